From an optimization exercise on the open Yosys and OpenROAD flow, aimed at small area and a short achievable clock period; shortcuts taken in it are not production practice. Where RTL was checked, it was by simulation tests only, not by an equivalence proof against the original. Order is by start time. A run may have started before the one above it ended, and the first run may already hold edits. Not every run is shown, and edits may drop behaviour that the tests do not exercise. Function not checked in runs 25 to 27: the RTL went through the layout flow alone. Power figures rest on the tool's default switching activity, not on a simulated workload.

File: flow/run.sh
#!/bin/bash
# synth_recipe.tcl (not shown) runs the flow's synth.tcl, then flattens the netlist and writes it again
# the make line also repeats each setting of config.mk as NAME=value (left out here)
make -C /OpenROAD-flow-scripts/flow DESIGN_CONFIG=/design/flow/config.mk WORK_HOME=/design/flow/orfs CLKGATE_MAP_FILE= SYNTH_SCRIPT=/design/flow/synth_recipe.tcl finish
File: flow/constraint.sdc
create_clock -name core_clock -period 55.0 [get_ports {clk}]
set_input_delay 11.0000 -clock core_clock [delete_from_list [all_inputs] [get_ports {clk}]]
set_output_delay 11.0000 -clock core_clock [all_outputs]
set_load 0.01 [all_outputs]
File: flow/design.v
module correlation_32(num_1, num_2, num_3, num_4, num_5, num_6, num_7, num_8, num_9, num_10, num_11, num_12, num_13, num_14, num_15, num_16, Target_Num, clk, Reset, Out_4);
input clk, Reset;
input [31:0] Target_Num,
num_1, num_2, num_3, num_4, num_5, num_6, num_7, num_8, num_9, num_10, num_11, num_12, num_13, num_14, num_15, num_16;
output [3:0] Out_4;
reg [4:0] i;
reg [5:0] corr [1:16];
reg [5:0] max_corr;
reg [4:0] max_num;
always@(posedge clk)
begin
	if(Reset)
	begin
		for(i = 1; i < 16; i = i + 1)
			corr[i] = 0;
	end
	else
	begin
		corr[1] = cal_correlation(num_1, Target_Num);
		corr[2] = cal_correlation(num_2, Target_Num);
		corr[3] = cal_correlation(num_3, Target_Num);
		corr[4] = cal_correlation(num_4, Target_Num);
		corr[5] = cal_correlation(num_5, Target_Num);
		corr[6] = cal_correlation(num_6, Target_Num);
		corr[7] = cal_correlation(num_7, Target_Num);
		corr[8] = cal_correlation(num_8, Target_Num);
		corr[9] = cal_correlation(num_9, Target_Num);
		corr[10] = cal_correlation(num_10, Target_Num);
		corr[11] = cal_correlation(num_11, Target_Num);
		corr[12] = cal_correlation(num_12, Target_Num);
		corr[13] = cal_correlation(num_13, Target_Num);
		corr[14] = cal_correlation(num_14, Target_Num);
		corr[15] = cal_correlation(num_15, Target_Num);
		corr[16] = cal_correlation(num_16, Target_Num);
		max_corr = 0;
		max_num = 1;
		for (i = 1; i <= 16; i = i + 1)
		begin
			if(max_corr < corr[i])
			begin
				max_corr = corr[i];
				max_num = i;
			end
		end
	end
end
assign Out_4 = max_num - 1;
function [5:0] cal_correlation;
input [31:0] num, target_num;
integer i;
begin
	cal_correlation = 0;
	for(i = 0; i < 32; i = i + 1)
	begin
		if(num[i] == target_num[i])
			cal_correlation = cal_correlation + 1;
	end
end
endfunction 
endmodule 
module RFCorrelator(bit_stream, clk, reset, Target_Num,
num_1, num_2, num_3, num_4, num_5, num_6, num_7, num_8, num_9, num_10, num_11, num_12, num_13, num_14, num_15, num_16, Out_str);
output [31:0] Target_Num;
input clk, reset, bit_stream;
output [3:0] Out_str;
input [31:0] num_1, num_2, num_3, num_4, num_5, num_6, num_7, num_8, num_9, num_10, num_11, num_12, num_13, num_14, num_15, num_16;
reg [31:0] shift_reg;
reg [5:0] current_bit;
reg [31:0] Target_Num;
wire [3:0] Out_4;
correlation_32 u(num_1, num_2, num_3, num_4, num_5, num_6, num_7, num_8, num_9, num_10, num_11, num_12, num_13, num_14, num_15, num_16, Target_Num, clk, reset, Out_4);
assign Out_str = Out_4;
always@(posedge clk)
begin
	if(reset)
	begin
		shift_reg <= 0;
		current_bit <= 0;
	end
	else if(current_bit < 32)
	begin
		shift_reg <= shift_reg >> 1;
		shift_reg[31] <= bit_stream;
		current_bit <= current_bit + 1;
	end
	else
	begin
		Target_Num <= shift_reg;
		shift_reg <= 0;
		current_bit <= 0;	
	end
end
endmodule 
File: flow/config.mk
export PLATFORM = sky130hd
export DESIGN_NAME = RFCorrelator
export DESIGN_NICKNAME = RFCorrelator
export VERILOG_FILES = /design/flow/design.v
export SDC_FILE = /design/flow/constraint.sdc
export NUM_CORES = 4
export LEC_CHECK = 0
export CAP_MARGIN = 20
export CORE_MARGIN = 2
export CORE_UTILIZATION = 40
export PLACE_DENSITY = 0.6
export SLEW_MARGIN = 20
==> run_results.csv, run 1 <==
group,metric,value,unit
drt,drc,0,
global_routing,first_global_vias,68900,
place,detailed_place_hpwl,203000,um
clock_network,ctsRootBufferMaster,"clkbuf_16",
logic_synthesis,avgSynthCellArea,7.44,um2
clock_network,h-tree-depth,3,
worst_hold_path,worstHoldPathType,"reg2reg",
global_routing,grt_util_all_layers,24.8,%
drt,num_vias,70300,
logic_synthesis,ys.warnings.count,3,
layout,area_growth,13.1,%
floorplan,die_w,427,um
logic_synthesis,synth_area_leaders,"xnor2_1 21%, xor2_1 10%, ha_1 10%",
drt,ant_nets,0,
drt,drtIter0Drc,3455,
place,io_buffers,550,
worst_setup_path,worst_r2r_endpoint,"u.max_num[1]",
clock_network,cts_buffers,9,
drt,drt-total-wl,236000,um
timing,fin_crit_sh,94.9,%
timing,fmax,0.0192,GHz
logic_synthesis,synthTopCellsByCount,"1,734 x xnor2_1, 1,212 x nand2_1, 823 x xor2_1, 813 x nor2_1, 573 x ha_1",
logic_synthesis,synth_edf_count,36,
layout,nNetsFinal,11200,
floorplan,coreArea,0.178,mm2
drt,drtPass1Iterations,8,
drt,vias_per_cell,5.60,
worst_hold_path,hold_path_end,"Target_Num[0]",
drt,wl_per_cell,18.8,um
layout,drive_above_1_share,4.06,%
logic_synthesis,synth_top_area_share,21.2,%
worst_setup_path,r2r_cells,217,
global_routing,antenna_found_initial,69,
clock_network,cts_sinks,74,
worst_setup_path,cpPeakStageDelay,0.47,ns
logic_synthesis,syn_nets,10700,
timing,worst_pin_slew,1.06,ns
floorplan,die_h,427,um
floorplan,pin_count,551,
global_routing,overflow,0,
floorplan,dieArea,0.182,mm2
timing,tns,0,ns
worst_setup_path,critical_path_class,"in2reg",
worst_hold_path,min_path_cells,0,
timing,slew_headroom,28.5,%
worst_setup_path,start_kind,"primary input",
logic_synthesis,syn_inst,9625,
logic_synthesis,synth_area_leader_cell,"xnor2_1",
run,max_cap_viol_count,0,
clock_network,cts_tree,"yes",
logic_synthesis,async_flop_share,0,%
place,place_congestion,0.966,
outcome,status,"timing/DRC/antenna clean",
logic_synthesis,synth_most_common_cell,"xnor2_1",
clock_network,cts.path.max_buffers,2,
global_routing,grt_max_degree,33,
worst_setup_path,critPathCaptureType,"register",
worst_setup_path,cp_slowest_cell,"clkdlybuf4s50_1",
worst_setup_path,crit_fanout,15,
floorplan,start_util,40.2,%
timing,final_max_slew_viol_count,0,
worst_setup_path,cp.required,55.09,ns
timing,finalHoldViolations,0,
timing,finalSetupViolCount,0,
clock_network,clock_latency,0.37,ns
logic_synthesis,synth_ff_type,"dfxtp_1",
global_routing,grt_pass1_wl,363000,um
logic_synthesis,synth_cell_type_count,100,
worst_setup_path,r2r_start,"Target_Num[1]",
worst_setup_path,cpMostUsedCell,"ha_1",
worst_setup_path,cp.arrival,52.30,ns
logic_synthesis,yosysSeqAreaShare,2.57,%
layout,layout.core_utilization,45.4,%
floorplan,rows,155,
worst_setup_path,r2r_slack,13.36,ns
clock_network,clk_pin_slew,0.06,ns
logic_synthesis,synthesis.area,0.0716,mm2
worst_hold_path,worstHoldStart,"shift_reg[0]",
timing,finalClockSkew,0.00856,ns
timing,period_minus_slack,52.20,ns
clock_network,hold_buffers,0,
logic_synthesis,yosys_register_bits,74,
-- how the worst max path moves through the flow --
stage,cells past startpoint,to,startpoint
after floorplan,223,u.max_num[1],num_2[2]
after global placement,227,u.max_num[0],num_2[0]
final,230,u.max_num[1],num_2[0]
after global routing,230,u.max_num[1],num_2[0]
after CTS,225,u.max_num[1],num_2[2]
after detailed placement,225,u.max_num[1],num_2[2]
-- placed cells by master, fill, tap and decap left out, drive strengths merged, types with 79 or more instances in the layout --
| cell | netlist | final |
|---|---|---|
| a21oi | 429 | 429 |
| a31oi | 135 | 135 |
| and2 | 125 | 125 |
| buf | 67 | 99 |
| clkdlybuf4s50 | 0 | 550 |
| ha | 573 | 573 |
| inv | 412 | 414 |
| mux2 | 84 | 84 |
| mux2i | 194 | 194 |
| nand2 | 1212 | 1212 |
| nand2b | 79 | 79 |
| nand3 | 284 | 284 |
| nand4 | 132 | 132 |
| nor2 | 813 | 813 |
| nor2b | 87 | 87 |
| nor3 | 218 | 218 |
| o21ai | 379 | 379 |
| o31ai | 84 | 84 |
| xnor2 | 1756 | 1756 |
| xnor3 | 229 | 229 |
| xor2 | 837 | 837 |
-- metrics by stage --
stage | setup WS (ns) | std cells | area, um2 | hold slack (ns)
after floorplan | 5.51 | 9625 | 71600 | 0.386
after global placement | 0.293 | 12500 | 80100 | 0.387
after detailed placement | -1.00 | 12500 | 80100 | 0.401
after CTS | 0.0354 | 12500 | 80500 | 0.414
after global routing | -0.0575 | 12500 | 81000 | 0.421
final | 2.80 | 12500 | 81000 | 0.413
-- metal layers --
| metal | part of all wire, % | global-route usage (%) | wire, um | vias up |
|---|---|---|---|---|
| li1 | - | - | - | 35200 |
| met1 | 40 | 27.3 | 93700 | 33200 |
| met2 | 51 | 47.0 | 121000 | 1346 |
| met3 | 3.1 | 1.57 | 7400 | 436 |
| met4 | 5.9 | 13.8 | 13800 | 40 |
| met5 | 0.10 | 0 | 237 | - |
-- critical path, delay by kind of cell --
kind | cells | cell delay, ns
compound gates | 81 | 13.75
fa+ha+maj | 44 | 13.24
simple gates | 64 | 7.62
buf+inv | 27 | 3.50
mux | 9 | 1.87
xor+xnor | 5 | 1.19
-- layout make-up --
cell class / instances / area, um2
multi-input combinational: 9005 / 68000
clock buffer: 9 / 225
clock inverter: 7 / 76.3
sequential: 74 / 1840
tap: 2355 / 2950
fill: 18000 / 97200
inverter: 413 / 1550
timing repair buffer: 649 / 6250
antenna: 37 / 92.6
-- cell families after synthesis --
family          Yosys count  share of synthesized area [%]
compound gates         1877                           17.4
flops                    74                           2.57
simple gates           3412                           22.5
mux                     278                           4.03
xor+xnor               2852                           40.3
buf+inv                 547                           2.99
fa+ha+maj               585                           10.2
-- timing repair --
action | 4_1_cts | 5_1_grt
resized for setup | 3 | 70
cloned | 0 | 1
buffers inserted | 0 | 16
endpoints found under the setup margin | 4 | 4
hold endpoints to repair | 0 | 0
pin swaps | 0 | 13
Power of run 1 is left out: the tool's default activity adds up to more than one toggle a clock period on the data nets, which glitch-free logic cannot reach.
==> inputs of run 2 (changes only) <==
==> flow/design.v (replaced) <==
module correlation_32(num_1, num_2, num_3, num_4, num_5, num_6, num_7, num_8, num_9, num_10, num_11, num_12, num_13, num_14, num_15, num_16, Target_Num, Out_4);
  input [31:0] Target_Num, num_1, num_2, num_3, num_4, num_5, num_6, num_7, num_8, num_9, num_10, num_11, num_12, num_13, num_14, num_15, num_16;
  output [3:0] Out_4;
  wire [31:0] x0 = num_1 ^ Target_Num;
  wire p0_s0, p0_c0;
  fa_cell p0_f1 (x0[0], x0[10], x0[11], p0_s0, p0_c0);
  wire p0_s1, p0_c1;
  fa_cell p0_f2 (x0[12], x0[13], x0[14], p0_s1, p0_c1);
  wire p0_s2, p0_c2;
  fa_cell p0_f3 (x0[15], x0[16], x0[17], p0_s2, p0_c2);
  wire p0_s3, p0_c3;
  fa_cell p0_f4 (x0[18], x0[19], x0[1], p0_s3, p0_c3);
  wire p0_s4, p0_c4;
  fa_cell p0_f5 (x0[20], x0[21], x0[22], p0_s4, p0_c4);
  wire p0_s5, p0_c5;
  fa_cell p0_f6 (x0[23], x0[24], x0[25], p0_s5, p0_c5);
  wire p0_s6, p0_c6;
  fa_cell p0_f7 (x0[26], x0[27], x0[28], p0_s6, p0_c6);
  wire p0_s7, p0_c7;
  fa_cell p0_f8 (x0[29], x0[2], x0[30], p0_s7, p0_c7);
  wire p0_s8, p0_c8;
  fa_cell p0_f9 (x0[31], x0[3], x0[4], p0_s8, p0_c8);
  wire p0_s9, p0_c9;
  fa_cell p0_f10 (x0[5], x0[6], x0[7], p0_s9, p0_c9);
  wire p0_s10, p0_c10;
  fa_cell p0_f11 (x0[8], x0[9], p0_s0, p0_s10, p0_c10);
  wire p0_s11, p0_c11;
  fa_cell p0_f12 (p0_s1, p0_s2, p0_s3, p0_s11, p0_c11);
  wire p0_s12, p0_c12;
  fa_cell p0_f13 (p0_s4, p0_s5, p0_s6, p0_s12, p0_c12);
  wire p0_s13, p0_c13;
  fa_cell p0_f14 (p0_s7, p0_s8, p0_s9, p0_s13, p0_c13);
  wire p0_s14, p0_c14;
  fa_cell p0_f15 (p0_s10, p0_s11, p0_s12, p0_s14, p0_c14);
  wire p0_s15, p0_c15;
  ha_cell p0_h16 (p0_s13, p0_s14, p0_s15, p0_c15);
  wire p0_s16, p0_c16;
  fa_cell p0_f17 (p0_c0, p0_c1, p0_c2, p0_s16, p0_c16);
  wire p0_s17, p0_c17;
  fa_cell p0_f18 (p0_c3, p0_c4, p0_c5, p0_s17, p0_c17);
  wire p0_s18, p0_c18;
  fa_cell p0_f19 (p0_c6, p0_c7, p0_c8, p0_s18, p0_c18);
  wire p0_s19, p0_c19;
  fa_cell p0_f20 (p0_c9, p0_c10, p0_c11, p0_s19, p0_c19);
  wire p0_s20, p0_c20;
  fa_cell p0_f21 (p0_c12, p0_c13, p0_s16, p0_s20, p0_c20);
  wire p0_s21, p0_c21;
  fa_cell p0_f22 (p0_s17, p0_s18, p0_c14, p0_s21, p0_c21);
  wire p0_s22, p0_c22;
  fa_cell p0_f23 (p0_s19, p0_s20, p0_c15, p0_s22, p0_c22);
  wire p0_s23, p0_c23;
  ha_cell p0_h24 (p0_s21, p0_s22, p0_s23, p0_c23);
  wire p0_s24, p0_c24;
  fa_cell p0_f25 (p0_c16, p0_c17, p0_c18, p0_s24, p0_c24);
  wire p0_s25, p0_c25;
  fa_cell p0_f26 (p0_c19, p0_c20, p0_s24, p0_s25, p0_c25);
  wire p0_s26, p0_c26;
  fa_cell p0_f27 (p0_c21, p0_s25, p0_c22, p0_s26, p0_c26);
  wire p0_s27, p0_c27;
  ha_cell p0_h28 (p0_c23, p0_s26, p0_s27, p0_c27);
  wire p0_s28, p0_c28;
  fa_cell p0_f29 (p0_c24, p0_c25, p0_c26, p0_s28, p0_c28);
  wire p0_s29, p0_c29;
  ha_cell p0_h30 (p0_c27, p0_s28, p0_s29, p0_c29);
  wire p0_s30, p0_c30;
  ha_cell p0_h31 (p0_c28, p0_c29, p0_s30, p0_c30);
  wire [5:0] d0 = {p0_c30, p0_s30, p0_s29, p0_s27, p0_s23, p0_s15};
  wire [31:0] x1 = num_2 ^ Target_Num;
  wire p1_s0, p1_c0;
  fa_cell p1_f1 (x1[0], x1[10], x1[11], p1_s0, p1_c0);
  wire p1_s1, p1_c1;
  fa_cell p1_f2 (x1[12], x1[13], x1[14], p1_s1, p1_c1);
  wire p1_s2, p1_c2;
  fa_cell p1_f3 (x1[15], x1[16], x1[17], p1_s2, p1_c2);
  wire p1_s3, p1_c3;
  fa_cell p1_f4 (x1[18], x1[19], x1[1], p1_s3, p1_c3);
  wire p1_s4, p1_c4;
  fa_cell p1_f5 (x1[20], x1[21], x1[22], p1_s4, p1_c4);
  wire p1_s5, p1_c5;
  fa_cell p1_f6 (x1[23], x1[24], x1[25], p1_s5, p1_c5);
  wire p1_s6, p1_c6;
  fa_cell p1_f7 (x1[26], x1[27], x1[28], p1_s6, p1_c6);
  wire p1_s7, p1_c7;
  fa_cell p1_f8 (x1[29], x1[2], x1[30], p1_s7, p1_c7);
  wire p1_s8, p1_c8;
  fa_cell p1_f9 (x1[31], x1[3], x1[4], p1_s8, p1_c8);
  wire p1_s9, p1_c9;
  fa_cell p1_f10 (x1[5], x1[6], x1[7], p1_s9, p1_c9);
  wire p1_s10, p1_c10;
  fa_cell p1_f11 (x1[8], x1[9], p1_s0, p1_s10, p1_c10);
  wire p1_s11, p1_c11;
  fa_cell p1_f12 (p1_s1, p1_s2, p1_s3, p1_s11, p1_c11);
  wire p1_s12, p1_c12;
  fa_cell p1_f13 (p1_s4, p1_s5, p1_s6, p1_s12, p1_c12);
  wire p1_s13, p1_c13;
  fa_cell p1_f14 (p1_s7, p1_s8, p1_s9, p1_s13, p1_c13);
  wire p1_s14, p1_c14;
  fa_cell p1_f15 (p1_s10, p1_s11, p1_s12, p1_s14, p1_c14);
  wire p1_s15, p1_c15;
  ha_cell p1_h16 (p1_s13, p1_s14, p1_s15, p1_c15);
  wire p1_s16, p1_c16;
  fa_cell p1_f17 (p1_c0, p1_c1, p1_c2, p1_s16, p1_c16);
  wire p1_s17, p1_c17;
  fa_cell p1_f18 (p1_c3, p1_c4, p1_c5, p1_s17, p1_c17);
  wire p1_s18, p1_c18;
  fa_cell p1_f19 (p1_c6, p1_c7, p1_c8, p1_s18, p1_c18);
  wire p1_s19, p1_c19;
  fa_cell p1_f20 (p1_c9, p1_c10, p1_c11, p1_s19, p1_c19);
  wire p1_s20, p1_c20;
  fa_cell p1_f21 (p1_c12, p1_c13, p1_s16, p1_s20, p1_c20);
  wire p1_s21, p1_c21;
  fa_cell p1_f22 (p1_s17, p1_s18, p1_c14, p1_s21, p1_c21);
  wire p1_s22, p1_c22;
  fa_cell p1_f23 (p1_s19, p1_s20, p1_c15, p1_s22, p1_c22);
  wire p1_s23, p1_c23;
  ha_cell p1_h24 (p1_s21, p1_s22, p1_s23, p1_c23);
  wire p1_s24, p1_c24;
  fa_cell p1_f25 (p1_c16, p1_c17, p1_c18, p1_s24, p1_c24);
  wire p1_s25, p1_c25;
  fa_cell p1_f26 (p1_c19, p1_c20, p1_s24, p1_s25, p1_c25);
  wire p1_s26, p1_c26;
  fa_cell p1_f27 (p1_c21, p1_s25, p1_c22, p1_s26, p1_c26);
  wire p1_s27, p1_c27;
  ha_cell p1_h28 (p1_c23, p1_s26, p1_s27, p1_c27);
  wire p1_s28, p1_c28;
  fa_cell p1_f29 (p1_c24, p1_c25, p1_c26, p1_s28, p1_c28);
  wire p1_s29, p1_c29;
  ha_cell p1_h30 (p1_c27, p1_s28, p1_s29, p1_c29);
  wire p1_s30, p1_c30;
  ha_cell p1_h31 (p1_c28, p1_c29, p1_s30, p1_c30);
  wire [5:0] d1 = {p1_c30, p1_s30, p1_s29, p1_s27, p1_s23, p1_s15};
  wire [31:0] x2 = num_3 ^ Target_Num;
  wire p2_s0, p2_c0;
  fa_cell p2_f1 (x2[0], x2[10], x2[11], p2_s0, p2_c0);
  wire p2_s1, p2_c1;
  fa_cell p2_f2 (x2[12], x2[13], x2[14], p2_s1, p2_c1);
  wire p2_s2, p2_c2;
  fa_cell p2_f3 (x2[15], x2[16], x2[17], p2_s2, p2_c2);
  wire p2_s3, p2_c3;
  fa_cell p2_f4 (x2[18], x2[19], x2[1], p2_s3, p2_c3);
  wire p2_s4, p2_c4;
  fa_cell p2_f5 (x2[20], x2[21], x2[22], p2_s4, p2_c4);
  wire p2_s5, p2_c5;
  fa_cell p2_f6 (x2[23], x2[24], x2[25], p2_s5, p2_c5);
  wire p2_s6, p2_c6;
  fa_cell p2_f7 (x2[26], x2[27], x2[28], p2_s6, p2_c6);
  wire p2_s7, p2_c7;
  fa_cell p2_f8 (x2[29], x2[2], x2[30], p2_s7, p2_c7);
  wire p2_s8, p2_c8;
  fa_cell p2_f9 (x2[31], x2[3], x2[4], p2_s8, p2_c8);
  wire p2_s9, p2_c9;
  fa_cell p2_f10 (x2[5], x2[6], x2[7], p2_s9, p2_c9);
  wire p2_s10, p2_c10;
  fa_cell p2_f11 (x2[8], x2[9], p2_s0, p2_s10, p2_c10);
  wire p2_s11, p2_c11;
  fa_cell p2_f12 (p2_s1, p2_s2, p2_s3, p2_s11, p2_c11);
  wire p2_s12, p2_c12;
  fa_cell p2_f13 (p2_s4, p2_s5, p2_s6, p2_s12, p2_c12);
  wire p2_s13, p2_c13;
  fa_cell p2_f14 (p2_s7, p2_s8, p2_s9, p2_s13, p2_c13);
  wire p2_s14, p2_c14;
  fa_cell p2_f15 (p2_s10, p2_s11, p2_s12, p2_s14, p2_c14);
  wire p2_s15, p2_c15;
  ha_cell p2_h16 (p2_s13, p2_s14, p2_s15, p2_c15);
  wire p2_s16, p2_c16;
  fa_cell p2_f17 (p2_c0, p2_c1, p2_c2, p2_s16, p2_c16);
  wire p2_s17, p2_c17;
  fa_cell p2_f18 (p2_c3, p2_c4, p2_c5, p2_s17, p2_c17);
  wire p2_s18, p2_c18;
  fa_cell p2_f19 (p2_c6, p2_c7, p2_c8, p2_s18, p2_c18);
  wire p2_s19, p2_c19;
  fa_cell p2_f20 (p2_c9, p2_c10, p2_c11, p2_s19, p2_c19);
  wire p2_s20, p2_c20;
  fa_cell p2_f21 (p2_c12, p2_c13, p2_s16, p2_s20, p2_c20);
  wire p2_s21, p2_c21;
  fa_cell p2_f22 (p2_s17, p2_s18, p2_c14, p2_s21, p2_c21);
  wire p2_s22, p2_c22;
  fa_cell p2_f23 (p2_s19, p2_s20, p2_c15, p2_s22, p2_c22);
  wire p2_s23, p2_c23;
  ha_cell p2_h24 (p2_s21, p2_s22, p2_s23, p2_c23);
  wire p2_s24, p2_c24;
  fa_cell p2_f25 (p2_c16, p2_c17, p2_c18, p2_s24, p2_c24);
  wire p2_s25, p2_c25;
  fa_cell p2_f26 (p2_c19, p2_c20, p2_s24, p2_s25, p2_c25);
  wire p2_s26, p2_c26;
  fa_cell p2_f27 (p2_c21, p2_s25, p2_c22, p2_s26, p2_c26);
  wire p2_s27, p2_c27;
  ha_cell p2_h28 (p2_c23, p2_s26, p2_s27, p2_c27);
  wire p2_s28, p2_c28;
  fa_cell p2_f29 (p2_c24, p2_c25, p2_c26, p2_s28, p2_c28);
  wire p2_s29, p2_c29;
  ha_cell p2_h30 (p2_c27, p2_s28, p2_s29, p2_c29);
  wire p2_s30, p2_c30;
  ha_cell p2_h31 (p2_c28, p2_c29, p2_s30, p2_c30);
  wire [5:0] d2 = {p2_c30, p2_s30, p2_s29, p2_s27, p2_s23, p2_s15};
  wire [31:0] x3 = num_4 ^ Target_Num;
  wire p3_s0, p3_c0;
  fa_cell p3_f1 (x3[0], x3[10], x3[11], p3_s0, p3_c0);
  wire p3_s1, p3_c1;
  fa_cell p3_f2 (x3[12], x3[13], x3[14], p3_s1, p3_c1);
  wire p3_s2, p3_c2;
  fa_cell p3_f3 (x3[15], x3[16], x3[17], p3_s2, p3_c2);
  wire p3_s3, p3_c3;
  fa_cell p3_f4 (x3[18], x3[19], x3[1], p3_s3, p3_c3);
  wire p3_s4, p3_c4;
  fa_cell p3_f5 (x3[20], x3[21], x3[22], p3_s4, p3_c4);
  wire p3_s5, p3_c5;
  fa_cell p3_f6 (x3[23], x3[24], x3[25], p3_s5, p3_c5);
  wire p3_s6, p3_c6;
  fa_cell p3_f7 (x3[26], x3[27], x3[28], p3_s6, p3_c6);
  wire p3_s7, p3_c7;
  fa_cell p3_f8 (x3[29], x3[2], x3[30], p3_s7, p3_c7);
  wire p3_s8, p3_c8;
  fa_cell p3_f9 (x3[31], x3[3], x3[4], p3_s8, p3_c8);
  wire p3_s9, p3_c9;
  fa_cell p3_f10 (x3[5], x3[6], x3[7], p3_s9, p3_c9);
  wire p3_s10, p3_c10;
  fa_cell p3_f11 (x3[8], x3[9], p3_s0, p3_s10, p3_c10);
  wire p3_s11, p3_c11;
  fa_cell p3_f12 (p3_s1, p3_s2, p3_s3, p3_s11, p3_c11);
  wire p3_s12, p3_c12;
  fa_cell p3_f13 (p3_s4, p3_s5, p3_s6, p3_s12, p3_c12);
  wire p3_s13, p3_c13;
  fa_cell p3_f14 (p3_s7, p3_s8, p3_s9, p3_s13, p3_c13);
  wire p3_s14, p3_c14;
  fa_cell p3_f15 (p3_s10, p3_s11, p3_s12, p3_s14, p3_c14);
  wire p3_s15, p3_c15;
  ha_cell p3_h16 (p3_s13, p3_s14, p3_s15, p3_c15);
  wire p3_s16, p3_c16;
  fa_cell p3_f17 (p3_c0, p3_c1, p3_c2, p3_s16, p3_c16);
  wire p3_s17, p3_c17;
  fa_cell p3_f18 (p3_c3, p3_c4, p3_c5, p3_s17, p3_c17);
  wire p3_s18, p3_c18;
  fa_cell p3_f19 (p3_c6, p3_c7, p3_c8, p3_s18, p3_c18);
  wire p3_s19, p3_c19;
  fa_cell p3_f20 (p3_c9, p3_c10, p3_c11, p3_s19, p3_c19);
  wire p3_s20, p3_c20;
  fa_cell p3_f21 (p3_c12, p3_c13, p3_s16, p3_s20, p3_c20);
  wire p3_s21, p3_c21;
  fa_cell p3_f22 (p3_s17, p3_s18, p3_c14, p3_s21, p3_c21);
  wire p3_s22, p3_c22;
  fa_cell p3_f23 (p3_s19, p3_s20, p3_c15, p3_s22, p3_c22);
  wire p3_s23, p3_c23;
  ha_cell p3_h24 (p3_s21, p3_s22, p3_s23, p3_c23);
  wire p3_s24, p3_c24;
  fa_cell p3_f25 (p3_c16, p3_c17, p3_c18, p3_s24, p3_c24);
  wire p3_s25, p3_c25;
  fa_cell p3_f26 (p3_c19, p3_c20, p3_s24, p3_s25, p3_c25);
  wire p3_s26, p3_c26;
  fa_cell p3_f27 (p3_c21, p3_s25, p3_c22, p3_s26, p3_c26);
  wire p3_s27, p3_c27;
  ha_cell p3_h28 (p3_c23, p3_s26, p3_s27, p3_c27);
  wire p3_s28, p3_c28;
  fa_cell p3_f29 (p3_c24, p3_c25, p3_c26, p3_s28, p3_c28);
  wire p3_s29, p3_c29;
  ha_cell p3_h30 (p3_c27, p3_s28, p3_s29, p3_c29);
  wire p3_s30, p3_c30;
  ha_cell p3_h31 (p3_c28, p3_c29, p3_s30, p3_c30);
  wire [5:0] d3 = {p3_c30, p3_s30, p3_s29, p3_s27, p3_s23, p3_s15};
  wire [31:0] x4 = num_5 ^ Target_Num;
  wire p4_s0, p4_c0;
  fa_cell p4_f1 (x4[0], x4[10], x4[11], p4_s0, p4_c0);
  wire p4_s1, p4_c1;
  fa_cell p4_f2 (x4[12], x4[13], x4[14], p4_s1, p4_c1);
  wire p4_s2, p4_c2;
  fa_cell p4_f3 (x4[15], x4[16], x4[17], p4_s2, p4_c2);
  wire p4_s3, p4_c3;
  fa_cell p4_f4 (x4[18], x4[19], x4[1], p4_s3, p4_c3);
  wire p4_s4, p4_c4;
  fa_cell p4_f5 (x4[20], x4[21], x4[22], p4_s4, p4_c4);
  wire p4_s5, p4_c5;
  fa_cell p4_f6 (x4[23], x4[24], x4[25], p4_s5, p4_c5);
  wire p4_s6, p4_c6;
  fa_cell p4_f7 (x4[26], x4[27], x4[28], p4_s6, p4_c6);
  wire p4_s7, p4_c7;
  fa_cell p4_f8 (x4[29], x4[2], x4[30], p4_s7, p4_c7);
  wire p4_s8, p4_c8;
  fa_cell p4_f9 (x4[31], x4[3], x4[4], p4_s8, p4_c8);
  wire p4_s9, p4_c9;
  fa_cell p4_f10 (x4[5], x4[6], x4[7], p4_s9, p4_c9);
  wire p4_s10, p4_c10;
  fa_cell p4_f11 (x4[8], x4[9], p4_s0, p4_s10, p4_c10);
  wire p4_s11, p4_c11;
  fa_cell p4_f12 (p4_s1, p4_s2, p4_s3, p4_s11, p4_c11);
  wire p4_s12, p4_c12;
  fa_cell p4_f13 (p4_s4, p4_s5, p4_s6, p4_s12, p4_c12);
  wire p4_s13, p4_c13;
  fa_cell p4_f14 (p4_s7, p4_s8, p4_s9, p4_s13, p4_c13);
  wire p4_s14, p4_c14;
  fa_cell p4_f15 (p4_s10, p4_s11, p4_s12, p4_s14, p4_c14);
  wire p4_s15, p4_c15;
  ha_cell p4_h16 (p4_s13, p4_s14, p4_s15, p4_c15);
  wire p4_s16, p4_c16;
  fa_cell p4_f17 (p4_c0, p4_c1, p4_c2, p4_s16, p4_c16);
  wire p4_s17, p4_c17;
  fa_cell p4_f18 (p4_c3, p4_c4, p4_c5, p4_s17, p4_c17);
  wire p4_s18, p4_c18;
  fa_cell p4_f19 (p4_c6, p4_c7, p4_c8, p4_s18, p4_c18);
  wire p4_s19, p4_c19;
  fa_cell p4_f20 (p4_c9, p4_c10, p4_c11, p4_s19, p4_c19);
  wire p4_s20, p4_c20;
  fa_cell p4_f21 (p4_c12, p4_c13, p4_s16, p4_s20, p4_c20);
  wire p4_s21, p4_c21;
  fa_cell p4_f22 (p4_s17, p4_s18, p4_c14, p4_s21, p4_c21);
  wire p4_s22, p4_c22;
  fa_cell p4_f23 (p4_s19, p4_s20, p4_c15, p4_s22, p4_c22);
  wire p4_s23, p4_c23;
  ha_cell p4_h24 (p4_s21, p4_s22, p4_s23, p4_c23);
  wire p4_s24, p4_c24;
  fa_cell p4_f25 (p4_c16, p4_c17, p4_c18, p4_s24, p4_c24);
  wire p4_s25, p4_c25;
  fa_cell p4_f26 (p4_c19, p4_c20, p4_s24, p4_s25, p4_c25);
  wire p4_s26, p4_c26;
  fa_cell p4_f27 (p4_c21, p4_s25, p4_c22, p4_s26, p4_c26);
  wire p4_s27, p4_c27;
  ha_cell p4_h28 (p4_c23, p4_s26, p4_s27, p4_c27);
  wire p4_s28, p4_c28;
  fa_cell p4_f29 (p4_c24, p4_c25, p4_c26, p4_s28, p4_c28);
  wire p4_s29, p4_c29;
  ha_cell p4_h30 (p4_c27, p4_s28, p4_s29, p4_c29);
  wire p4_s30, p4_c30;
  ha_cell p4_h31 (p4_c28, p4_c29, p4_s30, p4_c30);
  wire [5:0] d4 = {p4_c30, p4_s30, p4_s29, p4_s27, p4_s23, p4_s15};
  wire [31:0] x5 = num_6 ^ Target_Num;
  wire p5_s0, p5_c0;
  fa_cell p5_f1 (x5[0], x5[10], x5[11], p5_s0, p5_c0);
  wire p5_s1, p5_c1;
  fa_cell p5_f2 (x5[12], x5[13], x5[14], p5_s1, p5_c1);
  wire p5_s2, p5_c2;
  fa_cell p5_f3 (x5[15], x5[16], x5[17], p5_s2, p5_c2);
  wire p5_s3, p5_c3;
  fa_cell p5_f4 (x5[18], x5[19], x5[1], p5_s3, p5_c3);
  wire p5_s4, p5_c4;
  fa_cell p5_f5 (x5[20], x5[21], x5[22], p5_s4, p5_c4);
  wire p5_s5, p5_c5;
  fa_cell p5_f6 (x5[23], x5[24], x5[25], p5_s5, p5_c5);
  wire p5_s6, p5_c6;
  fa_cell p5_f7 (x5[26], x5[27], x5[28], p5_s6, p5_c6);
  wire p5_s7, p5_c7;
  fa_cell p5_f8 (x5[29], x5[2], x5[30], p5_s7, p5_c7);
  wire p5_s8, p5_c8;
  fa_cell p5_f9 (x5[31], x5[3], x5[4], p5_s8, p5_c8);
  wire p5_s9, p5_c9;
  fa_cell p5_f10 (x5[5], x5[6], x5[7], p5_s9, p5_c9);
  wire p5_s10, p5_c10;
  fa_cell p5_f11 (x5[8], x5[9], p5_s0, p5_s10, p5_c10);
  wire p5_s11, p5_c11;
  fa_cell p5_f12 (p5_s1, p5_s2, p5_s3, p5_s11, p5_c11);
  wire p5_s12, p5_c12;
  fa_cell p5_f13 (p5_s4, p5_s5, p5_s6, p5_s12, p5_c12);
  wire p5_s13, p5_c13;
  fa_cell p5_f14 (p5_s7, p5_s8, p5_s9, p5_s13, p5_c13);
  wire p5_s14, p5_c14;
  fa_cell p5_f15 (p5_s10, p5_s11, p5_s12, p5_s14, p5_c14);
  wire p5_s15, p5_c15;
  ha_cell p5_h16 (p5_s13, p5_s14, p5_s15, p5_c15);
  wire p5_s16, p5_c16;
  fa_cell p5_f17 (p5_c0, p5_c1, p5_c2, p5_s16, p5_c16);
  wire p5_s17, p5_c17;
  fa_cell p5_f18 (p5_c3, p5_c4, p5_c5, p5_s17, p5_c17);
  wire p5_s18, p5_c18;
  fa_cell p5_f19 (p5_c6, p5_c7, p5_c8, p5_s18, p5_c18);
  wire p5_s19, p5_c19;
  fa_cell p5_f20 (p5_c9, p5_c10, p5_c11, p5_s19, p5_c19);
  wire p5_s20, p5_c20;
  fa_cell p5_f21 (p5_c12, p5_c13, p5_s16, p5_s20, p5_c20);
  wire p5_s21, p5_c21;
  fa_cell p5_f22 (p5_s17, p5_s18, p5_c14, p5_s21, p5_c21);
  wire p5_s22, p5_c22;
  fa_cell p5_f23 (p5_s19, p5_s20, p5_c15, p5_s22, p5_c22);
  wire p5_s23, p5_c23;
  ha_cell p5_h24 (p5_s21, p5_s22, p5_s23, p5_c23);
  wire p5_s24, p5_c24;
  fa_cell p5_f25 (p5_c16, p5_c17, p5_c18, p5_s24, p5_c24);
  wire p5_s25, p5_c25;
  fa_cell p5_f26 (p5_c19, p5_c20, p5_s24, p5_s25, p5_c25);
  wire p5_s26, p5_c26;
  fa_cell p5_f27 (p5_c21, p5_s25, p5_c22, p5_s26, p5_c26);
  wire p5_s27, p5_c27;
  ha_cell p5_h28 (p5_c23, p5_s26, p5_s27, p5_c27);
  wire p5_s28, p5_c28;
  fa_cell p5_f29 (p5_c24, p5_c25, p5_c26, p5_s28, p5_c28);
  wire p5_s29, p5_c29;
  ha_cell p5_h30 (p5_c27, p5_s28, p5_s29, p5_c29);
  wire p5_s30, p5_c30;
  ha_cell p5_h31 (p5_c28, p5_c29, p5_s30, p5_c30);
  wire [5:0] d5 = {p5_c30, p5_s30, p5_s29, p5_s27, p5_s23, p5_s15};
  wire [31:0] x6 = num_7 ^ Target_Num;
  wire p6_s0, p6_c0;
  fa_cell p6_f1 (x6[0], x6[10], x6[11], p6_s0, p6_c0);
  wire p6_s1, p6_c1;
  fa_cell p6_f2 (x6[12], x6[13], x6[14], p6_s1, p6_c1);
  wire p6_s2, p6_c2;
  fa_cell p6_f3 (x6[15], x6[16], x6[17], p6_s2, p6_c2);
  wire p6_s3, p6_c3;
  fa_cell p6_f4 (x6[18], x6[19], x6[1], p6_s3, p6_c3);
  wire p6_s4, p6_c4;
  fa_cell p6_f5 (x6[20], x6[21], x6[22], p6_s4, p6_c4);
  wire p6_s5, p6_c5;
  fa_cell p6_f6 (x6[23], x6[24], x6[25], p6_s5, p6_c5);
  wire p6_s6, p6_c6;
  fa_cell p6_f7 (x6[26], x6[27], x6[28], p6_s6, p6_c6);
  wire p6_s7, p6_c7;
  fa_cell p6_f8 (x6[29], x6[2], x6[30], p6_s7, p6_c7);
  wire p6_s8, p6_c8;
  fa_cell p6_f9 (x6[31], x6[3], x6[4], p6_s8, p6_c8);
  wire p6_s9, p6_c9;
  fa_cell p6_f10 (x6[5], x6[6], x6[7], p6_s9, p6_c9);
  wire p6_s10, p6_c10;
  fa_cell p6_f11 (x6[8], x6[9], p6_s0, p6_s10, p6_c10);
  wire p6_s11, p6_c11;
  fa_cell p6_f12 (p6_s1, p6_s2, p6_s3, p6_s11, p6_c11);
  wire p6_s12, p6_c12;
  fa_cell p6_f13 (p6_s4, p6_s5, p6_s6, p6_s12, p6_c12);
  wire p6_s13, p6_c13;
  fa_cell p6_f14 (p6_s7, p6_s8, p6_s9, p6_s13, p6_c13);
  wire p6_s14, p6_c14;
  fa_cell p6_f15 (p6_s10, p6_s11, p6_s12, p6_s14, p6_c14);
  wire p6_s15, p6_c15;
  ha_cell p6_h16 (p6_s13, p6_s14, p6_s15, p6_c15);
  wire p6_s16, p6_c16;
  fa_cell p6_f17 (p6_c0, p6_c1, p6_c2, p6_s16, p6_c16);
  wire p6_s17, p6_c17;
  fa_cell p6_f18 (p6_c3, p6_c4, p6_c5, p6_s17, p6_c17);
  wire p6_s18, p6_c18;
  fa_cell p6_f19 (p6_c6, p6_c7, p6_c8, p6_s18, p6_c18);
  wire p6_s19, p6_c19;
  fa_cell p6_f20 (p6_c9, p6_c10, p6_c11, p6_s19, p6_c19);
  wire p6_s20, p6_c20;
  fa_cell p6_f21 (p6_c12, p6_c13, p6_s16, p6_s20, p6_c20);
  wire p6_s21, p6_c21;
  fa_cell p6_f22 (p6_s17, p6_s18, p6_c14, p6_s21, p6_c21);
  wire p6_s22, p6_c22;
  fa_cell p6_f23 (p6_s19, p6_s20, p6_c15, p6_s22, p6_c22);
  wire p6_s23, p6_c23;
  ha_cell p6_h24 (p6_s21, p6_s22, p6_s23, p6_c23);
  wire p6_s24, p6_c24;
  fa_cell p6_f25 (p6_c16, p6_c17, p6_c18, p6_s24, p6_c24);
  wire p6_s25, p6_c25;
  fa_cell p6_f26 (p6_c19, p6_c20, p6_s24, p6_s25, p6_c25);
  wire p6_s26, p6_c26;
  fa_cell p6_f27 (p6_c21, p6_s25, p6_c22, p6_s26, p6_c26);
  wire p6_s27, p6_c27;
  ha_cell p6_h28 (p6_c23, p6_s26, p6_s27, p6_c27);
  wire p6_s28, p6_c28;
  fa_cell p6_f29 (p6_c24, p6_c25, p6_c26, p6_s28, p6_c28);
  wire p6_s29, p6_c29;
  ha_cell p6_h30 (p6_c27, p6_s28, p6_s29, p6_c29);
  wire p6_s30, p6_c30;
  ha_cell p6_h31 (p6_c28, p6_c29, p6_s30, p6_c30);
  wire [5:0] d6 = {p6_c30, p6_s30, p6_s29, p6_s27, p6_s23, p6_s15};
  wire [31:0] x7 = num_8 ^ Target_Num;
  wire p7_s0, p7_c0;
  fa_cell p7_f1 (x7[0], x7[10], x7[11], p7_s0, p7_c0);
  wire p7_s1, p7_c1;
  fa_cell p7_f2 (x7[12], x7[13], x7[14], p7_s1, p7_c1);
  wire p7_s2, p7_c2;
  fa_cell p7_f3 (x7[15], x7[16], x7[17], p7_s2, p7_c2);
  wire p7_s3, p7_c3;
  fa_cell p7_f4 (x7[18], x7[19], x7[1], p7_s3, p7_c3);
  wire p7_s4, p7_c4;
  fa_cell p7_f5 (x7[20], x7[21], x7[22], p7_s4, p7_c4);
  wire p7_s5, p7_c5;
  fa_cell p7_f6 (x7[23], x7[24], x7[25], p7_s5, p7_c5);
  wire p7_s6, p7_c6;
  fa_cell p7_f7 (x7[26], x7[27], x7[28], p7_s6, p7_c6);
  wire p7_s7, p7_c7;
  fa_cell p7_f8 (x7[29], x7[2], x7[30], p7_s7, p7_c7);
  wire p7_s8, p7_c8;
  fa_cell p7_f9 (x7[31], x7[3], x7[4], p7_s8, p7_c8);
  wire p7_s9, p7_c9;
  fa_cell p7_f10 (x7[5], x7[6], x7[7], p7_s9, p7_c9);
  wire p7_s10, p7_c10;
  fa_cell p7_f11 (x7[8], x7[9], p7_s0, p7_s10, p7_c10);
  wire p7_s11, p7_c11;
  fa_cell p7_f12 (p7_s1, p7_s2, p7_s3, p7_s11, p7_c11);
  wire p7_s12, p7_c12;
  fa_cell p7_f13 (p7_s4, p7_s5, p7_s6, p7_s12, p7_c12);
  wire p7_s13, p7_c13;
  fa_cell p7_f14 (p7_s7, p7_s8, p7_s9, p7_s13, p7_c13);
  wire p7_s14, p7_c14;
  fa_cell p7_f15 (p7_s10, p7_s11, p7_s12, p7_s14, p7_c14);
  wire p7_s15, p7_c15;
  ha_cell p7_h16 (p7_s13, p7_s14, p7_s15, p7_c15);
  wire p7_s16, p7_c16;
  fa_cell p7_f17 (p7_c0, p7_c1, p7_c2, p7_s16, p7_c16);
  wire p7_s17, p7_c17;
  fa_cell p7_f18 (p7_c3, p7_c4, p7_c5, p7_s17, p7_c17);
  wire p7_s18, p7_c18;
  fa_cell p7_f19 (p7_c6, p7_c7, p7_c8, p7_s18, p7_c18);
  wire p7_s19, p7_c19;
  fa_cell p7_f20 (p7_c9, p7_c10, p7_c11, p7_s19, p7_c19);
  wire p7_s20, p7_c20;
  fa_cell p7_f21 (p7_c12, p7_c13, p7_s16, p7_s20, p7_c20);
  wire p7_s21, p7_c21;
  fa_cell p7_f22 (p7_s17, p7_s18, p7_c14, p7_s21, p7_c21);
  wire p7_s22, p7_c22;
  fa_cell p7_f23 (p7_s19, p7_s20, p7_c15, p7_s22, p7_c22);
  wire p7_s23, p7_c23;
  ha_cell p7_h24 (p7_s21, p7_s22, p7_s23, p7_c23);
  wire p7_s24, p7_c24;
  fa_cell p7_f25 (p7_c16, p7_c17, p7_c18, p7_s24, p7_c24);
  wire p7_s25, p7_c25;
  fa_cell p7_f26 (p7_c19, p7_c20, p7_s24, p7_s25, p7_c25);
  wire p7_s26, p7_c26;
  fa_cell p7_f27 (p7_c21, p7_s25, p7_c22, p7_s26, p7_c26);
  wire p7_s27, p7_c27;
  ha_cell p7_h28 (p7_c23, p7_s26, p7_s27, p7_c27);
  wire p7_s28, p7_c28;
  fa_cell p7_f29 (p7_c24, p7_c25, p7_c26, p7_s28, p7_c28);
  wire p7_s29, p7_c29;
  ha_cell p7_h30 (p7_c27, p7_s28, p7_s29, p7_c29);
  wire p7_s30, p7_c30;
  ha_cell p7_h31 (p7_c28, p7_c29, p7_s30, p7_c30);
  wire [5:0] d7 = {p7_c30, p7_s30, p7_s29, p7_s27, p7_s23, p7_s15};
  wire [31:0] x8 = num_9 ^ Target_Num;
  wire p8_s0, p8_c0;
  fa_cell p8_f1 (x8[0], x8[10], x8[11], p8_s0, p8_c0);
  wire p8_s1, p8_c1;
  fa_cell p8_f2 (x8[12], x8[13], x8[14], p8_s1, p8_c1);
  wire p8_s2, p8_c2;
  fa_cell p8_f3 (x8[15], x8[16], x8[17], p8_s2, p8_c2);
  wire p8_s3, p8_c3;
  fa_cell p8_f4 (x8[18], x8[19], x8[1], p8_s3, p8_c3);
  wire p8_s4, p8_c4;
  fa_cell p8_f5 (x8[20], x8[21], x8[22], p8_s4, p8_c4);
  wire p8_s5, p8_c5;
  fa_cell p8_f6 (x8[23], x8[24], x8[25], p8_s5, p8_c5);
  wire p8_s6, p8_c6;
  fa_cell p8_f7 (x8[26], x8[27], x8[28], p8_s6, p8_c6);
  wire p8_s7, p8_c7;
  fa_cell p8_f8 (x8[29], x8[2], x8[30], p8_s7, p8_c7);
  wire p8_s8, p8_c8;
  fa_cell p8_f9 (x8[31], x8[3], x8[4], p8_s8, p8_c8);
  wire p8_s9, p8_c9;
  fa_cell p8_f10 (x8[5], x8[6], x8[7], p8_s9, p8_c9);
  wire p8_s10, p8_c10;
  fa_cell p8_f11 (x8[8], x8[9], p8_s0, p8_s10, p8_c10);
  wire p8_s11, p8_c11;
  fa_cell p8_f12 (p8_s1, p8_s2, p8_s3, p8_s11, p8_c11);
  wire p8_s12, p8_c12;
  fa_cell p8_f13 (p8_s4, p8_s5, p8_s6, p8_s12, p8_c12);
  wire p8_s13, p8_c13;
  fa_cell p8_f14 (p8_s7, p8_s8, p8_s9, p8_s13, p8_c13);
  wire p8_s14, p8_c14;
  fa_cell p8_f15 (p8_s10, p8_s11, p8_s12, p8_s14, p8_c14);
  wire p8_s15, p8_c15;
  ha_cell p8_h16 (p8_s13, p8_s14, p8_s15, p8_c15);
  wire p8_s16, p8_c16;
  fa_cell p8_f17 (p8_c0, p8_c1, p8_c2, p8_s16, p8_c16);
  wire p8_s17, p8_c17;
  fa_cell p8_f18 (p8_c3, p8_c4, p8_c5, p8_s17, p8_c17);
  wire p8_s18, p8_c18;
  fa_cell p8_f19 (p8_c6, p8_c7, p8_c8, p8_s18, p8_c18);
  wire p8_s19, p8_c19;
  fa_cell p8_f20 (p8_c9, p8_c10, p8_c11, p8_s19, p8_c19);
  wire p8_s20, p8_c20;
  fa_cell p8_f21 (p8_c12, p8_c13, p8_s16, p8_s20, p8_c20);
  wire p8_s21, p8_c21;
  fa_cell p8_f22 (p8_s17, p8_s18, p8_c14, p8_s21, p8_c21);
  wire p8_s22, p8_c22;
  fa_cell p8_f23 (p8_s19, p8_s20, p8_c15, p8_s22, p8_c22);
  wire p8_s23, p8_c23;
  ha_cell p8_h24 (p8_s21, p8_s22, p8_s23, p8_c23);
  wire p8_s24, p8_c24;
  fa_cell p8_f25 (p8_c16, p8_c17, p8_c18, p8_s24, p8_c24);
  wire p8_s25, p8_c25;
  fa_cell p8_f26 (p8_c19, p8_c20, p8_s24, p8_s25, p8_c25);
  wire p8_s26, p8_c26;
  fa_cell p8_f27 (p8_c21, p8_s25, p8_c22, p8_s26, p8_c26);
  wire p8_s27, p8_c27;
  ha_cell p8_h28 (p8_c23, p8_s26, p8_s27, p8_c27);
  wire p8_s28, p8_c28;
  fa_cell p8_f29 (p8_c24, p8_c25, p8_c26, p8_s28, p8_c28);
  wire p8_s29, p8_c29;
  ha_cell p8_h30 (p8_c27, p8_s28, p8_s29, p8_c29);
  wire p8_s30, p8_c30;
  ha_cell p8_h31 (p8_c28, p8_c29, p8_s30, p8_c30);
  wire [5:0] d8 = {p8_c30, p8_s30, p8_s29, p8_s27, p8_s23, p8_s15};
  wire [31:0] x9 = num_10 ^ Target_Num;
  wire p9_s0, p9_c0;
  fa_cell p9_f1 (x9[0], x9[10], x9[11], p9_s0, p9_c0);
  wire p9_s1, p9_c1;
  fa_cell p9_f2 (x9[12], x9[13], x9[14], p9_s1, p9_c1);
  wire p9_s2, p9_c2;
  fa_cell p9_f3 (x9[15], x9[16], x9[17], p9_s2, p9_c2);
  wire p9_s3, p9_c3;
  fa_cell p9_f4 (x9[18], x9[19], x9[1], p9_s3, p9_c3);
  wire p9_s4, p9_c4;
  fa_cell p9_f5 (x9[20], x9[21], x9[22], p9_s4, p9_c4);
  wire p9_s5, p9_c5;
  fa_cell p9_f6 (x9[23], x9[24], x9[25], p9_s5, p9_c5);
  wire p9_s6, p9_c6;
  fa_cell p9_f7 (x9[26], x9[27], x9[28], p9_s6, p9_c6);
  wire p9_s7, p9_c7;
  fa_cell p9_f8 (x9[29], x9[2], x9[30], p9_s7, p9_c7);
  wire p9_s8, p9_c8;
  fa_cell p9_f9 (x9[31], x9[3], x9[4], p9_s8, p9_c8);
  wire p9_s9, p9_c9;
  fa_cell p9_f10 (x9[5], x9[6], x9[7], p9_s9, p9_c9);
  wire p9_s10, p9_c10;
  fa_cell p9_f11 (x9[8], x9[9], p9_s0, p9_s10, p9_c10);
  wire p9_s11, p9_c11;
  fa_cell p9_f12 (p9_s1, p9_s2, p9_s3, p9_s11, p9_c11);
  wire p9_s12, p9_c12;
  fa_cell p9_f13 (p9_s4, p9_s5, p9_s6, p9_s12, p9_c12);
  wire p9_s13, p9_c13;
  fa_cell p9_f14 (p9_s7, p9_s8, p9_s9, p9_s13, p9_c13);
  wire p9_s14, p9_c14;
  fa_cell p9_f15 (p9_s10, p9_s11, p9_s12, p9_s14, p9_c14);
  wire p9_s15, p9_c15;
  ha_cell p9_h16 (p9_s13, p9_s14, p9_s15, p9_c15);
  wire p9_s16, p9_c16;
  fa_cell p9_f17 (p9_c0, p9_c1, p9_c2, p9_s16, p9_c16);
  wire p9_s17, p9_c17;
  fa_cell p9_f18 (p9_c3, p9_c4, p9_c5, p9_s17, p9_c17);
  wire p9_s18, p9_c18;
  fa_cell p9_f19 (p9_c6, p9_c7, p9_c8, p9_s18, p9_c18);
  wire p9_s19, p9_c19;
  fa_cell p9_f20 (p9_c9, p9_c10, p9_c11, p9_s19, p9_c19);
  wire p9_s20, p9_c20;
  fa_cell p9_f21 (p9_c12, p9_c13, p9_s16, p9_s20, p9_c20);
  wire p9_s21, p9_c21;
  fa_cell p9_f22 (p9_s17, p9_s18, p9_c14, p9_s21, p9_c21);
  wire p9_s22, p9_c22;
  fa_cell p9_f23 (p9_s19, p9_s20, p9_c15, p9_s22, p9_c22);
  wire p9_s23, p9_c23;
  ha_cell p9_h24 (p9_s21, p9_s22, p9_s23, p9_c23);
  wire p9_s24, p9_c24;
  fa_cell p9_f25 (p9_c16, p9_c17, p9_c18, p9_s24, p9_c24);
  wire p9_s25, p9_c25;
  fa_cell p9_f26 (p9_c19, p9_c20, p9_s24, p9_s25, p9_c25);
  wire p9_s26, p9_c26;
  fa_cell p9_f27 (p9_c21, p9_s25, p9_c22, p9_s26, p9_c26);
  wire p9_s27, p9_c27;
  ha_cell p9_h28 (p9_c23, p9_s26, p9_s27, p9_c27);
  wire p9_s28, p9_c28;
  fa_cell p9_f29 (p9_c24, p9_c25, p9_c26, p9_s28, p9_c28);
  wire p9_s29, p9_c29;
  ha_cell p9_h30 (p9_c27, p9_s28, p9_s29, p9_c29);
  wire p9_s30, p9_c30;
  ha_cell p9_h31 (p9_c28, p9_c29, p9_s30, p9_c30);
  wire [5:0] d9 = {p9_c30, p9_s30, p9_s29, p9_s27, p9_s23, p9_s15};
  wire [31:0] x10 = num_11 ^ Target_Num;
  wire p10_s0, p10_c0;
  fa_cell p10_f1 (x10[0], x10[10], x10[11], p10_s0, p10_c0);
  wire p10_s1, p10_c1;
  fa_cell p10_f2 (x10[12], x10[13], x10[14], p10_s1, p10_c1);
  wire p10_s2, p10_c2;
  fa_cell p10_f3 (x10[15], x10[16], x10[17], p10_s2, p10_c2);
  wire p10_s3, p10_c3;
  fa_cell p10_f4 (x10[18], x10[19], x10[1], p10_s3, p10_c3);
  wire p10_s4, p10_c4;
  fa_cell p10_f5 (x10[20], x10[21], x10[22], p10_s4, p10_c4);
  wire p10_s5, p10_c5;
  fa_cell p10_f6 (x10[23], x10[24], x10[25], p10_s5, p10_c5);
  wire p10_s6, p10_c6;
  fa_cell p10_f7 (x10[26], x10[27], x10[28], p10_s6, p10_c6);
  wire p10_s7, p10_c7;
  fa_cell p10_f8 (x10[29], x10[2], x10[30], p10_s7, p10_c7);
  wire p10_s8, p10_c8;
  fa_cell p10_f9 (x10[31], x10[3], x10[4], p10_s8, p10_c8);
  wire p10_s9, p10_c9;
  fa_cell p10_f10 (x10[5], x10[6], x10[7], p10_s9, p10_c9);
  wire p10_s10, p10_c10;
  fa_cell p10_f11 (x10[8], x10[9], p10_s0, p10_s10, p10_c10);
  wire p10_s11, p10_c11;
  fa_cell p10_f12 (p10_s1, p10_s2, p10_s3, p10_s11, p10_c11);
  wire p10_s12, p10_c12;
  fa_cell p10_f13 (p10_s4, p10_s5, p10_s6, p10_s12, p10_c12);
  wire p10_s13, p10_c13;
  fa_cell p10_f14 (p10_s7, p10_s8, p10_s9, p10_s13, p10_c13);
  wire p10_s14, p10_c14;
  fa_cell p10_f15 (p10_s10, p10_s11, p10_s12, p10_s14, p10_c14);
  wire p10_s15, p10_c15;
  ha_cell p10_h16 (p10_s13, p10_s14, p10_s15, p10_c15);
  wire p10_s16, p10_c16;
  fa_cell p10_f17 (p10_c0, p10_c1, p10_c2, p10_s16, p10_c16);
  wire p10_s17, p10_c17;
  fa_cell p10_f18 (p10_c3, p10_c4, p10_c5, p10_s17, p10_c17);
  wire p10_s18, p10_c18;
  fa_cell p10_f19 (p10_c6, p10_c7, p10_c8, p10_s18, p10_c18);
  wire p10_s19, p10_c19;
  fa_cell p10_f20 (p10_c9, p10_c10, p10_c11, p10_s19, p10_c19);
  wire p10_s20, p10_c20;
  fa_cell p10_f21 (p10_c12, p10_c13, p10_s16, p10_s20, p10_c20);
  wire p10_s21, p10_c21;
  fa_cell p10_f22 (p10_s17, p10_s18, p10_c14, p10_s21, p10_c21);
  wire p10_s22, p10_c22;
  fa_cell p10_f23 (p10_s19, p10_s20, p10_c15, p10_s22, p10_c22);
  wire p10_s23, p10_c23;
  ha_cell p10_h24 (p10_s21, p10_s22, p10_s23, p10_c23);
  wire p10_s24, p10_c24;
  fa_cell p10_f25 (p10_c16, p10_c17, p10_c18, p10_s24, p10_c24);
  wire p10_s25, p10_c25;
  fa_cell p10_f26 (p10_c19, p10_c20, p10_s24, p10_s25, p10_c25);
  wire p10_s26, p10_c26;
  fa_cell p10_f27 (p10_c21, p10_s25, p10_c22, p10_s26, p10_c26);
  wire p10_s27, p10_c27;
  ha_cell p10_h28 (p10_c23, p10_s26, p10_s27, p10_c27);
  wire p10_s28, p10_c28;
  fa_cell p10_f29 (p10_c24, p10_c25, p10_c26, p10_s28, p10_c28);
  wire p10_s29, p10_c29;
  ha_cell p10_h30 (p10_c27, p10_s28, p10_s29, p10_c29);
  wire p10_s30, p10_c30;
  ha_cell p10_h31 (p10_c28, p10_c29, p10_s30, p10_c30);
  wire [5:0] d10 = {p10_c30, p10_s30, p10_s29, p10_s27, p10_s23, p10_s15};
  wire [31:0] x11 = num_12 ^ Target_Num;
  wire p11_s0, p11_c0;
  fa_cell p11_f1 (x11[0], x11[10], x11[11], p11_s0, p11_c0);
  wire p11_s1, p11_c1;
  fa_cell p11_f2 (x11[12], x11[13], x11[14], p11_s1, p11_c1);
  wire p11_s2, p11_c2;
  fa_cell p11_f3 (x11[15], x11[16], x11[17], p11_s2, p11_c2);
  wire p11_s3, p11_c3;
  fa_cell p11_f4 (x11[18], x11[19], x11[1], p11_s3, p11_c3);
  wire p11_s4, p11_c4;
  fa_cell p11_f5 (x11[20], x11[21], x11[22], p11_s4, p11_c4);
  wire p11_s5, p11_c5;
  fa_cell p11_f6 (x11[23], x11[24], x11[25], p11_s5, p11_c5);
  wire p11_s6, p11_c6;
  fa_cell p11_f7 (x11[26], x11[27], x11[28], p11_s6, p11_c6);
  wire p11_s7, p11_c7;
  fa_cell p11_f8 (x11[29], x11[2], x11[30], p11_s7, p11_c7);
  wire p11_s8, p11_c8;
  fa_cell p11_f9 (x11[31], x11[3], x11[4], p11_s8, p11_c8);
  wire p11_s9, p11_c9;
  fa_cell p11_f10 (x11[5], x11[6], x11[7], p11_s9, p11_c9);
  wire p11_s10, p11_c10;
  fa_cell p11_f11 (x11[8], x11[9], p11_s0, p11_s10, p11_c10);
  wire p11_s11, p11_c11;
  fa_cell p11_f12 (p11_s1, p11_s2, p11_s3, p11_s11, p11_c11);
  wire p11_s12, p11_c12;
  fa_cell p11_f13 (p11_s4, p11_s5, p11_s6, p11_s12, p11_c12);
  wire p11_s13, p11_c13;
  fa_cell p11_f14 (p11_s7, p11_s8, p11_s9, p11_s13, p11_c13);
  wire p11_s14, p11_c14;
  fa_cell p11_f15 (p11_s10, p11_s11, p11_s12, p11_s14, p11_c14);
  wire p11_s15, p11_c15;
  ha_cell p11_h16 (p11_s13, p11_s14, p11_s15, p11_c15);
  wire p11_s16, p11_c16;
  fa_cell p11_f17 (p11_c0, p11_c1, p11_c2, p11_s16, p11_c16);
  wire p11_s17, p11_c17;
  fa_cell p11_f18 (p11_c3, p11_c4, p11_c5, p11_s17, p11_c17);
  wire p11_s18, p11_c18;
  fa_cell p11_f19 (p11_c6, p11_c7, p11_c8, p11_s18, p11_c18);
  wire p11_s19, p11_c19;
  fa_cell p11_f20 (p11_c9, p11_c10, p11_c11, p11_s19, p11_c19);
  wire p11_s20, p11_c20;
  fa_cell p11_f21 (p11_c12, p11_c13, p11_s16, p11_s20, p11_c20);
  wire p11_s21, p11_c21;
  fa_cell p11_f22 (p11_s17, p11_s18, p11_c14, p11_s21, p11_c21);
  wire p11_s22, p11_c22;
  fa_cell p11_f23 (p11_s19, p11_s20, p11_c15, p11_s22, p11_c22);
  wire p11_s23, p11_c23;
  ha_cell p11_h24 (p11_s21, p11_s22, p11_s23, p11_c23);
  wire p11_s24, p11_c24;
  fa_cell p11_f25 (p11_c16, p11_c17, p11_c18, p11_s24, p11_c24);
  wire p11_s25, p11_c25;
  fa_cell p11_f26 (p11_c19, p11_c20, p11_s24, p11_s25, p11_c25);
  wire p11_s26, p11_c26;
  fa_cell p11_f27 (p11_c21, p11_s25, p11_c22, p11_s26, p11_c26);
  wire p11_s27, p11_c27;
  ha_cell p11_h28 (p11_c23, p11_s26, p11_s27, p11_c27);
  wire p11_s28, p11_c28;
  fa_cell p11_f29 (p11_c24, p11_c25, p11_c26, p11_s28, p11_c28);
  wire p11_s29, p11_c29;
  ha_cell p11_h30 (p11_c27, p11_s28, p11_s29, p11_c29);
  wire p11_s30, p11_c30;
  ha_cell p11_h31 (p11_c28, p11_c29, p11_s30, p11_c30);
  wire [5:0] d11 = {p11_c30, p11_s30, p11_s29, p11_s27, p11_s23, p11_s15};
  wire [31:0] x12 = num_13 ^ Target_Num;
  wire p12_s0, p12_c0;
  fa_cell p12_f1 (x12[0], x12[10], x12[11], p12_s0, p12_c0);
  wire p12_s1, p12_c1;
  fa_cell p12_f2 (x12[12], x12[13], x12[14], p12_s1, p12_c1);
  wire p12_s2, p12_c2;
  fa_cell p12_f3 (x12[15], x12[16], x12[17], p12_s2, p12_c2);
  wire p12_s3, p12_c3;
  fa_cell p12_f4 (x12[18], x12[19], x12[1], p12_s3, p12_c3);
  wire p12_s4, p12_c4;
  fa_cell p12_f5 (x12[20], x12[21], x12[22], p12_s4, p12_c4);
  wire p12_s5, p12_c5;
  fa_cell p12_f6 (x12[23], x12[24], x12[25], p12_s5, p12_c5);
  wire p12_s6, p12_c6;
  fa_cell p12_f7 (x12[26], x12[27], x12[28], p12_s6, p12_c6);
  wire p12_s7, p12_c7;
  fa_cell p12_f8 (x12[29], x12[2], x12[30], p12_s7, p12_c7);
  wire p12_s8, p12_c8;
  fa_cell p12_f9 (x12[31], x12[3], x12[4], p12_s8, p12_c8);
  wire p12_s9, p12_c9;
  fa_cell p12_f10 (x12[5], x12[6], x12[7], p12_s9, p12_c9);
  wire p12_s10, p12_c10;
  fa_cell p12_f11 (x12[8], x12[9], p12_s0, p12_s10, p12_c10);
  wire p12_s11, p12_c11;
  fa_cell p12_f12 (p12_s1, p12_s2, p12_s3, p12_s11, p12_c11);
  wire p12_s12, p12_c12;
  fa_cell p12_f13 (p12_s4, p12_s5, p12_s6, p12_s12, p12_c12);
  wire p12_s13, p12_c13;
  fa_cell p12_f14 (p12_s7, p12_s8, p12_s9, p12_s13, p12_c13);
  wire p12_s14, p12_c14;
  fa_cell p12_f15 (p12_s10, p12_s11, p12_s12, p12_s14, p12_c14);
  wire p12_s15, p12_c15;
  ha_cell p12_h16 (p12_s13, p12_s14, p12_s15, p12_c15);
  wire p12_s16, p12_c16;
  fa_cell p12_f17 (p12_c0, p12_c1, p12_c2, p12_s16, p12_c16);
  wire p12_s17, p12_c17;
  fa_cell p12_f18 (p12_c3, p12_c4, p12_c5, p12_s17, p12_c17);
  wire p12_s18, p12_c18;
  fa_cell p12_f19 (p12_c6, p12_c7, p12_c8, p12_s18, p12_c18);
  wire p12_s19, p12_c19;
  fa_cell p12_f20 (p12_c9, p12_c10, p12_c11, p12_s19, p12_c19);
  wire p12_s20, p12_c20;
  fa_cell p12_f21 (p12_c12, p12_c13, p12_s16, p12_s20, p12_c20);
  wire p12_s21, p12_c21;
  fa_cell p12_f22 (p12_s17, p12_s18, p12_c14, p12_s21, p12_c21);
  wire p12_s22, p12_c22;
  fa_cell p12_f23 (p12_s19, p12_s20, p12_c15, p12_s22, p12_c22);
  wire p12_s23, p12_c23;
  ha_cell p12_h24 (p12_s21, p12_s22, p12_s23, p12_c23);
  wire p12_s24, p12_c24;
  fa_cell p12_f25 (p12_c16, p12_c17, p12_c18, p12_s24, p12_c24);
  wire p12_s25, p12_c25;
  fa_cell p12_f26 (p12_c19, p12_c20, p12_s24, p12_s25, p12_c25);
  wire p12_s26, p12_c26;
  fa_cell p12_f27 (p12_c21, p12_s25, p12_c22, p12_s26, p12_c26);
  wire p12_s27, p12_c27;
  ha_cell p12_h28 (p12_c23, p12_s26, p12_s27, p12_c27);
  wire p12_s28, p12_c28;
  fa_cell p12_f29 (p12_c24, p12_c25, p12_c26, p12_s28, p12_c28);
  wire p12_s29, p12_c29;
  ha_cell p12_h30 (p12_c27, p12_s28, p12_s29, p12_c29);
  wire p12_s30, p12_c30;
  ha_cell p12_h31 (p12_c28, p12_c29, p12_s30, p12_c30);
  wire [5:0] d12 = {p12_c30, p12_s30, p12_s29, p12_s27, p12_s23, p12_s15};
  wire [31:0] x13 = num_14 ^ Target_Num;
  wire p13_s0, p13_c0;
  fa_cell p13_f1 (x13[0], x13[10], x13[11], p13_s0, p13_c0);
  wire p13_s1, p13_c1;
  fa_cell p13_f2 (x13[12], x13[13], x13[14], p13_s1, p13_c1);
  wire p13_s2, p13_c2;
  fa_cell p13_f3 (x13[15], x13[16], x13[17], p13_s2, p13_c2);
  wire p13_s3, p13_c3;
  fa_cell p13_f4 (x13[18], x13[19], x13[1], p13_s3, p13_c3);
  wire p13_s4, p13_c4;
  fa_cell p13_f5 (x13[20], x13[21], x13[22], p13_s4, p13_c4);
  wire p13_s5, p13_c5;
  fa_cell p13_f6 (x13[23], x13[24], x13[25], p13_s5, p13_c5);
  wire p13_s6, p13_c6;
  fa_cell p13_f7 (x13[26], x13[27], x13[28], p13_s6, p13_c6);
  wire p13_s7, p13_c7;
  fa_cell p13_f8 (x13[29], x13[2], x13[30], p13_s7, p13_c7);
  wire p13_s8, p13_c8;
  fa_cell p13_f9 (x13[31], x13[3], x13[4], p13_s8, p13_c8);
  wire p13_s9, p13_c9;
  fa_cell p13_f10 (x13[5], x13[6], x13[7], p13_s9, p13_c9);
  wire p13_s10, p13_c10;
  fa_cell p13_f11 (x13[8], x13[9], p13_s0, p13_s10, p13_c10);
  wire p13_s11, p13_c11;
  fa_cell p13_f12 (p13_s1, p13_s2, p13_s3, p13_s11, p13_c11);
  wire p13_s12, p13_c12;
  fa_cell p13_f13 (p13_s4, p13_s5, p13_s6, p13_s12, p13_c12);
  wire p13_s13, p13_c13;
  fa_cell p13_f14 (p13_s7, p13_s8, p13_s9, p13_s13, p13_c13);
  wire p13_s14, p13_c14;
  fa_cell p13_f15 (p13_s10, p13_s11, p13_s12, p13_s14, p13_c14);
  wire p13_s15, p13_c15;
  ha_cell p13_h16 (p13_s13, p13_s14, p13_s15, p13_c15);
  wire p13_s16, p13_c16;
  fa_cell p13_f17 (p13_c0, p13_c1, p13_c2, p13_s16, p13_c16);
  wire p13_s17, p13_c17;
  fa_cell p13_f18 (p13_c3, p13_c4, p13_c5, p13_s17, p13_c17);
  wire p13_s18, p13_c18;
  fa_cell p13_f19 (p13_c6, p13_c7, p13_c8, p13_s18, p13_c18);
  wire p13_s19, p13_c19;
  fa_cell p13_f20 (p13_c9, p13_c10, p13_c11, p13_s19, p13_c19);
  wire p13_s20, p13_c20;
  fa_cell p13_f21 (p13_c12, p13_c13, p13_s16, p13_s20, p13_c20);
  wire p13_s21, p13_c21;
  fa_cell p13_f22 (p13_s17, p13_s18, p13_c14, p13_s21, p13_c21);
  wire p13_s22, p13_c22;
  fa_cell p13_f23 (p13_s19, p13_s20, p13_c15, p13_s22, p13_c22);
  wire p13_s23, p13_c23;
  ha_cell p13_h24 (p13_s21, p13_s22, p13_s23, p13_c23);
  wire p13_s24, p13_c24;
  fa_cell p13_f25 (p13_c16, p13_c17, p13_c18, p13_s24, p13_c24);
  wire p13_s25, p13_c25;
  fa_cell p13_f26 (p13_c19, p13_c20, p13_s24, p13_s25, p13_c25);
  wire p13_s26, p13_c26;
  fa_cell p13_f27 (p13_c21, p13_s25, p13_c22, p13_s26, p13_c26);
  wire p13_s27, p13_c27;
  ha_cell p13_h28 (p13_c23, p13_s26, p13_s27, p13_c27);
  wire p13_s28, p13_c28;
  fa_cell p13_f29 (p13_c24, p13_c25, p13_c26, p13_s28, p13_c28);
  wire p13_s29, p13_c29;
  ha_cell p13_h30 (p13_c27, p13_s28, p13_s29, p13_c29);
  wire p13_s30, p13_c30;
  ha_cell p13_h31 (p13_c28, p13_c29, p13_s30, p13_c30);
  wire [5:0] d13 = {p13_c30, p13_s30, p13_s29, p13_s27, p13_s23, p13_s15};
  wire [31:0] x14 = num_15 ^ Target_Num;
  wire p14_s0, p14_c0;
  fa_cell p14_f1 (x14[0], x14[10], x14[11], p14_s0, p14_c0);
  wire p14_s1, p14_c1;
  fa_cell p14_f2 (x14[12], x14[13], x14[14], p14_s1, p14_c1);
  wire p14_s2, p14_c2;
  fa_cell p14_f3 (x14[15], x14[16], x14[17], p14_s2, p14_c2);
  wire p14_s3, p14_c3;
  fa_cell p14_f4 (x14[18], x14[19], x14[1], p14_s3, p14_c3);
  wire p14_s4, p14_c4;
  fa_cell p14_f5 (x14[20], x14[21], x14[22], p14_s4, p14_c4);
  wire p14_s5, p14_c5;
  fa_cell p14_f6 (x14[23], x14[24], x14[25], p14_s5, p14_c5);
  wire p14_s6, p14_c6;
  fa_cell p14_f7 (x14[26], x14[27], x14[28], p14_s6, p14_c6);
  wire p14_s7, p14_c7;
  fa_cell p14_f8 (x14[29], x14[2], x14[30], p14_s7, p14_c7);
  wire p14_s8, p14_c8;
  fa_cell p14_f9 (x14[31], x14[3], x14[4], p14_s8, p14_c8);
  wire p14_s9, p14_c9;
  fa_cell p14_f10 (x14[5], x14[6], x14[7], p14_s9, p14_c9);
  wire p14_s10, p14_c10;
  fa_cell p14_f11 (x14[8], x14[9], p14_s0, p14_s10, p14_c10);
  wire p14_s11, p14_c11;
  fa_cell p14_f12 (p14_s1, p14_s2, p14_s3, p14_s11, p14_c11);
  wire p14_s12, p14_c12;
  fa_cell p14_f13 (p14_s4, p14_s5, p14_s6, p14_s12, p14_c12);
  wire p14_s13, p14_c13;
  fa_cell p14_f14 (p14_s7, p14_s8, p14_s9, p14_s13, p14_c13);
  wire p14_s14, p14_c14;
  fa_cell p14_f15 (p14_s10, p14_s11, p14_s12, p14_s14, p14_c14);
  wire p14_s15, p14_c15;
  ha_cell p14_h16 (p14_s13, p14_s14, p14_s15, p14_c15);
  wire p14_s16, p14_c16;
  fa_cell p14_f17 (p14_c0, p14_c1, p14_c2, p14_s16, p14_c16);
  wire p14_s17, p14_c17;
  fa_cell p14_f18 (p14_c3, p14_c4, p14_c5, p14_s17, p14_c17);
  wire p14_s18, p14_c18;
  fa_cell p14_f19 (p14_c6, p14_c7, p14_c8, p14_s18, p14_c18);
  wire p14_s19, p14_c19;
  fa_cell p14_f20 (p14_c9, p14_c10, p14_c11, p14_s19, p14_c19);
  wire p14_s20, p14_c20;
  fa_cell p14_f21 (p14_c12, p14_c13, p14_s16, p14_s20, p14_c20);
  wire p14_s21, p14_c21;
  fa_cell p14_f22 (p14_s17, p14_s18, p14_c14, p14_s21, p14_c21);
  wire p14_s22, p14_c22;
  fa_cell p14_f23 (p14_s19, p14_s20, p14_c15, p14_s22, p14_c22);
  wire p14_s23, p14_c23;
  ha_cell p14_h24 (p14_s21, p14_s22, p14_s23, p14_c23);
  wire p14_s24, p14_c24;
  fa_cell p14_f25 (p14_c16, p14_c17, p14_c18, p14_s24, p14_c24);
  wire p14_s25, p14_c25;
  fa_cell p14_f26 (p14_c19, p14_c20, p14_s24, p14_s25, p14_c25);
  wire p14_s26, p14_c26;
  fa_cell p14_f27 (p14_c21, p14_s25, p14_c22, p14_s26, p14_c26);
  wire p14_s27, p14_c27;
  ha_cell p14_h28 (p14_c23, p14_s26, p14_s27, p14_c27);
  wire p14_s28, p14_c28;
  fa_cell p14_f29 (p14_c24, p14_c25, p14_c26, p14_s28, p14_c28);
  wire p14_s29, p14_c29;
  ha_cell p14_h30 (p14_c27, p14_s28, p14_s29, p14_c29);
  wire p14_s30, p14_c30;
  ha_cell p14_h31 (p14_c28, p14_c29, p14_s30, p14_c30);
  wire [5:0] d14 = {p14_c30, p14_s30, p14_s29, p14_s27, p14_s23, p14_s15};
  wire [31:0] x15 = num_16 ^ Target_Num;
  wire p15_s0, p15_c0;
  fa_cell p15_f1 (x15[0], x15[10], x15[11], p15_s0, p15_c0);
  wire p15_s1, p15_c1;
  fa_cell p15_f2 (x15[12], x15[13], x15[14], p15_s1, p15_c1);
  wire p15_s2, p15_c2;
  fa_cell p15_f3 (x15[15], x15[16], x15[17], p15_s2, p15_c2);
  wire p15_s3, p15_c3;
  fa_cell p15_f4 (x15[18], x15[19], x15[1], p15_s3, p15_c3);
  wire p15_s4, p15_c4;
  fa_cell p15_f5 (x15[20], x15[21], x15[22], p15_s4, p15_c4);
  wire p15_s5, p15_c5;
  fa_cell p15_f6 (x15[23], x15[24], x15[25], p15_s5, p15_c5);
  wire p15_s6, p15_c6;
  fa_cell p15_f7 (x15[26], x15[27], x15[28], p15_s6, p15_c6);
  wire p15_s7, p15_c7;
  fa_cell p15_f8 (x15[29], x15[2], x15[30], p15_s7, p15_c7);
  wire p15_s8, p15_c8;
  fa_cell p15_f9 (x15[31], x15[3], x15[4], p15_s8, p15_c8);
  wire p15_s9, p15_c9;
  fa_cell p15_f10 (x15[5], x15[6], x15[7], p15_s9, p15_c9);
  wire p15_s10, p15_c10;
  fa_cell p15_f11 (x15[8], x15[9], p15_s0, p15_s10, p15_c10);
  wire p15_s11, p15_c11;
  fa_cell p15_f12 (p15_s1, p15_s2, p15_s3, p15_s11, p15_c11);
  wire p15_s12, p15_c12;
  fa_cell p15_f13 (p15_s4, p15_s5, p15_s6, p15_s12, p15_c12);
  wire p15_s13, p15_c13;
  fa_cell p15_f14 (p15_s7, p15_s8, p15_s9, p15_s13, p15_c13);
  wire p15_s14, p15_c14;
  fa_cell p15_f15 (p15_s10, p15_s11, p15_s12, p15_s14, p15_c14);
  wire p15_s15, p15_c15;
  ha_cell p15_h16 (p15_s13, p15_s14, p15_s15, p15_c15);
  wire p15_s16, p15_c16;
  fa_cell p15_f17 (p15_c0, p15_c1, p15_c2, p15_s16, p15_c16);
  wire p15_s17, p15_c17;
  fa_cell p15_f18 (p15_c3, p15_c4, p15_c5, p15_s17, p15_c17);
  wire p15_s18, p15_c18;
  fa_cell p15_f19 (p15_c6, p15_c7, p15_c8, p15_s18, p15_c18);
  wire p15_s19, p15_c19;
  fa_cell p15_f20 (p15_c9, p15_c10, p15_c11, p15_s19, p15_c19);
  wire p15_s20, p15_c20;
  fa_cell p15_f21 (p15_c12, p15_c13, p15_s16, p15_s20, p15_c20);
  wire p15_s21, p15_c21;
  fa_cell p15_f22 (p15_s17, p15_s18, p15_c14, p15_s21, p15_c21);
  wire p15_s22, p15_c22;
  fa_cell p15_f23 (p15_s19, p15_s20, p15_c15, p15_s22, p15_c22);
  wire p15_s23, p15_c23;
  ha_cell p15_h24 (p15_s21, p15_s22, p15_s23, p15_c23);
  wire p15_s24, p15_c24;
  fa_cell p15_f25 (p15_c16, p15_c17, p15_c18, p15_s24, p15_c24);
  wire p15_s25, p15_c25;
  fa_cell p15_f26 (p15_c19, p15_c20, p15_s24, p15_s25, p15_c25);
  wire p15_s26, p15_c26;
  fa_cell p15_f27 (p15_c21, p15_s25, p15_c22, p15_s26, p15_c26);
  wire p15_s27, p15_c27;
  ha_cell p15_h28 (p15_c23, p15_s26, p15_s27, p15_c27);
  wire p15_s28, p15_c28;
  fa_cell p15_f29 (p15_c24, p15_c25, p15_c26, p15_s28, p15_c28);
  wire p15_s29, p15_c29;
  ha_cell p15_h30 (p15_c27, p15_s28, p15_s29, p15_c29);
  wire p15_s30, p15_c30;
  ha_cell p15_h31 (p15_c28, p15_c29, p15_s30, p15_c30);
  wire [5:0] d15 = {p15_c30, p15_s30, p15_s29, p15_s27, p15_s23, p15_s15};
  wire [6:0] l0g0_L01_c;
  assign l0g0_L01_c[0] = 1'b0;
  assign l0g0_L01_c[1] = (~d1[0] & d0[0]) | (l0g0_L01_c[0] & (~d1[0] | d0[0]));
  assign l0g0_L01_c[2] = (~d1[1] & d0[1]) | (l0g0_L01_c[1] & (~d1[1] | d0[1]));
  assign l0g0_L01_c[3] = (~d1[2] & d0[2]) | (l0g0_L01_c[2] & (~d1[2] | d0[2]));
  assign l0g0_L01_c[4] = (~d1[3] & d0[3]) | (l0g0_L01_c[3] & (~d1[3] | d0[3]));
  assign l0g0_L01_c[5] = (~d1[4] & d0[4]) | (l0g0_L01_c[4] & (~d1[4] | d0[4]));
  assign l0g0_L01_c[6] = (~d1[5] & d0[5]) | (l0g0_L01_c[5] & (~d1[5] | d0[5]));
  wire l0g0_L01 = l0g0_L01_c[6];
  wire l0g0_w0 = ~l0g0_L01;
  wire l0g0_w1 = l0g0_L01;
  wire [5:0] l0g0_v = ({6{l0g0_w0}} & d0) | ({6{l0g0_w1}} & d1);
  wire [0:0] l0g0_i = {(l0g0_w1)};
  wire [6:0] l0g1_L01_c;
  assign l0g1_L01_c[0] = 1'b0;
  assign l0g1_L01_c[1] = (~d3[0] & d2[0]) | (l0g1_L01_c[0] & (~d3[0] | d2[0]));
  assign l0g1_L01_c[2] = (~d3[1] & d2[1]) | (l0g1_L01_c[1] & (~d3[1] | d2[1]));
  assign l0g1_L01_c[3] = (~d3[2] & d2[2]) | (l0g1_L01_c[2] & (~d3[2] | d2[2]));
  assign l0g1_L01_c[4] = (~d3[3] & d2[3]) | (l0g1_L01_c[3] & (~d3[3] | d2[3]));
  assign l0g1_L01_c[5] = (~d3[4] & d2[4]) | (l0g1_L01_c[4] & (~d3[4] | d2[4]));
  assign l0g1_L01_c[6] = (~d3[5] & d2[5]) | (l0g1_L01_c[5] & (~d3[5] | d2[5]));
  wire l0g1_L01 = l0g1_L01_c[6];
  wire l0g1_w0 = ~l0g1_L01;
  wire l0g1_w1 = l0g1_L01;
  wire [5:0] l0g1_v = ({6{l0g1_w0}} & d2) | ({6{l0g1_w1}} & d3);
  wire [0:0] l0g1_i = {(l0g1_w1)};
  wire [6:0] l0g2_L01_c;
  assign l0g2_L01_c[0] = 1'b0;
  assign l0g2_L01_c[1] = (~d5[0] & d4[0]) | (l0g2_L01_c[0] & (~d5[0] | d4[0]));
  assign l0g2_L01_c[2] = (~d5[1] & d4[1]) | (l0g2_L01_c[1] & (~d5[1] | d4[1]));
  assign l0g2_L01_c[3] = (~d5[2] & d4[2]) | (l0g2_L01_c[2] & (~d5[2] | d4[2]));
  assign l0g2_L01_c[4] = (~d5[3] & d4[3]) | (l0g2_L01_c[3] & (~d5[3] | d4[3]));
  assign l0g2_L01_c[5] = (~d5[4] & d4[4]) | (l0g2_L01_c[4] & (~d5[4] | d4[4]));
  assign l0g2_L01_c[6] = (~d5[5] & d4[5]) | (l0g2_L01_c[5] & (~d5[5] | d4[5]));
  wire l0g2_L01 = l0g2_L01_c[6];
  wire l0g2_w0 = ~l0g2_L01;
  wire l0g2_w1 = l0g2_L01;
  wire [5:0] l0g2_v = ({6{l0g2_w0}} & d4) | ({6{l0g2_w1}} & d5);
  wire [0:0] l0g2_i = {(l0g2_w1)};
  wire [6:0] l0g3_L01_c;
  assign l0g3_L01_c[0] = 1'b0;
  assign l0g3_L01_c[1] = (~d7[0] & d6[0]) | (l0g3_L01_c[0] & (~d7[0] | d6[0]));
  assign l0g3_L01_c[2] = (~d7[1] & d6[1]) | (l0g3_L01_c[1] & (~d7[1] | d6[1]));
  assign l0g3_L01_c[3] = (~d7[2] & d6[2]) | (l0g3_L01_c[2] & (~d7[2] | d6[2]));
  assign l0g3_L01_c[4] = (~d7[3] & d6[3]) | (l0g3_L01_c[3] & (~d7[3] | d6[3]));
  assign l0g3_L01_c[5] = (~d7[4] & d6[4]) | (l0g3_L01_c[4] & (~d7[4] | d6[4]));
  assign l0g3_L01_c[6] = (~d7[5] & d6[5]) | (l0g3_L01_c[5] & (~d7[5] | d6[5]));
  wire l0g3_L01 = l0g3_L01_c[6];
  wire l0g3_w0 = ~l0g3_L01;
  wire l0g3_w1 = l0g3_L01;
  wire [5:0] l0g3_v = ({6{l0g3_w0}} & d6) | ({6{l0g3_w1}} & d7);
  wire [0:0] l0g3_i = {(l0g3_w1)};
  wire [6:0] l0g4_L01_c;
  assign l0g4_L01_c[0] = 1'b0;
  assign l0g4_L01_c[1] = (~d9[0] & d8[0]) | (l0g4_L01_c[0] & (~d9[0] | d8[0]));
  assign l0g4_L01_c[2] = (~d9[1] & d8[1]) | (l0g4_L01_c[1] & (~d9[1] | d8[1]));
  assign l0g4_L01_c[3] = (~d9[2] & d8[2]) | (l0g4_L01_c[2] & (~d9[2] | d8[2]));
  assign l0g4_L01_c[4] = (~d9[3] & d8[3]) | (l0g4_L01_c[3] & (~d9[3] | d8[3]));
  assign l0g4_L01_c[5] = (~d9[4] & d8[4]) | (l0g4_L01_c[4] & (~d9[4] | d8[4]));
  assign l0g4_L01_c[6] = (~d9[5] & d8[5]) | (l0g4_L01_c[5] & (~d9[5] | d8[5]));
  wire l0g4_L01 = l0g4_L01_c[6];
  wire l0g4_w0 = ~l0g4_L01;
  wire l0g4_w1 = l0g4_L01;
  wire [5:0] l0g4_v = ({6{l0g4_w0}} & d8) | ({6{l0g4_w1}} & d9);
  wire [0:0] l0g4_i = {(l0g4_w1)};
  wire [6:0] l0g5_L01_c;
  assign l0g5_L01_c[0] = 1'b0;
  assign l0g5_L01_c[1] = (~d11[0] & d10[0]) | (l0g5_L01_c[0] & (~d11[0] | d10[0]));
  assign l0g5_L01_c[2] = (~d11[1] & d10[1]) | (l0g5_L01_c[1] & (~d11[1] | d10[1]));
  assign l0g5_L01_c[3] = (~d11[2] & d10[2]) | (l0g5_L01_c[2] & (~d11[2] | d10[2]));
  assign l0g5_L01_c[4] = (~d11[3] & d10[3]) | (l0g5_L01_c[3] & (~d11[3] | d10[3]));
  assign l0g5_L01_c[5] = (~d11[4] & d10[4]) | (l0g5_L01_c[4] & (~d11[4] | d10[4]));
  assign l0g5_L01_c[6] = (~d11[5] & d10[5]) | (l0g5_L01_c[5] & (~d11[5] | d10[5]));
  wire l0g5_L01 = l0g5_L01_c[6];
  wire l0g5_w0 = ~l0g5_L01;
  wire l0g5_w1 = l0g5_L01;
  wire [5:0] l0g5_v = ({6{l0g5_w0}} & d10) | ({6{l0g5_w1}} & d11);
  wire [0:0] l0g5_i = {(l0g5_w1)};
  wire [6:0] l0g6_L01_c;
  assign l0g6_L01_c[0] = 1'b0;
  assign l0g6_L01_c[1] = (~d13[0] & d12[0]) | (l0g6_L01_c[0] & (~d13[0] | d12[0]));
  assign l0g6_L01_c[2] = (~d13[1] & d12[1]) | (l0g6_L01_c[1] & (~d13[1] | d12[1]));
  assign l0g6_L01_c[3] = (~d13[2] & d12[2]) | (l0g6_L01_c[2] & (~d13[2] | d12[2]));
  assign l0g6_L01_c[4] = (~d13[3] & d12[3]) | (l0g6_L01_c[3] & (~d13[3] | d12[3]));
  assign l0g6_L01_c[5] = (~d13[4] & d12[4]) | (l0g6_L01_c[4] & (~d13[4] | d12[4]));
  assign l0g6_L01_c[6] = (~d13[5] & d12[5]) | (l0g6_L01_c[5] & (~d13[5] | d12[5]));
  wire l0g6_L01 = l0g6_L01_c[6];
  wire l0g6_w0 = ~l0g6_L01;
  wire l0g6_w1 = l0g6_L01;
  wire [5:0] l0g6_v = ({6{l0g6_w0}} & d12) | ({6{l0g6_w1}} & d13);
  wire [0:0] l0g6_i = {(l0g6_w1)};
  wire [6:0] l0g7_L01_c;
  assign l0g7_L01_c[0] = 1'b0;
  assign l0g7_L01_c[1] = (~d15[0] & d14[0]) | (l0g7_L01_c[0] & (~d15[0] | d14[0]));
  assign l0g7_L01_c[2] = (~d15[1] & d14[1]) | (l0g7_L01_c[1] & (~d15[1] | d14[1]));
  assign l0g7_L01_c[3] = (~d15[2] & d14[2]) | (l0g7_L01_c[2] & (~d15[2] | d14[2]));
  assign l0g7_L01_c[4] = (~d15[3] & d14[3]) | (l0g7_L01_c[3] & (~d15[3] | d14[3]));
  assign l0g7_L01_c[5] = (~d15[4] & d14[4]) | (l0g7_L01_c[4] & (~d15[4] | d14[4]));
  assign l0g7_L01_c[6] = (~d15[5] & d14[5]) | (l0g7_L01_c[5] & (~d15[5] | d14[5]));
  wire l0g7_L01 = l0g7_L01_c[6];
  wire l0g7_w0 = ~l0g7_L01;
  wire l0g7_w1 = l0g7_L01;
  wire [5:0] l0g7_v = ({6{l0g7_w0}} & d14) | ({6{l0g7_w1}} & d15);
  wire [0:0] l0g7_i = {(l0g7_w1)};
  wire [6:0] l1g0_L01_c;
  assign l1g0_L01_c[0] = 1'b0;
  assign l1g0_L01_c[1] = (~l0g1_v[0] & l0g0_v[0]) | (l1g0_L01_c[0] & (~l0g1_v[0] | l0g0_v[0]));
  assign l1g0_L01_c[2] = (~l0g1_v[1] & l0g0_v[1]) | (l1g0_L01_c[1] & (~l0g1_v[1] | l0g0_v[1]));
  assign l1g0_L01_c[3] = (~l0g1_v[2] & l0g0_v[2]) | (l1g0_L01_c[2] & (~l0g1_v[2] | l0g0_v[2]));
  assign l1g0_L01_c[4] = (~l0g1_v[3] & l0g0_v[3]) | (l1g0_L01_c[3] & (~l0g1_v[3] | l0g0_v[3]));
  assign l1g0_L01_c[5] = (~l0g1_v[4] & l0g0_v[4]) | (l1g0_L01_c[4] & (~l0g1_v[4] | l0g0_v[4]));
  assign l1g0_L01_c[6] = (~l0g1_v[5] & l0g0_v[5]) | (l1g0_L01_c[5] & (~l0g1_v[5] | l0g0_v[5]));
  wire l1g0_L01 = l1g0_L01_c[6];
  wire l1g0_w0 = ~l1g0_L01;
  wire l1g0_w1 = l1g0_L01;
  wire [5:0] l1g0_v = ({6{l1g0_w0}} & l0g0_v) | ({6{l1g0_w1}} & l0g1_v);
  wire [1:0] l1g0_i = {(l1g0_w1), (({1{l1g0_w0}} & l0g0_i) | ({1{l1g0_w1}} & l0g1_i))};
  wire [6:0] l1g1_L01_c;
  assign l1g1_L01_c[0] = 1'b0;
  assign l1g1_L01_c[1] = (~l0g3_v[0] & l0g2_v[0]) | (l1g1_L01_c[0] & (~l0g3_v[0] | l0g2_v[0]));
  assign l1g1_L01_c[2] = (~l0g3_v[1] & l0g2_v[1]) | (l1g1_L01_c[1] & (~l0g3_v[1] | l0g2_v[1]));
  assign l1g1_L01_c[3] = (~l0g3_v[2] & l0g2_v[2]) | (l1g1_L01_c[2] & (~l0g3_v[2] | l0g2_v[2]));
  assign l1g1_L01_c[4] = (~l0g3_v[3] & l0g2_v[3]) | (l1g1_L01_c[3] & (~l0g3_v[3] | l0g2_v[3]));
  assign l1g1_L01_c[5] = (~l0g3_v[4] & l0g2_v[4]) | (l1g1_L01_c[4] & (~l0g3_v[4] | l0g2_v[4]));
  assign l1g1_L01_c[6] = (~l0g3_v[5] & l0g2_v[5]) | (l1g1_L01_c[5] & (~l0g3_v[5] | l0g2_v[5]));
  wire l1g1_L01 = l1g1_L01_c[6];
  wire l1g1_w0 = ~l1g1_L01;
  wire l1g1_w1 = l1g1_L01;
  wire [5:0] l1g1_v = ({6{l1g1_w0}} & l0g2_v) | ({6{l1g1_w1}} & l0g3_v);
  wire [1:0] l1g1_i = {(l1g1_w1), (({1{l1g1_w0}} & l0g2_i) | ({1{l1g1_w1}} & l0g3_i))};
  wire [6:0] l1g2_L01_c;
  assign l1g2_L01_c[0] = 1'b0;
  assign l1g2_L01_c[1] = (~l0g5_v[0] & l0g4_v[0]) | (l1g2_L01_c[0] & (~l0g5_v[0] | l0g4_v[0]));
  assign l1g2_L01_c[2] = (~l0g5_v[1] & l0g4_v[1]) | (l1g2_L01_c[1] & (~l0g5_v[1] | l0g4_v[1]));
  assign l1g2_L01_c[3] = (~l0g5_v[2] & l0g4_v[2]) | (l1g2_L01_c[2] & (~l0g5_v[2] | l0g4_v[2]));
  assign l1g2_L01_c[4] = (~l0g5_v[3] & l0g4_v[3]) | (l1g2_L01_c[3] & (~l0g5_v[3] | l0g4_v[3]));
  assign l1g2_L01_c[5] = (~l0g5_v[4] & l0g4_v[4]) | (l1g2_L01_c[4] & (~l0g5_v[4] | l0g4_v[4]));
  assign l1g2_L01_c[6] = (~l0g5_v[5] & l0g4_v[5]) | (l1g2_L01_c[5] & (~l0g5_v[5] | l0g4_v[5]));
  wire l1g2_L01 = l1g2_L01_c[6];
  wire l1g2_w0 = ~l1g2_L01;
  wire l1g2_w1 = l1g2_L01;
  wire [5:0] l1g2_v = ({6{l1g2_w0}} & l0g4_v) | ({6{l1g2_w1}} & l0g5_v);
  wire [1:0] l1g2_i = {(l1g2_w1), (({1{l1g2_w0}} & l0g4_i) | ({1{l1g2_w1}} & l0g5_i))};
  wire [6:0] l1g3_L01_c;
  assign l1g3_L01_c[0] = 1'b0;
  assign l1g3_L01_c[1] = (~l0g7_v[0] & l0g6_v[0]) | (l1g3_L01_c[0] & (~l0g7_v[0] | l0g6_v[0]));
  assign l1g3_L01_c[2] = (~l0g7_v[1] & l0g6_v[1]) | (l1g3_L01_c[1] & (~l0g7_v[1] | l0g6_v[1]));
  assign l1g3_L01_c[3] = (~l0g7_v[2] & l0g6_v[2]) | (l1g3_L01_c[2] & (~l0g7_v[2] | l0g6_v[2]));
  assign l1g3_L01_c[4] = (~l0g7_v[3] & l0g6_v[3]) | (l1g3_L01_c[3] & (~l0g7_v[3] | l0g6_v[3]));
  assign l1g3_L01_c[5] = (~l0g7_v[4] & l0g6_v[4]) | (l1g3_L01_c[4] & (~l0g7_v[4] | l0g6_v[4]));
  assign l1g3_L01_c[6] = (~l0g7_v[5] & l0g6_v[5]) | (l1g3_L01_c[5] & (~l0g7_v[5] | l0g6_v[5]));
  wire l1g3_L01 = l1g3_L01_c[6];
  wire l1g3_w0 = ~l1g3_L01;
  wire l1g3_w1 = l1g3_L01;
  wire [5:0] l1g3_v = ({6{l1g3_w0}} & l0g6_v) | ({6{l1g3_w1}} & l0g7_v);
  wire [1:0] l1g3_i = {(l1g3_w1), (({1{l1g3_w0}} & l0g6_i) | ({1{l1g3_w1}} & l0g7_i))};
  wire [6:0] l2g0_L01_c;
  assign l2g0_L01_c[0] = 1'b0;
  assign l2g0_L01_c[1] = (~l1g1_v[0] & l1g0_v[0]) | (l2g0_L01_c[0] & (~l1g1_v[0] | l1g0_v[0]));
  assign l2g0_L01_c[2] = (~l1g1_v[1] & l1g0_v[1]) | (l2g0_L01_c[1] & (~l1g1_v[1] | l1g0_v[1]));
  assign l2g0_L01_c[3] = (~l1g1_v[2] & l1g0_v[2]) | (l2g0_L01_c[2] & (~l1g1_v[2] | l1g0_v[2]));
  assign l2g0_L01_c[4] = (~l1g1_v[3] & l1g0_v[3]) | (l2g0_L01_c[3] & (~l1g1_v[3] | l1g0_v[3]));
  assign l2g0_L01_c[5] = (~l1g1_v[4] & l1g0_v[4]) | (l2g0_L01_c[4] & (~l1g1_v[4] | l1g0_v[4]));
  assign l2g0_L01_c[6] = (~l1g1_v[5] & l1g0_v[5]) | (l2g0_L01_c[5] & (~l1g1_v[5] | l1g0_v[5]));
  wire l2g0_L01 = l2g0_L01_c[6];
  wire [6:0] l2g0_L02_c;
  assign l2g0_L02_c[0] = 1'b0;
  assign l2g0_L02_c[1] = (~l1g2_v[0] & l1g0_v[0]) | (l2g0_L02_c[0] & (~l1g2_v[0] | l1g0_v[0]));
  assign l2g0_L02_c[2] = (~l1g2_v[1] & l1g0_v[1]) | (l2g0_L02_c[1] & (~l1g2_v[1] | l1g0_v[1]));
  assign l2g0_L02_c[3] = (~l1g2_v[2] & l1g0_v[2]) | (l2g0_L02_c[2] & (~l1g2_v[2] | l1g0_v[2]));
  assign l2g0_L02_c[4] = (~l1g2_v[3] & l1g0_v[3]) | (l2g0_L02_c[3] & (~l1g2_v[3] | l1g0_v[3]));
  assign l2g0_L02_c[5] = (~l1g2_v[4] & l1g0_v[4]) | (l2g0_L02_c[4] & (~l1g2_v[4] | l1g0_v[4]));
  assign l2g0_L02_c[6] = (~l1g2_v[5] & l1g0_v[5]) | (l2g0_L02_c[5] & (~l1g2_v[5] | l1g0_v[5]));
  wire l2g0_L02 = l2g0_L02_c[6];
  wire [6:0] l2g0_L03_c;
  assign l2g0_L03_c[0] = 1'b0;
  assign l2g0_L03_c[1] = (~l1g3_v[0] & l1g0_v[0]) | (l2g0_L03_c[0] & (~l1g3_v[0] | l1g0_v[0]));
  assign l2g0_L03_c[2] = (~l1g3_v[1] & l1g0_v[1]) | (l2g0_L03_c[1] & (~l1g3_v[1] | l1g0_v[1]));
  assign l2g0_L03_c[3] = (~l1g3_v[2] & l1g0_v[2]) | (l2g0_L03_c[2] & (~l1g3_v[2] | l1g0_v[2]));
  assign l2g0_L03_c[4] = (~l1g3_v[3] & l1g0_v[3]) | (l2g0_L03_c[3] & (~l1g3_v[3] | l1g0_v[3]));
  assign l2g0_L03_c[5] = (~l1g3_v[4] & l1g0_v[4]) | (l2g0_L03_c[4] & (~l1g3_v[4] | l1g0_v[4]));
  assign l2g0_L03_c[6] = (~l1g3_v[5] & l1g0_v[5]) | (l2g0_L03_c[5] & (~l1g3_v[5] | l1g0_v[5]));
  wire l2g0_L03 = l2g0_L03_c[6];
  wire [6:0] l2g0_L12_c;
  assign l2g0_L12_c[0] = 1'b0;
  assign l2g0_L12_c[1] = (~l1g2_v[0] & l1g1_v[0]) | (l2g0_L12_c[0] & (~l1g2_v[0] | l1g1_v[0]));
  assign l2g0_L12_c[2] = (~l1g2_v[1] & l1g1_v[1]) | (l2g0_L12_c[1] & (~l1g2_v[1] | l1g1_v[1]));
  assign l2g0_L12_c[3] = (~l1g2_v[2] & l1g1_v[2]) | (l2g0_L12_c[2] & (~l1g2_v[2] | l1g1_v[2]));
  assign l2g0_L12_c[4] = (~l1g2_v[3] & l1g1_v[3]) | (l2g0_L12_c[3] & (~l1g2_v[3] | l1g1_v[3]));
  assign l2g0_L12_c[5] = (~l1g2_v[4] & l1g1_v[4]) | (l2g0_L12_c[4] & (~l1g2_v[4] | l1g1_v[4]));
  assign l2g0_L12_c[6] = (~l1g2_v[5] & l1g1_v[5]) | (l2g0_L12_c[5] & (~l1g2_v[5] | l1g1_v[5]));
  wire l2g0_L12 = l2g0_L12_c[6];
  wire [6:0] l2g0_L13_c;
  assign l2g0_L13_c[0] = 1'b0;
  assign l2g0_L13_c[1] = (~l1g3_v[0] & l1g1_v[0]) | (l2g0_L13_c[0] & (~l1g3_v[0] | l1g1_v[0]));
  assign l2g0_L13_c[2] = (~l1g3_v[1] & l1g1_v[1]) | (l2g0_L13_c[1] & (~l1g3_v[1] | l1g1_v[1]));
  assign l2g0_L13_c[3] = (~l1g3_v[2] & l1g1_v[2]) | (l2g0_L13_c[2] & (~l1g3_v[2] | l1g1_v[2]));
  assign l2g0_L13_c[4] = (~l1g3_v[3] & l1g1_v[3]) | (l2g0_L13_c[3] & (~l1g3_v[3] | l1g1_v[3]));
  assign l2g0_L13_c[5] = (~l1g3_v[4] & l1g1_v[4]) | (l2g0_L13_c[4] & (~l1g3_v[4] | l1g1_v[4]));
  assign l2g0_L13_c[6] = (~l1g3_v[5] & l1g1_v[5]) | (l2g0_L13_c[5] & (~l1g3_v[5] | l1g1_v[5]));
  wire l2g0_L13 = l2g0_L13_c[6];
  wire [6:0] l2g0_L23_c;
  assign l2g0_L23_c[0] = 1'b0;
  assign l2g0_L23_c[1] = (~l1g3_v[0] & l1g2_v[0]) | (l2g0_L23_c[0] & (~l1g3_v[0] | l1g2_v[0]));
  assign l2g0_L23_c[2] = (~l1g3_v[1] & l1g2_v[1]) | (l2g0_L23_c[1] & (~l1g3_v[1] | l1g2_v[1]));
  assign l2g0_L23_c[3] = (~l1g3_v[2] & l1g2_v[2]) | (l2g0_L23_c[2] & (~l1g3_v[2] | l1g2_v[2]));
  assign l2g0_L23_c[4] = (~l1g3_v[3] & l1g2_v[3]) | (l2g0_L23_c[3] & (~l1g3_v[3] | l1g2_v[3]));
  assign l2g0_L23_c[5] = (~l1g3_v[4] & l1g2_v[4]) | (l2g0_L23_c[4] & (~l1g3_v[4] | l1g2_v[4]));
  assign l2g0_L23_c[6] = (~l1g3_v[5] & l1g2_v[5]) | (l2g0_L23_c[5] & (~l1g3_v[5] | l1g2_v[5]));
  wire l2g0_L23 = l2g0_L23_c[6];
  wire l2g0_w0 = ~l2g0_L01 & ~l2g0_L02 & ~l2g0_L03;
  wire l2g0_w1 = l2g0_L01 & ~l2g0_L12 & ~l2g0_L13;
  wire l2g0_w2 = l2g0_L02 & l2g0_L12 & ~l2g0_L23;
  wire l2g0_w3 = l2g0_L03 & l2g0_L13 & l2g0_L23;
  wire [3:0] l2g0_i = {(l2g0_w2 | l2g0_w3), (l2g0_w1 | l2g0_w3), (({2{l2g0_w0}} & l1g0_i) | ({2{l2g0_w1}} & l1g1_i) | ({2{l2g0_w2}} & l1g2_i) | ({2{l2g0_w3}} & l1g3_i))};
  assign Out_4 = l2g0_i;
endmodule
module fa_cell(a, b, c, s, co);
  input a, b, c;
  output s, co;
  assign s = a ^ b ^ c;
  assign co = (a & b) | (c & (a ^ b));
endmodule
module ha_cell(a, b, s, co);
  input a, b;
  output s, co;
  assign s = a ^ b;
  assign co = a & b;
endmodule
module RFCorrelator(bit_stream, clk, reset, Target_Num,
num_1, num_2, num_3, num_4, num_5, num_6, num_7, num_8, num_9, num_10, num_11, num_12, num_13, num_14, num_15, num_16, Out_str);
output [31:0] Target_Num;
input clk, reset, bit_stream;
output [3:0] Out_str;
input [31:0] num_1, num_2, num_3, num_4, num_5, num_6, num_7, num_8, num_9, num_10, num_11, num_12, num_13, num_14, num_15, num_16;
reg [31:0] shift_reg;
reg [5:0] current_bit;
reg [31:0] Target_Num;
reg [3:0] Out_str;
wire [3:0] best;
correlation_32 u(num_1, num_2, num_3, num_4, num_5, num_6, num_7, num_8, num_9, num_10, num_11, num_12, num_13, num_14, num_15, num_16, Target_Num, best);
wire load = current_bit[5];
always @(posedge clk)
begin
	shift_reg <= {bit_stream, shift_reg[31:1]};
	Out_str <= best;
	if (reset)
		current_bit <= 0;
	else if (load)
		current_bit <= 0;
	else
		current_bit <= current_bit + 1;
	if (!reset && load)
		Target_Num <= shift_reg;
end
endmodule
--- a/flow/config.mk
+++ b/flow/config.mk
@@ -10,3 +10,4 @@
 export CORE_UTILIZATION = 40
 export PLACE_DENSITY = 0.6
 export SLEW_MARGIN = 20
+export SYNTH_HIERARCHICAL = 1
==> run_results.csv, run 2 <==
group,metric,value,unit
outcome,status,"timing/DRC/antenna clean",
timing,finalClockSkew,0.00467,ns
drt,wl_per_cell,27.9,um
timing,final_max_slew_viol_count,0,
logic_synthesis,synth_cell_type_count,82,
clock_network,cts_buffers,9,
drt,vias_per_cell,5.39,
layout,nNetsFinal,3197,
logic_synthesis,synth_ff_type,"dfxtp_1",
layout,final_cell_mix,"550 x clkdlybuf4s50_1, 512 x xor2_1, 416 x fa_1",
drt,drtPass1Iterations,5,
drt,ant_nets,0,
worst_setup_path,crit_fanout,12,
logic_synthesis,syn_inst,1662,
layout,drive_above_1_share,4.47,%
logic_synthesis,async_flop_share,0,%
clock_network,h-tree-depth,3,
clock_network,hold_buffers,0,
clock_network,cts_sinks,74,
layout,fill_cells,4189,
timing,finalSetupViolCount,0,
timing,fin_crit_sh,35.0,%
layout,fin_area,0.0259,mm2
logic_synthesis,synthesis.area,0.0193,mm2
drt,drc,0,
logic_synthesis,ys.warnings.count,7,
logic_synthesis,syn_nets,2674,
layout,final_common_cell,"clkdlybuf4s50_1",
layout,multiInputGateArea,0.0170,mm2
drt,num_vias,15100,
global_routing,overflow,0,
layout,regArea,0.00180,mm2
place,place_congestion,0.950,
global_routing,antenna_found_initial,1,
worst_setup_path,start_kind,"primary input",
clock_network,clk_pin_slew,0.06,ns
global_routing,grt_max_degree,23,
floorplan,pin_count,551,
logic_synthesis,synthTopCellsByCount,"512 x xor2_1, 416 x fa_1, 81 x ha_1, 55 x nand2_1, 52 x clkbuf_1",
clock_network,cts_resized,0,
logic_synthesis,synth_most_common_cell,"xor2_1",
worst_setup_path,cp.arrival,19.53,ns
floorplan,start_util,40.4,%
floorplan,coreArea,0.0476,mm2
place,io_buffers,550,
logic_synthesis,synth_area_leaders,"fa_1 43%, xor2_1 23%, ha_1 5.3%",
clock_network,cts.path.max_buffers,2,
timing,rsz0062_at_grt,"no",
drt,drtIter0Drc,1134,
clock_network,cts_setup_buffers,0,
global_routing,grt_util_all_layers,31.5,%
worst_setup_path,critical_path_class,"in2reg",
floorplan,dieArea,0.0499,mm2
logic_synthesis,synth_area_leader_cell,"fa_1",
floorplan,die_w,223,um
worst_setup_path,critPathCaptureType,"register",
timing,tns,0,ns
clock_network,cts_tree,"yes",
global_routing,busiest_layer,"met2",
global_routing,grt_pass1_wl,113000,um
place,detailed_place_hpwl,62100,um
logic_synthesis,avgSynthCellArea,11.6,um2
timing,finalHoldViolations,0,
logic_synthesis,synth_top_area_share,43.2,%
worst_setup_path,cp.required,55.26,ns
floorplan,rows,80,
logic_synthesis,synth_edf_count,32,
global_routing,use_met2,53.3,%
clock_network,clock_latency,0.34,ns
run,max_cap_viol_count,0,
global_routing,first_global_vias,16900,
global_routing,use_met1,41.5,%
place,place_area,0.0255,mm2
layout,diodes,0,
timing,period_minus_slack,19.27,ns
floorplan,die_h,223,um
drt,drt-total-wl,78400,um
logic_synthesis,yosys_register_bits,74,
layout,area_growth,34.3,%
timing,fmax,0.0519,GHz
worst_hold_path,worstHoldPathType,"reg2reg",
global_routing,met3_usage,5.70,%
logic_synthesis,yosysSeqAreaShare,9.35,%
clock_network,ctsRootBufferMaster,"clkbuf_16",
timing,slew_headroom,26.4,%
timing,worst_pin_slew,1.10,ns
==> run 2: cell types whose count changed after synthesis, moves of 159 or more <==
cell and delta:
ha_1 -492, nor3_1 -206, nand3_1 -273, xnor2_1 -1733, xnor3_1 -225, nor2_1 -769, o21ai_0 -338, fa_1 +416
inv_1 -365, a21oi_1 -397, nand2_1 -1157, mux2i_1 -159, xor2_1 -311
==> run 2: critical path: stages <==
cell	delay, ns
clkdlybuf4s50_1	0.47
xor2_1	0.22
fa_1	0.59
fa_1	0.63
fa_1	0.47
fa_1	0.49
fa_1	0.43
fa_1	0.49
ha_1	0.21
ha_1	0.31
nand2b_1	0.15
a221oi_1	0.27
nor2_1	0.07
nand2_1	0.25
mux2_2	0.37
o21ai_0	0.15
a22oi_1	0.09
o211ai_1	0.89
mux2_2	0.46
a221oi_1	0.28
nor3b_1	0.09
or3_1	0.40
or3b_1	0.40
mux2_2	0.28
o221ai_2	0.06
==> run 2: logic make-up after synthesis <==
family	count (synthesis)	synth area share, %
and+or+nand+nor	209	5.75
buffers and inverters	117	2.39
AOI/OAI and AO/OA	180	6.73
xor gates and xnor gates	513	23.3
DFF	74	9.35
muxes	55	3.07
adders and majority gates	514	49.4
==> run 2: cell type report <==
class | instances | share of cell area (%)
well taps | 615 | 2.97
repair buffers | 584 | 22.3
multi-input cells | 1471 | 65.7
inverters | 45 | 0.653
flip-flops and latches | 74 | 6.96
clock buffers | 10 | 0.885
clock inverters | 6 | 0.532
==> run 2: metrics by stage <==
step / hold slack, ns / setup WS, ns / std cells / util, %
after floorplan: 0.327 / 36.99 / 1662 / -
after global placement: 0.331 / 35.46 / 2789 / 53.5
after detailed placement: 0.337 / 35.37 / 2789 / 53.5
after CTS: 0.350 / 35.72 / 2805 / 54.3
after global routing: 0.358 / 35.33 / 2805 / 54.3
final: 0.349 / 35.73 / 2805 / 54.3
==> run 2: path summary, 6_finish.rpt <==
path / start / to / slack [ns] / cells after the start
worst max-delay path: num_8[29] / Out_str[0] / 35.73 / 25
worst max register to register: Target_Num[2] / Out_str[0] / 45.86 / 25
worst min register to register: shift_reg[11] / shift_reg[10] / 0.35 / 0
worst min-delay path: shift_reg[11] / shift_reg[10] / 0.35 / 0
==> run 2: Yosys stat by module, one instance, submodules excluded <==
module	times used	cells
correlation_32	1	1074
RFCorrelator	1	92
fa_cell	416	1
ha_cell	80	1
==> run 2: per-layer routing <==
layer | up-vias | routed length, um
met5 | - | 15
met4 | 2 | 2410
met3 | 85 | 5520
met2 | 696 | 38000
met1 | 7822 | 32500
li1 | 6514 | -
Power of run 2 is left out for the same reason.
==> inputs of run 3 (changes only) <==
==> flow/flow/run.sh (new file) <==
#!/bin/bash
# The standard layout, except that the port buffers are the smallest buffer
# (buf_1) instead of the resizer's default choice.
set -euo pipefail
export BUFFER_PORTS_ARGS="-buffer_cell sky130_fd_sc_hd__buf_1"
bash standard.sh > standard_flow.log 2>&1
==> flow/standard.sh (new file) <==
#!/bin/bash
# synth_recipe.tcl (not shown) runs the flow's synth.tcl, then flattens the netlist and writes it again
# the make line also repeats each setting of config.mk as NAME=value (left out here)
make -C /OpenROAD-flow-scripts/flow DESIGN_CONFIG=/design/flow/config.mk WORK_HOME=/design/flow/orfs CLKGATE_MAP_FILE= SYNTH_SCRIPT=/design/flow/synth_recipe.tcl "${@:-finish}"
--- a/flow/config.mk
+++ b/flow/config.mk
@@ -5,6 +5,7 @@
 export SDC_FILE = /design/flow/constraint.sdc
 export NUM_CORES = 4
 export LEC_CHECK = 0
+export ABC_AREA = 1
 export CAP_MARGIN = 20
 export CORE_MARGIN = 2
 export CORE_UTILIZATION = 40
removed: flow/run.sh
==> run_results.csv, run 3 <==
group,metric,value,unit
floorplan,pin_count,551,
logic_synthesis,avgSynthCellArea,10.3,um2
clock_network,ctsRootBufferMaster,"clkbuf_16",
layout,fill_cells,4563,
logic_synthesis,yosysSeqAreaShare,9.44,%
worst_setup_path,start_kind,"primary input",
drt,wl_per_cell,23.8,um
logic_synthesis,synth_mux_area_share,0,%
clock_network,cts_tree,"yes",
place,place_congestion,0.958,
clock_network,cts.path.max_buffers,2,
outcome,status,"timing/DRC/antenna clean",
drt,num_vias,15200,
run,max_cap_viol_count,0,
logic_synthesis,ys.warnings.count,7,
logic_synthesis,synth_compound_area_share,2.47,%
layout,drive_above_1_share,5.23,%
drt,vias_per_cell,5.05,
worst_setup_path,critical_path_class,"in2reg",
worst_setup_path,r2r_cells,35,
logic_synthesis,synth_area_leaders,"fa_1 44%, xor2_1 24%, nand2_1 6.2%",
logic_synthesis,synth-adder-area-share,49.0,%
global_routing,overflow,0,
logic_synthesis,synth_edf_count,32,
clock_network,cts_sinks,74,
worst_setup_path,cp-endpoint,"Out_str[0]",
layout,final_common_cell,"buf_1",
logic_synthesis,syn_inst,1858,
place,io_buffers,550,
timing,period_minus_slack,17.32,ns
worst_setup_path,r2r_slack,47.56,ns
logic_synthesis,synth-simple-area-share,10.9,%
floorplan,dieArea,0.0495,mm2
drt,ant_nets,0,
worst_setup_path,cp.required,55.25,ns
floorplan,die_h,222,um
worst_hold_path,min_path_cells,0,
clock_network,hold_buffers,0,
worst_setup_path,cp.arrival,17.57,ns
clock_network,cts_resized,0,
floorplan,die_w,222,um
global_routing,grt_util_all_layers,29.5,%
logic_synthesis,synthesis.area,0.0191,mm2
global_routing,antenna_found_initial,0,
worst_setup_path,critPathCaptureType,"register",
logic_synthesis,synth_cell_type_count,35,
drt,drtPass1Iterations,7,
logic_synthesis,syn_nets,2870,
place,detailed_place_hpwl,59800,um
timing,slew_headroom,60.9,%
drt,drt-total-wl,71500,um
logic_synthesis,synth_ff_type,"dfxtp_1",
floorplan,rows,80,
timing,fmax,0.0577,GHz
timing,rsz0062_at_grt,"no",
clock_network,cts_setup_buffers,0,
clock_network,clk_pin_slew,0.08,ns
timing,finalSetupViolCount,0,
worst_setup_path,worst_r2r_endpoint,"Out_str[0]",
logic_synthesis,synth_area_leader_cell,"fa_1",
worst_setup_path,r2r_start,"Target_Num[13]",
logic_synthesis,yosys_register_bits,74,
timing,fin_crit_sh,31.5,%
worst_setup_path,cpPeakStageDelay,0.64,ns
timing,final_max_slew_viol_count,0,
drt,drc,0,
floorplan,coreArea,0.0474,mm2
floorplan,start_util,40.2,%
worst_setup_path,cp_slowest_cell,"fa_1",
worst_setup_path,crit_fanout,14,
layout,area_growth,16.3,%
drt,drtIter0Drc,870,
layout,final_cell_mix,"550 x buf_1, 512 x xor2_1, 416 x fa_1",
timing,worst_pin_slew,0.587,ns
timing,tns,0,ns
global_routing,grt_pass1_wl,106000,um
logic_synthesis,synth_top_area_share,43.7,%
clock_network,cts_buffers,9,
layout,nNetsFinal,3396,
logic_synthesis,synth_top_family_by_area,"adder cells",
layout,diodes,0,
worst_hold_path,worstHoldPathType,"reg2reg",
worst_setup_path,cpMostUsedCell,"fa_1",
logic_synthesis,async_flop_share,0,%
clock_network,clock_latency,0.37,ns
logic_synthesis,synth_most_common_cell,"xor2_1",
worst_setup_path,critPathLaunch,"num_1[13]",
logic_synthesis,synthTopCellsByCount,"512 x xor2_1, 416 x fa_1, 314 x nand2_1, 139 x inv_1, 81 x ha_1",
logic_synthesis,synthXorXnorAreaFrac,23.6,%
global_routing,grt_max_degree,33,
global_routing,first_global_vias,17100,
timing,finalHoldViolations,0,
timing,finalClockSkew,0.0175,ns
clock_network,h-tree-depth,3,
## run 3: changes by cell type after synthesis, moves of 19 or more
cell | before | now
nand3_1 | 11 | 69
inv_1 | 45 | 139
inv_2 | 0 | 19
mux2i_1 | 35 | 0
nor2b_1 | 22 | 0
o21ai_1 | 5 | 24
a21oi_1 | 32 | 4
nand2_1 | 55 | 314
## run 3: critical path, delay by kind of cell
| kind | cells | cell delay (ns) |
|---|---|---|
| adder cells (fa/ha/maj) | 9 | 3.50 |
| AND/OR/NAND/NOR | 15 | 1.32 |
| XOR/XNOR | 1 | 0.37 |
| AO/OA/AOI/OAI | 4 | 0.89 |
| buffers and inverters | 6 | 0.46 |
## run 3: final cells by class
cell class,instances,area (um2),share of cell area (%)
Clock buffer,9,225,1.02
Multi-Input combinational cell,1556,16400,73.9
Inverter,160,601,2.71
Timing Repair Buffer,583,2310,10.4
Tap cell,615,769,3.47
Clock inverter,7,82.6,0.372
Sequential cell,74,1800,8.12
## run 3: how the worst min path moves through the flow
stage	from	endpoint
CTS	shift_reg[26]	shift_reg[25]
detailed placement	shift_reg[15]	shift_reg[14]
finish	shift_reg[26]	shift_reg[25]
global route	shift_reg[26]	shift_reg[25]
floorplan	shift_reg[1]	shift_reg[0]
global placement	shift_reg[30]	shift_reg[29]
## run 3: stage by stage
stage               util, %  worst slack (ns)  area (um2)  hold slack (ns)  std cells
global route           46.8             37.28       22200            0.338       3004
floorplan                 -             38.42       19100            0.327       1858
global placement       46.1             37.33       21900            0.330       2988
CTS                    46.8             37.64       22200            0.337       3004
finish                 46.8             37.68       22200            0.348       3004
detailed placement     46.1             37.24       21900            0.335       2988
## run 3: logic make-up after synthesis
family / count (synthesis)
XOR/XNOR: 513
adder cells (fa/ha/maj): 497
AND/OR/NAND/NOR: 470
buffers and inverters: 228
AO/OA/AOI/OAI: 76
flip-flops: 74
## run 3: per-module statistics from Yosys, one instance, submodules excluded
module          flops+latches  copies in the design  cells inside  area (um2)
correlation_32              0                     1          1264        7840
RFCorrelator               74                     1            98        1910
fa_cell                     0                   416             1        20.0
ha_cell                     0                    80             1        12.5
## run 3: layer usage
metal	up-vias	part of all wire (%)	track usage [%]
met5	-	0	0
met4	0	4.7	12.2
met3	137	7.2	4.24
met2	812	49	51.1
met1	7499	39	37.1
li1	6722	-	-
Power of run 3 is left out for the same reason.
==> inputs of run 4 (changes only) <==
--- a/flow/config.mk
+++ b/flow/config.mk
@@ -8,7 +8,7 @@
 export ABC_AREA = 1
 export CAP_MARGIN = 20
 export CORE_MARGIN = 2
-export CORE_UTILIZATION = 40
-export PLACE_DENSITY = 0.6
+export CORE_UTILIZATION = 55
+export PLACE_DENSITY = 0.75
 export SLEW_MARGIN = 20
 export SYNTH_HIERARCHICAL = 1
==> run_results.csv, run 4 <==
group,metric,value,unit
timing,fin_crit_sh,31.2,%
worst_setup_path,cpPeakStageDelay,0.59,ns
clock_network,clk_pin_slew,0.07,ns
floorplan,pin_count,551,
timing,final_max_slew_viol_count,0,
clock_network,cts_resized,0,
timing,rsz0062_at_grt,"no",
logic_synthesis,syn_nets,2870,
worst_setup_path,cp.arrival,17.45,ns
clock_network,cts_sinks,74,
layout,area_growth,15.2,%
global_routing,antenna_found_initial,0,
place,io_buffers,550,
logic_synthesis,synth-adder-area-share,49.0,%
timing,worst_pin_slew,0.550,ns
logic_synthesis,synth_top_area_share,43.7,%
logic_synthesis,yosysSeqAreaShare,9.44,%
worst_setup_path,critPathCaptureType,"register",
timing,tns,0,ns
clock_network,cts_tree,"yes",
logic_synthesis,synth_top_family_by_area,"adder cells",
logic_synthesis,synth_area_leader_cell,"fa_1",
logic_synthesis,avgSynthCellArea,10.3,um2
layout,final_cell_mix,"550 x buf_1, 512 x xor2_1, 416 x fa_1",
drt,vias_per_cell,5.51,
drt,num_vias,15700,
logic_synthesis,async_flop_share,0,%
timing,finalClockSkew,0.00777,ns
timing,slew_headroom,63.4,%
logic_synthesis,synth_edf_count,32,
floorplan,die_h,190,um
timing,finalSetupViolCount,0,
drt,drt-total-wl,68200,um
floorplan,rows,68,
global_routing,overflow,0,
logic_synthesis,synthesis.area,0.0191,mm2
worst_hold_path,worstHoldPathType,"reg2reg",
clock_network,hold_buffers,0,
place,detailed_place_hpwl,54400,um
outcome,status,"timing/DRC/antenna clean",
timing,period_minus_slack,17.16,ns
worst_setup_path,crit_fanout,13,
global_routing,grt_max_degree,33,
drt,ant_nets,0,
clock_network,h-tree-depth,3,
global_routing,grt_pass1_wl,100000,um
logic_synthesis,synth_most_common_cell,"xor2_1",
timing,fmax,0.0583,GHz
layout,diodes,0,
worst_setup_path,critical_path_class,"in2reg",
logic_synthesis,synth_area_leaders,"fa_1 44%, xor2_1 24%, nand2_1 6.2%",
clock_network,ctsRootBufferMaster,"clkbuf_16",
clock_network,cts_setup_buffers,0,
logic_synthesis,synth_mux_area_share,0,%
global_routing,grt_util_all_layers,38.6,%
logic_synthesis,synth-simple-area-share,10.9,%
global_routing,first_global_vias,17300,
clock_network,cts.path.max_buffers,2,
drt,drtPass1Iterations,5,
layout,nNetsFinal,3396,
logic_synthesis,synth_cell_type_count,35,
place,place_congestion,0.966,
floorplan,die_w,190,um
drt,wl_per_cell,24.0,um
timing,finalHoldViolations,0,
clock_network,clock_latency,0.35,ns
layout,final_common_cell,"buf_1",
floorplan,dieArea,0.0362,mm2
layout,drive_above_1_share,5.23,%
worst_setup_path,start_kind,"primary input",
worst_setup_path,cp.required,55.29,ns
worst_setup_path,cpMostUsedCell,"nand2_1",
worst_setup_path,cp_slowest_cell,"fa_1",
logic_synthesis,synthXorXnorAreaFrac,23.6,%
logic_synthesis,synthTopCellsByCount,"512 x xor2_1, 416 x fa_1, 314 x nand2_1, 139 x inv_1, 81 x ha_1",
run,max_cap_viol_count,0,
floorplan,start_util,55.5,%
floorplan,coreArea,0.0344,mm2
clock_network,cts_buffers,9,
drt,drc,0,
drt,drtIter0Drc,1195,
logic_synthesis,synth_compound_area_share,2.47,%
logic_synthesis,synth_ff_type,"dfxtp_1",
logic_synthesis,syn_inst,1858,
logic_synthesis,ys.warnings.count,7,
logic_synthesis,yosys_register_bits,74,
[run 4: cell counts in the layout (fill, tap and decap cells not counted)]
No cell type changed its count.
[run 4: path summary, 6_finish.rpt]
path,from,end,slack (ns),depth (start not counted)
setup / recovery,num_14[12],Out_str[0],37.84,36
hold / removal,shift_reg[12],shift_reg[11],0.35,0
setup reg to reg,Target_Num[12],Out_str[1],47.66,37
hold reg to reg,shift_reg[12],shift_reg[11],0.35,0
[run 4: kinds of logic (layout without fill, tap and decap cells)]
family,count (synthesis),in the layout
buffers and inverters,228,759
AOI/OAI and AO/OA,76,76
xor gates and xnor gates,513,513
and+or+nand+nor,470,470
DFF,74,74
adders and majority gates,497,497
[run 4: area by class of cell]
cell class,instances,area [um2]
clock buffers,9,225
clock inverters,7,82.6
fillers,2835,12400
inverters,160,601
multi-input cells,1556,16400
flip-flops and latches,74,1800
well taps,455,569
repair buffers,583,2310
[run 4: per-stage QoR]
| stage | setup slack, ns | instances | hold WS, ns | instance area, um2 | utilization, % |
|---|---|---|---|---|---|
| floorplan | 38.42 | 1858 | 0.327 | 19100 | - |
| global placement | 37.61 | 2828 | 0.332 | 21700 | 63.1 |
| detailed placement | 37.55 | 2828 | 0.336 | 21700 | 63.1 |
| CTS | 37.91 | 2844 | 0.351 | 22000 | 64.0 |
| global route | 37.35 | 2844 | 0.355 | 22000 | 64.0 |
| finish | 37.84 | 2844 | 0.350 | 22000 | 64.0 |
[run 4: per-layer routing]
| metal | routed length, um | part of all wire, % | track usage, % | up-vias |
|---|---|---|---|---|
| met5 | 0 | 0 | 0 | - |
| met4 | 4920 | 7.2 | 24.1 | 0 |
| met3 | 7080 | 10 | 9.48 | 242 |
| met2 | 32700 | 48 | 64.7 | 1057 |
| met1 | 23500 | 34 | 44.6 | 7643 |
| li1 | - | - | - | 6719 |
[run 4: worst max-delay path, delay by kind of cell]
family / cells / cell delay [ns]
adder cells (fa/ha/maj): 9 / 3.43
AND/OR/NAND/NOR: 20 / 1.73
AO/OA/AOI/OAI: 3 / 0.64
buffers and inverters: 3 / 0.35
XOR/XNOR: 1 / 0.25
[run 4: modules after synthesis, one instance, submodules excluded]
module          times used  cells  area, um2
RFCorrelator             1     98       1910
correlation_32           1   1264       7840
fa_cell                416      1       20.0
ha_cell                 80      1       12.5
Power of run 4 is left out for the same reason.
==> inputs of run 5 (changes only) <==
--- a/flow/config.mk
+++ b/flow/config.mk
@@ -8,7 +8,7 @@
 export ABC_AREA = 1
 export CAP_MARGIN = 20
 export CORE_MARGIN = 2
-export CORE_UTILIZATION = 55
-export PLACE_DENSITY = 0.75
+export CORE_UTILIZATION = 70
+export PLACE_DENSITY = 0.85
 export SLEW_MARGIN = 20
 export SYNTH_HIERARCHICAL = 1
==> run_results.csv, run 5 <==
group,metric,value,unit
drt,drt-total-wl,71100,um
outcome,status,"timing/DRC/antenna clean",
floorplan,die_h,169,um
logic_synthesis,synth_area_leader_cell,"fa_1",
timing,tns,0,ns
drt,vias_per_cell,6.01,
logic_synthesis,synthTopCellsByCount,"512 x xor2_1, 416 x fa_1, 314 x nand2_1, 139 x inv_1, 81 x ha_1",
run,max_cap_viol_count,0,
worst_setup_path,cpMostUsedCell,"nand2_1",
floorplan,rows,60,
timing,finalSetupViolCount,0,
timing,timing.hold.ws,0.352,ns
drt,ant_nets,0,
clock_network,h-tree-depth,3,
worst_hold_path,worstHoldPathType,"reg2reg",
logic_synthesis,synth_ff_type,"dfxtp_1",
global_routing,antenna_found_initial,7,
timing,finalClockSkew,0.0159,ns
timing,period_minus_slack,17.30,ns
worst_setup_path,cp_slowest_cell,"fa_1",
clock_network,clk_pin_slew,0.06,ns
floorplan,start_util,71.0,%
logic_synthesis,yosysSeqAreaShare,9.44,%
drt,num_vias,16500,
drt,drtIter0Drc,1888,
layout,nNetsFinal,3396,
clock_network,ctsRootBufferMaster,"clkbuf_16",
logic_synthesis,synth_edf_count,32,
logic_synthesis,syn_inst,1858,
drt,drc,0,
logic_synthesis,synth_top_area_share,43.7,%
global_routing,grt_util_all_layers,50.5,%
clock_network,hold_buffers,0,
floorplan,pin_count,551,
worst_setup_path,cp.required,55.20,ns
global_routing,grt_pass1_wl,103000,um
worst_setup_path,crit_fanout,14,
logic_synthesis,synthesis.area,0.0191,mm2
logic_synthesis,yosys_register_bits,74,
timing,fmax,0.0578,GHz
floorplan,die_w,169,um
logic_synthesis,synth_cell_type_count,35,
worst_setup_path,critical_path_class,"in2reg",
clock_network,cts_buffers,9,
layout,fill_cells,1625,
timing,worst_pin_slew,0.565,ns
layout,area_growth,14.4,%
timing,slew_headroom,62.3,%
place,place_congestion,1.01,
worst_setup_path,critPathCaptureType,"register",
place,detailed_place_hpwl,54900,um
logic_synthesis,ys.warnings.count,7,
clock_network,cts_sinks,74,
worst_setup_path,start_kind,"primary input",
worst_setup_path,cpPeakStageDelay,0.66,ns
logic_synthesis,avgSynthCellArea,10.3,um2
worst_setup_path,cp.arrival,17.50,ns
global_routing,first_global_vias,17800,
timing,fin_crit_sh,31.5,%
clock_network,clock_latency,0.35,ns
layout,drive_above_1_share,5.19,%
timing,finalHoldViolations,0,
timing,rsz0062_at_grt,"no",
logic_synthesis,synth_most_common_cell,"xor2_1",
clock_network,cts.path.max_buffers,2,
clock_network,cts_tree,"yes",
drt,drtPass1Iterations,6,
logic_synthesis,async_flop_share,0,%
logic_synthesis,synth_area_leaders,"fa_1 44%, xor2_1 24%, nand2_1 6.2%",
global_routing,overflow,0,
drt,wl_per_cell,26.0,um
floorplan,coreArea,0.0269,mm2
floorplan,dieArea,0.0286,mm2
timing,final_max_slew_viol_count,0,
layout,final_common_cell,"buf_1",
logic_synthesis,syn_nets,2870,
layout,final_cell_mix,"550 x buf_1, 512 x xor2_1, 416 x fa_1",
clock_network,cts_setup_buffers,0,
global_routing,grt_max_degree,33,
clock_network,cts_resized,0,
place,io_buffers,550,
## run 5: layout make-up
cell class	count	area, um2	share of cell area [%]
repair buffers	583	2310	10.6
flip-flops and latches	74	1800	8.26
multi-input cells	1556	16400	75.1
clock buffers	10	229	1.05
clock inverters	6	41.3	0.189
inverters	160	601	2.75
well taps	341	427	1.96
diodes	6	15.0	0.0688
## run 5: logic make-up (layout without fill, tap and decap cells)
logic type / after synthesis / after routing / synth area share, %
AND/OR/NAND/NOR: 470 / 470 / 10.9
flip-flops: 74 / 74 / 9.44
XOR/XNOR: 513 / 513 / 23.6
other: 0 / 6 / 0
buffers and inverters: 228 / 759 / 4.64
AO/OA/AOI/OAI: 76 / 76 / 2.47
adder cells (fa/ha/maj): 497 / 497 / 49.0
## run 5: metal layers
metal | up-vias | global-route usage (%) | share of wire [%] | routed length [um]
met1 | 7883 | 57.1 | 32 | 23100
met4 | 4 | 44.1 | 10 | 7170
met5 | - | 0 | 0.041 | 29
met2 | 1396 | 75.7 | 45 | 32000
li1 | 6725 | - | - | -
met3 | 449 | 18.5 | 12 | 8840
## run 5: path summary, 6_finish.rpt
| check | start | end | slack (ns) | cells past startpoint |
|---|---|---|---|---|
| min reg2reg | shift_reg[28] | shift_reg[27] | 0.35 | 0 |
| max | num_2[12] | Out_str[0] | 37.70 | 37 |
| max reg2reg | Target_Num[12] | Out_str[0] | 47.45 | 37 |
| min | shift_reg[28] | shift_reg[27] | 0.35 | 0 |
## run 5: worst max-delay path: cells and delay by family
kind	cells	cell delay, ns
buffers and inverters	5	0.37
xor gates and xnor gates	1	0.26
and+or+nand+nor	19	1.76
AOI/OAI and AO/OA	3	0.54
adders and majority gates	9	3.55
## run 5: stage by stage
step / instances / setup slack, ns / utilization [%] / area [um2]
global placement: 2714 / 37.63 / 80.1 / 21500
global route: 2733 / 37.43 / 81.2 / 21800
CTS: 2730 / 37.88 / 81.1 / 21800
detailed placement: 2714 / 37.56 / 80.1 / 21500
floorplan: 1858 / 38.42 / - / 19100
finish: 2736 / 37.70 / 81.2 / 21800
## run 5: per-module statistics from Yosys (local to each module, per instance)
module          cell area, um2  flip-flops and latches  copies in the design
correlation_32            7840                       0                     1
RFCorrelator              1910                      74                     1
fa_cell                   20.0                       0                   416
ha_cell                   12.5                       0                    80
Power of run 5 is left out for the same reason.
==> inputs of run 6 (changes only) <==
--- a/flow/design.v
+++ b/flow/design.v
@@ -1,6 +1,6 @@
-module correlation_32(num_1, num_2, num_3, num_4, num_5, num_6, num_7, num_8, num_9, num_10, num_11, num_12, num_13, num_14, num_15, num_16, Target_Num, Out_4);
+module correlation_32(num_1, num_2, num_3, num_4, num_5, num_6, num_7, num_8, num_9, num_10, num_11, num_12, num_13, num_14, num_15, num_16, Target_Num, hdist);
   input [31:0] Target_Num, num_1, num_2, num_3, num_4, num_5, num_6, num_7, num_8, num_9, num_10, num_11, num_12, num_13, num_14, num_15, num_16;
-  output [3:0] Out_4;
+  output [95:0] hdist;
   wire [31:0] x0 = num_1 ^ Target_Num;
   wire p0_s0, p0_c0;
   fa_cell p0_f1 (x0[0], x0[10], x0[11], p0_s0, p0_c0);
@@ -64,7 +64,7 @@
   ha_cell p0_h30 (p0_c27, p0_s28, p0_s29, p0_c29);
   wire p0_s30, p0_c30;
   ha_cell p0_h31 (p0_c28, p0_c29, p0_s30, p0_c30);
-  wire [5:0] d0 = {p0_c30, p0_s30, p0_s29, p0_s27, p0_s23, p0_s15};
+  assign hdist[5:0] = {p0_c30, p0_s30, p0_s29, p0_s27, p0_s23, p0_s15};
   wire [31:0] x1 = num_2 ^ Target_Num;
   wire p1_s0, p1_c0;
   fa_cell p1_f1 (x1[0], x1[10], x1[11], p1_s0, p1_c0);
@@ -128,7 +128,7 @@
   ha_cell p1_h30 (p1_c27, p1_s28, p1_s29, p1_c29);
   wire p1_s30, p1_c30;
   ha_cell p1_h31 (p1_c28, p1_c29, p1_s30, p1_c30);
-  wire [5:0] d1 = {p1_c30, p1_s30, p1_s29, p1_s27, p1_s23, p1_s15};
+  assign hdist[11:6] = {p1_c30, p1_s30, p1_s29, p1_s27, p1_s23, p1_s15};
   wire [31:0] x2 = num_3 ^ Target_Num;
   wire p2_s0, p2_c0;
   fa_cell p2_f1 (x2[0], x2[10], x2[11], p2_s0, p2_c0);
@@ -192,7 +192,7 @@
   ha_cell p2_h30 (p2_c27, p2_s28, p2_s29, p2_c29);
   wire p2_s30, p2_c30;
   ha_cell p2_h31 (p2_c28, p2_c29, p2_s30, p2_c30);
-  wire [5:0] d2 = {p2_c30, p2_s30, p2_s29, p2_s27, p2_s23, p2_s15};
+  assign hdist[17:12] = {p2_c30, p2_s30, p2_s29, p2_s27, p2_s23, p2_s15};
   wire [31:0] x3 = num_4 ^ Target_Num;
   wire p3_s0, p3_c0;
   fa_cell p3_f1 (x3[0], x3[10], x3[11], p3_s0, p3_c0);
@@ -256,7 +256,7 @@
   ha_cell p3_h30 (p3_c27, p3_s28, p3_s29, p3_c29);
   wire p3_s30, p3_c30;
   ha_cell p3_h31 (p3_c28, p3_c29, p3_s30, p3_c30);
-  wire [5:0] d3 = {p3_c30, p3_s30, p3_s29, p3_s27, p3_s23, p3_s15};
+  assign hdist[23:18] = {p3_c30, p3_s30, p3_s29, p3_s27, p3_s23, p3_s15};
   wire [31:0] x4 = num_5 ^ Target_Num;
   wire p4_s0, p4_c0;
   fa_cell p4_f1 (x4[0], x4[10], x4[11], p4_s0, p4_c0);
@@ -320,7 +320,7 @@
   ha_cell p4_h30 (p4_c27, p4_s28, p4_s29, p4_c29);
   wire p4_s30, p4_c30;
   ha_cell p4_h31 (p4_c28, p4_c29, p4_s30, p4_c30);
-  wire [5:0] d4 = {p4_c30, p4_s30, p4_s29, p4_s27, p4_s23, p4_s15};
+  assign hdist[29:24] = {p4_c30, p4_s30, p4_s29, p4_s27, p4_s23, p4_s15};
   wire [31:0] x5 = num_6 ^ Target_Num;
   wire p5_s0, p5_c0;
   fa_cell p5_f1 (x5[0], x5[10], x5[11], p5_s0, p5_c0);
@@ -384,7 +384,7 @@
   ha_cell p5_h30 (p5_c27, p5_s28, p5_s29, p5_c29);
   wire p5_s30, p5_c30;
   ha_cell p5_h31 (p5_c28, p5_c29, p5_s30, p5_c30);
-  wire [5:0] d5 = {p5_c30, p5_s30, p5_s29, p5_s27, p5_s23, p5_s15};
+  assign hdist[35:30] = {p5_c30, p5_s30, p5_s29, p5_s27, p5_s23, p5_s15};
   wire [31:0] x6 = num_7 ^ Target_Num;
   wire p6_s0, p6_c0;
   fa_cell p6_f1 (x6[0], x6[10], x6[11], p6_s0, p6_c0);
@@ -448,7 +448,7 @@
   ha_cell p6_h30 (p6_c27, p6_s28, p6_s29, p6_c29);
   wire p6_s30, p6_c30;
   ha_cell p6_h31 (p6_c28, p6_c29, p6_s30, p6_c30);
-  wire [5:0] d6 = {p6_c30, p6_s30, p6_s29, p6_s27, p6_s23, p6_s15};
+  assign hdist[41:36] = {p6_c30, p6_s30, p6_s29, p6_s27, p6_s23, p6_s15};
   wire [31:0] x7 = num_8 ^ Target_Num;
   wire p7_s0, p7_c0;
   fa_cell p7_f1 (x7[0], x7[10], x7[11], p7_s0, p7_c0);
@@ -512,7 +512,7 @@
   ha_cell p7_h30 (p7_c27, p7_s28, p7_s29, p7_c29);
   wire p7_s30, p7_c30;
   ha_cell p7_h31 (p7_c28, p7_c29, p7_s30, p7_c30);
-  wire [5:0] d7 = {p7_c30, p7_s30, p7_s29, p7_s27, p7_s23, p7_s15};
+  assign hdist[47:42] = {p7_c30, p7_s30, p7_s29, p7_s27, p7_s23, p7_s15};
   wire [31:0] x8 = num_9 ^ Target_Num;
   wire p8_s0, p8_c0;
   fa_cell p8_f1 (x8[0], x8[10], x8[11], p8_s0, p8_c0);
@@ -576,7 +576,7 @@
   ha_cell p8_h30 (p8_c27, p8_s28, p8_s29, p8_c29);
   wire p8_s30, p8_c30;
   ha_cell p8_h31 (p8_c28, p8_c29, p8_s30, p8_c30);
-  wire [5:0] d8 = {p8_c30, p8_s30, p8_s29, p8_s27, p8_s23, p8_s15};
+  assign hdist[53:48] = {p8_c30, p8_s30, p8_s29, p8_s27, p8_s23, p8_s15};
   wire [31:0] x9 = num_10 ^ Target_Num;
   wire p9_s0, p9_c0;
   fa_cell p9_f1 (x9[0], x9[10], x9[11], p9_s0, p9_c0);
@@ -640,7 +640,7 @@
   ha_cell p9_h30 (p9_c27, p9_s28, p9_s29, p9_c29);
   wire p9_s30, p9_c30;
   ha_cell p9_h31 (p9_c28, p9_c29, p9_s30, p9_c30);
-  wire [5:0] d9 = {p9_c30, p9_s30, p9_s29, p9_s27, p9_s23, p9_s15};
+  assign hdist[59:54] = {p9_c30, p9_s30, p9_s29, p9_s27, p9_s23, p9_s15};
   wire [31:0] x10 = num_11 ^ Target_Num;
   wire p10_s0, p10_c0;
   fa_cell p10_f1 (x10[0], x10[10], x10[11], p10_s0, p10_c0);
@@ -704,7 +704,7 @@
   ha_cell p10_h30 (p10_c27, p10_s28, p10_s29, p10_c29);
   wire p10_s30, p10_c30;
   ha_cell p10_h31 (p10_c28, p10_c29, p10_s30, p10_c30);
-  wire [5:0] d10 = {p10_c30, p10_s30, p10_s29, p10_s27, p10_s23, p10_s15};
+  assign hdist[65:60] = {p10_c30, p10_s30, p10_s29, p10_s27, p10_s23, p10_s15};
   wire [31:0] x11 = num_12 ^ Target_Num;
   wire p11_s0, p11_c0;
   fa_cell p11_f1 (x11[0], x11[10], x11[11], p11_s0, p11_c0);
@@ -768,7 +768,7 @@
   ha_cell p11_h30 (p11_c27, p11_s28, p11_s29, p11_c29);
   wire p11_s30, p11_c30;
   ha_cell p11_h31 (p11_c28, p11_c29, p11_s30, p11_c30);
-  wire [5:0] d11 = {p11_c30, p11_s30, p11_s29, p11_s27, p11_s23, p11_s15};
+  assign hdist[71:66] = {p11_c30, p11_s30, p11_s29, p11_s27, p11_s23, p11_s15};
   wire [31:0] x12 = num_13 ^ Target_Num;
   wire p12_s0, p12_c0;
   fa_cell p12_f1 (x12[0], x12[10], x12[11], p12_s0, p12_c0);
@@ -832,7 +832,7 @@
   ha_cell p12_h30 (p12_c27, p12_s28, p12_s29, p12_c29);
   wire p12_s30, p12_c30;
   ha_cell p12_h31 (p12_c28, p12_c29, p12_s30, p12_c30);
-  wire [5:0] d12 = {p12_c30, p12_s30, p12_s29, p12_s27, p12_s23, p12_s15};
+  assign hdist[77:72] = {p12_c30, p12_s30, p12_s29, p12_s27, p12_s23, p12_s15};
   wire [31:0] x13 = num_14 ^ Target_Num;
   wire p13_s0, p13_c0;
   fa_cell p13_f1 (x13[0], x13[10], x13[11], p13_s0, p13_c0);
@@ -896,7 +896,7 @@
   ha_cell p13_h30 (p13_c27, p13_s28, p13_s29, p13_c29);
   wire p13_s30, p13_c30;
   ha_cell p13_h31 (p13_c28, p13_c29, p13_s30, p13_c30);
-  wire [5:0] d13 = {p13_c30, p13_s30, p13_s29, p13_s27, p13_s23, p13_s15};
+  assign hdist[83:78] = {p13_c30, p13_s30, p13_s29, p13_s27, p13_s23, p13_s15};
   wire [31:0] x14 = num_15 ^ Target_Num;
   wire p14_s0, p14_c0;
   fa_cell p14_f1 (x14[0], x14[10], x14[11], p14_s0, p14_c0);
@@ -960,7 +960,7 @@
   ha_cell p14_h30 (p14_c27, p14_s28, p14_s29, p14_c29);
   wire p14_s30, p14_c30;
   ha_cell p14_h31 (p14_c28, p14_c29, p14_s30, p14_c30);
-  wire [5:0] d14 = {p14_c30, p14_s30, p14_s29, p14_s27, p14_s23, p14_s15};
+  assign hdist[89:84] = {p14_c30, p14_s30, p14_s29, p14_s27, p14_s23, p14_s15};
   wire [31:0] x15 = num_16 ^ Target_Num;
   wire p15_s0, p15_c0;
   fa_cell p15_f1 (x15[0], x15[10], x15[11], p15_s0, p15_c0);
@@ -1024,7 +1024,27 @@
   ha_cell p15_h30 (p15_c27, p15_s28, p15_s29, p15_c29);
   wire p15_s30, p15_c30;
   ha_cell p15_h31 (p15_c28, p15_c29, p15_s30, p15_c30);
-  wire [5:0] d15 = {p15_c30, p15_s30, p15_s29, p15_s27, p15_s23, p15_s15};
+  assign hdist[95:90] = {p15_c30, p15_s30, p15_s29, p15_s27, p15_s23, p15_s15};
+endmodule
+module argmin_16(hdist, best);
+  input [95:0] hdist;
+  output [3:0] best;
+  wire [5:0] d0 = hdist[5:0];
+  wire [5:0] d1 = hdist[11:6];
+  wire [5:0] d2 = hdist[17:12];
+  wire [5:0] d3 = hdist[23:18];
+  wire [5:0] d4 = hdist[29:24];
+  wire [5:0] d5 = hdist[35:30];
+  wire [5:0] d6 = hdist[41:36];
+  wire [5:0] d7 = hdist[47:42];
+  wire [5:0] d8 = hdist[53:48];
+  wire [5:0] d9 = hdist[59:54];
+  wire [5:0] d10 = hdist[65:60];
+  wire [5:0] d11 = hdist[71:66];
+  wire [5:0] d12 = hdist[77:72];
+  wire [5:0] d13 = hdist[83:78];
+  wire [5:0] d14 = hdist[89:84];
+  wire [5:0] d15 = hdist[95:90];
   wire [6:0] l0g0_L01_c;
   assign l0g0_L01_c[0] = 1'b0;
   assign l0g0_L01_c[1] = (~d1[0] & d0[0]) | (l0g0_L01_c[0] & (~d1[0] | d0[0]));
@@ -1240,7 +1260,7 @@
   wire l2g0_w2 = l2g0_L02 & l2g0_L12 & ~l2g0_L23;
   wire l2g0_w3 = l2g0_L03 & l2g0_L13 & l2g0_L23;
   wire [3:0] l2g0_i = {(l2g0_w2 | l2g0_w3), (l2g0_w1 | l2g0_w3), (({2{l2g0_w0}} & l1g0_i) | ({2{l2g0_w1}} & l1g1_i) | ({2{l2g0_w2}} & l1g2_i) | ({2{l2g0_w3}} & l1g3_i))};
-  assign Out_4 = l2g0_i;
+  assign best = l2g0_i;
 endmodule
 module fa_cell(a, b, c, s, co);
   input a, b, c;
@@ -1263,14 +1283,15 @@
 reg [31:0] shift_reg;
 reg [5:0] current_bit;
 reg [31:0] Target_Num;
-reg [3:0] Out_str;
-wire [3:0] best;
-correlation_32 u(num_1, num_2, num_3, num_4, num_5, num_6, num_7, num_8, num_9, num_10, num_11, num_12, num_13, num_14, num_15, num_16, Target_Num, best);
+reg [95:0] hdist_reg;
+wire [95:0] hdist;
+correlation_32 u(num_1, num_2, num_3, num_4, num_5, num_6, num_7, num_8, num_9, num_10, num_11, num_12, num_13, num_14, num_15, num_16, Target_Num, hdist);
+argmin_16 s(hdist_reg, Out_str);
 wire load = current_bit[5];
 always @(posedge clk)
 begin
 	shift_reg <= {bit_stream, shift_reg[31:1]};
-	Out_str <= best;
+	hdist_reg <= hdist;
 	if (reset)
 		current_bit <= 0;
 	else if (load)
--- a/flow/config.mk
+++ b/flow/config.mk
@@ -8,7 +8,7 @@
 export ABC_AREA = 1
 export CAP_MARGIN = 20
 export CORE_MARGIN = 2
-export CORE_UTILIZATION = 70
-export PLACE_DENSITY = 0.85
+export CORE_UTILIZATION = 40
+export PLACE_DENSITY = 0.6
 export SLEW_MARGIN = 20
 export SYNTH_HIERARCHICAL = 1
==> run_results.csv, run 6 <==
group,metric,value,unit
logic_synthesis,yosysSeqAreaShare,13.8,%
logic_synthesis,synth_top_family_by_area,"adder cells",
timing,finalHoldViolations,0,
timing,tns,0,ns
timing,fin_crit_sh,26.6,%
clock_network,cts_tree,"yes",
layout,regArea,0.00364,mm2
logic_synthesis,synthXorXnorAreaFrac,0.0332,%
logic_synthesis,yosys_register_bits,166,
logic_synthesis,async_flop_share,0,%
timing,finalClockSkew,0.0212,ns
worst_setup_path,cp_slowest_cell,"fa_1",
place,io_buffers,550,
floorplan,dieArea,0.0680,mm2
drt,drtPass1Iterations,6,
layout,nNetsFinal,5063,
worst_setup_path,start_kind,"primary input",
worst_setup_path,critPathCaptureType,"register",
logic_synthesis,synthTopCellsByCount,"1,731 x nand2_1, 651 x inv_1, 416 x fa_1, 139 x nand2_2, 134 x dfxtp_1",
timing,rsz0062_at_grt,"no",
logic_synthesis,synthesis.area,0.0264,mm2
power,finalPower,0.00142,W
clock_network,cts_buffers,17,
worst_setup_path,crit_path_cell_trace,"buf_1 -> inv_1 -> nand2_1 -> nand2_1 -> fa_1 -> fa_1 -> fa_1 -> ha_1 -> fa_1 -> fa_1 -> fa_1 -> ha_1 -> ha_1",
global_routing,grt_max_degree,33,
global_routing,overflow,0,
clock_network,cts_setup_buffers,0,
power,power_density,49.6,mW/mm2
logic_synthesis,syn_nets,4658,
floorplan,die_w,261,um
clock_network,clk_pin_slew,0.07,ns
timing,finalSetupViolCount,0,
floorplan,rows,94,
layout,final_common_cell,"nand2_1",
outcome,status,"timing/DRC/antenna clean",
timing,period_minus_slack,14.61,ns
global_routing,grt_pass1_wl,137000,um
logic_synthesis,synth_mux_area_share,0,%
logic_synthesis,synth_area_leader_cell,"fa_1",
clock_network,clock_latency,0.46,ns
floorplan,pin_count,551,
drt,drtIter0Drc,1703,
drt,wl_per_cell,19.6,um
place,dpl_worst_slack,39.97,ns
worst_setup_path,cpMostUsedCell,"fa_1",
floorplan,die_h,261,um
logic_synthesis,synth-adder-area-share,35.4,%
clock_network,cts_resized,0,
logic_synthesis,ys.warnings.count,7,
drt,vias_per_cell,4.68,
worst_setup_path,cpPeakStageDelay,0.66,ns
clock_network,cts_sinks,166,
power,leakagePower,15.9,nW
logic_synthesis,synth_ff_type,"dfxtp_1",
logic_synthesis,synth_most_common_cell,"nand2_1",
timing,final_max_slew_viol_count,0,
logic_synthesis,avgSynthCellArea,7.23,um2
worst_hold_path,worstHoldPathType,"reg2reg",
layout,final_cell_mix,"1,731 x nand2_1, 651 x inv_1, 550 x buf_1",
drt,num_vias,23100,
worst_setup_path,cp.required,55.33,ns
logic_synthesis,synth_cell_type_count,37,
worst_hold_path,worstHoldStart,"shift_reg[9]",
place,detailed_place_hpwl,83000,um
drt,drt-total-wl,96700,um
timing,setup_ws,40.39,ns
clock_network,hold_buffers,0,
worst_setup_path,critPathLaunch,"num_11[26]",
global_routing,first_global_vias,21500,
timing,slew_headroom,33.6,%
logic_synthesis,synth-simple-area-share,30.9,%
layout,largest_register_ffs,96,
timing,worst_pin_slew,0.995,ns
power,ir_worst_vdd,0.0562,mV
logic_synthesis,synth_top_area_share,31.6,%
logic_synthesis,synth_compound_area_share,1.77,%
worst_setup_path,r2r_start,"Target_Num[17]",
run,max_cap_viol_count,0,
logic_synthesis,synth_edf_count,32,
floorplan,start_util,40.3,%
timing,fmax,0.0684,GHz
drt,ant_nets,0,
drt,drc,0,
worst_setup_path,crit_fanout,2,
global_routing,grt_util_all_layers,28.2,%
layout,area_growth,8.11,%
clock_network,ctsRootBufferMaster,"clkbuf_16",
clock_network,h-tree-depth,4,
place,place_congestion,1.02,
layout,drive_above_1_share,7.11,%
worst_setup_path,cp.arrival,14.94,ns
logic_synthesis,syn_inst,3646,
global_routing,antenna_found_initial,15,
floorplan,coreArea,0.0655,mm2
worst_setup_path,critical_path_class,"in2reg",
clock_network,cts.path.max_buffers,2,
layout,fill_cells,6719,
logic_synthesis,synth_area_leaders,"fa_1 32%, nand2_1 25%, dfxtp_1 10%",
layout,multiInputGateArea,0.0180,mm2
-- run 6: cell types whose count changed after synthesis, moves of 2 or more --
cell	delta
inv_8	+28
buf_4	+104
nand2_1	+1417
inv_6	+4
inv_1	+512
nand2_2	+120
dfxtp_1	+92
clkbuf_1	-54
buf_1	-10
xor2_1	-512
buf_12	+8
buf_6	+78
buf_8	+2
-- run 6: layer usage --
| layer | GRT usage [%] | vias up | part of all wire (%) |
|---|---|---|---|
| met3 | 5.49 | 161 | 7.9 |
| met4 | 10.1 | 8 | 3.3 |
| met2 | 45.8 | 875 | 46 |
| met5 | 0 | - | 0.055 |
| met1 | 37.2 | 10900 | 42 |
| li1 | - | 11200 | - |
-- run 6: power breakdown --
group          total, W  internal [W]  switching (W)
Clock          0.000121     0.0000678      0.0000536
Combinational   0.00110      0.000397       0.000704
Sequential     0.000192      0.000170      0.0000222
-- run 6: logic make-up after synthesis --
| kind of cell | Yosys count |
|---|---|
| AOI/OAI and AO/OA | 76 |
| xor gates and xnor gates | 1 |
| adders and majority gates | 497 |
| buffers and inverters | 900 |
| DFF | 166 |
| and+or+nand+nor | 2006 |
-- run 6: worst paths after layout --
| check | to | cells after the start | slack, ns |
|---|---|---|---|
| max | hdist_reg[64] | 13 | 40.39 |
| min | shift_reg[8] | 0 | 0.35 |
| max reg2reg | hdist_reg[16] | 12 | 49.98 |
| min reg2reg | shift_reg[8] | 0 | 0.35 |
-- run 6: Yosys stat by module, one instance, submodules excluded --
module,area [um2],cells inside
ha_cell,12.5,1
RFCorrelator,3750,190
argmin_16,3090,688
correlation_32,10200,2272
fa_cell,20.0,1
-- run 6: through the flow --
stage / area [um2] / util, % / cells / hold WS (ns)
6_report: 28500 / 43.5 / 4940 / 0.350
5_1_grt: 28500 / 43.5 / 4935 / 0.354
4_1_cts: 28500 / 43.4 / 4927 / 0.349
3_5_place_dp: 27900 / 42.5 / 4895 / 0.334
3_3_place_gp: 27900 / 42.5 / 4895 / 0.331
2_1_floorplan: 26400 / - / 3646 / 0.327
-- run 6: cell type report --
| cell class | count | area share [%] |
|---|---|---|
| inverters | 704 | 10.1 |
| flip-flops and latches | 166 | 12.8 |
| clock inverters | 12 | 0.448 |
| diodes | 12 | 0.105 |
| clock buffers | 20 | 1.64 |
| repair buffers | 582 | 8.15 |
| multi-input cells | 2580 | 63.0 |
| well taps | 864 | 3.79 |
-- run 6: worst max-delay path, delay by kind of cell --
family	cells	cell delay (ns)
buffers and inverters	2	0.17
AND/OR/NAND/NOR	2	0.13
adder cells (fa/ha/maj)	9	3.64
--- run 7: outline of the changes from run 6 ---
flow/design.v: 1304 -> 1789 lines; modules unchanged: 4
  correlation_32: edited, 1028 -> 1508 lines, shown in part
  xor_cell: new, 5 lines
==> module correlation_32, changes in run 7, first 31 of 1221 lines <==
@@ -1,7 +1,39 @@
 module correlation_32(num_1, num_2, num_3, num_4, num_5, num_6, num_7, num_8, num_9, num_10, num_11, num_12, num_13, num_14, num_15, num_16, Target_Num, hdist);
   input [31:0] Target_Num, num_1, num_2, num_3, num_4, num_5, num_6, num_7, num_8, num_9, num_10, num_11, num_12, num_13, num_14, num_15, num_16;
   output [95:0] hdist;
-  wire [31:0] x0 = num_1 ^ Target_Num;
+  wire [31:0] x0;
+  xor_cell p0_x0 (num_1[0], Target_Num[0], x0[0]);
+  xor_cell p0_x1 (num_1[1], Target_Num[1], x0[1]);
+  xor_cell p0_x2 (num_1[2], Target_Num[2], x0[2]);
+  xor_cell p0_x3 (num_1[3], Target_Num[3], x0[3]);
+  xor_cell p0_x4 (num_1[4], Target_Num[4], x0[4]);
+  xor_cell p0_x5 (num_1[5], Target_Num[5], x0[5]);
+  xor_cell p0_x6 (num_1[6], Target_Num[6], x0[6]);
+  xor_cell p0_x7 (num_1[7], Target_Num[7], x0[7]);
+  xor_cell p0_x8 (num_1[8], Target_Num[8], x0[8]);
+  xor_cell p0_x9 (num_1[9], Target_Num[9], x0[9]);
+  xor_cell p0_x10 (num_1[10], Target_Num[10], x0[10]);
+  xor_cell p0_x11 (num_1[11], Target_Num[11], x0[11]);
+  xor_cell p0_x12 (num_1[12], Target_Num[12], x0[12]);
+  xor_cell p0_x13 (num_1[13], Target_Num[13], x0[13]);
+  xor_cell p0_x14 (num_1[14], Target_Num[14], x0[14]);
+  xor_cell p0_x15 (num_1[15], Target_Num[15], x0[15]);
+  xor_cell p0_x16 (num_1[16], Target_Num[16], x0[16]);
+  xor_cell p0_x17 (num_1[17], Target_Num[17], x0[17]);
+  xor_cell p0_x18 (num_1[18], Target_Num[18], x0[18]);
+  xor_cell p0_x19 (num_1[19], Target_Num[19], x0[19]);
+  xor_cell p0_x20 (num_1[20], Target_Num[20], x0[20]);
+  xor_cell p0_x21 (num_1[21], Target_Num[21], x0[21]);
+  xor_cell p0_x22 (num_1[22], Target_Num[22], x0[22]);
+  xor_cell p0_x23 (num_1[23], Target_Num[23], x0[23]);
+  xor_cell p0_x24 (num_1[24], Target_Num[24], x0[24]);
==> module xor_cell as of run 7 <==
module xor_cell(a, b, y);
  input a, b;
  output y;
  assign y = a ^ b;
endmodule
==> flow/flow/run.sh (replaced) <==
#!/bin/bash
# The standard layout (standard.sh) with two changes:
#  - synthesis maps the logic with ABC scripts of our own (flow/abc_*.script):
#    the argmin module with flow/abc_argmin.script, everything else with
#    flow/abc_main.script. Everything else in synthesis is the standard flow's script
#    (synth_recipe.tcl), so the registers are the standard synthesis's.
#  - the port buffers are the smallest buffer (buf_1).
# Each tool's output goes to the ORFS logs under orfs/logs; make's own
# output goes to flow_make.log.
set -euo pipefail
W=$PWD
export MY_ABC_SCRIPT=$W/flow/abc_main.script
export MY_ABC_SEL_SCRIPT=$W/flow/abc_argmin.script
export BUFFER_PORTS_ARGS="-buffer_cell sky130_fd_sc_hd__buf_1"
cat > $W/my_synth.tcl <<EOF
proc abc {args} {
  set i [lsearch -exact \$args -script]
  if { \$i >= 0 } {
    set a1 \$args
    lset a1 [expr {\$i + 1}] \$::env(MY_ABC_SCRIPT)
    set a2 \$args
    lset a2 [expr {\$i + 1}] \$::env(MY_ABC_SEL_SCRIPT)
    yosys abc {*}\$a2 argmin_16
    yosys abc {*}\$a1
    return
  }
  yosys abc {*}\$args
}
source $W/synth_recipe.tcl
EOF
grep -q 'SYNTH_SCRIPT=[^ ]*synth_recipe.tcl' standard.sh
sed "s#SYNTH_SCRIPT=[^ ]*synth_recipe.tcl#SYNTH_SCRIPT=$W/my_synth.tcl#" standard.sh > my_standard.sh
bash my_standard.sh > flow_make.log 2>&1
==> flow/flow/abc_argmin.script (new file) <==
strash; dch; map -a; topo; buffer -c; upsize -c; dnsize -c; stime -c
==> flow/flow/abc_main.script (new file) <==
strash; dch; map -a; topo; stime -c
==> run_results.csv, run 7 <==
group,metric,value,unit
outcome,status,"timing/DRC/antenna clean",
worst_setup_path,critical_path_class,"reg2out",
clock_network,cts_buffers,17,
layout,diodes,0,
clock_network,ctsRootBufferMaster,"clkbuf_16",
worst_hold_path,min_path_cells,0,
timing,finalSetupViolCount,0,
timing,fmax,0.0618,GHz
worst_hold_path,worstHoldPathType,"reg2reg",
floorplan,die_w,226,um
logic_synthesis,yosysSeqAreaShare,18.4,%
drt,drtPass1Iterations,5,
logic_synthesis,synth_area_leaders,"fa_1 42%, xor2_1 23%, dfxtp_1 14%",
drt,drt-total-wl,71600,um
global_routing,grt_pass1_wl,102000,um
worst_hold_path,hold_path_end,"shift_reg[7]",
clock_network,cts_resized,0,
global_routing,grt_util_all_layers,28.3,%
layout,drive_above_1_share,4.32,%
floorplan,dieArea,0.0512,mm2
logic_synthesis,synth_cell_type_count,46,
clock_network,cts_tree,"yes",
global_routing,grt_max_degree,33,
power,ir_worst_vdd,0.0693,mV
timing,rsz0062_at_grt,"no",
timing,fin_crit_sh,29.4,%
logic_synthesis,synth_ff_type,"dfxtp_1",
clock_network,hold_buffers,0,
logic_synthesis,synthTopCellsByCount,"512 x xor2_1, 416 x fa_1, 134 x dfxtp_1, 117 x nand2_1, 90 x inv_1",
worst_hold_path,worstHoldStart,"shift_reg[8]",
clock_network,cts_sinks,166,
worst_setup_path,r2r_cells,11,
clock_network,cts.path.max_buffers,2,
worst_setup_path,cp_slowest_cell,"o21ai_0",
global_routing,overflow,0,
drt,num_vias,14700,
power,power_density,60.9,mW/mm2
timing,finalHoldViolations,0,
place,detailed_place_hpwl,56100,um
global_routing,first_global_vias,16300,
place,place_congestion,0.923,
worst_setup_path,crit_fanout,13,
global_routing,antenna_found_initial,0,
place,io_buffers,550,
timing,finalClockSkew,0.0165,ns
timing,worst_pin_slew,0.791,ns
drt,drtIter0Drc,992,
drt,vias_per_cell,5.07,
logic_synthesis,ys.warnings.count,7,
layout,layout.core_utilization,48.1,%
floorplan,rows,81,
worst_setup_path,critPathCaptureType,"output pin",
timing,slew_headroom,46.7,%
logic_synthesis,yosys_register_bits,166,
run,max_cap_viol_count,0,
layout,area_growth,18.8,%
worst_setup_path,r2r_start,"Target_Num[1]",
worst_setup_path,start_kind,"register",
logic_synthesis,avgSynthCellArea,12.1,um2
worst_setup_path,r2r_slack,50.21,ns
clock_network,clock_latency,0.44,ns
logic_synthesis,synth_top_area_share,42.1,%
drt,ant_nets,0,
logic_synthesis,syn_inst,1637,
drt,wl_per_cell,24.6,um
worst_setup_path,cp.arrival,5.18,ns
worst_setup_path,cp.required,44.00,ns
floorplan,pin_count,551,
clock_network,h-tree-depth,4,
floorplan,coreArea,0.0488,mm2
timing,tns,0,ns
timing,final_max_slew_viol_count,0,
logic_synthesis,synth_edf_count,32,
logic_synthesis,async_flop_share,0,%
worst_setup_path,cpPeakStageDelay,0.46,ns
layout,nNetsFinal,3243,
drt,drc,0,
logic_synthesis,synth_most_common_cell,"xor2_1",
layout,largest_register_ffs,96,
layout,final_cell_mix,"550 x buf_1, 512 x xor2_1, 416 x fa_1",
logic_synthesis,syn_nets,2649,
timing,period_minus_slack,16.18,ns
floorplan,die_h,226,um
layout,final_common_cell,"buf_1",
worst_setup_path,worst_r2r_endpoint,"hdist_reg[10]",
floorplan,start_util,40.5,%
logic_synthesis,synthesis.area,0.0198,mm2
clock_network,cts_setup_buffers,0,
logic_synthesis,synth_area_leader_cell,"fa_1",
layout,fill_cells,4533,
clock_network,clk_pin_slew,0.07,ns
power,leakagePower,9.52,nW
==> run 7: cell type report <==
type | instances | area [um2] | share of cell area (%)
Sequential cell | 166 | 3640 | 15.5
Multi-Input combinational cell | 1358 | 15700 | 66.7
Inverter | 105 | 397 | 1.69
Clock inverter | 15 | 196 | 0.837
Timing Repair Buffer | 583 | 2310 | 9.85
Tap cell | 664 | 831 | 3.54
Clock buffer | 17 | 425 | 1.81
==> run 7: stage by stage <==
step	cells	power [W]	hold slack (ns)	setup WS, ns	area (um2)
after CTS	2908	0.00144	0.347	38.87	23500
after detailed placement	2876	0.00131	0.332	39.35	22900
after global routing	2908	0.00160	0.355	38.25	23500
after global placement	2876	0.00130	0.332	39.47	22900
final	2908	0.00143	0.349	38.82	23500
after floorplan	1637	0.000976	0.327	40.40	19800
==> run 7: how the worst max path moves through the flow <==
stage / cells past startpoint / endpoint / slack (ns) / start
after floorplan: 10 / hdist_reg[10] / 40.40 / num_2[12]
after global placement: 30 / Out_str[0] / 39.47 / hdist_reg[85]
after detailed placement: 28 / Out_str[1] / 39.35 / hdist_reg[67]
after CTS: 28 / Out_str[1] / 38.87 / hdist_reg[67]
after global routing: 28 / Out_str[1] / 38.25 / hdist_reg[67]
final: 27 / Out_str[1] / 38.82 / hdist_reg[67]
==> run 7: cells by family after synthesis <==
kind of cell | synth area share [%]
and+or+nand+nor | 3.51
AOI/OAI and AO/OA | 5.46
DFF | 18.4
adders and majority gates | 47.6
buffers and inverters | 2.30
xor gates and xnor gates | 22.7
==> run 7: power by group <==
group | internal (W) | leakage (nW) | switching [W] | total, W
clock network | 0.0000624 | 0.301 | 0.0000593 | 0.000122
logic | 0.000436 | 7.81 | 0.000673 | 0.00111
registers | 0.000178 | 1.41 | 0.0000224 | 0.000200
==> run 7: modules after synthesis (local to each module, per instance), excerpt <==
module	flops+latches	cells inside	area [um2]
RFCorrelator	166	186	3750
xor_cell	0	1	8.76
argmin_16	0	443	2200
fa_cell	0	1	20.0
ha_cell	0	1	12.5
==> run 7: metal layers <==
| layer | part of all wire [%] | vias to the layer above | wire length, um | GRT usage, % |
|---|---|---|---|---|
| met5 | 0 | - | 0 | 0 |
| met4 | 3.2 | 0 | 2290 | 9.00 |
| met3 | 7.3 | 132 | 5240 | 6.13 |
| met2 | 50 | 668 | 35600 | 48.2 |
| met1 | 40 | 7530 | 28500 | 36.0 |
| li1 | - | 6402 | - | - |
==> run 7: worst max-delay path, delay by kind of cell, from the launching register on <==
kind	cells	cell delay (ns)
AOI/OAI and AO/OA	15	2.85
buffers and inverters	5	0.60
and+or+nand+nor	6	0.75
adders and majority gates	1	0.24
DFF	1	0.30
==> inputs of run 8 (changes only) <==
==> flow/flow/abc_argmin.script (replaced) <==
strash; dch; map; topo; buffer -c; upsize -c; dnsize -c; stime -c
==> run_results.csv, run 8 <==
group,metric,value,unit
floorplan,die_h,233,um
layout,final_cell_mix,"550 x buf_1, 512 x xor2_1, 416 x fa_1",
clock_network,cts_tree,"yes",
clock_network,hold_buffers,0,
clock_network,cts.path.max_buffers,2,
layout,area_growth,17.9,%
logic_synthesis,synth_area_leaders,"fa_1 40%, xor2_1 21%, dfxtp_1 13%",
logic_synthesis,ys.warnings.count,7,
timing,slew_headroom,49.5,%
timing,finalClockSkew,0.0131,ns
timing,period_minus_slack,15.17,ns
logic_synthesis,yosys_register_bits,166,
logic_synthesis,synth_cell_type_count,62,
logic_synthesis,synth_area_leader_cell,"fa_1",
place,detailed_place_hpwl,62800,um
worst_setup_path,critical_path_class,"reg2out",
worst_hold_path,worstHoldStart,"shift_reg[25]",
place,io_buffers,550,
layout,nNetsFinal,3412,
logic_synthesis,syn_inst,1800,
drt,num_vias,16200,
clock_network,cts_sinks,166,
global_routing,grt_util_all_layers,28.7,%
clock_network,clock_latency,0.45,ns
logic_synthesis,synthTopCellsByCount,"512 x xor2_1, 416 x fa_1, 146 x nand2_1, 134 x dfxtp_1, 111 x inv_1",
drt,wl_per_cell,25.0,um
worst_setup_path,crit_fanout,13,
timing,finalSetupViolCount,0,
floorplan,die_w,233,um
drt,vias_per_cell,5.24,
global_routing,overflow,0,
timing,fmax,0.0659,GHz
drt,drtPass1Iterations,5,
outcome,status,"timing/DRC/antenna clean",
timing,worst_pin_slew,0.754,ns
clock_network,h-tree-depth,4,
worst_setup_path,critPathLaunch,"hdist_reg[92]",
logic_synthesis,synth_top_area_share,39.8,%
logic_synthesis,async_flop_share,0,%
drt,ant_nets,0,
drt,drt-total-wl,77200,um
floorplan,start_util,40.6,%
worst_setup_path,start_kind,"register",
drt,drtIter0Drc,1057,
place,place_congestion,0.998,
clock_network,ctsRootBufferMaster,"clkbuf_16",
layout,largest_register_ffs,96,
clock_network,cts_resized,0,
logic_synthesis,synth_ff_type,"dfxtp_1",
global_routing,grt_max_degree,33,
logic_synthesis,avgSynthCellArea,11.6,um2
clock_network,cts_buffers,17,
run,max_cap_viol_count,0,
worst_setup_path,cp.arrival,4.17,ns
timing,final_max_slew_viol_count,0,
floorplan,coreArea,0.0515,mm2
drt,drc,0,
floorplan,pin_count,551,
clock_network,clk_pin_slew,0.07,ns
global_routing,first_global_vias,18000,
worst_setup_path,critPathCaptureType,"output pin",
logic_synthesis,synth_most_common_cell,"xor2_1",
worst_setup_path,cp.required,44.00,ns
clock_network,cts_setup_buffers,0,
logic_synthesis,synthesis.area,0.0209,mm2
layout,diodes,0,
floorplan,dieArea,0.0541,mm2
timing,finalHoldViolations,0,
worst_setup_path,r2r_start,"Target_Num[30]",
layout,drive_above_1_share,5.80,%
timing,fin_crit_sh,27.6,%
timing,tns,0,ns
global_routing,antenna_found_initial,0,
logic_synthesis,yosysSeqAreaShare,17.4,%
worst_hold_path,worstHoldPathType,"reg2reg",
timing,rsz0062_at_grt,"no",
layout,final_common_cell,"buf_1",
floorplan,rows,83,
logic_synthesis,synth_edf_count,32,
logic_synthesis,syn_nets,2812,
global_routing,grt_pass1_wl,111000,um
-- run 8: final timing paths --
kind,end,slack [ns],cells past startpoint
setup / recovery,Out_str[2],39.83,18
hold / removal,shift_reg[24],0.35,0
setup reg to reg,hdist_reg[76],50.09,10
hold reg to reg,shift_reg[24],0.35,0
-- run 8: kinds of logic (layout without fill, tap and decap cells) --
family                     count (synthesis)  in the layout  share of synthesized area, %
DFF                                      166            166                          17.4
AOI/OAI and AO/OA                        202            202                          7.23
buffers and inverters                    122            735                          2.26
and+or+nand+nor                          301            301                          6.93
adders and majority gates                497            497                          44.7
xor gates and xnor gates                 512            512                          21.5
-- run 8: modules after synthesis, one instance, submodules excluded, a selection --
module | flip-flops and latches | times used | cells
RFCorrelator | 166 | 1 | 186
argmin_16 | 0 | 1 | 606
fa_cell | 0 | 416 | 1
ha_cell | 0 | 80 | 1
xor_cell | 0 | 512 | 1
-- run 8: critical path, stage by stage (launching register included) --
cell	delay [ns]
dfxtp_1	0.40
o22ai_1	0.12
o21ai_1	0.20
a21oi_2	0.10
nor2_2	0.25
nand2_1	0.11
o21ai_0	0.12
nand2_1	0.11
o21ai_0	0.10
a21oi_1	0.07
o21ai_2	0.47
nand2_1	0.14
o21ai_1	0.34
o22ai_1	0.20
o21bai_1	0.25
a22oi_2	0.23
nand2_1	0.12
o32ai_1	0.19
buf_1	0.20
-- run 8: per-layer routing --
layer	up-vias	GRT usage [%]	part of all wire, %
met5	-	0	0
li1	7085	-	-
met3	153	6.07	7.1
met1	8264	38.5	42
met4	0	10.3	3.5
met2	709	46.1	47
-- run 8: metrics by stage --
| stage | instance area, um2 | utilization, % | hold slack, ns | instances | setup WS (ns) |
|---|---|---|---|---|---|
| floorplan | 20900 | - | 0.327 | 1800 | 40.40 |
| global placement | 24000 | 46.7 | 0.332 | 3061 | 40.04 |
| detailed placement | 24000 | 46.7 | 0.334 | 3061 | 40.02 |
| CTS | 24600 | 47.9 | 0.350 | 3093 | 39.88 |
| global route | 24600 | 47.9 | 0.355 | 3093 | 39.46 |
| finish | 24600 | 47.9 | 0.350 | 3093 | 39.83 |
-- run 8: final cells by class --
cell class	count	area [um2]
Inverter	120	450
Fill cell	4872	26900
Sequential cell	166	3640
Clock inverter	15	181
Tap cell	680	851
Timing Repair Buffer	583	2310
Multi-Input combinational cell	1512	16800
Clock buffer	17	425
Power of run 8 is not shown: the default activity estimate is doubtful for this run.
==> inputs of run 9 (changes only) <==
--- a/flow/design.v
+++ b/flow/design.v
@@ -1534,101 +1534,237 @@
   assign l0g0_L01_c[5] = (~d1[4] & d0[4]) | (l0g0_L01_c[4] & (~d1[4] | d0[4]));
   assign l0g0_L01_c[6] = (~d1[5] & d0[5]) | (l0g0_L01_c[5] & (~d1[5] | d0[5]));
   wire l0g0_L01 = l0g0_L01_c[6];
-  wire l0g0_w0 = ~l0g0_L01;
-  wire l0g0_w1 = l0g0_L01;
-  wire [5:0] l0g0_v = ({6{l0g0_w0}} & d0) | ({6{l0g0_w1}} & d1);
-  wire [0:0] l0g0_i = {(l0g0_w1)};
+  wire [6:0] l0g0_L02_c;
+  assign l0g0_L02_c[0] = 1'b0;
+  assign l0g0_L02_c[1] = (~d2[0] & d0[0]) | (l0g0_L02_c[0] & (~d2[0] | d0[0]));
+  assign l0g0_L02_c[2] = (~d2[1] & d0[1]) | (l0g0_L02_c[1] & (~d2[1] | d0[1]));
+  assign l0g0_L02_c[3] = (~d2[2] & d0[2]) | (l0g0_L02_c[2] & (~d2[2] | d0[2]));
+  assign l0g0_L02_c[4] = (~d2[3] & d0[3]) | (l0g0_L02_c[3] & (~d2[3] | d0[3]));
+  assign l0g0_L02_c[5] = (~d2[4] & d0[4]) | (l0g0_L02_c[4] & (~d2[4] | d0[4]));
+  assign l0g0_L02_c[6] = (~d2[5] & d0[5]) | (l0g0_L02_c[5] & (~d2[5] | d0[5]));
+  wire l0g0_L02 = l0g0_L02_c[6];
+  wire [6:0] l0g0_L03_c;
+  assign l0g0_L03_c[0] = 1'b0;
+  assign l0g0_L03_c[1] = (~d3[0] & d0[0]) | (l0g0_L03_c[0] & (~d3[0] | d0[0]));
+  assign l0g0_L03_c[2] = (~d3[1] & d0[1]) | (l0g0_L03_c[1] & (~d3[1] | d0[1]));
+  assign l0g0_L03_c[3] = (~d3[2] & d0[2]) | (l0g0_L03_c[2] & (~d3[2] | d0[2]));
+  assign l0g0_L03_c[4] = (~d3[3] & d0[3]) | (l0g0_L03_c[3] & (~d3[3] | d0[3]));
+  assign l0g0_L03_c[5] = (~d3[4] & d0[4]) | (l0g0_L03_c[4] & (~d3[4] | d0[4]));
+  assign l0g0_L03_c[6] = (~d3[5] & d0[5]) | (l0g0_L03_c[5] & (~d3[5] | d0[5]));
+  wire l0g0_L03 = l0g0_L03_c[6];
+  wire [6:0] l0g0_L12_c;
+  assign l0g0_L12_c[0] = 1'b0;
+  assign l0g0_L12_c[1] = (~d2[0] & d1[0]) | (l0g0_L12_c[0] & (~d2[0] | d1[0]));
+  assign l0g0_L12_c[2] = (~d2[1] & d1[1]) | (l0g0_L12_c[1] & (~d2[1] | d1[1]));
+  assign l0g0_L12_c[3] = (~d2[2] & d1[2]) | (l0g0_L12_c[2] & (~d2[2] | d1[2]));
+  assign l0g0_L12_c[4] = (~d2[3] & d1[3]) | (l0g0_L12_c[3] & (~d2[3] | d1[3]));
+  assign l0g0_L12_c[5] = (~d2[4] & d1[4]) | (l0g0_L12_c[4] & (~d2[4] | d1[4]));
+  assign l0g0_L12_c[6] = (~d2[5] & d1[5]) | (l0g0_L12_c[5] & (~d2[5] | d1[5]));
+  wire l0g0_L12 = l0g0_L12_c[6];
+  wire [6:0] l0g0_L13_c;
+  assign l0g0_L13_c[0] = 1'b0;
+  assign l0g0_L13_c[1] = (~d3[0] & d1[0]) | (l0g0_L13_c[0] & (~d3[0] | d1[0]));
+  assign l0g0_L13_c[2] = (~d3[1] & d1[1]) | (l0g0_L13_c[1] & (~d3[1] | d1[1]));
+  assign l0g0_L13_c[3] = (~d3[2] & d1[2]) | (l0g0_L13_c[2] & (~d3[2] | d1[2]));
+  assign l0g0_L13_c[4] = (~d3[3] & d1[3]) | (l0g0_L13_c[3] & (~d3[3] | d1[3]));
+  assign l0g0_L13_c[5] = (~d3[4] & d1[4]) | (l0g0_L13_c[4] & (~d3[4] | d1[4]));
+  assign l0g0_L13_c[6] = (~d3[5] & d1[5]) | (l0g0_L13_c[5] & (~d3[5] | d1[5]));
+  wire l0g0_L13 = l0g0_L13_c[6];
+  wire [6:0] l0g0_L23_c;
+  assign l0g0_L23_c[0] = 1'b0;
+  assign l0g0_L23_c[1] = (~d3[0] & d2[0]) | (l0g0_L23_c[0] & (~d3[0] | d2[0]));
+  assign l0g0_L23_c[2] = (~d3[1] & d2[1]) | (l0g0_L23_c[1] & (~d3[1] | d2[1]));
+  assign l0g0_L23_c[3] = (~d3[2] & d2[2]) | (l0g0_L23_c[2] & (~d3[2] | d2[2]));
+  assign l0g0_L23_c[4] = (~d3[3] & d2[3]) | (l0g0_L23_c[3] & (~d3[3] | d2[3]));
+  assign l0g0_L23_c[5] = (~d3[4] & d2[4]) | (l0g0_L23_c[4] & (~d3[4] | d2[4]));
+  assign l0g0_L23_c[6] = (~d3[5] & d2[5]) | (l0g0_L23_c[5] & (~d3[5] | d2[5]));
+  wire l0g0_L23 = l0g0_L23_c[6];
+  wire l0g0_w0 = ~l0g0_L01 & ~l0g0_L02 & ~l0g0_L03;
+  wire l0g0_w1 = l0g0_L01 & ~l0g0_L12 & ~l0g0_L13;
+  wire l0g0_w2 = l0g0_L02 & l0g0_L12 & ~l0g0_L23;
+  wire l0g0_w3 = l0g0_L03 & l0g0_L13 & l0g0_L23;
+  wire [5:0] l0g0_v = ({6{l0g0_w0}} & d0) | ({6{l0g0_w1}} & d1) | ({6{l0g0_w2}} & d2) | ({6{l0g0_w3}} & d3);
+  wire [1:0] l0g0_i = {(l0g0_w2 | l0g0_w3), (l0g0_w1 | l0g0_w3)};
   wire [6:0] l0g1_L01_c;
   assign l0g1_L01_c[0] = 1'b0;
-  assign l0g1_L01_c[1] = (~d3[0] & d2[0]) | (l0g1_L01_c[0] & (~d3[0] | d2[0]));
-  assign l0g1_L01_c[2] = (~d3[1] & d2[1]) | (l0g1_L01_c[1] & (~d3[1] | d2[1]));
-  assign l0g1_L01_c[3] = (~d3[2] & d2[2]) | (l0g1_L01_c[2] & (~d3[2] | d2[2]));
-  assign l0g1_L01_c[4] = (~d3[3] & d2[3]) | (l0g1_L01_c[3] & (~d3[3] | d2[3]));
-  assign l0g1_L01_c[5] = (~d3[4] & d2[4]) | (l0g1_L01_c[4] & (~d3[4] | d2[4]));
-  assign l0g1_L01_c[6] = (~d3[5] & d2[5]) | (l0g1_L01_c[5] & (~d3[5] | d2[5]));
+  assign l0g1_L01_c[1] = (~d5[0] & d4[0]) | (l0g1_L01_c[0] & (~d5[0] | d4[0]));
+  assign l0g1_L01_c[2] = (~d5[1] & d4[1]) | (l0g1_L01_c[1] & (~d5[1] | d4[1]));
+  assign l0g1_L01_c[3] = (~d5[2] & d4[2]) | (l0g1_L01_c[2] & (~d5[2] | d4[2]));
+  assign l0g1_L01_c[4] = (~d5[3] & d4[3]) | (l0g1_L01_c[3] & (~d5[3] | d4[3]));
+  assign l0g1_L01_c[5] = (~d5[4] & d4[4]) | (l0g1_L01_c[4] & (~d5[4] | d4[4]));
+  assign l0g1_L01_c[6] = (~d5[5] & d4[5]) | (l0g1_L01_c[5] & (~d5[5] | d4[5]));
   wire l0g1_L01 = l0g1_L01_c[6];
-  wire l0g1_w0 = ~l0g1_L01;
-  wire l0g1_w1 = l0g1_L01;
-  wire [5:0] l0g1_v = ({6{l0g1_w0}} & d2) | ({6{l0g1_w1}} & d3);
-  wire [0:0] l0g1_i = {(l0g1_w1)};
+  wire [6:0] l0g1_L02_c;
+  assign l0g1_L02_c[0] = 1'b0;
+  assign l0g1_L02_c[1] = (~d6[0] & d4[0]) | (l0g1_L02_c[0] & (~d6[0] | d4[0]));
+  assign l0g1_L02_c[2] = (~d6[1] & d4[1]) | (l0g1_L02_c[1] & (~d6[1] | d4[1]));
+  assign l0g1_L02_c[3] = (~d6[2] & d4[2]) | (l0g1_L02_c[2] & (~d6[2] | d4[2]));
+  assign l0g1_L02_c[4] = (~d6[3] & d4[3]) | (l0g1_L02_c[3] & (~d6[3] | d4[3]));
+  assign l0g1_L02_c[5] = (~d6[4] & d4[4]) | (l0g1_L02_c[4] & (~d6[4] | d4[4]));
+  assign l0g1_L02_c[6] = (~d6[5] & d4[5]) | (l0g1_L02_c[5] & (~d6[5] | d4[5]));
+  wire l0g1_L02 = l0g1_L02_c[6];
+  wire [6:0] l0g1_L03_c;
+  assign l0g1_L03_c[0] = 1'b0;
+  assign l0g1_L03_c[1] = (~d7[0] & d4[0]) | (l0g1_L03_c[0] & (~d7[0] | d4[0]));
+  assign l0g1_L03_c[2] = (~d7[1] & d4[1]) | (l0g1_L03_c[1] & (~d7[1] | d4[1]));
+  assign l0g1_L03_c[3] = (~d7[2] & d4[2]) | (l0g1_L03_c[2] & (~d7[2] | d4[2]));
+  assign l0g1_L03_c[4] = (~d7[3] & d4[3]) | (l0g1_L03_c[3] & (~d7[3] | d4[3]));
+  assign l0g1_L03_c[5] = (~d7[4] & d4[4]) | (l0g1_L03_c[4] & (~d7[4] | d4[4]));
+  assign l0g1_L03_c[6] = (~d7[5] & d4[5]) | (l0g1_L03_c[5] & (~d7[5] | d4[5]));
+  wire l0g1_L03 = l0g1_L03_c[6];
+  wire [6:0] l0g1_L12_c;
+  assign l0g1_L12_c[0] = 1'b0;
+  assign l0g1_L12_c[1] = (~d6[0] & d5[0]) | (l0g1_L12_c[0] & (~d6[0] | d5[0]));
+  assign l0g1_L12_c[2] = (~d6[1] & d5[1]) | (l0g1_L12_c[1] & (~d6[1] | d5[1]));
+  assign l0g1_L12_c[3] = (~d6[2] & d5[2]) | (l0g1_L12_c[2] & (~d6[2] | d5[2]));
+  assign l0g1_L12_c[4] = (~d6[3] & d5[3]) | (l0g1_L12_c[3] & (~d6[3] | d5[3]));
+  assign l0g1_L12_c[5] = (~d6[4] & d5[4]) | (l0g1_L12_c[4] & (~d6[4] | d5[4]));
+  assign l0g1_L12_c[6] = (~d6[5] & d5[5]) | (l0g1_L12_c[5] & (~d6[5] | d5[5]));
+  wire l0g1_L12 = l0g1_L12_c[6];
+  wire [6:0] l0g1_L13_c;
+  assign l0g1_L13_c[0] = 1'b0;
+  assign l0g1_L13_c[1] = (~d7[0] & d5[0]) | (l0g1_L13_c[0] & (~d7[0] | d5[0]));
+  assign l0g1_L13_c[2] = (~d7[1] & d5[1]) | (l0g1_L13_c[1] & (~d7[1] | d5[1]));
+  assign l0g1_L13_c[3] = (~d7[2] & d5[2]) | (l0g1_L13_c[2] & (~d7[2] | d5[2]));
+  assign l0g1_L13_c[4] = (~d7[3] & d5[3]) | (l0g1_L13_c[3] & (~d7[3] | d5[3]));
+  assign l0g1_L13_c[5] = (~d7[4] & d5[4]) | (l0g1_L13_c[4] & (~d7[4] | d5[4]));
+  assign l0g1_L13_c[6] = (~d7[5] & d5[5]) | (l0g1_L13_c[5] & (~d7[5] | d5[5]));
+  wire l0g1_L13 = l0g1_L13_c[6];
+  wire [6:0] l0g1_L23_c;
+  assign l0g1_L23_c[0] = 1'b0;
+  assign l0g1_L23_c[1] = (~d7[0] & d6[0]) | (l0g1_L23_c[0] & (~d7[0] | d6[0]));
+  assign l0g1_L23_c[2] = (~d7[1] & d6[1]) | (l0g1_L23_c[1] & (~d7[1] | d6[1]));
+  assign l0g1_L23_c[3] = (~d7[2] & d6[2]) | (l0g1_L23_c[2] & (~d7[2] | d6[2]));
+  assign l0g1_L23_c[4] = (~d7[3] & d6[3]) | (l0g1_L23_c[3] & (~d7[3] | d6[3]));
+  assign l0g1_L23_c[5] = (~d7[4] & d6[4]) | (l0g1_L23_c[4] & (~d7[4] | d6[4]));
+  assign l0g1_L23_c[6] = (~d7[5] & d6[5]) | (l0g1_L23_c[5] & (~d7[5] | d6[5]));
+  wire l0g1_L23 = l0g1_L23_c[6];
+  wire l0g1_w0 = ~l0g1_L01 & ~l0g1_L02 & ~l0g1_L03;
+  wire l0g1_w1 = l0g1_L01 & ~l0g1_L12 & ~l0g1_L13;
+  wire l0g1_w2 = l0g1_L02 & l0g1_L12 & ~l0g1_L23;
+  wire l0g1_w3 = l0g1_L03 & l0g1_L13 & l0g1_L23;
+  wire [5:0] l0g1_v = ({6{l0g1_w0}} & d4) | ({6{l0g1_w1}} & d5) | ({6{l0g1_w2}} & d6) | ({6{l0g1_w3}} & d7);
+  wire [1:0] l0g1_i = {(l0g1_w2 | l0g1_w3), (l0g1_w1 | l0g1_w3)};
   wire [6:0] l0g2_L01_c;
   assign l0g2_L01_c[0] = 1'b0;
-  assign l0g2_L01_c[1] = (~d5[0] & d4[0]) | (l0g2_L01_c[0] & (~d5[0] | d4[0]));
-  assign l0g2_L01_c[2] = (~d5[1] & d4[1]) | (l0g2_L01_c[1] & (~d5[1] | d4[1]));
-  assign l0g2_L01_c[3] = (~d5[2] & d4[2]) | (l0g2_L01_c[2] & (~d5[2] | d4[2]));
-  assign l0g2_L01_c[4] = (~d5[3] & d4[3]) | (l0g2_L01_c[3] & (~d5[3] | d4[3]));
-  assign l0g2_L01_c[5] = (~d5[4] & d4[4]) | (l0g2_L01_c[4] & (~d5[4] | d4[4]));
-  assign l0g2_L01_c[6] = (~d5[5] & d4[5]) | (l0g2_L01_c[5] & (~d5[5] | d4[5]));
+  assign l0g2_L01_c[1] = (~d9[0] & d8[0]) | (l0g2_L01_c[0] & (~d9[0] | d8[0]));
+  assign l0g2_L01_c[2] = (~d9[1] & d8[1]) | (l0g2_L01_c[1] & (~d9[1] | d8[1]));
+  assign l0g2_L01_c[3] = (~d9[2] & d8[2]) | (l0g2_L01_c[2] & (~d9[2] | d8[2]));
+  assign l0g2_L01_c[4] = (~d9[3] & d8[3]) | (l0g2_L01_c[3] & (~d9[3] | d8[3]));
+  assign l0g2_L01_c[5] = (~d9[4] & d8[4]) | (l0g2_L01_c[4] & (~d9[4] | d8[4]));
+  assign l0g2_L01_c[6] = (~d9[5] & d8[5]) | (l0g2_L01_c[5] & (~d9[5] | d8[5]));
   wire l0g2_L01 = l0g2_L01_c[6];
-  wire l0g2_w0 = ~l0g2_L01;
-  wire l0g2_w1 = l0g2_L01;
-  wire [5:0] l0g2_v = ({6{l0g2_w0}} & d4) | ({6{l0g2_w1}} & d5);
-  wire [0:0] l0g2_i = {(l0g2_w1)};
+  wire [6:0] l0g2_L02_c;
+  assign l0g2_L02_c[0] = 1'b0;
+  assign l0g2_L02_c[1] = (~d10[0] & d8[0]) | (l0g2_L02_c[0] & (~d10[0] | d8[0]));
+  assign l0g2_L02_c[2] = (~d10[1] & d8[1]) | (l0g2_L02_c[1] & (~d10[1] | d8[1]));
+  assign l0g2_L02_c[3] = (~d10[2] & d8[2]) | (l0g2_L02_c[2] & (~d10[2] | d8[2]));
+  assign l0g2_L02_c[4] = (~d10[3] & d8[3]) | (l0g2_L02_c[3] & (~d10[3] | d8[3]));
+  assign l0g2_L02_c[5] = (~d10[4] & d8[4]) | (l0g2_L02_c[4] & (~d10[4] | d8[4]));
+  assign l0g2_L02_c[6] = (~d10[5] & d8[5]) | (l0g2_L02_c[5] & (~d10[5] | d8[5]));
+  wire l0g2_L02 = l0g2_L02_c[6];
+  wire [6:0] l0g2_L03_c;
+  assign l0g2_L03_c[0] = 1'b0;
+  assign l0g2_L03_c[1] = (~d11[0] & d8[0]) | (l0g2_L03_c[0] & (~d11[0] | d8[0]));
+  assign l0g2_L03_c[2] = (~d11[1] & d8[1]) | (l0g2_L03_c[1] & (~d11[1] | d8[1]));
+  assign l0g2_L03_c[3] = (~d11[2] & d8[2]) | (l0g2_L03_c[2] & (~d11[2] | d8[2]));
+  assign l0g2_L03_c[4] = (~d11[3] & d8[3]) | (l0g2_L03_c[3] & (~d11[3] | d8[3]));
+  assign l0g2_L03_c[5] = (~d11[4] & d8[4]) | (l0g2_L03_c[4] & (~d11[4] | d8[4]));
+  assign l0g2_L03_c[6] = (~d11[5] & d8[5]) | (l0g2_L03_c[5] & (~d11[5] | d8[5]));
+  wire l0g2_L03 = l0g2_L03_c[6];
+  wire [6:0] l0g2_L12_c;
+  assign l0g2_L12_c[0] = 1'b0;
+  assign l0g2_L12_c[1] = (~d10[0] & d9[0]) | (l0g2_L12_c[0] & (~d10[0] | d9[0]));
+  assign l0g2_L12_c[2] = (~d10[1] & d9[1]) | (l0g2_L12_c[1] & (~d10[1] | d9[1]));
+  assign l0g2_L12_c[3] = (~d10[2] & d9[2]) | (l0g2_L12_c[2] & (~d10[2] | d9[2]));
+  assign l0g2_L12_c[4] = (~d10[3] & d9[3]) | (l0g2_L12_c[3] & (~d10[3] | d9[3]));
+  assign l0g2_L12_c[5] = (~d10[4] & d9[4]) | (l0g2_L12_c[4] & (~d10[4] | d9[4]));
+  assign l0g2_L12_c[6] = (~d10[5] & d9[5]) | (l0g2_L12_c[5] & (~d10[5] | d9[5]));
+  wire l0g2_L12 = l0g2_L12_c[6];
+  wire [6:0] l0g2_L13_c;
+  assign l0g2_L13_c[0] = 1'b0;
+  assign l0g2_L13_c[1] = (~d11[0] & d9[0]) | (l0g2_L13_c[0] & (~d11[0] | d9[0]));
+  assign l0g2_L13_c[2] = (~d11[1] & d9[1]) | (l0g2_L13_c[1] & (~d11[1] | d9[1]));
+  assign l0g2_L13_c[3] = (~d11[2] & d9[2]) | (l0g2_L13_c[2] & (~d11[2] | d9[2]));
+  assign l0g2_L13_c[4] = (~d11[3] & d9[3]) | (l0g2_L13_c[3] & (~d11[3] | d9[3]));
+  assign l0g2_L13_c[5] = (~d11[4] & d9[4]) | (l0g2_L13_c[4] & (~d11[4] | d9[4]));
+  assign l0g2_L13_c[6] = (~d11[5] & d9[5]) | (l0g2_L13_c[5] & (~d11[5] | d9[5]));
+  wire l0g2_L13 = l0g2_L13_c[6];
+  wire [6:0] l0g2_L23_c;
+  assign l0g2_L23_c[0] = 1'b0;
+  assign l0g2_L23_c[1] = (~d11[0] & d10[0]) | (l0g2_L23_c[0] & (~d11[0] | d10[0]));
+  assign l0g2_L23_c[2] = (~d11[1] & d10[1]) | (l0g2_L23_c[1] & (~d11[1] | d10[1]));
+  assign l0g2_L23_c[3] = (~d11[2] & d10[2]) | (l0g2_L23_c[2] & (~d11[2] | d10[2]));
+  assign l0g2_L23_c[4] = (~d11[3] & d10[3]) | (l0g2_L23_c[3] & (~d11[3] | d10[3]));
+  assign l0g2_L23_c[5] = (~d11[4] & d10[4]) | (l0g2_L23_c[4] & (~d11[4] | d10[4]));
+  assign l0g2_L23_c[6] = (~d11[5] & d10[5]) | (l0g2_L23_c[5] & (~d11[5] | d10[5]));
+  wire l0g2_L23 = l0g2_L23_c[6];
+  wire l0g2_w0 = ~l0g2_L01 & ~l0g2_L02 & ~l0g2_L03;
+  wire l0g2_w1 = l0g2_L01 & ~l0g2_L12 & ~l0g2_L13;
+  wire l0g2_w2 = l0g2_L02 & l0g2_L12 & ~l0g2_L23;
+  wire l0g2_w3 = l0g2_L03 & l0g2_L13 & l0g2_L23;
+  wire [5:0] l0g2_v = ({6{l0g2_w0}} & d8) | ({6{l0g2_w1}} & d9) | ({6{l0g2_w2}} & d10) | ({6{l0g2_w3}} & d11);
+  wire [1:0] l0g2_i = {(l0g2_w2 | l0g2_w3), (l0g2_w1 | l0g2_w3)};
   wire [6:0] l0g3_L01_c;
   assign l0g3_L01_c[0] = 1'b0;
-  assign l0g3_L01_c[1] = (~d7[0] & d6[0]) | (l0g3_L01_c[0] & (~d7[0] | d6[0]));
-  assign l0g3_L01_c[2] = (~d7[1] & d6[1]) | (l0g3_L01_c[1] & (~d7[1] | d6[1]));
-  assign l0g3_L01_c[3] = (~d7[2] & d6[2]) | (l0g3_L01_c[2] & (~d7[2] | d6[2]));
-  assign l0g3_L01_c[4] = (~d7[3] & d6[3]) | (l0g3_L01_c[3] & (~d7[3] | d6[3]));
-  assign l0g3_L01_c[5] = (~d7[4] & d6[4]) | (l0g3_L01_c[4] & (~d7[4] | d6[4]));
-  assign l0g3_L01_c[6] = (~d7[5] & d6[5]) | (l0g3_L01_c[5] & (~d7[5] | d6[5]));
+  assign l0g3_L01_c[1] = (~d13[0] & d12[0]) | (l0g3_L01_c[0] & (~d13[0] | d12[0]));
+  assign l0g3_L01_c[2] = (~d13[1] & d12[1]) | (l0g3_L01_c[1] & (~d13[1] | d12[1]));
+  assign l0g3_L01_c[3] = (~d13[2] & d12[2]) | (l0g3_L01_c[2] & (~d13[2] | d12[2]));
+  assign l0g3_L01_c[4] = (~d13[3] & d12[3]) | (l0g3_L01_c[3] & (~d13[3] | d12[3]));
+  assign l0g3_L01_c[5] = (~d13[4] & d12[4]) | (l0g3_L01_c[4] & (~d13[4] | d12[4]));
+  assign l0g3_L01_c[6] = (~d13[5] & d12[5]) | (l0g3_L01_c[5] & (~d13[5] | d12[5]));
   wire l0g3_L01 = l0g3_L01_c[6];
-  wire l0g3_w0 = ~l0g3_L01;
-  wire l0g3_w1 = l0g3_L01;
-  wire [5:0] l0g3_v = ({6{l0g3_w0}} & d6) | ({6{l0g3_w1}} & d7);
-  wire [0:0] l0g3_i = {(l0g3_w1)};
-  wire [6:0] l0g4_L01_c;
-  assign l0g4_L01_c[0] = 1'b0;
-  assign l0g4_L01_c[1] = (~d9[0] & d8[0]) | (l0g4_L01_c[0] & (~d9[0] | d8[0]));
-  assign l0g4_L01_c[2] = (~d9[1] & d8[1]) | (l0g4_L01_c[1] & (~d9[1] | d8[1]));
-  assign l0g4_L01_c[3] = (~d9[2] & d8[2]) | (l0g4_L01_c[2] & (~d9[2] | d8[2]));
-  assign l0g4_L01_c[4] = (~d9[3] & d8[3]) | (l0g4_L01_c[3] & (~d9[3] | d8[3]));
-  assign l0g4_L01_c[5] = (~d9[4] & d8[4]) | (l0g4_L01_c[4] & (~d9[4] | d8[4]));
-  assign l0g4_L01_c[6] = (~d9[5] & d8[5]) | (l0g4_L01_c[5] & (~d9[5] | d8[5]));
-  wire l0g4_L01 = l0g4_L01_c[6];
-  wire l0g4_w0 = ~l0g4_L01;
-  wire l0g4_w1 = l0g4_L01;
-  wire [5:0] l0g4_v = ({6{l0g4_w0}} & d8) | ({6{l0g4_w1}} & d9);
-  wire [0:0] l0g4_i = {(l0g4_w1)};
-  wire [6:0] l0g5_L01_c;
-  assign l0g5_L01_c[0] = 1'b0;
-  assign l0g5_L01_c[1] = (~d11[0] & d10[0]) | (l0g5_L01_c[0] & (~d11[0] | d10[0]));
-  assign l0g5_L01_c[2] = (~d11[1] & d10[1]) | (l0g5_L01_c[1] & (~d11[1] | d10[1]));
-  assign l0g5_L01_c[3] = (~d11[2] & d10[2]) | (l0g5_L01_c[2] & (~d11[2] | d10[2]));
-  assign l0g5_L01_c[4] = (~d11[3] & d10[3]) | (l0g5_L01_c[3] & (~d11[3] | d10[3]));
-  assign l0g5_L01_c[5] = (~d11[4] & d10[4]) | (l0g5_L01_c[4] & (~d11[4] | d10[4]));
-  assign l0g5_L01_c[6] = (~d11[5] & d10[5]) | (l0g5_L01_c[5] & (~d11[5] | d10[5]));
-  wire l0g5_L01 = l0g5_L01_c[6];
-  wire l0g5_w0 = ~l0g5_L01;
-  wire l0g5_w1 = l0g5_L01;
-  wire [5:0] l0g5_v = ({6{l0g5_w0}} & d10) | ({6{l0g5_w1}} & d11);
-  wire [0:0] l0g5_i = {(l0g5_w1)};
-  wire [6:0] l0g6_L01_c;
-  assign l0g6_L01_c[0] = 1'b0;
-  assign l0g6_L01_c[1] = (~d13[0] & d12[0]) | (l0g6_L01_c[0] & (~d13[0] | d12[0]));
-  assign l0g6_L01_c[2] = (~d13[1] & d12[1]) | (l0g6_L01_c[1] & (~d13[1] | d12[1]));
-  assign l0g6_L01_c[3] = (~d13[2] & d12[2]) | (l0g6_L01_c[2] & (~d13[2] | d12[2]));
-  assign l0g6_L01_c[4] = (~d13[3] & d12[3]) | (l0g6_L01_c[3] & (~d13[3] | d12[3]));
-  assign l0g6_L01_c[5] = (~d13[4] & d12[4]) | (l0g6_L01_c[4] & (~d13[4] | d12[4]));
-  assign l0g6_L01_c[6] = (~d13[5] & d12[5]) | (l0g6_L01_c[5] & (~d13[5] | d12[5]));
-  wire l0g6_L01 = l0g6_L01_c[6];
-  wire l0g6_w0 = ~l0g6_L01;
-  wire l0g6_w1 = l0g6_L01;
-  wire [5:0] l0g6_v = ({6{l0g6_w0}} & d12) | ({6{l0g6_w1}} & d13);
-  wire [0:0] l0g6_i = {(l0g6_w1)};
-  wire [6:0] l0g7_L01_c;
-  assign l0g7_L01_c[0] = 1'b0;
-  assign l0g7_L01_c[1] = (~d15[0] & d14[0]) | (l0g7_L01_c[0] & (~d15[0] | d14[0]));
-  assign l0g7_L01_c[2] = (~d15[1] & d14[1]) | (l0g7_L01_c[1] & (~d15[1] | d14[1]));
-  assign l0g7_L01_c[3] = (~d15[2] & d14[2]) | (l0g7_L01_c[2] & (~d15[2] | d14[2]));
-  assign l0g7_L01_c[4] = (~d15[3] & d14[3]) | (l0g7_L01_c[3] & (~d15[3] | d14[3]));
-  assign l0g7_L01_c[5] = (~d15[4] & d14[4]) | (l0g7_L01_c[4] & (~d15[4] | d14[4]));
-  assign l0g7_L01_c[6] = (~d15[5] & d14[5]) | (l0g7_L01_c[5] & (~d15[5] | d14[5]));
-  wire l0g7_L01 = l0g7_L01_c[6];
-  wire l0g7_w0 = ~l0g7_L01;
-  wire l0g7_w1 = l0g7_L01;
-  wire [5:0] l0g7_v = ({6{l0g7_w0}} & d14) | ({6{l0g7_w1}} & d15);
-  wire [0:0] l0g7_i = {(l0g7_w1)};
+  wire [6:0] l0g3_L02_c;
+  assign l0g3_L02_c[0] = 1'b0;
+  assign l0g3_L02_c[1] = (~d14[0] & d12[0]) | (l0g3_L02_c[0] & (~d14[0] | d12[0]));
+  assign l0g3_L02_c[2] = (~d14[1] & d12[1]) | (l0g3_L02_c[1] & (~d14[1] | d12[1]));
+  assign l0g3_L02_c[3] = (~d14[2] & d12[2]) | (l0g3_L02_c[2] & (~d14[2] | d12[2]));
+  assign l0g3_L02_c[4] = (~d14[3] & d12[3]) | (l0g3_L02_c[3] & (~d14[3] | d12[3]));
+  assign l0g3_L02_c[5] = (~d14[4] & d12[4]) | (l0g3_L02_c[4] & (~d14[4] | d12[4]));
+  assign l0g3_L02_c[6] = (~d14[5] & d12[5]) | (l0g3_L02_c[5] & (~d14[5] | d12[5]));
+  wire l0g3_L02 = l0g3_L02_c[6];
+  wire [6:0] l0g3_L03_c;
+  assign l0g3_L03_c[0] = 1'b0;
+  assign l0g3_L03_c[1] = (~d15[0] & d12[0]) | (l0g3_L03_c[0] & (~d15[0] | d12[0]));
+  assign l0g3_L03_c[2] = (~d15[1] & d12[1]) | (l0g3_L03_c[1] & (~d15[1] | d12[1]));
+  assign l0g3_L03_c[3] = (~d15[2] & d12[2]) | (l0g3_L03_c[2] & (~d15[2] | d12[2]));
+  assign l0g3_L03_c[4] = (~d15[3] & d12[3]) | (l0g3_L03_c[3] & (~d15[3] | d12[3]));
+  assign l0g3_L03_c[5] = (~d15[4] & d12[4]) | (l0g3_L03_c[4] & (~d15[4] | d12[4]));
+  assign l0g3_L03_c[6] = (~d15[5] & d12[5]) | (l0g3_L03_c[5] & (~d15[5] | d12[5]));
+  wire l0g3_L03 = l0g3_L03_c[6];
+  wire [6:0] l0g3_L12_c;
+  assign l0g3_L12_c[0] = 1'b0;
+  assign l0g3_L12_c[1] = (~d14[0] & d13[0]) | (l0g3_L12_c[0] & (~d14[0] | d13[0]));
+  assign l0g3_L12_c[2] = (~d14[1] & d13[1]) | (l0g3_L12_c[1] & (~d14[1] | d13[1]));
+  assign l0g3_L12_c[3] = (~d14[2] & d13[2]) | (l0g3_L12_c[2] & (~d14[2] | d13[2]));
+  assign l0g3_L12_c[4] = (~d14[3] & d13[3]) | (l0g3_L12_c[3] & (~d14[3] | d13[3]));
+  assign l0g3_L12_c[5] = (~d14[4] & d13[4]) | (l0g3_L12_c[4] & (~d14[4] | d13[4]));
+  assign l0g3_L12_c[6] = (~d14[5] & d13[5]) | (l0g3_L12_c[5] & (~d14[5] | d13[5]));
+  wire l0g3_L12 = l0g3_L12_c[6];
+  wire [6:0] l0g3_L13_c;
+  assign l0g3_L13_c[0] = 1'b0;
+  assign l0g3_L13_c[1] = (~d15[0] & d13[0]) | (l0g3_L13_c[0] & (~d15[0] | d13[0]));
+  assign l0g3_L13_c[2] = (~d15[1] & d13[1]) | (l0g3_L13_c[1] & (~d15[1] | d13[1]));
+  assign l0g3_L13_c[3] = (~d15[2] & d13[2]) | (l0g3_L13_c[2] & (~d15[2] | d13[2]));
+  assign l0g3_L13_c[4] = (~d15[3] & d13[3]) | (l0g3_L13_c[3] & (~d15[3] | d13[3]));
+  assign l0g3_L13_c[5] = (~d15[4] & d13[4]) | (l0g3_L13_c[4] & (~d15[4] | d13[4]));
+  assign l0g3_L13_c[6] = (~d15[5] & d13[5]) | (l0g3_L13_c[5] & (~d15[5] | d13[5]));
+  wire l0g3_L13 = l0g3_L13_c[6];
+  wire [6:0] l0g3_L23_c;
+  assign l0g3_L23_c[0] = 1'b0;
+  assign l0g3_L23_c[1] = (~d15[0] & d14[0]) | (l0g3_L23_c[0] & (~d15[0] | d14[0]));
+  assign l0g3_L23_c[2] = (~d15[1] & d14[1]) | (l0g3_L23_c[1] & (~d15[1] | d14[1]));
+  assign l0g3_L23_c[3] = (~d15[2] & d14[2]) | (l0g3_L23_c[2] & (~d15[2] | d14[2]));
+  assign l0g3_L23_c[4] = (~d15[3] & d14[3]) | (l0g3_L23_c[3] & (~d15[3] | d14[3]));
+  assign l0g3_L23_c[5] = (~d15[4] & d14[4]) | (l0g3_L23_c[4] & (~d15[4] | d14[4]));
+  assign l0g3_L23_c[6] = (~d15[5] & d14[5]) | (l0g3_L23_c[5] & (~d15[5] | d14[5]));
+  wire l0g3_L23 = l0g3_L23_c[6];
+  wire l0g3_w0 = ~l0g3_L01 & ~l0g3_L02 & ~l0g3_L03;
+  wire l0g3_w1 = l0g3_L01 & ~l0g3_L12 & ~l0g3_L13;
+  wire l0g3_w2 = l0g3_L02 & l0g3_L12 & ~l0g3_L23;
+  wire l0g3_w3 = l0g3_L03 & l0g3_L13 & l0g3_L23;
+  wire [5:0] l0g3_v = ({6{l0g3_w0}} & d12) | ({6{l0g3_w1}} & d13) | ({6{l0g3_w2}} & d14) | ({6{l0g3_w3}} & d15);
+  wire [1:0] l0g3_i = {(l0g3_w2 | l0g3_w3), (l0g3_w1 | l0g3_w3)};
   wire [6:0] l1g0_L01_c;
   assign l1g0_L01_c[0] = 1'b0;
   assign l1g0_L01_c[1] = (~l0g1_v[0] & l0g0_v[0]) | (l1g0_L01_c[0] & (~l0g1_v[0] | l0g0_v[0]));
@@ -1638,109 +1774,57 @@
   assign l1g0_L01_c[5] = (~l0g1_v[4] & l0g0_v[4]) | (l1g0_L01_c[4] & (~l0g1_v[4] | l0g0_v[4]));
   assign l1g0_L01_c[6] = (~l0g1_v[5] & l0g0_v[5]) | (l1g0_L01_c[5] & (~l0g1_v[5] | l0g0_v[5]));
   wire l1g0_L01 = l1g0_L01_c[6];
-  wire l1g0_w0 = ~l1g0_L01;
-  wire l1g0_w1 = l1g0_L01;
-  wire [5:0] l1g0_v = ({6{l1g0_w0}} & l0g0_v) | ({6{l1g0_w1}} & l0g1_v);
-  wire [1:0] l1g0_i = {(l1g0_w1), (({1{l1g0_w0}} & l0g0_i) | ({1{l1g0_w1}} & l0g1_i))};
-  wire [6:0] l1g1_L01_c;
-  assign l1g1_L01_c[0] = 1'b0;
-  assign l1g1_L01_c[1] = (~l0g3_v[0] & l0g2_v[0]) | (l1g1_L01_c[0] & (~l0g3_v[0] | l0g2_v[0]));
-  assign l1g1_L01_c[2] = (~l0g3_v[1] & l0g2_v[1]) | (l1g1_L01_c[1] & (~l0g3_v[1] | l0g2_v[1]));
-  assign l1g1_L01_c[3] = (~l0g3_v[2] & l0g2_v[2]) | (l1g1_L01_c[2] & (~l0g3_v[2] | l0g2_v[2]));
-  assign l1g1_L01_c[4] = (~l0g3_v[3] & l0g2_v[3]) | (l1g1_L01_c[3] & (~l0g3_v[3] | l0g2_v[3]));
-  assign l1g1_L01_c[5] = (~l0g3_v[4] & l0g2_v[4]) | (l1g1_L01_c[4] & (~l0g3_v[4] | l0g2_v[4]));
-  assign l1g1_L01_c[6] = (~l0g3_v[5] & l0g2_v[5]) | (l1g1_L01_c[5] & (~l0g3_v[5] | l0g2_v[5]));
-  wire l1g1_L01 = l1g1_L01_c[6];
-  wire l1g1_w0 = ~l1g1_L01;
-  wire l1g1_w1 = l1g1_L01;
-  wire [5:0] l1g1_v = ({6{l1g1_w0}} & l0g2_v) | ({6{l1g1_w1}} & l0g3_v);
-  wire [1:0] l1g1_i = {(l1g1_w1), (({1{l1g1_w0}} & l0g2_i) | ({1{l1g1_w1}} & l0g3_i))};
-  wire [6:0] l1g2_L01_c;
-  assign l1g2_L01_c[0] = 1'b0;
-  assign l1g2_L01_c[1] = (~l0g5_v[0] & l0g4_v[0]) | (l1g2_L01_c[0] & (~l0g5_v[0] | l0g4_v[0]));
-  assign l1g2_L01_c[2] = (~l0g5_v[1] & l0g4_v[1]) | (l1g2_L01_c[1] & (~l0g5_v[1] | l0g4_v[1]));
-  assign l1g2_L01_c[3] = (~l0g5_v[2] & l0g4_v[2]) | (l1g2_L01_c[2] & (~l0g5_v[2] | l0g4_v[2]));
-  assign l1g2_L01_c[4] = (~l0g5_v[3] & l0g4_v[3]) | (l1g2_L01_c[3] & (~l0g5_v[3] | l0g4_v[3]));
-  assign l1g2_L01_c[5] = (~l0g5_v[4] & l0g4_v[4]) | (l1g2_L01_c[4] & (~l0g5_v[4] | l0g4_v[4]));
-  assign l1g2_L01_c[6] = (~l0g5_v[5] & l0g4_v[5]) | (l1g2_L01_c[5] & (~l0g5_v[5] | l0g4_v[5]));
-  wire l1g2_L01 = l1g2_L01_c[6];
-  wire l1g2_w0 = ~l1g2_L01;
-  wire l1g2_w1 = l1g2_L01;
-  wire [5:0] l1g2_v = ({6{l1g2_w0}} & l0g4_v) | ({6{l1g2_w1}} & l0g5_v);
-  wire [1:0] l1g2_i = {(l1g2_w1), (({1{l1g2_w0}} & l0g4_i) | ({1{l1g2_w1}} & l0g5_i))};
-  wire [6:0] l1g3_L01_c;
-  assign l1g3_L01_c[0] = 1'b0;
-  assign l1g3_L01_c[1] = (~l0g7_v[0] & l0g6_v[0]) | (l1g3_L01_c[0] & (~l0g7_v[0] | l0g6_v[0]));
-  assign l1g3_L01_c[2] = (~l0g7_v[1] & l0g6_v[1]) | (l1g3_L01_c[1] & (~l0g7_v[1] | l0g6_v[1]));
-  assign l1g3_L01_c[3] = (~l0g7_v[2] & l0g6_v[2]) | (l1g3_L01_c[2] & (~l0g7_v[2] | l0g6_v[2]));
-  assign l1g3_L01_c[4] = (~l0g7_v[3] & l0g6_v[3]) | (l1g3_L01_c[3] & (~l0g7_v[3] | l0g6_v[3]));
-  assign l1g3_L01_c[5] = (~l0g7_v[4] & l0g6_v[4]) | (l1g3_L01_c[4] & (~l0g7_v[4] | l0g6_v[4]));
-  assign l1g3_L01_c[6] = (~l0g7_v[5] & l0g6_v[5]) | (l1g3_L01_c[5] & (~l0g7_v[5] | l0g6_v[5]));
-  wire l1g3_L01 = l1g3_L01_c[6];
-  wire l1g3_w0 = ~l1g3_L01;
-  wire l1g3_w1 = l1g3_L01;
-  wire [5:0] l1g3_v = ({6{l1g3_w0}} & l0g6_v) | ({6{l1g3_w1}} & l0g7_v);
-  wire [1:0] l1g3_i = {(l1g3_w1), (({1{l1g3_w0}} & l0g6_i) | ({1{l1g3_w1}} & l0g7_i))};
-  wire [6:0] l2g0_L01_c;
-  assign l2g0_L01_c[0] = 1'b0;
-  assign l2g0_L01_c[1] = (~l1g1_v[0] & l1g0_v[0]) | (l2g0_L01_c[0] & (~l1g1_v[0] | l1g0_v[0]));
-  assign l2g0_L01_c[2] = (~l1g1_v[1] & l1g0_v[1]) | (l2g0_L01_c[1] & (~l1g1_v[1] | l1g0_v[1]));
-  assign l2g0_L01_c[3] = (~l1g1_v[2] & l1g0_v[2]) | (l2g0_L01_c[2] & (~l1g1_v[2] | l1g0_v[2]));
-  assign l2g0_L01_c[4] = (~l1g1_v[3] & l1g0_v[3]) | (l2g0_L01_c[3] & (~l1g1_v[3] | l1g0_v[3]));
-  assign l2g0_L01_c[5] = (~l1g1_v[4] & l1g0_v[4]) | (l2g0_L01_c[4] & (~l1g1_v[4] | l1g0_v[4]));
-  assign l2g0_L01_c[6] = (~l1g1_v[5] & l1g0_v[5]) | (l2g0_L01_c[5] & (~l1g1_v[5] | l1g0_v[5]));
-  wire l2g0_L01 = l2g0_L01_c[6];
-  wire [6:0] l2g0_L02_c;
-  assign l2g0_L02_c[0] = 1'b0;
-  assign l2g0_L02_c[1] = (~l1g2_v[0] & l1g0_v[0]) | (l2g0_L02_c[0] & (~l1g2_v[0] | l1g0_v[0]));
-  assign l2g0_L02_c[2] = (~l1g2_v[1] & l1g0_v[1]) | (l2g0_L02_c[1] & (~l1g2_v[1] | l1g0_v[1]));
-  assign l2g0_L02_c[3] = (~l1g2_v[2] & l1g0_v[2]) | (l2g0_L02_c[2] & (~l1g2_v[2] | l1g0_v[2]));
-  assign l2g0_L02_c[4] = (~l1g2_v[3] & l1g0_v[3]) | (l2g0_L02_c[3] & (~l1g2_v[3] | l1g0_v[3]));
-  assign l2g0_L02_c[5] = (~l1g2_v[4] & l1g0_v[4]) | (l2g0_L02_c[4] & (~l1g2_v[4] | l1g0_v[4]));
-  assign l2g0_L02_c[6] = (~l1g2_v[5] & l1g0_v[5]) | (l2g0_L02_c[5] & (~l1g2_v[5] | l1g0_v[5]));
-  wire l2g0_L02 = l2g0_L02_c[6];
-  wire [6:0] l2g0_L03_c;
-  assign l2g0_L03_c[0] = 1'b0;
-  assign l2g0_L03_c[1] = (~l1g3_v[0] & l1g0_v[0]) | (l2g0_L03_c[0] & (~l1g3_v[0] | l1g0_v[0]));
-  assign l2g0_L03_c[2] = (~l1g3_v[1] & l1g0_v[1]) | (l2g0_L03_c[1] & (~l1g3_v[1] | l1g0_v[1]));
-  assign l2g0_L03_c[3] = (~l1g3_v[2] & l1g0_v[2]) | (l2g0_L03_c[2] & (~l1g3_v[2] | l1g0_v[2]));
-  assign l2g0_L03_c[4] = (~l1g3_v[3] & l1g0_v[3]) | (l2g0_L03_c[3] & (~l1g3_v[3] | l1g0_v[3]));
-  assign l2g0_L03_c[5] = (~l1g3_v[4] & l1g0_v[4]) | (l2g0_L03_c[4] & (~l1g3_v[4] | l1g0_v[4]));
-  assign l2g0_L03_c[6] = (~l1g3_v[5] & l1g0_v[5]) | (l2g0_L03_c[5] & (~l1g3_v[5] | l1g0_v[5]));
-  wire l2g0_L03 = l2g0_L03_c[6];
-  wire [6:0] l2g0_L12_c;
-  assign l2g0_L12_c[0] = 1'b0;
-  assign l2g0_L12_c[1] = (~l1g2_v[0] & l1g1_v[0]) | (l2g0_L12_c[0] & (~l1g2_v[0] | l1g1_v[0]));
-  assign l2g0_L12_c[2] = (~l1g2_v[1] & l1g1_v[1]) | (l2g0_L12_c[1] & (~l1g2_v[1] | l1g1_v[1]));
-  assign l2g0_L12_c[3] = (~l1g2_v[2] & l1g1_v[2]) | (l2g0_L12_c[2] & (~l1g2_v[2] | l1g1_v[2]));
-  assign l2g0_L12_c[4] = (~l1g2_v[3] & l1g1_v[3]) | (l2g0_L12_c[3] & (~l1g2_v[3] | l1g1_v[3]));
-  assign l2g0_L12_c[5] = (~l1g2_v[4] & l1g1_v[4]) | (l2g0_L12_c[4] & (~l1g2_v[4] | l1g1_v[4]));
-  assign l2g0_L12_c[6] = (~l1g2_v[5] & l1g1_v[5]) | (l2g0_L12_c[5] & (~l1g2_v[5] | l1g1_v[5]));
-  wire l2g0_L12 = l2g0_L12_c[6];
-  wire [6:0] l2g0_L13_c;
-  assign l2g0_L13_c[0] = 1'b0;
-  assign l2g0_L13_c[1] = (~l1g3_v[0] & l1g1_v[0]) | (l2g0_L13_c[0] & (~l1g3_v[0] | l1g1_v[0]));
-  assign l2g0_L13_c[2] = (~l1g3_v[1] & l1g1_v[1]) | (l2g0_L13_c[1] & (~l1g3_v[1] | l1g1_v[1]));
-  assign l2g0_L13_c[3] = (~l1g3_v[2] & l1g1_v[2]) | (l2g0_L13_c[2] & (~l1g3_v[2] | l1g1_v[2]));
-  assign l2g0_L13_c[4] = (~l1g3_v[3] & l1g1_v[3]) | (l2g0_L13_c[3] & (~l1g3_v[3] | l1g1_v[3]));
-  assign l2g0_L13_c[5] = (~l1g3_v[4] & l1g1_v[4]) | (l2g0_L13_c[4] & (~l1g3_v[4] | l1g1_v[4]));
-  assign l2g0_L13_c[6] = (~l1g3_v[5] & l1g1_v[5]) | (l2g0_L13_c[5] & (~l1g3_v[5] | l1g1_v[5]));
-  wire l2g0_L13 = l2g0_L13_c[6];
-  wire [6:0] l2g0_L23_c;
-  assign l2g0_L23_c[0] = 1'b0;
-  assign l2g0_L23_c[1] = (~l1g3_v[0] & l1g2_v[0]) | (l2g0_L23_c[0] & (~l1g3_v[0] | l1g2_v[0]));
-  assign l2g0_L23_c[2] = (~l1g3_v[1] & l1g2_v[1]) | (l2g0_L23_c[1] & (~l1g3_v[1] | l1g2_v[1]));
-  assign l2g0_L23_c[3] = (~l1g3_v[2] & l1g2_v[2]) | (l2g0_L23_c[2] & (~l1g3_v[2] | l1g2_v[2]));
-  assign l2g0_L23_c[4] = (~l1g3_v[3] & l1g2_v[3]) | (l2g0_L23_c[3] & (~l1g3_v[3] | l1g2_v[3]));
-  assign l2g0_L23_c[5] = (~l1g3_v[4] & l1g2_v[4]) | (l2g0_L23_c[4] & (~l1g3_v[4] | l1g2_v[4]));
-  assign l2g0_L23_c[6] = (~l1g3_v[5] & l1g2_v[5]) | (l2g0_L23_c[5] & (~l1g3_v[5] | l1g2_v[5]));
-  wire l2g0_L23 = l2g0_L23_c[6];
-  wire l2g0_w0 = ~l2g0_L01 & ~l2g0_L02 & ~l2g0_L03;
-  wire l2g0_w1 = l2g0_L01 & ~l2g0_L12 & ~l2g0_L13;
-  wire l2g0_w2 = l2g0_L02 & l2g0_L12 & ~l2g0_L23;
-  wire l2g0_w3 = l2g0_L03 & l2g0_L13 & l2g0_L23;
-  wire [3:0] l2g0_i = {(l2g0_w2 | l2g0_w3), (l2g0_w1 | l2g0_w3), (({2{l2g0_w0}} & l1g0_i) | ({2{l2g0_w1}} & l1g1_i) | ({2{l2g0_w2}} & l1g2_i) | ({2{l2g0_w3}} & l1g3_i))};
-  assign best = l2g0_i;
+  wire [6:0] l1g0_L02_c;
+  assign l1g0_L02_c[0] = 1'b0;
+  assign l1g0_L02_c[1] = (~l0g2_v[0] & l0g0_v[0]) | (l1g0_L02_c[0] & (~l0g2_v[0] | l0g0_v[0]));
+  assign l1g0_L02_c[2] = (~l0g2_v[1] & l0g0_v[1]) | (l1g0_L02_c[1] & (~l0g2_v[1] | l0g0_v[1]));
+  assign l1g0_L02_c[3] = (~l0g2_v[2] & l0g0_v[2]) | (l1g0_L02_c[2] & (~l0g2_v[2] | l0g0_v[2]));
+  assign l1g0_L02_c[4] = (~l0g2_v[3] & l0g0_v[3]) | (l1g0_L02_c[3] & (~l0g2_v[3] | l0g0_v[3]));
+  assign l1g0_L02_c[5] = (~l0g2_v[4] & l0g0_v[4]) | (l1g0_L02_c[4] & (~l0g2_v[4] | l0g0_v[4]));
+  assign l1g0_L02_c[6] = (~l0g2_v[5] & l0g0_v[5]) | (l1g0_L02_c[5] & (~l0g2_v[5] | l0g0_v[5]));
+  wire l1g0_L02 = l1g0_L02_c[6];
+  wire [6:0] l1g0_L03_c;
+  assign l1g0_L03_c[0] = 1'b0;
+  assign l1g0_L03_c[1] = (~l0g3_v[0] & l0g0_v[0]) | (l1g0_L03_c[0] & (~l0g3_v[0] | l0g0_v[0]));
+  assign l1g0_L03_c[2] = (~l0g3_v[1] & l0g0_v[1]) | (l1g0_L03_c[1] & (~l0g3_v[1] | l0g0_v[1]));
+  assign l1g0_L03_c[3] = (~l0g3_v[2] & l0g0_v[2]) | (l1g0_L03_c[2] & (~l0g3_v[2] | l0g0_v[2]));
+  assign l1g0_L03_c[4] = (~l0g3_v[3] & l0g0_v[3]) | (l1g0_L03_c[3] & (~l0g3_v[3] | l0g0_v[3]));
+  assign l1g0_L03_c[5] = (~l0g3_v[4] & l0g0_v[4]) | (l1g0_L03_c[4] & (~l0g3_v[4] | l0g0_v[4]));
+  assign l1g0_L03_c[6] = (~l0g3_v[5] & l0g0_v[5]) | (l1g0_L03_c[5] & (~l0g3_v[5] | l0g0_v[5]));
+  wire l1g0_L03 = l1g0_L03_c[6];
+  wire [6:0] l1g0_L12_c;
+  assign l1g0_L12_c[0] = 1'b0;
+  assign l1g0_L12_c[1] = (~l0g2_v[0] & l0g1_v[0]) | (l1g0_L12_c[0] & (~l0g2_v[0] | l0g1_v[0]));
+  assign l1g0_L12_c[2] = (~l0g2_v[1] & l0g1_v[1]) | (l1g0_L12_c[1] & (~l0g2_v[1] | l0g1_v[1]));
+  assign l1g0_L12_c[3] = (~l0g2_v[2] & l0g1_v[2]) | (l1g0_L12_c[2] & (~l0g2_v[2] | l0g1_v[2]));
+  assign l1g0_L12_c[4] = (~l0g2_v[3] & l0g1_v[3]) | (l1g0_L12_c[3] & (~l0g2_v[3] | l0g1_v[3]));
+  assign l1g0_L12_c[5] = (~l0g2_v[4] & l0g1_v[4]) | (l1g0_L12_c[4] & (~l0g2_v[4] | l0g1_v[4]));
+  assign l1g0_L12_c[6] = (~l0g2_v[5] & l0g1_v[5]) | (l1g0_L12_c[5] & (~l0g2_v[5] | l0g1_v[5]));
+  wire l1g0_L12 = l1g0_L12_c[6];
+  wire [6:0] l1g0_L13_c;
+  assign l1g0_L13_c[0] = 1'b0;
+  assign l1g0_L13_c[1] = (~l0g3_v[0] & l0g1_v[0]) | (l1g0_L13_c[0] & (~l0g3_v[0] | l0g1_v[0]));
+  assign l1g0_L13_c[2] = (~l0g3_v[1] & l0g1_v[1]) | (l1g0_L13_c[1] & (~l0g3_v[1] | l0g1_v[1]));
+  assign l1g0_L13_c[3] = (~l0g3_v[2] & l0g1_v[2]) | (l1g0_L13_c[2] & (~l0g3_v[2] | l0g1_v[2]));
+  assign l1g0_L13_c[4] = (~l0g3_v[3] & l0g1_v[3]) | (l1g0_L13_c[3] & (~l0g3_v[3] | l0g1_v[3]));
+  assign l1g0_L13_c[5] = (~l0g3_v[4] & l0g1_v[4]) | (l1g0_L13_c[4] & (~l0g3_v[4] | l0g1_v[4]));
+  assign l1g0_L13_c[6] = (~l0g3_v[5] & l0g1_v[5]) | (l1g0_L13_c[5] & (~l0g3_v[5] | l0g1_v[5]));
+  wire l1g0_L13 = l1g0_L13_c[6];
+  wire [6:0] l1g0_L23_c;
+  assign l1g0_L23_c[0] = 1'b0;
+  assign l1g0_L23_c[1] = (~l0g3_v[0] & l0g2_v[0]) | (l1g0_L23_c[0] & (~l0g3_v[0] | l0g2_v[0]));
+  assign l1g0_L23_c[2] = (~l0g3_v[1] & l0g2_v[1]) | (l1g0_L23_c[1] & (~l0g3_v[1] | l0g2_v[1]));
+  assign l1g0_L23_c[3] = (~l0g3_v[2] & l0g2_v[2]) | (l1g0_L23_c[2] & (~l0g3_v[2] | l0g2_v[2]));
+  assign l1g0_L23_c[4] = (~l0g3_v[3] & l0g2_v[3]) | (l1g0_L23_c[3] & (~l0g3_v[3] | l0g2_v[3]));
+  assign l1g0_L23_c[5] = (~l0g3_v[4] & l0g2_v[4]) | (l1g0_L23_c[4] & (~l0g3_v[4] | l0g2_v[4]));
+  assign l1g0_L23_c[6] = (~l0g3_v[5] & l0g2_v[5]) | (l1g0_L23_c[5] & (~l0g3_v[5] | l0g2_v[5]));
+  wire l1g0_L23 = l1g0_L23_c[6];
+  wire l1g0_w0 = ~l1g0_L01 & ~l1g0_L02 & ~l1g0_L03;
+  wire l1g0_w1 = l1g0_L01 & ~l1g0_L12 & ~l1g0_L13;
+  wire l1g0_w2 = l1g0_L02 & l1g0_L12 & ~l1g0_L23;
+  wire l1g0_w3 = l1g0_L03 & l1g0_L13 & l1g0_L23;
+  wire [3:0] l1g0_i = {(l1g0_w2 | l1g0_w3), (l1g0_w1 | l1g0_w3), (({2{l1g0_w0}} & l0g0_i) | ({2{l1g0_w1}} & l0g1_i) | ({2{l1g0_w2}} & l0g2_i) | ({2{l1g0_w3}} & l0g3_i))};
+  assign best = l1g0_i;
 endmodule
 module fa_cell(a, b, c, s, co);
   input a, b, c;
==> run_results.csv, run 9 <==
group,metric,value,unit
run,max_cap_viol_count,0,
layout,nNetsFinal,3479,
place,place_congestion,0.965,
worst_setup_path,critical_path_class,"in2reg",
logic_synthesis,avgSynthCellArea,11.5,um2
timing,tns,0,ns
timing,final_max_slew_viol_count,0,
global_routing,antenna_found_initial,0,
timing,finalClockSkew,0.0144,ns
timing,timing.hold.ws,0.352,ns
clock_network,cts_buffers,17,
logic_synthesis,yosys_register_bits,166,
worst_setup_path,cp_slowest_cell,"fa_1",
place,place_area,0.0247,mm2
clock_network,clock_latency,0.47,ns
power,p_clk_share,8.1,%
timing,slew_headroom,30.3,%
global_routing,grt_pass1_wl,122000,um
worst_setup_path,cpPeakStageDelay,0.58,ns
clock_network,cts.path.max_buffers,2,
logic_synthesis,synthTopCellsByCount,"512 x xor2_1, 416 x fa_1, 134 x dfxtp_1, 102 x nand2_1, 101 x inv_1",
drt,drt-total-wl,84300,um
worst_setup_path,crit_path_cell_trace,"buf_1 -> xor2_1 -> fa_1 -> fa_1 -> fa_1 -> ha_1 -> fa_1 -> fa_1 -> fa_1 -> ha_1 -> ha_1",
floorplan,dieArea,0.0559,mm2
global_routing,grt_util_all_layers,30.3,%
timing,worst_pin_slew,1.05,ns
layout,largest_register_ffs,96,
logic_synthesis,syn_nets,2885,
power,p_int,0.000686,W
logic_synthesis,ys.warnings.count,7,
worst_setup_path,cpMostUsedCell,"fa_1",
layout,diodes,0,
power,leakagePower,10.2,nW
clock_network,cts_sinks,166,
drt,drtIter0Drc,1364,
power,power_frac_comb,74.6,%
logic_synthesis,async_flop_share,0,%
worst_setup_path,cp.arrival,14.95,ns
worst_setup_path,crit_family,"adder cells",
worst_setup_path,critPathCaptureType,"register",
floorplan,pin_count,551,
layout,fill_cells,5038,
layout,regArea,0.00364,mm2
logic_synthesis,synth_cell_type_count,64,
clock_network,cts_tree,"yes",
worst_setup_path,worst-path-buf-inv,1,
global_routing,overflow,0,
logic_synthesis,synth_most_common_cell,"xor2_1",
floorplan,coreArea,0.0536,mm2
logic_synthesis,synth_edf_count,32,
worst_setup_path,cp.required,55.34,ns
clock_network,cts_setup_buffers,0,
floorplan,die_h,236,um
drt,num_vias,17600,
global_routing,grt_max_degree,33,
logic_synthesis,syn_inst,1873,
timing,setup_ws,40.39,ns
clock_network,cts_resized,0,
floorplan,rows,85,
layout,final_common_cell,"buf_1",
clock_network,ctsRootBufferMaster,"clkbuf_16",
layout,drive_above_1_share,6.21,%
layout,area_growth,17.4,%
global_routing,busiest_layer,"met2",
drt,vias_per_cell,5.55,
clock_network,clk_pin_slew,0.07,ns
global_routing,met3_usage,6.02,%
logic_synthesis,synth_top_area_share,38.5,%
outcome,status,"timing/DRC/antenna clean",
global_routing,use_met1,40.4,%
logic_synthesis,synth_ff_type,"dfxtp_1",
place,detailed_place_hpwl,67100,um
timing,period_minus_slack,14.61,ns
power,power_density,58.4,mW/mm2
logic_synthesis,synth_area_leader_cell,"fa_1",
timing,finalSetupViolCount,0,
layout,multiInputGateArea,0.0174,mm2
power,seq_power_share,17.3,%
global_routing,first_global_vias,19100,
floorplan,start_util,40.3,%
layout,final_cell_mix,"550 x buf_1, 512 x xor2_1, 416 x fa_1",
drt,drc,0,
power,ir_worst_vdd,0.0402,mV
drt,drtPass1Iterations,5,
timing,rsz0062_at_grt,"no",
power,p_sw_share,53.7,%
logic_synthesis,synth_area_leaders,"fa_1 39%, xor2_1 21%, dfxtp_1 12%",
drt,ant_nets,0,
place,io_buffers,550,
global_routing,use_met2,47.4,%
timing,finalHoldViolations,0,
place,dpl_worst_slack,39.88,ns
timing,fmax,0.0684,GHz
layout,fin_area,0.0254,mm2
worst_setup_path,start_kind,"primary input",
logic_synthesis,yosysSeqAreaShare,16.9,%
power,p_sw,0.000794,W
clock_network,h-tree-depth,4,
drt,wl_per_cell,26.5,um
logic_synthesis,synthesis.area,0.0216,mm2
floorplan,die_w,236,um
worst_setup_path,crit_fanout,1,
worst_hold_path,worstHoldPathType,"reg2reg",
timing,fin_crit_sh,26.6,%
clock_network,hold_buffers,0,
==> run 9: layout make-up <==
cell class | count | area share [%]
clock buffers | 19 | 1.75
clock inverters | 13 | 0.558
inverters | 129 | 1.91
multi-input cells | 1569 | 68.8
flip-flops and latches | 166 | 14.4
well taps | 696 | 3.43
repair buffers | 584 | 9.23
==> run 9: metrics by stage <==
stage	std cells	util, %	total power [W]
2_1_floorplan	1873	-	0.00100
3_3_place_gp	3143	46.2	0.00133
3_5_place_dp	3143	46.2	0.00134
4_1_cts	3175	47.3	0.00148
5_1_grt	3176	47.3	0.00163
6_report	3176	47.3	0.00148
==> run 9: worst paths after layout <==
path / slack (ns) / endpoint / startpoint / cells after the start
max: 40.39 / hdist_reg[4] / num_1[15] / 11
min: 0.35 / shift_reg[5] / shift_reg[6] / 0
max reg2reg: 49.60 / hdist_reg[4] / Target_Num[21] / 11
min reg2reg: 0.35 / shift_reg[5] / shift_reg[6] / 0
==> run 9: layer usage <==
metal	share of wire [%]	wire length (um)	up-vias
met5	0	0	-
met3	7.8	6530	175
met2	46	38600	939
met1	42	35000	8963
met4	4.9	4130	0
li1	-	-	7561
==> run 9: power groups by stage <==
stage / Sequential [W] / Clock, W / Combinational [W]
global route: 0.000260 / 0.000127 / 0.00124
global placement: 0.000259 / 0 / 0.00107
detailed placement: 0.000255 / 0 / 0.00109
finish: 0.000256 / 0.000120 / 0.00110
CTS: 0.000253 / 0.000123 / 0.00110
floorplan: 0.000215 / 0 / 0.000789
==> run 9: logic make-up after synthesis <==
| group | after synthesis | share of synthesized area [%] |
|---|---|---|
| adders and majority gates | 497 | 43.2 |
| xor gates and xnor gates | 512 | 20.8 |
| buffers and inverters | 138 | 2.46 |
| and+or+nand+nor | 270 | 6.29 |
| DFF | 166 | 16.9 |
| AOI/OAI and AO/OA | 290 | 10.4 |
==> run 9: worst reg2reg max path: stages (launching register included) <==
cell and delay [ns]:
edfxtp_1 1.03, buf_4 0.46, xor2_1 0.24, fa_1 0.47
fa_1 0.68, fa_1 0.47, ha_1 0.21, fa_1 0.39
fa_1 0.39, fa_1 0.45, ha_1 0.20, ha_1 0.29
==> run 9: modules after synthesis, one instance, submodules excluded, excerpt <==
module,times used,cell area [um2]
RFCorrelator,1,3740
argmin_16,1,4050
fa_cell,416,20.0
ha_cell,80,12.5
xor_cell,512,8.76
==> inputs of run 10 (changes only) <==
--- a/flow/config.mk
+++ b/flow/config.mk
@@ -6,9 +6,10 @@
 export NUM_CORES = 4
 export LEC_CHECK = 0
 export ABC_AREA = 1
-export CAP_MARGIN = 20
+export CAP_MARGIN = 5
 export CORE_MARGIN = 2
 export CORE_UTILIZATION = 40
+export CTS_BUF_LIST = sky130_fd_sc_hd__clkbuf_8
 export PLACE_DENSITY = 0.6
-export SLEW_MARGIN = 20
+export SLEW_MARGIN = 5
 export SYNTH_HIERARCHICAL = 1
==> run_results.csv, run 10 <==
group,metric,value,unit
worst_setup_path,cp_slowest_cell,"dfxtp_1",
logic_synthesis,synth_top_area_share,38.5,%
run,max_cap_viol_count,0,
logic_synthesis,synthTopCellsByCount,"512 x xor2_1, 416 x fa_1, 134 x dfxtp_1, 102 x nand2_1, 101 x inv_1",
worst_setup_path,r2r_start,"Target_Num[21]",
clock_network,clock_latency,0.52,ns
logic_synthesis,synth_ff_type,"dfxtp_1",
layout,multiInputGateArea,0.0174,mm2
timing,period_minus_slack,14.67,ns
floorplan,die_h,236,um
logic_synthesis,syn_nets,2885,
layout,final_cell_mix,"550 x buf_1, 512 x xor2_1, 416 x fa_1",
global_routing,grt_pass1_wl,122000,um
floorplan,pin_count,551,
clock_network,hold_buffers,0,
timing,fmax,0.0682,GHz
logic_synthesis,yosys_register_bits,166,
worst_setup_path,cp.required,44.00,ns
global_routing,grt_util_all_layers,30.3,%
worst_setup_path,crit_path_cell_trace,"inv_1 -> o2bb2ai_1 -> a21oi_1 -> o21ai_2 -> a21oi_4 -> nand4_1 -> nand4_1 -> a32oi_1 -> o21ai_1 -> nand3_1 -> a31oi_1 -> nand4_1 -> nand4_1 -> buf_1",
timing,tns,0,ns
worst_setup_path,critPathLaunch,"hdist_reg[32]",
drt,wl_met2,38500,um
place,dp.cells,3143,
drt,drc,0,
power,seq_power_share,17.7,%
floorplan,coreArea,0.0536,mm2
power,finalPower,0.00145,W
timing,rsz0062_at_grt,"no",
worst_setup_path,cpMostUsedCell,"nand4_1",
clock_network,h-tree-depth,4,
worst_setup_path,r2r_slack,49.58,ns
power,p_int,0.000659,W
floorplan,die_w,236,um
logic_synthesis,avgSynthCellArea,11.5,um2
logic_synthesis,syn_inst,1873,
worst_setup_path,crit_fanout,8,
drt,wl_met3,7050,um
logic_synthesis,ys.warnings.count,7,
drt,drtPass1Iterations,5,
layout,nNetsFinal,3478,
layout,drive_above_1_share,6.17,%
layout,layout.core_utilization,46.9,%
clock_network,cts_resized,0,
outcome,status,"timing/DRC/antenna clean",
power,p_clk_share,6.2,%
clock_network,ctsRootBufferMaster,"clkbuf_8",
worst_setup_path,critPathCaptureType,"output pin",
drt,met1_length,34400,um
power,power_density,57.7,mW/mm2
floorplan,start_util,40.3,%
layout,area_growth,16.4,%
place,io_buffers,550,
worst_hold_path,worstHoldStart,"shift_reg[9]",
drt,wl_per_cell,26.5,um
logic_synthesis,synth_cell_type_count,64,
timing,finalHoldViolations,0,
drt,vias_per_cell,5.55,
worst_setup_path,worst-path-buf-inv,2,
logic_synthesis,synth_area_leader_cell,"fa_1",
clock_network,cts.path.max_buffers,2,
layout,final_common_cell,"buf_1",
drt,drt-total-wl,84200,um
global_routing,first_global_vias,19200,
floorplan,dieArea,0.0559,mm2
layout,regArea,0.00364,mm2
timing,finalSetupViolCount,0,
clock_network,cts_sinks,166,
worst_setup_path,cpPeakStageDelay,0.52,ns
worst_hold_path,min_path_cells,0,
logic_synthesis,async_flop_share,0,%
worst_setup_path,start_kind,"register",
floorplan,rows,85,
worst_hold_path,worstHoldPathType,"reg2reg",
layout,fill_cells,5052,
power,ir_worst_vdd,0.0414,mV
power,p_sw_share,54.6,%
timing,final_max_slew_viol_count,0,
worst_hold_path,hold_path_end,"shift_reg[8]",
global_routing,grt_max_degree,33,
global_routing,overflow,0,
drt,num_vias,17600,
place,place_congestion,0.965,
layout,largest_register_ffs,96,
clock_network,cts_buffers,17,
clock_network,clk_pin_slew,0.09,ns
drt,dr.max_layer_used,"met4",
worst_setup_path,crit_family,"compound AO/OA/AOI/OAI gates",
worst_setup_path,critical_path_class,"reg2out",
power,leakagePower,10.1,nW
logic_synthesis,synth_most_common_cell,"xor2_1",
power,p_sw,0.000791,W
logic_synthesis,synth_area_leaders,"fa_1 39%, xor2_1 21%, dfxtp_1 12%",
timing,worst_pin_slew,1.24,ns
place,detailed_place_hpwl,67100,um
logic_synthesis,yosysSeqAreaShare,16.9,%
timing,slew_headroom,17.2,%
logic_synthesis,synthesis.area,0.0216,mm2
drt,ant_nets,0,
worst_setup_path,cp.arrival,3.67,ns
global_routing,antenna_found_initial,1,
timing,fin_crit_sh,26.7,%
clock_network,cts_setup_buffers,0,
power,power_frac_comb,76.1,%
timing,finalClockSkew,0.0175,ns
worst_setup_path,worst_r2r_endpoint,"hdist_reg[4]",
layout,finalNonFillerCells,3176,
drt,drtIter0Drc,1362,
logic_synthesis,synth_edf_count,32,
worst_setup_path,r2r_cells,11,
clock_network,cts_tree,"yes",
[run 10: cell counts after synthesis]
No cell type changed its count.
[run 10: per-module statistics from Yosys, one instance, submodules excluded, excerpt]
module | cells inside | flip-flops and latches | area, um2
fa_cell | 1 | 0 | 20.0
argmin_16 | 679 | 0 | 4050
xor_cell | 1 | 0 | 8.76
ha_cell | 1 | 0 | 12.5
RFCorrelator | 186 | 166 | 3740
[run 10: area by class of cell]
class                      instances  share of cell area (%)
clock inverter                    14                   0.577
multi-input combinational       1569                    69.3
tap                              696                    3.46
timing repair buffer             583                    9.20
clock buffer                      18                   0.985
inverter                         129                    1.93
antenna                            1                 0.00995
sequential                       166                    14.5
[run 10: per-stage QoR]
step                      setup slack [ns]  hold slack [ns]  area (um2)
final                                40.33            0.356       25100
after global routing                 40.10            0.363       25100
after CTS                            40.38            0.353       25100
after detailed placement             39.88            0.335       24700
after global placement               39.94            0.331       24700
after floorplan                      40.40            0.327       21600
[run 10: power groups by stage]
stage | clock (W) | combinational [W] | sequential [W]
after global placement | 0 | 0.00107 | 0.000259
after CTS | 0.0000923 | 0.00110 | 0.000253
after global routing | 0.0000971 | 0.00124 | 0.000260
final | 0.0000900 | 0.00110 | 0.000256
after detailed placement | 0 | 0.00109 | 0.000255
after floorplan | 0 | 0.000789 | 0.000215
[run 10: worst max-delay path by stage]
stage | end | depth (start not counted) | slack [ns]
finish | Out_str[0] | 14 | 40.33
global route | Out_str[2] | 14 | 40.10
CTS | Out_str[0] | 14 | 40.38
detailed placement | hdist_reg[4] | 11 | 39.88
global placement | hdist_reg[4] | 11 | 39.94
floorplan | hdist_reg[10] | 10 | 40.40
[run 10: worst reg2reg max path, delay by kind of cell (launching register included)]
family / cells / cell delay, ns
buf+inv: 1 / 0.46
fa+ha+maj: 9 / 3.55
xor+xnor: 1 / 0.24
flops: 1 / 1.06
[run 10: logic make-up (layout without fill, tap and decap cells)]
logic type / Yosys count / in the layout / synth area share (%)
buffers and inverters: 138 / 744 / 2.46
xor gates and xnor gates: 512 / 512 / 20.8
AOI/OAI and AO/OA: 290 / 290 / 10.4
DFF: 166 / 166 / 16.9
and+or+nand+nor: 270 / 270 / 6.29
other: 0 / 1 / 0
adders and majority gates: 497 / 497 / 43.2
[run 10: layer usage]
layer | up-vias | global-route usage (%)
met5 | - | 0
li1 | 7546 | -
met4 | 0 | 14.5
met1 | 8933 | 40.4
met2 | 951 | 47.4
met3 | 189 | 5.91
==> inputs of run 11 (changes only) <==
==> flow/flow/abc_argmin.script (replaced) <==
strash; dch; map -D 2000; topo; buffer -c; upsize -c; dnsize -c; stime -c
==> run_results.csv, run 11 <==
group,metric,value,unit
timing,period_minus_slack,15.20,ns
global_routing,grt_util_all_layers,28.3,%
timing,finalHoldViolations,0,
clock_network,hold_buffers,0,
place,dpl_worst_slack,40.00,ns
global_routing,met3_usage,5.00,%
global_routing,first_global_vias,17700,
logic_synthesis,synth_top_area_share,40.3,%
layout,nNetsFinal,3353,
floorplan,dieArea,0.0535,mm2
drt,vias_per_cell,5.31,
run,max_cap_viol_count,0,
clock_network,clk_pin_slew,0.12,ns
timing,finalClockSkew,0.0341,ns
power,power_density,53.8,mW/mm2
layout,final_common_cell,"buf_1",
layout,largest_register_ffs,96,
worst_setup_path,critical_path_class,"reg2out",
power,leakagePower,9.70,nW
timing,rsz0062_at_grt,"no",
floorplan,coreArea,0.0512,mm2
clock_network,cts_resized,0,
layout,layout.core_utilization,47.3,%
clock_network,clock_latency,0.50,ns
timing,finalSetupViolCount,0,
timing,slew_headroom,31.7,%
global_routing,grt_max_degree,33,
logic_synthesis,synthesis.area,0.0207,mm2
floorplan,die_h,231,um
logic_synthesis,synthXorXnorAreaFrac,21.7,%
drt,num_vias,16100,
outcome,status,"timing/DRC/antenna clean",
drt,ant_nets,0,
worst_setup_path,cp.arrival,4.20,ns
floorplan,start_util,40.3,%
logic_synthesis,yosysSeqAreaShare,17.6,%
timing,final_max_slew_viol_count,0,
drt,drc,0,
logic_synthesis,synth_edf_count,32,
logic_synthesis,synth_area_leader_cell,"fa_1",
logic_synthesis,synth_ff_type,"dfxtp_1",
place,io_buffers,550,
layout,drive_above_1_share,5.31,%
timing,worst_pin_slew,0.999,ns
worst_setup_path,cp.required,44.00,ns
logic_synthesis,synthTopCellsByCount,"512 x xor2_1, 416 x fa_1, 134 x dfxtp_1, 114 x nand2_1, 100 x inv_1",
logic_synthesis,syn_nets,2753,
clock_network,cts.path.max_buffers,2,
power,ir_worst_vdd,0.0474,mV
timing,tns,0,ns
logic_synthesis,synth-adder-area-share,45.3,%
worst_setup_path,critPathCaptureType,"output pin",
logic_synthesis,synth_area_leaders,"fa_1 40%, xor2_1 22%, dfxtp_1 13%",
global_routing,antenna_found_initial,1,
global_routing,use_met2,46.9,%
logic_synthesis,syn_inst,1741,
logic_synthesis,synth_cell_type_count,58,
place,detailed_place_hpwl,59000,um
logic_synthesis,synth_top_family_by_area,"adder cells",
logic_synthesis,async_flop_share,0,%
global_routing,busiest_layer,"met2",
timing,setup_ws,39.80,ns
layout,area_growth,17.2,%
clock_network,cts_setup_buffers,0,
clock_network,h-tree-depth,4,
global_routing,use_met1,36.7,%
clock_network,cts_tree,"yes",
logic_synthesis,synth_mux_area_share,0,%
place,place_congestion,0.932,
worst_setup_path,crit_fanout,8,
worst_setup_path,start_kind,"register",
drt,drtPass1Iterations,5,
timing,fmax,0.0658,GHz
drt,wl_per_cell,24.6,um
logic_synthesis,ys.warnings.count,7,
logic_synthesis,avgSynthCellArea,11.9,um2
global_routing,grt_pass1_wl,108000,um
clock_network,cts_sinks,166,
logic_synthesis,synth-simple-area-share,4.84,%
clock_network,ctsRootBufferMaster,"clkbuf_8",
drt,drt-total-wl,74700,um
layout,final_cell_mix,"550 x buf_1, 512 x xor2_1, 416 x fa_1",
floorplan,rows,83,
clock_network,cts_buffers,17,
floorplan,pin_count,551,
worst_hold_path,worstHoldPathType,"reg2reg",
logic_synthesis,synth_most_common_cell,"xor2_1",
logic_synthesis,yosys_register_bits,166,
logic_synthesis,synth_compound_area_share,8.30,%
floorplan,die_w,231,um
global_routing,overflow,0,
timing,fin_crit_sh,27.6,%
drt,drtIter0Drc,1140,
==> run 11: cell count changes in the layout (fill, tap and decap cells not counted), sizes merged, moves of 16 or more <==
cell and change:
a22oi -34, nand3 -16, nand4 -58, nor2 +19, o221ai +20, o22ai -38
==> run 11: report_power, final <==
group / internal (W) / leakage [nW] / switching (W)
clock: 0.0000339 / 0.195 / 0.0000543
sequential: 0.000178 / 1.41 / 0.0000570
combinational: 0.000396 / 8.10 / 0.000583
total: 0.000607 / 9.70 / 0.000694
==> run 11: per-layer routing <==
metal	part of all wire [%]	vias to the layer above
met5	0	-
met4	3.9	0
met3	7.0	136
met2	49	768
met1	40	8224
li1	-	6976
==> run 11: worst paths after layout <==
check | startpoint | end | slack [ns] | cells after the start
worst max-delay path | hdist_reg[8] | Out_str[1] | 39.80 | 16
worst max register to register | Target_Num[6] | hdist_reg[52] | 50.01 | 10
worst min register to register | shift_reg[26] | shift_reg[25] | 0.32 | 0
worst min-delay path | shift_reg[26] | shift_reg[25] | 0.32 | 0
==> run 11: modules after synthesis (local to each module, per instance), excerpt <==
module / cells inside / copies in the design
RFCorrelator: 186 / 1
argmin_16: 547 / 1
fa_cell: 1 / 416
ha_cell: 1 / 80
xor_cell: 1 / 512
==> run 11: cells by family (layout without fill, tap and decap cells) <==
group	after synthesis	after routing
xor+xnor	512	512
buf+inv	119	732
compound gates	225	225
simple gates	220	220
flops	166	166
other cells	0	1
fa+ha+maj	499	499
==> run 11: layout make-up <==
type / count / area, um2
Clock buffer: 17 / 234
Multi-Input combinational cell: 1456 / 16600
Clock inverter: 15 / 161
Fill cell: 4811 / 27000
Timing Repair Buffer: 583 / 2310
Tap cell: 680 / 851
Antenna cell: 1 / 2.50
Sequential cell: 166 / 3640
Inverter: 117 / 439
==> run 11: through the flow <==
step	total power, W	area (um2)	cells	hold WS [ns]
after global placement	0.00119	23800	3002	0.330
after global routing	0.00145	24200	3035	0.324
after CTS	0.00131	24200	3034	0.317
after floorplan	0.000912	20700	1741	0.327
final	0.00130	24200	3035	0.319
after detailed placement	0.00121	23800	3002	0.334
==> run 11: worst max-delay path, stage by stage (launching register included) <==
cell	delay (ns)
dfxtp_1	0.51
o22ai_1	0.14
a31oi_1	0.20
a221oi_1	0.08
a21oi_1	0.16
nor2_1	0.06
nor2_1	0.19
nor2_2	0.15
a2111oi_0	0.88
o22ai_1	0.16
nand3_1	0.12
o221ai_1	0.12
o211ai_2	0.10
a31o_1	0.25
o2111ai_1	0.17
nand4_1	0.20
buf_1	0.20
==> inputs of run 12 (changes only) <==
--- a/flow/config.mk
+++ b/flow/config.mk
@@ -6,10 +6,9 @@
 export NUM_CORES = 4
 export LEC_CHECK = 0
 export ABC_AREA = 1
-export CAP_MARGIN = 5
+export CAP_MARGIN = 20
 export CORE_MARGIN = 2
 export CORE_UTILIZATION = 40
-export CTS_BUF_LIST = sky130_fd_sc_hd__clkbuf_8
 export PLACE_DENSITY = 0.6
-export SLEW_MARGIN = 5
+export SLEW_MARGIN = 20
 export SYNTH_HIERARCHICAL = 1
==> run_results.csv, run 12 <==
group,metric,value,unit
outcome,status,"timing/DRC/antenna clean",
logic_synthesis,synth_most_common_cell,"xor2_1",
clock_network,clk_pin_slew,0.08,ns
worst_hold_path,min_path_cells,0,
logic_synthesis,synth_top_area_share,40.3,%
floorplan,start_util,40.3,%
worst_hold_path,worstHoldPathType,"reg2reg",
logic_synthesis,yosys_register_bits,166,
logic_synthesis,synthesis.area,0.0207,mm2
clock_network,cts_resized,0,
logic_synthesis,syn_inst,1741,
worst_setup_path,start_kind,"register",
logic_synthesis,synth_area_leader_cell,"fa_1",
global_routing,grt_pass1_wl,108000,um
global_routing,grt_util_all_layers,28.2,%
power,seq_power_share,17.7,%
floorplan,die_w,231,um
logic_synthesis,async_flop_share,0,%
floorplan,dieArea,0.0535,mm2
worst_setup_path,critical_path_class,"reg2out",
logic_synthesis,synth_cell_type_count,58,
drt,num_vias,16100,
floorplan,rows,83,
drt,drtIter0Drc,1149,
global_routing,grt_max_degree,33,
place,dpl_worst_slack,40.00,ns
worst_setup_path,cp.required,44.00,ns
clock_network,cts.path.max_buffers,2,
clock_network,hold_buffers,0,
floorplan,die_h,231,um
layout,drive_above_1_share,5.31,%
timing,finalClockSkew,0.0194,ns
clock_network,cts_tree,"yes",
drt,dr.max_layer_used,"met4",
drt,wl_per_cell,24.7,um
logic_synthesis,avgSynthCellArea,11.9,um2
clock_network,h-tree-depth,4,
layout,regArea,0.00364,mm2
power,p_sw_share,52.4,%
worst_setup_path,crit_fanout,5,
place,dp.cells,3002,
power,leakagePower,9.79,nW
worst_setup_path,cp.arrival,4.07,ns
timing,fmax,0.0664,GHz
place,place_congestion,0.932,
clock_network,cts_sinks,166,
timing,rsz0062_at_grt,"no",
layout,largest_register_ffs,96,
clock_network,cts_buffers,17,
layout,finalNonFillerCells,3034,
layout,area_growth,18.1,%
clock_network,clock_latency,0.45,ns
power,power_frac_comb,73.4,%
run,max_cap_viol_count,0,
power,power_density,54.6,mW/mm2
timing,worst_pin_slew,0.936,ns
drt,vias_per_cell,5.30,
drt,drt-total-wl,74800,um
drt,wl_met2,36200,um
global_routing,overflow,0,
global_routing,antenna_found_initial,0,
power,ir_worst_vdd,0.0485,mV
drt,ant_nets,0,
logic_synthesis,syn_nets,2753,
timing,slew_headroom,36.0,%
logic_synthesis,yosysSeqAreaShare,17.6,%
logic_synthesis,synth_edf_count,32,
layout,fill_cells,4788,
drt,drc,0,
drt,wl_met3,6250,um
layout,nNetsFinal,3353,
timing,fin_crit_sh,27.4,%
worst_setup_path,critPathCaptureType,"output pin",
clock_network,cts_setup_buffers,0,
layout,final_cell_mix,"550 x buf_1, 512 x xor2_1, 416 x fa_1",
place,detailed_place_hpwl,59000,um
timing,tns,0,ns
logic_synthesis,synthTopCellsByCount,"512 x xor2_1, 416 x fa_1, 134 x dfxtp_1, 114 x nand2_1, 100 x inv_1",
timing,period_minus_slack,15.07,ns
power,p_int,0.000634,W
clock_network,ctsRootBufferMaster,"clkbuf_16",
logic_synthesis,ys.warnings.count,7,
timing,setup_ws,39.93,ns
drt,drtPass1Iterations,5,
logic_synthesis,synth_area_leaders,"fa_1 40%, xor2_1 22%, dfxtp_1 13%",
place,io_buffers,550,
power,p_sw,0.000698,W
timing,finalHoldViolations,0,
logic_synthesis,synth_ff_type,"dfxtp_1",
floorplan,pin_count,551,
floorplan,coreArea,0.0512,mm2
layout,final_common_cell,"buf_1",
worst_setup_path,r2r_cells,10,
layout,multiInputGateArea,0.0166,mm2
global_routing,first_global_vias,17700,
power,p_clk_share,8.9,%
layout,diodes,0,
timing,finalSetupViolCount,0,
timing,final_max_slew_viol_count,0,
drt,met1_length,29300,um
==> run 12: metal layers <==
layer | track usage [%] | up-vias
met4 | 11.8 | 0
met1 | 35.5 | 8195
li1 | - | 6971
met3 | 6.88 | 141
met5 | 0 | -
met2 | 46.5 | 781
==> run 12: per-stage QoR <==
stage          utilization [%]  instance area (um2)  hold WS (ns)  power, W
6_report                  47.7                24400         0.335   0.00133
5_1_grt                   47.7                24400         0.344   0.00148
4_1_cts                   47.7                24400         0.331   0.00134
3_5_place_dp              46.5                23800         0.334   0.00121
3_3_place_gp              46.5                23800         0.330   0.00119
2_1_floorplan                -                20700         0.327  0.000912
==> run 12: logic make-up (layout without fill, tap and decap cells) <==
logic type / after synthesis / in the layout / share of synthesized area, %
flops: 166 / 166 / 17.6
compound gates: 225 / 225 / 8.30
fa+ha+maj: 499 / 499 / 45.3
simple gates: 220 / 220 / 4.84
xor+xnor: 512 / 512 / 21.7
buf+inv: 119 / 732 / 2.17
==> run 12: modules after synthesis, one instance, submodules excluded, a selection <==
| module | cell area [um2] | copies in the design | flops+latches |
|---|---|---|---|
| RFCorrelator | 3740 | 1 | 166 |
| argmin_16 | 3100 | 1 | 0 |
| xor_cell | 8.76 | 512 | 0 |
| ha_cell | 12.5 | 80 | 0 |
| fa_cell | 20.0 | 416 | 0 |
==> run 12: area by class of cell <==
class	count	area share, %
clock buffers	18	1.76
clock inverters	14	0.646
inverters	117	1.80
multi-input cells	1456	67.9
flip-flops and latches	166	14.9
well taps	680	3.49
repair buffers	583	9.48
==> run 12: power groups by stage <==
stage	Combinational, W	Clock, W	Sequential (W)
floorplan	0.000701	0	0.000211
finish	0.000978	0.000119	0.000235
global placement	0.000950	0	0.000238
detailed placement	0.000975	0	0.000236
global route	0.00112	0.000126	0.000240
CTS	0.000983	0.000122	0.000234
==> run 12: path summary, 6_finish.rpt <==
kind	startpoint	end	slack (ns)
max	hdist_reg[13]	Out_str[1]	39.93
min reg2reg	shift_reg[26]	shift_reg[25]	0.33
max reg2reg	Target_Num[6]	hdist_reg[52]	49.98
min	shift_reg[26]	shift_reg[25]	0.33
==> run 12: worst max-delay path, cell delays in order, from the launching register on <==
cell and delay, ns:
dfxtp_1 0.48, inv_2 0.08, o22ai_1 0.15, o221ai_1 0.12
o21ai_1 0.09, o21ai_0 0.13, a31oi_2 0.28, nor4_1 0.14
a2111oi_0 0.84, o22ai_1 0.16, nand3_1 0.12, o221ai_1 0.13
o211ai_2 0.10, a31o_1 0.25, o2111ai_1 0.17, nand4_1 0.19
buf_1 0.19
--- run 13: outline of the changes from run 12 ---
flow/design.v: 1873 -> 1722 lines; modules unchanged: 3
  correlation_32: edited, 1508 -> 1532 lines, shown in part
  pair_min: new, 13 lines
  argmin_16: edited, 320 -> 132 lines
  RFCorrelator: edited, 28 -> 28 lines
==> module correlation_32, changes in run 13, first 40 of 687 lines <==
@@ -1,6 +1,6 @@
-module correlation_32(num_1, num_2, num_3, num_4, num_5, num_6, num_7, num_8, num_9, num_10, num_11, num_12, num_13, num_14, num_15, num_16, Target_Num, hdist);
+module correlation_32(num_1, num_2, num_3, num_4, num_5, num_6, num_7, num_8, num_9, num_10, num_11, num_12, num_13, num_14, num_15, num_16, Target_Num, hpair);
   input [31:0] Target_Num, num_1, num_2, num_3, num_4, num_5, num_6, num_7, num_8, num_9, num_10, num_11, num_12, num_13, num_14, num_15, num_16;
-  output [95:0] hdist;
+  output [55:0] hpair;
   wire [31:0] x0;
   xor_cell p0_x0 (num_1[0], Target_Num[0], x0[0]);
   xor_cell p0_x1 (num_1[1], Target_Num[1], x0[1]);
@@ -34,6 +34,7 @@
   xor_cell p0_x29 (num_1[29], Target_Num[29], x0[29]);
   xor_cell p0_x30 (num_1[30], Target_Num[30], x0[30]);
   xor_cell p0_x31 (num_1[31], Target_Num[31], x0[31]);
+  wire [5:0] d0;
   wire p0_s0, p0_c0;
   fa_cell p0_f1 (x0[0], x0[10], x0[11], p0_s0, p0_c0);
   wire p0_s1, p0_c1;
@@ -65,7 +66,7 @@
   wire p0_s14, p0_c14;
   fa_cell p0_f15 (p0_s10, p0_s11, p0_s12, p0_s14, p0_c14);
   wire p0_c15;
-  ha_cell p0_h16 (p0_s13, p0_s14, hdist[0], p0_c15);
+  ha_cell p0_h16 (p0_s13, p0_s14, d0[0], p0_c15);
   wire p0_s16, p0_c16;
   fa_cell p0_f17 (p0_c0, p0_c1, p0_c2, p0_s16, p0_c16);
   wire p0_s17, p0_c17;
@@ -81,7 +82,7 @@
   wire p0_s22, p0_c22;
   fa_cell p0_f23 (p0_s19, p0_s20, p0_c15, p0_s22, p0_c22);
   wire p0_c23;
-  ha_cell p0_h24 (p0_s21, p0_s22, hdist[1], p0_c23);
+  ha_cell p0_h24 (p0_s21, p0_s22, d0[1], p0_c23);
   wire p0_s24, p0_c24;
   fa_cell p0_f25 (p0_c16, p0_c17, p0_c18, p0_s24, p0_c24);
   wire p0_s25, p0_c25;
@@ -89,12 +90,12 @@
   wire p0_s26, p0_c26;
   fa_cell p0_f27 (p0_c21, p0_s25, p0_c22, p0_s26, p0_c26);
   wire p0_c27;
-  ha_cell p0_h28 (p0_c23, p0_s26, hdist[2], p0_c27);
==> module pair_min as of run 13 <==
module pair_min(a, b, m, sel);
  input [5:0] a, b;
  output [5:0] m;
  output sel;
  wire [6:0] c;
  assign c[0] = 1'b0;
  genvar k;
  generate for (k = 0; k < 6; k = k + 1) begin : chain
    assign c[k+1] = (~b[k] & a[k]) | (c[k] & (~b[k] | a[k]));
  end endgenerate
  assign sel = c[6];
  assign m = sel ? b : a;
endmodule
==> module argmin_16 as of run 13 <==
module argmin_16(hpair, best);
  input [55:0] hpair;
  output [3:0] best;
  wire [5:0] v0 = hpair[5:0];
  wire s0 = hpair[6];
  wire [5:0] v1 = hpair[12:7];
  wire s1 = hpair[13];
  wire [5:0] v2 = hpair[19:14];
  wire s2 = hpair[20];
  wire [5:0] v3 = hpair[26:21];
  wire s3 = hpair[27];
  wire [5:0] v4 = hpair[33:28];
  wire s4 = hpair[34];
  wire [5:0] v5 = hpair[40:35];
  wire s5 = hpair[41];
  wire [5:0] v6 = hpair[47:42];
  wire s6 = hpair[48];
  wire [5:0] v7 = hpair[54:49];
  wire s7 = hpair[55];
  wire [6:0] l0g0_L01_c;
  assign l0g0_L01_c[0] = 1'b0;
  assign l0g0_L01_c[1] = (~v1[0] & v0[0]) | (l0g0_L01_c[0] & (~v1[0] | v0[0]));
  assign l0g0_L01_c[2] = (~v1[1] & v0[1]) | (l0g0_L01_c[1] & (~v1[1] | v0[1]));
  assign l0g0_L01_c[3] = (~v1[2] & v0[2]) | (l0g0_L01_c[2] & (~v1[2] | v0[2]));
  assign l0g0_L01_c[4] = (~v1[3] & v0[3]) | (l0g0_L01_c[3] & (~v1[3] | v0[3]));
  assign l0g0_L01_c[5] = (~v1[4] & v0[4]) | (l0g0_L01_c[4] & (~v1[4] | v0[4]));
  assign l0g0_L01_c[6] = (~v1[5] & v0[5]) | (l0g0_L01_c[5] & (~v1[5] | v0[5]));
  wire l0g0_L01 = l0g0_L01_c[6];
  wire l0g0_w0 = ~l0g0_L01;
  wire l0g0_w1 = l0g0_L01;
  wire [5:0] l0g0_v = ({6{l0g0_w0}} & v0) | ({6{l0g0_w1}} & v1);
  wire [1:0] l0g0_i = {(l0g0_w1), (({1{l0g0_w0}} & s0) | ({1{l0g0_w1}} & s1))};
  wire [6:0] l0g1_L01_c;
  assign l0g1_L01_c[0] = 1'b0;
  assign l0g1_L01_c[1] = (~v3[0] & v2[0]) | (l0g1_L01_c[0] & (~v3[0] | v2[0]));
  assign l0g1_L01_c[2] = (~v3[1] & v2[1]) | (l0g1_L01_c[1] & (~v3[1] | v2[1]));
  assign l0g1_L01_c[3] = (~v3[2] & v2[2]) | (l0g1_L01_c[2] & (~v3[2] | v2[2]));
  assign l0g1_L01_c[4] = (~v3[3] & v2[3]) | (l0g1_L01_c[3] & (~v3[3] | v2[3]));
  assign l0g1_L01_c[5] = (~v3[4] & v2[4]) | (l0g1_L01_c[4] & (~v3[4] | v2[4]));
  assign l0g1_L01_c[6] = (~v3[5] & v2[5]) | (l0g1_L01_c[5] & (~v3[5] | v2[5]));
  wire l0g1_L01 = l0g1_L01_c[6];
  wire l0g1_w0 = ~l0g1_L01;
  wire l0g1_w1 = l0g1_L01;
  wire [5:0] l0g1_v = ({6{l0g1_w0}} & v2) | ({6{l0g1_w1}} & v3);
  wire [1:0] l0g1_i = {(l0g1_w1), (({1{l0g1_w0}} & s2) | ({1{l0g1_w1}} & s3))};
  wire [6:0] l0g2_L01_c;
  assign l0g2_L01_c[0] = 1'b0;
  assign l0g2_L01_c[1] = (~v5[0] & v4[0]) | (l0g2_L01_c[0] & (~v5[0] | v4[0]));
  assign l0g2_L01_c[2] = (~v5[1] & v4[1]) | (l0g2_L01_c[1] & (~v5[1] | v4[1]));
  assign l0g2_L01_c[3] = (~v5[2] & v4[2]) | (l0g2_L01_c[2] & (~v5[2] | v4[2]));
  assign l0g2_L01_c[4] = (~v5[3] & v4[3]) | (l0g2_L01_c[3] & (~v5[3] | v4[3]));
  assign l0g2_L01_c[5] = (~v5[4] & v4[4]) | (l0g2_L01_c[4] & (~v5[4] | v4[4]));
  assign l0g2_L01_c[6] = (~v5[5] & v4[5]) | (l0g2_L01_c[5] & (~v5[5] | v4[5]));
  wire l0g2_L01 = l0g2_L01_c[6];
  wire l0g2_w0 = ~l0g2_L01;
  wire l0g2_w1 = l0g2_L01;
  wire [5:0] l0g2_v = ({6{l0g2_w0}} & v4) | ({6{l0g2_w1}} & v5);
  wire [1:0] l0g2_i = {(l0g2_w1), (({1{l0g2_w0}} & s4) | ({1{l0g2_w1}} & s5))};
  wire [6:0] l0g3_L01_c;
  assign l0g3_L01_c[0] = 1'b0;
  assign l0g3_L01_c[1] = (~v7[0] & v6[0]) | (l0g3_L01_c[0] & (~v7[0] | v6[0]));
  assign l0g3_L01_c[2] = (~v7[1] & v6[1]) | (l0g3_L01_c[1] & (~v7[1] | v6[1]));
  assign l0g3_L01_c[3] = (~v7[2] & v6[2]) | (l0g3_L01_c[2] & (~v7[2] | v6[2]));
  assign l0g3_L01_c[4] = (~v7[3] & v6[3]) | (l0g3_L01_c[3] & (~v7[3] | v6[3]));
  assign l0g3_L01_c[5] = (~v7[4] & v6[4]) | (l0g3_L01_c[4] & (~v7[4] | v6[4]));
  assign l0g3_L01_c[6] = (~v7[5] & v6[5]) | (l0g3_L01_c[5] & (~v7[5] | v6[5]));
  wire l0g3_L01 = l0g3_L01_c[6];
  wire l0g3_w0 = ~l0g3_L01;
  wire l0g3_w1 = l0g3_L01;
  wire [5:0] l0g3_v = ({6{l0g3_w0}} & v6) | ({6{l0g3_w1}} & v7);
  wire [1:0] l0g3_i = {(l0g3_w1), (({1{l0g3_w0}} & s6) | ({1{l0g3_w1}} & s7))};
  wire [6:0] l1g0_L01_c;
  assign l1g0_L01_c[0] = 1'b0;
  assign l1g0_L01_c[1] = (~l0g1_v[0] & l0g0_v[0]) | (l1g0_L01_c[0] & (~l0g1_v[0] | l0g0_v[0]));
  assign l1g0_L01_c[2] = (~l0g1_v[1] & l0g0_v[1]) | (l1g0_L01_c[1] & (~l0g1_v[1] | l0g0_v[1]));
  assign l1g0_L01_c[3] = (~l0g1_v[2] & l0g0_v[2]) | (l1g0_L01_c[2] & (~l0g1_v[2] | l0g0_v[2]));
  assign l1g0_L01_c[4] = (~l0g1_v[3] & l0g0_v[3]) | (l1g0_L01_c[3] & (~l0g1_v[3] | l0g0_v[3]));
  assign l1g0_L01_c[5] = (~l0g1_v[4] & l0g0_v[4]) | (l1g0_L01_c[4] & (~l0g1_v[4] | l0g0_v[4]));
  assign l1g0_L01_c[6] = (~l0g1_v[5] & l0g0_v[5]) | (l1g0_L01_c[5] & (~l0g1_v[5] | l0g0_v[5]));
  wire l1g0_L01 = l1g0_L01_c[6];
  wire [6:0] l1g0_L02_c;
  assign l1g0_L02_c[0] = 1'b0;
  assign l1g0_L02_c[1] = (~l0g2_v[0] & l0g0_v[0]) | (l1g0_L02_c[0] & (~l0g2_v[0] | l0g0_v[0]));
  assign l1g0_L02_c[2] = (~l0g2_v[1] & l0g0_v[1]) | (l1g0_L02_c[1] & (~l0g2_v[1] | l0g0_v[1]));
  assign l1g0_L02_c[3] = (~l0g2_v[2] & l0g0_v[2]) | (l1g0_L02_c[2] & (~l0g2_v[2] | l0g0_v[2]));
  assign l1g0_L02_c[4] = (~l0g2_v[3] & l0g0_v[3]) | (l1g0_L02_c[3] & (~l0g2_v[3] | l0g0_v[3]));
  assign l1g0_L02_c[5] = (~l0g2_v[4] & l0g0_v[4]) | (l1g0_L02_c[4] & (~l0g2_v[4] | l0g0_v[4]));
  assign l1g0_L02_c[6] = (~l0g2_v[5] & l0g0_v[5]) | (l1g0_L02_c[5] & (~l0g2_v[5] | l0g0_v[5]));
  wire l1g0_L02 = l1g0_L02_c[6];
  wire [6:0] l1g0_L03_c;
  assign l1g0_L03_c[0] = 1'b0;
  assign l1g0_L03_c[1] = (~l0g3_v[0] & l0g0_v[0]) | (l1g0_L03_c[0] & (~l0g3_v[0] | l0g0_v[0]));
  assign l1g0_L03_c[2] = (~l0g3_v[1] & l0g0_v[1]) | (l1g0_L03_c[1] & (~l0g3_v[1] | l0g0_v[1]));
  assign l1g0_L03_c[3] = (~l0g3_v[2] & l0g0_v[2]) | (l1g0_L03_c[2] & (~l0g3_v[2] | l0g0_v[2]));
  assign l1g0_L03_c[4] = (~l0g3_v[3] & l0g0_v[3]) | (l1g0_L03_c[3] & (~l0g3_v[3] | l0g0_v[3]));
  assign l1g0_L03_c[5] = (~l0g3_v[4] & l0g0_v[4]) | (l1g0_L03_c[4] & (~l0g3_v[4] | l0g0_v[4]));
  assign l1g0_L03_c[6] = (~l0g3_v[5] & l0g0_v[5]) | (l1g0_L03_c[5] & (~l0g3_v[5] | l0g0_v[5]));
  wire l1g0_L03 = l1g0_L03_c[6];
  wire [6:0] l1g0_L12_c;
  assign l1g0_L12_c[0] = 1'b0;
  assign l1g0_L12_c[1] = (~l0g2_v[0] & l0g1_v[0]) | (l1g0_L12_c[0] & (~l0g2_v[0] | l0g1_v[0]));
  assign l1g0_L12_c[2] = (~l0g2_v[1] & l0g1_v[1]) | (l1g0_L12_c[1] & (~l0g2_v[1] | l0g1_v[1]));
  assign l1g0_L12_c[3] = (~l0g2_v[2] & l0g1_v[2]) | (l1g0_L12_c[2] & (~l0g2_v[2] | l0g1_v[2]));
  assign l1g0_L12_c[4] = (~l0g2_v[3] & l0g1_v[3]) | (l1g0_L12_c[3] & (~l0g2_v[3] | l0g1_v[3]));
  assign l1g0_L12_c[5] = (~l0g2_v[4] & l0g1_v[4]) | (l1g0_L12_c[4] & (~l0g2_v[4] | l0g1_v[4]));
  assign l1g0_L12_c[6] = (~l0g2_v[5] & l0g1_v[5]) | (l1g0_L12_c[5] & (~l0g2_v[5] | l0g1_v[5]));
  wire l1g0_L12 = l1g0_L12_c[6];
  wire [6:0] l1g0_L13_c;
  assign l1g0_L13_c[0] = 1'b0;
  assign l1g0_L13_c[1] = (~l0g3_v[0] & l0g1_v[0]) | (l1g0_L13_c[0] & (~l0g3_v[0] | l0g1_v[0]));
  assign l1g0_L13_c[2] = (~l0g3_v[1] & l0g1_v[1]) | (l1g0_L13_c[1] & (~l0g3_v[1] | l0g1_v[1]));
  assign l1g0_L13_c[3] = (~l0g3_v[2] & l0g1_v[2]) | (l1g0_L13_c[2] & (~l0g3_v[2] | l0g1_v[2]));
  assign l1g0_L13_c[4] = (~l0g3_v[3] & l0g1_v[3]) | (l1g0_L13_c[3] & (~l0g3_v[3] | l0g1_v[3]));
  assign l1g0_L13_c[5] = (~l0g3_v[4] & l0g1_v[4]) | (l1g0_L13_c[4] & (~l0g3_v[4] | l0g1_v[4]));
  assign l1g0_L13_c[6] = (~l0g3_v[5] & l0g1_v[5]) | (l1g0_L13_c[5] & (~l0g3_v[5] | l0g1_v[5]));
  wire l1g0_L13 = l1g0_L13_c[6];
  wire [6:0] l1g0_L23_c;
  assign l1g0_L23_c[0] = 1'b0;
  assign l1g0_L23_c[1] = (~l0g3_v[0] & l0g2_v[0]) | (l1g0_L23_c[0] & (~l0g3_v[0] | l0g2_v[0]));
  assign l1g0_L23_c[2] = (~l0g3_v[1] & l0g2_v[1]) | (l1g0_L23_c[1] & (~l0g3_v[1] | l0g2_v[1]));
  assign l1g0_L23_c[3] = (~l0g3_v[2] & l0g2_v[2]) | (l1g0_L23_c[2] & (~l0g3_v[2] | l0g2_v[2]));
  assign l1g0_L23_c[4] = (~l0g3_v[3] & l0g2_v[3]) | (l1g0_L23_c[3] & (~l0g3_v[3] | l0g2_v[3]));
  assign l1g0_L23_c[5] = (~l0g3_v[4] & l0g2_v[4]) | (l1g0_L23_c[4] & (~l0g3_v[4] | l0g2_v[4]));
  assign l1g0_L23_c[6] = (~l0g3_v[5] & l0g2_v[5]) | (l1g0_L23_c[5] & (~l0g3_v[5] | l0g2_v[5]));
  wire l1g0_L23 = l1g0_L23_c[6];
  wire l1g0_w0 = ~l1g0_L01 & ~l1g0_L02 & ~l1g0_L03;
  wire l1g0_w1 = l1g0_L01 & ~l1g0_L12 & ~l1g0_L13;
  wire l1g0_w2 = l1g0_L02 & l1g0_L12 & ~l1g0_L23;
  wire l1g0_w3 = l1g0_L03 & l1g0_L13 & l1g0_L23;
  wire [3:0] l1g0_i = {(l1g0_w2 | l1g0_w3), (l1g0_w1 | l1g0_w3), (({2{l1g0_w0}} & l0g0_i) | ({2{l1g0_w1}} & l0g1_i) | ({2{l1g0_w2}} & l0g2_i) | ({2{l1g0_w3}} & l0g3_i))};
  assign best = l1g0_i;
endmodule
==> module RFCorrelator as of run 13 <==
module RFCorrelator(bit_stream, clk, reset, Target_Num,
num_1, num_2, num_3, num_4, num_5, num_6, num_7, num_8, num_9, num_10, num_11, num_12, num_13, num_14, num_15, num_16, Out_str);
output [31:0] Target_Num;
input clk, reset, bit_stream;
output [3:0] Out_str;
input [31:0] num_1, num_2, num_3, num_4, num_5, num_6, num_7, num_8, num_9, num_10, num_11, num_12, num_13, num_14, num_15, num_16;
reg [31:0] shift_reg;
reg [5:0] current_bit;
reg [31:0] Target_Num;
reg [55:0] hpair_reg;
wire [55:0] hpair;
correlation_32 u(num_1, num_2, num_3, num_4, num_5, num_6, num_7, num_8, num_9, num_10, num_11, num_12, num_13, num_14, num_15, num_16, Target_Num, hpair);
argmin_16 s(hpair_reg, Out_str);
wire load = current_bit[5];
always @(posedge clk)
begin
	shift_reg <= {bit_stream, shift_reg[31:1]};
	hpair_reg <= hpair;
	if (reset)
		current_bit <= 0;
	else if (load)
		current_bit <= 0;
	else
		current_bit <= current_bit + 1;
	if (!reset && load)
		Target_Num <= shift_reg;
end
endmodule
--- a/flow/flow/run.sh
+++ b/flow/flow/run.sh
@@ -1,7 +1,7 @@
 #!/bin/bash
 # The standard layout (standard.sh) with two changes:
 #  - synthesis maps the logic with ABC scripts of our own (flow/abc_*.script):
-#    the argmin module with flow/abc_argmin.script, everything else with
+#    the argmin_16 and pair_min modules with flow/abc_argmin.script, the rest with
 #    flow/abc_main.script. Everything else in synthesis is the standard flow's script
 #    (synth_recipe.tcl), so the registers are the standard synthesis's.
 #  - the port buffers are the smallest buffer (buf_1).
@@ -20,7 +20,7 @@
     lset a1 [expr {\$i + 1}] \$::env(MY_ABC_SCRIPT)
     set a2 \$args
     lset a2 [expr {\$i + 1}] \$::env(MY_ABC_SEL_SCRIPT)
-    yosys abc {*}\$a2 argmin_16
+    yosys abc {*}\$a2 argmin_16 pair_min
     yosys abc {*}\$a1
     return
   }
==> run_results.csv, run 13 <==
group,metric,value,unit
layout,final_common_cell,"buf_1",
clock_network,cts_buffers,17,
worst_setup_path,critPathCaptureType,"register",
run,max_cap_viol_count,0,
logic_synthesis,syn_inst,1605,
timing,tns,0,ns
timing,rsz0062_at_grt,"no",
worst_setup_path,cpPeakStageDelay,0.71,ns
place,place_congestion,0.919,
logic_synthesis,synth_edf_count,32,
worst_setup_path,crit_family,"adder cells",
clock_network,cts_tree,"yes",
timing,fmax,0.0646,GHz
logic_synthesis,synthesis.area,0.0191,mm2
clock_network,ctsRootBufferMaster,"clkbuf_16",
clock_network,cts_setup_buffers,0,
layout,fin_area,0.0227,mm2
floorplan,start_util,40.3,%
timing,period_minus_slack,15.47,ns
global_routing,grt_util_all_layers,28.8,%
logic_synthesis,yosys_register_bits,126,
layout,diodes,0,
layout,layout.core_utilization,47.8,%
worst_setup_path,critical_path_class,"in2reg",
worst_setup_path,start_kind,"primary input",
timing,fin_crit_sh,28.1,%
timing,worst_pin_slew,0.705,ns
worst_setup_path,worst-path-buf-inv,2,
outcome,status,"timing/DRC/antenna clean",
global_routing,overflow,0,
logic_synthesis,synthTopCellsByCount,"512 x xor2_1, 416 x fa_1, 106 x inv_1, 94 x dfxtp_1, 81 x ha_1",
clock_network,clock_latency,0.41,ns
layout,largest_register_ffs,56,
drt,drtPass1Iterations,6,
layout,fill_cells,4412,
clock_network,clk_pin_slew,0.06,ns
clock_network,cts_sinks,126,
power,leakagePower,9.19,nW
floorplan,die_h,223,um
worst_setup_path,crit_path_cell_trace,"buf_1 -> xor2_1 -> fa_1 -> fa_1 -> fa_1 -> ha_1 -> fa_1 -> fa_1 -> fa_1 -> ha_1 -> inv_1 -> o22ai_1 -> a21oi_1 -> a21oi_1 -> a21oi_1 -> o22ai_1 -> o21ai_1 -> nand2_1 -> o21ai_1",
clock_network,cts_resized,0,
timing,finalSetupViolCount,0,
floorplan,rows,80,
drt,drt-total-wl,69900,um
layout,final_cell_mix,"550 x buf_1, 512 x xor2_1, 416 x fa_1",
place,io_buffers,550,
floorplan,dieArea,0.0496,mm2
worst_hold_path,worstHoldPathType,"reg2reg",
logic_synthesis,yosysSeqAreaShare,14.9,%
layout,area_growth,18.6,%
logic_synthesis,ys.warnings.count,7,
layout,drive_above_1_share,4.66,%
floorplan,coreArea,0.0474,mm2
global_routing,grt_pass1_wl,102000,um
logic_synthesis,synth_most_common_cell,"xor2_1",
drt,num_vias,14400,
place,detailed_place_hpwl,54300,um
logic_synthesis,syn_nets,2617,
logic_synthesis,synth_ff_type,"dfxtp_1",
drt,wl_per_cell,24.7,um
logic_synthesis,synth_cell_type_count,47,
floorplan,pin_count,551,
logic_synthesis,synth_area_leaders,"fa_1 44%, xor2_1 23%, dfxtp_1 9.8%",
logic_synthesis,async_flop_share,0,%
clock_network,cts.path.max_buffers,2,
drt,ant_nets,0,
logic_synthesis,synth_top_area_share,43.6,%
clock_network,h-tree-depth,4,
global_routing,antenna_found_initial,0,
logic_synthesis,avgSynthCellArea,11.9,um2
worst_setup_path,cp.arrival,15.81,ns
place,place_area,0.0221,mm2
worst_setup_path,cpMostUsedCell,"fa_1",
floorplan,die_w,223,um
logic_synthesis,synth_area_leader_cell,"fa_1",
global_routing,grt_max_degree,26,
power,power_density,63.8,mW/mm2
drt,drc,0,
timing,final_max_slew_viol_count,0,
drt,vias_per_cell,5.11,
worst_setup_path,cp_slowest_cell,"fa_1",
power,ir_worst_vdd,0.0488,mV
timing,finalClockSkew,0.00978,ns
clock_network,hold_buffers,0,
layout,nNetsFinal,3208,
drt,drtIter0Drc,1037,
timing,finalHoldViolations,0,
worst_setup_path,crit_fanout,11,
worst_setup_path,cp.required,55.34,ns
timing,slew_headroom,52.8,%
global_routing,first_global_vias,16500,
worst_setup_path,r2r_slack,49.19,ns
## run 13: cell count changes after synthesis, moves of 13 or more
cell,previous run,this run
nor2_1,50,71
o22ai_1,50,25
nand3_1,16,1
a21oi_1,18,65
nand4_1,19,6
a31oi_1,16,2
nand2_1,114,59
dfxtp_1,134,94
## run 13: worst register-to-register path, stage by stage (launching register included)
cell	delay, ns
edfxtp_1	0.44
buf_4	0.53
xor2_1	0.21
fa_1	0.71
fa_1	0.50
fa_1	0.49
ha_1	0.20
fa_1	0.38
fa_1	0.39
fa_1	0.45
ha_1	0.28
inv_1	0.09
o22ai_1	0.08
a21oi_1	0.13
a21oi_1	0.06
a21oi_1	0.13
o22ai_1	0.09
o21ai_1	0.36
nand2_1	0.12
o21ai_1	0.11
## run 13: where the power goes
part	internal (W)	leakage [nW]	total (W)	switching, W
clock network	0.0000648	0.291	0.000113	0.0000482
logic	0.000476	7.82	0.00118	0.000706
registers	0.000139	1.08	0.000153	0.0000139
## run 13: layout make-up
type	instances	area [um2]	share of cell area, %
flip-flops and latches	126	2840	12.5
well taps	615	769	3.39
inverters	117	439	1.94
multi-input cells	1351	15700	69.3
repair buffers	583	2310	10.2
clock inverters	15	174	0.767
clock buffers	17	425	1.88
## run 13: logic make-up after synthesis
family                     share of synthesized area [%]
AOI/OAI and AO/OA                                   6.69
xor gates and xnor gates                            23.5
adders and majority gates                           48.9
and+or+nand+nor                                     3.18
buffers and inverters                               2.93
DFF                                                 14.9
## run 13: worst paths after layout
| kind | end | depth (start not counted) | from |
|---|---|---|---|
| max | hpair_reg[11] | 19 | num_4[0] |
| min | shift_reg[11] | 0 | shift_reg[12] |
| max reg2reg | hpair_reg[11] | 19 | Target_Num[0] |
| min reg2reg | shift_reg[11] | 0 | shift_reg[12] |
## run 13: per-stage QoR
step           hold WS, ns  cells  power, W  worst slack, ns
5_1_grt              0.357   2824   0.00164            39.26
4_1_cts              0.349   2824   0.00145            39.57
2_1_floorplan        0.327   1605   0.00111            39.74
3_3_place_gp         0.333   2792   0.00130            39.23
6_report             0.350   2824   0.00145            39.53
3_5_place_dp         0.335   2792   0.00133            39.12
## run 13: routing by layer
layer / up-vias / GRT usage, % / wire length (um)
li1: 6321 / - / -
met1: 7370 / 36.7 / 27900
met2: 639 / 48.6 / 34500
met3: 114 / 6.27 / 5040
met4: 0 / 10.0 / 2430
met5: - / 0 / 0
## run 13: per-module statistics from Yosys, one instance, submodules excluded, excerpt
module | flops+latches | times used
pair_min | 0 | 8
argmin_16 | 0 | 1
ha_cell | 0 | 80
xor_cell | 0 | 512
fa_cell | 0 | 416
RFCorrelator | 126 | 1
==> inputs of run 14 (changes only) <==
--- a/flow/design.v
+++ b/flow/design.v
@@ -89,13 +89,8 @@
   fa_cell p0_f26 (p0_c19, p0_c20, p0_s24, p0_s25, p0_c25);
   wire p0_s26, p0_c26;
   fa_cell p0_f27 (p0_c21, p0_s25, p0_c22, p0_s26, p0_c26);
-  wire p0_c27;
-  ha_cell p0_h28 (p0_c23, p0_s26, d0[2], p0_c27);
-  wire p0_s28, p0_c28;
-  fa_cell p0_f29 (p0_c24, p0_c25, p0_c26, p0_s28, p0_c28);
-  wire p0_c29;
-  ha_cell p0_h30 (p0_c27, p0_s28, d0[3], p0_c29);
-  ha_cell p0_h31 (p0_c28, p0_c29, d0[4], d0[5]);
+  ha_cell p0_h28 (p0_c23, p0_s26, d0[2], d0[3]);
+  fa_cell p0_f29 (p0_c24, p0_c25, p0_c26, d0[4], d0[5]);
   wire [31:0] x1;
   xor_cell p1_x0 (num_2[0], Target_Num[0], x1[0]);
   xor_cell p1_x1 (num_2[1], Target_Num[1], x1[1]);
@@ -184,13 +179,8 @@
   fa_cell p1_f26 (p1_c19, p1_c20, p1_s24, p1_s25, p1_c25);
   wire p1_s26, p1_c26;
   fa_cell p1_f27 (p1_c21, p1_s25, p1_c22, p1_s26, p1_c26);
-  wire p1_c27;
-  ha_cell p1_h28 (p1_c23, p1_s26, d1[2], p1_c27);
-  wire p1_s28, p1_c28;
-  fa_cell p1_f29 (p1_c24, p1_c25, p1_c26, p1_s28, p1_c28);
-  wire p1_c29;
-  ha_cell p1_h30 (p1_c27, p1_s28, d1[3], p1_c29);
-  ha_cell p1_h31 (p1_c28, p1_c29, d1[4], d1[5]);
+  ha_cell p1_h28 (p1_c23, p1_s26, d1[2], d1[3]);
+  fa_cell p1_f29 (p1_c24, p1_c25, p1_c26, d1[4], d1[5]);
   wire [31:0] x2;
   xor_cell p2_x0 (num_3[0], Target_Num[0], x2[0]);
   xor_cell p2_x1 (num_3[1], Target_Num[1], x2[1]);
@@ -279,13 +269,8 @@
   fa_cell p2_f26 (p2_c19, p2_c20, p2_s24, p2_s25, p2_c25);
   wire p2_s26, p2_c26;
   fa_cell p2_f27 (p2_c21, p2_s25, p2_c22, p2_s26, p2_c26);
-  wire p2_c27;
-  ha_cell p2_h28 (p2_c23, p2_s26, d2[2], p2_c27);
-  wire p2_s28, p2_c28;
-  fa_cell p2_f29 (p2_c24, p2_c25, p2_c26, p2_s28, p2_c28);
-  wire p2_c29;
-  ha_cell p2_h30 (p2_c27, p2_s28, d2[3], p2_c29);
-  ha_cell p2_h31 (p2_c28, p2_c29, d2[4], d2[5]);
+  ha_cell p2_h28 (p2_c23, p2_s26, d2[2], d2[3]);
+  fa_cell p2_f29 (p2_c24, p2_c25, p2_c26, d2[4], d2[5]);
   wire [31:0] x3;
   xor_cell p3_x0 (num_4[0], Target_Num[0], x3[0]);
   xor_cell p3_x1 (num_4[1], Target_Num[1], x3[1]);
@@ -374,13 +359,8 @@
   fa_cell p3_f26 (p3_c19, p3_c20, p3_s24, p3_s25, p3_c25);
   wire p3_s26, p3_c26;
   fa_cell p3_f27 (p3_c21, p3_s25, p3_c22, p3_s26, p3_c26);
-  wire p3_c27;
-  ha_cell p3_h28 (p3_c23, p3_s26, d3[2], p3_c27);
-  wire p3_s28, p3_c28;
-  fa_cell p3_f29 (p3_c24, p3_c25, p3_c26, p3_s28, p3_c28);
-  wire p3_c29;
-  ha_cell p3_h30 (p3_c27, p3_s28, d3[3], p3_c29);
-  ha_cell p3_h31 (p3_c28, p3_c29, d3[4], d3[5]);
+  ha_cell p3_h28 (p3_c23, p3_s26, d3[2], d3[3]);
+  fa_cell p3_f29 (p3_c24, p3_c25, p3_c26, d3[4], d3[5]);
   wire [31:0] x4;
   xor_cell p4_x0 (num_5[0], Target_Num[0], x4[0]);
   xor_cell p4_x1 (num_5[1], Target_Num[1], x4[1]);
@@ -469,13 +449,8 @@
   fa_cell p4_f26 (p4_c19, p4_c20, p4_s24, p4_s25, p4_c25);
   wire p4_s26, p4_c26;
   fa_cell p4_f27 (p4_c21, p4_s25, p4_c22, p4_s26, p4_c26);
-  wire p4_c27;
-  ha_cell p4_h28 (p4_c23, p4_s26, d4[2], p4_c27);
-  wire p4_s28, p4_c28;
-  fa_cell p4_f29 (p4_c24, p4_c25, p4_c26, p4_s28, p4_c28);
-  wire p4_c29;
-  ha_cell p4_h30 (p4_c27, p4_s28, d4[3], p4_c29);
-  ha_cell p4_h31 (p4_c28, p4_c29, d4[4], d4[5]);
+  ha_cell p4_h28 (p4_c23, p4_s26, d4[2], d4[3]);
+  fa_cell p4_f29 (p4_c24, p4_c25, p4_c26, d4[4], d4[5]);
   wire [31:0] x5;
   xor_cell p5_x0 (num_6[0], Target_Num[0], x5[0]);
   xor_cell p5_x1 (num_6[1], Target_Num[1], x5[1]);
@@ -564,13 +539,8 @@
   fa_cell p5_f26 (p5_c19, p5_c20, p5_s24, p5_s25, p5_c25);
   wire p5_s26, p5_c26;
   fa_cell p5_f27 (p5_c21, p5_s25, p5_c22, p5_s26, p5_c26);
-  wire p5_c27;
-  ha_cell p5_h28 (p5_c23, p5_s26, d5[2], p5_c27);
-  wire p5_s28, p5_c28;
-  fa_cell p5_f29 (p5_c24, p5_c25, p5_c26, p5_s28, p5_c28);
-  wire p5_c29;
-  ha_cell p5_h30 (p5_c27, p5_s28, d5[3], p5_c29);
-  ha_cell p5_h31 (p5_c28, p5_c29, d5[4], d5[5]);
+  ha_cell p5_h28 (p5_c23, p5_s26, d5[2], d5[3]);
+  fa_cell p5_f29 (p5_c24, p5_c25, p5_c26, d5[4], d5[5]);
   wire [31:0] x6;
   xor_cell p6_x0 (num_7[0], Target_Num[0], x6[0]);
   xor_cell p6_x1 (num_7[1], Target_Num[1], x6[1]);
@@ -659,13 +629,8 @@
   fa_cell p6_f26 (p6_c19, p6_c20, p6_s24, p6_s25, p6_c25);
   wire p6_s26, p6_c26;
   fa_cell p6_f27 (p6_c21, p6_s25, p6_c22, p6_s26, p6_c26);
-  wire p6_c27;
-  ha_cell p6_h28 (p6_c23, p6_s26, d6[2], p6_c27);
-  wire p6_s28, p6_c28;
-  fa_cell p6_f29 (p6_c24, p6_c25, p6_c26, p6_s28, p6_c28);
-  wire p6_c29;
-  ha_cell p6_h30 (p6_c27, p6_s28, d6[3], p6_c29);
-  ha_cell p6_h31 (p6_c28, p6_c29, d6[4], d6[5]);
+  ha_cell p6_h28 (p6_c23, p6_s26, d6[2], d6[3]);
+  fa_cell p6_f29 (p6_c24, p6_c25, p6_c26, d6[4], d6[5]);
   wire [31:0] x7;
   xor_cell p7_x0 (num_8[0], Target_Num[0], x7[0]);
   xor_cell p7_x1 (num_8[1], Target_Num[1], x7[1]);
@@ -754,13 +719,8 @@
   fa_cell p7_f26 (p7_c19, p7_c20, p7_s24, p7_s25, p7_c25);
   wire p7_s26, p7_c26;
   fa_cell p7_f27 (p7_c21, p7_s25, p7_c22, p7_s26, p7_c26);
-  wire p7_c27;
-  ha_cell p7_h28 (p7_c23, p7_s26, d7[2], p7_c27);
-  wire p7_s28, p7_c28;
-  fa_cell p7_f29 (p7_c24, p7_c25, p7_c26, p7_s28, p7_c28);
-  wire p7_c29;
-  ha_cell p7_h30 (p7_c27, p7_s28, d7[3], p7_c29);
-  ha_cell p7_h31 (p7_c28, p7_c29, d7[4], d7[5]);
+  ha_cell p7_h28 (p7_c23, p7_s26, d7[2], d7[3]);
+  fa_cell p7_f29 (p7_c24, p7_c25, p7_c26, d7[4], d7[5]);
   wire [31:0] x8;
   xor_cell p8_x0 (num_9[0], Target_Num[0], x8[0]);
   xor_cell p8_x1 (num_9[1], Target_Num[1], x8[1]);
@@ -849,13 +809,8 @@
   fa_cell p8_f26 (p8_c19, p8_c20, p8_s24, p8_s25, p8_c25);
   wire p8_s26, p8_c26;
   fa_cell p8_f27 (p8_c21, p8_s25, p8_c22, p8_s26, p8_c26);
-  wire p8_c27;
-  ha_cell p8_h28 (p8_c23, p8_s26, d8[2], p8_c27);
-  wire p8_s28, p8_c28;
-  fa_cell p8_f29 (p8_c24, p8_c25, p8_c26, p8_s28, p8_c28);
-  wire p8_c29;
-  ha_cell p8_h30 (p8_c27, p8_s28, d8[3], p8_c29);
-  ha_cell p8_h31 (p8_c28, p8_c29, d8[4], d8[5]);
+  ha_cell p8_h28 (p8_c23, p8_s26, d8[2], d8[3]);
+  fa_cell p8_f29 (p8_c24, p8_c25, p8_c26, d8[4], d8[5]);
   wire [31:0] x9;
   xor_cell p9_x0 (num_10[0], Target_Num[0], x9[0]);
   xor_cell p9_x1 (num_10[1], Target_Num[1], x9[1]);
@@ -944,13 +899,8 @@
   fa_cell p9_f26 (p9_c19, p9_c20, p9_s24, p9_s25, p9_c25);
   wire p9_s26, p9_c26;
   fa_cell p9_f27 (p9_c21, p9_s25, p9_c22, p9_s26, p9_c26);
-  wire p9_c27;
-  ha_cell p9_h28 (p9_c23, p9_s26, d9[2], p9_c27);
-  wire p9_s28, p9_c28;
-  fa_cell p9_f29 (p9_c24, p9_c25, p9_c26, p9_s28, p9_c28);
-  wire p9_c29;
-  ha_cell p9_h30 (p9_c27, p9_s28, d9[3], p9_c29);
-  ha_cell p9_h31 (p9_c28, p9_c29, d9[4], d9[5]);
+  ha_cell p9_h28 (p9_c23, p9_s26, d9[2], d9[3]);
+  fa_cell p9_f29 (p9_c24, p9_c25, p9_c26, d9[4], d9[5]);
   wire [31:0] x10;
   xor_cell p10_x0 (num_11[0], Target_Num[0], x10[0]);
   xor_cell p10_x1 (num_11[1], Target_Num[1], x10[1]);
@@ -1039,13 +989,8 @@
   fa_cell p10_f26 (p10_c19, p10_c20, p10_s24, p10_s25, p10_c25);
   wire p10_s26, p10_c26;
   fa_cell p10_f27 (p10_c21, p10_s25, p10_c22, p10_s26, p10_c26);
-  wire p10_c27;
-  ha_cell p10_h28 (p10_c23, p10_s26, d10[2], p10_c27);
-  wire p10_s28, p10_c28;
-  fa_cell p10_f29 (p10_c24, p10_c25, p10_c26, p10_s28, p10_c28);
-  wire p10_c29;
-  ha_cell p10_h30 (p10_c27, p10_s28, d10[3], p10_c29);
-  ha_cell p10_h31 (p10_c28, p10_c29, d10[4], d10[5]);
+  ha_cell p10_h28 (p10_c23, p10_s26, d10[2], d10[3]);
+  fa_cell p10_f29 (p10_c24, p10_c25, p10_c26, d10[4], d10[5]);
   wire [31:0] x11;
   xor_cell p11_x0 (num_12[0], Target_Num[0], x11[0]);
   xor_cell p11_x1 (num_12[1], Target_Num[1], x11[1]);
@@ -1134,13 +1079,8 @@
   fa_cell p11_f26 (p11_c19, p11_c20, p11_s24, p11_s25, p11_c25);
   wire p11_s26, p11_c26;
   fa_cell p11_f27 (p11_c21, p11_s25, p11_c22, p11_s26, p11_c26);
-  wire p11_c27;
-  ha_cell p11_h28 (p11_c23, p11_s26, d11[2], p11_c27);
-  wire p11_s28, p11_c28;
-  fa_cell p11_f29 (p11_c24, p11_c25, p11_c26, p11_s28, p11_c28);
-  wire p11_c29;
-  ha_cell p11_h30 (p11_c27, p11_s28, d11[3], p11_c29);
-  ha_cell p11_h31 (p11_c28, p11_c29, d11[4], d11[5]);
+  ha_cell p11_h28 (p11_c23, p11_s26, d11[2], d11[3]);
+  fa_cell p11_f29 (p11_c24, p11_c25, p11_c26, d11[4], d11[5]);
   wire [31:0] x12;
   xor_cell p12_x0 (num_13[0], Target_Num[0], x12[0]);
   xor_cell p12_x1 (num_13[1], Target_Num[1], x12[1]);
@@ -1229,13 +1169,8 @@
   fa_cell p12_f26 (p12_c19, p12_c20, p12_s24, p12_s25, p12_c25);
   wire p12_s26, p12_c26;
   fa_cell p12_f27 (p12_c21, p12_s25, p12_c22, p12_s26, p12_c26);
-  wire p12_c27;
-  ha_cell p12_h28 (p12_c23, p12_s26, d12[2], p12_c27);
-  wire p12_s28, p12_c28;
-  fa_cell p12_f29 (p12_c24, p12_c25, p12_c26, p12_s28, p12_c28);
-  wire p12_c29;
-  ha_cell p12_h30 (p12_c27, p12_s28, d12[3], p12_c29);
-  ha_cell p12_h31 (p12_c28, p12_c29, d12[4], d12[5]);
+  ha_cell p12_h28 (p12_c23, p12_s26, d12[2], d12[3]);
+  fa_cell p12_f29 (p12_c24, p12_c25, p12_c26, d12[4], d12[5]);
   wire [31:0] x13;
   xor_cell p13_x0 (num_14[0], Target_Num[0], x13[0]);
   xor_cell p13_x1 (num_14[1], Target_Num[1], x13[1]);
@@ -1324,13 +1259,8 @@
   fa_cell p13_f26 (p13_c19, p13_c20, p13_s24, p13_s25, p13_c25);
   wire p13_s26, p13_c26;
   fa_cell p13_f27 (p13_c21, p13_s25, p13_c22, p13_s26, p13_c26);
-  wire p13_c27;
-  ha_cell p13_h28 (p13_c23, p13_s26, d13[2], p13_c27);
-  wire p13_s28, p13_c28;
-  fa_cell p13_f29 (p13_c24, p13_c25, p13_c26, p13_s28, p13_c28);
-  wire p13_c29;
-  ha_cell p13_h30 (p13_c27, p13_s28, d13[3], p13_c29);
-  ha_cell p13_h31 (p13_c28, p13_c29, d13[4], d13[5]);
+  ha_cell p13_h28 (p13_c23, p13_s26, d13[2], d13[3]);
+  fa_cell p13_f29 (p13_c24, p13_c25, p13_c26, d13[4], d13[5]);
   wire [31:0] x14;
   xor_cell p14_x0 (num_15[0], Target_Num[0], x14[0]);
   xor_cell p14_x1 (num_15[1], Target_Num[1], x14[1]);
@@ -1419,13 +1349,8 @@
   fa_cell p14_f26 (p14_c19, p14_c20, p14_s24, p14_s25, p14_c25);
   wire p14_s26, p14_c26;
   fa_cell p14_f27 (p14_c21, p14_s25, p14_c22, p14_s26, p14_c26);
-  wire p14_c27;
-  ha_cell p14_h28 (p14_c23, p14_s26, d14[2], p14_c27);
-  wire p14_s28, p14_c28;
-  fa_cell p14_f29 (p14_c24, p14_c25, p14_c26, p14_s28, p14_c28);
-  wire p14_c29;
-  ha_cell p14_h30 (p14_c27, p14_s28, d14[3], p14_c29);
-  ha_cell p14_h31 (p14_c28, p14_c29, d14[4], d14[5]);
+  ha_cell p14_h28 (p14_c23, p14_s26, d14[2], d14[3]);
+  fa_cell p14_f29 (p14_c24, p14_c25, p14_c26, d14[4], d14[5]);
   wire [31:0] x15;
   xor_cell p15_x0 (num_16[0], Target_Num[0], x15[0]);
   xor_cell p15_x1 (num_16[1], Target_Num[1], x15[1]);
@@ -1514,13 +1439,8 @@
   fa_cell p15_f26 (p15_c19, p15_c20, p15_s24, p15_s25, p15_c25);
   wire p15_s26, p15_c26;
   fa_cell p15_f27 (p15_c21, p15_s25, p15_c22, p15_s26, p15_c26);
-  wire p15_c27;
-  ha_cell p15_h28 (p15_c23, p15_s26, d15[2], p15_c27);
-  wire p15_s28, p15_c28;
-  fa_cell p15_f29 (p15_c24, p15_c25, p15_c26, p15_s28, p15_c28);
-  wire p15_c29;
-  ha_cell p15_h30 (p15_c27, p15_s28, d15[3], p15_c29);
-  ha_cell p15_h31 (p15_c28, p15_c29, d15[4], d15[5]);
+  ha_cell p15_h28 (p15_c23, p15_s26, d15[2], d15[3]);
+  fa_cell p15_f29 (p15_c24, p15_c25, p15_c26, d15[4], d15[5]);
   pair_min q0 (d0, d1, hpair[5:0], hpair[6]);
   pair_min q1 (d2, d3, hpair[12:7], hpair[13]);
   pair_min q2 (d4, d5, hpair[19:14], hpair[20]);
@@ -1534,34 +1454,133 @@
   input [5:0] a, b;
   output [5:0] m;
   output sel;
-  wire [6:0] c;
+  wire [4:1] ta, tb;
+  assign ta[1] = ((a[3]) | (a[4]) | (a[5]));
+  assign tb[1] = ((b[3]) | (b[4]) | (b[5]));
+  assign ta[2] = ((a[5]) | (a[3] & a[4]));
+  assign tb[2] = ((b[5]) | (b[3] & b[4]));
+  assign ta[3] = ((a[3] & a[5]) | (a[4] & a[5]));
+  assign tb[3] = ((b[3] & b[5]) | (b[4] & b[5]));
+  assign ta[4] = ((a[3] & a[4] & a[5]));
+  assign tb[4] = ((b[3] & b[4] & b[5]));
+  wire top_lt = |(ta & ~tb);
+  wire top_gt = |(tb & ~ta);
+  wire [3:0] c;
   assign c[0] = 1'b0;
   genvar k;
-  generate for (k = 0; k < 6; k = k + 1) begin : chain
+  generate for (k = 0; k < 3; k = k + 1) begin : chain
     assign c[k+1] = (~b[k] & a[k]) | (c[k] & (~b[k] | a[k]));
   end endgenerate
-  assign sel = c[6];
+  assign sel = top_lt | (~top_gt & c[3]);
   assign m = sel ? b : a;
 endmodule
 module argmin_16(hpair, best);
   input [55:0] hpair;
   output [3:0] best;
-  wire [5:0] v0 = hpair[5:0];
+  wire [5:0] r0 = hpair[5:0];
   wire s0 = hpair[6];
-  wire [5:0] v1 = hpair[12:7];
+  wire [5:0] v0;
+  assign v0[0] = r0[0];
+  assign v0[1] = r0[1];
+  assign v0[2] = r0[2];
+  wire v0_s0 = r0[3] ^ r0[4];
+  wire v0_c0 = r0[3] & r0[4];
+  assign v0[3] = v0_s0;
+  wire v0_s1 = r0[5] ^ v0_c0;
+  wire v0_c1 = r0[5] & v0_c0;
+  assign v0[4] = v0_s1;
+  assign v0[5] = v0_c1;
+  wire [5:0] r1 = hpair[12:7];
   wire s1 = hpair[13];
-  wire [5:0] v2 = hpair[19:14];
+  wire [5:0] v1;
+  assign v1[0] = r1[0];
+  assign v1[1] = r1[1];
+  assign v1[2] = r1[2];
+  wire v1_s0 = r1[3] ^ r1[4];
+  wire v1_c0 = r1[3] & r1[4];
+  assign v1[3] = v1_s0;
+  wire v1_s1 = r1[5] ^ v1_c0;
+  wire v1_c1 = r1[5] & v1_c0;
+  assign v1[4] = v1_s1;
+  assign v1[5] = v1_c1;
+  wire [5:0] r2 = hpair[19:14];
   wire s2 = hpair[20];
-  wire [5:0] v3 = hpair[26:21];
+  wire [5:0] v2;
+  assign v2[0] = r2[0];
+  assign v2[1] = r2[1];
+  assign v2[2] = r2[2];
+  wire v2_s0 = r2[3] ^ r2[4];
+  wire v2_c0 = r2[3] & r2[4];
+  assign v2[3] = v2_s0;
+  wire v2_s1 = r2[5] ^ v2_c0;
+  wire v2_c1 = r2[5] & v2_c0;
+  assign v2[4] = v2_s1;
+  assign v2[5] = v2_c1;
+  wire [5:0] r3 = hpair[26:21];
   wire s3 = hpair[27];
-  wire [5:0] v4 = hpair[33:28];
+  wire [5:0] v3;
+  assign v3[0] = r3[0];
+  assign v3[1] = r3[1];
+  assign v3[2] = r3[2];
+  wire v3_s0 = r3[3] ^ r3[4];
+  wire v3_c0 = r3[3] & r3[4];
+  assign v3[3] = v3_s0;
+  wire v3_s1 = r3[5] ^ v3_c0;
+  wire v3_c1 = r3[5] & v3_c0;
+  assign v3[4] = v3_s1;
+  assign v3[5] = v3_c1;
+  wire [5:0] r4 = hpair[33:28];
   wire s4 = hpair[34];
-  wire [5:0] v5 = hpair[40:35];
+  wire [5:0] v4;
+  assign v4[0] = r4[0];
+  assign v4[1] = r4[1];
+  assign v4[2] = r4[2];
+  wire v4_s0 = r4[3] ^ r4[4];
+  wire v4_c0 = r4[3] & r4[4];
+  assign v4[3] = v4_s0;
+  wire v4_s1 = r4[5] ^ v4_c0;
+  wire v4_c1 = r4[5] & v4_c0;
+  assign v4[4] = v4_s1;
+  assign v4[5] = v4_c1;
+  wire [5:0] r5 = hpair[40:35];
   wire s5 = hpair[41];
-  wire [5:0] v6 = hpair[47:42];
+  wire [5:0] v5;
+  assign v5[0] = r5[0];
+  assign v5[1] = r5[1];
+  assign v5[2] = r5[2];
+  wire v5_s0 = r5[3] ^ r5[4];
+  wire v5_c0 = r5[3] & r5[4];
+  assign v5[3] = v5_s0;
+  wire v5_s1 = r5[5] ^ v5_c0;
+  wire v5_c1 = r5[5] & v5_c0;
+  assign v5[4] = v5_s1;
+  assign v5[5] = v5_c1;
+  wire [5:0] r6 = hpair[47:42];
   wire s6 = hpair[48];
-  wire [5:0] v7 = hpair[54:49];
+  wire [5:0] v6;
+  assign v6[0] = r6[0];
+  assign v6[1] = r6[1];
+  assign v6[2] = r6[2];
+  wire v6_s0 = r6[3] ^ r6[4];
+  wire v6_c0 = r6[3] & r6[4];
+  assign v6[3] = v6_s0;
+  wire v6_s1 = r6[5] ^ v6_c0;
+  wire v6_c1 = r6[5] & v6_c0;
+  assign v6[4] = v6_s1;
+  assign v6[5] = v6_c1;
+  wire [5:0] r7 = hpair[54:49];
   wire s7 = hpair[55];
+  wire [5:0] v7;
+  assign v7[0] = r7[0];
+  assign v7[1] = r7[1];
+  assign v7[2] = r7[2];
+  wire v7_s0 = r7[3] ^ r7[4];
+  wire v7_c0 = r7[3] & r7[4];
+  assign v7[3] = v7_s0;
+  wire v7_s1 = r7[5] ^ v7_c0;
+  wire v7_c1 = r7[5] & v7_c0;
+  assign v7[4] = v7_s1;
+  assign v7[5] = v7_c1;
   wire [6:0] l0g0_L01_c;
   assign l0g0_L01_c[0] = 1'b0;
   assign l0g0_L01_c[1] = (~v1[0] & v0[0]) | (l0g0_L01_c[0] & (~v1[0] | v0[0]));
--- a/flow/flow/run.sh
+++ b/flow/flow/run.sh
@@ -1,8 +1,9 @@
 #!/bin/bash
 # The standard layout (standard.sh) with two changes:
 #  - synthesis maps the logic with ABC scripts of our own (flow/abc_*.script):
-#    the argmin_16 and pair_min modules with flow/abc_argmin.script, the rest with
-#    flow/abc_main.script. Everything else in synthesis is the standard flow's script
+#    the pair_min module with flow/abc_pair.script, the argmin_16 module with
+#    flow/abc_argmin.script, the rest with flow/abc_main.script. Everything
+#    else in synthesis is the standard flow's script
 #    (synth_recipe.tcl), so the registers are the standard synthesis's.
 #  - the port buffers are the smallest buffer (buf_1).
 # Each tool's output goes to the ORFS logs under orfs/logs; make's own
@@ -11,6 +12,7 @@
 W=$PWD
 export MY_ABC_SCRIPT=$W/flow/abc_main.script
 export MY_ABC_SEL_SCRIPT=$W/flow/abc_argmin.script
+export MY_ABC_PAIR_SCRIPT=$W/flow/abc_pair.script
 export BUFFER_PORTS_ARGS="-buffer_cell sky130_fd_sc_hd__buf_1"
 cat > $W/my_synth.tcl <<EOF
 proc abc {args} {
@@ -20,7 +22,10 @@
     lset a1 [expr {\$i + 1}] \$::env(MY_ABC_SCRIPT)
     set a2 \$args
     lset a2 [expr {\$i + 1}] \$::env(MY_ABC_SEL_SCRIPT)
-    yosys abc {*}\$a2 argmin_16 pair_min
+    set a3 \$args
+    lset a3 [expr {\$i + 1}] \$::env(MY_ABC_PAIR_SCRIPT)
+    yosys abc {*}\$a3 pair_min
+    yosys abc {*}\$a2 argmin_16
     yosys abc {*}\$a1
     return
   }
==> flow/flow/abc_pair.script (new file) <==
strash; dch; map -a; topo; stime -c
==> run_results.csv, run 14 <==
group,metric,value,unit
outcome,status,"timing/DRC/antenna clean",
logic_synthesis,synth_most_common_cell,"xor2_1",
worst_setup_path,cpPeakStageDelay,0.56,ns
clock_network,hold_buffers,0,
timing,slew_headroom,21.6,%
power,leakagePower,9.04,nW
timing,worst_pin_slew,1.18,ns
drt,drc,0,
logic_synthesis,synth_top_area_share,43.3,%
clock_network,cts_resized,0,
run,max_cap_viol_count,0,
drt,ant_nets,0,
logic_synthesis,syn_inst,1672,
timing,finalSetupViolCount,0,
timing,setup_ws,39.70,ns
logic_synthesis,yosys_register_bits,126,
place,dpl_worst_slack,39.32,ns
logic_synthesis,synth_area_leaders,"fa_1 43%, xor2_1 23%, dfxtp_1 9.8%",
layout,largest_register_ffs,56,
drt,vias_per_cell,5.23,
drt,wl_per_cell,24.7,um
power,ir_worst_vdd,0.0414,mV
logic_synthesis,synth_ff_type,"dfxtp_1",
worst_setup_path,crit_path_cell_trace,"buf_1 -> xor2_1 -> fa_1 -> fa_1 -> fa_1 -> ha_1 -> fa_1 -> fa_1 -> fa_1 -> clkinv_1 -> nor3_1 -> a22oi_1 -> o2111ai_1 -> nand2_1 -> nor2_1 -> a21oi_1",
worst_setup_path,start_kind,"primary input",
layout,fill_cells,4435,
worst_setup_path,cp.arrival,15.60,ns
global_routing,first_global_vias,17000,
logic_synthesis,synth_edf_count,32,
floorplan,coreArea,0.0476,mm2
global_routing,grt_pass1_wl,104000,um
place,place_congestion,0.912,
timing,rsz0062_at_grt,"no",
logic_synthesis,ys.warnings.count,7,
clock_network,ctsRootBufferMaster,"clkbuf_16",
global_routing,grt_max_degree,33,
global_routing,antenna_found_initial,0,
layout,final_common_cell,"buf_1",
layout,diodes,0,
drt,drt-total-wl,71600,um
floorplan,start_util,40.4,%
place,detailed_place_hpwl,56800,um
layout,drive_above_1_share,4.16,%
worst_hold_path,worstHoldPathType,"reg2reg",
timing,final_max_slew_viol_count,0,
logic_synthesis,synthesis.area,0.0192,mm2
timing,tns,0,ns
logic_synthesis,synth_area_leader_cell,"fa_1",
logic_synthesis,async_flop_share,0,%
worst_setup_path,cp.required,55.30,ns
layout,final_cell_mix,"550 x buf_1, 512 x xor2_1, 416 x fa_1",
layout,nNetsFinal,3267,
power,power_density,66.9,mW/mm2
timing,finalHoldViolations,0,
global_routing,grt_util_all_layers,29.2,%
worst_setup_path,critPathCaptureType,"register",
layout,area_growth,19.0,%
clock_network,clk_pin_slew,0.06,ns
drt,drtIter0Drc,1159,
clock_network,cts_buffers,17,
worst_setup_path,cp_slowest_cell,"fa_1",
clock_network,cts_sinks,126,
worst_setup_path,crit_fanout,13,
clock_network,cts_tree,"yes",
worst_setup_path,critical_path_class,"in2reg",
worst_setup_path,cpMostUsedCell,"fa_1",
floorplan,pin_count,551,
place,io_buffers,550,
timing,finalClockSkew,0.0142,ns
timing,fmax,0.0653,GHz
layout,regArea,0.00284,mm2
timing,fin_crit_sh,27.8,%
logic_synthesis,synth_cell_type_count,45,
floorplan,die_w,223,um
drt,drtPass1Iterations,5,
timing,period_minus_slack,15.30,ns
clock_network,cts.path.max_buffers,2,
logic_synthesis,yosysSeqAreaShare,14.8,%
floorplan,rows,80,
drt,num_vias,15200,
logic_synthesis,syn_nets,2668,
logic_synthesis,avgSynthCellArea,11.5,um2
clock_network,cts_setup_buffers,0,
global_routing,overflow,0,
clock_network,clock_latency,0.44,ns
timing,timing.hold.ws,0.343,ns
floorplan,die_h,223,um
floorplan,dieArea,0.0499,mm2
layout,multiInputGateArea,0.0159,mm2
clock_network,h-tree-depth,4,
logic_synthesis,synthTopCellsByCount,"512 x xor2_1, 416 x fa_1, 94 x dfxtp_1, 93 x nand2_1, 68 x clkinv_1",
==> run 14: cell types whose count changed after synthesis, moves of 18 or more <==
| cell | delta |
|---|---|
| o21ai_1 | -18 |
| inv_1 | -55 |
| clkinv_1 | +64 |
| o21ai_0 | +36 |
| nand2_1 | +34 |
| nor3_1 | +24 |
==> run 14: cell type report <==
| class | instances | share of cell area [%] |
|---|---|---|
| well taps | 615 | 3.36 |
| inverters | 125 | 2.05 |
| flip-flops and latches | 126 | 12.4 |
| repair buffers | 584 | 10.2 |
| multi-input cells | 1417 | 69.4 |
| clock buffers | 18 | 1.92 |
| clock inverters | 14 | 0.634 |
==> run 14: kinds of logic after synthesis <==
logic type,share of synthesized area [%]
XOR/XNOR,23.3
flip-flops,14.8
adder cells (fa/ha/maj),47.5
multiplexers,0.0520
buffers and inverters,2.61
AO/OA/AOI/OAI,7.44
AND/OR/NAND/NOR,4.31
==> run 14: report_power, final <==
part	internal, W	total, W	switching [W]
Combinational	0.000488	0.00127	0.000781
Clock	0.0000649	0.000113	0.0000480
Sequential	0.000139	0.000150	0.0000114
Total	0.000691	0.00153	0.000841
==> run 14: path summary, 6_finish.rpt <==
| check | slack (ns) | to | cells after the start | start |
|---|---|---|---|---|
| min reg2reg | 0.34 | shift_reg[25] | 0 | shift_reg[26] |
| max | 39.70 | hpair_reg[4] | 16 | num_2[10] |
| min | 0.34 | shift_reg[25] | 0 | shift_reg[26] |
| max reg2reg | 49.09 | hpair_reg[4] | 14 | Target_Num[2] |
==> run 14: metal layers <==
| layer | up-vias | GRT usage, % | share of wire (%) |
|---|---|---|---|
| li1 | 6613 | - | - |
| met1 | 7737 | 36.6 | 40 |
| met2 | 682 | 49.0 | 49 |
| met3 | 130 | 6.08 | 7.1 |
| met4 | 0 | 12.3 | 4.1 |
| met5 | - | 0 | 0 |
==> run 14: critical path, delay by kind of cell <==
family                   cells  cell delay (ns)
AND/OR/NAND/NOR              3             0.70
XOR/XNOR                     1             0.32
adder cells (fa/ha/maj)      7             3.06
AO/OA/AOI/OAI                3             0.28
buffers and inverters        2             0.23
==> run 14: per-module statistics from Yosys (local to each module, per instance), a selection <==
module / area, um2 / cells
RFCorrelator: 2950 / 146
xor_cell: 8.76 / 1
fa_cell: 20.0 / 1
pair_min: 184 / 38
argmin_16: 1410 / 246
ha_cell: 12.5 / 1
==> run 14: per-stage QoR <==
stage | cell area, um2 | utilization, % | std cells | power [W]
6_report | 22900 | 48.1 | 2899 | 0.00153
4_1_cts | 22900 | 48.0 | 2898 | 0.00153
5_1_grt | 22900 | 48.1 | 2899 | 0.00172
2_1_floorplan | 19200 | - | 1672 | 0.00110
3_5_place_dp | 22300 | 46.8 | 2866 | 0.00141
3_3_place_gp | 22300 | 46.8 | 2866 | 0.00138
==> inputs of run 15 (changes only) <==
--- a/flow/config.mk
+++ b/flow/config.mk
@@ -9,6 +9,7 @@
 export CAP_MARGIN = 20
 export CORE_MARGIN = 2
 export CORE_UTILIZATION = 40
+export CTS_BUF_LIST = sky130_fd_sc_hd__clkbuf_8
 export PLACE_DENSITY = 0.6
 export SLEW_MARGIN = 20
 export SYNTH_HIERARCHICAL = 1
==> run_results.csv, run 15 <==
group,metric,value,unit
outcome,status,"timing/DRC/antenna clean",
logic_synthesis,synth_cell_type_count,45,
place,io_buffers,550,
global_routing,antenna_found_initial,0,
power,p_clk_share,5.5,%
worst_hold_path,worstHoldStart,"shift_reg[8]",
power,ir_worst_vdd,0.0412,mV
logic_synthesis,synthesis.area,0.0192,mm2
clock_network,cts.path.max_buffers,2,
place,place_congestion,0.912,
logic_synthesis,ys.warnings.count,7,
layout,area_growth,18.0,%
floorplan,die_h,223,um
drt,dr.max_layer_used,"met4",
clock_network,cts_tree,"yes",
timing,rsz0062_at_grt,"no",
power,power_density,66.0,mW/mm2
power,seq_power_share,10.0,%
power,p_int,0.000665,W
clock_network,clock_latency,0.47,ns
floorplan,rows,80,
power,p_sw_share,55.7,%
logic_synthesis,synth_top_area_share,43.3,%
floorplan,pin_count,551,
place,dpl_worst_slack,39.32,ns
global_routing,grt_max_degree,33,
clock_network,clk_pin_slew,0.09,ns
worst_setup_path,start_kind,"primary input",
worst_setup_path,cpMostUsedCell,"fa_1",
power,leakagePower,8.95,nW
logic_synthesis,synth_ff_type,"dfxtp_1",
logic_synthesis,yosys_register_bits,126,
worst_setup_path,cp.required,55.33,ns
worst_setup_path,crit_fanout,13,
layout,drive_above_1_share,4.16,%
floorplan,dieArea,0.0499,mm2
power,power_frac_comb,84.5,%
global_routing,grt_pass1_wl,103000,um
place,detailed_place_hpwl,56800,um
logic_synthesis,synth_area_leader_cell,"fa_1",
timing,period_minus_slack,15.24,ns
drt,drtPass1Iterations,5,
timing,final_max_slew_viol_count,0,
drt,ant_nets,0,
layout,nNetsFinal,3267,
timing,fin_crit_sh,27.7,%
layout,final_common_cell,"buf_1",
floorplan,die_w,223,um
clock_network,cts_setup_buffers,0,
clock_network,cts_buffers,17,
worst_hold_path,min_path_cells,0,
global_routing,overflow,0,
run,max_cap_viol_count,0,
floorplan,start_util,40.4,%
drt,drtIter0Drc,1141,
drt,drt-total-wl,71500,um
drt,wl_met3,5510,um
clock_network,ctsRootBufferMaster,"clkbuf_8",
layout,final_cell_mix,"550 x buf_1, 512 x xor2_1, 416 x fa_1",
logic_synthesis,avgSynthCellArea,11.5,um2
worst_setup_path,cpPeakStageDelay,0.56,ns
drt,drc,0,
clock_network,hold_buffers,0,
worst_setup_path,worst_r2r_endpoint,"hpair_reg[12]",
global_routing,first_global_vias,17000,
worst_setup_path,r2r_slack,49.09,ns
worst_setup_path,crit_path_cell_trace,"buf_1 -> xor2_1 -> fa_1 -> fa_1 -> fa_1 -> ha_1 -> fa_1 -> fa_1 -> fa_1 -> clkinv_1 -> nor3_1 -> a22oi_1 -> o2111ai_1 -> nand2_1 -> nor2_1 -> a21oi_1",
worst_setup_path,cp_slowest_cell,"fa_1",
logic_synthesis,synth_most_common_cell,"xor2_1",
timing,finalSetupViolCount,0,
clock_network,cts_resized,0,
logic_synthesis,syn_nets,2668,
global_routing,grt_util_all_layers,29.1,%
clock_network,cts_sinks,126,
logic_synthesis,yosysSeqAreaShare,14.8,%
drt,met1_length,28100,um
timing,slew_headroom,22.9,%
timing,finalClockSkew,0.0184,ns
drt,wl_per_cell,24.7,um
timing,worst_pin_slew,1.16,ns
timing,tns,0,ns
worst_setup_path,r2r_cells,14,
timing,fmax,0.0656,GHz
timing,finalHoldViolations,0,
worst_hold_path,worstHoldPathType,"reg2reg",
worst_setup_path,critical_path_class,"in2reg",
logic_synthesis,async_flop_share,0,%
worst_setup_path,cp.arrival,15.57,ns
power,p_sw,0.000835,W
logic_synthesis,syn_inst,1672,
worst_setup_path,critPathCaptureType,"register",
clock_network,h-tree-depth,4,
logic_synthesis,synth_area_leaders,"fa_1 43%, xor2_1 23%, dfxtp_1 9.8%",
worst_hold_path,hold_path_end,"shift_reg[7]",
worst_setup_path,r2r_start,"Target_Num[2]",
logic_synthesis,synthTopCellsByCount,"512 x xor2_1, 416 x fa_1, 94 x dfxtp_1, 93 x nand2_1, 68 x clkinv_1",
drt,wl_met2,34700,um
timing,setup_ws,39.76,ns
drt,num_vias,15200,
layout,largest_register_ffs,56,
floorplan,coreArea,0.0476,mm2
logic_synthesis,synth_edf_count,32,
layout,diodes,0,
drt,vias_per_cell,5.23,
run 15: cell count changes in the layout (fill, tap and decap cells not counted):
cell	previous run	this run
clkbuf_8	1	18
clkbuf_16	17	0
run 15: layout make-up:
class                      instances  area (um2)
timing repair buffer             584        2340
multi-input combinational       1417       15900
tap                              615         769
clock inverter                    14         145
clock buffer                      18         248
sequential                       126        2840
inverter                         125         470
fill                            4456       24900
run 15: cells by family after synthesis:
| group | synth area share, % |
|---|---|
| flip-flops | 14.8 |
| AND/OR/NAND/NOR | 4.31 |
| XOR/XNOR | 23.3 |
| adder cells (fa/ha/maj) | 47.5 |
| buffers and inverters | 2.61 |
| AO/OA/AOI/OAI | 7.44 |
| multiplexers | 0.0520 |
run 15: stage by stage:
| step | hold WS [ns] | cell area [um2] | std cells | power (W) | util [%] |
|---|---|---|---|---|---|
| floorplan | 0.327 | 19200 | 1672 | 0.00110 | - |
| global placement | 0.332 | 22300 | 2866 | 0.00138 | 46.8 |
| detailed placement | 0.336 | 22300 | 2866 | 0.00141 | 46.8 |
| CTS | 0.347 | 22700 | 2898 | 0.00150 | 47.6 |
| global route | 0.357 | 22700 | 2899 | 0.00169 | 47.7 |
| finish | 0.346 | 22700 | 2899 | 0.00150 | 47.7 |
run 15: layer usage:
layer	GRT usage, %	vias up
met2	48.7	745
li1	-	6615
met4	12.3	0
met5	0	-
met3	6.23	154
met1	36.5	7644
run 15: critical path: cells and delay by family:
kind	cells	cell delay [ns]
adder cells (fa/ha/maj)	7	3.07
AND/OR/NAND/NOR	3	0.69
buffers and inverters	2	0.23
AO/OA/AOI/OAI	3	0.26
XOR/XNOR	1	0.33
run 15: Yosys stat by module, one instance, submodules excluded, excerpt:
module        times used  cells  area, um2
pair_min               8     38        184
xor_cell             512      1       8.76
ha_cell               48      1       12.5
RFCorrelator           1    146       2950
fa_cell              416      1       20.0
argmin_16              1    246       1410
run 15: how the worst max path moves through the flow:
stage                         start            end  slack (ns)  cells after the start
after floorplan           num_4[12]  hpair_reg[10]       39.90                     15
after CTS                 num_2[10]   hpair_reg[4]       39.82                     16
final                     num_2[10]   hpair_reg[4]       39.76                     16
after detailed placement  num_2[10]   hpair_reg[4]       39.32                     16
after global placement    num_2[15]   hpair_reg[4]       39.40                     16
after global routing      num_8[12]  hpair_reg[25]       39.53                     16
run 15: power by group through the flow:
| stage | registers (W) | clock network (W) | logic [W] |
|---|---|---|---|
| global route | 0.000153 | 0.0000887 | 0.00145 |
| finish | 0.000150 | 0.0000823 | 0.00127 |
| global placement | 0.000153 | 0 | 0.00123 |
| CTS | 0.000150 | 0.0000855 | 0.00127 |
| floorplan | 0.000147 | 0 | 0.000949 |
| detailed placement | 0.000152 | 0 | 0.00126 |
==> inputs of run 16 (changes only) <==
==> flow/flow/abc_pair.script (replaced) <==
strash; dch; map -a; topo; buffer -c; upsize -c; dnsize -c; stime -c
==> run_results.csv, run 16 <==
group,metric,value,unit
worst_setup_path,start_kind,"primary input",
timing,tns,0,ns
worst_setup_path,cp.required,55.39,ns
logic_synthesis,synth_ff_type,"dfxtp_1",
drt,drtIter0Drc,1086,
place,place_congestion,0.917,
layout,final_cell_mix,"550 x buf_1, 512 x xor2_1, 416 x fa_1",
global_routing,overflow,0,
logic_synthesis,synth_edf_count,32,
clock_network,h-tree-depth,4,
logic_synthesis,yosysSeqAreaShare,14.6,%
logic_synthesis,synth_cell_type_count,47,
clock_network,cts_resized,0,
worst_setup_path,critical_path_class,"in2reg",
timing,period_minus_slack,15.13,ns
drt,drt-total-wl,71000,um
worst_setup_path,critPathCaptureType,"register",
timing,worst_pin_slew,0.660,ns
floorplan,dieArea,0.0504,mm2
timing,rsz0062_at_grt,"no",
clock_network,cts_setup_buffers,0,
worst_setup_path,r2r_cells,15,
outcome,status,"timing/DRC/antenna clean",
timing,finalHoldViolations,0,
logic_synthesis,yosys_register_bits,126,
timing,finalClockSkew,0.0204,ns
global_routing,first_global_vias,16700,
run,max_cap_viol_count,0,
floorplan,start_util,40.7,%
global_routing,grt_pass1_wl,102000,um
worst_setup_path,crit_fanout,13,
worst_setup_path,cp.arrival,15.52,ns
drt,drtPass1Iterations,5,
logic_synthesis,syn_inst,1680,
logic_synthesis,async_flop_share,0,%
logic_synthesis,synth_area_leader_cell,"fa_1",
layout,diodes,0,
logic_synthesis,synth_top_area_share,42.8,%
logic_synthesis,synthesis.area,0.0195,mm2
clock_network,hold_buffers,0,
layout,largest_register_ffs,56,
place,io_buffers,550,
worst_setup_path,r2r_start,"Target_Num[20]",
logic_synthesis,ys.warnings.count,7,
worst_setup_path,r2r_slack,49.53,ns
drt,num_vias,15100,
global_routing,grt_util_all_layers,28.4,%
layout,nNetsFinal,3266,
drt,ant_nets,0,
logic_synthesis,synth_area_leaders,"fa_1 43%, xor2_1 23%, dfxtp_1 9.7%",
timing,slew_headroom,55.6,%
worst_hold_path,worstHoldPathType,"reg2reg",
floorplan,pin_count,551,
logic_synthesis,avgSynthCellArea,11.6,um2
clock_network,clk_pin_slew,0.10,ns
timing,final_max_slew_viol_count,0,
drt,drc,0,
layout,area_growth,17.2,%
floorplan,coreArea,0.0478,mm2
global_routing,grt_max_degree,30,
layout,final_common_cell,"buf_1",
clock_network,clock_latency,0.47,ns
worst_setup_path,critPathLaunch,"num_1[12]",
timing,finalSetupViolCount,0,
floorplan,rows,80,
global_routing,antenna_found_initial,1,
clock_network,ctsRootBufferMaster,"clkbuf_8",
logic_synthesis,synth_most_common_cell,"xor2_1",
floorplan,die_h,225,um
drt,vias_per_cell,5.20,
drt,wl_per_cell,24.5,um
worst_setup_path,cp-endpoint,"hpair_reg[5]",
timing,fmax,0.0661,GHz
clock_network,cts_buffers,17,
floorplan,die_w,225,um
worst_setup_path,worst_r2r_endpoint,"hpair_reg[31]",
logic_synthesis,synthTopCellsByCount,"512 x xor2_1, 416 x fa_1, 115 x inv_1, 94 x dfxtp_1, 85 x nand2_1",
place,detailed_place_hpwl,56900,um
clock_network,cts_sinks,126,
logic_synthesis,syn_nets,2676,
timing,fin_crit_sh,27.5,%
clock_network,cts_tree,"yes",
layout,drive_above_1_share,5.52,%
clock_network,cts.path.max_buffers,2,
==> run 16: cell types whose count changed after synthesis, moves of 16 or more <==
| cell | change |
|---|---|
| o21ai_0 | -24 |
| inv_1 | +64 |
| o21ai_1 | +16 |
| clkinv_1 | -64 |
==> run 16: logic make-up (layout without fill, tap and decap cells) <==
| group | after synthesis | count (layout) | share of synthesized area [%] |
|---|---|---|---|
| fa+ha+maj | 481 | 481 | 47.0 |
| flops | 126 | 126 | 14.6 |
| mux | 1 | 1 | 0.0515 |
| simple gates | 200 | 200 | 4.57 |
| compound gates | 223 | 223 | 7.67 |
| xor+xnor | 512 | 512 | 23.1 |
| buf+inv | 137 | 740 | 3.05 |
==> run 16: how the worst min path moves through the flow <==
stage	to	cells past startpoint	startpoint	slack, ns
after floorplan	shift_reg[0]	0	shift_reg[1]	0.33
after global placement	shift_reg[11]	0	shift_reg[12]	0.33
after detailed placement	shift_reg[9]	0	shift_reg[10]	0.34
after CTS	shift_reg[5]	0	shift_reg[6]	0.35
after global routing	shift_reg[2]	0	shift_reg[3]	0.35
final	shift_reg[15]	0	shift_reg[16]	0.35
==> run 16: Yosys stat by module, one instance, submodules excluded, excerpt <==
module        flip-flops and latches  cells inside
RFCorrelator                     126           146
argmin_16                          0           246
fa_cell                            0             1
ha_cell                            0             1
pair_min                           0            39
xor_cell                           0             1
==> run 16: worst max-delay path: stages <==
cell	delay [ns]
buf_1	0.09
xor2_1	0.34
fa_1	0.49
fa_1	0.66
fa_1	0.45
ha_1	0.21
fa_1	0.38
fa_1	0.38
fa_1	0.59
o21ai_0	0.15
a22oi_1	0.22
o2111ai_1	0.15
nand2_2	0.22
nor2_1	0.06
a21oi_1	0.12
==> run 16: metrics by stage <==
step | hold WS [ns] | cells | instance area, um2 | util, % | worst slack [ns]
finish | 0.351 | 2898 | 22800 | 47.7 | 39.87
floorplan | 0.327 | 1680 | 19500 | - | 39.99
detailed placement | 0.336 | 2866 | 22400 | 46.8 | 39.44
global route | 0.353 | 2898 | 22800 | 47.7 | 39.55
global placement | 0.333 | 2866 | 22400 | 46.8 | 39.46
CTS | 0.354 | 2898 | 22800 | 47.7 | 39.92
==> run 16: layout make-up <==
type	instances	area (um2)
fillers	4462	25000
multi-input cells	1417	16000
flip-flops and latches	126	2840
repair buffers	583	2310
well taps	615	769
inverters	125	470
clock buffers	17	234
clock inverters	15	159
==> run 16: layer usage <==
layer | GRT usage (%) | part of all wire, %
met1 | 35.7 | 40
met2 | 46.4 | 47
met3 | 7.52 | 8.4
met4 | 12.4 | 4.8
met5 | 0 | 0.013
Power of run 16 is not shown: the default activity estimate is doubtful for this run.
==> inputs of run 17 (changes only) <==
==> flow/flow/abc_pair.script (replaced) <==
strash; dch; map -a; topo; stime -c
--- a/flow/config.mk
+++ b/flow/config.mk
@@ -6,10 +6,10 @@
 export NUM_CORES = 4
 export LEC_CHECK = 0
 export ABC_AREA = 1
-export CAP_MARGIN = 20
+export CAP_MARGIN = 5
 export CORE_MARGIN = 2
 export CORE_UTILIZATION = 40
 export CTS_BUF_LIST = sky130_fd_sc_hd__clkbuf_8
 export PLACE_DENSITY = 0.6
-export SLEW_MARGIN = 20
+export SLEW_MARGIN = 5
 export SYNTH_HIERARCHICAL = 1
==> run_results.csv, run 17 <==
group,metric,value,unit
floorplan,die_w,223,um
global_routing,overflow,0,
floorplan,pin_count,551,
logic_synthesis,yosys_register_bits,126,
drt,met1_length,28200,um
place,dpl_worst_slack,39.32,ns
logic_synthesis,synth_most_common_cell,"xor2_1",
clock_network,cts_buffers,17,
worst_setup_path,r2r_start,"Target_Num[31]",
timing,fin_crit_sh,27.7,%
layout,fin_area,0.0227,mm2
drt,ant_nets,0,
timing,finalHoldViolations,0,
global_routing,first_global_vias,17000,
drt,vias_per_cell,5.24,
drt,wl_met2,34700,um
clock_network,clk_pin_slew,0.09,ns
power,power_density,66.0,mW/mm2
worst_setup_path,cpMostUsedCell,"fa_1",
worst_setup_path,critical_path_class,"in2reg",
layout,drive_above_1_share,4.12,%
run,max_cap_viol_count,0,
clock_network,cts_setup_buffers,0,
clock_network,cts_tree,"yes",
clock_network,cts_sinks,126,
clock_network,cts_resized,0,
timing,rsz0062_at_grt,"no",
logic_synthesis,ys.warnings.count,7,
layout,area_growth,17.9,%
power,ir_worst_vdd,0.0414,mV
timing,finalClockSkew,0.0173,ns
worst_setup_path,cp.required,55.33,ns
clock_network,h-tree-depth,4,
floorplan,dieArea,0.0499,mm2
place,detailed_place_hpwl,56800,um
logic_synthesis,synthTopCellsByCount,"512 x xor2_1, 416 x fa_1, 94 x dfxtp_1, 93 x nand2_1, 68 x clkinv_1",
worst_setup_path,cp.depth,16,
logic_synthesis,synth_top_area_share,43.3,%
drt,dr.max_layer_used,"met4",
timing,worst_pin_slew,1.19,ns
layout,diodes,0,
worst_setup_path,crit_family,"adder cells",
worst_setup_path,cpPeakStageDelay,0.56,ns
outcome,status,"timing/DRC/antenna clean",
floorplan,die_h,223,um
worst_setup_path,worst_r2r_endpoint,"hpair_reg[4]",
worst_setup_path,cp_slowest_cell,"fa_1",
drt,wl_met3,5380,um
logic_synthesis,yosysSeqAreaShare,14.8,%
worst_setup_path,critPathCaptureType,"register",
global_routing,grt_util_all_layers,29.1,%
logic_synthesis,synth_cell_type_count,45,
timing,fmax,0.0656,GHz
clock_network,ctsRootBufferMaster,"clkbuf_8",
place,place_congestion,0.912,
logic_synthesis,synthesis.area,0.0192,mm2
worst_setup_path,r2r_slack,49.09,ns
place,io_buffers,550,
timing,tns,0,ns
layout,nNetsFinal,3266,
drt,drtPass1Iterations,5,
timing,final_max_slew_viol_count,0,
clock_network,hold_buffers,0,
logic_synthesis,synth_area_leader_cell,"fa_1",
worst_hold_path,min_path_cells,0,
clock_network,clock_latency,0.47,ns
timing,period_minus_slack,15.25,ns
floorplan,start_util,40.4,%
power,leakagePower,8.94,nW
worst_hold_path,worstHoldPathType,"reg2reg",
layout,final_common_cell,"buf_1",
logic_synthesis,synth_area_leaders,"fa_1 43%, xor2_1 23%, dfxtp_1 9.8%",
clock_network,cts.path.max_buffers,2,
drt,drc,0,
timing,finalSetupViolCount,0,
layout,final_cell_mix,"550 x buf_1, 512 x xor2_1, 416 x fa_1",
floorplan,rows,80,
drt,num_vias,15200,
global_routing,antenna_found_initial,0,
place,place_area,0.0223,mm2
worst_setup_path,cp-endpoint,"hpair_reg[4]",
worst_setup_path,crit_fanout,13,
logic_synthesis,synth_ff_type,"dfxtp_1",
layout,largest_register_ffs,56,
drt,drt-total-wl,71400,um
logic_synthesis,async_flop_share,0,%
logic_synthesis,syn_inst,1672,
logic_synthesis,syn_nets,2668,
global_routing,grt_pass1_wl,103000,um
timing,slew_headroom,20.6,%
worst_setup_path,r2r_cells,14,
worst_setup_path,crit_path_cell_trace,"buf_1 -> xor2_1 -> fa_1 -> fa_1 -> fa_1 -> ha_1 -> fa_1 -> fa_1 -> fa_1 -> clkinv_1 -> nor3_1 -> a22oi_1 -> o2111ai_1 -> nand2_1 -> nor2_1 -> a21oi_1",
worst_setup_path,critPathLaunch,"num_2[10]",
global_routing,grt_max_degree,33,
worst_setup_path,cp.arrival,15.58,ns
logic_synthesis,synth_edf_count,32,
drt,wl_per_cell,24.6,um
worst_setup_path,worst-path-buf-inv,2,
timing,setup_ws,39.75,ns
drt,drtIter0Drc,1134,
floorplan,coreArea,0.0476,mm2
worst_setup_path,start_kind,"primary input",
logic_synthesis,avgSynthCellArea,11.5,um2
-- run 17: metrics by stage --
stage                     total power (W)  cells  util, %  hold WS [ns]
after floorplan                   0.00110   1672        -         0.327
after global placement            0.00138   2866     46.8         0.332
after detailed placement          0.00141   2866     46.8         0.336
after CTS                         0.00150   2898     47.6         0.347
after global routing              0.00169   2898     47.6         0.357
final                             0.00150   2898     47.6         0.348
-- run 17: logic make-up (layout without fill, tap and decap cells) --
group | count (synthesis) | after routing | share of synthesized area (%)
adder cells (fa/ha/maj) | 481 | 481 | 47.5
flip-flops | 126 | 126 | 14.8
multiplexers | 1 | 1 | 0.0520
AO/OA/AOI/OAI | 223 | 223 | 7.44
AND/OR/NAND/NOR | 200 | 200 | 4.31
XOR/XNOR | 512 | 512 | 23.3
buffers and inverters | 129 | 740 | 2.61
-- run 17: cell type report --
| type | instances | area, um2 |
|---|---|---|
| Sequential cell | 126 | 2840 |
| Multi-Input combinational cell | 1417 | 15900 |
| Inverter | 125 | 470 |
| Clock buffer | 18 | 248 |
| Fill cell | 4457 | 25000 |
| Tap cell | 615 | 769 |
| Clock inverter | 14 | 145 |
| Timing Repair Buffer | 583 | 2310 |
-- run 17: per-module statistics from Yosys (local to each module, per instance), excerpt --
module / copies in the design / flip-flops and latches
ha_cell: 48 / 0
xor_cell: 512 / 0
argmin_16: 1 / 0
fa_cell: 416 / 0
pair_min: 8 / 0
RFCorrelator: 1 / 126
-- run 17: worst min-delay path by stage --
stage / to / start / slack, ns
floorplan: shift_reg[0] / shift_reg[1] / 0.33
finish: shift_reg[7] / shift_reg[8] / 0.35
global route: shift_reg[7] / shift_reg[8] / 0.36
global placement: shift_reg[24] / shift_reg[25] / 0.33
detailed placement: shift_reg[9] / shift_reg[10] / 0.34
CTS: shift_reg[7] / shift_reg[8] / 0.35
-- run 17: power breakdown --
group / internal (W) / switching (W) / leakage, nW
sequential: 0.000139 / 0.0000114 / 1.08
combinational: 0.000487 / 0.000778 / 7.67
clock: 0.0000384 / 0.0000438 / 0.192
-- run 17: per-layer routing --
layer	vias up	global-route usage [%]
met2	714	48.7
li1	6615	-
met4	0	12.3
met5	-	0
met1	7716	36.5
met3	150	6.23
==> inputs of run 18 (changes only) <==
--- a/flow/config.mk
+++ b/flow/config.mk
@@ -6,10 +6,10 @@
 export NUM_CORES = 4
 export LEC_CHECK = 0
 export ABC_AREA = 1
-export CAP_MARGIN = 5
+export CAP_MARGIN = 20
 export CORE_MARGIN = 2
-export CORE_UTILIZATION = 40
+export CORE_UTILIZATION = 60
 export CTS_BUF_LIST = sky130_fd_sc_hd__clkbuf_8
-export PLACE_DENSITY = 0.6
-export SLEW_MARGIN = 5
+export PLACE_DENSITY = 0.75
+export SLEW_MARGIN = 20
 export SYNTH_HIERARCHICAL = 1
==> run_results.csv, run 18 <==
group,metric,value,unit
worst_hold_path,min_path_cells,0,
floorplan,die_w,183,um
logic_synthesis,yosysSeqAreaShare,14.8,%
logic_synthesis,synth_compound_area_share,7.44,%
layout,finalNonFillerCells,2687,
logic_synthesis,synth_mux_area_share,0.0520,%
place,place_congestion,0.957,
logic_synthesis,synth_area_leaders,"fa_1 43%, xor2_1 23%, dfxtp_1 9.8%",
clock_network,cts_resized,0,
timing,finalClockSkew,0.0228,ns
logic_synthesis,synth-adder-area-share,47.5,%
global_routing,overflow,0,
clock_network,hold_buffers,0,
timing,slew_headroom,60.4,%
place,detailed_place_hpwl,53000,um
worst_hold_path,worstHoldPathType,"reg2reg",
timing,period_minus_slack,15.44,ns
timing,fmax,0.0648,GHz
global_routing,grt_max_degree,33,
logic_synthesis,yosys_register_bits,126,
logic_synthesis,synth_area_leader_cell,"fa_1",
run,max_cap_viol_count,0,
floorplan,die_h,183,um
worst_hold_path,hold_path_end,"shift_reg[20]",
timing,fin_crit_sh,28.1,%
logic_synthesis,avgSynthCellArea,11.5,um2
clock_network,ctsRootBufferMaster,"clkbuf_8",
worst_setup_path,cp.required,55.32,ns
layout,nNetsFinal,3266,
drt,ant_nets,0,
logic_synthesis,synth_most_common_cell,"xor2_1",
worst_setup_path,cp.arrival,15.76,ns
power,p_clk_share,5.9,%
power,leakagePower,8.97,nW
floorplan,rows,65,
worst_setup_path,crit_fanout,13,
logic_synthesis,synth_cell_type_count,45,
timing,worst_pin_slew,0.588,ns
clock_network,cts_tree,"yes",
logic_synthesis,synthesis.area,0.0192,mm2
power,ir_worst_vdd,0.0490,mV
logic_synthesis,synth-simple-area-share,4.31,%
place,dp.cells,2653,
power,finalPower,0.00151,W
floorplan,dieArea,0.0335,mm2
floorplan,start_util,61.0,%
timing,tns,0,ns
worst_setup_path,r2r_start,"Target_Num[23]",
clock_network,clk_pin_slew,0.08,ns
worst_setup_path,critical_path_class,"in2reg",
logic_synthesis,synth_top_area_share,43.3,%
clock_network,clock_latency,0.45,ns
layout,largest_register_ffs,56,
clock_network,cts_buffers,17,
timing,timing.hold.ws,0.348,ns
clock_network,cts_sinks,126,
logic_synthesis,synthXorXnorAreaFrac,23.3,%
layout,area_growth,16.8,%
layout,drive_above_1_share,4.03,%
worst_setup_path,r2r_slack,49.32,ns
logic_synthesis,syn_nets,2668,
power,power_frac_comb,84.1,%
layout,layout.core_utilization,71.2,%
layout,final_common_cell,"buf_1",
worst_setup_path,r2r_cells,16,
worst_hold_path,worstHoldStart,"shift_reg[21]",
global_routing,grt_pass1_wl,96000,um
timing,rsz0062_at_grt,"no",
logic_synthesis,synth_edf_count,32,
logic_synthesis,synth_top_family_by_area,"adder cells",
global_routing,antenna_found_initial,2,
drt,drtPass1Iterations,5,
drt,vias_per_cell,5.84,
logic_synthesis,synthTopCellsByCount,"512 x xor2_1, 416 x fa_1, 94 x dfxtp_1, 93 x nand2_1, 68 x clkinv_1",
layout,final_cell_mix,"550 x buf_1, 512 x xor2_1, 416 x fa_1",
layout,fill_cells,2355,
logic_synthesis,synth_ff_type,"dfxtp_1",
floorplan,pin_count,551,
drt,drt-total-wl,66900,um
timing,final_max_slew_viol_count,0,
logic_synthesis,async_flop_share,0,%
drt,drc,0,
power,power_density,67.1,mW/mm2
power,p_sw,0.000828,W
worst_setup_path,critPathCaptureType,"register",
drt,num_vias,15700,
timing,finalHoldViolations,0,
worst_setup_path,worst_r2r_endpoint,"hpair_reg[25]",
power,p_sw_share,54.9,%
drt,wl_per_cell,24.9,um
drt,drtIter0Drc,1411,
timing,finalSetupViolCount,0,
place,io_buffers,550,
worst_setup_path,start_kind,"primary input",
floorplan,coreArea,0.0316,mm2
clock_network,cts.path.max_buffers,2,
clock_network,h-tree-depth,4,
power,p_int,0.000679,W
global_routing,grt_util_all_layers,40.2,%
logic_synthesis,ys.warnings.count,7,
logic_synthesis,syn_inst,1672,
power,seq_power_share,10.0,%
outcome,status,"timing/DRC/antenna clean",
clock_network,cts_setup_buffers,0,
global_routing,first_global_vias,16600,
[run 18: changes by cell type in the layout (fill, tap and decap cells not counted), moves of 2 or more]
cell / previous run / this run
bufinv_16: 1 / 4
clkinv_4: 2 / 4
diode_2: 0 / 2
inv_6: 6 / 1
inv_8: 2 / 0
[run 18: modules after synthesis, one instance, submodules excluded, a selection]
module / area [um2] / cells / flops+latches / times used
RFCorrelator: 2950 / 146 / 126 / 1
argmin_16: 1410 / 246 / 0 / 1
fa_cell: 20.0 / 1 / 0 / 416
ha_cell: 12.5 / 1 / 0 / 48
pair_min: 184 / 38 / 0 / 8
xor_cell: 8.76 / 1 / 0 / 512
[run 18: final cells by class]
cell class | instances | area, um2 | share of cell area [%]
Inverter | 125 | 470 | 2.09
Tap cell | 402 | 503 | 2.24
Sequential cell | 126 | 2840 | 12.7
Multi-Input combinational cell | 1417 | 15900 | 70.8
Timing Repair Buffer | 583 | 2310 | 10.3
Clock buffer | 18 | 248 | 1.10
Antenna cell | 2 | 5.00 | 0.0223
Clock inverter | 14 | 191 | 0.852
[run 18: worst max-delay path: stages]
cell	delay, ns
buf_1	0.08
xor2_1	0.42
fa_1	0.51
fa_1	0.62
fa_1	0.48
ha_1	0.22
fa_1	0.38
fa_1	0.39
fa_1	0.54
clkinv_1	0.11
nor3_1	0.28
a22oi_1	0.12
o2111ai_1	0.11
nand2_1	0.27
nor2_1	0.17
a21oi_1	0.05
[run 18: per-layer routing]
metal / part of all wire [%] / global-route usage, % / wire (um)
met5: 0 / 0 / 0
met2: 47 / 64.2 / 31300
met4: 5.2 / 18.8 / 3500
met1: 37 / 50.9 / 24600
met3: 11 / 11.8 / 7520
[run 18: cell families (layout without fill, tap and decap cells)]
family                   count (synthesis)  after routing
AO/OA/AOI/OAI                          223            223
XOR/XNOR                               512            512
adder cells (fa/ha/maj)                481            481
buffers and inverters                  129            740
flip-flops                             126            126
multiplexers                             1              1
other                                    0              2
AND/OR/NAND/NOR                        200            200
[run 18: through the flow]
step / setup slack [ns] / instance area [um2]
CTS: 39.68 / 22500
detailed placement: 39.19 / 22000
floorplan: 39.90 / 19200
finish: 39.56 / 22500
global route: 39.37 / 22500
global placement: 39.41 / 22000
[run 18: power by group through the flow]
stage               logic [W]  registers [W]  clock network (W)
floorplan            0.000949       0.000147                  0
CTS                   0.00125       0.000151          0.0000905
detailed placement    0.00124       0.000152                  0
finish                0.00127       0.000151          0.0000891
global route          0.00142       0.000153          0.0000940
global placement      0.00120       0.000152                  0
[run 18: how the worst max path moves through the flow]
stage / from / endpoint / slack [ns]
detailed placement: num_8[23] / hpair_reg[24] / 39.19
global route: num_8[23] / hpair_reg[25] / 39.37
finish: num_8[23] / hpair_reg[25] / 39.56
CTS: num_8[23] / hpair_reg[24] / 39.68
global placement: num_8[20] / hpair_reg[25] / 39.41
floorplan: num_4[12] / hpair_reg[10] / 39.90
==> inputs of run 19 (changes only) <==
==> flow/flow/abc_argmin.script (replaced) <==
strash; dch; map -a; topo; buffer -c; upsize -c; dnsize -c; stime -c
==> flow/flow/abc_pair.script (replaced) <==
strash; dch; map -a; topo; buffer -c; upsize -c; dnsize -c; stime -c
--- a/flow/config.mk
+++ b/flow/config.mk
@@ -8,8 +8,8 @@
 export ABC_AREA = 1
 export CAP_MARGIN = 20
 export CORE_MARGIN = 2
-export CORE_UTILIZATION = 60
+export CORE_UTILIZATION = 40
 export CTS_BUF_LIST = sky130_fd_sc_hd__clkbuf_8
-export PLACE_DENSITY = 0.75
+export PLACE_DENSITY = 0.6
 export SLEW_MARGIN = 20
 export SYNTH_HIERARCHICAL = 1
==> run_results.csv, run 19 <==
group,metric,value,unit
outcome,status,"timing/DRC/antenna clean",
logic_synthesis,syn_nets,2657,
logic_synthesis,synth_top_area_share,43.0,%
timing,finalHoldViolations,0,
worst_setup_path,cp_slowest_cell,"o21ai_0",
floorplan,rows,80,
timing,tns,0,ns
layout,diodes,0,
global_routing,grt_max_degree,33,
clock_network,cts.path.max_buffers,2,
layout,largest_register_ffs,56,
floorplan,die_h,224,um
drt,ant_nets,0,
clock_network,cts_sinks,126,
timing,final_max_slew_viol_count,0,
clock_network,clock_latency,0.46,ns
worst_setup_path,crit_path_cell_trace,"ha_1 -> ha_1 -> a221oi_1 -> o22ai_2 -> o21ai_0 -> nand3_1 -> o21ai_0 -> o21ai_0 -> o221ai_1 -> o221ai_1 -> a31oi_1 -> inv_1 -> nor3_2 -> inv_2 -> o221ai_1 -> buf_1",
place,io_buffers,550,
worst_setup_path,critPathCaptureType,"output pin",
worst_hold_path,worstHoldPathType,"reg2reg",
clock_network,ctsRootBufferMaster,"clkbuf_8",
logic_synthesis,async_flop_share,0,%
drt,drtPass1Iterations,6,
global_routing,overflow,0,
timing,finalClockSkew,0.0252,ns
clock_network,hold_buffers,0,
logic_synthesis,yosys_register_bits,126,
logic_synthesis,synth_most_common_cell,"xor2_1",
worst_setup_path,cp.required,44.00,ns
place,dp.cells,2851,
global_routing,antenna_found_initial,0,
drt,drt-total-wl,70200,um
clock_network,cts_resized,0,
drt,drtIter0Drc,1015,
floorplan,coreArea,0.0477,mm2
global_routing,grt_util_all_layers,28.4,%
global_routing,first_global_vias,16800,
worst_setup_path,cpPeakStageDelay,0.58,ns
layout,finalNonFillerCells,2883,
floorplan,pin_count,551,
timing,fmax,0.0659,GHz
logic_synthesis,avgSynthCellArea,11.6,um2
clock_network,h-tree-depth,4,
floorplan,start_util,40.5,%
worst_setup_path,start_kind,"register",
timing,rsz0062_at_grt,"no",
logic_synthesis,synth_edf_count,32,
clock_network,clk_pin_slew,0.08,ns
logic_synthesis,synth_area_leaders,"fa_1 43%, xor2_1 23%, dfxtp_1 9.7%",
logic_synthesis,synth_area_leader_cell,"fa_1",
layout,final_common_cell,"buf_1",
logic_synthesis,synth_ff_type,"dfxtp_1",
worst_setup_path,crit_fanout,5,
drt,wl_per_cell,24.4,um
drt,num_vias,15100,
floorplan,dieArea,0.0501,mm2
worst_setup_path,cp.arrival,4.18,ns
logic_synthesis,yosysSeqAreaShare,14.7,%
clock_network,cts_buffers,17,
layout,final_cell_mix,"550 x buf_1, 512 x xor2_1, 416 x fa_1",
floorplan,die_w,224,um
logic_synthesis,synth_cell_type_count,39,
timing,finalSetupViolCount,0,
clock_network,cts_tree,"yes",
place,detailed_place_hpwl,56800,um
logic_synthesis,syn_inst,1661,
layout,fin_area,0.0227,mm2
drt,vias_per_cell,5.24,
layout,drive_above_1_share,5.73,%
timing,worst_pin_slew,1.25,ns
logic_synthesis,synthesis.area,0.0193,mm2
logic_synthesis,ys.warnings.count,7,
layout,layout.core_utilization,47.5,%
timing,slew_headroom,16.6,%
layout,nNetsFinal,3251,
worst_setup_path,critical_path_class,"reg2out",
run,max_cap_viol_count,0,
timing,fin_crit_sh,27.6,%
logic_synthesis,synthTopCellsByCount,"512 x xor2_1, 416 x fa_1, 104 x inv_1, 94 x dfxtp_1, 69 x nand2_1",
drt,drc,0,
place,place_area,0.0223,mm2
global_routing,grt_pass1_wl,102000,um
place,place_congestion,0.958,
timing,period_minus_slack,15.18,ns
clock_network,cts_setup_buffers,0,
layout,area_growth,17.3,%
-- run 19: logic make-up (layout without fill, tap and decap cells) --
| kind of cell | after synthesis | in the layout | synth area share [%] |
|---|---|---|---|
| adder cells (fa/ha/maj) | 485 | 485 | 47.5 |
| AO/OA/AOI/OAI | 223 | 223 | 7.42 |
| buffers and inverters | 132 | 739 | 2.91 |
| flip-flops | 126 | 126 | 14.7 |
| XOR/XNOR | 512 | 512 | 23.2 |
| AND/OR/NAND/NOR | 183 | 183 | 4.33 |
-- run 19: final cells by class --
type	count	area, um2
fill	4450	25100
clock inverter	14	109
multi-input combinational	1403	15900
inverter	123	462
clock buffer	18	248
sequential	126	2840
timing repair buffer	584	2320
tap	615	769
-- run 19: per-stage QoR --
stage | worst slack [ns] | hold WS, ns
after floorplan | 39.99 | 0.327
after global placement | 39.51 | 0.332
after detailed placement | 39.46 | 0.337
after CTS | 39.83 | 0.353
after global routing | 39.49 | 0.357
final | 39.82 | 0.352
-- run 19: metal layers --
metal / global-route usage [%] / wire length [um] / vias to the layer above
li1: - / - / 6567
met1: 36.2 / 27900 / 7677
met2: 46.7 / 33500 / 728
met3: 7.59 / 6140 / 141
met4: 10.3 / 2690 / 0
met5: 0 / 0 / -
-- run 19: per-module statistics from Yosys (local to each module, per instance), a selection --
module	flops+latches	cell area [um2]
xor_cell	0	8.76
argmin_16	0	1310
RFCorrelator	126	2950
pair_min	0	210
ha_cell	0	12.5
fa_cell	0	20.0
-- run 19: path summary, 6_finish.rpt --
kind                                startpoint            end  slack, ns  cells past startpoint
worst min-delay path              shift_reg[6]   shift_reg[5]       0.35                      0
worst max register to register  Target_Num[26]  hpair_reg[52]      49.21                     15
worst min register to register    shift_reg[6]   shift_reg[5]       0.35                      0
worst max-delay path              hpair_reg[3]     Out_str[1]      39.82                     16
-- run 19: worst max-delay path: cells and delay by family (launching register included) --
family                     cells  cell delay, ns
DFF                            1            0.31
and+or+nand+nor                2            0.35
AOI/OAI and AO/OA              9            2.21
buffers and inverters          3            0.37
adders and majority gates      2            0.50
Power of run 19 is not shown: the default activity estimate is doubtful for this run.
==> inputs of run 20 (changes only) <==
==> flow/flow/abc_pair.script (replaced) <==
strash; dch; map -a; topo; stime -c
--- a/flow/config.mk
+++ b/flow/config.mk
@@ -10,6 +10,8 @@
 export CORE_MARGIN = 2
 export CORE_UTILIZATION = 40
 export CTS_BUF_LIST = sky130_fd_sc_hd__clkbuf_8
+export CTS_CLUSTER_DIAMETER = 80
+export CTS_CLUSTER_SIZE = 30
 export PLACE_DENSITY = 0.6
 export SLEW_MARGIN = 20
 export SYNTH_HIERARCHICAL = 1
==> run_results.csv, run 20 <==
group,metric,value,unit
logic_synthesis,yosysSeqAreaShare,14.9,%
logic_synthesis,synth_most_common_cell,"xor2_1",
power,seq_power_share,10.4,%
worst_hold_path,worstHoldStart,"shift_reg[16]",
clock_network,clk_pin_slew,0.09,ns
timing,worst_pin_slew,1.14,ns
worst_setup_path,r2r_cells,14,
clock_network,hold_buffers,0,
global_routing,grt_pass1_wl,99800,um
power,ir_worst_vdd,0.0426,mV
timing,tns,0,ns
global_routing,grt_util_all_layers,28.1,%
logic_synthesis,synth_area_leaders,"fa_1 44%, xor2_1 23%, dfxtp_1 9.8%",
worst_setup_path,cpMostUsedCell,"fa_1",
global_routing,grt_max_degree,21,
timing,slew_headroom,24.2,%
power,p_sw,0.000815,W
layout,drive_above_1_share,4.19,%
logic_synthesis,syn_nets,2649,
worst_setup_path,crit_family,"adder cells",
layout,area_growth,18.1,%
worst_setup_path,r2r_slack,49.15,ns
worst_setup_path,cp_slowest_cell,"fa_1",
floorplan,start_util,40.3,%
clock_network,clock_latency,0.47,ns
worst_setup_path,cp.arrival,15.55,ns
layout,multiInputGateArea,0.0158,mm2
power,p_int,0.000659,W
timing,finalHoldViolations,0,
floorplan,dieArea,0.0496,mm2
worst_setup_path,r2r_start,"Target_Num[29]",
drt,ant_nets,0,
place,place_congestion,0.924,
clock_network,cts.path.max_buffers,2,
global_routing,antenna_found_initial,2,
worst_setup_path,crit_path_cell_trace,"buf_1 -> xor2_1 -> fa_1 -> fa_1 -> fa_1 -> ha_1 -> fa_1 -> fa_1 -> fa_1 -> clkinv_1 -> nor3_1 -> a22oi_1 -> o2111ai_1 -> nand2_1 -> o21ai_0",
layout,final_common_cell,"buf_1",
power,power_frac_comb,84.2,%
outcome,status,"timing/DRC/antenna clean",
layout,final_cell_mix,"550 x buf_1, 512 x xor2_1, 416 x fa_1",
layout,regArea,0.00284,mm2
timing,fin_crit_sh,27.6,%
clock_network,ctsRootBufferMaster,"clkbuf_8",
logic_synthesis,ys.warnings.count,7,
drt,drt-total-wl,68600,um
place,detailed_place_hpwl,53300,um
timing,fmax,0.0658,GHz
global_routing,first_global_vias,16500,
logic_synthesis,async_flop_share,0,%
layout,finalNonFillerCells,2883,
clock_network,cts_setup_buffers,0,
logic_synthesis,syn_inst,1653,
worst_hold_path,min_path_cells,0,
worst_hold_path,worstHoldPathType,"reg2reg",
logic_synthesis,synth_top_area_share,43.5,%
worst_setup_path,cpPeakStageDelay,0.58,ns
drt,wl_per_cell,23.8,um
floorplan,coreArea,0.0474,mm2
drt,drtIter0Drc,925,
timing,timing.hold.ws,0.345,ns
logic_synthesis,synth_edf_count,32,
worst_setup_path,start_kind,"primary input",
clock_network,h-tree-depth,4,
global_routing,overflow,0,
power,power_density,65.3,mW/mm2
timing,period_minus_slack,15.20,ns
worst_setup_path,cp.required,55.35,ns
worst_hold_path,hold_path_end,"shift_reg[15]",
power,p_clk_share,5.4,%
logic_synthesis,synthesis.area,0.0191,mm2
logic_synthesis,synth_area_leader_cell,"fa_1",
timing,rsz0062_at_grt,"no",
place,dp.cells,2850,
logic_synthesis,yosys_register_bits,126,
drt,drtPass1Iterations,6,
layout,fill_cells,4424,
power,p_sw_share,55.3,%
power,leakagePower,8.85,nW
clock_network,cts_sinks,126,
layout,largest_register_ffs,56,
layout,nNetsFinal,3250,
worst_setup_path,worst_r2r_endpoint,"hpair_reg[26]",
worst_setup_path,critPathCaptureType,"register",
clock_network,cts_tree,"yes",
drt,drc,0,
logic_synthesis,synthTopCellsByCount,"512 x xor2_1, 416 x fa_1, 94 x dfxtp_1, 77 x nand2_1, 69 x clkinv_1",
logic_synthesis,synth_cell_type_count,38,
worst_setup_path,critical_path_class,"in2reg",
logic_synthesis,synth_ff_type,"dfxtp_1",
floorplan,die_w,223,um
clock_network,cts_resized,0,
drt,num_vias,14900,
run,max_cap_viol_count,0,
worst_setup_path,crit_fanout,13,
timing,final_max_slew_viol_count,0,
timing,finalClockSkew,0.0201,ns
timing,finalSetupViolCount,0,
floorplan,pin_count,551,
floorplan,rows,80,
worst_setup_path,worst-path-buf-inv,2,
drt,vias_per_cell,5.18,
place,io_buffers,550,
clock_network,cts_buffers,17,
logic_synthesis,avgSynthCellArea,11.6,um2
floorplan,die_h,223,um
[run 20: cell count changes after synthesis, moves of 16 or more]
cell,before,now
o21ai_1,30,14
inv_1,104,40
o21ai_0,28,52
clkinv_1,5,69
[run 20: worst max-delay path by stage]
stage                  start             to  depth (start not counted)
2_1_floorplan      num_4[12]  hpair_reg[10]                         15
3_3_place_gp       num_2[21]   hpair_reg[0]                         15
3_5_place_dp       num_3[16]  hpair_reg[12]                         15
4_1_cts            num_2[13]   hpair_reg[0]                         15
5_1_grt        hpair_reg[45]     Out_str[0]                         21
6_report           num_2[13]   hpair_reg[0]                         15
[run 20: layout make-up]
| cell class | instances | area share (%) |
|---|---|---|
| antenna | 1 | 0.0111 |
| clock buffer | 17 | 1.04 |
| clock inverter | 15 | 0.659 |
| inverter | 123 | 2.04 |
| multi-input combinational | 1403 | 70.0 |
| sequential | 126 | 12.6 |
| tap | 615 | 3.41 |
| timing repair buffer | 583 | 10.2 |
[run 20: routing by layer]
layer  routed length [um]  global-route usage (%)  up-vias
li1                     -                       -     6560
met5                    0                       0        -
met3                 5300                    6.25      144
met1                27700                    35.9     7469
met4                 2710                    10.8        0
met2                32900                    46.4      748
[run 20: per-stage QoR]
step	total power (W)	util, %	setup slack [ns]	area (um2)
2_1_floorplan	0.00107	-	39.90	19100
3_5_place_dp	0.00139	46.8	39.36	22200
6_report	0.00147	47.6	39.80	22600
3_3_place_gp	0.00136	46.8	39.48	22200
4_1_cts	0.00148	47.6	39.83	22600
5_1_grt	0.00166	47.6	39.55	22600
[run 20: kinds of logic after synthesis]
family | Yosys count | share of synthesized area (%)
XOR/XNOR | 512 | 23.4
adder cells (fa/ha/maj) | 485 | 48.0
AO/OA/AOI/OAI | 223 | 7.19
AND/OR/NAND/NOR | 183 | 4.06
flip-flops | 126 | 14.9
buffers and inverters | 124 | 2.47
[run 20: per-module statistics from Yosys, one instance, submodules excluded, excerpt]
module        copies in the design  area [um2]  cells inside  flops+latches
ha_cell                         48        12.5             1              0
argmin_16                        1        1310           227              0
pair_min                         8         184            38              0
xor_cell                       512        8.76             1              0
fa_cell                        416        20.0             1              0
RFCorrelator                     1        2950           146            126
[run 20: power groups by stage]
stage	sequential (W)	clock, W	combinational (W)
3_5_place_dp	0.000154	0	0.00123
6_report	0.000153	0.0000799	0.00124
3_3_place_gp	0.000155	0	0.00121
4_1_cts	0.000153	0.0000818	0.00124
2_1_floorplan	0.000147	0	0.000926
5_1_grt	0.000155	0.0000854	0.00142
==> inputs of run 21 (changes only) <==
--- a/flow/config.mk
+++ b/flow/config.mk
@@ -9,9 +9,7 @@
 export CAP_MARGIN = 20
 export CORE_MARGIN = 2
 export CORE_UTILIZATION = 40
-export CTS_BUF_LIST = sky130_fd_sc_hd__clkbuf_8
-export CTS_CLUSTER_DIAMETER = 80
-export CTS_CLUSTER_SIZE = 30
+export CTS_BUF_LIST = sky130_fd_sc_hd__clkbuf_4 sky130_fd_sc_hd__clkbuf_8
 export PLACE_DENSITY = 0.6
 export SLEW_MARGIN = 20
 export SYNTH_HIERARCHICAL = 1
==> run_results.csv, run 21 <==
group,metric,value,unit
layout,layout.core_utilization,47.6,%
clock_network,hold_buffers,0,
logic_synthesis,synth_area_leaders,"fa_1 44%, xor2_1 23%, dfxtp_1 9.8%",
place,detailed_place_hpwl,53300,um
drt,ant_nets,0,
floorplan,coreArea,0.0474,mm2
timing,worst_pin_slew,1.14,ns
logic_synthesis,syn_inst,1653,
place,dpl_worst_slack,39.36,ns
timing,slew_headroom,24.2,%
power,finalPower,0.00148,W
logic_synthesis,synth_most_common_cell,"xor2_1",
run,max_cap_viol_count,0,
power,power_density,65.3,mW/mm2
layout,nNetsFinal,3250,
timing,rsz0062_at_grt,"no",
logic_synthesis,synth_area_leader_cell,"fa_1",
logic_synthesis,avgSynthCellArea,11.6,um2
global_routing,grt_max_degree,21,
logic_synthesis,synth_edf_count,32,
logic_synthesis,yosys_register_bits,126,
worst_setup_path,crit_fanout,13,
timing,finalHoldViolations,0,
power,leakagePower,8.85,nW
logic_synthesis,yosysSeqAreaShare,14.9,%
power,ir_worst_vdd,0.0426,mV
layout,fill_cells,4422,
timing,fin_crit_sh,27.7,%
worst_setup_path,critPathCaptureType,"register",
logic_synthesis,ys.warnings.count,7,
drt,drtIter0Drc,925,
clock_network,cts_setup_buffers,0,
outcome,status,"timing/DRC/antenna clean",
drt,drt-total-wl,68600,um
timing,setup_ws,39.78,ns
floorplan,die_h,223,um
floorplan,dieArea,0.0496,mm2
worst_hold_path,worstHoldPathType,"reg2reg",
clock_network,cts_buffers,17,
worst_setup_path,critical_path_class,"in2reg",
clock_network,cts.path.max_buffers,2,
worst_setup_path,cp.required,55.35,ns
drt,num_vias,14900,
drt,drtPass1Iterations,6,
worst_setup_path,cp.arrival,15.57,ns
layout,drive_above_1_share,4.23,%
place,io_buffers,550,
clock_network,cts_tree,"yes",
timing,finalSetupViolCount,0,
global_routing,grt_pass1_wl,99800,um
logic_synthesis,async_flop_share,0,%
logic_synthesis,synthTopCellsByCount,"512 x xor2_1, 416 x fa_1, 94 x dfxtp_1, 77 x nand2_1, 69 x clkinv_1",
logic_synthesis,synth_top_area_share,43.5,%
global_routing,antenna_found_initial,2,
place,place_congestion,0.924,
floorplan,rows,80,
timing,finalClockSkew,0.0201,ns
clock_network,ctsRootBufferMaster,"clkbuf_8",
layout,final_common_cell,"buf_1",
layout,largest_register_ffs,56,
clock_network,cts_resized,0,
logic_synthesis,synth_ff_type,"dfxtp_1",
layout,area_growth,18.1,%
floorplan,die_w,223,um
logic_synthesis,syn_nets,2649,
drt,vias_per_cell,5.17,
timing,period_minus_slack,15.22,ns
timing,fmax,0.0657,GHz
drt,wl_per_cell,23.8,um
layout,final_cell_mix,"550 x buf_1, 512 x xor2_1, 416 x fa_1",
clock_network,cts_sinks,126,
floorplan,start_util,40.3,%
timing,final_max_slew_viol_count,0,
logic_synthesis,synthesis.area,0.0191,mm2
worst_setup_path,start_kind,"primary input",
global_routing,grt_util_all_layers,28.1,%
drt,drc,0,
floorplan,pin_count,551,
logic_synthesis,synth_cell_type_count,38,
clock_network,clock_latency,0.47,ns
clock_network,h-tree-depth,4,
clock_network,clk_pin_slew,0.09,ns
timing,tns,0,ns
global_routing,first_global_vias,16500,
global_routing,overflow,0,
-- run 21: cell counts after synthesis --
No cell type changed its count.
-- run 21: cell families (layout without fill, tap and decap cells) --
logic type               count (synthesis)  in the layout  synth area share [%]
buffers and inverters                  124            738                  2.47
other                                    0              1                     0
flip-flops                             126            126                  14.9
AND/OR/NAND/NOR                        183            183                  4.06
adder cells (fa/ha/maj)                485            485                  48.0
XOR/XNOR                               512            512                  23.4
AO/OA/AOI/OAI                          223            223                  7.19
-- run 21: final cells by class --
| cell class | count | area, um2 | area share, % |
|---|---|---|---|
| multi-input cells | 1403 | 15800 | 70.0 |
| flip-flops and latches | 126 | 2840 | 12.6 |
| repair buffers | 583 | 2310 | 10.2 |
| well taps | 615 | 769 | 3.40 |
| inverters | 123 | 462 | 2.04 |
| clock buffers | 18 | 241 | 1.07 |
| clock inverters | 14 | 145 | 0.642 |
| diodes | 1 | 2.50 | 0.0111 |
-- run 21: path summary, 6_finish.rpt --
| check | depth (start not counted) | end | slack (ns) | from |
|---|---|---|---|---|
| setup / recovery | 15 | hpair_reg[0] | 39.78 | num_2[13] |
| hold / removal | 0 | shift_reg[15] | 0.34 | shift_reg[16] |
| setup reg to reg | 14 | hpair_reg[26] | 49.15 | Target_Num[29] |
| hold reg to reg | 0 | shift_reg[15] | 0.34 | shift_reg[16] |
-- run 21: metrics by stage --
step           instance area (um2)  std cells  hold WS (ns)
5_1_grt                      22600       2883         0.344
3_3_place_gp                 22200       2850         0.335
2_1_floorplan                19100       1653         0.327
6_report                     22600       2883         0.345
4_1_cts                      22600       2882         0.339
3_5_place_dp                 22200       2850         0.337
-- run 21: worst max-delay path, cell delays in order --
cell and delay, ns:
buf_1 0.10, xor2_1 0.23, fa_1 0.49, fa_1 0.58
fa_1 0.44, ha_1 0.22, fa_1 0.40, fa_1 0.39
fa_1 0.55, clkinv_1 0.12, nor3_1 0.25, a22oi_1 0.11
o2111ai_1 0.09, nand2_1 0.24, o21ai_0 0.35
-- run 21: modules after synthesis, one instance, submodules excluded, excerpt --
module        cells inside  flops+latches
argmin_16              227              0
fa_cell                  1              0
RFCorrelator           146            126
pair_min                38              0
ha_cell                  1              0
xor_cell                 1              0
-- run 21: report_power, final --
group	switching, W	internal, W	leakage [nW]	total (W)
Clock	0.0000401	0.0000405	0.180	0.0000806
Sequential	0.0000139	0.000139	1.08	0.000153
Combinational	0.000762	0.000480	7.60	0.00124
Total	0.000815	0.000660	8.85	0.00148
-- run 21: per-layer routing --
| metal | up-vias | global-route usage, % | share of wire [%] |
|---|---|---|---|
| li1 | 6558 | - | - |
| met4 | 0 | 10.8 | 3.9 |
| met2 | 745 | 46.4 | 48 |
| met3 | 144 | 6.25 | 7.7 |
| met1 | 7468 | 35.9 | 40 |
| met5 | - | 0 | 0 |
==> inputs of run 22 (changes only) <==
--- a/flow/config.mk
+++ b/flow/config.mk
@@ -9,7 +9,7 @@
 export CAP_MARGIN = 20
 export CORE_MARGIN = 2
 export CORE_UTILIZATION = 40
-export CTS_BUF_LIST = sky130_fd_sc_hd__clkbuf_4 sky130_fd_sc_hd__clkbuf_8
+export CTS_BUF_LIST = sky130_fd_sc_hd__clkbuf_8
 export PLACE_DENSITY = 0.6
 export SLEW_MARGIN = 20
 export SYNTH_HIERARCHICAL = 1
==> run_results.csv, run 22 <==
group,metric,value,unit
outcome,status,"timing/DRC/antenna clean",
clock_network,clk_pin_slew,0.09,ns
logic_synthesis,yosysSeqAreaShare,14.9,%
worst_setup_path,cp_slowest_cell,"fa_1",
worst_setup_path,start_kind,"primary input",
worst_setup_path,crit_path_cell_trace,"buf_1 -> xor2_1 -> fa_1 -> fa_1 -> fa_1 -> ha_1 -> fa_1 -> fa_1 -> fa_1 -> clkinv_1 -> nor3_1 -> a22oi_1 -> o2111ai_1 -> nand2_1 -> o21ai_0",
timing,fmax,0.0658,GHz
drt,drc,0,
timing,finalClockSkew,0.0201,ns
worst_setup_path,cpPeakStageDelay,0.58,ns
logic_synthesis,synth_ff_type,"dfxtp_1",
logic_synthesis,synthTopCellsByCount,"512 x xor2_1, 416 x fa_1, 94 x dfxtp_1, 77 x nand2_1, 69 x clkinv_1",
timing,fin_crit_sh,27.6,%
logic_synthesis,yosys_register_bits,126,
logic_synthesis,syn_nets,2649,
global_routing,grt_max_degree,21,
global_routing,first_global_vias,16500,
timing,slew_headroom,24.2,%
place,dp.cells,2850,
layout,fill_cells,4424,
floorplan,die_w,223,um
place,detailed_place_hpwl,53300,um
global_routing,grt_util_all_layers,28.1,%
drt,vias_per_cell,5.18,
worst_hold_path,worstHoldPathType,"reg2reg",
clock_network,clock_latency,0.47,ns
timing,rsz0062_at_grt,"no",
drt,wl_per_cell,23.8,um
logic_synthesis,synth_top_area_share,43.5,%
global_routing,overflow,0,
drt,num_vias,14900,
logic_synthesis,synth_area_leader_cell,"fa_1",
floorplan,dieArea,0.0496,mm2
timing,worst_pin_slew,1.14,ns
layout,regArea,0.00284,mm2
global_routing,antenna_found_initial,2,
clock_network,cts_buffers,17,
worst_setup_path,critPathCaptureType,"register",
worst_setup_path,cp.required,55.35,ns
layout,nNetsFinal,3250,
power,ir_worst_vdd,0.0426,mV
timing,tns,0,ns
clock_network,cts_resized,0,
worst_setup_path,crit_fanout,13,
drt,drtIter0Drc,925,
timing,finalSetupViolCount,0,
worst_setup_path,critPathLaunch,"num_2[13]",
logic_synthesis,ys.warnings.count,7,
drt,drtPass1Iterations,6,
clock_network,ctsRootBufferMaster,"clkbuf_8",
clock_network,cts_tree,"yes",
layout,final_cell_mix,"550 x buf_1, 512 x xor2_1, 416 x fa_1",
run,max_cap_viol_count,0,
worst_setup_path,cp.arrival,15.55,ns
logic_synthesis,synth_edf_count,32,
logic_synthesis,synthesis.area,0.0191,mm2
floorplan,die_h,223,um
floorplan,start_util,40.3,%
power,power_density,65.3,mW/mm2
layout,layout.core_utilization,47.6,%
clock_network,h-tree-depth,4,
layout,final_common_cell,"buf_1",
place,place_congestion,0.924,
timing,finalHoldViolations,0,
logic_synthesis,synth_cell_type_count,38,
timing,period_minus_slack,15.20,ns
drt,drt-total-wl,68600,um
layout,multiInputGateArea,0.0158,mm2
clock_network,hold_buffers,0,
floorplan,coreArea,0.0474,mm2
layout,area_growth,18.1,%
clock_network,cts_sinks,126,
place,dpl_worst_slack,39.36,ns
worst_setup_path,worst_r2r_endpoint,"hpair_reg[26]",
worst_setup_path,r2r_cells,14,
layout,largest_register_ffs,56,
layout,drive_above_1_share,4.19,%
clock_network,cts.path.max_buffers,2,
timing,final_max_slew_viol_count,0,
worst_setup_path,cpMostUsedCell,"fa_1",
worst_setup_path,critical_path_class,"in2reg",
worst_setup_path,r2r_start,"Target_Num[29]",
place,io_buffers,550,
logic_synthesis,async_flop_share,0,%
clock_network,cts_setup_buffers,0,
floorplan,pin_count,551,
layout,finalNonFillerCells,2883,
timing,setup_ws,39.80,ns
logic_synthesis,avgSynthCellArea,11.6,um2
worst_setup_path,cp-endpoint,"hpair_reg[0]",
floorplan,rows,80,
drt,ant_nets,0,
logic_synthesis,synth_most_common_cell,"xor2_1",
power,leakagePower,8.85,nW
logic_synthesis,syn_inst,1653,
worst_hold_path,min_path_cells,0,
worst_setup_path,r2r_slack,49.15,ns
logic_synthesis,synth_area_leaders,"fa_1 44%, xor2_1 23%, dfxtp_1 9.8%",
global_routing,grt_pass1_wl,99800,um
==> run 22: worst max-delay path: cells and delay by family <==
family                     cells  cell delay, ns
adders and majority gates      7            3.07
xor gates and xnor gates       1            0.23
buffers and inverters          2            0.22
and+or+nand+nor                2            0.49
AOI/OAI and AO/OA              3            0.53
==> run 22: kinds of logic (layout without fill, tap and decap cells) <==
group	count (synthesis)	after routing	share of synthesized area [%]
xor+xnor	512	512	23.4
fa+ha+maj	485	485	48.0
compound gates	223	223	7.19
simple gates	183	183	4.06
flops	126	126	14.9
buf+inv	124	738	2.47
other cells	0	1	0
==> run 22: through the flow <==
| step | cell area [um2] | power [W] | hold WS (ns) |
|---|---|---|---|
| global route | 22600 | 0.00166 | 0.344 |
| CTS | 22600 | 0.00148 | 0.339 |
| detailed placement | 22200 | 0.00139 | 0.337 |
| finish | 22600 | 0.00147 | 0.345 |
| floorplan | 19100 | 0.00107 | 0.327 |
| global placement | 22200 | 0.00136 | 0.335 |
==> run 22: per-module statistics from Yosys (local to each module, per instance), a selection <==
module,flip-flops and latches,copies in the design,area (um2),cells inside
fa_cell,0,416,20.0,1
ha_cell,0,48,12.5,1
pair_min,0,8,184,38
argmin_16,0,1,1310,227
RFCorrelator,126,1,2950,146
xor_cell,0,512,8.76,1
==> run 22: per-layer routing <==
metal | vias to the layer above | track usage [%] | wire (um)
li1 | 6560 | - | -
met1 | 7469 | 35.9 | 27700
met2 | 748 | 46.4 | 32900
met3 | 144 | 6.25 | 5300
met4 | 0 | 10.8 | 2710
met5 | - | 0 | 0
==> run 22: how the worst min path moves through the flow <==
| stage | start | end | slack (ns) |
|---|---|---|---|
| 2_1_floorplan | shift_reg[1] | shift_reg[0] | 0.33 |
| 3_3_place_gp | shift_reg[29] | shift_reg[28] | 0.33 |
| 3_5_place_dp | shift_reg[24] | shift_reg[23] | 0.34 |
| 4_1_cts | shift_reg[16] | shift_reg[15] | 0.34 |
| 5_1_grt | shift_reg[16] | shift_reg[15] | 0.34 |
| 6_report | shift_reg[16] | shift_reg[15] | 0.34 |
==> run 22: area by class of cell <==
type	count	share of cell area (%)
Multi-Input combinational cell	1403	70.0
Clock inverter	15	0.659
Inverter	123	2.04
Sequential cell	126	12.6
Clock buffer	17	1.04
Antenna cell	1	0.0111
Timing Repair Buffer	583	10.2
Tap cell	615	3.41
==> run 22: report_power, final <==
part	internal [W]	leakage [nW]	switching, W
sequential	0.000139	1.08	0.0000139
clock	0.0000398	0.180	0.0000401
combinational	0.000480	7.60	0.000761
==> inputs of run 23 (changes only) <==
--- a/flow/config.mk
+++ b/flow/config.mk
@@ -10,6 +10,6 @@
 export CORE_MARGIN = 2
 export CORE_UTILIZATION = 40
 export CTS_BUF_LIST = sky130_fd_sc_hd__clkbuf_8
-export PLACE_DENSITY = 0.6
+export PLACE_DENSITY = 0.75
 export SLEW_MARGIN = 20
 export SYNTH_HIERARCHICAL = 1
==> run_results.csv, run 23 <==
group,metric,value,unit
outcome,status,"timing/DRC/antenna clean",
timing,final_max_slew_viol_count,0,
power,leakagePower,8.86,nW
worst_setup_path,cp-endpoint,"Out_str[0]",
logic_synthesis,synth_most_common_cell,"xor2_1",
clock_network,clock_latency,0.48,ns
layout,fill_cells,4383,
clock_network,cts.path.max_buffers,2,
timing,finalSetupViolCount,0,
timing,fmax,0.0656,GHz
worst_hold_path,worstHoldPathType,"reg2reg",
power,ir_worst_vdd,0.0440,mV
logic_synthesis,synth_cell_type_count,38,
logic_synthesis,synth_ff_type,"dfxtp_1",
floorplan,die_h,223,um
logic_synthesis,synth_compound_area_share,7.19,%
layout,diodes,0,
floorplan,pin_count,551,
floorplan,start_util,40.3,%
timing,worst_pin_slew,0.727,ns
timing,tns,0,ns
clock_network,clk_pin_slew,0.09,ns
logic_synthesis,avgSynthCellArea,11.6,um2
worst_setup_path,r2r_slack,49.45,ns
logic_synthesis,async_flop_share,0,%
drt,drtIter0Drc,1187,
global_routing,overflow,0,
floorplan,coreArea,0.0474,mm2
place,detailed_place_hpwl,56600,um
layout,largest_register_ffs,56,
global_routing,antenna_found_initial,0,
power,power_density,65.4,mW/mm2
floorplan,die_w,223,um
drt,wl_per_cell,24.6,um
logic_synthesis,synth_mux_area_share,0,%
global_routing,grt_util_all_layers,28.8,%
logic_synthesis,synthesis.area,0.0191,mm2
worst_setup_path,cp.required,44.00,ns
layout,area_growth,17.9,%
drt,drc,0,
logic_synthesis,syn_inst,1653,
logic_synthesis,synth_area_leader_cell,"fa_1",
worst_setup_path,critPathLaunch,"hpair_reg[38]",
run,max_cap_viol_count,0,
logic_synthesis,synth_area_leaders,"fa_1 44%, xor2_1 23%, dfxtp_1 9.8%",
worst_setup_path,critPathCaptureType,"output pin",
worst_setup_path,r2r_cells,16,
logic_synthesis,synthTopCellsByCount,"512 x xor2_1, 416 x fa_1, 94 x dfxtp_1, 77 x nand2_1, 69 x clkinv_1",
layout,regArea,0.00284,mm2
worst_setup_path,start_kind,"register",
clock_network,cts_buffers,17,
timing,fin_crit_sh,27.7,%
worst_setup_path,cp.arrival,4.24,ns
drt,num_vias,15300,
layout,final_common_cell,"buf_1",
logic_synthesis,synth_top_family_by_area,"adder cells",
clock_network,cts_resized,0,
global_routing,grt_pass1_wl,103000,um
drt,drtPass1Iterations,5,
logic_synthesis,ys.warnings.count,7,
logic_synthesis,syn_nets,2649,
logic_synthesis,synthXorXnorAreaFrac,23.4,%
timing,finalClockSkew,0.0205,ns
layout,final_cell_mix,"550 x buf_1, 512 x xor2_1, 416 x fa_1",
layout,drive_above_1_share,4.28,%
global_routing,first_global_vias,17100,
worst_setup_path,worst_r2r_endpoint,"hpair_reg[11]",
timing,finalHoldViolations,0,
clock_network,ctsRootBufferMaster,"clkbuf_8",
timing,rsz0062_at_grt,"no",
worst_setup_path,critical_path_class,"reg2out",
place,io_buffers,550,
layout,multiInputGateArea,0.0158,mm2
logic_synthesis,synth_edf_count,32,
clock_network,cts_setup_buffers,0,
timing,timing.hold.ws,0.348,ns
logic_synthesis,synth-simple-area-share,4.06,%
timing,period_minus_slack,15.24,ns
clock_network,cts_tree,"yes",
logic_synthesis,yosysSeqAreaShare,14.9,%
global_routing,grt_max_degree,21,
place,place_congestion,0.939,
floorplan,dieArea,0.0496,mm2
drt,ant_nets,0,
clock_network,cts_sinks,126,
floorplan,rows,80,
clock_network,hold_buffers,0,
drt,drt-total-wl,71000,um
logic_synthesis,synth-adder-area-share,48.0,%
drt,vias_per_cell,5.32,
timing,slew_headroom,51.5,%
layout,nNetsFinal,3250,
worst_setup_path,r2r_start,"Target_Num[28]",
logic_synthesis,synth_top_area_share,43.5,%
logic_synthesis,yosys_register_bits,126,
worst_setup_path,crit_fanout,10,
clock_network,h-tree-depth,4,
-- run 23: modules after synthesis (local to each module, per instance), excerpt --
| module | flip-flops and latches | cell area, um2 | cells inside |
|---|---|---|---|
| RFCorrelator | 126 | 2950 | 146 |
| argmin_16 | 0 | 1310 | 227 |
| fa_cell | 0 | 20.0 | 1 |
| ha_cell | 0 | 12.5 | 1 |
| pair_min | 0 | 184 | 38 |
| xor_cell | 0 | 8.76 | 1 |
-- run 23: worst min path at each step --
| stage | endpoint | slack [ns] | start | depth (start not counted) |
|---|---|---|---|---|
| floorplan | shift_reg[0] | 0.33 | shift_reg[1] | 0 |
| global placement | shift_reg[12] | 0.33 | shift_reg[13] | 0 |
| detailed placement | shift_reg[20] | 0.33 | shift_reg[21] | 0 |
| CTS | shift_reg[6] | 0.35 | shift_reg[7] | 0 |
| global route | shift_reg[13] | 0.35 | shift_reg[14] | 0 |
| finish | shift_reg[10] | 0.35 | shift_reg[11] | 0 |
-- run 23: critical path, cell delays in order (launching register included) --
cell and delay [ns]:
dfxtp_1 0.31, ha_1 0.19, ha_1 0.27, inv_1 0.06
a22oi_1 0.17, a21oi_1 0.13, nor2_4 0.21, inv_2 0.10
or2_1 0.21, o21ai_0 0.21, inv_1 0.16, nand2_1 0.09
nand3_1 0.06, o21ai_0 0.09, o21ai_0 0.10, o221ai_1 0.09
o221ai_1 0.16, a31oi_1 0.22, nand2_1 0.11, nor2_1 0.25
o211ai_1 0.20, o311ai_2 0.12, buf_1 0.26
-- run 23: logic make-up after synthesis --
group | after synthesis
AO/OA/AOI/OAI | 223
XOR/XNOR | 512
adder cells (fa/ha/maj) | 485
buffers and inverters | 124
flip-flops | 126
AND/OR/NAND/NOR | 183
-- run 23: cell type report --
cell class,instances,area share (%)
Sequential cell,126,12.6
Clock inverter,14,0.477
Inverter,123,2.05
Tap cell,615,3.41
Multi-Input combinational cell,1403,70.1
Timing Repair Buffer,583,10.2
Clock buffer,18,1.10
-- run 23: through the flow --
step	cell area [um2]	setup slack [ns]	util [%]	power (W)	std cells
final	22600	39.76	47.6	0.00148	2882
after global routing	22600	39.40	47.6	0.00166	2882
after CTS	22600	39.75	47.6	0.00147	2882
after detailed placement	22200	39.32	46.8	0.00139	2850
after global placement	22200	39.43	46.8	0.00135	2850
after floorplan	19100	39.90	-	0.00107	1653
-- run 23: report_power, final --
part	total [W]	switching [W]	internal [W]
combinational	0.00125	0.000765	0.000483
sequential	0.000153	0.0000139	0.000139
clock	0.0000743	0.0000412	0.0000331
total	0.00148	0.000820	0.000655
-- run 23: per-layer routing --
| layer | up-vias | global-route usage (%) | share of wire (%) |
|---|---|---|---|
| li1 | 6553 | - | - |
| met1 | 7695 | 35.6 | 38 |
| met2 | 901 | 47.1 | 48 |
| met3 | 177 | 8.56 | 9.6 |
| met4 | 0 | 12.1 | 4.5 |
| met5 | - | 0 | 0 |
==> inputs of run 24 (changes only) <==
--- a/flow/config.mk
+++ b/flow/config.mk
@@ -8,8 +8,8 @@
 export ABC_AREA = 1
 export CAP_MARGIN = 20
 export CORE_MARGIN = 2
-export CORE_UTILIZATION = 40
+export CORE_UTILIZATION = 45
 export CTS_BUF_LIST = sky130_fd_sc_hd__clkbuf_8
-export PLACE_DENSITY = 0.75
+export PLACE_DENSITY = 0.5
 export SLEW_MARGIN = 20
 export SYNTH_HIERARCHICAL = 1
==> run_results.csv, run 24 <==
group,metric,value,unit
outcome,status,"timing/DRC/antenna clean",
drt,ant_nets,0,
power,ir_worst_vdd,0.0391,mV
logic_synthesis,synth_ff_type,"dfxtp_1",
clock_network,cts_resized,0,
layout,diodes,0,
timing,finalHoldViolations,0,
clock_network,cts_setup_buffers,0,
floorplan,start_util,45.6,%
drt,vias_per_cell,5.23,
logic_synthesis,ys.warnings.count,7,
worst_setup_path,crit_family,"adder cells",
worst_setup_path,critPathLaunch,"num_4[13]",
power,p_clk_share,5.4,%
run,max_cap_viol_count,0,
clock_network,cts.path.max_buffers,2,
place,io_buffers,550,
layout,area_growth,17.6,%
floorplan,dieArea,0.0442,mm2
clock_network,cts_sinks,126,
drt,drtPass1Iterations,6,
layout,nNetsFinal,3251,
clock_network,hold_buffers,0,
global_routing,grt_util_all_layers,31.5,%
timing,worst_pin_slew,0.644,ns
worst_setup_path,worst-path-buf-inv,2,
floorplan,die_h,210,um
floorplan,rows,75,
logic_synthesis,synth_cell_type_count,38,
global_routing,first_global_vias,16200,
layout,fin_area,0.0225,mm2
worst_setup_path,cpPeakStageDelay,0.60,ns
power,power_density,65.3,mW/mm2
power,seq_power_share,10.3,%
logic_synthesis,avgSynthCellArea,11.6,um2
logic_synthesis,synth_edf_count,32,
power,p_int,0.000662,W
logic_synthesis,synth_area_leader_cell,"fa_1",
layout,largest_register_ffs,56,
logic_synthesis,synthTopCellsByCount,"512 x xor2_1, 416 x fa_1, 94 x dfxtp_1, 77 x nand2_1, 69 x clkinv_1",
worst_setup_path,r2r_cells,16,
logic_synthesis,syn_nets,2649,
worst_setup_path,critical_path_class,"in2reg",
worst_setup_path,cp.depth,16,
global_routing,grt_max_degree,20,
floorplan,die_w,210,um
logic_synthesis,synth_most_common_cell,"xor2_1",
place,place_area,0.0221,mm2
worst_setup_path,crit_path_cell_trace,"buf_1 -> xor2_1 -> fa_1 -> fa_1 -> fa_1 -> ha_1 -> fa_1 -> fa_1 -> fa_1 -> clkinv_1 -> nor3_1 -> a22oi_1 -> o2111ai_1 -> nand2_1 -> nor2_1 -> a21oi_1",
logic_synthesis,yosys_register_bits,126,
timing,slew_headroom,57.0,%
worst_setup_path,crit_fanout,13,
worst_setup_path,worst_r2r_endpoint,"hpair_reg[11]",
worst_setup_path,start_kind,"primary input",
timing,rsz0062_at_grt,"no",
power,power_frac_comb,84.3,%
global_routing,antenna_found_initial,0,
timing,fin_crit_sh,27.7,%
floorplan,pin_count,551,
worst_setup_path,cp_slowest_cell,"fa_1",
worst_setup_path,cpMostUsedCell,"fa_1",
timing,period_minus_slack,15.22,ns
logic_synthesis,async_flop_share,0,%
drt,drtIter0Drc,980,
drt,num_vias,14700,
clock_network,h-tree-depth,4,
floorplan,coreArea,0.0419,mm2
layout,final_cell_mix,"550 x buf_1, 512 x xor2_1, 416 x fa_1",
worst_setup_path,r2r_start,"Target_Num[1]",
clock_network,clk_pin_slew,0.09,ns
clock_network,ctsRootBufferMaster,"clkbuf_8",
timing,finalClockSkew,0.0212,ns
place,detailed_place_hpwl,54000,um
logic_synthesis,synthesis.area,0.0191,mm2
global_routing,overflow,0,
layout,final_common_cell,"buf_1",
global_routing,grt_pass1_wl,98800,um
worst_setup_path,cp-endpoint,"hpair_reg[11]",
logic_synthesis,synth_top_area_share,43.5,%
drt,drt-total-wl,68400,um
worst_setup_path,cp.required,55.32,ns
worst_setup_path,r2r_slack,49.25,ns
drt,drc,0,
worst_setup_path,critPathCaptureType,"register",
place,place_congestion,0.921,
logic_synthesis,synth_area_leaders,"fa_1 44%, xor2_1 23%, dfxtp_1 9.8%",
timing,fmax,0.0657,GHz
logic_synthesis,syn_inst,1653,
logic_synthesis,yosysSeqAreaShare,14.9,%
drt,wl_per_cell,24.4,um
clock_network,clock_latency,0.46,ns
power,leakagePower,8.85,nW
clock_network,cts_buffers,17,
power,p_sw,0.000808,W
clock_network,cts_tree,"yes",
power,p_sw_share,55.0,%
timing,final_max_slew_viol_count,0,
timing,tns,0,ns
worst_setup_path,cp.arrival,15.53,ns
timing,finalSetupViolCount,0,
layout,drive_above_1_share,4.28,%
worst_hold_path,worstHoldPathType,"reg2reg",
-- run 24: cell counts after synthesis --
No cell type changed its count.
-- run 24: per-module statistics from Yosys (local to each module, per instance), excerpt --
module	cells	times used	cell area, um2	flops+latches
RFCorrelator	146	1	2950	126
argmin_16	227	1	1310	0
fa_cell	1	416	20.0	0
ha_cell	1	48	12.5	0
pair_min	38	8	184	0
xor_cell	1	512	8.76	0
-- run 24: power by group through the flow --
stage                     Clock (W)  Combinational (W)  Sequential [W]
after floorplan                   0           0.000926        0.000147
after global placement            0            0.00122        0.000153
after detailed placement          0            0.00123        0.000153
after CTS                 0.0000819            0.00124        0.000151
after global routing      0.0000854            0.00141        0.000154
final                     0.0000795            0.00124        0.000151
-- run 24: final cells by class --
type | count | area [um2]
Fill cell | 3841 | 19400
Multi-Input combinational cell | 1403 | 15800
Sequential cell | 126 | 2840
Timing Repair Buffer | 584 | 2320
Tap cell | 539 | 674
Inverter | 123 | 462
Clock buffer | 17 | 234
Clock inverter | 15 | 148
-- run 24: kinds of logic (layout without fill, tap and decap cells) --
family / Yosys count / in the layout / synth area share [%]
simple gates: 183 / 183 / 4.06
flops: 126 / 126 / 14.9
compound gates: 223 / 223 / 7.19
fa+ha+maj: 485 / 485 / 48.0
buf+inv: 124 / 739 / 2.47
xor+xnor: 512 / 512 / 23.4
-- run 24: per-layer routing --
metal | GRT usage, % | wire [um] | vias up
li1 | - | - | 6559
met1 | 41.8 | 28500 | 7367
met2 | 52.0 | 32800 | 659
met3 | 7.45 | 5370 | 82
met4 | 8.61 | 1740 | 0
met5 | 0 | 0 | -
-- run 24: worst min path at each step --
stage | cells after the start | end | slack (ns) | from
after floorplan | 0 | shift_reg[0] | 0.33 | shift_reg[1]
final | 0 | shift_reg[29] | 0.35 | shift_reg[30]
after global routing | 0 | shift_reg[23] | 0.35 | shift_reg[24]
after CTS | 0 | shift_reg[29] | 0.34 | shift_reg[30]
after detailed placement | 0 | shift_reg[29] | 0.33 | shift_reg[30]
after global placement | 0 | shift_reg[22] | 0.33 | shift_reg[23]
-- run 24: per-stage QoR --
step / instances / total power, W / hold slack, ns / setup WS, ns / utilization, %
floorplan: 1653 / 0.00107 / 0.327 / 39.90 / -
global placement: 2774 / 0.00137 / 0.333 / 39.41 / 52.7
global route: 2807 / 0.00165 / 0.351 / 39.50 / 53.7
detailed placement: 2774 / 0.00138 / 0.334 / 39.34 / 52.7
CTS: 2806 / 0.00147 / 0.345 / 39.85 / 53.6
finish: 2807 / 0.00147 / 0.348 / 39.78 / 53.7
## Run 25: large edit since run 24, in outline
flow/design.v: 1741 -> 1741 lines; modules unchanged: 6
  correlation_32: edited, 1452 -> 1452 lines, shown in part
==> module correlation_32, changes in run 25, first 41 of 1408 lines <==
@@ -36,61 +36,61 @@
   xor_cell p0_x31 (num_1[31], Target_Num[31], x0[31]);
   wire [5:0] d0;
   wire p0_s0, p0_c0;
-  fa_cell p0_f1 (x0[0], x0[10], x0[11], p0_s0, p0_c0);
+  fa_cell p0_f1 (x0[0], x0[11], x0[10], p0_s0, p0_c0);
   wire p0_s1, p0_c1;
-  fa_cell p0_f2 (x0[12], x0[13], x0[14], p0_s1, p0_c1);
+  fa_cell p0_f2 (x0[12], x0[14], x0[13], p0_s1, p0_c1);
   wire p0_s2, p0_c2;
-  fa_cell p0_f3 (x0[15], x0[16], x0[17], p0_s2, p0_c2);
+  fa_cell p0_f3 (x0[15], x0[17], x0[16], p0_s2, p0_c2);
   wire p0_s3, p0_c3;
-  fa_cell p0_f4 (x0[18], x0[19], x0[1], p0_s3, p0_c3);
+  fa_cell p0_f4 (x0[18], x0[1], x0[19], p0_s3, p0_c3);
   wire p0_s4, p0_c4;
-  fa_cell p0_f5 (x0[20], x0[21], x0[22], p0_s4, p0_c4);
+  fa_cell p0_f5 (x0[20], x0[22], x0[21], p0_s4, p0_c4);
   wire p0_s5, p0_c5;
-  fa_cell p0_f6 (x0[23], x0[24], x0[25], p0_s5, p0_c5);
+  fa_cell p0_f6 (x0[23], x0[25], x0[24], p0_s5, p0_c5);
   wire p0_s6, p0_c6;
-  fa_cell p0_f7 (x0[26], x0[27], x0[28], p0_s6, p0_c6);
+  fa_cell p0_f7 (x0[26], x0[28], x0[27], p0_s6, p0_c6);
   wire p0_s7, p0_c7;
-  fa_cell p0_f8 (x0[29], x0[2], x0[30], p0_s7, p0_c7);
+  fa_cell p0_f8 (x0[29], x0[30], x0[2], p0_s7, p0_c7);
   wire p0_s8, p0_c8;
-  fa_cell p0_f9 (x0[31], x0[3], x0[4], p0_s8, p0_c8);
+  fa_cell p0_f9 (x0[31], x0[4], x0[3], p0_s8, p0_c8);
   wire p0_s9, p0_c9;
-  fa_cell p0_f10 (x0[5], x0[6], x0[7], p0_s9, p0_c9);
+  fa_cell p0_f10 (x0[5], x0[7], x0[6], p0_s9, p0_c9);
   wire p0_s10, p0_c10;
-  fa_cell p0_f11 (x0[8], x0[9], p0_s0, p0_s10, p0_c10);
+  fa_cell p0_f11 (x0[8], p0_s0, x0[9], p0_s10, p0_c10);
   wire p0_s11, p0_c11;
-  fa_cell p0_f12 (p0_s1, p0_s2, p0_s3, p0_s11, p0_c11);
+  fa_cell p0_f12 (p0_s1, p0_s3, p0_s2, p0_s11, p0_c11);
   wire p0_s12, p0_c12;
-  fa_cell p0_f13 (p0_s4, p0_s5, p0_s6, p0_s12, p0_c12);
--- a/flow/config.mk
+++ b/flow/config.mk
@@ -8,8 +8,8 @@
 export ABC_AREA = 1
 export CAP_MARGIN = 20
 export CORE_MARGIN = 2
-export CORE_UTILIZATION = 45
+export CORE_UTILIZATION = 40
 export CTS_BUF_LIST = sky130_fd_sc_hd__clkbuf_8
-export PLACE_DENSITY = 0.5
+export PLACE_DENSITY = 0.6
 export SLEW_MARGIN = 20
 export SYNTH_HIERARCHICAL = 1
==> run_results.csv, run 25 <==
group,metric,value,unit
worst_setup_path,r2r_cells,15,
logic_synthesis,synth_edf_count,32,
drt,wl_per_cell,23.8,um
worst_setup_path,cpPeakStageDelay,0.62,ns
worst_hold_path,min_path_cells,0,
drt,ant_nets,0,
timing,timing.hold.ws,0.344,ns
logic_synthesis,synth_area_leaders,"fa_1 44%, xor2_1 23%, dfxtp_1 9.8%",
power,seq_power_share,10.3,%
power,p_clk_share,5.6,%
timing,final_max_slew_viol_count,0,
worst_setup_path,r2r_start,"Target_Num[14]",
logic_synthesis,synth_top_area_share,43.5,%
logic_synthesis,syn_nets,2649,
layout,area_growth,18.1,%
worst_hold_path,hold_path_end,"shift_reg[11]",
global_routing,grt_max_degree,23,
worst_setup_path,critical_path_class,"in2reg",
worst_setup_path,cp_slowest_cell,"fa_1",
layout,final_cell_mix,"550 x buf_1, 512 x xor2_1, 416 x fa_1",
worst_setup_path,cp.required,55.36,ns
worst_setup_path,crit_fanout,13,
place,place_area,0.0222,mm2
floorplan,start_util,40.3,%
timing,worst_pin_slew,0.790,ns
floorplan,die_w,223,um
clock_network,cts.path.max_buffers,2,
worst_setup_path,critPathCaptureType,"register",
timing,period_minus_slack,15.37,ns
clock_network,clk_pin_slew,0.08,ns
worst_setup_path,worst_r2r_endpoint,"hpair_reg[25]",
power,leakagePower,8.86,nW
outcome,status,"timing/DRC/antenna clean",
place,dp.cells,2850,
clock_network,cts_sinks,126,
power,p_sw_share,55.5,%
drt,drt-total-wl,68700,um
logic_synthesis,avgSynthCellArea,11.6,um2
worst_setup_path,cp.arrival,15.72,ns
place,io_buffers,550,
floorplan,rows,80,
worst_setup_path,crit_path_cell_trace,"buf_1 -> xor2_1 -> fa_1 -> fa_1 -> fa_1 -> ha_1 -> fa_1 -> fa_1 -> fa_1 -> clkinv_1 -> nor3_1 -> a22oi_1 -> o2111ai_1 -> nand2_1 -> a21oi_1",
logic_synthesis,synth_area_leader_cell,"fa_1",
global_routing,antenna_found_initial,1,
floorplan,dieArea,0.0496,mm2
timing,finalSetupViolCount,0,
clock_network,cts_tree,"yes",
logic_synthesis,ys.warnings.count,7,
timing,tns,0,ns
logic_synthesis,syn_inst,1653,
timing,finalHoldViolations,0,
place,detailed_place_hpwl,53500,um
layout,finalNonFillerCells,2883,
drt,num_vias,15000,
timing,fin_crit_sh,27.9,%
drt,vias_per_cell,5.20,
worst_setup_path,cp.depth,15,
logic_synthesis,yosysSeqAreaShare,14.9,%
power,power_density,65.7,mW/mm2
floorplan,die_h,223,um
worst_hold_path,worstHoldPathType,"reg2reg",
global_routing,overflow,0,
timing,slew_headroom,47.3,%
place,place_congestion,0.884,
clock_network,cts_setup_buffers,0,
logic_synthesis,synth_most_common_cell,"xor2_1",
global_routing,first_global_vias,16500,
power,power_frac_comb,84.1,%
floorplan,coreArea,0.0474,mm2
floorplan,pin_count,551,
run,max_cap_viol_count,0,
power,ir_worst_vdd,0.0455,mV
worst_hold_path,worstHoldStart,"shift_reg[12]",
layout,drive_above_1_share,4.23,%
clock_network,clock_latency,0.47,ns
logic_synthesis,synth_cell_type_count,38,
logic_synthesis,synthTopCellsByCount,"512 x xor2_1, 416 x fa_1, 94 x dfxtp_1, 77 x nand2_1, 69 x clkinv_1",
layout,final_common_cell,"buf_1",
timing,rsz0062_at_grt,"no",
clock_network,cts_buffers,17,
drt,drtIter0Drc,1106,
timing,finalClockSkew,0.0281,ns
layout,largest_register_ffs,56,
layout,nNetsFinal,3250,
worst_setup_path,crit_family,"adder cells",
power,p_int,0.000661,W
timing,fmax,0.0651,GHz
clock_network,ctsRootBufferMaster,"clkbuf_8",
worst_setup_path,cpMostUsedCell,"fa_1",
worst_setup_path,start_kind,"primary input",
clock_network,hold_buffers,0,
global_routing,grt_pass1_wl,100000,um
drt,drtPass1Iterations,5,
logic_synthesis,yosys_register_bits,126,
layout,fin_area,0.0226,mm2
logic_synthesis,synth_ff_type,"dfxtp_1",
logic_synthesis,synthesis.area,0.0191,mm2
drt,drc,0,
global_routing,grt_util_all_layers,28.1,%
clock_network,h-tree-depth,4,
logic_synthesis,async_flop_share,0,%
worst_setup_path,r2r_slack,49.27,ns
worst_setup_path,worst-path-buf-inv,2,
power,p_sw,0.000825,W
clock_network,cts_resized,0,
-- run 25: stage by stage --
step | total power, W | setup slack (ns) | util [%]
after floorplan | 0.00108 | 39.78 | -
after global placement | 0.00136 | 39.34 | 46.8
after detailed placement | 0.00139 | 39.26 | 46.8
after CTS | 0.00149 | 39.75 | 47.6
after global routing | 0.00167 | 39.41 | 47.6
final | 0.00149 | 39.63 | 47.6
-- run 25: logic make-up after synthesis --
family / synth area share (%)
XOR/XNOR: 23.4
adder cells (fa/ha/maj): 48.0
AO/OA/AOI/OAI: 7.19
AND/OR/NAND/NOR: 4.06
flip-flops: 14.9
buffers and inverters: 2.47
-- run 25: final cells by class --
class                   count  area [um2]
fillers                  4521       24800
multi-input cells        1403       15800
flip-flops and latches    126        2840
repair buffers            583        2310
well taps                 615         769
inverters                 123         462
clock buffers              18         248
clock inverters            14         143
diodes                      1        2.50
-- run 25: modules after synthesis (local to each module, per instance), a selection --
module | area [um2] | copies in the design | flip-flops and latches
RFCorrelator | 2950 | 1 | 126
argmin_16 | 1310 | 1 | 0
fa_cell | 20.0 | 416 | 0
ha_cell | 12.5 | 48 | 0
pair_min | 184 | 8 | 0
xor_cell | 8.76 | 512 | 0
-- run 25: worst reg2reg max path: cells and delay by family (launching register included) --
family          cells  cell delay [ns]
compound gates      3             0.54
flops               1             0.49
simple gates        2             0.56
buf+inv             2             0.66
fa+ha+maj           7             3.12
xor+xnor            1             0.26
-- run 25: worst max-delay path by stage --
stage,startpoint,endpoint
floorplan,num_4[20],hpair_reg[10]
global placement,num_2[22],hpair_reg[2]
detailed placement,num_14[20],hpair_reg[43]
CTS,num_14[20],hpair_reg[43]
global route,num_14[20],hpair_reg[43]
finish,num_8[20],hpair_reg[25]
-- run 25: power groups by stage --
stage	combinational, W	clock (W)	sequential, W
2_1_floorplan	0.000930	0	0.000147
4_1_cts	0.00125	0.0000848	0.000154
3_5_place_dp	0.00124	0	0.000155
6_report	0.00125	0.0000825	0.000153
3_3_place_gp	0.00121	0	0.000156
5_1_grt	0.00142	0.0000887	0.000156
-- run 25: metal layers --
metal	vias to the layer above	track usage (%)	wire length, um
met3	133	6.63	5360
met2	721	45.8	32500
met1	7574	35.7	27800
li1	6558	-	-
met4	0	12.1	3030
met5	-	0	0
==> run 26: too many edits to list; what changed since run 25 <==
flow/design.v: 1741 -> 1720 lines; modules unchanged: 5
  correlation_32: edited, 1452 -> 1452 lines, shown in part
  argmin_16: edited, 220 -> 199 lines
==> module correlation_32, changes in run 26, first 41 of 1408 lines <==
@@ -36,61 +36,61 @@
   xor_cell p0_x31 (num_1[31], Target_Num[31], x0[31]);
   wire [5:0] d0;
   wire p0_s0, p0_c0;
-  fa_cell p0_f1 (x0[0], x0[11], x0[10], p0_s0, p0_c0);
+  fa_cell p0_f1 (x0[0], x0[10], x0[11], p0_s0, p0_c0);
   wire p0_s1, p0_c1;
-  fa_cell p0_f2 (x0[12], x0[14], x0[13], p0_s1, p0_c1);
+  fa_cell p0_f2 (x0[12], x0[13], x0[14], p0_s1, p0_c1);
   wire p0_s2, p0_c2;
-  fa_cell p0_f3 (x0[15], x0[17], x0[16], p0_s2, p0_c2);
+  fa_cell p0_f3 (x0[15], x0[16], x0[17], p0_s2, p0_c2);
   wire p0_s3, p0_c3;
-  fa_cell p0_f4 (x0[18], x0[1], x0[19], p0_s3, p0_c3);
+  fa_cell p0_f4 (x0[18], x0[19], x0[1], p0_s3, p0_c3);
   wire p0_s4, p0_c4;
-  fa_cell p0_f5 (x0[20], x0[22], x0[21], p0_s4, p0_c4);
+  fa_cell p0_f5 (x0[20], x0[21], x0[22], p0_s4, p0_c4);
   wire p0_s5, p0_c5;
-  fa_cell p0_f6 (x0[23], x0[25], x0[24], p0_s5, p0_c5);
+  fa_cell p0_f6 (x0[23], x0[24], x0[25], p0_s5, p0_c5);
   wire p0_s6, p0_c6;
-  fa_cell p0_f7 (x0[26], x0[28], x0[27], p0_s6, p0_c6);
+  fa_cell p0_f7 (x0[26], x0[27], x0[28], p0_s6, p0_c6);
   wire p0_s7, p0_c7;
-  fa_cell p0_f8 (x0[29], x0[30], x0[2], p0_s7, p0_c7);
+  fa_cell p0_f8 (x0[29], x0[2], x0[30], p0_s7, p0_c7);
   wire p0_s8, p0_c8;
-  fa_cell p0_f9 (x0[31], x0[4], x0[3], p0_s8, p0_c8);
+  fa_cell p0_f9 (x0[31], x0[3], x0[4], p0_s8, p0_c8);
   wire p0_s9, p0_c9;
-  fa_cell p0_f10 (x0[5], x0[7], x0[6], p0_s9, p0_c9);
+  fa_cell p0_f10 (x0[5], x0[6], x0[7], p0_s9, p0_c9);
   wire p0_s10, p0_c10;
-  fa_cell p0_f11 (x0[8], p0_s0, x0[9], p0_s10, p0_c10);
+  fa_cell p0_f11 (x0[8], x0[9], p0_s0, p0_s10, p0_c10);
   wire p0_s11, p0_c11;
-  fa_cell p0_f12 (p0_s1, p0_s3, p0_s2, p0_s11, p0_c11);
+  fa_cell p0_f12 (p0_s1, p0_s2, p0_s3, p0_s11, p0_c11);
   wire p0_s12, p0_c12;
-  fa_cell p0_f13 (p0_s4, p0_s6, p0_s5, p0_s12, p0_c12);
==> module argmin_16 as of run 26 <==
module argmin_16(hpair, best);
  input [55:0] hpair;
  output [3:0] best;
  wire [5:0] r0 = hpair[5:0];
  wire s0 = hpair[6];
  wire [5:0] v0;
  assign v0[0] = r0[0];
  assign v0[1] = r0[1];
  assign v0[2] = r0[2];
  wire v0_s0 = r0[3] ^ r0[4];
  wire v0_c0 = r0[3] & r0[4];
  assign v0[3] = v0_s0;
  wire v0_s1 = r0[5] ^ v0_c0;
  wire v0_c1 = r0[5] & v0_c0;
  assign v0[4] = v0_s1;
  assign v0[5] = v0_c1;
  wire [5:0] r1 = hpair[12:7];
  wire s1 = hpair[13];
  wire [5:0] v1;
  assign v1[0] = r1[0];
  assign v1[1] = r1[1];
  assign v1[2] = r1[2];
  wire v1_s0 = r1[3] ^ r1[4];
  wire v1_c0 = r1[3] & r1[4];
  assign v1[3] = v1_s0;
  wire v1_s1 = r1[5] ^ v1_c0;
  wire v1_c1 = r1[5] & v1_c0;
  assign v1[4] = v1_s1;
  assign v1[5] = v1_c1;
  wire [5:0] r2 = hpair[19:14];
  wire s2 = hpair[20];
  wire [5:0] v2;
  assign v2[0] = r2[0];
  assign v2[1] = r2[1];
  assign v2[2] = r2[2];
  wire v2_s0 = r2[3] ^ r2[4];
  wire v2_c0 = r2[3] & r2[4];
  assign v2[3] = v2_s0;
  wire v2_s1 = r2[5] ^ v2_c0;
  wire v2_c1 = r2[5] & v2_c0;
  assign v2[4] = v2_s1;
  assign v2[5] = v2_c1;
  wire [5:0] r3 = hpair[26:21];
  wire s3 = hpair[27];
  wire [5:0] v3;
  assign v3[0] = r3[0];
  assign v3[1] = r3[1];
  assign v3[2] = r3[2];
  wire v3_s0 = r3[3] ^ r3[4];
  wire v3_c0 = r3[3] & r3[4];
  assign v3[3] = v3_s0;
  wire v3_s1 = r3[5] ^ v3_c0;
  wire v3_c1 = r3[5] & v3_c0;
  assign v3[4] = v3_s1;
  assign v3[5] = v3_c1;
  wire [5:0] r4 = hpair[33:28];
  wire s4 = hpair[34];
  wire [5:0] v4;
  assign v4[0] = r4[0];
  assign v4[1] = r4[1];
  assign v4[2] = r4[2];
  wire v4_s0 = r4[3] ^ r4[4];
  wire v4_c0 = r4[3] & r4[4];
  assign v4[3] = v4_s0;
  wire v4_s1 = r4[5] ^ v4_c0;
  wire v4_c1 = r4[5] & v4_c0;
  assign v4[4] = v4_s1;
  assign v4[5] = v4_c1;
  wire [5:0] r5 = hpair[40:35];
  wire s5 = hpair[41];
  wire [5:0] v5;
  assign v5[0] = r5[0];
  assign v5[1] = r5[1];
  assign v5[2] = r5[2];
  wire v5_s0 = r5[3] ^ r5[4];
  wire v5_c0 = r5[3] & r5[4];
  assign v5[3] = v5_s0;
  wire v5_s1 = r5[5] ^ v5_c0;
  wire v5_c1 = r5[5] & v5_c0;
  assign v5[4] = v5_s1;
  assign v5[5] = v5_c1;
  wire [5:0] r6 = hpair[47:42];
  wire s6 = hpair[48];
  wire [5:0] v6;
  assign v6[0] = r6[0];
  assign v6[1] = r6[1];
  assign v6[2] = r6[2];
  wire v6_s0 = r6[3] ^ r6[4];
  wire v6_c0 = r6[3] & r6[4];
  assign v6[3] = v6_s0;
  wire v6_s1 = r6[5] ^ v6_c0;
  wire v6_c1 = r6[5] & v6_c0;
  assign v6[4] = v6_s1;
  assign v6[5] = v6_c1;
  wire [5:0] r7 = hpair[54:49];
  wire s7 = hpair[55];
  wire [5:0] v7;
  assign v7[0] = r7[0];
  assign v7[1] = r7[1];
  assign v7[2] = r7[2];
  wire v7_s0 = r7[3] ^ r7[4];
  wire v7_c0 = r7[3] & r7[4];
  assign v7[3] = v7_s0;
  wire v7_s1 = r7[5] ^ v7_c0;
  wire v7_c1 = r7[5] & v7_c0;
  assign v7[4] = v7_s1;
  assign v7[5] = v7_c1;
  wire [6:0] l0g0_L01_c;
  assign l0g0_L01_c[0] = 1'b0;
  assign l0g0_L01_c[1] = (~v1[0] & v0[0]) | (l0g0_L01_c[0] & (~v1[0] | v0[0]));
  assign l0g0_L01_c[2] = (~v1[1] & v0[1]) | (l0g0_L01_c[1] & (~v1[1] | v0[1]));
  assign l0g0_L01_c[3] = (~v1[2] & v0[2]) | (l0g0_L01_c[2] & (~v1[2] | v0[2]));
  assign l0g0_L01_c[4] = (~v1[3] & v0[3]) | (l0g0_L01_c[3] & (~v1[3] | v0[3]));
  assign l0g0_L01_c[5] = (~v1[4] & v0[4]) | (l0g0_L01_c[4] & (~v1[4] | v0[4]));
  assign l0g0_L01_c[6] = (~v1[5] & v0[5]) | (l0g0_L01_c[5] & (~v1[5] | v0[5]));
  wire l0g0_L01 = l0g0_L01_c[6];
  wire l0g0_w0 = ~l0g0_L01;
  wire l0g0_w1 = l0g0_L01;
  wire [5:0] l0g0_v = ({6{l0g0_w0}} & v0) | ({6{l0g0_w1}} & v1);
  wire [1:0] l0g0_i = {(l0g0_w1), (({1{l0g0_w0}} & s0) | ({1{l0g0_w1}} & s1))};
  wire [6:0] l0g1_L01_c;
  assign l0g1_L01_c[0] = 1'b0;
  assign l0g1_L01_c[1] = (~v3[0] & v2[0]) | (l0g1_L01_c[0] & (~v3[0] | v2[0]));
  assign l0g1_L01_c[2] = (~v3[1] & v2[1]) | (l0g1_L01_c[1] & (~v3[1] | v2[1]));
  assign l0g1_L01_c[3] = (~v3[2] & v2[2]) | (l0g1_L01_c[2] & (~v3[2] | v2[2]));
  assign l0g1_L01_c[4] = (~v3[3] & v2[3]) | (l0g1_L01_c[3] & (~v3[3] | v2[3]));
  assign l0g1_L01_c[5] = (~v3[4] & v2[4]) | (l0g1_L01_c[4] & (~v3[4] | v2[4]));
  assign l0g1_L01_c[6] = (~v3[5] & v2[5]) | (l0g1_L01_c[5] & (~v3[5] | v2[5]));
  wire l0g1_L01 = l0g1_L01_c[6];
  wire l0g1_w0 = ~l0g1_L01;
  wire l0g1_w1 = l0g1_L01;
  wire [5:0] l0g1_v = ({6{l0g1_w0}} & v2) | ({6{l0g1_w1}} & v3);
  wire [1:0] l0g1_i = {(l0g1_w1), (({1{l0g1_w0}} & s2) | ({1{l0g1_w1}} & s3))};
  wire [6:0] l0g2_L01_c;
  assign l0g2_L01_c[0] = 1'b0;
  assign l0g2_L01_c[1] = (~v5[0] & v4[0]) | (l0g2_L01_c[0] & (~v5[0] | v4[0]));
  assign l0g2_L01_c[2] = (~v5[1] & v4[1]) | (l0g2_L01_c[1] & (~v5[1] | v4[1]));
  assign l0g2_L01_c[3] = (~v5[2] & v4[2]) | (l0g2_L01_c[2] & (~v5[2] | v4[2]));
  assign l0g2_L01_c[4] = (~v5[3] & v4[3]) | (l0g2_L01_c[3] & (~v5[3] | v4[3]));
  assign l0g2_L01_c[5] = (~v5[4] & v4[4]) | (l0g2_L01_c[4] & (~v5[4] | v4[4]));
  assign l0g2_L01_c[6] = (~v5[5] & v4[5]) | (l0g2_L01_c[5] & (~v5[5] | v4[5]));
  wire l0g2_L01 = l0g2_L01_c[6];
  wire l0g2_w0 = ~l0g2_L01;
  wire l0g2_w1 = l0g2_L01;
  wire [5:0] l0g2_v = ({6{l0g2_w0}} & v4) | ({6{l0g2_w1}} & v5);
  wire [1:0] l0g2_i = {(l0g2_w1), (({1{l0g2_w0}} & s4) | ({1{l0g2_w1}} & s5))};
  wire [6:0] l0g3_L01_c;
  assign l0g3_L01_c[0] = 1'b0;
  assign l0g3_L01_c[1] = (~v7[0] & v6[0]) | (l0g3_L01_c[0] & (~v7[0] | v6[0]));
  assign l0g3_L01_c[2] = (~v7[1] & v6[1]) | (l0g3_L01_c[1] & (~v7[1] | v6[1]));
  assign l0g3_L01_c[3] = (~v7[2] & v6[2]) | (l0g3_L01_c[2] & (~v7[2] | v6[2]));
  assign l0g3_L01_c[4] = (~v7[3] & v6[3]) | (l0g3_L01_c[3] & (~v7[3] | v6[3]));
  assign l0g3_L01_c[5] = (~v7[4] & v6[4]) | (l0g3_L01_c[4] & (~v7[4] | v6[4]));
  assign l0g3_L01_c[6] = (~v7[5] & v6[5]) | (l0g3_L01_c[5] & (~v7[5] | v6[5]));
  wire l0g3_L01 = l0g3_L01_c[6];
  wire l0g3_w0 = ~l0g3_L01;
  wire l0g3_w1 = l0g3_L01;
  wire [5:0] l0g3_v = ({6{l0g3_w0}} & v6) | ({6{l0g3_w1}} & v7);
  wire [1:0] l0g3_i = {(l0g3_w1), (({1{l0g3_w0}} & s6) | ({1{l0g3_w1}} & s7))};
  wire [6:0] l1g0_L01_c;
  assign l1g0_L01_c[0] = 1'b0;
  assign l1g0_L01_c[1] = (~l0g1_v[0] & l0g0_v[0]) | (l1g0_L01_c[0] & (~l0g1_v[0] | l0g0_v[0]));
  assign l1g0_L01_c[2] = (~l0g1_v[1] & l0g0_v[1]) | (l1g0_L01_c[1] & (~l0g1_v[1] | l0g0_v[1]));
  assign l1g0_L01_c[3] = (~l0g1_v[2] & l0g0_v[2]) | (l1g0_L01_c[2] & (~l0g1_v[2] | l0g0_v[2]));
  assign l1g0_L01_c[4] = (~l0g1_v[3] & l0g0_v[3]) | (l1g0_L01_c[3] & (~l0g1_v[3] | l0g0_v[3]));
  assign l1g0_L01_c[5] = (~l0g1_v[4] & l0g0_v[4]) | (l1g0_L01_c[4] & (~l0g1_v[4] | l0g0_v[4]));
  assign l1g0_L01_c[6] = (~l0g1_v[5] & l0g0_v[5]) | (l1g0_L01_c[5] & (~l0g1_v[5] | l0g0_v[5]));
  wire l1g0_L01 = l1g0_L01_c[6];
  wire l1g0_w0 = ~l1g0_L01;
  wire l1g0_w1 = l1g0_L01;
  wire [5:0] l1g0_v = ({6{l1g0_w0}} & l0g0_v) | ({6{l1g0_w1}} & l0g1_v);
  wire [2:0] l1g0_i = {(l1g0_w1), (({2{l1g0_w0}} & l0g0_i) | ({2{l1g0_w1}} & l0g1_i))};
  wire [6:0] l1g1_L01_c;
  assign l1g1_L01_c[0] = 1'b0;
  assign l1g1_L01_c[1] = (~l0g3_v[0] & l0g2_v[0]) | (l1g1_L01_c[0] & (~l0g3_v[0] | l0g2_v[0]));
  assign l1g1_L01_c[2] = (~l0g3_v[1] & l0g2_v[1]) | (l1g1_L01_c[1] & (~l0g3_v[1] | l0g2_v[1]));
  assign l1g1_L01_c[3] = (~l0g3_v[2] & l0g2_v[2]) | (l1g1_L01_c[2] & (~l0g3_v[2] | l0g2_v[2]));
  assign l1g1_L01_c[4] = (~l0g3_v[3] & l0g2_v[3]) | (l1g1_L01_c[3] & (~l0g3_v[3] | l0g2_v[3]));
  assign l1g1_L01_c[5] = (~l0g3_v[4] & l0g2_v[4]) | (l1g1_L01_c[4] & (~l0g3_v[4] | l0g2_v[4]));
  assign l1g1_L01_c[6] = (~l0g3_v[5] & l0g2_v[5]) | (l1g1_L01_c[5] & (~l0g3_v[5] | l0g2_v[5]));
  wire l1g1_L01 = l1g1_L01_c[6];
  wire l1g1_w0 = ~l1g1_L01;
  wire l1g1_w1 = l1g1_L01;
  wire [5:0] l1g1_v = ({6{l1g1_w0}} & l0g2_v) | ({6{l1g1_w1}} & l0g3_v);
  wire [2:0] l1g1_i = {(l1g1_w1), (({2{l1g1_w0}} & l0g2_i) | ({2{l1g1_w1}} & l0g3_i))};
  wire [6:0] l2g0_L01_c;
  assign l2g0_L01_c[0] = 1'b0;
  assign l2g0_L01_c[1] = (~l1g1_v[0] & l1g0_v[0]) | (l2g0_L01_c[0] & (~l1g1_v[0] | l1g0_v[0]));
  assign l2g0_L01_c[2] = (~l1g1_v[1] & l1g0_v[1]) | (l2g0_L01_c[1] & (~l1g1_v[1] | l1g0_v[1]));
  assign l2g0_L01_c[3] = (~l1g1_v[2] & l1g0_v[2]) | (l2g0_L01_c[2] & (~l1g1_v[2] | l1g0_v[2]));
  assign l2g0_L01_c[4] = (~l1g1_v[3] & l1g0_v[3]) | (l2g0_L01_c[3] & (~l1g1_v[3] | l1g0_v[3]));
  assign l2g0_L01_c[5] = (~l1g1_v[4] & l1g0_v[4]) | (l2g0_L01_c[4] & (~l1g1_v[4] | l1g0_v[4]));
  assign l2g0_L01_c[6] = (~l1g1_v[5] & l1g0_v[5]) | (l2g0_L01_c[5] & (~l1g1_v[5] | l1g0_v[5]));
  wire l2g0_L01 = l2g0_L01_c[6];
  wire l2g0_w0 = ~l2g0_L01;
  wire l2g0_w1 = l2g0_L01;
  wire [3:0] l2g0_i = {(l2g0_w1), (({3{l2g0_w0}} & l1g0_i) | ({3{l2g0_w1}} & l1g1_i))};
  assign best = l2g0_i;
endmodule
==> run_results.csv, run 26 <==
group,metric,value,unit
logic_synthesis,synth_cell_type_count,38,
floorplan,rows,79,
logic_synthesis,synth_mux_area_share,0.105,%
global_routing,grt_pass1_wl,102000,um
drt,drtIter0Drc,1105,
floorplan,coreArea,0.0468,mm2
global_routing,first_global_vias,16600,
clock_network,cts_tree,"yes",
timing,fmax,0.0621,GHz
logic_synthesis,synth_top_family_by_area,"adder cells",
logic_synthesis,syn_inst,1639,
timing,tns,0,ns
layout,diodes,0,
timing,finalHoldViolations,0,
logic_synthesis,async_flop_share,0,%
timing,final_max_slew_viol_count,0,
logic_synthesis,synth_area_leader_cell,"fa_1",
drt,drc,0,
drt,num_vias,14800,
drt,ant_nets,0,
run,max_cap_viol_count,0,
logic_synthesis,synthTopCellsByCount,"512 x xor2_1, 416 x fa_1, 94 x dfxtp_1, 81 x nand2_1, 72 x clkinv_1",
logic_synthesis,synth-simple-area-share,4.08,%
worst_hold_path,worstHoldPathType,"reg2reg",
global_routing,overflow,0,
clock_network,cts_resized,0,
logic_synthesis,synth-adder-area-share,48.1,%
layout,drive_above_1_share,3.96,%
worst_setup_path,crit_fanout,12,
global_routing,grt_max_degree,18,
layout,largest_register_ffs,56,
worst_setup_path,cp.required,44.00,ns
layout,final_common_cell,"buf_1",
clock_network,cts_setup_buffers,0,
logic_synthesis,synth_edf_count,32,
logic_synthesis,synth_top_area_share,43.7,%
layout,fill_cells,4390,
drt,drtPass1Iterations,5,
logic_synthesis,syn_nets,2635,
logic_synthesis,avgSynthCellArea,11.6,um2
clock_network,hold_buffers,0,
floorplan,pin_count,551,
logic_synthesis,synth_most_common_cell,"xor2_1",
place,io_buffers,550,
timing,slew_headroom,40.0,%
global_routing,grt_util_all_layers,28.6,%
clock_network,ctsRootBufferMaster,"clkbuf_8",
logic_synthesis,yosysSeqAreaShare,14.9,%
logic_synthesis,ys.warnings.count,7,
outcome,status,"timing/DRC/antenna clean",
worst_setup_path,cp.arrival,5.11,ns
clock_network,h-tree-depth,4,
logic_synthesis,synth_ff_type,"dfxtp_1",
layout,nNetsFinal,3231,
floorplan,dieArea,0.0494,mm2
floorplan,die_h,222,um
drt,drt-total-wl,69500,um
layout,final_cell_mix,"550 x buf_1, 512 x xor2_1, 416 x fa_1",
floorplan,start_util,40.8,%
place,detailed_place_hpwl,54300,um
logic_synthesis,yosys_register_bits,126,
logic_synthesis,synthesis.area,0.0191,mm2
timing,rsz0062_at_grt,"no",
timing,finalSetupViolCount,0,
logic_synthesis,synth_compound_area_share,6.85,%
worst_setup_path,critical_path_class,"reg2out",
global_routing,antenna_found_initial,0,
place,place_congestion,0.909,
clock_network,cts_sinks,126,
logic_synthesis,synth_area_leaders,"fa_1 44%, xor2_1 24%, dfxtp_1 9.9%",
logic_synthesis,synthXorXnorAreaFrac,23.5,%
clock_network,clk_pin_slew,0.09,ns
timing,period_minus_slack,16.11,ns
clock_network,clock_latency,0.45,ns
timing,worst_pin_slew,0.900,ns
timing,fin_crit_sh,29.3,%
clock_network,cts_buffers,17,
floorplan,die_w,222,um
timing,finalClockSkew,0.0155,ns
drt,vias_per_cell,5.20,
worst_setup_path,critPathCaptureType,"output pin",
worst_setup_path,start_kind,"register",
drt,wl_per_cell,24.3,um
layout,area_growth,18.1,%
timing,timing.hold.ws,0.351,ns
clock_network,cts.path.max_buffers,2,
[run 26: changes by cell type in the layout (fill, tap and decap cells not counted), sizes merged, moves of 5 or more]
cell and delta:
o221ai -7, o22ai -5, a21oi +15, a31oi -6, nor2 +5, nand2 +5, o21ai -6, inv -19
[run 26: final cells by class]
type	instances	area, um2	area share [%]
Clock buffer	17	234	1.04
Inverter	105	394	1.75
Clock inverter	15	186	0.828
Tap cell	607	759	3.37
Timing Repair Buffer	584	2320	10.3
Multi-Input combinational cell	1401	15800	70.1
Sequential cell	126	2840	12.6
[run 26: cells by family after synthesis]
family	Yosys count
buffers and inverters	112
XOR/XNOR	512
AND/OR/NAND/NOR	186
flip-flops	126
adder cells (fa/ha/maj)	484
AO/OA/AOI/OAI	217
multiplexers	2
[run 26: metrics by stage]
step           util, %  area (um2)  std cells  setup WS (ns)
2_1_floorplan        -       19100       1639          39.90
3_3_place_gp      47.2       22100       2822          39.33
3_5_place_dp      47.2       22100       2823          39.30
4_1_cts           48.1       22500       2855          38.82
5_1_grt           48.1       22500       2855          38.38
6_report          48.1       22500       2855          38.89
[run 26: worst paths after layout]
path	start	end	slack, ns	cells after the start
max	hpair_reg[10]	Out_str[1]	38.89	20
min	shift_reg[13]	shift_reg[12]	0.35	0
max reg2reg	Target_Num[1]	hpair_reg[36]	49.12	15
min reg2reg	shift_reg[13]	shift_reg[12]	0.35	0
[run 26: modules after synthesis (local to each module, per instance), excerpt]
module        cell area (um2)  cells  copies in the design  flops+latches
ha_cell                  12.5      1                    48              0
RFCorrelator             2950    146                     1            126
xor_cell                 8.76      1                   512              0
argmin_16                1230    213                     1              0
pair_min                  184     38                     8              0
fa_cell                  20.0      1                   416              0
[run 26: worst max-delay path, stage by stage (launching register included)]
cell and delay [ns]:
dfxtp_1 0.32, ha_1 0.20, ha_1 0.32, a22o_1 0.24, o22ai_1 0.68, inv_1 0.16
o21ai_0 0.37, maj3_2 0.28, a21oi_1 0.04, o22ai_1 0.16, a221oi_2 0.08, nor2_1 0.51
o21ai_0 0.26, a22oi_1 0.23, a21oi_1 0.10, o21ai_2 0.16, nand2_4 0.08, inv_2 0.07
nand2_1 0.05, nand2_1 0.06, buf_1 0.29
[run 26: per-layer routing]
| layer | global-route usage, % | routed length [um] |
|---|---|---|
| met1 | 37.4 | 28800 |
| met2 | 48.4 | 33600 |
| met3 | 4.96 | 4810 |
| met4 | 8.87 | 2290 |
| met5 | 0 | 0 |
Power of run 26 is not shown: the default activity estimate is doubtful for this run.
==> inputs of run 27 (changes only) <==
--- a/flow/design.v
+++ b/flow/design.v
@@ -1590,49 +1590,117 @@
   assign l0g0_L01_c[5] = (~v1[4] & v0[4]) | (l0g0_L01_c[4] & (~v1[4] | v0[4]));
   assign l0g0_L01_c[6] = (~v1[5] & v0[5]) | (l0g0_L01_c[5] & (~v1[5] | v0[5]));
   wire l0g0_L01 = l0g0_L01_c[6];
-  wire l0g0_w0 = ~l0g0_L01;
-  wire l0g0_w1 = l0g0_L01;
-  wire [5:0] l0g0_v = ({6{l0g0_w0}} & v0) | ({6{l0g0_w1}} & v1);
-  wire [1:0] l0g0_i = {(l0g0_w1), (({1{l0g0_w0}} & s0) | ({1{l0g0_w1}} & s1))};
+  wire [6:0] l0g0_L02_c;
+  assign l0g0_L02_c[0] = 1'b0;
+  assign l0g0_L02_c[1] = (~v2[0] & v0[0]) | (l0g0_L02_c[0] & (~v2[0] | v0[0]));
+  assign l0g0_L02_c[2] = (~v2[1] & v0[1]) | (l0g0_L02_c[1] & (~v2[1] | v0[1]));
+  assign l0g0_L02_c[3] = (~v2[2] & v0[2]) | (l0g0_L02_c[2] & (~v2[2] | v0[2]));
+  assign l0g0_L02_c[4] = (~v2[3] & v0[3]) | (l0g0_L02_c[3] & (~v2[3] | v0[3]));
+  assign l0g0_L02_c[5] = (~v2[4] & v0[4]) | (l0g0_L02_c[4] & (~v2[4] | v0[4]));
+  assign l0g0_L02_c[6] = (~v2[5] & v0[5]) | (l0g0_L02_c[5] & (~v2[5] | v0[5]));
+  wire l0g0_L02 = l0g0_L02_c[6];
+  wire [6:0] l0g0_L03_c;
+  assign l0g0_L03_c[0] = 1'b0;
+  assign l0g0_L03_c[1] = (~v3[0] & v0[0]) | (l0g0_L03_c[0] & (~v3[0] | v0[0]));
+  assign l0g0_L03_c[2] = (~v3[1] & v0[1]) | (l0g0_L03_c[1] & (~v3[1] | v0[1]));
+  assign l0g0_L03_c[3] = (~v3[2] & v0[2]) | (l0g0_L03_c[2] & (~v3[2] | v0[2]));
+  assign l0g0_L03_c[4] = (~v3[3] & v0[3]) | (l0g0_L03_c[3] & (~v3[3] | v0[3]));
+  assign l0g0_L03_c[5] = (~v3[4] & v0[4]) | (l0g0_L03_c[4] & (~v3[4] | v0[4]));
+  assign l0g0_L03_c[6] = (~v3[5] & v0[5]) | (l0g0_L03_c[5] & (~v3[5] | v0[5]));
+  wire l0g0_L03 = l0g0_L03_c[6];
+  wire [6:0] l0g0_L12_c;
+  assign l0g0_L12_c[0] = 1'b0;
+  assign l0g0_L12_c[1] = (~v2[0] & v1[0]) | (l0g0_L12_c[0] & (~v2[0] | v1[0]));
+  assign l0g0_L12_c[2] = (~v2[1] & v1[1]) | (l0g0_L12_c[1] & (~v2[1] | v1[1]));
+  assign l0g0_L12_c[3] = (~v2[2] & v1[2]) | (l0g0_L12_c[2] & (~v2[2] | v1[2]));
+  assign l0g0_L12_c[4] = (~v2[3] & v1[3]) | (l0g0_L12_c[3] & (~v2[3] | v1[3]));
+  assign l0g0_L12_c[5] = (~v2[4] & v1[4]) | (l0g0_L12_c[4] & (~v2[4] | v1[4]));
+  assign l0g0_L12_c[6] = (~v2[5] & v1[5]) | (l0g0_L12_c[5] & (~v2[5] | v1[5]));
+  wire l0g0_L12 = l0g0_L12_c[6];
+  wire [6:0] l0g0_L13_c;
+  assign l0g0_L13_c[0] = 1'b0;
+  assign l0g0_L13_c[1] = (~v3[0] & v1[0]) | (l0g0_L13_c[0] & (~v3[0] | v1[0]));
+  assign l0g0_L13_c[2] = (~v3[1] & v1[1]) | (l0g0_L13_c[1] & (~v3[1] | v1[1]));
+  assign l0g0_L13_c[3] = (~v3[2] & v1[2]) | (l0g0_L13_c[2] & (~v3[2] | v1[2]));
+  assign l0g0_L13_c[4] = (~v3[3] & v1[3]) | (l0g0_L13_c[3] & (~v3[3] | v1[3]));
+  assign l0g0_L13_c[5] = (~v3[4] & v1[4]) | (l0g0_L13_c[4] & (~v3[4] | v1[4]));
+  assign l0g0_L13_c[6] = (~v3[5] & v1[5]) | (l0g0_L13_c[5] & (~v3[5] | v1[5]));
+  wire l0g0_L13 = l0g0_L13_c[6];
+  wire [6:0] l0g0_L23_c;
+  assign l0g0_L23_c[0] = 1'b0;
+  assign l0g0_L23_c[1] = (~v3[0] & v2[0]) | (l0g0_L23_c[0] & (~v3[0] | v2[0]));
+  assign l0g0_L23_c[2] = (~v3[1] & v2[1]) | (l0g0_L23_c[1] & (~v3[1] | v2[1]));
+  assign l0g0_L23_c[3] = (~v3[2] & v2[2]) | (l0g0_L23_c[2] & (~v3[2] | v2[2]));
+  assign l0g0_L23_c[4] = (~v3[3] & v2[3]) | (l0g0_L23_c[3] & (~v3[3] | v2[3]));
+  assign l0g0_L23_c[5] = (~v3[4] & v2[4]) | (l0g0_L23_c[4] & (~v3[4] | v2[4]));
+  assign l0g0_L23_c[6] = (~v3[5] & v2[5]) | (l0g0_L23_c[5] & (~v3[5] | v2[5]));
+  wire l0g0_L23 = l0g0_L23_c[6];
+  wire l0g0_w0 = ~l0g0_L01 & ~l0g0_L02 & ~l0g0_L03;
+  wire l0g0_w1 = l0g0_L01 & ~l0g0_L12 & ~l0g0_L13;
+  wire l0g0_w2 = l0g0_L02 & l0g0_L12 & ~l0g0_L23;
+  wire l0g0_w3 = l0g0_L03 & l0g0_L13 & l0g0_L23;
+  wire [5:0] l0g0_v = ({6{l0g0_w0}} & v0) | ({6{l0g0_w1}} & v1) | ({6{l0g0_w2}} & v2) | ({6{l0g0_w3}} & v3);
+  wire [2:0] l0g0_i = {(l0g0_w2 | l0g0_w3), (l0g0_w1 | l0g0_w3), (({1{l0g0_w0}} & s0) | ({1{l0g0_w1}} & s1) | ({1{l0g0_w2}} & s2) | ({1{l0g0_w3}} & s3))};
   wire [6:0] l0g1_L01_c;
   assign l0g1_L01_c[0] = 1'b0;
-  assign l0g1_L01_c[1] = (~v3[0] & v2[0]) | (l0g1_L01_c[0] & (~v3[0] | v2[0]));
-  assign l0g1_L01_c[2] = (~v3[1] & v2[1]) | (l0g1_L01_c[1] & (~v3[1] | v2[1]));
-  assign l0g1_L01_c[3] = (~v3[2] & v2[2]) | (l0g1_L01_c[2] & (~v3[2] | v2[2]));
-  assign l0g1_L01_c[4] = (~v3[3] & v2[3]) | (l0g1_L01_c[3] & (~v3[3] | v2[3]));
-  assign l0g1_L01_c[5] = (~v3[4] & v2[4]) | (l0g1_L01_c[4] & (~v3[4] | v2[4]));
-  assign l0g1_L01_c[6] = (~v3[5] & v2[5]) | (l0g1_L01_c[5] & (~v3[5] | v2[5]));
+  assign l0g1_L01_c[1] = (~v5[0] & v4[0]) | (l0g1_L01_c[0] & (~v5[0] | v4[0]));
+  assign l0g1_L01_c[2] = (~v5[1] & v4[1]) | (l0g1_L01_c[1] & (~v5[1] | v4[1]));
+  assign l0g1_L01_c[3] = (~v5[2] & v4[2]) | (l0g1_L01_c[2] & (~v5[2] | v4[2]));
+  assign l0g1_L01_c[4] = (~v5[3] & v4[3]) | (l0g1_L01_c[3] & (~v5[3] | v4[3]));
+  assign l0g1_L01_c[5] = (~v5[4] & v4[4]) | (l0g1_L01_c[4] & (~v5[4] | v4[4]));
+  assign l0g1_L01_c[6] = (~v5[5] & v4[5]) | (l0g1_L01_c[5] & (~v5[5] | v4[5]));
   wire l0g1_L01 = l0g1_L01_c[6];
-  wire l0g1_w0 = ~l0g1_L01;
-  wire l0g1_w1 = l0g1_L01;
-  wire [5:0] l0g1_v = ({6{l0g1_w0}} & v2) | ({6{l0g1_w1}} & v3);
-  wire [1:0] l0g1_i = {(l0g1_w1), (({1{l0g1_w0}} & s2) | ({1{l0g1_w1}} & s3))};
-  wire [6:0] l0g2_L01_c;
-  assign l0g2_L01_c[0] = 1'b0;
-  assign l0g2_L01_c[1] = (~v5[0] & v4[0]) | (l0g2_L01_c[0] & (~v5[0] | v4[0]));
-  assign l0g2_L01_c[2] = (~v5[1] & v4[1]) | (l0g2_L01_c[1] & (~v5[1] | v4[1]));
-  assign l0g2_L01_c[3] = (~v5[2] & v4[2]) | (l0g2_L01_c[2] & (~v5[2] | v4[2]));
-  assign l0g2_L01_c[4] = (~v5[3] & v4[3]) | (l0g2_L01_c[3] & (~v5[3] | v4[3]));
-  assign l0g2_L01_c[5] = (~v5[4] & v4[4]) | (l0g2_L01_c[4] & (~v5[4] | v4[4]));
-  assign l0g2_L01_c[6] = (~v5[5] & v4[5]) | (l0g2_L01_c[5] & (~v5[5] | v4[5]));
-  wire l0g2_L01 = l0g2_L01_c[6];
-  wire l0g2_w0 = ~l0g2_L01;
-  wire l0g2_w1 = l0g2_L01;
-  wire [5:0] l0g2_v = ({6{l0g2_w0}} & v4) | ({6{l0g2_w1}} & v5);
-  wire [1:0] l0g2_i = {(l0g2_w1), (({1{l0g2_w0}} & s4) | ({1{l0g2_w1}} & s5))};
-  wire [6:0] l0g3_L01_c;
-  assign l0g3_L01_c[0] = 1'b0;
-  assign l0g3_L01_c[1] = (~v7[0] & v6[0]) | (l0g3_L01_c[0] & (~v7[0] | v6[0]));
-  assign l0g3_L01_c[2] = (~v7[1] & v6[1]) | (l0g3_L01_c[1] & (~v7[1] | v6[1]));
-  assign l0g3_L01_c[3] = (~v7[2] & v6[2]) | (l0g3_L01_c[2] & (~v7[2] | v6[2]));
-  assign l0g3_L01_c[4] = (~v7[3] & v6[3]) | (l0g3_L01_c[3] & (~v7[3] | v6[3]));
-  assign l0g3_L01_c[5] = (~v7[4] & v6[4]) | (l0g3_L01_c[4] & (~v7[4] | v6[4]));
-  assign l0g3_L01_c[6] = (~v7[5] & v6[5]) | (l0g3_L01_c[5] & (~v7[5] | v6[5]));
-  wire l0g3_L01 = l0g3_L01_c[6];
-  wire l0g3_w0 = ~l0g3_L01;
-  wire l0g3_w1 = l0g3_L01;
-  wire [5:0] l0g3_v = ({6{l0g3_w0}} & v6) | ({6{l0g3_w1}} & v7);
-  wire [1:0] l0g3_i = {(l0g3_w1), (({1{l0g3_w0}} & s6) | ({1{l0g3_w1}} & s7))};
+  wire [6:0] l0g1_L02_c;
+  assign l0g1_L02_c[0] = 1'b0;
+  assign l0g1_L02_c[1] = (~v6[0] & v4[0]) | (l0g1_L02_c[0] & (~v6[0] | v4[0]));
+  assign l0g1_L02_c[2] = (~v6[1] & v4[1]) | (l0g1_L02_c[1] & (~v6[1] | v4[1]));
+  assign l0g1_L02_c[3] = (~v6[2] & v4[2]) | (l0g1_L02_c[2] & (~v6[2] | v4[2]));
+  assign l0g1_L02_c[4] = (~v6[3] & v4[3]) | (l0g1_L02_c[3] & (~v6[3] | v4[3]));
+  assign l0g1_L02_c[5] = (~v6[4] & v4[4]) | (l0g1_L02_c[4] & (~v6[4] | v4[4]));
+  assign l0g1_L02_c[6] = (~v6[5] & v4[5]) | (l0g1_L02_c[5] & (~v6[5] | v4[5]));
+  wire l0g1_L02 = l0g1_L02_c[6];
+  wire [6:0] l0g1_L03_c;
+  assign l0g1_L03_c[0] = 1'b0;
+  assign l0g1_L03_c[1] = (~v7[0] & v4[0]) | (l0g1_L03_c[0] & (~v7[0] | v4[0]));
+  assign l0g1_L03_c[2] = (~v7[1] & v4[1]) | (l0g1_L03_c[1] & (~v7[1] | v4[1]));
+  assign l0g1_L03_c[3] = (~v7[2] & v4[2]) | (l0g1_L03_c[2] & (~v7[2] | v4[2]));
+  assign l0g1_L03_c[4] = (~v7[3] & v4[3]) | (l0g1_L03_c[3] & (~v7[3] | v4[3]));
+  assign l0g1_L03_c[5] = (~v7[4] & v4[4]) | (l0g1_L03_c[4] & (~v7[4] | v4[4]));
+  assign l0g1_L03_c[6] = (~v7[5] & v4[5]) | (l0g1_L03_c[5] & (~v7[5] | v4[5]));
+  wire l0g1_L03 = l0g1_L03_c[6];
+  wire [6:0] l0g1_L12_c;
+  assign l0g1_L12_c[0] = 1'b0;
+  assign l0g1_L12_c[1] = (~v6[0] & v5[0]) | (l0g1_L12_c[0] & (~v6[0] | v5[0]));
+  assign l0g1_L12_c[2] = (~v6[1] & v5[1]) | (l0g1_L12_c[1] & (~v6[1] | v5[1]));
+  assign l0g1_L12_c[3] = (~v6[2] & v5[2]) | (l0g1_L12_c[2] & (~v6[2] | v5[2]));
+  assign l0g1_L12_c[4] = (~v6[3] & v5[3]) | (l0g1_L12_c[3] & (~v6[3] | v5[3]));
+  assign l0g1_L12_c[5] = (~v6[4] & v5[4]) | (l0g1_L12_c[4] & (~v6[4] | v5[4]));
+  assign l0g1_L12_c[6] = (~v6[5] & v5[5]) | (l0g1_L12_c[5] & (~v6[5] | v5[5]));
+  wire l0g1_L12 = l0g1_L12_c[6];
+  wire [6:0] l0g1_L13_c;
+  assign l0g1_L13_c[0] = 1'b0;
+  assign l0g1_L13_c[1] = (~v7[0] & v5[0]) | (l0g1_L13_c[0] & (~v7[0] | v5[0]));
+  assign l0g1_L13_c[2] = (~v7[1] & v5[1]) | (l0g1_L13_c[1] & (~v7[1] | v5[1]));
+  assign l0g1_L13_c[3] = (~v7[2] & v5[2]) | (l0g1_L13_c[2] & (~v7[2] | v5[2]));
+  assign l0g1_L13_c[4] = (~v7[3] & v5[3]) | (l0g1_L13_c[3] & (~v7[3] | v5[3]));
+  assign l0g1_L13_c[5] = (~v7[4] & v5[4]) | (l0g1_L13_c[4] & (~v7[4] | v5[4]));
+  assign l0g1_L13_c[6] = (~v7[5] & v5[5]) | (l0g1_L13_c[5] & (~v7[5] | v5[5]));
+  wire l0g1_L13 = l0g1_L13_c[6];
+  wire [6:0] l0g1_L23_c;
+  assign l0g1_L23_c[0] = 1'b0;
+  assign l0g1_L23_c[1] = (~v7[0] & v6[0]) | (l0g1_L23_c[0] & (~v7[0] | v6[0]));
+  assign l0g1_L23_c[2] = (~v7[1] & v6[1]) | (l0g1_L23_c[1] & (~v7[1] | v6[1]));
+  assign l0g1_L23_c[3] = (~v7[2] & v6[2]) | (l0g1_L23_c[2] & (~v7[2] | v6[2]));
+  assign l0g1_L23_c[4] = (~v7[3] & v6[3]) | (l0g1_L23_c[3] & (~v7[3] | v6[3]));
+  assign l0g1_L23_c[5] = (~v7[4] & v6[4]) | (l0g1_L23_c[4] & (~v7[4] | v6[4]));
+  assign l0g1_L23_c[6] = (~v7[5] & v6[5]) | (l0g1_L23_c[5] & (~v7[5] | v6[5]));
+  wire l0g1_L23 = l0g1_L23_c[6];
+  wire l0g1_w0 = ~l0g1_L01 & ~l0g1_L02 & ~l0g1_L03;
+  wire l0g1_w1 = l0g1_L01 & ~l0g1_L12 & ~l0g1_L13;
+  wire l0g1_w2 = l0g1_L02 & l0g1_L12 & ~l0g1_L23;
+  wire l0g1_w3 = l0g1_L03 & l0g1_L13 & l0g1_L23;
+  wire [5:0] l0g1_v = ({6{l0g1_w0}} & v4) | ({6{l0g1_w1}} & v5) | ({6{l0g1_w2}} & v6) | ({6{l0g1_w3}} & v7);
+  wire [2:0] l0g1_i = {(l0g1_w2 | l0g1_w3), (l0g1_w1 | l0g1_w3), (({1{l0g1_w0}} & s4) | ({1{l0g1_w1}} & s5) | ({1{l0g1_w2}} & s6) | ({1{l0g1_w3}} & s7))};
   wire [6:0] l1g0_L01_c;
   assign l1g0_L01_c[0] = 1'b0;
   assign l1g0_L01_c[1] = (~l0g1_v[0] & l0g0_v[0]) | (l1g0_L01_c[0] & (~l0g1_v[0] | l0g0_v[0]));
@@ -1644,34 +1712,8 @@
   wire l1g0_L01 = l1g0_L01_c[6];
   wire l1g0_w0 = ~l1g0_L01;
   wire l1g0_w1 = l1g0_L01;
-  wire [5:0] l1g0_v = ({6{l1g0_w0}} & l0g0_v) | ({6{l1g0_w1}} & l0g1_v);
-  wire [2:0] l1g0_i = {(l1g0_w1), (({2{l1g0_w0}} & l0g0_i) | ({2{l1g0_w1}} & l0g1_i))};
-  wire [6:0] l1g1_L01_c;
-  assign l1g1_L01_c[0] = 1'b0;
-  assign l1g1_L01_c[1] = (~l0g3_v[0] & l0g2_v[0]) | (l1g1_L01_c[0] & (~l0g3_v[0] | l0g2_v[0]));
-  assign l1g1_L01_c[2] = (~l0g3_v[1] & l0g2_v[1]) | (l1g1_L01_c[1] & (~l0g3_v[1] | l0g2_v[1]));
-  assign l1g1_L01_c[3] = (~l0g3_v[2] & l0g2_v[2]) | (l1g1_L01_c[2] & (~l0g3_v[2] | l0g2_v[2]));
-  assign l1g1_L01_c[4] = (~l0g3_v[3] & l0g2_v[3]) | (l1g1_L01_c[3] & (~l0g3_v[3] | l0g2_v[3]));
-  assign l1g1_L01_c[5] = (~l0g3_v[4] & l0g2_v[4]) | (l1g1_L01_c[4] & (~l0g3_v[4] | l0g2_v[4]));
-  assign l1g1_L01_c[6] = (~l0g3_v[5] & l0g2_v[5]) | (l1g1_L01_c[5] & (~l0g3_v[5] | l0g2_v[5]));
-  wire l1g1_L01 = l1g1_L01_c[6];
-  wire l1g1_w0 = ~l1g1_L01;
-  wire l1g1_w1 = l1g1_L01;
-  wire [5:0] l1g1_v = ({6{l1g1_w0}} & l0g2_v) | ({6{l1g1_w1}} & l0g3_v);
-  wire [2:0] l1g1_i = {(l1g1_w1), (({2{l1g1_w0}} & l0g2_i) | ({2{l1g1_w1}} & l0g3_i))};
-  wire [6:0] l2g0_L01_c;
-  assign l2g0_L01_c[0] = 1'b0;
-  assign l2g0_L01_c[1] = (~l1g1_v[0] & l1g0_v[0]) | (l2g0_L01_c[0] & (~l1g1_v[0] | l1g0_v[0]));
-  assign l2g0_L01_c[2] = (~l1g1_v[1] & l1g0_v[1]) | (l2g0_L01_c[1] & (~l1g1_v[1] | l1g0_v[1]));
-  assign l2g0_L01_c[3] = (~l1g1_v[2] & l1g0_v[2]) | (l2g0_L01_c[2] & (~l1g1_v[2] | l1g0_v[2]));
-  assign l2g0_L01_c[4] = (~l1g1_v[3] & l1g0_v[3]) | (l2g0_L01_c[3] & (~l1g1_v[3] | l1g0_v[3]));
-  assign l2g0_L01_c[5] = (~l1g1_v[4] & l1g0_v[4]) | (l2g0_L01_c[4] & (~l1g1_v[4] | l1g0_v[4]));
-  assign l2g0_L01_c[6] = (~l1g1_v[5] & l1g0_v[5]) | (l2g0_L01_c[5] & (~l1g1_v[5] | l1g0_v[5]));
-  wire l2g0_L01 = l2g0_L01_c[6];
-  wire l2g0_w0 = ~l2g0_L01;
-  wire l2g0_w1 = l2g0_L01;
-  wire [3:0] l2g0_i = {(l2g0_w1), (({3{l2g0_w0}} & l1g0_i) | ({3{l2g0_w1}} & l1g1_i))};
-  assign best = l2g0_i;
+  wire [3:0] l1g0_i = {(l1g0_w1), (({3{l1g0_w0}} & l0g0_i) | ({3{l1g0_w1}} & l0g1_i))};
+  assign best = l1g0_i;
 endmodule
 module fa_cell(a, b, c, s, co);
   input a, b, c;
==> run_results.csv, run 27 <==
group,metric,value,unit
outcome,status,"timing/DRC/antenna clean",
timing,finalHoldViolations,0,
place,io_buffers,550,
floorplan,start_util,40.5,%
logic_synthesis,yosysSeqAreaShare,14.7,%
logic_synthesis,yosys_register_bits,126,
logic_synthesis,avgSynthCellArea,11.5,um2
global_routing,antenna_found_initial,2,
drt,ant_nets,0,
timing,slew_headroom,32.4,%
place,place_congestion,0.985,
global_routing,first_global_vias,16900,
floorplan,die_w,224,um
layout,largest_register_ffs,56,
clock_network,hold_buffers,0,
logic_synthesis,synth_cell_type_count,39,
timing,finalSetupViolCount,0,
logic_synthesis,async_flop_share,0,%
worst_setup_path,critical_path_class,"reg2out",
drt,drtIter0Drc,1281,
layout,nNetsFinal,3269,
drt,drtPass1Iterations,5,
worst_setup_path,cp.required,44.00,ns
logic_synthesis,synth_area_leaders,"fa_1 43%, xor2_1 23%, dfxtp_1 9.8%",
clock_network,clock_latency,0.45,ns
timing,final_max_slew_viol_count,0,
place,place_area,0.0224,mm2
global_routing,grt_pass1_wl,107000,um
drt,drc,0,
logic_synthesis,synth_top_area_share,43.2,%
clock_network,cts.path.max_buffers,2,
layout,regArea,0.00284,mm2
clock_network,cts_sinks,126,
power,p_clk_share,6.0,%
worst_hold_path,worstHoldPathType,"reg2reg",
worst_setup_path,crit_fanout,6,
timing,timing.hold.ws,0.346,ns
timing,tns,0,ns
layout,multiInputGateArea,0.0160,mm2
floorplan,die_h,224,um
layout,final_common_cell,"buf_1",
clock_network,cts_tree,"yes",
worst_setup_path,critPathCaptureType,"output pin",
run,max_cap_viol_count,0,
clock_network,cts_resized,0,
logic_synthesis,synthTopCellsByCount,"512 x xor2_1, 416 x fa_1, 94 x dfxtp_1, 71 x clkinv_1, 65 x ha_1",
power,p_int,0.000661,W
drt,wl_met3,5230,um
drt,wl_met2,36100,um
layout,final_cell_mix,"550 x buf_1, 512 x xor2_1, 416 x fa_1",
timing,fin_crit_sh,28.6,%
power,power_frac_comb,83.2,%
global_routing,overflow,0,
drt,vias_per_cell,5.34,
layout,fill_cells,4454,
worst_setup_path,cp.arrival,4.71,ns
power,leakagePower,8.95,nW
drt,met1_length,30700,um
logic_synthesis,syn_nets,2666,
power,ir_worst_vdd,0.0388,mV
timing,period_minus_slack,15.71,ns
global_routing,grt_max_degree,33,
logic_synthesis,synthesis.area,0.0193,mm2
logic_synthesis,ys.warnings.count,7,
timing,worst_pin_slew,1.01,ns
layout,area_growth,18.4,%
logic_synthesis,synth_area_leader_cell,"fa_1",
timing,rsz0062_at_grt,"no",
clock_network,h-tree-depth,4,
worst_setup_path,start_kind,"register",
drt,dr.max_layer_used,"met4",
global_routing,grt_util_all_layers,30.0,%
floorplan,rows,80,
drt,drt-total-wl,74200,um
clock_network,ctsRootBufferMaster,"clkbuf_8",
logic_synthesis,synth_edf_count,32,
logic_synthesis,synth_ff_type,"dfxtp_1",
power,p_sw,0.000815,W
layout,drive_above_1_share,3.98,%
clock_network,clk_pin_slew,0.09,ns
logic_synthesis,synth_most_common_cell,"xor2_1",
timing,fmax,0.0636,GHz
floorplan,dieArea,0.0500,mm2
logic_synthesis,syn_inst,1670,
clock_network,cts_setup_buffers,0,
power,p_sw_share,55.2,%
floorplan,coreArea,0.0476,mm2
drt,wl_per_cell,25.6,um
floorplan,pin_count,551,
clock_network,cts_buffers,17,
power,power_density,64.7,mW/mm2
layout,fin_area,0.0228,mm2
power,seq_power_share,10.8,%
place,detailed_place_hpwl,59900,um
timing,finalClockSkew,0.0221,ns
drt,num_vias,15500,
## run 27: cell count changes in the layout (fill, tap and decap cells not counted), sizes merged, moves of 6 or more
cell,delta
a21oi,-7
o21ai,-7
a31oi,+6
o22ai,+20
a221oi,+8
inv,+31
nand2,-23
o221ai,+6
## run 27: per-layer routing
metal / vias up / track usage, %
li1: 6685 / -
met1: 7978 / 40.6
met2: 737 / 50.2
met3: 106 / 4.70
met4: 0 / 8.39
met5: - / 0
## run 27: through the flow
step                utilization [%]  std cells  setup slack, ns  power [W]
detailed placement             47.0       2869            39.33    0.00137
global placement               47.0       2868            39.44    0.00135
finish                         47.9       2903            39.29    0.00148
floorplan                         -       1670            39.90    0.00105
CTS                            47.9       2901            39.30    0.00147
global route                   47.9       2903            38.88    0.00166
## run 27: cell families (layout without fill, tap and decap cells)
logic type | count (synthesis) | in the layout | share of synthesized area, %
compound gates | 252 | 252 | 8.24
xor+xnor | 512 | 512 | 23.2
fa+ha+maj | 485 | 485 | 47.6
buf+inv | 131 | 747 | 2.57
flops | 126 | 126 | 14.7
other cells | 0 | 2 | 0
simple gates | 164 | 164 | 3.58
## run 27: layout make-up
cell class / instances / share of cell area (%)
sequential: 126 / 12.5
multi-input combinational: 1413 / 69.9
clock inverter: 15 / 0.849
inverter: 130 / 2.14
antenna: 2 / 0.0219
tap: 615 / 3.37
clock buffer: 17 / 1.02
timing repair buffer: 585 / 10.3
## run 27: final timing paths
path,start,to,slack [ns],cells past startpoint
min reg2reg,shift_reg[20],shift_reg[19],0.35,0
max,hpair_reg[3],Out_str[0],39.29,22
min,shift_reg[20],shift_reg[19],0.35,0
max reg2reg,Target_Num[11],hpair_reg[42],49.01,15
## run 27: power groups by stage
stage	clock network, W	registers, W	logic [W]
2_1_floorplan	0	0.000150	0.000904
3_3_place_gp	0	0.000161	0.00119
3_5_place_dp	0	0.000161	0.00121
4_1_cts	0.0000903	0.000159	0.00122
5_1_grt	0.0000947	0.000161	0.00140
6_report	0.0000885	0.000159	0.00123
## run 27: critical path, stage by stage (launching register included)
cell and delay, ns:
dfxtp_1 0.34, ha_1 0.36, inv_1 0.12, a221oi_1 0.33
a21oi_1 0.08, a21oi_1 0.13, a21oi_1 0.06, maj3_2 0.30
nor3_1 0.44, inv_2 0.15, o22ai_1 0.15, a21oi_1 0.07
o21ai_0 0.10, o2111ai_1 0.13, a21oi_1 0.17, maj3_2 0.20
maj3_2 0.17, maj3_2 0.17, nand2_1 0.05, o21ai_2 0.14
a211oi_2 0.07, a41oi_1 0.33, buf_1 0.22
## run 27: Yosys stat by module (local to each module, per instance), excerpt
module	cells inside	times used	cell area, um2
argmin_16	244	1	1460
xor_cell	1	512	8.76
pair_min	38	8	184
fa_cell	1	416	20.0
ha_cell	1	48	12.5
RFCorrelator	146	1	2950

==> static timing again, ports no longer ideal <==
The results above use ideal ports. As a check the final layouts listed here were re-extracted and re-timed, cells and wires unchanged. Step 1 sets driving cells, clkbuf_16 on the clock port and buf_2 on the other inputs (assumed; they add their load-dependent delay and slew). Step 2 also shifts input and output timing later by t, the mid clock arrival at the registers, as if the neighbouring blocks saw the same clock. Slacks: ideal ports / drivers / drivers and shift; pairs: ideal ports / drivers.
run	t (ns)	slack for setup (ns)	hold slack, ns
run 1	0.415	2.795 / 2.829 / 2.413	0.413 / 0.413 / 0.413
run 2	0.391	35.733 / 35.726 / 35.335	0.349 / 0.349 / 0.349
run 3	0.405	37.679 / 37.699 / 37.293	0.348 / 0.348 / 0.348
run 4	0.389	37.841 / 37.854 / 37.465	0.350 / 0.350 / 0.350
run 5	0.381	37.700 / 37.686 / 37.306	0.352 / 0.352 / 0.352
run 6	0.504	40.388 / 40.342 / 39.918	0.350 / 0.350 / 0.350
run 7	0.488	38.817 / 38.763 / 39.251	0.349 / 0.349 / 0.349
run 8	0.493	39.835 / 39.780 / 39.947	0.350 / 0.350 / 0.350
run 9	0.518	40.389 / 40.372 / 39.899	0.352 / 0.352 / 0.352
run 10	0.567	40.333 / 40.280 / 39.904	0.356 / 0.356 / 0.356
run 11	0.544	39.803 / 39.745 / 39.989	0.319 / 0.319 / 0.319
run 12	0.502	39.932 / 39.871 / 40.007	0.335 / 0.335 / 0.335
run 13	0.463	39.531 / 39.560 / 39.097	0.350 / 0.350 / 0.350
run 14	0.481	39.697 / 39.725 / 39.244	0.343 / 0.343 / 0.343
run 15	0.506	39.760 / 39.783 / 39.277	0.346 / 0.346 / 0.346
run 16	0.516	39.867 / 39.892 / 39.376	0.351 / 0.351 / 0.351
run 17	0.506	39.754 / 39.777 / 39.271	0.348 / 0.348 / 0.348
run 18	0.487	39.557 / 39.582 / 39.094	0.348 / 0.348 / 0.348
run 19	0.495	39.816 / 39.769 / 39.403	0.352 / 0.352 / 0.352
run 20	0.519	39.799 / 39.810 / 39.310	0.345 / 0.345 / 0.345
run 21	0.519	39.780 / 39.809 / 39.290	0.345 / 0.345 / 0.345
run 22	0.519	39.799 / 39.810 / 39.310	0.345 / 0.345 / 0.345
run 23	0.512	39.762 / 39.717 / 39.300	0.348 / 0.348 / 0.348
run 24	0.499	39.783 / 39.808 / 39.309	0.348 / 0.348 / 0.348
run 25	0.514	39.633 / 39.669 / 39.155	0.344 / 0.344 / 0.344
run 26	0.490	38.887 / 38.840 / 39.250	0.351 / 0.351 / 0.351
run 27	0.486	39.287 / 39.237 / 39.296	0.346 / 0.346 / 0.346
After both steps setup and hold are still met in every run listed. For run 16, which loses most, drivers alone change the setup slack by +0.025 ns; drivers and shift together by -0.491 ns.
